This is an optimization exercise on Yosys and OpenROAD, whose aim is small area, a short achievable clock period and few clock cycles per item, not a production implementation.
Where RTL was checked, it was by simulation tests only, not by an equivalence proof against the original.
The runs stand in the order in which they began. Some may have run side by side, so a run need not build on the results above it, and the first need not be the original design.
Some runs may be left out. An edit can pass the tests and still lose a function that they never use.
No functional check of the RTL was part of runs 1, 2, 6 and 8 to 10.
Power and IR drop assume default switching activity.

### design/flow/constraint.sdc
create_clock -name core_clock -period 10.0 [get_ports {clk}]
set_input_delay 2.0000 -clock core_clock [delete_from_list [all_inputs] [get_ports {clk}]]
set_output_delay 2.0000 -clock core_clock [all_outputs]
set_load 0.01 [all_outputs]
### design/flow/design.v
module multi_64_33_9_10_16_3(clk, reset, s_data_in_x, s_valid_x, s_ready_x, m_data_out_y, m_valid_y, m_ready_y);
	input 				clk, reset, s_valid_x, m_ready_y;
	input signed [15:0] 		s_data_in_x;
	output logic        		s_ready_x, m_valid_y;
	output logic signed [15:0] m_data_out_y;
	logic 				m_valid_y0, m_valid_y1, m_ready_y0, m_ready_y1;
	logic signed [15:0]		m_data_out_y0, m_data_out_y1;
	layer1_64_33_16_1 conv1(clk, reset, s_data_in_x, s_valid_x, s_ready_x, m_data_out_y0, m_valid_y0, m_ready_y0);
	layer2_32_9_16_1 conv2(clk, reset, m_data_out_y0, m_valid_y0, m_ready_y0, m_data_out_y1, m_valid_y1, m_ready_y1);
	layer3_24_9_16_1 conv3(clk, reset, m_data_out_y1, m_valid_y1, m_ready_y1, m_data_out_y, m_valid_y, m_ready_y);
endmodule
module layer1_64_33_16_1(clk, reset, s_data_in_x, s_valid_x, s_ready_x, m_data_out_y, m_valid_y, m_ready_y);
	input 				clk, reset, s_valid_x, m_ready_y;
	input signed [15:0] 		s_data_in_x;
	output logic        		s_ready_x, m_valid_y;
	output logic signed [15:0] m_data_out_y;
	logic [5:0]		addr_f;
	logic [5:0]		addr_x;
	logic [5:0]		acc_addr;
	logic 					wr_en_x, clear_acc, en_acc, valid_out, bias_addr_x;
	controlpath_64_33_16_1 mycontrolpath(	clk, reset, s_valid_x, s_ready_x, m_valid_y, m_ready_y,
					addr_x, wr_en_x,addr_f, clear_acc, en_acc, acc_addr,
					valid_out, bias_addr_x);
	datapath_64_33_16_1 mydatapath(	clk, reset, s_data_in_x, addr_x, wr_en_x, addr_f, clear_acc, en_acc,
				m_data_out_y, acc_addr, valid_out, bias_addr_x);
endmodule
module controlpath_64_33_16_1(	clk, reset, s_valid_x, s_ready_x,
			m_valid_y, m_ready_y, addr_x, wr_en_x,
			addr_f, clear_acc, en_acc, acc_addr, valid_out, bias_addr_x);
	input 			clk, reset, s_valid_x, m_ready_y, valid_out;
	output logic    	s_ready_x, m_valid_y, wr_en_x, clear_acc, en_acc, bias_addr_x;
		logic [1:0]		x_state, acc_state, acc_state_cntr;
	logic [5:0]	L_cntr;
	logic			pipeline_delay; 
	output logic [5:0]	addr_f;
	output logic [5:0] addr_x;
	output logic [5:0] acc_addr;
	always_ff @(posedge clk) begin
	    if(reset==1) begin
	    	s_ready_x<=1; m_valid_y<=0; addr_x<=0; bias_addr_x<=0;
	    	addr_f<=0; clear_acc<=1; en_acc<=0; x_state<=0;
		acc_state<=0; L_cntr <=0; acc_addr<=0; pipeline_delay<=0;
	    end
	    else begin
	    	if(x_state==0) begin 
		    if(s_valid_x==1) begin
			if(addr_x==63) begin  
		    	    x_state <= 1;
			    addr_x <= 0;
			    s_ready_x <= 0;
			end else begin
			    addr_x <= addr_x + 1;
			end
		    end
		end
		if(acc_state==0) begin 
		    acc_state_cntr <= 0;
		    en_acc <= 0;
		    if(x_state==1) begin
			acc_state <= 1;
			addr_x <= 0; addr_f <= 0;
			L_cntr <= 1;
			bias_addr_x <= 1;
		    end
		end else if(acc_state==1) begin 
		    if(acc_addr == 32) begin
			acc_state <= 2;
			acc_addr <= 0;
			en_acc <= 0;
			addr_x <= 0; addr_f <= 0;
			x_state <= 0;
			s_ready_x <= 1;
			bias_addr_x <= 0;
		    end else begin
			en_acc <= 1;
		    	if(pipeline_delay==1) begin 
			    addr_f <= 0;
			    addr_x <= 1*L_cntr;
			    L_cntr <= L_cntr + 1;
			    acc_addr <= L_cntr;
			    clear_acc <= 1;
			    pipeline_delay <= 0;
			end else if(addr_f!=32) begin
			    clear_acc <= 0;
			    addr_f <= addr_f + 1;
			    addr_x <= addr_x + 1;
			end else if(valid_out==1)
			    pipeline_delay <= 1;
		    end
		end else if(acc_state==2) begin 
		    if(m_ready_y==1) begin
			if(m_valid_y == 1) begin
			    if(acc_addr == 31) begin
			        acc_addr <= 0;
			        acc_state <= 0;
			        m_valid_y <= 0;
			    end else begin
				acc_addr <= acc_addr + 1;
			    	m_valid_y <= 0;
			    end
			end else
			    m_valid_y <= 1;
		    end
		end
	    end
	end
	always_comb begin
	    if(x_state==0)
		wr_en_x = s_valid_x;
	    else
		wr_en_x = 0;
	end
endmodule
module datapath_64_33_16_1(clk, reset, s_data_in_x, 
		addr_x, wr_en_x, addr_f, clear_acc, en_acc, 
		m_data_out_y, acc_addr, valid_out, bias_addr_x);
	input 				clk, reset, wr_en_x, clear_acc, en_acc, bias_addr_x;
	input signed [15:0] 		s_data_in_x;
	input [5:0]		addr_f;
	input [5:0]		addr_x;
	output logic signed [15:0] m_data_out_y;
	logic [15:0]			dout_x, dout_f;
	logic signed [15:0]	din_y, ReLU;
	input [5:0]		acc_addr;
	output logic 			valid_out;
	memory_64_33_16_1 #(64, 6) memX(clk, s_data_in_x, dout_x, addr_x, wr_en_x);
	layer1_64_33_16_1_f_rom my_rom(clk, addr_f, dout_f);
	memory_64_33_16_1 #(32, 6) memY(clk, ReLU, m_data_out_y, acc_addr, valid_out);
	mult_acc_64_33_16_1 my_mult_acc(clk, clear_acc, dout_x, dout_f, en_acc, din_y, valid_out);
	always_comb begin
	    if(din_y < 0)
		ReLU = 0;
	    else
		ReLU = din_y;
    end
endmodule
module layer1_64_33_16_1_f_rom(clk, addr, z);
   input clk;
   input [5:0] addr;
   output logic signed [15:0] z;
   always_ff @(posedge clk) begin
      case(addr)
        0: z <= -16'd65;
        1: z <= 16'd6;
        2: z <= -16'd72;
        3: z <= -16'd157;
        4: z <= -16'd196;
        5: z <= 16'd198;
        6: z <= -16'd111;
        7: z <= 16'd193;
        8: z <= -16'd256;
        9: z <= 16'd43;
        10: z <= 16'd187;
        11: z <= 16'd74;
        12: z <= -16'd71;
        13: z <= 16'd207;
        14: z <= 16'd203;
        15: z <= -16'd246;
        16: z <= -16'd208;
        17: z <= -16'd194;
        18: z <= 16'd111;
        19: z <= -16'd12;
        20: z <= 16'd17;
        21: z <= -16'd223;
        22: z <= 16'd135;
        23: z <= -16'd165;
        24: z <= 16'd216;
        25: z <= -16'd242;
        26: z <= -16'd238;
        27: z <= -16'd198;
        28: z <= 16'd181;
        29: z <= 16'd45;
        30: z <= 16'd136;
        31: z <= -16'd139;
        32: z <= -16'd205;
      endcase
   end
endmodule
module memory_64_33_16_1(clk, data_in, data_out, addr, wr_en);
    parameter                   		SIZE=64, LOGSIZE=6;
    input [15:0]			data_in;
    output logic [15:0]   	data_out;
    input [LOGSIZE-1:0]         		addr;
    input                       		clk, wr_en;
    logic [SIZE-1:0][15:0]	mem;
    always_ff @(posedge clk) begin
	    data_out <= mem[addr];
	    if (wr_en)
		mem[addr] <= data_in;
    end
endmodule
module mult_acc_64_33_16_1(clk, reset, a, b, valid_in, f, valid_out);
    input 				clk, reset, valid_in;
    input signed [15:0] 		a, b; 
    output logic signed [15:0] 	f;
    output logic 			valid_out;
    logic signed [37:0] 		sum, product;
    logic [32:0]			sum_count;
    logic				pipeline_delay;
    localparam signed [37:0] MAXVAL = 38'd32767; 
    localparam signed [37:0] MINVAL = -38'd32768; 
    always_ff @(posedge clk) begin
        if(reset == 1) begin
	    f <= 0;
	    valid_out <= 0;
	    sum_count <= 0;
	    product <= 0;
	    pipeline_delay <= 0;
	end
	else begin
	    if(valid_in == 1) begin
		if( sum < MINVAL )
		    f <= -16'd32768; 
		else if ( sum > MAXVAL )
		    f <= 16'd32767; 
		else
	    	    f <= sum;
		if( a*b < MINVAL )
		    product <= -16'd32768; 
		else if ( a*b > MAXVAL)
		    product <= 16'd32767; 
		else
	    	    product <= a*b;
		if(pipeline_delay == 1) begin
	    	    valid_out <= 1;
		    sum_count <= 0;
		    pipeline_delay <= 0;
		end else if(sum_count == 32)
		    pipeline_delay <= 1;
	    	else begin
		    valid_out <= 0;
		    sum_count <= sum_count + 1;
		end
	    end
	end
    end
    always_comb begin
	sum = product+f;
    end 
endmodule
module layer2_32_9_16_1(clk, reset, s_data_in_x, s_valid_x, s_ready_x, m_data_out_y, m_valid_y, m_ready_y);
	input 				clk, reset, s_valid_x, m_ready_y;
	input signed [15:0] 		s_data_in_x;
	output logic        		s_ready_x, m_valid_y;
	output logic signed [15:0] m_data_out_y;
	logic [3:0]		addr_f;
	logic [4:0]		addr_x;
	logic [5:0]		acc_addr;
	logic 					wr_en_x, clear_acc, en_acc, valid_out, bias_addr_x;
	controlpath_32_9_16_1 mycontrolpath(	clk, reset, s_valid_x, s_ready_x, m_valid_y, m_ready_y,
					addr_x, wr_en_x,addr_f, clear_acc, en_acc, acc_addr,
					valid_out, bias_addr_x);
	datapath_32_9_16_1 mydatapath(	clk, reset, s_data_in_x, addr_x, wr_en_x, addr_f, clear_acc, en_acc,
				m_data_out_y, acc_addr, valid_out, bias_addr_x);
endmodule
module controlpath_32_9_16_1(	clk, reset, s_valid_x, s_ready_x,
			m_valid_y, m_ready_y, addr_x, wr_en_x,
			addr_f, clear_acc, en_acc, acc_addr, valid_out, bias_addr_x);
	input 			clk, reset, s_valid_x, m_ready_y, valid_out;
	output logic    	s_ready_x, m_valid_y, wr_en_x, clear_acc, en_acc, bias_addr_x;
		logic [1:0]		x_state, acc_state, acc_state_cntr;
	logic [5:0]	L_cntr;
	logic			pipeline_delay; 
	output logic [3:0]	addr_f;
	output logic [4:0] addr_x;
	output logic [5:0] acc_addr;
	always_ff @(posedge clk) begin
	    if(reset==1) begin
	    	s_ready_x<=1; m_valid_y<=0; addr_x<=0; bias_addr_x<=0;
	    	addr_f<=0; clear_acc<=1; en_acc<=0; x_state<=0;
		acc_state<=0; L_cntr <=0; acc_addr<=0; pipeline_delay<=0;
	    end
	    else begin
	    	if(x_state==0) begin 
		    if(s_valid_x==1) begin
			if(addr_x==31) begin  
		    	    x_state <= 1;
			    addr_x <= 0;
			    s_ready_x <= 0;
			end else begin
			    addr_x <= addr_x + 1;
			end
		    end
		end
		if(acc_state==0) begin 
		    acc_state_cntr <= 0;
		    en_acc <= 0;
		    if(x_state==1) begin
			acc_state <= 1;
			addr_x <= 0; addr_f <= 0;
			L_cntr <= 1;
			bias_addr_x <= 1;
		    end
		end else if(acc_state==1) begin 
		    if(acc_addr == 24) begin
			acc_state <= 2;
			acc_addr <= 0;
			en_acc <= 0;
			addr_x <= 0; addr_f <= 0;
			x_state <= 0;
			s_ready_x <= 1;
			bias_addr_x <= 0;
		    end else begin
			en_acc <= 1;
		    	if(pipeline_delay==1) begin 
			    addr_f <= 0;
			    addr_x <= 1*L_cntr;
			    L_cntr <= L_cntr + 1;
			    acc_addr <= L_cntr;
			    clear_acc <= 1;
			    pipeline_delay <= 0;
			end else if(addr_f!=8) begin
			    clear_acc <= 0;
			    addr_f <= addr_f + 1;
			    addr_x <= addr_x + 1;
			end else if(valid_out==1)
			    pipeline_delay <= 1;
		    end
		end else if(acc_state==2) begin 
		    if(m_ready_y==1) begin
			if(m_valid_y == 1) begin
			    if(acc_addr == 23) begin
			        acc_addr <= 0;
			        acc_state <= 0;
			        m_valid_y <= 0;
			    end else begin
				acc_addr <= acc_addr + 1;
			    	m_valid_y <= 0;
			    end
			end else
			    m_valid_y <= 1;
		    end
		end
	    end
	end
	always_comb begin
	    if(x_state==0)
		wr_en_x = s_valid_x;
	    else
		wr_en_x = 0;
	end
endmodule
module datapath_32_9_16_1(clk, reset, s_data_in_x, 
		addr_x, wr_en_x, addr_f, clear_acc, en_acc, 
		m_data_out_y, acc_addr, valid_out, bias_addr_x);
	input 				clk, reset, wr_en_x, clear_acc, en_acc, bias_addr_x;
	input signed [15:0] 		s_data_in_x;
	input [3:0]		addr_f;
	input [4:0]		addr_x;
	output logic signed [15:0] m_data_out_y;
	logic [15:0]			dout_x, dout_f;
	logic signed [15:0]	din_y, ReLU;
	input [5:0]		acc_addr;
	output logic 			valid_out;
	memory_32_9_16_1 #(32, 5) memX(clk, s_data_in_x, dout_x, addr_x, wr_en_x);
	layer2_32_9_16_1_f_rom my_rom(clk, addr_f, dout_f);
	memory_32_9_16_1 #(24, 6) memY(clk, ReLU, m_data_out_y, acc_addr, valid_out);
	mult_acc_32_9_16_1 my_mult_acc(clk, clear_acc, dout_x, dout_f, en_acc, din_y, valid_out);
	always_comb begin
	    if(din_y < 0)
		ReLU = 0;
	    else
		ReLU = din_y;
    end
endmodule
module layer2_32_9_16_1_f_rom(clk, addr, z);
   input clk;
   input [3:0] addr;
   output logic signed [15:0] z;
   always_ff @(posedge clk) begin
      case(addr)
        0: z <= -16'd192;
        1: z <= -16'd40;
        2: z <= -16'd144;
        3: z <= -16'd250;
        4: z <= 16'd105;
        5: z <= -16'd207;
        6: z <= -16'd250;
        7: z <= -16'd107;
        8: z <= 16'd236;
      endcase
   end
endmodule
module memory_32_9_16_1(clk, data_in, data_out, addr, wr_en);
    parameter                   		SIZE=64, LOGSIZE=6;
    input [15:0]			data_in;
    output logic [15:0]   	data_out;
    input [LOGSIZE-1:0]         		addr;
    input                       		clk, wr_en;
    logic [SIZE-1:0][15:0]	mem;
    always_ff @(posedge clk) begin
	    data_out <= mem[addr];
	    if (wr_en)
		mem[addr] <= data_in;
    end
endmodule
module mult_acc_32_9_16_1(clk, reset, a, b, valid_in, f, valid_out);
    input 				clk, reset, valid_in;
    input signed [15:0] 		a, b; 
    output logic signed [15:0] 	f;
    output logic 			valid_out;
    logic signed [35:0] 		sum, product;
    logic [8:0]			sum_count;
    logic				pipeline_delay;
    localparam signed [35:0] MAXVAL = 36'd32767; 
    localparam signed [35:0] MINVAL = -36'd32768; 
    always_ff @(posedge clk) begin
        if(reset == 1) begin
	    f <= 0;
	    valid_out <= 0;
	    sum_count <= 0;
	    product <= 0;
	    pipeline_delay <= 0;
	end
	else begin
	    if(valid_in == 1) begin
		if( sum < MINVAL )
		    f <= -16'd32768; 
		else if ( sum > MAXVAL )
		    f <= 16'd32767; 
		else
	    	    f <= sum;
		if( a*b < MINVAL )
		    product <= -16'd32768; 
		else if ( a*b > MAXVAL)
		    product <= 16'd32767; 
		else
	    	    product <= a*b;
		if(pipeline_delay == 1) begin
	    	    valid_out <= 1;
		    sum_count <= 0;
		    pipeline_delay <= 0;
		end else if(sum_count == 8)
		    pipeline_delay <= 1;
	    	else begin
		    valid_out <= 0;
		    sum_count <= sum_count + 1;
		end
	    end
	end
    end
    always_comb begin
	sum = product+f;
    end 
endmodule
module layer3_24_9_16_1(clk, reset, s_data_in_x, s_valid_x, s_ready_x, m_data_out_y, m_valid_y, m_ready_y);
	input 				clk, reset, s_valid_x, m_ready_y;
	input signed [15:0] 		s_data_in_x;
	output logic        		s_ready_x, m_valid_y;
	output logic signed [15:0] m_data_out_y;
	logic [3:0]		addr_f;
	logic [4:0]		addr_x;
	logic [4:0]		acc_addr;
	logic 					wr_en_x, clear_acc, en_acc, valid_out, bias_addr_x;
	controlpath_24_10_16_1 mycontrolpath(	clk, reset, s_valid_x, s_ready_x, m_valid_y, m_ready_y,
					addr_x, wr_en_x,addr_f, clear_acc, en_acc, acc_addr,
					valid_out, bias_addr_x);
	datapath_24_10_16_1 mydatapath(	clk, reset, s_data_in_x, addr_x, wr_en_x, addr_f, clear_acc, en_acc,
				m_data_out_y, acc_addr, valid_out, bias_addr_x);
endmodule
module controlpath_24_10_16_1(	clk, reset, s_valid_x, s_ready_x,
			m_valid_y, m_ready_y, addr_x, wr_en_x,
			addr_f, clear_acc, en_acc, acc_addr, valid_out, bias_addr_x);
	input 			clk, reset, s_valid_x, m_ready_y, valid_out;
	output logic    	s_ready_x, m_valid_y, wr_en_x, clear_acc, en_acc, bias_addr_x;
		logic [1:0]		x_state, acc_state, acc_state_cntr;
	logic [4:0]	L_cntr;
	logic			pipeline_delay; 
	output logic [3:0]	addr_f;
	output logic [4:0] addr_x;
	output logic [4:0] acc_addr;
	always_ff @(posedge clk) begin
	    if(reset==1) begin
	    	s_ready_x<=1; m_valid_y<=0; addr_x<=0; bias_addr_x<=0;
	    	addr_f<=0; clear_acc<=1; en_acc<=0; x_state<=0;
		acc_state<=0; L_cntr <=0; acc_addr<=0; pipeline_delay<=0;
	    end
	    else begin
	    	if(x_state==0) begin 
		    if(s_valid_x==1) begin
			if(addr_x==23) begin  
		    	    x_state <= 1;
			    addr_x <= 0;
			    s_ready_x <= 0;
			end else begin
			    addr_x <= addr_x + 1;
			end
		    end
		end
		if(acc_state==0) begin 
		    acc_state_cntr <= 0;
		    en_acc <= 0;
		    if(x_state==1) begin
			acc_state <= 1;
			addr_x <= 0; addr_f <= 0;
			L_cntr <= 1;
			bias_addr_x <= 1;
		    end
		end else if(acc_state==1) begin 
		    if(acc_addr == 15) begin
			acc_state <= 2;
			acc_addr <= 0;
			en_acc <= 0;
			addr_x <= 0; addr_f <= 0;
			x_state <= 0;
			s_ready_x <= 1;
			bias_addr_x <= 0;
		    end else begin
			en_acc <= 1;
		    	if(pipeline_delay==1) begin 
			    addr_f <= 0;
			    addr_x <= 1*L_cntr;
			    L_cntr <= L_cntr + 1;
			    acc_addr <= L_cntr;
			    clear_acc <= 1;
			    pipeline_delay <= 0;
			end else if(addr_f!=9) begin
			    clear_acc <= 0;
			    addr_f <= addr_f + 1;
			    addr_x <= addr_x + 1;
			end else if(valid_out==1)
			    pipeline_delay <= 1;
		    end
		end else if(acc_state==2) begin 
		    if(m_ready_y==1) begin
			if(m_valid_y == 1) begin
			    if(acc_addr == 14) begin
			        acc_addr <= 0;
			        acc_state <= 0;
			        m_valid_y <= 0;
			    end else begin
				acc_addr <= acc_addr + 1;
			    	m_valid_y <= 0;
			    end
			end else
			    m_valid_y <= 1;
		    end
		end
	    end
	end
	always_comb begin
	    if(x_state==0)
		wr_en_x = s_valid_x;
	    else
		wr_en_x = 0;
	end
endmodule
module datapath_24_10_16_1(clk, reset, s_data_in_x, 
		addr_x, wr_en_x, addr_f, clear_acc, en_acc, 
		m_data_out_y, acc_addr, valid_out, bias_addr_x);
	input 				clk, reset, wr_en_x, clear_acc, en_acc, bias_addr_x;
	input signed [15:0] 		s_data_in_x;
	input [3:0]		addr_f;
	input [4:0]		addr_x;
	output logic signed [15:0] m_data_out_y;
	logic [15:0]			dout_x, dout_f;
	logic signed [15:0]	din_y, ReLU;
	input [4:0]		acc_addr;
	output logic 			valid_out;
	memory_24_10_16_1 #(24, 5) memX(clk, s_data_in_x, dout_x, addr_x, wr_en_x);
	layer3_24_9_16_1_f_rom my_rom(clk, addr_f, dout_f);
	memory_24_10_16_1 #(15, 5) memY(clk, ReLU, m_data_out_y, acc_addr, valid_out);
	mult_acc_24_10_16_1 my_mult_acc(clk, clear_acc, dout_x, dout_f, en_acc, din_y, valid_out);
	always_comb begin
	    if(din_y < 0)
		ReLU = 0;
	    else
		ReLU = din_y;
    end
endmodule
module layer3_24_9_16_1_f_rom(clk, addr, z);
   input clk;
   input [3:0] addr;
   output logic signed [15:0] z;
   always_ff @(posedge clk) begin
      case(addr)
        0: z <= 16'd80;
        1: z <= 16'd78;
        2: z <= 16'd187;
        3: z <= 16'd27;
        4: z <= 16'd88;
        5: z <= 16'd236;
        6: z <= 16'd90;
        7: z <= -16'd57;
        8: z <= -16'd32;
        9: z <= -16'd149;
      endcase
   end
endmodule
module memory_24_10_16_1(clk, data_in, data_out, addr, wr_en);
    parameter                   		SIZE=64, LOGSIZE=6;
    input [15:0]			data_in;
    output logic [15:0]   	data_out;
    input [LOGSIZE-1:0]         		addr;
    input                       		clk, wr_en;
    logic [SIZE-1:0][15:0]	mem;
    always_ff @(posedge clk) begin
	    data_out <= mem[addr];
	    if (wr_en)
		mem[addr] <= data_in;
    end
endmodule
module mult_acc_24_10_16_1(clk, reset, a, b, valid_in, f, valid_out);
    input 				clk, reset, valid_in;
    input signed [15:0] 		a, b; 
    output logic signed [15:0] 	f;
    output logic 			valid_out;
    logic signed [35:0] 		sum, product;
    logic [9:0]			sum_count;
    logic				pipeline_delay;
    localparam signed [35:0] MAXVAL = 36'd32767; 
    localparam signed [35:0] MINVAL = -36'd32768; 
    always_ff @(posedge clk) begin
        if(reset == 1) begin
	    f <= 0;
	    valid_out <= 0;
	    sum_count <= 0;
	    product <= 0;
	    pipeline_delay <= 0;
	end
	else begin
	    if(valid_in == 1) begin
		if( sum < MINVAL )
		    f <= -16'd32768; 
		else if ( sum > MAXVAL )
		    f <= 16'd32767; 
		else
	    	    f <= sum;
		if( a*b < MINVAL )
		    product <= -16'd32768; 
		else if ( a*b > MAXVAL)
		    product <= 16'd32767; 
		else
	    	    product <= a*b;
		if(pipeline_delay == 1) begin
	    	    valid_out <= 1;
		    sum_count <= 0;
		    pipeline_delay <= 0;
		end else if(sum_count == 9)
		    pipeline_delay <= 1;
	    	else begin
		    valid_out <= 0;
		    sum_count <= sum_count + 1;
		end
	    end
	end
    end
    always_comb begin
	sum = product+f;
    end 
endmodule
### design/flow/config.mk
export PLATFORM = sky130hd
export DESIGN_NAME = multi_64_33_9_10_16_3
export DESIGN_NICKNAME = multi_64_33_9_10_16_3
export VERILOG_FILES = /design/flow/design.v
export SDC_FILE = /design/flow/constraint.sdc
export NUM_CORES = 4
export LEC_CHECK = 0
export CAP_MARGIN = 20
export CORE_MARGIN = 2
export CORE_UTILIZATION = 40
export SLEW_MARGIN = 20
### design/flow/run.sh
#!/bin/bash
# synth_recipe.tcl (not shown) runs the flow's synth.tcl, then flattens the netlist and writes it again
# the make line also repeats each setting of config.mk as NAME=value (left out here)
make -C /OpenROAD-flow-scripts/flow DESIGN_CONFIG=/design/flow/config.mk WORK_HOME=/design/flow/orfs CLKGATE_MAP_FILE= SYNTH_SCRIPT=/design/flow/synth_recipe.tcl finish
==> results.ini, run 1 <==
[synth]
post_synth_inst_count=16110
synth-seq-cells=3472
yosys_most_used_dff=sky130_fd_sc_hd__edfxtp_1
netlist.area_leader.share=0.4576
ys_async_sr_fraction=0
number_of_synthesized_flops_with_an_enable_pin=3083
synth_top_cell_by_area=sky130_fd_sc_hd__edfxtp_1
ys_top_cells_by_area=sky130_fd_sc_hd__edfxtp_1 (46%), sky130_fd_sc_hd__mux4_2 (10%), sky130_fd_sc_hd__fa_1 (7.5%), sky130_fd_sc_hd__mux2_2 (5.4%), sky130_fd_sc_hd__dfxtp_1 (3.8%)
ys_seq_area_frac=0.4961
syn_area_per_cell_um2=12.56
synthDistinctLibCells=103
synth.yosys.warnings=18
syn_area_um2=202300

[floorplanning]
chipWidth_um=715.2
placement_rows=261
io_pins=38
start_util=0.4010
design.die.area_um2=511500
die_height_um=715.2
fp.coreArea_um2=504500

[route]
postRouteAntennaNets=0
drt_first_iter_violations=13850
routed.top_layer=met5
drt_drc_violations_left=0
dr_total_vias=131200
routedLengthMet1_mm=235.8
routed_wire_length_per_instance_um=23.77
met3WireLength_mm=35.24
drt-pass1-iter-count=6
routed-wl-met2_mm=251.3
route.detailed.vias_per_inst=5.790
route.final.wire_length_mm=538.8

[cells_and_area]
final-seq-area_um2=100400
design_area_um2=222100
final_common_cell=sky130_fd_sc_hd__edfxtp_1
nNetsFinal=16800
drive_gt1_frac=0.1823
syn_to_final_growth_pct=9.793
fillerInstances=46120
combined_area_of_the_multi_input_logic_cells_um2=93950
layout.cells.most_common_list=sky130_fd_sc_hd__edfxtp_1 (3083), sky130_fd_sc_hd__nand2_1 (1939), sky130_fd_sc_hd__o21ai_0 (1442)

[clock_tree]
clock_path_buffers=4
cts_hold_buffers=0
cts.repair.resized=0
clock_pin_slew_on_the_worst_setup_and_hold_paths_ps=60
tritoncts.num_buffers=389
ctsRootBufferMaster=sky130_fd_sc_hd__clkbuf_16
cts_htree_levels=5
cts.sink_count=3472
tritoncts=yes
clkLatencyLatePin_ps=1080
post_cts_setup_buffer_count=0

[global_routing]
vias_in_the_first_global_route=130200
grt_max_degree=188
grt_overflow=0
grtUsageTotal=0.2054
grt_pass1_wl_mm=821.5
antenna_violations_before_repair=17

[placed_design]
placed_cell_area_um2=209100
placement.io_buffers=37
dp_hpwl_mm=345.1
routability_congestion_estimate=0.8695

[critical_path]
cp-end-kind=flop
path_cells=nand2_1 -> inv_1 -> fa_1 -> fa_1 -> fa_1 -> fa_1 -> fa_1 -> inv_1 -> fa_1 -> inv_1 -> ha_1 -> a21o_1 -> a21o_1 -> a21oi_1 -> mux2_2 -> a311oi_1 -> o311ai_0 -> or4_1 -> nor2_1 -> nand4b_1 -> a221oi_1
path_class=flop to flop
worstSetupStartpoint=conv2.mydatapath.my_rom.z[14]
critPathLaunchType=flop
crit_slowest_cell=sky130_fd_sc_hd__edfxtp_1
r2r-start=conv2.mydatapath.my_rom.z[14]
cp_slowest_stage_delay_ps=840
worst-path-max-fanout=23
cpMostUsedCell=sky130_fd_sc_hd__fa_1
cp.required_ps=10840
arrival_time_worst_endpoint_ps=9250

[sta]
grt_setup_unrepaired=no
timing.setup.tns_ps=0
setup-violations-final=0
clock_tree_skew_after_final_layout_ps=140.4
max_slew.worst_pin.slew_ps=1180
final-max-slew-violation-count=0
slew-limit-headroom=0.2136
timing_hold_violations_final=0
finalCritPeriodShare=0.8402
fmaxAchievable_mhz=119.0
final.min_clock_period_ps=8402

[min_path]
min_path_type=flop to flop
min-delay-start=conv1.mydatapath.my_mult_acc.product[36]

[run]
timing.max_cap.violations=0

[run_status]
outcome=complete, no violations

[layout make-up]
type / instances / area share
sequential: 3472 / 0.4522
multi-input combinational: 10460 / 0.4229
clock buffer: 513 / 0.04788
tap: 6706 / 0.03777
inverter: 976 / 0.01658
timing repair buffer: 322 / 0.01229
clock inverter: 211 / 0.01027
antenna: 7 / 0.00007886
[Yosys cell counts (154+ instances only)]
master                        n
sky130_fd_sc_hd__inv_1      973
sky130_fd_sc_hd__edfxtp_1  3083
sky130_fd_sc_hd__fa_1       754
sky130_fd_sc_hd__mux2i_1    154
sky130_fd_sc_hd__a21oi_1    323
sky130_fd_sc_hd__ha_1       404
sky130_fd_sc_hd__nand2_1   1944
sky130_fd_sc_hd__mux2_2     979
sky130_fd_sc_hd__o21ai_0   1444
sky130_fd_sc_hd__mux4_2     906
sky130_fd_sc_hd__clkbuf_1  1044
sky130_fd_sc_hd__a22o_1     787
sky130_fd_sc_hd__nor2_1     573
sky130_fd_sc_hd__and2_1     420
sky130_fd_sc_hd__dfxtp_1    389
[flip-flops by register name, summed over array words and instances (netlist names), 33 cells and up]
| name | flops |
|---|---|
| conv1.mydatapath.memY.mem | 512 |
| conv1.mydatapath.memX.mem | 1024 |
| conv3.mydatapath.memX.mem | 384 |
| conv2.mydatapath.memY.mem | 384 |
| conv2.mydatapath.memX.mem | 512 |
| conv3.mydatapath.memY.mem | 240 |
| conv1.mydatapath.my_mult_acc.sum_count | 33 |
[layer usage]
layer	vias up	global-route usage
met1	67350	0.2913
met3	772	0.02718
met4	4	0.05948
li1	58800	-
met2	4304	0.3310
met5	-	0
[worst max-delay path: cells and delay by family, from the launching register on]
| family | cells | cell delay [ps] |
|---|---|---|
| DFF | 1 | 840 |
| adders and majority gates | 7 | 3370 |
| AOI/OAI and AO/OA | 6 | 1760 |
| muxes | 1 | 380 |
| and+or+nand+nor | 4 | 1490 |
| buffers and inverters | 3 | 380 |
[cells by family (layout without fill, tap and decap cells)]
logic type      after synthesis  count (layout)  synth area share
fa+ha+maj                  1158            1158           0.09959
buf+inv                    2173            2022           0.04067
other cells                   0               7                 0
mux                        2040            2040            0.1630
simple gates               3758            3758           0.08453
xor+xnor                    258             258           0.01117
flops                      3472            3472            0.4961
compound gates             3246            3246            0.1049
[stage by stage]
step / hold WS [ps] / std cells / util / worst slack, ps
final: 454.9 / 22670 / 0.4403 / 1598
after global routing: 469.6 / 22660 / 0.4402 / 991.8
after CTS: 460.0 / 22660 / 0.4400 / 1645
after detailed placement: 446.1 / 21930 / 0.4144 / 1694
after global placement: 438.3 / 21930 / 0.4142 / 1814
after floorplan: 429.8 / 16110 / - / -8532
[final timing paths]
| check | depth (start not counted) | end | slack, ps |
|---|---|---|---|
| worst max-delay path | 21 | conv2.mydatapath.my_mult_acc.product[5] | 1600 |
| worst min-delay path | 1 | conv1.mydatapath.my_mult_acc.product[36] | 450 |
| worst max register to register | 21 | conv2.mydatapath.my_mult_acc.product[5] | 1600 |
| worst min register to register | 1 | conv1.mydatapath.my_mult_acc.product[36] | 450 |
Power of run 1 is not shown: the default activity estimate is doubtful for this run.
==> run 2, diff against run 1 <==
==> design/flow/design.v (replaced) <==
module multi_64_33_9_10_16_3(clk, reset, s_data_in_x, s_valid_x, s_ready_x, m_data_out_y, m_valid_y, m_ready_y);
  input                       clk, reset, s_valid_x, m_ready_y;
  input signed [15:0]         s_data_in_x;
  output logic                s_ready_x, m_valid_y;
  output logic signed [15:0]  m_data_out_y;
  logic [5:0] cnt;               
  logic       acc_in;
  assign acc_in = s_valid_x & s_ready_x;
  logic signed [15:0] x_r;
  logic       v1;
  logic [5:0] i1;
  always_ff @(posedge clk) begin
    x_r <= s_data_in_x;
    i1  <= cnt;
    if (reset) begin
      cnt <= 6'd0;
      v1  <= 1'b0;
    end else begin
      v1  <= acc_in;
      if (acc_in) cnt <= cnt + 6'd1;
    end
  end
  logic signed [16:0] vs_l1;
  assign vs_l1 = x_r;
  logic signed [15:0] l1_p [0:32];
  logic signed [15:0] l1_m0;
  assign l1_m0 = (16'sd0 - x_r) - (x_r <<< 6);
  logic signed [15:0] l1_m1;
  assign l1_m1 = (16'sd0 - (x_r <<< 1)) + (x_r <<< 3);
  logic signed [15:0] l1_m2;
  assign l1_m2 = (16'sd0 - (x_r <<< 3)) - (x_r <<< 6);
  logic signed [15:0] l1_m3;
  assign l1_m3 = (16'sd0 - x_r) + (x_r <<< 2) - (x_r <<< 5) - (x_r <<< 7);
  logic signed [15:0] l1_m4;
  assign l1_m4 = (16'sd0 - (x_r <<< 2)) + (x_r <<< 6) - (x_r <<< 8);
  logic signed [15:0] l1_m5;
  assign l1_m5 = (16'sd0 - (x_r <<< 1)) + (x_r <<< 3) - (x_r <<< 6) + (x_r <<< 8);
  logic signed [15:0] l1_m6;
  assign l1_m6 = x_r + (x_r <<< 4) - (x_r <<< 7);
  logic signed [15:0] l1_m7;
  assign l1_m7 = x_r - (x_r <<< 6) + (x_r <<< 8);
  logic signed [15:0] l1_m8;
  assign l1_m8 = (16'sd0 - (x_r <<< 8));
  logic signed [15:0] l1_m9;
  assign l1_m9 = (16'sd0 - x_r) - (x_r <<< 2) - (x_r <<< 4) + (x_r <<< 6);
  logic signed [15:0] l1_m10;
  assign l1_m10 = (16'sd0 - x_r) - (x_r <<< 2) - (x_r <<< 6) + (x_r <<< 8);
  logic signed [15:0] l1_m11;
  assign l1_m11 = (x_r <<< 1) + (x_r <<< 3) + (x_r <<< 6);
  logic signed [15:0] l1_m12;
  assign l1_m12 = x_r - (x_r <<< 3) - (x_r <<< 6);
  logic signed [15:0] l1_m13;
  assign l1_m13 = (16'sd0 - x_r) + (x_r <<< 4) - (x_r <<< 6) + (x_r <<< 8);
  logic signed [15:0] l1_m14;
  assign l1_m14 = (16'sd0 - x_r) - (x_r <<< 2) + (x_r <<< 4) - (x_r <<< 6) + (x_r <<< 8);
  logic signed [15:0] l1_m15;
  assign l1_m15 = (x_r <<< 1) + (x_r <<< 3) - (x_r <<< 8);
  logic signed [15:0] l1_m16;
  assign l1_m16 = (16'sd0 - (x_r <<< 4)) + (x_r <<< 6) - (x_r <<< 8);
  logic signed [15:0] l1_m17;
  assign l1_m17 = (16'sd0 - (x_r <<< 1)) + (x_r <<< 6) - (x_r <<< 8);
  logic signed [15:0] l1_m18;
  assign l1_m18 = (16'sd0 - x_r) - (x_r <<< 4) + (x_r <<< 7);
  logic signed [15:0] l1_m19;
  assign l1_m19 = (x_r <<< 2) - (x_r <<< 4);
  logic signed [15:0] l1_m20;
  assign l1_m20 = x_r + (x_r <<< 4);
  logic signed [15:0] l1_m21;
  assign l1_m21 = x_r + (x_r <<< 5) - (x_r <<< 8);
  logic signed [15:0] l1_m22;
  assign l1_m22 = (16'sd0 - x_r) + (x_r <<< 3) + (x_r <<< 7);
  logic signed [15:0] l1_m23;
  assign l1_m23 = (16'sd0 - x_r) - (x_r <<< 2) - (x_r <<< 5) - (x_r <<< 7);
  logic signed [15:0] l1_m24;
  assign l1_m24 = (16'sd0 - (x_r <<< 3)) - (x_r <<< 5) + (x_r <<< 8);
  logic signed [15:0] l1_m25;
  assign l1_m25 = (16'sd0 - (x_r <<< 1)) + (x_r <<< 4) - (x_r <<< 8);
  logic signed [15:0] l1_m26;
  assign l1_m26 = (x_r <<< 1) + (x_r <<< 4) - (x_r <<< 8);
  logic signed [15:0] l1_m27;
  assign l1_m27 = (x_r <<< 1) - (x_r <<< 3) + (x_r <<< 6) - (x_r <<< 8);
  logic signed [15:0] l1_m28;
  assign l1_m28 = x_r + (x_r <<< 2) - (x_r <<< 4) - (x_r <<< 6) + (x_r <<< 8);
  logic signed [15:0] l1_m29;
  assign l1_m29 = x_r - (x_r <<< 2) - (x_r <<< 4) + (x_r <<< 6);
  logic signed [15:0] l1_m30;
  assign l1_m30 = (x_r <<< 3) + (x_r <<< 7);
  logic signed [15:0] l1_m31;
  assign l1_m31 = x_r + (x_r <<< 2) - (x_r <<< 4) - (x_r <<< 7);
  logic signed [15:0] l1_m32;
  assign l1_m32 = (16'sd0 - x_r) + (x_r <<< 2) - (x_r <<< 4) + (x_r <<< 6) - (x_r <<< 8);
  always_ff @(posedge clk) begin
    l1_p[0] <= (vs_l1 <= -17'sd505) ? 16'sd32767 : ((vs_l1 >= 17'sd505) ? -16'sd32768 : l1_m0);
    l1_p[1] <= (vs_l1 >= 17'sd5462) ? 16'sd32767 : ((vs_l1 <= -17'sd5462) ? -16'sd32768 : l1_m1);
    l1_p[2] <= (vs_l1 <= -17'sd456) ? 16'sd32767 : ((vs_l1 >= 17'sd456) ? -16'sd32768 : l1_m2);
    l1_p[3] <= (vs_l1 <= -17'sd209) ? 16'sd32767 : ((vs_l1 >= 17'sd209) ? -16'sd32768 : l1_m3);
    l1_p[4] <= (vs_l1 <= -17'sd168) ? 16'sd32767 : ((vs_l1 >= 17'sd168) ? -16'sd32768 : l1_m4);
    l1_p[5] <= (vs_l1 >= 17'sd166) ? 16'sd32767 : ((vs_l1 <= -17'sd166) ? -16'sd32768 : l1_m5);
    l1_p[6] <= (vs_l1 <= -17'sd296) ? 16'sd32767 : ((vs_l1 >= 17'sd296) ? -16'sd32768 : l1_m6);
    l1_p[7] <= (vs_l1 >= 17'sd170) ? 16'sd32767 : ((vs_l1 <= -17'sd170) ? -16'sd32768 : l1_m7);
    l1_p[8] <= (vs_l1 <= -17'sd128) ? 16'sd32767 : ((vs_l1 >= 17'sd128) ? -16'sd32768 : l1_m8);
    l1_p[9] <= (vs_l1 >= 17'sd763) ? 16'sd32767 : ((vs_l1 <= -17'sd763) ? -16'sd32768 : l1_m9);
    l1_p[10] <= (vs_l1 >= 17'sd176) ? 16'sd32767 : ((vs_l1 <= -17'sd176) ? -16'sd32768 : l1_m10);
    l1_p[11] <= (vs_l1 >= 17'sd443) ? 16'sd32767 : ((vs_l1 <= -17'sd443) ? -16'sd32768 : l1_m11);
    l1_p[12] <= (vs_l1 <= -17'sd462) ? 16'sd32767 : ((vs_l1 >= 17'sd462) ? -16'sd32768 : l1_m12);
    l1_p[13] <= (vs_l1 >= 17'sd159) ? 16'sd32767 : ((vs_l1 <= -17'sd159) ? -16'sd32768 : l1_m13);
    l1_p[14] <= (vs_l1 >= 17'sd162) ? 16'sd32767 : ((vs_l1 <= -17'sd162) ? -16'sd32768 : l1_m14);
    l1_p[15] <= (vs_l1 <= -17'sd134) ? 16'sd32767 : ((vs_l1 >= 17'sd134) ? -16'sd32768 : l1_m15);
    l1_p[16] <= (vs_l1 <= -17'sd158) ? 16'sd32767 : ((vs_l1 >= 17'sd158) ? -16'sd32768 : l1_m16);
    l1_p[17] <= (vs_l1 <= -17'sd169) ? 16'sd32767 : ((vs_l1 >= 17'sd169) ? -16'sd32768 : l1_m17);
    l1_p[18] <= (vs_l1 >= 17'sd296) ? 16'sd32767 : ((vs_l1 <= -17'sd296) ? -16'sd32768 : l1_m18);
    l1_p[19] <= (vs_l1 <= -17'sd2731) ? 16'sd32767 : ((vs_l1 >= 17'sd2731) ? -16'sd32768 : l1_m19);
    l1_p[20] <= (vs_l1 >= 17'sd1928) ? 16'sd32767 : ((vs_l1 <= -17'sd1928) ? -16'sd32768 : l1_m20);
    l1_p[21] <= (vs_l1 <= -17'sd147) ? 16'sd32767 : ((vs_l1 >= 17'sd147) ? -16'sd32768 : l1_m21);
    l1_p[22] <= (vs_l1 >= 17'sd243) ? 16'sd32767 : ((vs_l1 <= -17'sd243) ? -16'sd32768 : l1_m22);
    l1_p[23] <= (vs_l1 <= -17'sd199) ? 16'sd32767 : ((vs_l1 >= 17'sd199) ? -16'sd32768 : l1_m23);
    l1_p[24] <= (vs_l1 >= 17'sd152) ? 16'sd32767 : ((vs_l1 <= -17'sd152) ? -16'sd32768 : l1_m24);
    l1_p[25] <= (vs_l1 <= -17'sd136) ? 16'sd32767 : ((vs_l1 >= 17'sd136) ? -16'sd32768 : l1_m25);
    l1_p[26] <= (vs_l1 <= -17'sd138) ? 16'sd32767 : ((vs_l1 >= 17'sd138) ? -16'sd32768 : l1_m26);
    l1_p[27] <= (vs_l1 <= -17'sd166) ? 16'sd32767 : ((vs_l1 >= 17'sd166) ? -16'sd32768 : l1_m27);
    l1_p[28] <= (vs_l1 >= 17'sd182) ? 16'sd32767 : ((vs_l1 <= -17'sd182) ? -16'sd32768 : l1_m28);
    l1_p[29] <= (vs_l1 >= 17'sd729) ? 16'sd32767 : ((vs_l1 <= -17'sd729) ? -16'sd32768 : l1_m29);
    l1_p[30] <= (vs_l1 >= 17'sd241) ? 16'sd32767 : ((vs_l1 <= -17'sd241) ? -16'sd32768 : l1_m30);
    l1_p[31] <= (vs_l1 <= -17'sd236) ? 16'sd32767 : ((vs_l1 >= 17'sd236) ? -16'sd32768 : l1_m31);
    l1_p[32] <= (vs_l1 <= -17'sd160) ? 16'sd32767 : ((vs_l1 >= 17'sd160) ? -16'sd32768 : l1_m32);
  end
  logic v2;
  logic [5:0] i2;
  always_ff @(posedge clk) begin
    i2 <= i1;
    v2 <= reset ? 1'b0 : v1;
  end
  logic [32:1][15:0] l1_s;
  logic [32:0][16:0] l1_t;
  assign l1_t[0] = {l1_p[0][15], l1_p[0]};
  assign l1_t[1] = {l1_s[1][15], l1_s[1]} + {l1_p[1][15], l1_p[1]};
  assign l1_t[2] = {l1_s[2][15], l1_s[2]} + {l1_p[2][15], l1_p[2]};
  assign l1_t[3] = {l1_s[3][15], l1_s[3]} + {l1_p[3][15], l1_p[3]};
  assign l1_t[4] = {l1_s[4][15], l1_s[4]} + {l1_p[4][15], l1_p[4]};
  assign l1_t[5] = {l1_s[5][15], l1_s[5]} + {l1_p[5][15], l1_p[5]};
  assign l1_t[6] = {l1_s[6][15], l1_s[6]} + {l1_p[6][15], l1_p[6]};
  assign l1_t[7] = {l1_s[7][15], l1_s[7]} + {l1_p[7][15], l1_p[7]};
  assign l1_t[8] = {l1_s[8][15], l1_s[8]} + {l1_p[8][15], l1_p[8]};
  assign l1_t[9] = {l1_s[9][15], l1_s[9]} + {l1_p[9][15], l1_p[9]};
  assign l1_t[10] = {l1_s[10][15], l1_s[10]} + {l1_p[10][15], l1_p[10]};
  assign l1_t[11] = {l1_s[11][15], l1_s[11]} + {l1_p[11][15], l1_p[11]};
  assign l1_t[12] = {l1_s[12][15], l1_s[12]} + {l1_p[12][15], l1_p[12]};
  assign l1_t[13] = {l1_s[13][15], l1_s[13]} + {l1_p[13][15], l1_p[13]};
  assign l1_t[14] = {l1_s[14][15], l1_s[14]} + {l1_p[14][15], l1_p[14]};
  assign l1_t[15] = {l1_s[15][15], l1_s[15]} + {l1_p[15][15], l1_p[15]};
  assign l1_t[16] = {l1_s[16][15], l1_s[16]} + {l1_p[16][15], l1_p[16]};
  assign l1_t[17] = {l1_s[17][15], l1_s[17]} + {l1_p[17][15], l1_p[17]};
  assign l1_t[18] = {l1_s[18][15], l1_s[18]} + {l1_p[18][15], l1_p[18]};
  assign l1_t[19] = {l1_s[19][15], l1_s[19]} + {l1_p[19][15], l1_p[19]};
  assign l1_t[20] = {l1_s[20][15], l1_s[20]} + {l1_p[20][15], l1_p[20]};
  assign l1_t[21] = {l1_s[21][15], l1_s[21]} + {l1_p[21][15], l1_p[21]};
  assign l1_t[22] = {l1_s[22][15], l1_s[22]} + {l1_p[22][15], l1_p[22]};
  assign l1_t[23] = {l1_s[23][15], l1_s[23]} + {l1_p[23][15], l1_p[23]};
  assign l1_t[24] = {l1_s[24][15], l1_s[24]} + {l1_p[24][15], l1_p[24]};
  assign l1_t[25] = {l1_s[25][15], l1_s[25]} + {l1_p[25][15], l1_p[25]};
  assign l1_t[26] = {l1_s[26][15], l1_s[26]} + {l1_p[26][15], l1_p[26]};
  assign l1_t[27] = {l1_s[27][15], l1_s[27]} + {l1_p[27][15], l1_p[27]};
  assign l1_t[28] = {l1_s[28][15], l1_s[28]} + {l1_p[28][15], l1_p[28]};
  assign l1_t[29] = {l1_s[29][15], l1_s[29]} + {l1_p[29][15], l1_p[29]};
  assign l1_t[30] = {l1_s[30][15], l1_s[30]} + {l1_p[30][15], l1_p[30]};
  assign l1_t[31] = {l1_s[31][15], l1_s[31]} + {l1_p[31][15], l1_p[31]};
  assign l1_t[32] = {l1_s[32][15], l1_s[32]} + {l1_p[32][15], l1_p[32]};
  logic [14:0] l1_y;    
  logic [14:0] b_r;
  assign l1_y = l1_t[32][16] ? 15'd0 : (l1_t[32][15] ? 15'h7fff : l1_t[32][14:0]);
  always_ff @(posedge clk) begin
    if (v2) begin
      l1_s[1] <= (l1_t[0][16] != l1_t[0][15]) ? (l1_t[0][16] ? -16'sd32768 : 16'sd32767) : l1_t[0][15:0];
      l1_s[2] <= (l1_t[1][16] != l1_t[1][15]) ? (l1_t[1][16] ? -16'sd32768 : 16'sd32767) : l1_t[1][15:0];
      l1_s[3] <= (l1_t[2][16] != l1_t[2][15]) ? (l1_t[2][16] ? -16'sd32768 : 16'sd32767) : l1_t[2][15:0];
      l1_s[4] <= (l1_t[3][16] != l1_t[3][15]) ? (l1_t[3][16] ? -16'sd32768 : 16'sd32767) : l1_t[3][15:0];
      l1_s[5] <= (l1_t[4][16] != l1_t[4][15]) ? (l1_t[4][16] ? -16'sd32768 : 16'sd32767) : l1_t[4][15:0];
      l1_s[6] <= (l1_t[5][16] != l1_t[5][15]) ? (l1_t[5][16] ? -16'sd32768 : 16'sd32767) : l1_t[5][15:0];
      l1_s[7] <= (l1_t[6][16] != l1_t[6][15]) ? (l1_t[6][16] ? -16'sd32768 : 16'sd32767) : l1_t[6][15:0];
      l1_s[8] <= (l1_t[7][16] != l1_t[7][15]) ? (l1_t[7][16] ? -16'sd32768 : 16'sd32767) : l1_t[7][15:0];
      l1_s[9] <= (l1_t[8][16] != l1_t[8][15]) ? (l1_t[8][16] ? -16'sd32768 : 16'sd32767) : l1_t[8][15:0];
      l1_s[10] <= (l1_t[9][16] != l1_t[9][15]) ? (l1_t[9][16] ? -16'sd32768 : 16'sd32767) : l1_t[9][15:0];
      l1_s[11] <= (l1_t[10][16] != l1_t[10][15]) ? (l1_t[10][16] ? -16'sd32768 : 16'sd32767) : l1_t[10][15:0];
      l1_s[12] <= (l1_t[11][16] != l1_t[11][15]) ? (l1_t[11][16] ? -16'sd32768 : 16'sd32767) : l1_t[11][15:0];
      l1_s[13] <= (l1_t[12][16] != l1_t[12][15]) ? (l1_t[12][16] ? -16'sd32768 : 16'sd32767) : l1_t[12][15:0];
      l1_s[14] <= (l1_t[13][16] != l1_t[13][15]) ? (l1_t[13][16] ? -16'sd32768 : 16'sd32767) : l1_t[13][15:0];
      l1_s[15] <= (l1_t[14][16] != l1_t[14][15]) ? (l1_t[14][16] ? -16'sd32768 : 16'sd32767) : l1_t[14][15:0];
      l1_s[16] <= (l1_t[15][16] != l1_t[15][15]) ? (l1_t[15][16] ? -16'sd32768 : 16'sd32767) : l1_t[15][15:0];
      l1_s[17] <= (l1_t[16][16] != l1_t[16][15]) ? (l1_t[16][16] ? -16'sd32768 : 16'sd32767) : l1_t[16][15:0];
      l1_s[18] <= (l1_t[17][16] != l1_t[17][15]) ? (l1_t[17][16] ? -16'sd32768 : 16'sd32767) : l1_t[17][15:0];
      l1_s[19] <= (l1_t[18][16] != l1_t[18][15]) ? (l1_t[18][16] ? -16'sd32768 : 16'sd32767) : l1_t[18][15:0];
      l1_s[20] <= (l1_t[19][16] != l1_t[19][15]) ? (l1_t[19][16] ? -16'sd32768 : 16'sd32767) : l1_t[19][15:0];
      l1_s[21] <= (l1_t[20][16] != l1_t[20][15]) ? (l1_t[20][16] ? -16'sd32768 : 16'sd32767) : l1_t[20][15:0];
      l1_s[22] <= (l1_t[21][16] != l1_t[21][15]) ? (l1_t[21][16] ? -16'sd32768 : 16'sd32767) : l1_t[21][15:0];
      l1_s[23] <= (l1_t[22][16] != l1_t[22][15]) ? (l1_t[22][16] ? -16'sd32768 : 16'sd32767) : l1_t[22][15:0];
      l1_s[24] <= (l1_t[23][16] != l1_t[23][15]) ? (l1_t[23][16] ? -16'sd32768 : 16'sd32767) : l1_t[23][15:0];
      l1_s[25] <= (l1_t[24][16] != l1_t[24][15]) ? (l1_t[24][16] ? -16'sd32768 : 16'sd32767) : l1_t[24][15:0];
      l1_s[26] <= (l1_t[25][16] != l1_t[25][15]) ? (l1_t[25][16] ? -16'sd32768 : 16'sd32767) : l1_t[25][15:0];
      l1_s[27] <= (l1_t[26][16] != l1_t[26][15]) ? (l1_t[26][16] ? -16'sd32768 : 16'sd32767) : l1_t[26][15:0];
      l1_s[28] <= (l1_t[27][16] != l1_t[27][15]) ? (l1_t[27][16] ? -16'sd32768 : 16'sd32767) : l1_t[27][15:0];
      l1_s[29] <= (l1_t[28][16] != l1_t[28][15]) ? (l1_t[28][16] ? -16'sd32768 : 16'sd32767) : l1_t[28][15:0];
      l1_s[30] <= (l1_t[29][16] != l1_t[29][15]) ? (l1_t[29][16] ? -16'sd32768 : 16'sd32767) : l1_t[29][15:0];
      l1_s[31] <= (l1_t[30][16] != l1_t[30][15]) ? (l1_t[30][16] ? -16'sd32768 : 16'sd32767) : l1_t[30][15:0];
      l1_s[32] <= (l1_t[31][16] != l1_t[31][15]) ? (l1_t[31][16] ? -16'sd32768 : 16'sd32767) : l1_t[31][15:0];
    end
    b_r <= l1_y;
  end
  logic bv;
  logic [4:0] bi;
  always_ff @(posedge clk) begin
    bi <= i2[4:0];
    bv <= reset ? 1'b0 : (v2 & i2[5]);
  end
  logic signed [15:0] bx;
  assign bx = {1'b0, b_r};
  logic signed [16:0] vs_l2;
  assign vs_l2 = bx;
  logic signed [15:0] l2_p [0:8];
  logic signed [15:0] l2_m0;
  assign l2_m0 = (bx <<< 6) - (bx <<< 8);
  logic signed [15:0] l2_m1;
  assign l2_m1 = (16'sd0 - (bx <<< 3)) - (bx <<< 5);
  logic signed [15:0] l2_m2;
  assign l2_m2 = (16'sd0 - (bx <<< 4)) - (bx <<< 7);
  logic signed [15:0] l2_m3;
  assign l2_m3 = (16'sd0 - (bx <<< 1)) + (bx <<< 3) - (bx <<< 8);
  logic signed [15:0] l2_m4;
  assign l2_m4 = bx + (bx <<< 3) - (bx <<< 5) + (bx <<< 7);
  logic signed [15:0] l2_m5;
  assign l2_m5 = bx - (bx <<< 4) + (bx <<< 6) - (bx <<< 8);
  logic signed [15:0] l2_m6;
  assign l2_m6 = (16'sd0 - (bx <<< 1)) + (bx <<< 3) - (bx <<< 8);
  logic signed [15:0] l2_m7;
  assign l2_m7 = bx + (bx <<< 2) + (bx <<< 4) - (bx <<< 7);
  logic signed [15:0] l2_m8;
  assign l2_m8 = (16'sd0 - (bx <<< 2)) - (bx <<< 4) + (bx <<< 8);
  always_ff @(posedge clk) begin
    l2_p[0] <= (vs_l2 >= 17'sd171) ? -16'sd32768 : l2_m0;
    l2_p[1] <= (vs_l2 >= 17'sd820) ? -16'sd32768 : l2_m1;
    l2_p[2] <= (vs_l2 >= 17'sd228) ? -16'sd32768 : l2_m2;
    l2_p[3] <= (vs_l2 >= 17'sd132) ? -16'sd32768 : l2_m3;
    l2_p[4] <= (vs_l2 >= 17'sd313) ? 16'sd32767 : (l2_m4);
    l2_p[5] <= (vs_l2 >= 17'sd159) ? -16'sd32768 : l2_m5;
    l2_p[6] <= (vs_l2 >= 17'sd132) ? -16'sd32768 : l2_m6;
    l2_p[7] <= (vs_l2 >= 17'sd307) ? -16'sd32768 : l2_m7;
    l2_p[8] <= (vs_l2 >= 17'sd139) ? 16'sd32767 : (l2_m8);
  end
  logic v3;
  logic [4:0] bi3;
  always_ff @(posedge clk) begin
    bi3 <= bi;
    v3 <= reset ? 1'b0 : bv;
  end
  logic [8:1][15:0] l2_s;
  logic [8:0][16:0] l2_t;
  assign l2_t[0] = {l2_p[0][15], l2_p[0]};
  assign l2_t[1] = {l2_s[1][15], l2_s[1]} + {l2_p[1][15], l2_p[1]};
  assign l2_t[2] = {l2_s[2][15], l2_s[2]} + {l2_p[2][15], l2_p[2]};
  assign l2_t[3] = {l2_s[3][15], l2_s[3]} + {l2_p[3][15], l2_p[3]};
  assign l2_t[4] = {l2_s[4][15], l2_s[4]} + {l2_p[4][15], l2_p[4]};
  assign l2_t[5] = {l2_s[5][15], l2_s[5]} + {l2_p[5][15], l2_p[5]};
  assign l2_t[6] = {l2_s[6][15], l2_s[6]} + {l2_p[6][15], l2_p[6]};
  assign l2_t[7] = {l2_s[7][15], l2_s[7]} + {l2_p[7][15], l2_p[7]};
  assign l2_t[8] = {l2_s[8][15], l2_s[8]} + {l2_p[8][15], l2_p[8]};
  logic [14:0] l2_y;    
  logic [14:0] c_r;
  assign l2_y = l2_t[8][16] ? 15'd0 : (l2_t[8][15] ? 15'h7fff : l2_t[8][14:0]);
  always_ff @(posedge clk) begin
    if (v3) begin
      l2_s[1] <= (l2_t[0][16] != l2_t[0][15]) ? (l2_t[0][16] ? -16'sd32768 : 16'sd32767) : l2_t[0][15:0];
      l2_s[2] <= (l2_t[1][16] != l2_t[1][15]) ? (l2_t[1][16] ? -16'sd32768 : 16'sd32767) : l2_t[1][15:0];
      l2_s[3] <= (l2_t[2][16] != l2_t[2][15]) ? (l2_t[2][16] ? -16'sd32768 : 16'sd32767) : l2_t[2][15:0];
      l2_s[4] <= (l2_t[3][16] != l2_t[3][15]) ? (l2_t[3][16] ? -16'sd32768 : 16'sd32767) : l2_t[3][15:0];
      l2_s[5] <= (l2_t[4][16] != l2_t[4][15]) ? (l2_t[4][16] ? -16'sd32768 : 16'sd32767) : l2_t[4][15:0];
      l2_s[6] <= (l2_t[5][16] != l2_t[5][15]) ? (l2_t[5][16] ? -16'sd32768 : 16'sd32767) : l2_t[5][15:0];
      l2_s[7] <= (l2_t[6][16] != l2_t[6][15]) ? (l2_t[6][16] ? -16'sd32768 : 16'sd32767) : l2_t[6][15:0];
      l2_s[8] <= (l2_t[7][16] != l2_t[7][15]) ? (l2_t[7][16] ? -16'sd32768 : 16'sd32767) : l2_t[7][15:0];
    end
    c_r <= l2_y;
  end
  logic cv;
  logic [4:0] ci;
  always_ff @(posedge clk) begin
    ci <= bi3 - 5'd8;
    cv <= reset ? 1'b0 : (v3 & (bi3 >= 5'd8));
  end
  logic signed [15:0] cx;
  assign cx = {1'b0, c_r};
  logic signed [16:0] vs_l3;
  assign vs_l3 = cx;
  logic signed [15:0] l3_p [0:9];
  logic signed [15:0] l3_m0;
  assign l3_m0 = (cx <<< 4) + (cx <<< 6);
  logic signed [15:0] l3_m1;
  assign l3_m1 = (16'sd0 - (cx <<< 1)) + (cx <<< 4) + (cx <<< 6);
  logic signed [15:0] l3_m2;
  assign l3_m2 = (16'sd0 - cx) - (cx <<< 2) - (cx <<< 6) + (cx <<< 8);
  logic signed [15:0] l3_m3;
  assign l3_m3 = (16'sd0 - cx) - (cx <<< 2) + (cx <<< 5);
  logic signed [15:0] l3_m4;
  assign l3_m4 = (16'sd0 - (cx <<< 3)) - (cx <<< 5) + (cx <<< 7);
  logic signed [15:0] l3_m5;
  assign l3_m5 = (16'sd0 - (cx <<< 2)) - (cx <<< 4) + (cx <<< 8);
  logic signed [15:0] l3_m6;
  assign l3_m6 = (cx <<< 1) - (cx <<< 3) - (cx <<< 5) + (cx <<< 7);
  logic signed [15:0] l3_m7;
  assign l3_m7 = (16'sd0 - cx) + (cx <<< 3) - (cx <<< 6);
  logic signed [15:0] l3_m8;
  assign l3_m8 = (16'sd0 - (cx <<< 5));
  logic signed [15:0] l3_m9;
  assign l3_m9 = (16'sd0 - cx) - (cx <<< 2) - (cx <<< 4) - (cx <<< 7);
  always_ff @(posedge clk) begin
    l3_p[0] <= (vs_l3 >= 17'sd410) ? 16'sd32767 : (l3_m0);
    l3_p[1] <= (vs_l3 >= 17'sd421) ? 16'sd32767 : (l3_m1);
    l3_p[2] <= (vs_l3 >= 17'sd176) ? 16'sd32767 : (l3_m2);
    l3_p[3] <= (vs_l3 >= 17'sd1214) ? 16'sd32767 : (l3_m3);
    l3_p[4] <= (vs_l3 >= 17'sd373) ? 16'sd32767 : (l3_m4);
    l3_p[5] <= (vs_l3 >= 17'sd139) ? 16'sd32767 : (l3_m5);
    l3_p[6] <= (vs_l3 >= 17'sd365) ? 16'sd32767 : (l3_m6);
    l3_p[7] <= (vs_l3 >= 17'sd575) ? -16'sd32768 : l3_m7;
    l3_p[8] <= (vs_l3 >= 17'sd1024) ? -16'sd32768 : l3_m8;
    l3_p[9] <= (vs_l3 >= 17'sd220) ? -16'sd32768 : l3_m9;
  end
  logic v5;
  logic [4:0] ci5;
  always_ff @(posedge clk) begin
    ci5 <= ci;
    v5 <= reset ? 1'b0 : cv;
  end
  logic [9:1][15:0] l3_s;
  logic [9:0][16:0] l3_t;
  assign l3_t[0] = {l3_p[0][15], l3_p[0]};
  assign l3_t[1] = {l3_s[1][15], l3_s[1]} + {l3_p[1][15], l3_p[1]};
  assign l3_t[2] = {l3_s[2][15], l3_s[2]} + {l3_p[2][15], l3_p[2]};
  assign l3_t[3] = {l3_s[3][15], l3_s[3]} + {l3_p[3][15], l3_p[3]};
  assign l3_t[4] = {l3_s[4][15], l3_s[4]} + {l3_p[4][15], l3_p[4]};
  assign l3_t[5] = {l3_s[5][15], l3_s[5]} + {l3_p[5][15], l3_p[5]};
  assign l3_t[6] = {l3_s[6][15], l3_s[6]} + {l3_p[6][15], l3_p[6]};
  assign l3_t[7] = {l3_s[7][15], l3_s[7]} + {l3_p[7][15], l3_p[7]};
  assign l3_t[8] = {l3_s[8][15], l3_s[8]} + {l3_p[8][15], l3_p[8]};
  assign l3_t[9] = {l3_s[9][15], l3_s[9]} + {l3_p[9][15], l3_p[9]};
  logic [14:0] l3_y;    
  assign l3_y = l3_t[9][16] ? 15'd0 : (l3_t[9][15] ? 15'h7fff : l3_t[9][14:0]);
  always_ff @(posedge clk) begin
    if (v5) begin
      l3_s[1] <= (l3_t[0][16] != l3_t[0][15]) ? (l3_t[0][16] ? -16'sd32768 : 16'sd32767) : l3_t[0][15:0];
      l3_s[2] <= (l3_t[1][16] != l3_t[1][15]) ? (l3_t[1][16] ? -16'sd32768 : 16'sd32767) : l3_t[1][15:0];
      l3_s[3] <= (l3_t[2][16] != l3_t[2][15]) ? (l3_t[2][16] ? -16'sd32768 : 16'sd32767) : l3_t[2][15:0];
      l3_s[4] <= (l3_t[3][16] != l3_t[3][15]) ? (l3_t[3][16] ? -16'sd32768 : 16'sd32767) : l3_t[3][15:0];
      l3_s[5] <= (l3_t[4][16] != l3_t[4][15]) ? (l3_t[4][16] ? -16'sd32768 : 16'sd32767) : l3_t[4][15:0];
      l3_s[6] <= (l3_t[5][16] != l3_t[5][15]) ? (l3_t[5][16] ? -16'sd32768 : 16'sd32767) : l3_t[5][15:0];
      l3_s[7] <= (l3_t[6][16] != l3_t[6][15]) ? (l3_t[6][16] ? -16'sd32768 : 16'sd32767) : l3_t[6][15:0];
      l3_s[8] <= (l3_t[7][16] != l3_t[7][15]) ? (l3_t[7][16] ? -16'sd32768 : 16'sd32767) : l3_t[7][15:0];
      l3_s[9] <= (l3_t[8][16] != l3_t[8][15]) ? (l3_t[8][16] ? -16'sd32768 : 16'sd32767) : l3_t[8][15:0];
    end
  end
  logic       push;
  assign push = v5 & (ci5 >= 5'd9);
  logic [6:0][14:0] q;
  logic [2:0] wp, rp;
  logic [3:0] qn;
  logic [3:0] pend, pend_n;
  logic [14:0] out_r;
  logic        out_v, pop;
  logic [5:0]  cnt_n;
  assign pop = out_v & m_ready_y;
  assign m_valid_y = out_v;
  assign m_data_out_y = {1'b0, out_r};
  assign cnt_n = acc_in ? cnt + 6'd1 : cnt;
  assign pend_n = pend + 4'(acc_in & (cnt >= 6'd49)) - 4'(pop);
  always_ff @(posedge clk) begin
    if (reset) begin
      out_v <= 1'b0; qn <= '0; wp <= '0; rp <= '0; pend <= '0; s_ready_x <= 1'b1;
    end else begin
      pend <= pend_n;
      s_ready_x <= (cnt_n < 6'd49) | (pend_n < 4'd8);
      if (!out_v || pop) begin
        if (qn != 0) begin
          out_r <= q[rp]; out_v <= 1'b1;
          rp <= (rp == 3'd6) ? '0 : rp + 1'b1;
          if (push) begin
            q[wp] <= l3_y;
            wp <= (wp == 3'd6) ? '0 : wp + 1'b1;
          end else qn <= qn - 1'b1;
        end else if (push) begin
          out_r <= l3_y; out_v <= 1'b1;
        end else out_v <= 1'b0;
      end else if (push) begin
        q[wp] <= l3_y;
        wp <= (wp == 3'd6) ? '0 : wp + 1'b1;
        qn <= qn + 1'b1;
      end
    end
  end
endmodule
==> results.ini, run 2 <==
[clock_tree]
cts.sink_count=1769  ; -49%
post_cts_setup_buffer_count=0  ; unchanged
cts_hold_buffers=0  ; unchanged
clock_pin_slew_on_the_worst_setup_and_hold_paths_ps=60  ; about the same
tritoncts.num_buffers=206  ; -47%
ctsRootBufferMaster=sky130_fd_sc_hd__clkbuf_16
clkLatencyLatePin_ps=920  ; -160 ps
cts_htree_levels=4  ; -1
tritoncts=yes
clock_path_buffers=4  ; unchanged
cts.repair.resized=0  ; unchanged

[sta]
timing.setup.tns_ps=0  ; unchanged
timing_hold_violations_final=0  ; unchanged
fmaxAchievable_mhz=127.2  ; +6.9%
finalCritPeriodShare=0.7861  ; -0.05409
setup-violations-final=0  ; unchanged
final-max-slew-violation-count=0  ; unchanged
max_slew.worst_pin.slew_ps=1285  ; +105.9 ps
slew-limit-headroom=0.1413  ; -0.07237
final.min_clock_period_ps=7861  ; -540.9 ps
clock_tree_skew_after_final_layout_ps=87.24  ; -53.14 ps
grt_setup_unrepaired=no

[synth]
synth_adder_area_share=0.2150  ; +0.1154
cell_with_the_most_instances_after_synthesis=sky130_fd_sc_hd__ha_1
yosys_most_used_dff=sky130_fd_sc_hd__edfxtp_1
synthDistinctLibCells=114  ; +11%
synth.yosys.warnings=4  ; -14
synth_top_family_by_area=adder cells
post_synth_mux_area_share=0.005972  ; -0.1570
synth-compound-area-share=0.2023  ; +0.09740
post_synth_inst_count=13260  ; -18%
ys_seq_area_frac=0.3474  ; -0.1487
synth.cells.most_frequent=sky130_fd_sc_hd__ha_1 (1553), sky130_fd_sc_hd__o21ai_0 (1172), sky130_fd_sc_hd__a21oi_1 (1075)
syn_area_um2=127600  ; -37%
netlist.area_leader.share=0.2097  ; -0.2479
synth-seq-cells=1769  ; -49%
number_of_synthesized_flops_with_an_enable_pin=891  ; -71%
ys_top_cells_by_area=sky130_fd_sc_hd__edfxtp_1 (21%), sky130_fd_sc_hd__ha_1 (15%), sky130_fd_sc_hd__dfxtp_1 (14%), sky130_fd_sc_hd__fa_1 (6.1%), sky130_fd_sc_hd__o21ai_0 (4.6%)
ys_async_sr_fraction=0  ; unchanged
syn_area_per_cell_um2=9.620  ; -23%
synth_simple_gate_area_share=0.1105  ; +0.02600
synth_xor_area_frac=0.07963  ; +0.06846
synth_top_cell_by_area=sky130_fd_sc_hd__edfxtp_1

[placed_design]
placed_cell_area_um2=133600  ; -36%
placement.io_buffers=36  ; -2.7%
routability_congestion_estimate=0.9976  ; +15%
placed_cells_incl_taps=17360  ; -21%
dp_hpwl_mm=303.1  ; -12%

[cells_and_area]
drive_gt1_frac=0.05748  ; -0.1248
top_regs=l1_s: 512 flops, l1_p: 510 flops, l3_p: 149 flops
max_flop_register=l1_s
syn_to_final_growth_pct=10.25
nNetsFinal=15360  ; -8.6%
max_reg_flops=512  ; -50%
final_cells=17770  ; -22%
finalCoreUtilization=0.4427  ; +0.002407
layout.cells.most_common_list=sky130_fd_sc_hd__ha_1 (1553), sky130_fd_sc_hd__o21ai_0 (1170), sky130_fd_sc_hd__a21oi_1 (1071)
design_area_um2=140700  ; -37%
final_common_cell=sky130_fd_sc_hd__ha_1

[critical_path]
endpoint=l1_p[23][14]
timing.rr.end=l1_p[23][14]
worst-path-max-fanout=28  ; +22%
cp-end-kind=flop
critPathLaunchType=flop
arrival_time_worst_endpoint_ps=8590  ; -660 ps
r2r-start=x_r[3]
worstSetupStartpoint=x_r[3]
worst-r2r-cell-count=24  ; +14%
path_class=flop to flop
setup.reg_to_reg.worst_slack_ps=2140  ; +540 ps
cp.required_ps=10730  ; -110 ps

[route]
routed_wire_length_per_instance_um=22.37  ; -5.9%
drt_drc_violations_left=0  ; unchanged
route.final.wire_length_mm=397.4  ; -26%
drt_first_iter_violations=8515  ; -38%
route.detailed.vias_per_inst=5.601  ; -3.2%
dr_total_vias=99520  ; -24%
drt-pass1-iter-count=7  ; +1
postRouteAntennaNets=0  ; unchanged

[floorplanning]
design.die.area_um2=323500  ; -37%
die_height_um=568.8  ; -20%
start_util=0.4015  ; +0.0005323
io_pins=38  ; unchanged
chipWidth_um=568.8  ; -20%
placement_rows=207  ; -21%
fp.coreArea_um2=317800  ; -37%

[pwr]
power_per_cell_area_nw_per_um2=264.0
p_leak_nw=57.54
vdd_ir_drop_max_mv=0.4463

[global_routing]
antenna_violations_before_repair=22  ; +5
grtUsageTotal=0.2397  ; +0.03422
grt_pass1_wl_mm=594.9  ; -28%
vias_in_the_first_global_route=95760  ; -26%
grt_max_degree=158  ; -16%
grt_overflow=0  ; unchanged

[min_path]
min_path_type=flop to flop

[run]
timing.max_cap.violations=0  ; unchanged

[run_status]
outcome=complete, no violations

run 2: kinds of logic (layout without fill, tap and decap cells):
kind of cell / count (synthesis) / in the layout
muxes: 56 / 56
xor gates and xnor gates: 1157 / 1157
other: 1 / 18
DFF: 1769 / 1769
buffers and inverters: 1302 / 1607
and+or+nand+nor: 2933 / 2933
adders and majority gates: 1964 / 1964
AOI/OAI and AO/OA: 4082 / 4082
run 2: worst max-delay path, cell delays in order, from the launching register on:
cell and delay, ps:
sky130_fd_sc_hd__dfxtp_4 500, sky130_fd_sc_hd__inv_2 590, sky130_fd_sc_hd__buf_4 730, sky130_fd_sc_hd__ha_1 370, sky130_fd_sc_hd__nand3_1 140, sky130_fd_sc_hd__xnor2_1 620
sky130_fd_sc_hd__inv_1 450, sky130_fd_sc_hd__ha_1 540, sky130_fd_sc_hd__o21a_1 180, sky130_fd_sc_hd__o21ai_0 140, sky130_fd_sc_hd__nand2_1 110, sky130_fd_sc_hd__xnor2_1 590
sky130_fd_sc_hd__inv_1 200, sky130_fd_sc_hd__fa_1 520, sky130_fd_sc_hd__inv_1 40, sky130_fd_sc_hd__ha_1 340, sky130_fd_sc_hd__a21o_1 180, sky130_fd_sc_hd__a21o_1 190
sky130_fd_sc_hd__a211oi_1 410, sky130_fd_sc_hd__o21bai_1 160, sky130_fd_sc_hd__a21oi_1 250, sky130_fd_sc_hd__nor2b_1 80, sky130_fd_sc_hd__nor2_1 120, sky130_fd_sc_hd__xor2_1 160
sky130_fd_sc_hd__o21ai_0 80
run 2: report_power, final:
part | total [W] | internal (W) | switching (W)
clock network | 0.00779 | 0.00450 | 0.00329
logic | 0.0200 | 0.00785 | 0.0121
registers | 0.00939 | 0.00882 | 0.000574
run 2: worst min-delay path by stage:
stage / startpoint / endpoint / cells after the start
2_1_floorplan: bi[0] / bi3[0] / 0
5_1_grt: ci[1] / ci5[1] / 0
4_1_cts: ci[0] / ci5[0] / 0
6_report: i1[4] / i2[4] / 0
3_5_place_dp: bi[2] / bi3[2] / 0
3_3_place_gp: bi3[2] / ci[2] / 0
run 2: through the flow:
stage	setup slack (ps)	hold slack (ps)	total power (W)
floorplan	1076	309.6	0.02345
global placement	2633	310.5	0.02900
detailed placement	2439	312.1	0.02902
CTS	2417	326.1	0.03698
global route	1955	329.2	0.03962
finish	2139	323.8	0.03713
run 2: final cells by class:
cell class | instances | area (um2)
multi-input combinational | 10190 | 78520
fill | 30520 | 177100
timing repair buffer | 222 | 1798
antenna | 17 | 42.54
clock inverter | 122 | 1252
tap | 4180 | 5230
clock buffer | 259 | 5687
sequential | 1769 | 44370
inverter | 1004 | 3776
run 2: routing by layer:
| metal | up-vias | global-route usage | share of wire |
|---|---|---|---|
| met5 | - | 0 | 0.00024 |
| met4 | 14 | 0.1022 | 0.050 |
| met3 | 781 | 0.03550 | 0.066 |
| met2 | 3089 | 0.3818 | 0.44 |
| met1 | 47630 | 0.3232 | 0.44 |
| li1 | 48010 | - | - |
==> run 3, diff against run 2 <==
==> design/flow/design.v (replaced) <==
module multi_64_33_9_10_16_3(clk, reset, s_data_in_x, s_valid_x, s_ready_x, m_data_out_y, m_valid_y, m_ready_y);
  input                       clk, reset, s_valid_x, m_ready_y;
  input signed [15:0]         s_data_in_x;
  output logic                s_ready_x, m_valid_y;
  output logic signed [15:0]  m_data_out_y;
  logic [5:0] cnt;               
  logic       acc_in;
  assign acc_in = s_valid_x & s_ready_x;
  logic signed [15:0] x_r;
  logic       v1;
  logic [5:0] i1;
  always_ff @(posedge clk) begin
    x_r <= s_data_in_x;
    i1  <= cnt;
    if (reset) begin
      cnt <= 6'd0;
      v1  <= 1'b0;
    end else begin
      v1  <= acc_in;
      if (acc_in) cnt <= cnt + 6'd1;
    end
  end
  logic signed [15:0] l1_in1;    
  always_ff @(posedge clk) l1_in1 <= x_r;
  logic signed [15:0] l1_d3;
  assign l1_d3 = (x_r <<< 1) + x_r;
  logic signed [15:0] l1_d5;
  assign l1_d5 = (x_r <<< 2) + x_r;
  logic signed [15:0] l1_d9;
  assign l1_d9 = (x_r <<< 3) + x_r;
  logic signed [15:0] l1_d17;
  assign l1_d17 = (x_r <<< 4) + x_r;
  logic signed [15:0] l1_d65;
  assign l1_d65 = (x_r <<< 6) + x_r;
  logic signed [15:0] l1_m3, l1_f3;
  assign l1_m3 = l1_d3;
  logic signed [15:0] l1_m9, l1_f9;
  assign l1_m9 = l1_d9;
  logic signed [15:0] l1_m13, l1_f13;
  assign l1_m13 = x_r + (l1_d3 <<< 2);
  logic signed [15:0] l1_m17, l1_f17;
  assign l1_m17 = l1_d17;
  logic signed [15:0] l1_m27, l1_f27;
  assign l1_m27 = (x_r <<< 5) - l1_d5;
  logic signed [15:0] l1_m37, l1_f37;
  assign l1_m37 = (x_r <<< 5) + l1_d5;
  logic signed [15:0] l1_m43, l1_f43;
  assign l1_m43 = l1_d3 + (l1_d5 <<< 3);
  logic signed [15:0] l1_m45, l1_f45;
  assign l1_m45 = (l1_d3 <<< 4) - l1_d3;
  logic signed [15:0] l1_m49, l1_f49;
  assign l1_m49 = x_r + (l1_d3 <<< 4);
  logic signed [15:0] l1_m65, l1_f65;
  assign l1_m65 = l1_d65;
  logic signed [15:0] l1_m71, l1_f71;
  assign l1_m71 = (l1_d9 <<< 3) - x_r;
  logic signed [15:0] l1_m97, l1_f97;
  assign l1_m97 = x_r + (l1_d3 <<< 5);
  logic signed [15:0] l1_m99, l1_f99;
  assign l1_m99 = l1_d3 + (l1_d3 <<< 5);
  logic signed [15:0] l1_m111, l1_f111;
  assign l1_m111 = (x_r <<< 7) - l1_d17;
  logic signed [15:0] l1_m119, l1_f119;
  assign l1_m119 = (x_r <<< 7) - l1_d9;
  logic signed [15:0] l1_m121, l1_f121;
  assign l1_m121 = (l1_d65 <<< 1) - l1_d9;
  logic signed [15:0] l1_m123, l1_f123;
  assign l1_m123 = (x_r <<< 7) - l1_d5;
  logic signed [15:0] l1_m135, l1_f135;
  assign l1_m135 = (l1_d17 <<< 3) - x_r;
  logic signed [15:0] l1_m139, l1_f139;
  assign l1_m139 = l1_d3 + (l1_d17 <<< 3);
  logic signed [15:0] l1_m157, l1_f157;
  assign l1_m157 = (l1_d5 <<< 5) - l1_d3;
  logic signed [15:0] l1_m165, l1_f165;
  assign l1_m165 = l1_d5 + (l1_d5 <<< 5);
  logic signed [15:0] l1_m181, l1_f181;
  assign l1_m181 = x_r - (l1_d3 <<< 2) + (l1_d3 <<< 6);
  logic signed [15:0] l1_m187, l1_f187;
  assign l1_m187 = (l1_d3 <<< 6) - l1_d5;
  logic signed [15:0] l1_m193, l1_f193;
  assign l1_m193 = x_r + (l1_d3 <<< 6);
  logic signed [15:0] l1_m203, l1_f203;
  assign l1_m203 = (x_r <<< 3) + l1_d3 + (l1_d3 <<< 6);
  logic signed [15:0] l1_m205, l1_f205;
  assign l1_m205 = x_r + (l1_d3 <<< 2) + (l1_d3 <<< 6);
  logic signed [15:0] l1_m207, l1_f207;
  assign l1_m207 = (l1_d17 <<< 4) - l1_d65;
  logic signed [15:0] l1_m223, l1_f223;
  assign l1_m223 = (l1_d9 <<< 5) - l1_d65;
  logic [32:0] l1_sat;    
  logic l1_neg;             
  logic l1_va;
  always_ff @(posedge clk) begin
    l1_f3 <= l1_m3;
    l1_f9 <= l1_m9;
    l1_f13 <= l1_m13;
    l1_f17 <= l1_m17;
    l1_f27 <= l1_m27;
    l1_f37 <= l1_m37;
    l1_f43 <= l1_m43;
    l1_f45 <= l1_m45;
    l1_f49 <= l1_m49;
    l1_f65 <= l1_m65;
    l1_f71 <= l1_m71;
    l1_f97 <= l1_m97;
    l1_f99 <= l1_m99;
    l1_f111 <= l1_m111;
    l1_f119 <= l1_m119;
    l1_f121 <= l1_m121;
    l1_f123 <= l1_m123;
    l1_f135 <= l1_m135;
    l1_f139 <= l1_m139;
    l1_f157 <= l1_m157;
    l1_f165 <= l1_m165;
    l1_f181 <= l1_m181;
    l1_f187 <= l1_m187;
    l1_f193 <= l1_m193;
    l1_f203 <= l1_m203;
    l1_f205 <= l1_m205;
    l1_f207 <= l1_m207;
    l1_f223 <= l1_m223;
    l1_sat[0] <= (x_r <= -16'sd505) | (x_r >= 16'sd505);
    l1_sat[1] <= (x_r >= 16'sd5462) | (x_r <= -16'sd5462);
    l1_sat[2] <= (x_r <= -16'sd456) | (x_r >= 16'sd456);
    l1_sat[3] <= (x_r <= -16'sd209) | (x_r >= 16'sd209);
    l1_sat[4] <= (x_r <= -16'sd168) | (x_r >= 16'sd168);
    l1_sat[5] <= (x_r >= 16'sd166) | (x_r <= -16'sd166);
    l1_sat[6] <= (x_r <= -16'sd296) | (x_r >= 16'sd296);
    l1_sat[7] <= (x_r >= 16'sd170) | (x_r <= -16'sd170);
    l1_sat[8] <= (x_r <= -16'sd128) | (x_r >= 16'sd128);
    l1_sat[9] <= (x_r >= 16'sd763) | (x_r <= -16'sd763);
    l1_sat[10] <= (x_r >= 16'sd176) | (x_r <= -16'sd176);
    l1_sat[11] <= (x_r >= 16'sd443) | (x_r <= -16'sd443);
    l1_sat[12] <= (x_r <= -16'sd462) | (x_r >= 16'sd462);
    l1_sat[13] <= (x_r >= 16'sd159) | (x_r <= -16'sd159);
    l1_sat[14] <= (x_r >= 16'sd162) | (x_r <= -16'sd162);
    l1_sat[15] <= (x_r <= -16'sd134) | (x_r >= 16'sd134);
    l1_sat[16] <= (x_r <= -16'sd158) | (x_r >= 16'sd158);
    l1_sat[17] <= (x_r <= -16'sd169) | (x_r >= 16'sd169);
    l1_sat[18] <= (x_r >= 16'sd296) | (x_r <= -16'sd296);
    l1_sat[19] <= (x_r <= -16'sd2731) | (x_r >= 16'sd2731);
    l1_sat[20] <= (x_r >= 16'sd1928) | (x_r <= -16'sd1928);
    l1_sat[21] <= (x_r <= -16'sd147) | (x_r >= 16'sd147);
    l1_sat[22] <= (x_r >= 16'sd243) | (x_r <= -16'sd243);
    l1_sat[23] <= (x_r <= -16'sd199) | (x_r >= 16'sd199);
    l1_sat[24] <= (x_r >= 16'sd152) | (x_r <= -16'sd152);
    l1_sat[25] <= (x_r <= -16'sd136) | (x_r >= 16'sd136);
    l1_sat[26] <= (x_r <= -16'sd138) | (x_r >= 16'sd138);
    l1_sat[27] <= (x_r <= -16'sd166) | (x_r >= 16'sd166);
    l1_sat[28] <= (x_r >= 16'sd182) | (x_r <= -16'sd182);
    l1_sat[29] <= (x_r >= 16'sd729) | (x_r <= -16'sd729);
    l1_sat[30] <= (x_r >= 16'sd241) | (x_r <= -16'sd241);
    l1_sat[31] <= (x_r <= -16'sd236) | (x_r >= 16'sd236);
    l1_sat[32] <= (x_r <= -16'sd160) | (x_r >= 16'sd160);
    l1_neg <= x_r[15];
    l1_va <= reset ? 1'b0 : v1;
  end
  logic [32:1][15:0] l1_s;
  logic [32:0][16:0] l1_t;
  logic signed [16:0] l1_o0;
  assign l1_o0 = (l1_sat[0] ? (l1_neg ? -17'sd32767 : 17'sd32768) : 17'(signed'(l1_f65)));
  assign l1_t[0] = 17'sd0 - l1_o0;
  logic signed [16:0] l1_o1;
  assign l1_o1 = (l1_sat[1] ? (!l1_neg ? 17'sd32767 : -17'sd32768) : 17'(signed'((l1_f3 <<< 1))));
  assign l1_t[1] = 17'(signed'(l1_s[1])) + l1_o1;
  logic signed [16:0] l1_o2;
  assign l1_o2 = (l1_sat[2] ? (l1_neg ? -17'sd32767 : 17'sd32768) : 17'(signed'((l1_f9 <<< 3))));
  assign l1_t[2] = 17'(signed'(l1_s[2])) - l1_o2;
  logic signed [16:0] l1_o3;
  assign l1_o3 = (l1_sat[3] ? (l1_neg ? -17'sd32767 : 17'sd32768) : 17'(signed'(l1_f157)));
  assign l1_t[3] = 17'(signed'(l1_s[3])) - l1_o3;
  logic signed [16:0] l1_o4;
  assign l1_o4 = (l1_sat[4] ? (l1_neg ? -17'sd32767 : 17'sd32768) : 17'(signed'((l1_f49 <<< 2))));
  assign l1_t[4] = 17'(signed'(l1_s[4])) - l1_o4;
  logic signed [16:0] l1_o5;
  assign l1_o5 = (l1_sat[5] ? (!l1_neg ? 17'sd32767 : -17'sd32768) : 17'(signed'((l1_f99 <<< 1))));
  assign l1_t[5] = 17'(signed'(l1_s[5])) + l1_o5;
  logic signed [16:0] l1_o6;
  assign l1_o6 = (l1_sat[6] ? (l1_neg ? -17'sd32767 : 17'sd32768) : 17'(signed'(l1_f111)));
  assign l1_t[6] = 17'(signed'(l1_s[6])) - l1_o6;
  logic signed [16:0] l1_o7;
  assign l1_o7 = (l1_sat[7] ? (!l1_neg ? 17'sd32767 : -17'sd32768) : 17'(signed'(l1_f193)));
  assign l1_t[7] = 17'(signed'(l1_s[7])) + l1_o7;
  logic signed [16:0] l1_o8;
  assign l1_o8 = (l1_sat[8] ? (l1_neg ? -17'sd32767 : 17'sd32768) : 17'(signed'((l1_in1 <<< 8))));
  assign l1_t[8] = 17'(signed'(l1_s[8])) - l1_o8;
  logic signed [16:0] l1_o9;
  assign l1_o9 = (l1_sat[9] ? (!l1_neg ? 17'sd32767 : -17'sd32768) : 17'(signed'(l1_f43)));
  assign l1_t[9] = 17'(signed'(l1_s[9])) + l1_o9;
  logic signed [16:0] l1_o10;
  assign l1_o10 = (l1_sat[10] ? (!l1_neg ? 17'sd32767 : -17'sd32768) : 17'(signed'(l1_f187)));
  assign l1_t[10] = 17'(signed'(l1_s[10])) + l1_o10;
  logic signed [16:0] l1_o11;
  assign l1_o11 = (l1_sat[11] ? (!l1_neg ? 17'sd32767 : -17'sd32768) : 17'(signed'((l1_f37 <<< 1))));
  assign l1_t[11] = 17'(signed'(l1_s[11])) + l1_o11;
  logic signed [16:0] l1_o12;
  assign l1_o12 = (l1_sat[12] ? (l1_neg ? -17'sd32767 : 17'sd32768) : 17'(signed'(l1_f71)));
  assign l1_t[12] = 17'(signed'(l1_s[12])) - l1_o12;
  logic signed [16:0] l1_o13;
  assign l1_o13 = (l1_sat[13] ? (!l1_neg ? 17'sd32767 : -17'sd32768) : 17'(signed'(l1_f207)));
  assign l1_t[13] = 17'(signed'(l1_s[13])) + l1_o13;
  logic signed [16:0] l1_o14;
  assign l1_o14 = (l1_sat[14] ? (!l1_neg ? 17'sd32767 : -17'sd32768) : 17'(signed'(l1_f203)));
  assign l1_t[14] = 17'(signed'(l1_s[14])) + l1_o14;
  logic signed [16:0] l1_o15;
  assign l1_o15 = (l1_sat[15] ? (l1_neg ? -17'sd32767 : 17'sd32768) : 17'(signed'((l1_f123 <<< 1))));
  assign l1_t[15] = 17'(signed'(l1_s[15])) - l1_o15;
  logic signed [16:0] l1_o16;
  assign l1_o16 = (l1_sat[16] ? (l1_neg ? -17'sd32767 : 17'sd32768) : 17'(signed'((l1_f13 <<< 4))));
  assign l1_t[16] = 17'(signed'(l1_s[16])) - l1_o16;
  logic signed [16:0] l1_o17;
  assign l1_o17 = (l1_sat[17] ? (l1_neg ? -17'sd32767 : 17'sd32768) : 17'(signed'((l1_f97 <<< 1))));
  assign l1_t[17] = 17'(signed'(l1_s[17])) - l1_o17;
  logic signed [16:0] l1_o18;
  assign l1_o18 = (l1_sat[18] ? (!l1_neg ? 17'sd32767 : -17'sd32768) : 17'(signed'(l1_f111)));
  assign l1_t[18] = 17'(signed'(l1_s[18])) + l1_o18;
  logic signed [16:0] l1_o19;
  assign l1_o19 = (l1_sat[19] ? (l1_neg ? -17'sd32767 : 17'sd32768) : 17'(signed'((l1_f3 <<< 2))));
  assign l1_t[19] = 17'(signed'(l1_s[19])) - l1_o19;
  logic signed [16:0] l1_o20;
  assign l1_o20 = (l1_sat[20] ? (!l1_neg ? 17'sd32767 : -17'sd32768) : 17'(signed'(l1_f17)));
  assign l1_t[20] = 17'(signed'(l1_s[20])) + l1_o20;
  logic signed [16:0] l1_o21;
  assign l1_o21 = (l1_sat[21] ? (l1_neg ? -17'sd32767 : 17'sd32768) : 17'(signed'(l1_f223)));
  assign l1_t[21] = 17'(signed'(l1_s[21])) - l1_o21;
  logic signed [16:0] l1_o22;
  assign l1_o22 = (l1_sat[22] ? (!l1_neg ? 17'sd32767 : -17'sd32768) : 17'(signed'(l1_f135)));
  assign l1_t[22] = 17'(signed'(l1_s[22])) + l1_o22;
  logic signed [16:0] l1_o23;
  assign l1_o23 = (l1_sat[23] ? (l1_neg ? -17'sd32767 : 17'sd32768) : 17'(signed'(l1_f165)));
  assign l1_t[23] = 17'(signed'(l1_s[23])) - l1_o23;
  logic signed [16:0] l1_o24;
  assign l1_o24 = (l1_sat[24] ? (!l1_neg ? 17'sd32767 : -17'sd32768) : 17'(signed'((l1_f27 <<< 3))));
  assign l1_t[24] = 17'(signed'(l1_s[24])) + l1_o24;
  logic signed [16:0] l1_o25;
  assign l1_o25 = (l1_sat[25] ? (l1_neg ? -17'sd32767 : 17'sd32768) : 17'(signed'((l1_f121 <<< 1))));
  assign l1_t[25] = 17'(signed'(l1_s[25])) - l1_o25;
  logic signed [16:0] l1_o26;
  assign l1_o26 = (l1_sat[26] ? (l1_neg ? -17'sd32767 : 17'sd32768) : 17'(signed'((l1_f119 <<< 1))));
  assign l1_t[26] = 17'(signed'(l1_s[26])) - l1_o26;
  logic signed [16:0] l1_o27;
  assign l1_o27 = (l1_sat[27] ? (l1_neg ? -17'sd32767 : 17'sd32768) : 17'(signed'((l1_f99 <<< 1))));
  assign l1_t[27] = 17'(signed'(l1_s[27])) - l1_o27;
  logic signed [16:0] l1_o28;
  assign l1_o28 = (l1_sat[28] ? (!l1_neg ? 17'sd32767 : -17'sd32768) : 17'(signed'(l1_f181)));
  assign l1_t[28] = 17'(signed'(l1_s[28])) + l1_o28;
  logic signed [16:0] l1_o29;
  assign l1_o29 = (l1_sat[29] ? (!l1_neg ? 17'sd32767 : -17'sd32768) : 17'(signed'(l1_f45)));
  assign l1_t[29] = 17'(signed'(l1_s[29])) + l1_o29;
  logic signed [16:0] l1_o30;
  assign l1_o30 = (l1_sat[30] ? (!l1_neg ? 17'sd32767 : -17'sd32768) : 17'(signed'((l1_f17 <<< 3))));
  assign l1_t[30] = 17'(signed'(l1_s[30])) + l1_o30;
  logic signed [16:0] l1_o31;
  assign l1_o31 = (l1_sat[31] ? (l1_neg ? -17'sd32767 : 17'sd32768) : 17'(signed'(l1_f139)));
  assign l1_t[31] = 17'(signed'(l1_s[31])) - l1_o31;
  logic signed [16:0] l1_o32;
  assign l1_o32 = (l1_sat[32] ? (l1_neg ? -17'sd32767 : 17'sd32768) : 17'(signed'(l1_f205)));
  assign l1_t[32] = 17'(signed'(l1_s[32])) - l1_o32;
  always_ff @(posedge clk) begin
    if (l1_va) begin
      l1_s[1] <= (l1_t[0][16] != l1_t[0][15]) ? (l1_t[0][16] ? 16'h8000 : 16'h7fff) : l1_t[0][15:0];
      l1_s[2] <= (l1_t[1][16] != l1_t[1][15]) ? (l1_t[1][16] ? 16'h8000 : 16'h7fff) : l1_t[1][15:0];
      l1_s[3] <= (l1_t[2][16] != l1_t[2][15]) ? (l1_t[2][16] ? 16'h8000 : 16'h7fff) : l1_t[2][15:0];
      l1_s[4] <= (l1_t[3][16] != l1_t[3][15]) ? (l1_t[3][16] ? 16'h8000 : 16'h7fff) : l1_t[3][15:0];
      l1_s[5] <= (l1_t[4][16] != l1_t[4][15]) ? (l1_t[4][16] ? 16'h8000 : 16'h7fff) : l1_t[4][15:0];
      l1_s[6] <= (l1_t[5][16] != l1_t[5][15]) ? (l1_t[5][16] ? 16'h8000 : 16'h7fff) : l1_t[5][15:0];
      l1_s[7] <= (l1_t[6][16] != l1_t[6][15]) ? (l1_t[6][16] ? 16'h8000 : 16'h7fff) : l1_t[6][15:0];
      l1_s[8] <= (l1_t[7][16] != l1_t[7][15]) ? (l1_t[7][16] ? 16'h8000 : 16'h7fff) : l1_t[7][15:0];
      l1_s[9] <= (l1_t[8][16] != l1_t[8][15]) ? (l1_t[8][16] ? 16'h8000 : 16'h7fff) : l1_t[8][15:0];
      l1_s[10] <= (l1_t[9][16] != l1_t[9][15]) ? (l1_t[9][16] ? 16'h8000 : 16'h7fff) : l1_t[9][15:0];
      l1_s[11] <= (l1_t[10][16] != l1_t[10][15]) ? (l1_t[10][16] ? 16'h8000 : 16'h7fff) : l1_t[10][15:0];
      l1_s[12] <= (l1_t[11][16] != l1_t[11][15]) ? (l1_t[11][16] ? 16'h8000 : 16'h7fff) : l1_t[11][15:0];
      l1_s[13] <= (l1_t[12][16] != l1_t[12][15]) ? (l1_t[12][16] ? 16'h8000 : 16'h7fff) : l1_t[12][15:0];
      l1_s[14] <= (l1_t[13][16] != l1_t[13][15]) ? (l1_t[13][16] ? 16'h8000 : 16'h7fff) : l1_t[13][15:0];
      l1_s[15] <= (l1_t[14][16] != l1_t[14][15]) ? (l1_t[14][16] ? 16'h8000 : 16'h7fff) : l1_t[14][15:0];
      l1_s[16] <= (l1_t[15][16] != l1_t[15][15]) ? (l1_t[15][16] ? 16'h8000 : 16'h7fff) : l1_t[15][15:0];
      l1_s[17] <= (l1_t[16][16] != l1_t[16][15]) ? (l1_t[16][16] ? 16'h8000 : 16'h7fff) : l1_t[16][15:0];
      l1_s[18] <= (l1_t[17][16] != l1_t[17][15]) ? (l1_t[17][16] ? 16'h8000 : 16'h7fff) : l1_t[17][15:0];
      l1_s[19] <= (l1_t[18][16] != l1_t[18][15]) ? (l1_t[18][16] ? 16'h8000 : 16'h7fff) : l1_t[18][15:0];
      l1_s[20] <= (l1_t[19][16] != l1_t[19][15]) ? (l1_t[19][16] ? 16'h8000 : 16'h7fff) : l1_t[19][15:0];
      l1_s[21] <= (l1_t[20][16] != l1_t[20][15]) ? (l1_t[20][16] ? 16'h8000 : 16'h7fff) : l1_t[20][15:0];
      l1_s[22] <= (l1_t[21][16] != l1_t[21][15]) ? (l1_t[21][16] ? 16'h8000 : 16'h7fff) : l1_t[21][15:0];
      l1_s[23] <= (l1_t[22][16] != l1_t[22][15]) ? (l1_t[22][16] ? 16'h8000 : 16'h7fff) : l1_t[22][15:0];
      l1_s[24] <= (l1_t[23][16] != l1_t[23][15]) ? (l1_t[23][16] ? 16'h8000 : 16'h7fff) : l1_t[23][15:0];
      l1_s[25] <= (l1_t[24][16] != l1_t[24][15]) ? (l1_t[24][16] ? 16'h8000 : 16'h7fff) : l1_t[24][15:0];
      l1_s[26] <= (l1_t[25][16] != l1_t[25][15]) ? (l1_t[25][16] ? 16'h8000 : 16'h7fff) : l1_t[25][15:0];
      l1_s[27] <= (l1_t[26][16] != l1_t[26][15]) ? (l1_t[26][16] ? 16'h8000 : 16'h7fff) : l1_t[26][15:0];
      l1_s[28] <= (l1_t[27][16] != l1_t[27][15]) ? (l1_t[27][16] ? 16'h8000 : 16'h7fff) : l1_t[27][15:0];
      l1_s[29] <= (l1_t[28][16] != l1_t[28][15]) ? (l1_t[28][16] ? 16'h8000 : 16'h7fff) : l1_t[28][15:0];
      l1_s[30] <= (l1_t[29][16] != l1_t[29][15]) ? (l1_t[29][16] ? 16'h8000 : 16'h7fff) : l1_t[29][15:0];
      l1_s[31] <= (l1_t[30][16] != l1_t[30][15]) ? (l1_t[30][16] ? 16'h8000 : 16'h7fff) : l1_t[30][15:0];
      l1_s[32] <= (l1_t[31][16] != l1_t[31][15]) ? (l1_t[31][16] ? 16'h8000 : 16'h7fff) : l1_t[31][15:0];
    end
  end
  logic [14:0] l1_y;    
  assign l1_y = l1_t[32][16] ? 15'd0 : (l1_t[32][15] ? 15'h7fff : l1_t[32][14:0]);
  logic [5:0] i2;
  always_ff @(posedge clk) i2 <= i1;
  logic [14:0] b_r;
  logic bv;
  logic [4:0] bi;
  always_ff @(posedge clk) begin
    b_r <= l1_y;
    bi <= i2[4:0];
    bv <= reset ? 1'b0 : (l1_va & i2[5]);
  end
  logic signed [15:0] bx;
  assign bx = {1'b0, b_r};
  logic signed [15:0] l2_d3;
  assign l2_d3 = (bx <<< 1) + bx;
  logic signed [15:0] l2_d5;
  assign l2_d5 = (bx <<< 2) + bx;
  logic signed [15:0] l2_d9;
  assign l2_d9 = (bx <<< 3) + bx;
  logic signed [15:0] l2_d127;
  assign l2_d127 = (bx <<< 7) - bx;
  logic signed [15:0] l2_m3, l2_f3;
  assign l2_m3 = l2_d3;
  logic signed [15:0] l2_m5, l2_f5;
  assign l2_m5 = l2_d5;
  logic signed [15:0] l2_m9, l2_f9;
  assign l2_m9 = l2_d9;
  logic signed [15:0] l2_m59, l2_f59;
  assign l2_m59 = (bx <<< 6) - l2_d5;
  logic signed [15:0] l2_m105, l2_f105;
  assign l2_m105 = (l2_d3 <<< 5) + l2_d9;
  logic signed [15:0] l2_m107, l2_f107;
  assign l2_m107 = l2_d127 - (l2_d5 <<< 2);
  logic signed [15:0] l2_m125, l2_f125;
  assign l2_m125 = (bx <<< 7) - l2_d3;
  logic signed [15:0] l2_m207, l2_f207;
  assign l2_m207 = (l2_d5 <<< 4) + l2_d127;
  logic [8:0] l2_sat;    
  logic l2_va;
  always_ff @(posedge clk) begin
    l2_f3 <= l2_m3;
    l2_f5 <= l2_m5;
    l2_f9 <= l2_m9;
    l2_f59 <= l2_m59;
    l2_f105 <= l2_m105;
    l2_f107 <= l2_m107;
    l2_f125 <= l2_m125;
    l2_f207 <= l2_m207;
    l2_sat[0] <= (bx >= 16'sd171);
    l2_sat[1] <= (bx >= 16'sd820);
    l2_sat[2] <= (bx >= 16'sd228);
    l2_sat[3] <= (bx >= 16'sd132);
    l2_sat[4] <= (bx >= 16'sd313);
    l2_sat[5] <= (bx >= 16'sd159);
    l2_sat[6] <= (bx >= 16'sd132);
    l2_sat[7] <= (bx >= 16'sd307);
    l2_sat[8] <= (bx >= 16'sd139);
    l2_va <= reset ? 1'b0 : bv;
  end
  logic [8:1][15:0] l2_s;
  logic [8:0][16:0] l2_t;
  logic signed [16:0] l2_o0;
  assign l2_o0 = (l2_sat[0] ? (1'b0 ? -17'sd32767 : 17'sd32768) : 17'(signed'((l2_f3 <<< 6))));
  assign l2_t[0] = 17'sd0 - l2_o0;
  logic signed [16:0] l2_o1;
  assign l2_o1 = (l2_sat[1] ? (1'b0 ? -17'sd32767 : 17'sd32768) : 17'(signed'((l2_f5 <<< 3))));
  assign l2_t[1] = 17'(signed'(l2_s[1])) - l2_o1;
  logic signed [16:0] l2_o2;
  assign l2_o2 = (l2_sat[2] ? (1'b0 ? -17'sd32767 : 17'sd32768) : 17'(signed'((l2_f9 <<< 4))));
  assign l2_t[2] = 17'(signed'(l2_s[2])) - l2_o2;
  logic signed [16:0] l2_o3;
  assign l2_o3 = (l2_sat[3] ? (1'b0 ? -17'sd32767 : 17'sd32768) : 17'(signed'((l2_f125 <<< 1))));
  assign l2_t[3] = 17'(signed'(l2_s[3])) - l2_o3;
  logic signed [16:0] l2_o4;
  assign l2_o4 = (l2_sat[4] ? (1'b1 ? 17'sd32767 : -17'sd32768) : 17'(signed'(l2_f105)));
  assign l2_t[4] = 17'(signed'(l2_s[4])) + l2_o4;
  logic signed [16:0] l2_o5;
  assign l2_o5 = (l2_sat[5] ? (1'b0 ? -17'sd32767 : 17'sd32768) : 17'(signed'(l2_f207)));
  assign l2_t[5] = 17'(signed'(l2_s[5])) - l2_o5;
  logic signed [16:0] l2_o6;
  assign l2_o6 = (l2_sat[6] ? (1'b0 ? -17'sd32767 : 17'sd32768) : 17'(signed'((l2_f125 <<< 1))));
  assign l2_t[6] = 17'(signed'(l2_s[6])) - l2_o6;
  logic signed [16:0] l2_o7;
  assign l2_o7 = (l2_sat[7] ? (1'b0 ? -17'sd32767 : 17'sd32768) : 17'(signed'(l2_f107)));
  assign l2_t[7] = 17'(signed'(l2_s[7])) - l2_o7;
  logic signed [16:0] l2_o8;
  assign l2_o8 = (l2_sat[8] ? (1'b1 ? 17'sd32767 : -17'sd32768) : 17'(signed'((l2_f59 <<< 2))));
  assign l2_t[8] = 17'(signed'(l2_s[8])) + l2_o8;
  always_ff @(posedge clk) begin
    if (l2_va) begin
      l2_s[1] <= (l2_t[0][16] != l2_t[0][15]) ? (l2_t[0][16] ? 16'h8000 : 16'h7fff) : l2_t[0][15:0];
      l2_s[2] <= (l2_t[1][16] != l2_t[1][15]) ? (l2_t[1][16] ? 16'h8000 : 16'h7fff) : l2_t[1][15:0];
      l2_s[3] <= (l2_t[2][16] != l2_t[2][15]) ? (l2_t[2][16] ? 16'h8000 : 16'h7fff) : l2_t[2][15:0];
      l2_s[4] <= (l2_t[3][16] != l2_t[3][15]) ? (l2_t[3][16] ? 16'h8000 : 16'h7fff) : l2_t[3][15:0];
      l2_s[5] <= (l2_t[4][16] != l2_t[4][15]) ? (l2_t[4][16] ? 16'h8000 : 16'h7fff) : l2_t[4][15:0];
      l2_s[6] <= (l2_t[5][16] != l2_t[5][15]) ? (l2_t[5][16] ? 16'h8000 : 16'h7fff) : l2_t[5][15:0];
      l2_s[7] <= (l2_t[6][16] != l2_t[6][15]) ? (l2_t[6][16] ? 16'h8000 : 16'h7fff) : l2_t[6][15:0];
      l2_s[8] <= (l2_t[7][16] != l2_t[7][15]) ? (l2_t[7][16] ? 16'h8000 : 16'h7fff) : l2_t[7][15:0];
    end
  end
  logic [14:0] l2_y;    
  assign l2_y = l2_t[8][16] ? 15'd0 : (l2_t[8][15] ? 15'h7fff : l2_t[8][14:0]);
  logic [4:0] bi3;
  always_ff @(posedge clk) bi3 <= bi;
  logic [14:0] c_r;
  logic cv;
  logic [4:0] ci;
  always_ff @(posedge clk) begin
    c_r <= l2_y;
    ci <= bi3 - 5'd8;
    cv <= reset ? 1'b0 : (l2_va & (bi3 >= 5'd8));
  end
  logic signed [15:0] cx;
  assign cx = {1'b0, c_r};
  logic signed [15:0] l3_in1;
  always_ff @(posedge clk) l3_in1 <= cx;
  logic signed [15:0] l3_d5;
  assign l3_d5 = (cx <<< 2) + cx;
  logic signed [15:0] l3_m5, l3_f5;
  assign l3_m5 = l3_d5;
  logic signed [15:0] l3_m11, l3_f11;
  assign l3_m11 = cx + (l3_d5 <<< 1);
  logic signed [15:0] l3_m27, l3_f27;
  assign l3_m27 = (cx <<< 5) - l3_d5;
  logic signed [15:0] l3_m39, l3_f39;
  assign l3_m39 = (l3_d5 <<< 3) - cx;
  logic signed [15:0] l3_m45, l3_f45;
  assign l3_m45 = l3_d5 + (l3_d5 <<< 3);
  logic signed [15:0] l3_m57, l3_f57;
  assign l3_m57 = cx - (cx <<< 3) + (cx <<< 6);
  logic signed [15:0] l3_m59, l3_f59;
  assign l3_m59 = (cx <<< 6) - l3_d5;
  logic signed [15:0] l3_m149, l3_f149;
  assign l3_m149 = cx + (cx <<< 7) + (l3_d5 <<< 2);
  logic signed [15:0] l3_m187, l3_f187;
  assign l3_m187 = (cx <<< 6) + (cx <<< 7) - l3_d5;
  logic [9:0] l3_sat;    
  logic l3_va;
  always_ff @(posedge clk) begin
    l3_f5 <= l3_m5;
    l3_f11 <= l3_m11;
    l3_f27 <= l3_m27;
    l3_f39 <= l3_m39;
    l3_f45 <= l3_m45;
    l3_f57 <= l3_m57;
    l3_f59 <= l3_m59;
    l3_f149 <= l3_m149;
    l3_f187 <= l3_m187;
    l3_sat[0] <= (cx >= 16'sd410);
    l3_sat[1] <= (cx >= 16'sd421);
    l3_sat[2] <= (cx >= 16'sd176);
    l3_sat[3] <= (cx >= 16'sd1214);
    l3_sat[4] <= (cx >= 16'sd373);
    l3_sat[5] <= (cx >= 16'sd139);
    l3_sat[6] <= (cx >= 16'sd365);
    l3_sat[7] <= (cx >= 16'sd575);
    l3_sat[8] <= (cx >= 16'sd1024);
    l3_sat[9] <= (cx >= 16'sd220);
    l3_va <= reset ? 1'b0 : cv;
  end
  logic [9:1][15:0] l3_s;
  logic [9:0][16:0] l3_t;
  logic signed [16:0] l3_o0;
  assign l3_o0 = (l3_sat[0] ? (1'b1 ? 17'sd32767 : -17'sd32768) : 17'(signed'((l3_f5 <<< 4))));
  assign l3_t[0] = 17'sd0 + l3_o0;
  logic signed [16:0] l3_o1;
  assign l3_o1 = (l3_sat[1] ? (1'b1 ? 17'sd32767 : -17'sd32768) : 17'(signed'((l3_f39 <<< 1))));
  assign l3_t[1] = 17'(signed'(l3_s[1])) + l3_o1;
  logic signed [16:0] l3_o2;
  assign l3_o2 = (l3_sat[2] ? (1'b1 ? 17'sd32767 : -17'sd32768) : 17'(signed'(l3_f187)));
  assign l3_t[2] = 17'(signed'(l3_s[2])) + l3_o2;
  logic signed [16:0] l3_o3;
  assign l3_o3 = (l3_sat[3] ? (1'b1 ? 17'sd32767 : -17'sd32768) : 17'(signed'(l3_f27)));
  assign l3_t[3] = 17'(signed'(l3_s[3])) + l3_o3;
  logic signed [16:0] l3_o4;
  assign l3_o4 = (l3_sat[4] ? (1'b1 ? 17'sd32767 : -17'sd32768) : 17'(signed'((l3_f11 <<< 3))));
  assign l3_t[4] = 17'(signed'(l3_s[4])) + l3_o4;
  logic signed [16:0] l3_o5;
  assign l3_o5 = (l3_sat[5] ? (1'b1 ? 17'sd32767 : -17'sd32768) : 17'(signed'((l3_f59 <<< 2))));
  assign l3_t[5] = 17'(signed'(l3_s[5])) + l3_o5;
  logic signed [16:0] l3_o6;
  assign l3_o6 = (l3_sat[6] ? (1'b1 ? 17'sd32767 : -17'sd32768) : 17'(signed'((l3_f45 <<< 1))));
  assign l3_t[6] = 17'(signed'(l3_s[6])) + l3_o6;
  logic signed [16:0] l3_o7;
  assign l3_o7 = (l3_sat[7] ? (1'b0 ? -17'sd32767 : 17'sd32768) : 17'(signed'(l3_f57)));
  assign l3_t[7] = 17'(signed'(l3_s[7])) - l3_o7;
  logic signed [16:0] l3_o8;
  assign l3_o8 = (l3_sat[8] ? (1'b0 ? -17'sd32767 : 17'sd32768) : 17'(signed'((l3_in1 <<< 5))));
  assign l3_t[8] = 17'(signed'(l3_s[8])) - l3_o8;
  logic signed [16:0] l3_o9;
  assign l3_o9 = (l3_sat[9] ? (1'b0 ? -17'sd32767 : 17'sd32768) : 17'(signed'(l3_f149)));
  assign l3_t[9] = 17'(signed'(l3_s[9])) - l3_o9;
  always_ff @(posedge clk) begin
    if (l3_va) begin
      l3_s[1] <= (l3_t[0][16] != l3_t[0][15]) ? (l3_t[0][16] ? 16'h8000 : 16'h7fff) : l3_t[0][15:0];
      l3_s[2] <= (l3_t[1][16] != l3_t[1][15]) ? (l3_t[1][16] ? 16'h8000 : 16'h7fff) : l3_t[1][15:0];
      l3_s[3] <= (l3_t[2][16] != l3_t[2][15]) ? (l3_t[2][16] ? 16'h8000 : 16'h7fff) : l3_t[2][15:0];
      l3_s[4] <= (l3_t[3][16] != l3_t[3][15]) ? (l3_t[3][16] ? 16'h8000 : 16'h7fff) : l3_t[3][15:0];
      l3_s[5] <= (l3_t[4][16] != l3_t[4][15]) ? (l3_t[4][16] ? 16'h8000 : 16'h7fff) : l3_t[4][15:0];
      l3_s[6] <= (l3_t[5][16] != l3_t[5][15]) ? (l3_t[5][16] ? 16'h8000 : 16'h7fff) : l3_t[5][15:0];
      l3_s[7] <= (l3_t[6][16] != l3_t[6][15]) ? (l3_t[6][16] ? 16'h8000 : 16'h7fff) : l3_t[6][15:0];
      l3_s[8] <= (l3_t[7][16] != l3_t[7][15]) ? (l3_t[7][16] ? 16'h8000 : 16'h7fff) : l3_t[7][15:0];
      l3_s[9] <= (l3_t[8][16] != l3_t[8][15]) ? (l3_t[8][16] ? 16'h8000 : 16'h7fff) : l3_t[8][15:0];
    end
  end
  logic [14:0] l3_y;    
  assign l3_y = l3_t[9][16] ? 15'd0 : (l3_t[9][15] ? 15'h7fff : l3_t[9][14:0]);
  logic [4:0] ci5;
  always_ff @(posedge clk) ci5 <= ci;
  logic       push;
  assign push = l3_va & (ci5 >= 5'd9);
  logic [6:0][14:0] q;
  logic [2:0] wp, rp;
  logic [3:0] qn;
  logic [3:0] pend, pend_n;
  logic [14:0] out_r;
  logic        out_v, pop;
  logic [5:0]  cnt_n;
  assign pop = out_v & m_ready_y;
  assign m_valid_y = out_v;
  assign m_data_out_y = {1'b0, out_r};
  assign cnt_n = acc_in ? cnt + 6'd1 : cnt;
  assign pend_n = pend + 4'(acc_in & (cnt >= 6'd49)) - 4'(pop);
  logic        take;        
  logic        adv;         
  assign take = ~out_v | m_ready_y;
  assign adv  = take & ((qn != 0) | push);
  always_ff @(posedge clk) begin
    if (push) q[wp] <= l3_y;
    if (take) out_r <= (qn != 0) ? q[rp] : l3_y;
    if (reset) begin
      out_v <= 1'b0; qn <= '0; wp <= '0; rp <= '0; pend <= '0; s_ready_x <= 1'b1;
    end else begin
      pend <= pend_n;
      s_ready_x <= (cnt_n < 6'd49) | (pend_n < 4'd8);
      if (take) out_v <= (qn != 0) | push;
      if (push) wp <= (wp == 3'd6) ? '0 : wp + 1'b1;
      if (adv)  rp <= (rp == 3'd6) ? '0 : rp + 1'b1;
      qn <= qn + 4'(push) - 4'(adv);
    end
  end
endmodule
==> results.ini, run 3 <==
[cells_and_area]
max_reg_flops=512  ; unchanged
nNetsFinal=13620  ; -11%
combined_area_of_the_multi_input_logic_cells_um2=68650  ; -13%
final-seq-area_um2=40760  ; -8.1%
design_area_um2=124700  ; -11%
layout.cells.most_common_list=sky130_fd_sc_hd__ha_1 (1355), sky130_fd_sc_hd__a21oi_1 (1033), sky130_fd_sc_hd__o21ai_0 (1016)
drive_gt1_frac=0.05726  ; -0.0002271
syn_to_final_growth_pct=9.997
final_common_cell=sky130_fd_sc_hd__ha_1
fillerInstances=27430  ; -10%
max_flop_register=l1_s
top_regs=l1_s: 512 flops, l3_s: 141 flops, l2_s: 119 flops

[min_path]
hold-path-cell-count=0  ; unchanged
min_path_type=flop to flop

[critical_path]
arrival_time_worst_endpoint_ps=6720  ; -1870 ps
worst-path-max-fanout=21  ; -25%
critPathLaunchType=flop
cp.required_ps=10730  ; about the same
cp-end-kind=flop
worst-r2r-cell-count=18  ; -25%
path_class=flop to flop

[placed_design]
placed_cell_area_um2=118200  ; -11%
dp_hpwl_mm=269.3  ; -11%
routability_congestion_estimate=0.9796  ; -1.8%
placement.io_buffers=36  ; unchanged

[floorplanning]
die_height_um=536.3  ; -5.7%
placement_rows=195  ; -5.8%
design.die.area_um2=287600  ; -11%
start_util=0.4019  ; about the same
fp.coreArea_um2=282000  ; -11%
chipWidth_um=536.3  ; -5.7%
io_pins=38  ; unchanged

[global_routing]
vias_in_the_first_global_route=83610  ; -13%
grt_max_degree=154  ; -2.5%
grt_pass1_wl_mm=521.2  ; -12%
antenna_violations_before_repair=20  ; -9.1%
grt_overflow=0  ; unchanged
grtUsageTotal=0.2365  ; -0.003176

[route]
route.final.wire_length_mm=349.8  ; -12%
route.detailed.vias_per_inst=5.509  ; -1.7%
dr_total_vias=88360  ; -11%
drt-pass1-iter-count=6  ; -1
routed_wire_length_per_instance_um=21.81  ; -2.5%
drt_first_iter_violations=7015  ; -18%
postRouteAntennaNets=0  ; unchanged
drt_drc_violations_left=0  ; unchanged

[clock_tree]
clkLatencyLatePin_ps=880  ; -40 ps
cts_hold_buffers=0  ; unchanged
ctsRootBufferMaster=sky130_fd_sc_hd__clkbuf_16
tritoncts=yes
cts_htree_levels=4  ; unchanged
post_cts_setup_buffer_count=0  ; unchanged
clock_path_buffers=4  ; unchanged
tritoncts.num_buffers=188  ; -8.7%
clock_pin_slew_on_the_worst_setup_and_hold_paths_ps=60  ; about the same
cts.sink_count=1589  ; -10%
cts.repair.resized=0  ; unchanged

[synth]
ys_seq_area_frac=0.3594  ; +0.01200
synth.cells.most_frequent=sky130_fd_sc_hd__ha_1 (1355), sky130_fd_sc_hd__a21oi_1 (1036), sky130_fd_sc_hd__o21ai_0 (1016)
syn_area_per_cell_um2=9.388  ; -2.4%
netlist.area_leader.share=0.2363  ; +0.02664
cell_with_the_most_instances_after_synthesis=sky130_fd_sc_hd__ha_1
synth-seq-cells=1589  ; -10%
synth.yosys.warnings=1  ; -3
synthDistinctLibCells=96  ; -16%
number_of_synthesized_flops_with_an_enable_pin=892  ; +0.11%
synth_top_cell_by_area=sky130_fd_sc_hd__edfxtp_1
yosys_most_used_dff=sky130_fd_sc_hd__edfxtp_1
ys_top_cells_by_area=sky130_fd_sc_hd__edfxtp_1 (24%), sky130_fd_sc_hd__ha_1 (15%), sky130_fd_sc_hd__dfxtp_1 (12%), sky130_fd_sc_hd__xnor2_1 (6.0%), sky130_fd_sc_hd__a21oi_1 (4.6%)
syn_area_um2=113300  ; -11%
ys_async_sr_fraction=0  ; unchanged
post_synth_inst_count=12070  ; -9.0%

[pwr]
vdd_ir_drop_max_mv=0.4090  ; -8.3%
p_leak_nw=50.67  ; -12%
power_per_cell_area_nw_per_um2=285.5  ; +8.2%

[sta]
setup-violations-final=0  ; unchanged
timing_hold_violations_final=0  ; unchanged
fmaxAchievable_mhz=166.9  ; +31%
finalCritPeriodShare=0.5991  ; -0.1870
clock_tree_skew_after_final_layout_ps=54.16  ; -33.08 ps
timing.hold.ws_ps=325.2  ; +1.407 ps
slew-limit-headroom=0.1573  ; +0.01601
timing.setup.tns_ps=0  ; unchanged
final-max-slew-violation-count=0  ; unchanged
grt_setup_unrepaired=no
final.min_clock_period_ps=5991  ; -1870 ps
max_slew.worst_pin.slew_ps=1264  ; -21.36 ps

[run_status]
outcome=complete, no violations

[run]
timing.max_cap.violations=0  ; unchanged

==> run 3: cell types whose count changed after synthesis, sizes merged, moves of 98 or more <==
cell and change:
maj3 +98, fa -274, ha -198, nor3 -105, xor2 -135, nand2b +187, o21ai -136, dfxtp -181
xnor2 +136, inv -208
==> run 3: final timing paths <==
| path | end | slack, ps | from |
|---|---|---|---|
| worst max register to register | l1_f203[15] | 4010 | x_r[5] |
| worst min register to register | i2[4] | 330 | i1[4] |
| worst max-delay path | l1_f203[15] | 4010 | x_r[5] |
| worst min-delay path | i2[4] | 330 | i1[4] |
==> run 3: cell families (layout without fill, tap and decap cells) <==
kind of cell               Yosys count  in the layout  synth area share
other                                1             20        0.00003308
DFF                               1589           1589            0.3594
adders and majority gates         1590           1590            0.1805
xor gates and xnor gates          1159           1159           0.09006
buffers and inverters             1079           1283           0.03588
AOI/OAI and AO/OA                 3564           3564            0.1942
and+or+nand+nor                   3027           3027            0.1324
muxes                               65             65          0.007573
==> run 3: cell type report <==
type / count / area share
multi-input cells: 9406 / 0.5506
well taps: 3743 / 0.03756
inverters: 796 / 0.02399
diodes: 19 / 0.0003814
repair buffers: 145 / 0.009634
clock buffers: 262 / 0.04427
clock inverters: 80 / 0.006573
flip-flops and latches: 1589 / 0.3270
==> run 3: critical path, stage by stage (launching register included) <==
cell,delay (ps)
sky130_fd_sc_hd__dfxtp_2,770
sky130_fd_sc_hd__inv_1,410
sky130_fd_sc_hd__ha_1,430
sky130_fd_sc_hd__o21a_1,110
sky130_fd_sc_hd__o31a_1,130
sky130_fd_sc_hd__o31a_1,300
sky130_fd_sc_hd__o31a_1,290
sky130_fd_sc_hd__a21o_1,190
sky130_fd_sc_hd__a21oi_1,170
sky130_fd_sc_hd__xor2_1,640
sky130_fd_sc_hd__inv_1,500
sky130_fd_sc_hd__fa_1,560
sky130_fd_sc_hd__ha_1,360
sky130_fd_sc_hd__nand2_1,90
sky130_fd_sc_hd__a21oi_1,60
sky130_fd_sc_hd__a41o_1,220
sky130_fd_sc_hd__o41ai_1,340
sky130_fd_sc_hd__xnor2_1,140
sky130_fd_sc_hd__xnor2_1,150
==> run 3: per-stage QoR <==
step                        util  power [W]  std cells  setup slack [ps]
after global routing      0.4420    0.03792      16030              3980
after global placement    0.4192    0.02837      15680              4258
final                     0.4420    0.03560      16040              4009
after CTS                 0.4417    0.03563      16020              4219
after floorplan                -    0.02288      12070              1942
after detailed placement  0.4192    0.02834      15680              4216
==> run 3: report_power, final <==
part	total, W	internal, W	switching [W]	leakage, nW
Sequential	0.00979	0.00877	0.00102	14.0
Clock	0.00711	0.00418	0.00293	3.11
Combinational	0.0187	0.00768	0.0110	33.6
==> run 3: metal layers <==
layer  up-vias  part of all wire  global-route usage
met3       603             0.053             0.02699
met1     41700              0.44              0.3103
li1      43630                 -                   -
met2      2419              0.46              0.3863
met5         -           0.00011                   0
met4         6             0.055              0.1155
Testbench counts for the RTL of run 3, summed over its fixed seeds: cycles 5,176, frames 80.
==> run 4, diff against run 3 <==
--- a/design/flow/config.mk
+++ b/design/flow/config.mk
@@ -7,5 +7,6 @@
 export LEC_CHECK = 0
+export ABC_CLOCK_PERIOD_IN_PS = 3000
 export CAP_MARGIN = 20
 export CORE_MARGIN = 2
-export CORE_UTILIZATION = 40
+export CORE_UTILIZATION = 55
 export SLEW_MARGIN = 20
==> results.ini, run 4 <==
[run_status]
outcome=complete, no violations

[synth]
post_synth_inst_count=12070  ; unchanged
synthDistinctLibCells=96  ; unchanged
netlist.area_leader.share=0.2363  ; unchanged
synth-seq-cells=1589  ; unchanged
ys_seq_area_frac=0.3594  ; unchanged
syn_area_um2=113300  ; unchanged
yosys_most_used_dff=sky130_fd_sc_hd__edfxtp_1
synth.yosys.warnings=1  ; unchanged
syn_area_per_cell_um2=9.388  ; unchanged
cell_with_the_most_instances_after_synthesis=sky130_fd_sc_hd__ha_1
ys_top_cells_by_area=sky130_fd_sc_hd__edfxtp_1 (24%), sky130_fd_sc_hd__ha_1 (15%), sky130_fd_sc_hd__dfxtp_1 (12%), sky130_fd_sc_hd__xnor2_1 (6.0%), sky130_fd_sc_hd__a21oi_1 (4.6%)
synth.cells.most_frequent=sky130_fd_sc_hd__ha_1 (1355), sky130_fd_sc_hd__a21oi_1 (1036), sky130_fd_sc_hd__o21ai_0 (1016)
number_of_synthesized_flops_with_an_enable_pin=892  ; unchanged
synth_top_cell_by_area=sky130_fd_sc_hd__edfxtp_1
ys_async_sr_fraction=0  ; unchanged

[cells_and_area]
finalCoreUtilization=0.6023  ; +0.1602
layout.cells.most_common_list=sky130_fd_sc_hd__ha_1 (1355), sky130_fd_sc_hd__a21oi_1 (1033), sky130_fd_sc_hd__o21ai_0 (1016)
drive_gt1_frac=0.05647  ; -0.0007915
fillerInstances=17470  ; -36%
final_common_cell=sky130_fd_sc_hd__ha_1
top_regs=l1_s: 512 flops, l3_s: 141 flops, l2_s: 119 flops
max_flop_register=l1_s
nNetsFinal=13610  ; -0.066%
final_cells=14970  ; -6.6%
max_reg_flops=512  ; unchanged
syn_to_final_growth_pct=8.816

[placed_design]
placed_cells_incl_taps=14620  ; -6.7%
dp_hpwl_mm=278.7  ; +3.5%
placement.io_buffers=36  ; unchanged
routability_congestion_estimate=0.9953  ; +1.6%

[sta]
timing_hold_violations_final=0  ; unchanged
timing.setup.tns_ps=0  ; unchanged
finalCritPeriodShare=0.6013  ; +0.002266
fmaxAchievable_mhz=166.3  ; -0.38%
clock_tree_skew_after_final_layout_ps=68.56  ; +14.40 ps
setup-violations-final=0  ; unchanged
final.min_clock_period_ps=6013  ; +22.66 ps
final-max-slew-violation-count=0  ; unchanged
max_slew.worst_pin.slew_ps=1173  ; -91.10 ps
grt_setup_unrepaired=no
slew-limit-headroom=0.2180  ; +0.06073

[route]
dr_total_vias=90350  ; +2.2%
postRouteAntennaNets=0  ; unchanged
drt_drc_violations_left=0  ; unchanged
routed.top_layer=met5
drt_first_iter_violations=7894  ; +13%
route.detailed.vias_per_inst=6.034  ; +9.5%
routed_wire_length_per_instance_um=23.77  ; +9.0%
route.final.wire_length_mm=355.9  ; +1.7%
routed-wl-met2_mm=161.2  ; +1.2%
routedLengthMet1_mm=150.4  ; -1.4%
drt-pass1-iter-count=7  ; +1
met3WireLength_mm=20.32  ; +9.7%

[critical_path]
setup.reg_to_reg.worst_slack_ps=3990  ; -20 ps
timing.rr.end=l1_f203[15]
path_cells=buf_4 -> inv_1 -> ha_1 -> o21a_1 -> o31a_1 -> o31a_1 -> o31a_1 -> a21o_1 -> a21oi_1 -> xor2_1 -> inv_1 -> fa_1 -> ha_1 -> nand2_1 -> a21oi_1 -> a41o_1 -> o41ai_1 -> xnor2_1 -> xnor2_1
cp.required_ps=10740  ; about the same
worst-r2r-cell-count=19  ; +1
crit_slowest_cell=sky130_fd_sc_hd__xor2_1
path_class=flop to flop
cp_slowest_stage_delay_ps=670  ; -100 ps
cp-end-kind=flop
worst-path-max-fanout=24  ; +14%
cpMostUsedCell=sky130_fd_sc_hd__o31a_1
arrival_time_worst_endpoint_ps=6760  ; +40 ps
r2r-start=x_r[4]
critPathLaunchType=flop

[clock_tree]
ctsRootBufferMaster=sky130_fd_sc_hd__clkbuf_16
cts.repair.resized=0  ; unchanged
cts_hold_buffers=0  ; unchanged
tritoncts.num_buffers=179  ; -4.8%
tritoncts=yes
post_cts_setup_buffer_count=0  ; unchanged
cts.sink_count=1589  ; unchanged
clock_path_buffers=3  ; -1
cts_htree_levels=4  ; unchanged
clock_pin_slew_on_the_worst_setup_and_hold_paths_ps=70  ; about the same
clkLatencyLatePin_ps=890  ; about the same

[floorplanning]
placement_rows=166  ; -15%
io_pins=38  ; unchanged
fp.coreArea_um2=204800  ; -27%
chipWidth_um=458.0  ; -15%
start_util=0.5535  ; +0.1516
die_height_um=458.0  ; -15%
design.die.area_um2=209700  ; -27%

[global_routing]
grt_max_degree=163  ; +5.8%
grt_pass1_wl_mm=530.5  ; +1.8%
grtUsageTotal=0.3315  ; +0.09502
grt_overflow=0  ; unchanged
antenna_violations_before_repair=31  ; +55%
vias_in_the_first_global_route=87110  ; +4.2%

[run]
timing.max_cap.violations=0  ; unchanged

[pwr]
p_leak_nw=50.63  ; about the same
vdd_ir_drop_max_mv=0.3577  ; -13%
design_power_total_w=0.03562  ; about the same
power_per_cell_area_nw_per_um2=288.8  ; +1.1%

[min_path]
min-delay-start=bi[0]
hold-path-cell-count=0  ; unchanged
whs_endpoint=bi3[0]
min_path_type=flop to flop

run 4: logic make-up after synthesis:
| logic type | count (synthesis) | share of synthesized area |
|---|---|---|
| AOI/OAI and AO/OA | 3564 | 0.1942 |
| and+or+nand+nor | 3027 | 0.1324 |
| adders and majority gates | 1590 | 0.1805 |
| DFF | 1589 | 0.3594 |
| xor gates and xnor gates | 1159 | 0.09006 |
| buffers and inverters | 1079 | 0.03588 |
| muxes | 65 | 0.007573 |
| other | 1 | 0.00003308 |
run 4: through the flow:
| step | hold WS [ps] | cell area, um2 | setup slack (ps) |
|---|---|---|---|
| after floorplan | 309.6 | 113300 | 1942 |
| after global placement | 313.4 | 116900 | 4027 |
| after detailed placement | 312.1 | 116900 | 3993 |
| after CTS | 326.6 | 123300 | 3987 |
| after global routing | 336.2 | 123300 | 3672 |
| final | 324.8 | 123300 | 3987 |
run 4: area by class of cell:
type                       count  area, um2  share of cell area
multi-input combinational   9406      68620              0.5563
clock inverter               118       1506             0.01221
sequential                  1589      40760              0.3305
tap                         2688       3363             0.02727
timing repair buffer         145       1220            0.009891
inverter                     796       2990             0.02425
clock buffer                 219       4847             0.03930
antenna                       13      32.53           0.0002638
run 4: critical path: cells and delay by family (launching register included):
| family | cells | cell delay, ps |
|---|---|---|
| AO/OA/AOI/OAI | 9 | 1910 |
| adder cells (fa/ha/maj) | 3 | 1360 |
| buffers and inverters | 3 | 1260 |
| XOR/XNOR | 3 | 940 |
| flip-flops | 1 | 310 |
| AND/OR/NAND/NOR | 1 | 90 |
run 4: worst max-delay path by stage:
stage / from / end / slack (ps) / cells after the start
after floorplan: l3_va / qn[2] / 1940 / 10
after global placement: x_r[2] / l1_f203[15] / 4030 / 19
after detailed placement: x_r[2] / l1_f203[15] / 3990 / 19
after CTS: x_r[2] / l1_f203[15] / 3990 / 19
after global routing: c_r[3] / l3_f187[15] / 3670 / 18
final: x_r[4] / l1_f203[15] / 3990 / 19
run 4: layer usage:
layer,vias up,global-route usage
met5,-,0
met1,43060,0.4255
met4,12,0.1942
met3,762,0.04002
li1,43620,-
met2,2889,0.5389
run 4: power breakdown:
part           total (W)  switching [W]  internal [W]
clock            0.00707        0.00297       0.00411
sequential       0.00970       0.000929       0.00877
combinational     0.0188         0.0111       0.00771
==> run 5, diff against run 4 <==
==> design/flow/flow/run.sh (new file) <==
#!/bin/bash
set -euo pipefail
MARGIN=$(cat flow/margin.txt)
echo "running standard.sh with SETUP_SLACK_MARGIN=$MARGIN" > flow_run.log
bash standard.sh SETUP_SLACK_MARGIN=$MARGIN finish > standard_make.log 2>&1
echo "done" >> flow_run.log
==> design/flow/flow/margin.txt (new file) <==
6.7
==> design/flow/standard.sh (new file) <==
#!/bin/bash
# synth_recipe.tcl (not shown) runs the flow's synth.tcl, then flattens the netlist and writes it again
# the make line also repeats each setting of config.mk as NAME=value (left out here)
make -C /OpenROAD-flow-scripts/flow DESIGN_CONFIG=/design/flow/config.mk WORK_HOME=/design/flow/orfs CLKGATE_MAP_FILE= SYNTH_SCRIPT=/design/flow/synth_recipe.tcl "${@:-finish}"
--- a/design/flow/config.mk
+++ b/design/flow/config.mk
@@ -7,6 +7,5 @@
 export LEC_CHECK = 0
-export ABC_CLOCK_PERIOD_IN_PS = 3000
 export CAP_MARGIN = 20
 export CORE_MARGIN = 2
-export CORE_UTILIZATION = 55
+export CORE_UTILIZATION = 40
 export SLEW_MARGIN = 20
removed: design/flow/run.sh
==> results.ini, run 5 <==
[run_status]
outcome=finished with violations
failed_checks=max-capacitance violations, max-slew violations

[floorplanning]
die_height_um=536.3  ; +17%
placement_rows=195  ; +17%
io_pins=38  ; unchanged
design.die.area_um2=287600  ; +37%
chipWidth_um=536.3  ; +17%
fp.coreArea_um2=282000  ; +38%
start_util=0.4019  ; -0.1516

[global_routing]
vias_in_the_first_global_route=94690  ; +8.7%
grt_overflow=0  ; unchanged
grt_pass1_wl_mm=583.9  ; +10%
antenna_violations_before_repair=30  ; -3.2%
grtUsageTotal=0.2650  ; -0.06654
grt_max_degree=144  ; -12%

[critical_path]
path_class=flop to flop
critPathLaunchType=flop
cp-end-kind=flop
worst-path-max-fanout=23  ; -4.2%
worstSetupStartpoint=x_r[9]
arrival_time_worst_endpoint_ps=5320  ; -1440 ps
cp.required_ps=10770  ; +30 ps
r2r-start=x_r[9]

[sta]
clock_tree_skew_after_final_layout_ps=56.53  ; -12.03 ps
slew-limit-headroom=-0.2993  ; -0.5173
timing_hold_violations_final=0  ; unchanged
final.min_clock_period_ps=4543  ; -1471 ps
max_slew.worst_pin.slew_ps=1935  ; +762.0 ps
timing.setup.tns_ps=0  ; unchanged
final-max-slew-violation-count=2  ; +2
timing.hold.ws_ps=325.5  ; +0.7160 ps
fmaxAchievable_mhz=220.1  ; +32%
grt_setup_unrepaired=yes
setup-violations-final=0  ; unchanged
finalCritPeriodShare=0.4543  ; -0.1471

[synth]
synth-seq-cells=1589  ; unchanged
synth_simple_gate_area_share=0.1324  ; unchanged
yosys_most_used_dff=sky130_fd_sc_hd__edfxtp_1
post_synth_inst_count=12070  ; unchanged
synth_top_cell_by_area=sky130_fd_sc_hd__edfxtp_1
synth_top_family_by_area=compound AO/OA/AOI/OAI gates
synthDistinctLibCells=96  ; unchanged
number_of_synthesized_flops_with_an_enable_pin=892  ; unchanged
ys_top_cells_by_area=sky130_fd_sc_hd__edfxtp_1 (24%), sky130_fd_sc_hd__ha_1 (15%), sky130_fd_sc_hd__dfxtp_1 (12%), sky130_fd_sc_hd__xnor2_1 (6.0%), sky130_fd_sc_hd__a21oi_1 (4.6%)
syn_area_per_cell_um2=9.388  ; unchanged
synth.yosys.warnings=1  ; unchanged
cell_with_the_most_instances_after_synthesis=sky130_fd_sc_hd__ha_1
ys_seq_area_frac=0.3594  ; unchanged
syn_area_um2=113300  ; unchanged
synth-compound-area-share=0.1942  ; unchanged
synth.cells.most_frequent=sky130_fd_sc_hd__ha_1 (1355), sky130_fd_sc_hd__a21oi_1 (1036), sky130_fd_sc_hd__o21ai_0 (1016)
synth_adder_area_share=0.1805  ; unchanged
ys_async_sr_fraction=0  ; unchanged
netlist.area_leader.share=0.2363  ; unchanged
post_synth_mux_area_share=0.007573  ; unchanged
synth_xor_area_frac=0.09006  ; unchanged

[clock_tree]
clock_path_buffers=4  ; +1
clkLatencyLatePin_ps=890  ; about the same
ctsRootBufferMaster=sky130_fd_sc_hd__clkbuf_16
tritoncts.num_buffers=187  ; +4.5%
clock_pin_slew_on_the_worst_setup_and_hold_paths_ps=70  ; about the same
cts_htree_levels=4  ; unchanged
cts.sink_count=1589  ; unchanged
tritoncts=yes

[route]
dr_total_vias=100600  ; +11%
drt_first_iter_violations=8845  ; +12%
drt_drc_violations_left=0  ; unchanged
route.detailed.vias_per_inst=5.736  ; -4.9%
routed_wire_length_per_instance_um=23.45  ; -1.3%
drt-pass1-iter-count=6  ; -1
postRouteAntennaNets=0  ; unchanged
route.final.wire_length_mm=411.2  ; +16%

[placed_design]
dp_hpwl_mm=271.5  ; -2.6%
placement.io_buffers=36  ; unchanged
routability_congestion_estimate=0.9983  ; +0.30%
placed_cells_incl_taps=15680  ; +7.2%

[cells_and_area]
finalCoreUtilization=0.5480  ; -0.05430
max_reg_flops=512  ; unchanged
layout.cells.most_common_list=sky130_fd_sc_hd__ha_1 (1064), sky130_fd_sc_hd__buf_4 (1006), sky130_fd_sc_hd__edfxtp_1 (892)
final_common_cell=sky130_fd_sc_hd__ha_1
final_cells=17540  ; +17%
max_flop_register=l1_s
top_regs=l1_s: 512 flops, l3_s: 141 flops, l2_s: 119 flops
nNetsFinal=15120  ; +11%
syn_to_final_growth_pct=36.35
drive_gt1_frac=0.3297  ; +0.2733

[min_path]
min_path_type=flop to flop
min-delay-start=ci[3]

[pwr]
vdd_ir_drop_max_mv=0.6915  ; +93%
p_leak_nw=62.00  ; +22%
power_per_cell_area_nw_per_um2=301.9  ; +4.5%
design_power_total_w=0.04666  ; +31%

[run]
timing.max_cap.violations=1  ; +1

-- run 5: changes by cell type in the layout (fill, tap and decap cells not counted), moves of 106 or more --
cell	previous run	this run
sky130_fd_sc_hd__xnor2_2	7	134
sky130_fd_sc_hd__xnor2_1	769	580
sky130_fd_sc_hd__a21oi_2	3	372
sky130_fd_sc_hd__o21ai_2	0	277
sky130_fd_sc_hd__ha_4	0	233
sky130_fd_sc_hd__inv_1	793	655
sky130_fd_sc_hd__a21oi_1	1033	589
sky130_fd_sc_hd__o21ai_1	51	157
sky130_fd_sc_hd__buf_6	1	412
sky130_fd_sc_hd__o21ai_0	1016	589
sky130_fd_sc_hd__ha_1	1355	1064
sky130_fd_sc_hd__buf_4	105	1006
-- run 5: critical path: stages, from the launching register on --
cell                         delay, ps
sky130_fd_sc_hd__dfxtp_1           360
sky130_fd_sc_hd__buf_8             340
sky130_fd_sc_hd__clkinvlp_4        270
sky130_fd_sc_hd__ha_1              600
sky130_fd_sc_hd__nand4_1           240
sky130_fd_sc_hd__o21ai_0           210
sky130_fd_sc_hd__o21ai_1           150
sky130_fd_sc_hd__xnor2_2           290
sky130_fd_sc_hd__buf_4             230
sky130_fd_sc_hd__inv_1             210
sky130_fd_sc_hd__fa_1              580
sky130_fd_sc_hd__inv_1              50
sky130_fd_sc_hd__ha_1              350
sky130_fd_sc_hd__nor3_1            200
sky130_fd_sc_hd__nor2_1             70
sky130_fd_sc_hd__o41ai_2            60
sky130_fd_sc_hd__xnor2_1           130
sky130_fd_sc_hd__xnor2_1           130
-- run 5: timing repair --
item | in CTS | in global routing
gates resized for setup | 2503 | 1652
endpoints found under the setup margin | 1248 | 1131
cloned | 67 | 12
buffers inserted | 980 | 444
hold buffers | 0 | 0
pin swaps | 958 | 1078
-- run 5: cell type report --
class / instances / area (um2)
Antenna cell: 17 / 42.54
Timing Repair Buffer: 1591 / 15150
Sequential cell: 1589 / 40920
Tap cell: 3743 / 4683
Multi-Input combinational cell: 9461 / 84100
Clock inverter: 85 / 799.5
Fill cell: 24020 / 127500
Clock buffer: 253 / 5615
Inverter: 796 / 3243
-- run 5: through the flow --
stage | cell area (um2) | setup WS, ps
final | 154500 | 5458
after global routing | 154500 | 5328
after CTS | 143700 | 5599
after detailed placement | 118500 | 4387
after global placement | 118500 | 4347
after floorplan | 113700 | 5300
-- run 5: report_power, final --
group | internal (W) | switching [W] | total [W]
Combinational | 0.0141 | 0.0157 | 0.0298
Sequential | 0.00878 | 0.000902 | 0.00969
Clock | 0.00421 | 0.00295 | 0.00717
-- run 5: kinds of logic (layout without fill, tap and decap cells) --
group | Yosys count | in the layout
AO/OA/AOI/OAI | 3564 | 3571
AND/OR/NAND/NOR | 3027 | 3070
adder cells (fa/ha/maj) | 1590 | 1590
flip-flops | 1589 | 1589
XOR/XNOR | 1159 | 1163
buffers and inverters | 1079 | 2725
multiplexers | 65 | 66
other | 1 | 18
-- run 5: path summary, 6_finish.rpt --
check	endpoint	slack, ps	cells past startpoint
worst min-delay path	ci5[3]	330	0
worst max register to register	l1_f203[15]	5460	17
worst max-delay path	l1_f203[15]	5460	17
worst min register to register	ci5[3]	330	0
-- run 5: metal layers --
| layer | vias to the layer above | track usage | part of all wire |
|---|---|---|---|
| met5 | - | 0 | 0.00033 |
| met4 | 22 | 0.1644 | 0.078 |
| met3 | 1409 | 0.04574 | 0.073 |
| met2 | 4117 | 0.4214 | 0.45 |
| met1 | 48240 | 0.3343 | 0.40 |
| li1 | 46790 | - | - |
==> run 6, diff against run 5 <==
==> design/flow/design.v (replaced) <==
module multi_64_33_9_10_16_3(clk, reset, s_data_in_x, s_valid_x, s_ready_x, m_data_out_y, m_valid_y, m_ready_y);
  input                       clk, reset, s_valid_x, m_ready_y;
  input signed [15:0]         s_data_in_x;
  output logic                s_ready_x, m_valid_y;
  output logic signed [15:0]  m_data_out_y;
  logic [5:0] cnt;               
  logic       acc_in;
  assign acc_in = s_valid_x & s_ready_x;
  logic signed [15:0] x_r;
  logic       v0;
  logic [5:0] i0;
  always_ff @(posedge clk) begin
    x_r <= s_data_in_x;
    i0  <= cnt;
    if (reset) begin
      cnt <= 6'd0;
      v0  <= 1'b0;
    end else begin
      v0  <= acc_in;
      if (acc_in) cnt <= cnt + 6'd1;
    end
  end
  logic signed [15:0] l1_x;
  logic signed [15:0] l1_d3;
  logic signed [15:0] l1_d5;
  logic signed [15:0] l1_d9;
  logic signed [15:0] l1_d15;
  logic signed [15:0] l1_d17;
  logic signed [15:0] l1_d129;
  logic [32:0] l1_sat;    
  logic l1_neg;             
  logic l1_v1, l1_v2;
  always_ff @(posedge clk) begin
    l1_x <= x_r;
    l1_d3 <= (x_r <<< 1) + x_r;
    l1_d5 <= (x_r <<< 2) + x_r;
    l1_d9 <= (x_r <<< 3) + x_r;
    l1_d15 <= (x_r <<< 4) - x_r;
    l1_d17 <= (x_r <<< 4) + x_r;
    l1_d129 <= (x_r <<< 7) + x_r;
    l1_sat[0] <= (x_r <= -16'sd505) | (x_r >= 16'sd505);
    l1_sat[1] <= (x_r >= 16'sd5462) | (x_r <= -16'sd5462);
    l1_sat[2] <= (x_r <= -16'sd456) | (x_r >= 16'sd456);
    l1_sat[3] <= (x_r <= -16'sd209) | (x_r >= 16'sd209);
    l1_sat[4] <= (x_r <= -16'sd168) | (x_r >= 16'sd168);
    l1_sat[5] <= (x_r >= 16'sd166) | (x_r <= -16'sd166);
    l1_sat[6] <= (x_r <= -16'sd296) | (x_r >= 16'sd296);
    l1_sat[7] <= (x_r >= 16'sd170) | (x_r <= -16'sd170);
    l1_sat[8] <= (x_r <= -16'sd128) | (x_r >= 16'sd128);
    l1_sat[9] <= (x_r >= 16'sd763) | (x_r <= -16'sd763);
    l1_sat[10] <= (x_r >= 16'sd176) | (x_r <= -16'sd176);
    l1_sat[11] <= (x_r >= 16'sd443) | (x_r <= -16'sd443);
    l1_sat[12] <= (x_r <= -16'sd462) | (x_r >= 16'sd462);
    l1_sat[13] <= (x_r >= 16'sd159) | (x_r <= -16'sd159);
    l1_sat[14] <= (x_r >= 16'sd162) | (x_r <= -16'sd162);
    l1_sat[15] <= (x_r <= -16'sd134) | (x_r >= 16'sd134);
    l1_sat[16] <= (x_r <= -16'sd158) | (x_r >= 16'sd158);
    l1_sat[17] <= (x_r <= -16'sd169) | (x_r >= 16'sd169);
    l1_sat[18] <= (x_r >= 16'sd296) | (x_r <= -16'sd296);
    l1_sat[19] <= (x_r <= -16'sd2731) | (x_r >= 16'sd2731);
    l1_sat[20] <= (x_r >= 16'sd1928) | (x_r <= -16'sd1928);
    l1_sat[21] <= (x_r <= -16'sd147) | (x_r >= 16'sd147);
    l1_sat[22] <= (x_r >= 16'sd243) | (x_r <= -16'sd243);
    l1_sat[23] <= (x_r <= -16'sd199) | (x_r >= 16'sd199);
    l1_sat[24] <= (x_r >= 16'sd152) | (x_r <= -16'sd152);
    l1_sat[25] <= (x_r <= -16'sd136) | (x_r >= 16'sd136);
    l1_sat[26] <= (x_r <= -16'sd138) | (x_r >= 16'sd138);
    l1_sat[27] <= (x_r <= -16'sd166) | (x_r >= 16'sd166);
    l1_sat[28] <= (x_r >= 16'sd182) | (x_r <= -16'sd182);
    l1_sat[29] <= (x_r >= 16'sd729) | (x_r <= -16'sd729);
    l1_sat[30] <= (x_r >= 16'sd241) | (x_r <= -16'sd241);
    l1_sat[31] <= (x_r <= -16'sd236) | (x_r >= 16'sd236);
    l1_sat[32] <= (x_r <= -16'sd160) | (x_r >= 16'sd160);
    l1_neg <= x_r[15];
    l1_v1 <= reset ? 1'b0 : v0;
  end
  logic [15:0] l1_p0;
  logic [15:0] l1_p1;
  logic [15:0] l1_p2;
  logic [15:0] l1_p3;
  logic [15:0] l1_p4;
  logic [15:0] l1_p5;
  logic [15:0] l1_p6;
  logic [15:0] l1_p7;
  logic [15:0] l1_p8;
  logic [15:0] l1_p9;
  logic [15:0] l1_p10;
  logic [15:0] l1_p11;
  logic [15:0] l1_p12;
  logic [15:0] l1_p13;
  logic [15:0] l1_p14;
  logic [15:0] l1_p15;
  logic [15:0] l1_p16;
  logic [15:0] l1_p17;
  logic [15:0] l1_p18;
  logic [15:0] l1_p19;
  logic [15:0] l1_p20;
  logic [15:0] l1_p21;
  logic [15:0] l1_p22;
  logic [15:0] l1_p23;
  logic [15:0] l1_p24;
  logic [15:0] l1_p25;
  logic [15:0] l1_p26;
  logic [15:0] l1_p27;
  logic [15:0] l1_p28;
  logic [15:0] l1_p29;
  logic [15:0] l1_p30;
  logic [15:0] l1_p31;
  logic [15:0] l1_p32;
  always_ff @(posedge clk) begin
    l1_p0 <= l1_sat[0] ? (l1_neg ? 16'sh7fff : 16'sh8000) : 16'((l1_x <<< 6) - l1_d129);
    l1_p1 <= l1_sat[1] ? (!l1_neg ? 16'sh7fff : 16'sh8000) : 16'(((l1_d3) <<< 1));
    l1_p2 <= l1_sat[2] ? (l1_neg ? 16'sh7fff : 16'sh8000) : 16'(((16'sd0 - l1_d9) <<< 3));
    l1_p3 <= l1_sat[3] ? (l1_neg ? 16'sh7fff : 16'sh8000) : 16'(l1_d3 - (l1_d5 <<< 5));
    l1_p4 <= l1_sat[4] ? (l1_neg ? 16'sh7fff : 16'sh8000) : 16'(((16'sd0 - (l1_x <<< 6) + l1_d15) <<< 2));
    l1_p5 <= l1_sat[5] ? (!l1_neg ? 16'sh7fff : 16'sh8000) : 16'(((l1_d3 + (l1_d3 <<< 5)) <<< 1));
    l1_p6 <= l1_sat[6] ? (l1_neg ? 16'sh7fff : 16'sh8000) : 16'(16'sd0 - (l1_x <<< 7) + l1_d17);
    l1_p7 <= l1_sat[7] ? (!l1_neg ? 16'sh7fff : 16'sh8000) : 16'(l1_x + (l1_d3 <<< 6));
    l1_p8 <= l1_sat[8] ? (l1_neg ? 16'sh7fff : 16'sh8000) : 16'(((16'sd0 - l1_x) <<< 8));
    l1_p9 <= l1_sat[9] ? (!l1_neg ? 16'sh7fff : 16'sh8000) : 16'(l1_d3 + (l1_d5 <<< 3));
    l1_p10 <= l1_sat[10] ? (!l1_neg ? 16'sh7fff : 16'sh8000) : 16'((l1_d3 <<< 6) - l1_d5);
    l1_p11 <= l1_sat[11] ? (!l1_neg ? 16'sh7fff : 16'sh8000) : 16'((((l1_x <<< 5) + l1_d5) <<< 1));
    l1_p12 <= l1_sat[12] ? (l1_neg ? 16'sh7fff : 16'sh8000) : 16'(l1_x - (l1_d9 <<< 3));
    l1_p13 <= l1_sat[13] ? (!l1_neg ? 16'sh7fff : 16'sh8000) : 16'((l1_d3 <<< 6) + l1_d15);
    l1_p14 <= l1_sat[14] ? (!l1_neg ? 16'sh7fff : 16'sh8000) : 16'((l1_x <<< 3) + l1_d3 + (l1_d3 <<< 6));
    l1_p15 <= l1_sat[15] ? (l1_neg ? 16'sh7fff : 16'sh8000) : 16'(((16'sd0 - (l1_x <<< 7) + l1_d5) <<< 1));
    l1_p16 <= l1_sat[16] ? (l1_neg ? 16'sh7fff : 16'sh8000) : 16'(((16'sd0 - (l1_x <<< 4) + l1_d3) <<< 4));
    l1_p17 <= l1_sat[17] ? (l1_neg ? 16'sh7fff : 16'sh8000) : 16'((((l1_x <<< 5) - l1_d129) <<< 1));
    l1_p18 <= l1_sat[18] ? (!l1_neg ? 16'sh7fff : 16'sh8000) : 16'((l1_x <<< 7) - l1_d17);
    l1_p19 <= l1_sat[19] ? (l1_neg ? 16'sh7fff : 16'sh8000) : 16'(((16'sd0 - l1_d3) <<< 2));
    l1_p20 <= l1_sat[20] ? (!l1_neg ? 16'sh7fff : 16'sh8000) : 16'(l1_d17);
    l1_p21 <= l1_sat[21] ? (l1_neg ? 16'sh7fff : 16'sh8000) : 16'(16'sd0 - (l1_d15 <<< 4) + l1_d17);
    l1_p22 <= l1_sat[22] ? (!l1_neg ? 16'sh7fff : 16'sh8000) : 16'(16'sd0 - l1_x + (l1_d17 <<< 3));
    l1_p23 <= l1_sat[23] ? (l1_neg ? 16'sh7fff : 16'sh8000) : 16'(l1_x - (l1_d3 <<< 1) - (l1_d5 <<< 5));
    l1_p24 <= l1_sat[24] ? (!l1_neg ? 16'sh7fff : 16'sh8000) : 16'((((l1_x <<< 5) - l1_d5) <<< 3));
    l1_p25 <= l1_sat[25] ? (l1_neg ? 16'sh7fff : 16'sh8000) : 16'((((l1_x <<< 3) - l1_d129) <<< 1));
    l1_p26 <= l1_sat[26] ? (l1_neg ? 16'sh7fff : 16'sh8000) : 16'(((16'sd0 - (l1_x <<< 7) + l1_d9) <<< 1));
    l1_p27 <= l1_sat[27] ? (l1_neg ? 16'sh7fff : 16'sh8000) : 16'((((l1_d15 <<< 1) - l1_d129) <<< 1));
    l1_p28 <= l1_sat[28] ? (!l1_neg ? 16'sh7fff : 16'sh8000) : 16'(l1_x - (l1_d3 <<< 2) + (l1_d3 <<< 6));
    l1_p29 <= l1_sat[29] ? (!l1_neg ? 16'sh7fff : 16'sh8000) : 16'(16'sd0 - l1_d3 + (l1_d3 <<< 4));
    l1_p30 <= l1_sat[30] ? (!l1_neg ? 16'sh7fff : 16'sh8000) : 16'(((l1_d17) <<< 3));
    l1_p31 <= l1_sat[31] ? (l1_neg ? 16'sh7fff : 16'sh8000) : 16'(l1_d5 - (l1_d9 <<< 4));
    l1_p32 <= l1_sat[32] ? (l1_neg ? 16'sh7fff : 16'sh8000) : 16'((l1_x <<< 1) - (l1_d3 <<< 6) - l1_d15);
    l1_v2 <= reset ? 1'b0 : l1_v1;
  end
  logic [15:0] l1_r0;
  assign l1_r0 = 16'sd0 + l1_p0;
  logic [15:0] l1_s1;
  logic [15:0] l1_r1;
  assign l1_r1 = l1_s1 + l1_p1;
  logic [15:0] l1_s2;
  logic [15:0] l1_r2;
  assign l1_r2 = l1_s2 + l1_p2;
  logic [15:0] l1_s3;
  logic [15:0] l1_r3;
  assign l1_r3 = l1_s3 + l1_p3;
  logic [15:0] l1_s4;
  logic [15:0] l1_r4;
  assign l1_r4 = l1_s4 + l1_p4;
  logic [15:0] l1_s5;
  logic [15:0] l1_r5;
  assign l1_r5 = l1_s5 + l1_p5;
  logic [15:0] l1_s6;
  logic [15:0] l1_r6;
  assign l1_r6 = l1_s6 + l1_p6;
  logic [15:0] l1_s7;
  logic [15:0] l1_r7;
  assign l1_r7 = l1_s7 + l1_p7;
  logic [15:0] l1_s8;
  logic [15:0] l1_r8;
  assign l1_r8 = l1_s8 + l1_p8;
  logic [15:0] l1_s9;
  logic [15:0] l1_r9;
  assign l1_r9 = l1_s9 + l1_p9;
  logic [15:0] l1_s10;
  logic [15:0] l1_r10;
  assign l1_r10 = l1_s10 + l1_p10;
  logic [15:0] l1_s11;
  logic [15:0] l1_r11;
  assign l1_r11 = l1_s11 + l1_p11;
  logic [15:0] l1_s12;
  logic [15:0] l1_r12;
  assign l1_r12 = l1_s12 + l1_p12;
  logic [15:0] l1_s13;
  logic [15:0] l1_r13;
  assign l1_r13 = l1_s13 + l1_p13;
  logic [15:0] l1_s14;
  logic [15:0] l1_r14;
  assign l1_r14 = l1_s14 + l1_p14;
  logic [15:0] l1_s15;
  logic [15:0] l1_r15;
  assign l1_r15 = l1_s15 + l1_p15;
  logic [15:0] l1_s16;
  logic [15:0] l1_r16;
  assign l1_r16 = l1_s16 + l1_p16;
  logic [15:0] l1_s17;
  logic [15:0] l1_r17;
  assign l1_r17 = l1_s17 + l1_p17;
  logic [15:0] l1_s18;
  logic [15:0] l1_r18;
  assign l1_r18 = l1_s18 + l1_p18;
  logic [15:0] l1_s19;
  logic [15:0] l1_r19;
  assign l1_r19 = l1_s19 + l1_p19;
  logic [15:0] l1_s20;
  logic [15:0] l1_r20;
  assign l1_r20 = l1_s20 + l1_p20;
  logic [15:0] l1_s21;
  logic [15:0] l1_r21;
  assign l1_r21 = l1_s21 + l1_p21;
  logic [15:0] l1_s22;
  logic [15:0] l1_r22;
  assign l1_r22 = l1_s22 + l1_p22;
  logic [15:0] l1_s23;
  logic [15:0] l1_r23;
  assign l1_r23 = l1_s23 + l1_p23;
  logic [15:0] l1_s24;
  logic [15:0] l1_r24;
  assign l1_r24 = l1_s24 + l1_p24;
  logic [15:0] l1_s25;
  logic [15:0] l1_r25;
  assign l1_r25 = l1_s25 + l1_p25;
  logic [15:0] l1_s26;
  logic [15:0] l1_r26;
  assign l1_r26 = l1_s26 + l1_p26;
  logic [15:0] l1_s27;
  logic [15:0] l1_r27;
  assign l1_r27 = l1_s27 + l1_p27;
  logic [15:0] l1_s28;
  logic [15:0] l1_r28;
  assign l1_r28 = l1_s28 + l1_p28;
  logic [15:0] l1_s29;
  logic [15:0] l1_r29;
  assign l1_r29 = l1_s29 + l1_p29;
  logic [15:0] l1_s30;
  logic [15:0] l1_r30;
  assign l1_r30 = l1_s30 + l1_p30;
  logic [15:0] l1_s31;
  logic [15:0] l1_r31;
  assign l1_r31 = l1_s31 + l1_p31;
  logic [15:0] l1_s32;
  logic [15:0] l1_r32;
  assign l1_r32 = l1_s32 + l1_p32;
  logic [14:0] l1_y;    
  assign l1_y = (l1_s32[15] & l1_p32[15] & ~l1_r32[15]) ? 15'd0 : ((~l1_s32[15] & ~l1_p32[15] & l1_r32[15]) ? 15'h7fff : (l1_r32[15] ? 15'd0 : l1_r32[14:0]));
  always_ff @(posedge clk) begin
    if (l1_v2) begin
      l1_s1 <= l1_r0[15:0];
      l1_s2 <= (l1_s1[15] & l1_p1[15] & ~l1_r1[15]) ? 16'h8000 : ((~l1_s1[15] & ~l1_p1[15] & l1_r1[15]) ? 16'h7fff : l1_r1[15:0]);
      l1_s3 <= (l1_s2[15] & l1_p2[15] & ~l1_r2[15]) ? 16'h8000 : ((~l1_s2[15] & ~l1_p2[15] & l1_r2[15]) ? 16'h7fff : l1_r2[15:0]);
      l1_s4 <= (l1_s3[15] & l1_p3[15] & ~l1_r3[15]) ? 16'h8000 : ((~l1_s3[15] & ~l1_p3[15] & l1_r3[15]) ? 16'h7fff : l1_r3[15:0]);
      l1_s5 <= (l1_s4[15] & l1_p4[15] & ~l1_r4[15]) ? 16'h8000 : ((~l1_s4[15] & ~l1_p4[15] & l1_r4[15]) ? 16'h7fff : l1_r4[15:0]);
      l1_s6 <= (l1_s5[15] & l1_p5[15] & ~l1_r5[15]) ? 16'h8000 : ((~l1_s5[15] & ~l1_p5[15] & l1_r5[15]) ? 16'h7fff : l1_r5[15:0]);
      l1_s7 <= (l1_s6[15] & l1_p6[15] & ~l1_r6[15]) ? 16'h8000 : ((~l1_s6[15] & ~l1_p6[15] & l1_r6[15]) ? 16'h7fff : l1_r6[15:0]);
      l1_s8 <= (l1_s7[15] & l1_p7[15] & ~l1_r7[15]) ? 16'h8000 : ((~l1_s7[15] & ~l1_p7[15] & l1_r7[15]) ? 16'h7fff : l1_r7[15:0]);
      l1_s9 <= (l1_s8[15] & l1_p8[15] & ~l1_r8[15]) ? 16'h8000 : ((~l1_s8[15] & ~l1_p8[15] & l1_r8[15]) ? 16'h7fff : l1_r8[15:0]);
      l1_s10 <= (l1_s9[15] & l1_p9[15] & ~l1_r9[15]) ? 16'h8000 : ((~l1_s9[15] & ~l1_p9[15] & l1_r9[15]) ? 16'h7fff : l1_r9[15:0]);
      l1_s11 <= (l1_s10[15] & l1_p10[15] & ~l1_r10[15]) ? 16'h8000 : ((~l1_s10[15] & ~l1_p10[15] & l1_r10[15]) ? 16'h7fff : l1_r10[15:0]);
      l1_s12 <= (l1_s11[15] & l1_p11[15] & ~l1_r11[15]) ? 16'h8000 : ((~l1_s11[15] & ~l1_p11[15] & l1_r11[15]) ? 16'h7fff : l1_r11[15:0]);
      l1_s13 <= (l1_s12[15] & l1_p12[15] & ~l1_r12[15]) ? 16'h8000 : ((~l1_s12[15] & ~l1_p12[15] & l1_r12[15]) ? 16'h7fff : l1_r12[15:0]);
      l1_s14 <= (l1_s13[15] & l1_p13[15] & ~l1_r13[15]) ? 16'h8000 : ((~l1_s13[15] & ~l1_p13[15] & l1_r13[15]) ? 16'h7fff : l1_r13[15:0]);
      l1_s15 <= (l1_s14[15] & l1_p14[15] & ~l1_r14[15]) ? 16'h8000 : ((~l1_s14[15] & ~l1_p14[15] & l1_r14[15]) ? 16'h7fff : l1_r14[15:0]);
      l1_s16 <= (l1_s15[15] & l1_p15[15] & ~l1_r15[15]) ? 16'h8000 : ((~l1_s15[15] & ~l1_p15[15] & l1_r15[15]) ? 16'h7fff : l1_r15[15:0]);
      l1_s17 <= (l1_s16[15] & l1_p16[15] & ~l1_r16[15]) ? 16'h8000 : ((~l1_s16[15] & ~l1_p16[15] & l1_r16[15]) ? 16'h7fff : l1_r16[15:0]);
      l1_s18 <= (l1_s17[15] & l1_p17[15] & ~l1_r17[15]) ? 16'h8000 : ((~l1_s17[15] & ~l1_p17[15] & l1_r17[15]) ? 16'h7fff : l1_r17[15:0]);
      l1_s19 <= (l1_s18[15] & l1_p18[15] & ~l1_r18[15]) ? 16'h8000 : ((~l1_s18[15] & ~l1_p18[15] & l1_r18[15]) ? 16'h7fff : l1_r18[15:0]);
      l1_s20 <= (l1_s19[15] & l1_p19[15] & ~l1_r19[15]) ? 16'h8000 : ((~l1_s19[15] & ~l1_p19[15] & l1_r19[15]) ? 16'h7fff : l1_r19[15:0]);
      l1_s21 <= (l1_s20[15] & l1_p20[15] & ~l1_r20[15]) ? 16'h8000 : ((~l1_s20[15] & ~l1_p20[15] & l1_r20[15]) ? 16'h7fff : l1_r20[15:0]);
      l1_s22 <= (l1_s21[15] & l1_p21[15] & ~l1_r21[15]) ? 16'h8000 : ((~l1_s21[15] & ~l1_p21[15] & l1_r21[15]) ? 16'h7fff : l1_r21[15:0]);
      l1_s23 <= (l1_s22[15] & l1_p22[15] & ~l1_r22[15]) ? 16'h8000 : ((~l1_s22[15] & ~l1_p22[15] & l1_r22[15]) ? 16'h7fff : l1_r22[15:0]);
      l1_s24 <= (l1_s23[15] & l1_p23[15] & ~l1_r23[15]) ? 16'h8000 : ((~l1_s23[15] & ~l1_p23[15] & l1_r23[15]) ? 16'h7fff : l1_r23[15:0]);
      l1_s25 <= (l1_s24[15] & l1_p24[15] & ~l1_r24[15]) ? 16'h8000 : ((~l1_s24[15] & ~l1_p24[15] & l1_r24[15]) ? 16'h7fff : l1_r24[15:0]);
      l1_s26 <= (l1_s25[15] & l1_p25[15] & ~l1_r25[15]) ? 16'h8000 : ((~l1_s25[15] & ~l1_p25[15] & l1_r25[15]) ? 16'h7fff : l1_r25[15:0]);
      l1_s27 <= (l1_s26[15] & l1_p26[15] & ~l1_r26[15]) ? 16'h8000 : ((~l1_s26[15] & ~l1_p26[15] & l1_r26[15]) ? 16'h7fff : l1_r26[15:0]);
      l1_s28 <= (l1_s27[15] & l1_p27[15] & ~l1_r27[15]) ? 16'h8000 : ((~l1_s27[15] & ~l1_p27[15] & l1_r27[15]) ? 16'h7fff : l1_r27[15:0]);
      l1_s29 <= (l1_s28[15] & l1_p28[15] & ~l1_r28[15]) ? 16'h8000 : ((~l1_s28[15] & ~l1_p28[15] & l1_r28[15]) ? 16'h7fff : l1_r28[15:0]);
      l1_s30 <= (l1_s29[15] & l1_p29[15] & ~l1_r29[15]) ? 16'h8000 : ((~l1_s29[15] & ~l1_p29[15] & l1_r29[15]) ? 16'h7fff : l1_r29[15:0]);
      l1_s31 <= (l1_s30[15] & l1_p30[15] & ~l1_r30[15]) ? 16'h8000 : ((~l1_s30[15] & ~l1_p30[15] & l1_r30[15]) ? 16'h7fff : l1_r30[15:0]);
      l1_s32 <= (l1_s31[15] & l1_p31[15] & ~l1_r31[15]) ? 16'h8000 : ((~l1_s31[15] & ~l1_p31[15] & l1_r31[15]) ? 16'h7fff : l1_r31[15:0]);
    end
  end
  logic [5:0] i1a, i1b;
  always_ff @(posedge clk) begin i1a <= i0; i1b <= i1a; end
  logic [14:0] b_r;
  logic bv;
  logic [4:0] bi;
  always_ff @(posedge clk) begin
    b_r <= l1_y;
    bi <= i1b[4:0];
    bv <= reset ? 1'b0 : (l1_v2 & i1b[5]);
  end
  logic signed [15:0] bx;
  assign bx = {1'b0, b_r};
  logic signed [15:0] l2_x;
  logic signed [15:0] l2_d3;
  logic signed [15:0] l2_d5;
  logic signed [15:0] l2_d7;
  logic [8:0] l2_sat;    
  logic l2_v1, l2_v2;
  always_ff @(posedge clk) begin
    l2_x <= bx;
    l2_d3 <= (bx <<< 1) + bx;
    l2_d5 <= (bx <<< 2) + bx;
    l2_d7 <= (bx <<< 3) - bx;
    l2_sat[0] <= (bx >= 16'sd171);
    l2_sat[1] <= (bx >= 16'sd820);
    l2_sat[2] <= (bx >= 16'sd228);
    l2_sat[3] <= (bx >= 16'sd132);
    l2_sat[4] <= (bx >= 16'sd313);
    l2_sat[5] <= (bx >= 16'sd159);
    l2_sat[6] <= (bx >= 16'sd132);
    l2_sat[7] <= (bx >= 16'sd307);
    l2_sat[8] <= (bx >= 16'sd139);
    l2_v1 <= reset ? 1'b0 : bv;
  end
  logic [15:0] l2_p0;
  logic [15:0] l2_p1;
  logic [15:0] l2_p2;
  logic [15:0] l2_p3;
  logic [14:0] l2_p4;
  logic [15:0] l2_p5;
  logic [15:0] l2_p6;
  logic [15:0] l2_p7;
  logic [14:0] l2_p8;
  always_ff @(posedge clk) begin
    l2_p0 <= l2_sat[0] ? 16'sh8000 : 16'(((16'sd0 - l2_d3) <<< 6));
    l2_p1 <= l2_sat[1] ? 16'sh8000 : 16'(((16'sd0 - l2_d5) <<< 3));
    l2_p2 <= l2_sat[2] ? 16'sh8000 : 16'(((l2_x - (l2_d5 <<< 1)) <<< 4));
    l2_p3 <= l2_sat[3] ? 16'sh8000 : 16'(((16'sd0 - (l2_x <<< 7) + l2_d3) <<< 1));
    l2_p4 <= 15'(l2_sat[4] ? 16'sh7fff : 16'(16'sd0 - l2_d7 + (l2_d7 <<< 4)));
    l2_p5 <= l2_sat[5] ? 16'sh8000 : 16'(l2_x - (l2_x <<< 4) - (l2_d3 <<< 6));
    l2_p6 <= l2_sat[6] ? 16'sh8000 : 16'(((16'sd0 - (l2_x <<< 7) + l2_d3) <<< 1));
    l2_p7 <= l2_sat[7] ? 16'sh8000 : 16'(l2_d5 - (l2_d7 <<< 4));
    l2_p8 <= 15'(l2_sat[8] ? 16'sh7fff : 16'((((l2_x <<< 6) - l2_d5) <<< 2)));
    l2_v2 <= reset ? 1'b0 : l2_v1;
  end
  logic [15:0] l2_r0;
  assign l2_r0 = 16'sd0 + l2_p0;
  logic [15:0] l2_s1;
  logic [15:0] l2_r1;
  assign l2_r1 = l2_s1 + l2_p1;
  logic [15:0] l2_s2;
  logic [15:0] l2_r2;
  assign l2_r2 = l2_s2 + l2_p2;
  logic [15:0] l2_s3;
  logic [15:0] l2_r3;
  assign l2_r3 = l2_s3 + l2_p3;
  logic [15:0] l2_s4;
  logic [15:0] l2_r4;
  assign l2_r4 = l2_s4 + 16'(l2_p4);
  logic [15:0] l2_s5;
  logic [15:0] l2_r5;
  assign l2_r5 = l2_s5 + l2_p5;
  logic [15:0] l2_s6;
  logic [15:0] l2_r6;
  assign l2_r6 = l2_s6 + l2_p6;
  logic [15:0] l2_s7;
  logic [15:0] l2_r7;
  assign l2_r7 = l2_s7 + l2_p7;
  logic [15:0] l2_s8;
  logic [15:0] l2_r8;
  assign l2_r8 = l2_s8 + 16'(l2_p8);
  logic [14:0] l2_y;    
  assign l2_y = (~l2_s8[15] & l2_r8[15]) ? 15'h7fff : (l2_r8[15] ? 15'd0 : l2_r8[14:0]);
  always_ff @(posedge clk) begin
    if (l2_v2) begin
      l2_s1 <= l2_r0[15:0];
      l2_s2 <= (l2_s1[15] & ~l2_r1[15]) ? 16'h8000 : (l2_r1[15:0]);
      l2_s3 <= (l2_s2[15] & ~l2_r2[15]) ? 16'h8000 : (l2_r2[15:0]);
      l2_s4 <= (l2_s3[15] & ~l2_r3[15]) ? 16'h8000 : (l2_r3[15:0]);
      l2_s5 <= l2_r4[15:0];
      l2_s6 <= (l2_s5[15] & ~l2_r5[15]) ? 16'h8000 : (l2_r5[15:0]);
      l2_s7 <= (l2_s6[15] & ~l2_r6[15]) ? 16'h8000 : (l2_r6[15:0]);
      l2_s8 <= (l2_s7[15] & ~l2_r7[15]) ? 16'h8000 : (l2_r7[15:0]);
    end
  end
  logic [4:0] bi2a, bi2b;
  always_ff @(posedge clk) begin bi2a <= bi; bi2b <= bi2a; end
  logic [14:0] c_r;
  logic cv;
  logic [4:0] ci;
  always_ff @(posedge clk) begin
    c_r <= l2_y;
    ci <= bi2b - 5'd8;
    cv <= reset ? 1'b0 : (l2_v2 & (bi2b >= 5'd8));
  end
  logic signed [15:0] cx;
  assign cx = {1'b0, c_r};
  logic signed [15:0] l3_x;
  logic signed [15:0] l3_d5;
  logic [9:0] l3_sat;    
  logic l3_v1, l3_v2;
  always_ff @(posedge clk) begin
    l3_x <= cx;
    l3_d5 <= (cx <<< 2) + cx;
    l3_sat[0] <= (cx >= 16'sd410);
    l3_sat[1] <= (cx >= 16'sd421);
    l3_sat[2] <= (cx >= 16'sd176);
    l3_sat[3] <= (cx >= 16'sd1214);
    l3_sat[4] <= (cx >= 16'sd373);
    l3_sat[5] <= (cx >= 16'sd139);
    l3_sat[6] <= (cx >= 16'sd365);
    l3_sat[7] <= (cx >= 16'sd575);
    l3_sat[8] <= (cx >= 16'sd1024);
    l3_sat[9] <= (cx >= 16'sd220);
    l3_v1 <= reset ? 1'b0 : cv;
  end
  logic [14:0] l3_p0;
  logic [14:0] l3_p1;
  logic [14:0] l3_p2;
  logic [14:0] l3_p3;
  logic [14:0] l3_p4;
  logic [14:0] l3_p5;
  logic [14:0] l3_p6;
  logic [15:0] l3_p7;
  logic [15:0] l3_p8;
  logic [15:0] l3_p9;
  always_ff @(posedge clk) begin
    l3_p0 <= 15'(l3_sat[0] ? 16'sh7fff : 16'(((l3_d5) <<< 4)));
    l3_p1 <= 15'(l3_sat[1] ? 16'sh7fff : 16'(((16'sd0 - l3_x + (l3_d5 <<< 3)) <<< 1)));
    l3_p2 <= 15'(l3_sat[2] ? 16'sh7fff : 16'((l3_x <<< 6) + (l3_x <<< 7) - l3_d5));
    l3_p3 <= 15'(l3_sat[3] ? 16'sh7fff : 16'((l3_x <<< 5) - l3_d5));
    l3_p4 <= 15'(l3_sat[4] ? 16'sh7fff : 16'(((l3_x + (l3_d5 <<< 1)) <<< 3)));
    l3_p5 <= 15'(l3_sat[5] ? 16'sh7fff : 16'((((l3_x <<< 6) - l3_d5) <<< 2)));
    l3_p6 <= 15'(l3_sat[6] ? 16'sh7fff : 16'(((l3_d5 + (l3_d5 <<< 3)) <<< 1)));
    l3_p7 <= l3_sat[7] ? 16'sh8000 : 16'((l3_x <<< 3) - l3_x - (l3_x <<< 6));
    l3_p8 <= l3_sat[8] ? 16'sh8000 : 16'(((16'sd0 - l3_x) <<< 5));
    l3_p9 <= l3_sat[9] ? 16'sh8000 : 16'(l3_x + (l3_d5 <<< 1) - (l3_d5 <<< 5));
    l3_v2 <= reset ? 1'b0 : l3_v1;
  end
  logic [15:0] l3_r0;
  assign l3_r0 = 16'sd0 + 16'(l3_p0);
  logic [14:0] l3_s1;
  logic [15:0] l3_r1;
  assign l3_r1 = 16'(l3_s1) + 16'(l3_p1);
  logic [14:0] l3_s2;
  logic [15:0] l3_r2;
  assign l3_r2 = 16'(l3_s2) + 16'(l3_p2);
  logic [14:0] l3_s3;
  logic [15:0] l3_r3;
  assign l3_r3 = 16'(l3_s3) + 16'(l3_p3);
  logic [14:0] l3_s4;
  logic [15:0] l3_r4;
  assign l3_r4 = 16'(l3_s4) + 16'(l3_p4);
  logic [14:0] l3_s5;
  logic [15:0] l3_r5;
  assign l3_r5 = 16'(l3_s5) + 16'(l3_p5);
  logic [14:0] l3_s6;
  logic [15:0] l3_r6;
  assign l3_r6 = 16'(l3_s6) + 16'(l3_p6);
  logic [14:0] l3_s7;
  logic [15:0] l3_r7;
  assign l3_r7 = 16'(l3_s7) + l3_p7;
  logic [15:0] l3_s8;
  logic [15:0] l3_r8;
  assign l3_r8 = l3_s8 + l3_p8;
  logic [15:0] l3_s9;
  logic [15:0] l3_r9;
  assign l3_r9 = l3_s9 + l3_p9;
  logic [14:0] l3_y;    
  assign l3_y = (l3_s9[15] & ~l3_r9[15]) ? 15'd0 : (l3_r9[15] ? 15'd0 : l3_r9[14:0]);
  always_ff @(posedge clk) begin
    if (l3_v2) begin
      l3_s1 <= l3_r0[14:0];
      l3_s2 <= (~1'b0 & l3_r1[15]) ? 15'h7fff : l3_r1[14:0];
      l3_s3 <= (~1'b0 & l3_r2[15]) ? 15'h7fff : l3_r2[14:0];
      l3_s4 <= (~1'b0 & l3_r3[15]) ? 15'h7fff : l3_r3[14:0];
      l3_s5 <= (~1'b0 & l3_r4[15]) ? 15'h7fff : l3_r4[14:0];
      l3_s6 <= (~1'b0 & l3_r5[15]) ? 15'h7fff : l3_r5[14:0];
      l3_s7 <= (~1'b0 & l3_r6[15]) ? 15'h7fff : l3_r6[14:0];
      l3_s8 <= l3_r7[15:0];
      l3_s9 <= (l3_s8[15] & ~l3_r8[15]) ? 16'h8000 : (l3_r8[15:0]);
    end
  end
  logic [4:0] ci3a, ci3b;
  always_ff @(posedge clk) begin ci3a <= ci; ci3b <= ci3a; end
  logic       push;
  assign push = l3_v2 & (ci3b >= 5'd9);
  logic [9:0][14:0] q;
  logic [3:0] wp, rp;
  logic [3:0] qn;
  logic [3:0] pend, pend_n;
  logic [14:0] out_r;
  logic        out_v;
  logic [5:0]  cnt_n;
  assign m_valid_y = out_v;
  assign m_data_out_y = {1'b0, out_r};
  assign cnt_n = acc_in ? cnt + 6'd1 : cnt;
  assign pend_n = pend + 4'(acc_in & (cnt >= 6'd49)) - 4'(out_v & m_ready_y);
  logic        take;        
  logic        adv;         
  assign take = ~out_v | m_ready_y;
  assign adv  = take & ((qn != 0) | push);
  always_ff @(posedge clk) begin
    if (push) q[wp] <= l3_y;
    if (take) out_r <= (qn != 0) ? q[rp] : l3_y;
    if (reset) begin
      out_v <= 1'b0; qn <= '0; wp <= '0; rp <= '0; pend <= '0; s_ready_x <= 1'b1;
    end else begin
      pend <= pend_n;
      s_ready_x <= (cnt_n < 6'd49) | (pend_n < 4'd11);
      if (take) out_v <= (qn != 0) | push;
      if (push) wp <= (wp == 4'd9) ? '0 : wp + 1'b1;
      if (adv)  rp <= (rp == 4'd9) ? '0 : rp + 1'b1;
      qn <= qn + 4'(push) - 4'(adv);
    end
  end
endmodule
==> design/flow/run.sh (new file) <==
#!/bin/bash
# synth_recipe.tcl (not shown) runs the flow's synth.tcl, then flattens the netlist and writes it again
# the make line also repeats each setting of config.mk as NAME=value (left out here)
make -C /OpenROAD-flow-scripts/flow DESIGN_CONFIG=/design/flow/config.mk WORK_HOME=/design/flow/orfs CLKGATE_MAP_FILE= SYNTH_SCRIPT=/design/flow/synth_recipe.tcl finish
--- a/design/flow/config.mk
+++ b/design/flow/config.mk
@@ -10,2 +10,3 @@
 export CORE_UTILIZATION = 40
+export SETUP_SLACK_MARGIN = 5
 export SLEW_MARGIN = 20
removed: design/flow/flow/run.sh
removed: design/flow/flow/margin.txt
removed: design/flow/standard.sh
==> results.ini, run 6 <==
[synth]
synth-seq-cells=2041  ; +28%
ys_seq_area_frac=0.3965  ; +0.03709
netlist.area_leader.share=0.2200  ; -0.01637
syn_area_um2=126400  ; +12%
synthDistinctLibCells=104  ; +8.3%
synth_top_cell_by_area=sky130_fd_sc_hd__edfxtp_1
post_synth_inst_count=13090  ; +8.4%
syn_area_per_cell_um2=9.659  ; +2.9%
cell_with_the_most_instances_after_synthesis=sky130_fd_sc_hd__ha_1
ys_async_sr_fraction=0  ; unchanged
ys_top_cells_by_area=sky130_fd_sc_hd__edfxtp_1 (22%), sky130_fd_sc_hd__dfxtp_1 (18%), sky130_fd_sc_hd__ha_1 (14%), sky130_fd_sc_hd__o21ai_0 (4.3%), sky130_fd_sc_hd__xnor2_1 (4.2%)
synth.yosys.warnings=1  ; unchanged
yosys_most_used_dff=sky130_fd_sc_hd__dfxtp_1
synth.cells.most_frequent=sky130_fd_sc_hd__ha_1 (1433), sky130_fd_sc_hd__dfxtp_1 (1115), sky130_fd_sc_hd__o21ai_0 (1098)
number_of_synthesized_flops_with_an_enable_pin=926  ; +3.8%

[clock_tree]
cts_htree_levels=4  ; unchanged
ctsRootBufferMaster=sky130_fd_sc_hd__clkbuf_16
cts.repair.resized=0  ; -100%
clock_path_buffers=4  ; unchanged
tritoncts=yes
cts.sink_count=2041  ; +28%
clkLatencyLatePin_ps=940  ; +50 ps
cts_hold_buffers=0  ; unchanged
clock_pin_slew_on_the_worst_setup_and_hold_paths_ps=60  ; about the same
post_cts_setup_buffer_count=0  ; -100%
tritoncts.num_buffers=230  ; +23%

[min_path]
min_path_type=flop to flop

[sta]
slew-limit-headroom=0.2386  ; +0.5379
fmaxAchievable_mhz=216.1  ; -1.9%
timing_hold_violations_final=0  ; unchanged
finalCritPeriodShare=0.4628  ; +0.008573
clock_tree_skew_after_final_layout_ps=74.87  ; +18.33 ps
timing.setup.tns_ps=0  ; unchanged
max_slew.worst_pin.slew_ps=1134  ; -801.1 ps
grt_setup_unrepaired=no
final.min_clock_period_ps=4628  ; +85.73 ps
setup-violations-final=0  ; unchanged
final-max-slew-violation-count=0  ; -2
timing.hold.ws_ps=292.4  ; -33.04 ps

[floorplanning]
chipWidth_um=566.2  ; +5.6%
fp.coreArea_um2=314700  ; +12%
io_pins=38  ; unchanged
die_height_um=566.2  ; +5.6%
placement_rows=206  ; +5.6%
start_util=0.4017  ; about the same
design.die.area_um2=320600  ; +11%

[cells_and_area]
final-seq-area_um2=50150  ; +23%
drive_gt1_frac=0.05635  ; -0.2734
layout.cells.most_common_list=sky130_fd_sc_hd__ha_1 (1433), sky130_fd_sc_hd__dfxtp_1 (1107), sky130_fd_sc_hd__o21ai_0 (1098)
fillerInstances=30000  ; +25%
combined_area_of_the_multi_input_logic_cells_um2=71540  ; -15%
max_reg_flops=150  ; -71%
top_regs=q: 150 flops, l1_sat: 31 flops
max_flop_register=q
final_common_cell=sky130_fd_sc_hd__ha_1
nNetsFinal=14740  ; -2.5%
syn_to_final_growth_pct=10.46
design_area_um2=139600  ; -9.6%

[pwr]
vdd_ir_drop_max_mv=0.1660  ; -76%
power_frac_clock=0.277  ; +0.123
power_per_cell_area_nw_per_um2=234.3  ; -22%
part_of_the_power_in_combinational_logic=0.396  ; -0.243
p_leak_nw=57.71  ; -6.9%
seq_power_share=0.327  ; +0.119
net-switching-power_w=0.01233  ; -37%
power_switching_share=0.3768  ; -0.04176
internal_power_consumption_w=0.02039  ; -25%

[route]
dr_total_vias=97320  ; -3.2%
drt_first_iter_violations=8516  ; -3.7%
drt_drc_violations_left=0  ; unchanged
drt-pass1-iter-count=6  ; unchanged
postRouteAntennaNets=0  ; unchanged
route.detailed.vias_per_inst=5.558  ; -3.1%
routed_wire_length_per_instance_um=22.11  ; -5.7%
route.final.wire_length_mm=387.2  ; -5.8%

[run_status]
outcome=complete, no violations

[critical_path]
cp-end-kind=flop
critPathLaunchType=flop
worst-r2r-cell-count=14  ; -3
cp.required_ps=10770  ; about the same
endpoint=l3_p1[14]
worst-path-max-fanout=14  ; -39%
setup.reg_to_reg.worst_slack_ps=5370  ; -90 ps
timing.rr.end=l3_p1[14]
worstSetupStartpoint=l3_d5[0]
r2r-start=l3_d5[0]
path_class=flop to flop
arrival_time_worst_endpoint_ps=5400  ; +80 ps

[global_routing]
grt_max_degree=158  ; +9.7%
grtUsageTotal=0.2342  ; -0.03082
vias_in_the_first_global_route=92920  ; -1.9%
grt_pass1_wl_mm=577.7  ; -1.1%
antenna_violations_before_repair=27  ; -10%
grt_overflow=0  ; unchanged

[placed_design]
routability_congestion_estimate=0.9841  ; -1.4%
placement.io_buffers=36  ; unchanged
dp_hpwl_mm=293.7  ; +8.2%
placed_cell_area_um2=131500  ; +11%

[run]
timing.max_cap.violations=0  ; -1

-- run 6: critical path: stages (launching register included) --
cell                       delay, ps
sky130_fd_sc_hd__dfxtp_1         530
sky130_fd_sc_hd__inv_1           480
sky130_fd_sc_hd__ha_1            430
sky130_fd_sc_hd__inv_1           100
sky130_fd_sc_hd__nor4_1          750
sky130_fd_sc_hd__nor2_1          200
sky130_fd_sc_hd__fa_1            480
sky130_fd_sc_hd__a21o_1          180
sky130_fd_sc_hd__a21oi_1         240
sky130_fd_sc_hd__o21bai_1         90
sky130_fd_sc_hd__a21oi_1         220
sky130_fd_sc_hd__o21ai_0         180
sky130_fd_sc_hd__nand3_1         130
sky130_fd_sc_hd__a21oi_1          60
sky130_fd_sc_hd__or3b_2          430
-- run 6: how the worst min path moves through the flow --
stage	depth (start not counted)	startpoint	end	slack, ps
2_1_floorplan	0	bi[0]	bi2a[0]	310
3_3_place_gp	0	bi2b[2]	ci[2]	310
3_5_place_dp	0	bi[4]	bi2a[4]	310
4_1_cts	0	bi2a[3]	bi2b[3]	290
5_1_grt	0	bi2a[3]	bi2b[3]	310
6_report	0	bi2a[3]	bi2b[3]	290
-- run 6: layout make-up --
cell class,count,area share
clock buffer,292,0.04606
clock inverter,141,0.01208
sequential,2041,0.3591
tap,4160,0.03727
antenna,5,0.00008960
inverter,928,0.02494
multi-input combinational,9808,0.5123
timing repair buffer,135,0.008082
-- run 6: metal layers --
| metal | wire, um | GRT usage |
|---|---|---|
| met5 | 91 | 0 |
| met4 | 18340 | 0.09933 |
| met3 | 24870 | 0.03123 |
| met2 | 175800 | 0.3819 |
| met1 | 168100 | 0.3106 |
-- run 6: power groups by stage --
stage               sequential (W)  combinational [W]  clock (W)
global route                0.0108             0.0144    0.00952
global placement            0.0109             0.0128          0
finish                      0.0107             0.0130    0.00906
floorplan                   0.0104            0.00953          0
CTS                         0.0107             0.0129    0.00921
detailed placement          0.0109             0.0128          0
-- run 6: cell families after synthesis --
kind of cell | count (synthesis) | synth area share
muxes | 118 | 0.01236
and+or+nand+nor | 3378 | 0.1315
other | 1 | 0.00002966
AOI/OAI and AO/OA | 3761 | 0.1900
buffers and inverters | 1239 | 0.03782
adders and majority gates | 1574 | 0.1642
xor gates and xnor gates | 976 | 0.06762
DFF | 2041 | 0.3965
-- run 6: metrics by stage --
step / utilization / setup slack (ps) / total power, W / cells
4_1_cts: 0.4436 / 5424 / 0.03276 / 17510
2_1_floorplan: - / 5272 / 0.01989 / 13090
3_5_place_dp: 0.4178 / 5406 / 0.02363 / 17070
6_report: 0.4437 / 5372 / 0.03272 / 17510
3_3_place_gp: 0.4178 / 5380 / 0.02363 / 17070
5_1_grt: 0.4437 / 5058 / 0.03464 / 17510
==> run 7, diff against run 6 <==
==> design/flow/design.v: back to that of run 3 <==
==> results.ini, run 7 <==
[run_status]
outcome=complete, no violations

[clock_tree]
clock_pin_slew_on_the_worst_setup_and_hold_paths_ps=70  ; about the same
tritoncts=yes
ctsRootBufferMaster=sky130_fd_sc_hd__clkbuf_16
cts_htree_levels=4  ; unchanged
cts.sink_count=1589  ; -22%
clkLatencyLatePin_ps=860  ; -80 ps
clock_path_buffers=4  ; unchanged
tritoncts.num_buffers=188  ; -18%

[critical_path]
cp_slowest_stage_delay_ps=390  ; -360 ps
r2r-start=x_r[2]
critPathLaunchType=flop
arrival_time_worst_endpoint_ps=5600  ; +200 ps
crit_slowest_cell=sky130_fd_sc_hd__dfxtp_4
cp-end-kind=flop
worst-path-max-fanout=13  ; -1
worstSetupStartpoint=x_r[2]
path_cells=buf_12 -> clkinvlp_4 -> ha_1 -> a21o_1 -> a21oi_2 -> o21bai_1 -> a21oi_2 -> o21bai_1 -> a21oi_2 -> xnor2_4 -> buf_6 -> ha_1 -> a21o_1 -> a21oi_1 -> xnor2_1 -> ha_1 -> a21oi_1 -> o21ai_0 -> a21o_1 -> a21oi_1 -> xor2_1 -> xnor2_1
cp.required_ps=10760  ; about the same
path_class=flop to flop

[sta]
clock_tree_skew_after_final_layout_ps=48.79  ; -26.08 ps
timing.hold.ws_ps=325.3  ; +32.89 ps
slew-limit-headroom=0.1254  ; -0.1132
max_slew.worst_pin.slew_ps=1312  ; +178.0 ps
grt_setup_unrepaired=yes
fmaxAchievable_mhz=206.8  ; -4.3%
timing.final.ws_setup_ps=5164  ; -207.7 ps
final-max-slew-violation-count=0  ; unchanged
timing_hold_violations_final=0  ; unchanged
setup-violations-final=0  ; unchanged
final.min_clock_period_ps=4836  ; +207.7 ps
finalCritPeriodShare=0.4836  ; +0.02076
timing.setup.tns_ps=0  ; unchanged

[route]
route.final.wire_length_mm=348.2  ; -10%
drt_first_iter_violations=7118  ; -16%
postRouteAntennaNets=0  ; unchanged
drt_drc_violations_left=0  ; unchanged
route.detailed.vias_per_inst=5.506  ; -0.94%
drt-pass1-iter-count=6  ; unchanged
dr_total_vias=88540  ; -9.0%
routed_wire_length_per_instance_um=21.65  ; -2.1%

[pwr]
vdd_ir_drop_max_mv=0.4128  ; +150%
p_leak_nw=51.00  ; -12%
power_per_cell_area_nw_per_um2=285.7  ; +22%

[global_routing]
grt_max_degree=161  ; +1.9%
vias_in_the_first_global_route=83550  ; -10%
antenna_violations_before_repair=22  ; -19%
grt_overflow=0  ; unchanged
grtUsageTotal=0.2348  ; +0.0006763
grt_pass1_wl_mm=518.2  ; -10%

[placed_design]
routability_congestion_estimate=1.003  ; +1.9%
placement.io_buffers=36  ; unchanged
place_worst_setup_slack_ps=4365  ; -1041 ps
dp_hpwl_mm=267.3  ; -9.0%

[floorplanning]
placement_rows=195  ; -5.3%
fp.coreArea_um2=282000  ; -10%
design.die.area_um2=287600  ; -10%
chipWidth_um=536.3  ; -5.3%
start_util=0.4019  ; about the same
io_pins=38  ; unchanged
die_height_um=536.3  ; -5.3%

[cells_and_area]
nNetsFinal=13660  ; -7.3%
max_reg_flops=512  ; +240%
drive_gt1_frac=0.06492  ; +0.008574
layout.cells.most_common_list=sky130_fd_sc_hd__ha_1 (1351), sky130_fd_sc_hd__a21oi_1 (1025), sky130_fd_sc_hd__o21ai_0 (1015)
max_flop_register=l1_s
final_common_cell=sky130_fd_sc_hd__ha_1
top_regs=l1_s: 512 flops, l3_s: 141 flops, l2_s: 119 flops
syn_to_final_growth_pct=10.78

[run]
timing.max_cap.violations=0  ; unchanged

[synth]
syn_area_um2=113300  ; -10%
synth.cells.most_frequent=sky130_fd_sc_hd__ha_1 (1355), sky130_fd_sc_hd__a21oi_1 (1036), sky130_fd_sc_hd__o21ai_0 (1016)
ys_async_sr_fraction=0  ; unchanged
synth-seq-cells=1589  ; -22%
post_synth_inst_count=12070  ; -7.7%
yosys_most_used_dff=sky130_fd_sc_hd__edfxtp_1
synthDistinctLibCells=96  ; -7.7%
number_of_synthesized_flops_with_an_enable_pin=892  ; -3.7%
cell_with_the_most_instances_after_synthesis=sky130_fd_sc_hd__ha_1
synth_xor_area_frac=0.09006  ; +0.02244
synth_adder_area_share=0.1805  ; +0.01634
post_synth_mux_area_share=0.007573  ; -0.004789
syn_area_per_cell_um2=9.388  ; -2.8%
ys_seq_area_frac=0.3594  ; -0.03709
netlist.area_leader.share=0.2363  ; +0.01637
synth_top_family_by_area=compound AO/OA/AOI/OAI gates
synth_simple_gate_area_share=0.1324  ; +0.0008820
synth_top_cell_by_area=sky130_fd_sc_hd__edfxtp_1
synth-compound-area-share=0.1942  ; +0.004159
ys_top_cells_by_area=sky130_fd_sc_hd__edfxtp_1 (24%), sky130_fd_sc_hd__ha_1 (15%), sky130_fd_sc_hd__dfxtp_1 (12%), sky130_fd_sc_hd__xnor2_1 (6.0%), sky130_fd_sc_hd__a21oi_1 (4.6%)
synth.yosys.warnings=1  ; unchanged

[min_path]
min-delay-start=i1[5]
min_path_type=flop to flop

run 7: cell count changes after synthesis, moves of 79 or more:
cell,previous run,this run
sky130_fd_sc_hd__a22o_1,140,22
sky130_fd_sc_hd__xnor2_1,609,775
sky130_fd_sc_hd__o21ai_0,1098,1016
sky130_fd_sc_hd__o21a_1,277,198
sky130_fd_sc_hd__nor2_1,809,716
sky130_fd_sc_hd__dfxtp_1,1115,697
sky130_fd_sc_hd__nor3_1,392,199
sky130_fd_sc_hd__nand2b_1,207,383
sky130_fd_sc_hd__maj3_1,0,112
sky130_fd_sc_hd__a21oi_1,904,1036
sky130_fd_sc_hd__inv_1,926,794
run 7: cell type report:
cell class,count,area [um2]
Fill cell,27410,156500
Multi-Input combinational cell,9406,68910
Sequential cell,1589,40790
Clock buffer,247,5404
Tap cell,3743,4683
Inverter,796,3029
Timing Repair Buffer,191,1652
Clock inverter,93,1057
Antenna cell,17,42.54
run 7: through the flow:
| stage | util | total power [W] | instance area [um2] | std cells |
|---|---|---|---|---|
| 2_1_floorplan | - | 0.02287 | 113400 | 12070 |
| 3_3_place_gp | 0.4195 | 0.02839 | 118300 | 15680 |
| 3_5_place_dp | 0.4195 | 0.02835 | 118300 | 15680 |
| 6_report | 0.4452 | 0.03587 | 125600 | 16080 |
| 5_1_grt | 0.4451 | 0.03828 | 125500 | 16070 |
| 4_1_cts | 0.4429 | 0.03583 | 124900 | 16030 |
run 7: report_power, final:
group	total, W	switching, W	internal (W)	leakage [nW]
clock	0.00723	0.00294	0.00429	3.18
sequential	0.00968	0.000904	0.00877	14.0
combinational	0.0190	0.0112	0.00780	33.8
run 7: path summary, 6_finish.rpt:
kind	slack (ps)	depth (start not counted)	end
worst min register to register	330	0	i2[5]
worst max register to register	5160	22	l1_f205[15]
worst max-delay path	5160	22	l1_f205[15]
worst min-delay path	330	0	i2[5]
run 7: what timing repair did:
item | CTS | global route
setup endpoints to repair | 51 | 130
setup buffers | 8 | 33
hold endpoints to repair | 0 | 0
pin swaps | 2 | 4
hold buffers | 0 | 0
gates cloned | 0 | 1
gates resized for setup | 23 | 63
run 7: logic make-up (layout without fill, tap and decap cells):
family / Yosys count / in the layout
AOI/OAI and AO/OA: 3564 / 3564
and+or+nand+nor: 3027 / 3027
adders and majority gates: 1590 / 1590
DFF: 1589 / 1589
xor gates and xnor gates: 1159 / 1159
buffers and inverters: 1079 / 1327
muxes: 65 / 65
other: 1 / 18
run 7: per-layer routing:
layer / wire length, um / global-route usage / vias up
li1: - / - / 43730
met4: 16660 / 0.1010 / 14
met3: 19270 / 0.02831 / 602
met5: 92 / 0 / -
met2: 156700 / 0.3771 / 2363
met1: 155500 / 0.3176 / 41830
run 7: critical path, delay by kind of cell, from the launching register on:
kind	cells	cell delay (ps)
compound gates	12	2150
xor+xnor	4	690
fa+ha+maj	3	920
buf+inv	3	570
flops	1	390
Testbench counts for the RTL of run 7, summed over its fixed seeds: cycles 5,176, frames 80.
==> run 8, diff against run 7 <==
--- a/design/flow/design.v
+++ b/design/flow/design.v
@@ -355,45 +355,42 @@
   end
-  logic [8:1][15:0] l2_s;
-  logic [8:0][16:0] l2_t;
-  logic signed [16:0] l2_o0;
-  assign l2_o0 = (l2_sat[0] ? (1'b0 ? -17'sd32767 : 17'sd32768) : 17'(signed'((l2_f3 <<< 6))));
-  assign l2_t[0] = 17'sd0 - l2_o0;
-  logic signed [16:0] l2_o1;
-  assign l2_o1 = (l2_sat[1] ? (1'b0 ? -17'sd32767 : 17'sd32768) : 17'(signed'((l2_f5 <<< 3))));
-  assign l2_t[1] = 17'(signed'(l2_s[1])) - l2_o1;
-  logic signed [16:0] l2_o2;
-  assign l2_o2 = (l2_sat[2] ? (1'b0 ? -17'sd32767 : 17'sd32768) : 17'(signed'((l2_f9 <<< 4))));
-  assign l2_t[2] = 17'(signed'(l2_s[2])) - l2_o2;
-  logic signed [16:0] l2_o3;
-  assign l2_o3 = (l2_sat[3] ? (1'b0 ? -17'sd32767 : 17'sd32768) : 17'(signed'((l2_f125 <<< 1))));
-  assign l2_t[3] = 17'(signed'(l2_s[3])) - l2_o3;
-  logic signed [16:0] l2_o4;
-  assign l2_o4 = (l2_sat[4] ? (1'b1 ? 17'sd32767 : -17'sd32768) : 17'(signed'(l2_f105)));
-  assign l2_t[4] = 17'(signed'(l2_s[4])) + l2_o4;
-  logic signed [16:0] l2_o5;
-  assign l2_o5 = (l2_sat[5] ? (1'b0 ? -17'sd32767 : 17'sd32768) : 17'(signed'(l2_f207)));
-  assign l2_t[5] = 17'(signed'(l2_s[5])) - l2_o5;
-  logic signed [16:0] l2_o6;
-  assign l2_o6 = (l2_sat[6] ? (1'b0 ? -17'sd32767 : 17'sd32768) : 17'(signed'((l2_f125 <<< 1))));
-  assign l2_t[6] = 17'(signed'(l2_s[6])) - l2_o6;
-  logic signed [16:0] l2_o7;
-  assign l2_o7 = (l2_sat[7] ? (1'b0 ? -17'sd32767 : 17'sd32768) : 17'(signed'(l2_f107)));
-  assign l2_t[7] = 17'(signed'(l2_s[7])) - l2_o7;
-  logic signed [16:0] l2_o8;
-  assign l2_o8 = (l2_sat[8] ? (1'b1 ? 17'sd32767 : -17'sd32768) : 17'(signed'((l2_f59 <<< 2))));
-  assign l2_t[8] = 17'(signed'(l2_s[8])) + l2_o8;
+  logic [15:0] l2_r0;
+  assign l2_r0 = 16'd0 + (l2_sat[0] ? 16'h8000 : ~(16'((l2_f3 <<< 6)))) + {15'd0, !l2_sat[0]};
+  logic [15:0] l2_s1;
+  logic [15:0] l2_r1;
+  assign l2_r1 = l2_s1 + (l2_sat[1] ? 16'h8000 : ~(16'((l2_f5 <<< 3)))) + {15'd0, !l2_sat[1]};
+  logic [15:0] l2_s2;
+  logic [15:0] l2_r2;
+  assign l2_r2 = l2_s2 + (l2_sat[2] ? 16'h8000 : ~(16'((l2_f9 <<< 4)))) + {15'd0, !l2_sat[2]};
+  logic [15:0] l2_s3;
+  logic [15:0] l2_r3;
+  assign l2_r3 = l2_s3 + (l2_sat[3] ? 16'h8000 : ~(16'((l2_f125 <<< 1)))) + {15'd0, !l2_sat[3]};
+  logic [15:0] l2_s4;
+  logic [15:0] l2_r4;
+  assign l2_r4 = l2_s4 + (l2_sat[4] ? 16'h7fff : 16'(l2_f105)) + {15'd0, 1'b0};
+  logic [15:0] l2_s5;
+  logic [15:0] l2_r5;
+  assign l2_r5 = l2_s5 + (l2_sat[5] ? 16'h8000 : ~(16'(l2_f207))) + {15'd0, !l2_sat[5]};
+  logic [15:0] l2_s6;
+  logic [15:0] l2_r6;
+  assign l2_r6 = l2_s6 + (l2_sat[6] ? 16'h8000 : ~(16'((l2_f125 <<< 1)))) + {15'd0, !l2_sat[6]};
+  logic [15:0] l2_s7;
+  logic [15:0] l2_r7;
+  assign l2_r7 = l2_s7 + (l2_sat[7] ? 16'h8000 : ~(16'(l2_f107))) + {15'd0, !l2_sat[7]};
+  logic [15:0] l2_s8;
+  logic [15:0] l2_r8;
+  assign l2_r8 = l2_s8 + (l2_sat[8] ? 16'h7fff : 16'((l2_f59 <<< 2))) + {15'd0, 1'b0};
+  logic [14:0] l2_y;    
+  assign l2_y = (~l2_s8[15] & l2_r8[15]) ? 15'h7fff : (l2_r8[15] ? 15'd0 : l2_r8[14:0]);
   always_ff @(posedge clk) begin
     if (l2_va) begin
-      l2_s[1] <= (l2_t[0][16] != l2_t[0][15]) ? (l2_t[0][16] ? 16'h8000 : 16'h7fff) : l2_t[0][15:0];
-      l2_s[2] <= (l2_t[1][16] != l2_t[1][15]) ? (l2_t[1][16] ? 16'h8000 : 16'h7fff) : l2_t[1][15:0];
-      l2_s[3] <= (l2_t[2][16] != l2_t[2][15]) ? (l2_t[2][16] ? 16'h8000 : 16'h7fff) : l2_t[2][15:0];
-      l2_s[4] <= (l2_t[3][16] != l2_t[3][15]) ? (l2_t[3][16] ? 16'h8000 : 16'h7fff) : l2_t[3][15:0];
-      l2_s[5] <= (l2_t[4][16] != l2_t[4][15]) ? (l2_t[4][16] ? 16'h8000 : 16'h7fff) : l2_t[4][15:0];
-      l2_s[6] <= (l2_t[5][16] != l2_t[5][15]) ? (l2_t[5][16] ? 16'h8000 : 16'h7fff) : l2_t[5][15:0];
-      l2_s[7] <= (l2_t[6][16] != l2_t[6][15]) ? (l2_t[6][16] ? 16'h8000 : 16'h7fff) : l2_t[6][15:0];
-      l2_s[8] <= (l2_t[7][16] != l2_t[7][15]) ? (l2_t[7][16] ? 16'h8000 : 16'h7fff) : l2_t[7][15:0];
+      l2_s1 <= l2_r0[15:0];
+      l2_s2 <= (l2_s1[15] & ~l2_r1[15]) ? 16'h8000 : (l2_r1[15:0]);
+      l2_s3 <= (l2_s2[15] & ~l2_r2[15]) ? 16'h8000 : (l2_r2[15:0]);
+      l2_s4 <= (l2_s3[15] & ~l2_r3[15]) ? 16'h8000 : (l2_r3[15:0]);
+      l2_s5 <= l2_r4[15:0];
+      l2_s6 <= (l2_s5[15] & ~l2_r5[15]) ? 16'h8000 : (l2_r5[15:0]);
+      l2_s7 <= (l2_s6[15] & ~l2_r6[15]) ? 16'h8000 : (l2_r6[15:0]);
+      l2_s8 <= (l2_s7[15] & ~l2_r7[15]) ? 16'h8000 : (l2_r7[15:0]);
     end
   end
-  logic [14:0] l2_y;    
-  assign l2_y = l2_t[8][16] ? 15'd0 : (l2_t[8][15] ? 15'h7fff : l2_t[8][14:0]);
   logic [4:0] bi3;
@@ -456,49 +453,46 @@
   end
-  logic [9:1][15:0] l3_s;
-  logic [9:0][16:0] l3_t;
-  logic signed [16:0] l3_o0;
-  assign l3_o0 = (l3_sat[0] ? (1'b1 ? 17'sd32767 : -17'sd32768) : 17'(signed'((l3_f5 <<< 4))));
-  assign l3_t[0] = 17'sd0 + l3_o0;
-  logic signed [16:0] l3_o1;
-  assign l3_o1 = (l3_sat[1] ? (1'b1 ? 17'sd32767 : -17'sd32768) : 17'(signed'((l3_f39 <<< 1))));
-  assign l3_t[1] = 17'(signed'(l3_s[1])) + l3_o1;
-  logic signed [16:0] l3_o2;
-  assign l3_o2 = (l3_sat[2] ? (1'b1 ? 17'sd32767 : -17'sd32768) : 17'(signed'(l3_f187)));
-  assign l3_t[2] = 17'(signed'(l3_s[2])) + l3_o2;
-  logic signed [16:0] l3_o3;
-  assign l3_o3 = (l3_sat[3] ? (1'b1 ? 17'sd32767 : -17'sd32768) : 17'(signed'(l3_f27)));
-  assign l3_t[3] = 17'(signed'(l3_s[3])) + l3_o3;
-  logic signed [16:0] l3_o4;
-  assign l3_o4 = (l3_sat[4] ? (1'b1 ? 17'sd32767 : -17'sd32768) : 17'(signed'((l3_f11 <<< 3))));
-  assign l3_t[4] = 17'(signed'(l3_s[4])) + l3_o4;
-  logic signed [16:0] l3_o5;
-  assign l3_o5 = (l3_sat[5] ? (1'b1 ? 17'sd32767 : -17'sd32768) : 17'(signed'((l3_f59 <<< 2))));
-  assign l3_t[5] = 17'(signed'(l3_s[5])) + l3_o5;
-  logic signed [16:0] l3_o6;
-  assign l3_o6 = (l3_sat[6] ? (1'b1 ? 17'sd32767 : -17'sd32768) : 17'(signed'((l3_f45 <<< 1))));
-  assign l3_t[6] = 17'(signed'(l3_s[6])) + l3_o6;
-  logic signed [16:0] l3_o7;
-  assign l3_o7 = (l3_sat[7] ? (1'b0 ? -17'sd32767 : 17'sd32768) : 17'(signed'(l3_f57)));
-  assign l3_t[7] = 17'(signed'(l3_s[7])) - l3_o7;
-  logic signed [16:0] l3_o8;
-  assign l3_o8 = (l3_sat[8] ? (1'b0 ? -17'sd32767 : 17'sd32768) : 17'(signed'((l3_in1 <<< 5))));
-  assign l3_t[8] = 17'(signed'(l3_s[8])) - l3_o8;
-  logic signed [16:0] l3_o9;
-  assign l3_o9 = (l3_sat[9] ? (1'b0 ? -17'sd32767 : 17'sd32768) : 17'(signed'(l3_f149)));
-  assign l3_t[9] = 17'(signed'(l3_s[9])) - l3_o9;
+  logic [15:0] l3_r0;
+  assign l3_r0 = 16'd0 + (l3_sat[0] ? 16'h7fff : 16'((l3_f5 <<< 4))) + {15'd0, 1'b0};
+  logic [14:0] l3_s1;
+  logic [15:0] l3_r1;
+  assign l3_r1 = {1'b0, l3_s1} + (l3_sat[1] ? 16'h7fff : 16'((l3_f39 <<< 1))) + {15'd0, 1'b0};
+  logic [14:0] l3_s2;
+  logic [15:0] l3_r2;
+  assign l3_r2 = {1'b0, l3_s2} + (l3_sat[2] ? 16'h7fff : 16'(l3_f187)) + {15'd0, 1'b0};
+  logic [14:0] l3_s3;
+  logic [15:0] l3_r3;
+  assign l3_r3 = {1'b0, l3_s3} + (l3_sat[3] ? 16'h7fff : 16'(l3_f27)) + {15'd0, 1'b0};
+  logic [14:0] l3_s4;
+  logic [15:0] l3_r4;
+  assign l3_r4 = {1'b0, l3_s4} + (l3_sat[4] ? 16'h7fff : 16'((l3_f11 <<< 3))) + {15'd0, 1'b0};
+  logic [14:0] l3_s5;
+  logic [15:0] l3_r5;
+  assign l3_r5 = {1'b0, l3_s5} + (l3_sat[5] ? 16'h7fff : 16'((l3_f59 <<< 2))) + {15'd0, 1'b0};
+  logic [14:0] l3_s6;
+  logic [15:0] l3_r6;
+  assign l3_r6 = {1'b0, l3_s6} + (l3_sat[6] ? 16'h7fff : 16'((l3_f45 <<< 1))) + {15'd0, 1'b0};
+  logic [14:0] l3_s7;
+  logic [15:0] l3_r7;
+  assign l3_r7 = {1'b0, l3_s7} + (l3_sat[7] ? 16'h8000 : ~(16'(l3_f57))) + {15'd0, !l3_sat[7]};
+  logic [15:0] l3_s8;
+  logic [15:0] l3_r8;
+  assign l3_r8 = l3_s8 + (l3_sat[8] ? 16'h8000 : ~(16'((l3_in1 <<< 5)))) + {15'd0, !l3_sat[8]};
+  logic [15:0] l3_s9;
+  logic [15:0] l3_r9;
+  assign l3_r9 = l3_s9 + (l3_sat[9] ? 16'h8000 : ~(16'(l3_f149))) + {15'd0, !l3_sat[9]};
+  logic [14:0] l3_y;    
+  assign l3_y = (l3_s9[15] & ~l3_r9[15]) ? 15'd0 : (l3_r9[15] ? 15'd0 : l3_r9[14:0]);
   always_ff @(posedge clk) begin
     if (l3_va) begin
-      l3_s[1] <= (l3_t[0][16] != l3_t[0][15]) ? (l3_t[0][16] ? 16'h8000 : 16'h7fff) : l3_t[0][15:0];
-      l3_s[2] <= (l3_t[1][16] != l3_t[1][15]) ? (l3_t[1][16] ? 16'h8000 : 16'h7fff) : l3_t[1][15:0];
-      l3_s[3] <= (l3_t[2][16] != l3_t[2][15]) ? (l3_t[2][16] ? 16'h8000 : 16'h7fff) : l3_t[2][15:0];
-      l3_s[4] <= (l3_t[3][16] != l3_t[3][15]) ? (l3_t[3][16] ? 16'h8000 : 16'h7fff) : l3_t[3][15:0];
-      l3_s[5] <= (l3_t[4][16] != l3_t[4][15]) ? (l3_t[4][16] ? 16'h8000 : 16'h7fff) : l3_t[4][15:0];
-      l3_s[6] <= (l3_t[5][16] != l3_t[5][15]) ? (l3_t[5][16] ? 16'h8000 : 16'h7fff) : l3_t[5][15:0];
-      l3_s[7] <= (l3_t[6][16] != l3_t[6][15]) ? (l3_t[6][16] ? 16'h8000 : 16'h7fff) : l3_t[6][15:0];
-      l3_s[8] <= (l3_t[7][16] != l3_t[7][15]) ? (l3_t[7][16] ? 16'h8000 : 16'h7fff) : l3_t[7][15:0];
-      l3_s[9] <= (l3_t[8][16] != l3_t[8][15]) ? (l3_t[8][16] ? 16'h8000 : 16'h7fff) : l3_t[8][15:0];
+      l3_s1 <= l3_r0[14:0];
+      l3_s2 <= (~1'b0 & l3_r1[15]) ? 15'h7fff : l3_r1[14:0];
+      l3_s3 <= (~1'b0 & l3_r2[15]) ? 15'h7fff : l3_r2[14:0];
+      l3_s4 <= (~1'b0 & l3_r3[15]) ? 15'h7fff : l3_r3[14:0];
+      l3_s5 <= (~1'b0 & l3_r4[15]) ? 15'h7fff : l3_r4[14:0];
+      l3_s6 <= (~1'b0 & l3_r5[15]) ? 15'h7fff : l3_r5[14:0];
+      l3_s7 <= (~1'b0 & l3_r6[15]) ? 15'h7fff : l3_r6[14:0];
+      l3_s8 <= l3_r7[15:0];
+      l3_s9 <= (l3_s8[15] & ~l3_r8[15]) ? 16'h8000 : (l3_r8[15:0]);
     end
   end
-  logic [14:0] l3_y;    
-  assign l3_y = l3_t[9][16] ? 15'd0 : (l3_t[9][15] ? 15'h7fff : l3_t[9][14:0]);
   logic [4:0] ci5;
==> results.ini, run 8 <==
[route]
dr_total_vias=89860  ; +1.5%
postRouteAntennaNets=0  ; unchanged
drt-pass1-iter-count=7  ; +1
drt_drc_violations_left=0  ; unchanged
drt_first_iter_violations=7208  ; +1.3%
routed_wire_length_per_instance_um=22.88  ; +5.7%
route.final.wire_length_mm=364.4  ; +4.7%
route.detailed.vias_per_inst=5.642  ; +2.5%

[synth]
cell_with_the_most_instances_after_synthesis=sky130_fd_sc_hd__ha_1
ys_seq_area_frac=0.3616  ; +0.002143
syn_area_um2=112000  ; -1.2%
synth.yosys.warnings=1  ; unchanged
ys_top_cells_by_area=sky130_fd_sc_hd__edfxtp_1 (24%), sky130_fd_sc_hd__ha_1 (15%), sky130_fd_sc_hd__dfxtp_1 (12%), sky130_fd_sc_hd__xnor2_1 (5.9%), sky130_fd_sc_hd__a21oi_1 (4.2%)
synth-seq-cells=1580  ; -0.57%
synthDistinctLibCells=93  ; -3.1%
yosys_most_used_dff=sky130_fd_sc_hd__edfxtp_1
syn_area_per_cell_um2=9.398  ; +0.12%
netlist.area_leader.share=0.2373  ; +0.001001
post_synth_inst_count=11920  ; -1.3%
number_of_synthesized_flops_with_an_enable_pin=885  ; -0.78%
ys_async_sr_fraction=0  ; unchanged
synth.cells.most_frequent=sky130_fd_sc_hd__ha_1 (1347), sky130_fd_sc_hd__a21oi_1 (934), sky130_fd_sc_hd__edfxtp_1 (885)
synth_top_cell_by_area=sky130_fd_sc_hd__edfxtp_1

[floorplanning]
io_pins=38  ; unchanged
placement_rows=194  ; -0.51%
die_height_um=533.1  ; -0.60%
chipWidth_um=533.1  ; -0.60%
fp.coreArea_um2=278900  ; -1.1%
start_util=0.4015  ; about the same
design.die.area_um2=284200  ; -1.2%

[clock_tree]
tritoncts.num_buffers=193  ; +2.7%
clock_pin_slew_on_the_worst_setup_and_hold_paths_ps=70  ; about the same
cts.sink_count=1580  ; -0.57%
tritoncts=yes
ctsRootBufferMaster=sky130_fd_sc_hd__clkbuf_16
cts_hold_buffers=0  ; unchanged
cts_htree_levels=4  ; unchanged
clock_path_buffers=4  ; unchanged
clkLatencyLatePin_ps=900  ; +40 ps

[min_path]
min_path_type=flop to flop

[placed_design]
routability_congestion_estimate=0.9749  ; -2.8%
placement.io_buffers=36  ; unchanged
dp_hpwl_mm=281.6  ; +5.3%

[cells_and_area]
combined_area_of_the_multi_input_logic_cells_um2=68240  ; -0.96%
final-seq-area_um2=40530  ; -0.63%
layout.cells.most_common_list=sky130_fd_sc_hd__ha_1 (1338), sky130_fd_sc_hd__a21oi_1 (920), sky130_fd_sc_hd__edfxtp_1 (885)
max_reg_flops=512  ; unchanged
nNetsFinal=13520  ; -1.1%
final_common_cell=sky130_fd_sc_hd__ha_1
fillerInstances=26530  ; -3.2%
max_flop_register=l1_s
drive_gt1_frac=0.07054  ; +0.005619
syn_to_final_growth_pct=11.21
top_regs=l1_s: 512 flops, q: 105 flops, l1_sat: 31 flops

[critical_path]
arrival_time_worst_endpoint_ps=5640  ; +40 ps
path_class=flop to flop
worst-path-max-fanout=22  ; +9
cp-end-kind=flop
cp.required_ps=10760  ; about the same
critPathLaunchType=flop

[run]
timing.max_cap.violations=0  ; unchanged

[global_routing]
vias_in_the_first_global_route=87750  ; +5.0%
antenna_violations_before_repair=24  ; +9.1%
grt_max_degree=181  ; +12%
grt_overflow=0  ; unchanged
grt_pass1_wl_mm=540.2  ; +4.2%
grtUsageTotal=0.2471  ; +0.01228

[pwr]
design_power_total_w=0.03567  ; -0.56%
p_leak_nw=51.32  ; +0.65%
power_per_cell_area_nw_per_um2=286.4  ; +0.26%
vdd_ir_drop_max_mv=0.3240  ; -22%

[sta]
setup-violations-final=0  ; unchanged
timing.hold.ws_ps=315.5  ; -9.857 ps
final-max-slew-violation-count=0  ; unchanged
finalCritPeriodShare=0.4882  ; +0.004605
slew-limit-headroom=0.2152  ; +0.08979
fmaxAchievable_mhz=204.8  ; -0.94%
timing.setup.tns_ps=0  ; unchanged
max_slew.worst_pin.slew_ps=1169  ; -143.1 ps
final.min_clock_period_ps=4882  ; +46.05 ps
clock_tree_skew_after_final_layout_ps=82.69  ; +33.90 ps
timing_hold_violations_final=0  ; unchanged
grt_setup_unrepaired=no

[run_status]
outcome=complete, no violations

## run 8: changes by cell type after synthesis, moves of 52 or more
cell	change
sky130_fd_sc_hd__o21ai_0	-161
sky130_fd_sc_hd__nor2_1	+126
sky130_fd_sc_hd__nor3_1	+121
sky130_fd_sc_hd__a21oi_1	-102
sky130_fd_sc_hd__nand2b_1	-96
sky130_fd_sc_hd__nand2_1	+61
sky130_fd_sc_hd__inv_1	-54
sky130_fd_sc_hd__a21o_1	+52
## run 8: per-layer routing
layer  routed length [um]  share of wire  track usage  up-vias
met5                   78        0.00021            0        -
met3                20460          0.056      0.03671      750
li1                     -              -            -    43220
met4                19940          0.055       0.1202       12
met2               169200           0.46       0.4119     2736
met1               154700           0.42       0.3122    43140
## run 8: path summary, 6_finish.rpt
check | depth (start not counted) | slack (ps) | from | to
min | 0 | 320 | bi3[2] | ci[2]
max reg2reg | 18 | 5120 | x_r[0] | l1_f165[14]
min reg2reg | 0 | 320 | bi3[2] | ci[2]
max | 18 | 5120 | x_r[0] | l1_f165[14]
## run 8: area by class of cell
cell class | instances | area share
diodes | 12 | 0.0002411
clock buffers | 265 | 0.04529
clock inverters | 88 | 0.007505
inverters | 740 | 0.02267
multi-input cells | 9329 | 0.5480
flip-flops and latches | 1580 | 0.3255
well taps | 3724 | 0.03742
repair buffers | 189 | 0.01341
## run 8: cells by family (layout without fill, tap and decap cells)
kind of cell / count (synthesis) / after routing / share of synthesized area
AND/OR/NAND/NOR: 3246 / 3246 / 0.1402
AO/OA/AOI/OAI: 3343 / 3343 / 0.1893
XOR/XNOR: 1131 / 1131 / 0.08870
adder cells (fa/ha/maj): 1539 / 1539 / 0.1780
other: 1 / 14 / 0.00003349
buffers and inverters: 1007 / 1282 / 0.03418
flip-flops: 1580 / 1580 / 0.3616
multiplexers: 68 / 68 / 0.007967
## run 8: worst max-delay path, stage by stage, from the launching register on
cell and delay, ps:
sky130_fd_sc_hd__dfxtp_4 430, sky130_fd_sc_hd__buf_4 210, sky130_fd_sc_hd__buf_6 310, sky130_fd_sc_hd__ha_2 330, sky130_fd_sc_hd__fa_1 230, sky130_fd_sc_hd__a21o_1 130
sky130_fd_sc_hd__a21oi_1 90, sky130_fd_sc_hd__xnor2_1 670, sky130_fd_sc_hd__buf_4 360, sky130_fd_sc_hd__ha_1 320, sky130_fd_sc_hd__a21o_1 220, sky130_fd_sc_hd__a21oi_1 260
sky130_fd_sc_hd__o21bai_1 100, sky130_fd_sc_hd__a21oi_1 230, sky130_fd_sc_hd__o21bai_1 90, sky130_fd_sc_hd__a21oi_1 220, sky130_fd_sc_hd__o21bai_1 100, sky130_fd_sc_hd__a21oi_1 190
sky130_fd_sc_hd__xnor2_1 230
## run 8: timing repair
action / CTS / global route
setup endpoints to repair: 254 / 223
pin swaps: 1 / 11
resized for setup: 61 / 76
gates cloned: 0 / 1
buffers inserted: 14 / 24
## run 8: per-stage QoR
| step | cell area, um2 | util | worst slack, ps | instances |
|---|---|---|---|---|
| floorplan | 112000 | - | 5007 | 11920 |
| global placement | 116900 | 0.4193 | 4209 | 15520 |
| detailed placement | 117000 | 0.4194 | 4066 | 15520 |
| CTS | 123900 | 0.4444 | 4940 | 15890 |
| global route | 124500 | 0.4464 | 4889 | 15920 |
| finish | 124500 | 0.4465 | 5118 | 15930 |
## run 8: power by group
| group | switching [W] | internal (W) | total, W |
|---|---|---|---|
| clock | 0.00295 | 0.00435 | 0.00730 |
| sequential | 0.000958 | 0.00868 | 0.00964 |
| combinational | 0.0111 | 0.00768 | 0.0187 |
==> run 9, diff against run 8 <==
--- a/design/flow/config.mk
+++ b/design/flow/config.mk
@@ -9,3 +9,5 @@
 export CORE_MARGIN = 2
-export CORE_UTILIZATION = 40
+export CORE_UTILIZATION = 60
+export CTS_BUF_LIST = sky130_fd_sc_hd__clkbuf_8
+export CTS_CLUSTER_SIZE = 20
 export SETUP_SLACK_MARGIN = 5
==> results.ini, run 9 <==
[route]
dr_total_vias=91700  ; +2.0%
route.detailed.vias_per_inst=6.182  ; +9.6%
drt_drc_violations_left=0  ; unchanged
postRouteAntennaNets=0  ; unchanged
route.final.wire_length_mm=353.2  ; -3.1%
routed_wire_length_per_instance_um=23.81  ; +4.1%
drt_first_iter_violations=7832  ; +8.7%
drt-pass1-iter-count=8  ; +1

[synth]
synthDistinctLibCells=93  ; unchanged
ys_seq_area_frac=0.3616  ; unchanged
ys_top_cells_by_area=sky130_fd_sc_hd__edfxtp_1 (24%), sky130_fd_sc_hd__ha_1 (15%), sky130_fd_sc_hd__dfxtp_1 (12%), sky130_fd_sc_hd__xnor2_1 (5.9%), sky130_fd_sc_hd__a21oi_1 (4.2%)
cell_with_the_most_instances_after_synthesis=sky130_fd_sc_hd__ha_1
synth.cells.most_frequent=sky130_fd_sc_hd__ha_1 (1347), sky130_fd_sc_hd__a21oi_1 (934), sky130_fd_sc_hd__edfxtp_1 (885)
synth_xor_area_frac=0.08870  ; unchanged
ys_async_sr_fraction=0  ; unchanged
synth-seq-cells=1580  ; unchanged
post_synth_mux_area_share=0.007967  ; unchanged
synth_top_cell_by_area=sky130_fd_sc_hd__edfxtp_1
yosys_most_used_dff=sky130_fd_sc_hd__edfxtp_1
post_synth_inst_count=11920  ; unchanged
synth_top_family_by_area=compound AO/OA/AOI/OAI gates
netlist.area_leader.share=0.2373  ; unchanged
syn_area_um2=112000  ; unchanged
synth.yosys.warnings=1  ; unchanged
synth-compound-area-share=0.1893  ; unchanged
synth_simple_gate_area_share=0.1402  ; unchanged
synth_adder_area_share=0.1780  ; unchanged
number_of_synthesized_flops_with_an_enable_pin=885  ; unchanged
syn_area_per_cell_um2=9.398  ; unchanged

[cells_and_area]
combined_area_of_the_multi_input_logic_cells_um2=68080  ; -0.24%
fillerInstances=15170  ; -43%
final_cells=14830  ; -6.9%
layout.cells.most_common_list=sky130_fd_sc_hd__ha_1 (1342), sky130_fd_sc_hd__a21oi_1 (925), sky130_fd_sc_hd__edfxtp_1 (885)
final_common_cell=sky130_fd_sc_hd__ha_1
nNetsFinal=13600  ; +0.63%
top_regs=l1_s: 512 flops, q: 105 flops, l1_sat: 31 flops
max_reg_flops=512  ; unchanged
syn_to_final_growth_pct=9.084
max_flop_register=l1_s
drive_gt1_frac=0.07581  ; +0.005269
final-seq-area_um2=40520  ; about the same

[sta]
timing_hold_violations_final=0  ; unchanged
finalCritPeriodShare=0.4957  ; +0.007459
final.min_clock_period_ps=4957  ; +74.59 ps
grt_setup_unrepaired=yes
timing.setup.tns_ps=0  ; unchanged
fmaxAchievable_mhz=201.8  ; -1.5%
final-max-slew-violation-count=0  ; unchanged
clock_tree_skew_after_final_layout_ps=60.53  ; -22.16 ps
setup-violations-final=0  ; unchanged
timing.final.ws_setup_ps=5043  ; -74.59 ps
max_slew.worst_pin.slew_ps=1223  ; +54.39 ps
slew-limit-headroom=0.1787  ; -0.03652
timing.hold.ws_ps=318.5  ; +3.000 ps

[critical_path]
critPathLaunchType=flop
worst-path-max-fanout=17  ; -23%
worstSetupStartpoint=l3_sat[9]
r2r-start=l3_sat[9]
cp-end-kind=flop
path_class=flop to flop
arrival_time_worst_endpoint_ps=5640  ; about the same
cp.required_ps=10680  ; -80 ps

[clock_tree]
clock_path_buffers=4  ; unchanged
cts_hold_buffers=0  ; unchanged
clkLatencyLatePin_ps=1060  ; +160 ps
cts_htree_levels=5  ; +1
tritoncts=yes
tritoncts.num_buffers=294  ; +52%
ctsRootBufferMaster=sky130_fd_sc_hd__clkbuf_8
cts.sink_count=1580  ; unchanged
clock_pin_slew_on_the_worst_setup_and_hold_paths_ps=60  ; about the same

[global_routing]
vias_in_the_first_global_route=89240  ; +1.7%
grtUsageTotal=0.3612  ; +0.1141
grt_overflow=0  ; unchanged
antenna_violations_before_repair=16  ; -33%
grt_pass1_wl_mm=529.4  ; -2.0%
grt_max_degree=168  ; -7.2%

[placed_design]
dp_hpwl_mm=271.1  ; -3.7%
placed_cells_incl_taps=14270  ; -8.1%
place_worst_setup_slack_ps=4234  ; +168.4 ps
routability_congestion_estimate=1.018  ; +4.5%
placement.io_buffers=36  ; unchanged

[pwr]
power_switching_share=0.4266  ; +0.007301
p_leak_nw=51.29  ; about the same
internal_power_consumption_w=0.02001  ; -3.4%
power_per_cell_area_nw_per_um2=285.6  ; -0.28%
part_of_the_power_in_combinational_logic=0.538  ; +0.013
seq_power_share=0.275  ; +0.005
net-switching-power_w=0.01489  ; -0.48%
power_frac_clock=0.187  ; -0.018
vdd_ir_drop_max_mv=0.3856  ; +19%

[run_status]
outcome=complete, no violations

[floorplanning]
io_pins=38  ; unchanged
chipWidth_um=436.0  ; -18%
placement_rows=158  ; -19%
start_util=0.6039  ; +0.2024
die_height_um=436.0  ; -18%
design.die.area_um2=190100  ; -33%
fp.coreArea_um2=185400  ; -34%

[min_path]
min-delay-start=i1[5]
min_path_type=flop to flop

[run]
timing.max_cap.violations=0  ; unchanged

## run 9: cell families (layout without fill, tap and decap cells)
family,Yosys count,count (layout)
muxes,68,68
and+or+nand+nor,3246,3246
AOI/OAI and AO/OA,3343,3343
xor gates and xnor gates,1131,1131
DFF,1580,1580
buffers and inverters,1007,1424
other,1,23
adders and majority gates,1539,1539
## run 9: power by group through the flow
stage / clock network [W] / logic (W) / registers, W
after floorplan: 0 / 0.0133 / 0.00924
after global placement: 0 / 0.0178 / 0.00969
after detailed placement: 0 / 0.0181 / 0.00969
after CTS: 0.00660 / 0.0184 / 0.00958
after global routing: 0.00688 / 0.0205 / 0.00967
final: 0.00653 / 0.0188 / 0.00960
## run 9: final timing paths
path,endpoint,slack [ps],cells after the start
worst min register to register,i2[5],320,0
worst min-delay path,i2[5],320,0
worst max register to register,out_r[11],5040,11
worst max-delay path,out_r[11],5040,11
## run 9: routing by layer
metal / track usage / vias up / share of wire
li1: - / 43490 / -
met1: 0.4376 / 43640 / 0.40
met2: 0.5895 / 3499 / 0.46
met3: 0.05557 / 1072 / 0.066
met4: 0.2543 / 4 / 0.080
met5: 0 / - / 0.000082
## run 9: what timing repair did
| action | in CTS | in global routing |
|---|---|---|
| gates resized for setup | 40 | 52 |
| setup buffers | 13 | 16 |
| endpoints found under the setup margin | 170 | 165 |
| pin swaps | 0 | 1 |
| gates cloned | 0 | 2 |
## run 9: final cells by class
cell class,instances,share of cell area
diodes,21,0.0004302
clock buffers,354,0.03989
clock inverters,157,0.009382
inverters,740,0.02314
multi-input cells,9329,0.5573
flip-flops and latches,1580,0.3317
well taps,2480,0.02540
repair buffers,172,0.01268
repair inverters,1,0.00004097
## run 9: through the flow
step	area, um2	total power [W]	util
global route	122100	0.03700	0.6585
detailed placement	115300	0.02782	0.6220
finish	122200	0.03489	0.6587
global placement	115300	0.02744	0.6219
floorplan	112000	0.02251	-
CTS	121600	0.03455	0.6559
## run 9: critical path, cell delays in order (launching register included)
cell and delay (ps):
sky130_fd_sc_hd__dfxtp_1 710, sky130_fd_sc_hd__inv_1 200, sky130_fd_sc_hd__fa_1 440, sky130_fd_sc_hd__a21o_1 170, sky130_fd_sc_hd__a21o_1 190, sky130_fd_sc_hd__a21o_1 190, sky130_fd_sc_hd__o31a_1 270, sky130_fd_sc_hd__a311oi_2 480
sky130_fd_sc_hd__a31oi_1 160, sky130_fd_sc_hd__mux2_2 500, sky130_fd_sc_hd__nand2_1 300, sky130_fd_sc_hd__o21ai_0 980
==> run 10, diff against run 9 <==
==> design/flow/flow/run.sh (new file) <==
#!/bin/bash
set -euo pipefail
MARGIN=$(cat flow/margin.txt)
echo "running standard.sh with SETUP_SLACK_MARGIN=$MARGIN" > flow_run.log
bash standard.sh SETUP_SLACK_MARGIN=$MARGIN finish > standard_make.log 2>&1
echo "done" >> flow_run.log
==> design/flow/flow/margin.txt (new file) <==
5.6
==> design/flow/standard.sh (new file) <==
#!/bin/bash
# synth_recipe.tcl (not shown) runs the flow's synth.tcl, then flattens the netlist and writes it again
# the make line also repeats each setting of config.mk as NAME=value (left out here)
make -C /OpenROAD-flow-scripts/flow DESIGN_CONFIG=/design/flow/config.mk WORK_HOME=/design/flow/orfs CLKGATE_MAP_FILE= SYNTH_SCRIPT=/design/flow/synth_recipe.tcl "${@:-finish}"
--- a/design/flow/config.mk
+++ b/design/flow/config.mk
@@ -9,6 +9,3 @@
 export CORE_MARGIN = 2
-export CORE_UTILIZATION = 60
-export CTS_BUF_LIST = sky130_fd_sc_hd__clkbuf_8
-export CTS_CLUSTER_SIZE = 20
-export SETUP_SLACK_MARGIN = 5
+export CORE_UTILIZATION = 40
 export SLEW_MARGIN = 20
removed: design/flow/run.sh
==> results.ini, run 10 <==
[run_status]
outcome=complete, no violations

[sta]
max_slew.worst_pin.slew_ps=1118  ; -105.1 ps
final-max-slew-violation-count=0  ; unchanged
clock_tree_skew_after_final_layout_ps=48.72  ; -11.81 ps
fmaxAchievable_mhz=226.5  ; +12%
slew-limit-headroom=0.2546  ; +0.07594
final.min_clock_period_ps=4415  ; -541.9 ps
finalCritPeriodShare=0.4415  ; -0.05419
timing.setup.tns_ps=0  ; unchanged
timing.hold.ws_ps=325.6  ; +7.149 ps
timing_hold_violations_final=0  ; unchanged
grt_setup_unrepaired=yes
setup-violations-final=0  ; unchanged

[route]
postRouteAntennaNets=0  ; unchanged
routedLengthMet1_mm=161.3  ; +15%
routed_wire_length_per_instance_um=23.41  ; -1.7%
drt_first_iter_violations=7377  ; -5.8%
routed-wl-met2_mm=172.2  ; +6.4%
route.detailed.vias_per_inst=5.660  ; -8.4%
route.final.wire_length_mm=375.7  ; +6.4%
dr_total_vias=90840  ; -0.94%
met3WireLength_mm=20.48  ; -12%
drt_drc_violations_left=0  ; unchanged
drt-pass1-iter-count=8  ; unchanged
routed.top_layer=met5

[synth]
syn_area_per_cell_um2=9.398  ; unchanged
syn_area_um2=112000  ; unchanged
synth.cells.most_frequent=sky130_fd_sc_hd__ha_1 (1347), sky130_fd_sc_hd__a21oi_1 (934), sky130_fd_sc_hd__edfxtp_1 (885)
synthDistinctLibCells=93  ; unchanged
synth_top_family_by_area=compound AO/OA/AOI/OAI gates
synth-compound-area-share=0.1893  ; unchanged
synth.yosys.warnings=1  ; unchanged
yosys_most_used_dff=sky130_fd_sc_hd__edfxtp_1
synth_top_cell_by_area=sky130_fd_sc_hd__edfxtp_1
synth_adder_area_share=0.1780  ; unchanged
netlist.area_leader.share=0.2373  ; unchanged
ys_seq_area_frac=0.3616  ; unchanged
post_synth_inst_count=11920  ; unchanged
cell_with_the_most_instances_after_synthesis=sky130_fd_sc_hd__ha_1
synth_xor_area_frac=0.08870  ; unchanged
ys_async_sr_fraction=0  ; unchanged
ys_top_cells_by_area=sky130_fd_sc_hd__edfxtp_1 (24%), sky130_fd_sc_hd__ha_1 (15%), sky130_fd_sc_hd__dfxtp_1 (12%), sky130_fd_sc_hd__xnor2_1 (5.9%), sky130_fd_sc_hd__a21oi_1 (4.2%)
number_of_synthesized_flops_with_an_enable_pin=885  ; unchanged
synth-seq-cells=1580  ; unchanged
post_synth_mux_area_share=0.007967  ; unchanged
synth_simple_gate_area_share=0.1402  ; unchanged

[placed_design]
placement.io_buffers=36  ; unchanged
dp_hpwl_mm=288.1  ; +6.2%
placed_cells_incl_taps=15530  ; +8.8%
placed_cell_area_um2=117200  ; +1.6%
routability_congestion_estimate=0.9725  ; -4.5%

[critical_path]
path_class=flop to flop
worst-path-max-fanout=6  ; -11
arrival_time_worst_endpoint_ps=5200  ; -440 ps
cp.required_ps=10780  ; +100 ps
critPathLaunchType=flop
cp-end-kind=flop

[min_path]
min_path_type=flop to flop

[clock_tree]
ctsRootBufferMaster=sky130_fd_sc_hd__clkbuf_16
cts_htree_levels=4  ; -1
tritoncts.num_buffers=188  ; -36%
clkLatencyLatePin_ps=900  ; -160 ps
cts_hold_buffers=0  ; unchanged
tritoncts=yes
cts.sink_count=1580  ; unchanged
clock_path_buffers=4  ; unchanged
clock_pin_slew_on_the_worst_setup_and_hold_paths_ps=60  ; about the same

[cells_and_area]
design_area_um2=126900  ; +3.9%
layout.cells.most_common_list=sky130_fd_sc_hd__ha_1 (1310), sky130_fd_sc_hd__a21oi_1 (891), sky130_fd_sc_hd__edfxtp_1 (885)
drive_gt1_frac=0.09625  ; +0.02043
max_reg_flops=512  ; unchanged
syn_to_final_growth_pct=13.29
final_cells=16050  ; +8.2%
final_common_cell=sky130_fd_sc_hd__ha_1
nNetsFinal=13640  ; +0.26%
max_flop_register=l1_s
top_regs=l1_s: 512 flops, q: 105 flops, l1_sat: 31 flops

[run]
timing.max_cap.violations=0  ; unchanged

[global_routing]
grtUsageTotal=0.2532  ; -0.1080
grt_pass1_wl_mm=549.7  ; +3.8%
antenna_violations_before_repair=37  ; +21
grt_overflow=0  ; unchanged
vias_in_the_first_global_route=87890  ; -1.5%
grt_max_degree=151  ; -10%

[floorplanning]
io_pins=38  ; unchanged
start_util=0.4015  ; -0.2024
die_height_um=533.1  ; +22%
placement_rows=194  ; +23%
chipWidth_um=533.1  ; +22%
fp.coreArea_um2=278900  ; +50%
design.die.area_um2=284200  ; +49%

[pwr]
p_leak_nw=52.10  ; +1.6%
power_per_cell_area_nw_per_um2=286.2  ; +0.20%
vdd_ir_drop_max_mv=0.3493  ; -9.4%
design_power_total_w=0.03631  ; +4.1%

-- run 10: cell counts after synthesis --
No cell type changed its count.
-- run 10: metrics by stage --
step             util  worst slack (ps)
2_1_floorplan       -              5561
4_1_cts        0.4479              5381
3_3_place_gp   0.4201              4330
3_5_place_dp   0.4201              4278
5_1_grt        0.4548              5417
6_report       0.4549              5585
-- run 10: worst paths after layout --
kind / start / to / slack [ps] / cells past startpoint
worst max-delay path: x_r[2] / l1_f205[15] / 5590 / 22
worst min-delay path: bi[4] / bi3[4] / 330 / 0
worst max register to register: x_r[2] / l1_f205[15] / 5590 / 22
worst min register to register: bi[4] / bi3[4] / 330 / 0
-- run 10: area by class of cell --
class	count	area [um2]
fillers	26320	152000
multi-input cells	9332	69400
flip-flops and latches	1580	40560
clock buffers	259	5453
well taps	3724	4659
repair buffers	311	2902
inverters	740	2878
clock inverters	90	978.4
diodes	13	32.53
-- run 10: kinds of logic (layout without fill, tap and decap cells) --
logic type      after synthesis  in the layout
compound gates             3343           3344
xor+xnor                   1131           1131
fa+ha+maj                  1539           1539
buf+inv                    1007           1400
flops                      1580           1580
mux                          68             68
other cells                   1             15
simple gates               3246           3248
-- run 10: critical path, cell delays in order (launching register included) --
cell                         delay, ps
sky130_fd_sc_hd__dfxtp_4           430
sky130_fd_sc_hd__clkinvlp_4        180
sky130_fd_sc_hd__buf_6             160
sky130_fd_sc_hd__fa_2              620
sky130_fd_sc_hd__clkinvlp_4        190
sky130_fd_sc_hd__ha_4              270
sky130_fd_sc_hd__a21o_1            180
sky130_fd_sc_hd__a21oi_2           180
sky130_fd_sc_hd__o21bai_1          100
sky130_fd_sc_hd__a21oi_2           190
sky130_fd_sc_hd__nor2b_2            70
sky130_fd_sc_hd__o21a_1            170
sky130_fd_sc_hd__nor2_1            110
sky130_fd_sc_hd__xnor2_1           170
sky130_fd_sc_hd__ha_1              330
sky130_fd_sc_hd__nand2_1            90
sky130_fd_sc_hd__o21ai_1            80
sky130_fd_sc_hd__o21ai_1           130
sky130_fd_sc_hd__nand2b_1          100
sky130_fd_sc_hd__a21oi_2           200
sky130_fd_sc_hd__o21ai_2            90
sky130_fd_sc_hd__xnor2_2           140
sky130_fd_sc_hd__xnor2_1           150
-- run 10: power by group --
group	internal [W]	total [W]	switching, W
registers	0.00869	0.00967	0.000980
logic	0.00811	0.0195	0.0114
clock network	0.00417	0.00717	0.00299
-- run 10: timing repair --
item | CTS | global route
pin swaps | 8 | 65
setup buffers | 63 | 91
setup endpoints to repair | 436 | 501
hold endpoints to repair | 0 | 0
cloned | 1 | 6
gates resized for setup | 167 | 228
-- run 10: routing by layer --
layer,GRT usage,up-vias
met5,0,-
met4,0.1348,12
met3,0.03023,708
met2,0.4140,2731
met1,0.3269,43870
li1,-,43520
==> run 11, diff against run 10 <==
--- a/design/flow/design.v
+++ b/design/flow/design.v
@@ -10,6 +10,6 @@
   logic       v1;
-  logic [5:0] i1;
+  logic [2:0] i1;               
   always_ff @(posedge clk) begin
     x_r <= s_data_in_x;
-    i1  <= cnt;
+    i1  <= {cnt >= 6'd49, cnt >= 6'd40, cnt[5]};
     if (reset) begin
@@ -297,3 +297,3 @@
   assign l1_y = l1_t[32][16] ? 15'd0 : (l1_t[32][15] ? 15'h7fff : l1_t[32][14:0]);
-  logic [5:0] i2;
+  logic [2:0] i2;
   always_ff @(posedge clk) i2 <= i1;
@@ -301,7 +301,7 @@
   logic bv;
-  logic [4:0] bi;
+  logic [1:0] bi;
   always_ff @(posedge clk) begin
     b_r <= l1_y;
-    bi <= i2[4:0];
-    bv <= reset ? 1'b0 : (l1_va & i2[5]);
+    bi <= i2[2:1];
+    bv <= reset ? 1'b0 : (l1_va & i2[0]);
   end
@@ -395,3 +395,3 @@
   end
-  logic [4:0] bi3;
+  logic [1:0] bi3;
   always_ff @(posedge clk) bi3 <= bi;
@@ -399,7 +399,7 @@
   logic cv;
-  logic [4:0] ci;
+  logic ci;
   always_ff @(posedge clk) begin
     c_r <= l2_y;
-    ci <= bi3 - 5'd8;
-    cv <= reset ? 1'b0 : (l2_va & (bi3 >= 5'd8));
+    ci <= bi3[1];
+    cv <= reset ? 1'b0 : (l2_va & bi3[0]);
   end
@@ -497,6 +497,6 @@
   end
-  logic [4:0] ci5;
+  logic ci5;
   always_ff @(posedge clk) ci5 <= ci;
   logic       push;
-  assign push = l3_va & (ci5 >= 5'd9);
+  assign push = l3_va & ci5;
   logic [6:0][14:0] q;
--- a/design/flow/config.mk
+++ b/design/flow/config.mk
@@ -10,2 +10,3 @@
 export CORE_UTILIZATION = 40
+export CTS_CLUSTER_SIZE = 28
 export SLEW_MARGIN = 20
==> results.ini, run 11 <==
[run_status]
outcome=complete, no violations

[sta]
clock_tree_skew_after_final_layout_ps=49.30  ; +0.5806 ps
final.min_clock_period_ps=4473  ; +58.00 ps
setup-violations-final=0  ; unchanged
final-max-slew-violation-count=0  ; unchanged
max_slew.worst_pin.slew_ps=1201  ; +82.91 ps
grt_setup_unrepaired=yes
slew-limit-headroom=0.1993  ; -0.05528
timing.setup.tns_ps=0  ; unchanged
timing_hold_violations_final=0  ; unchanged
finalCritPeriodShare=0.4473  ; +0.005800
fmaxAchievable_mhz=223.6  ; -1.3%

[clock_tree]
clock_pin_slew_on_the_worst_setup_and_hold_paths_ps=70  ; about the same
tritoncts.num_buffers=189  ; +0.53%
clock_path_buffers=4  ; unchanged
tritoncts=yes
cts.sink_count=1562  ; -1.1%
cts_htree_levels=4  ; unchanged
cts_hold_buffers=0  ; unchanged
ctsRootBufferMaster=sky130_fd_sc_hd__clkbuf_16
clkLatencyLatePin_ps=880  ; -20 ps

[synth]
yosys_most_used_dff=sky130_fd_sc_hd__edfxtp_1
synth_top_cell_by_area=sky130_fd_sc_hd__edfxtp_1
ys_top_cells_by_area=sky130_fd_sc_hd__edfxtp_1 (24%), sky130_fd_sc_hd__ha_1 (15%), sky130_fd_sc_hd__dfxtp_1 (12%), sky130_fd_sc_hd__xnor2_1 (6.2%), sky130_fd_sc_hd__a21oi_1 (4.6%)
post_synth_inst_count=11840  ; -0.67%
synth.yosys.warnings=1  ; unchanged
cell_with_the_most_instances_after_synthesis=sky130_fd_sc_hd__ha_1
number_of_synthesized_flops_with_an_enable_pin=885  ; unchanged
synth-compound-area-share=0.1858  ; -0.003533
ys_seq_area_frac=0.3626  ; +0.001053
synth_xor_area_frac=0.09209  ; +0.003386
synthDistinctLibCells=89  ; -4.3%
syn_area_per_cell_um2=9.350  ; -0.51%
synth.cells.most_frequent=sky130_fd_sc_hd__ha_1 (1346), sky130_fd_sc_hd__a21oi_1 (1009), sky130_fd_sc_hd__o21ai_0 (957)
synth-seq-cells=1562  ; -1.1%
synth_top_family_by_area=compound AO/OA/AOI/OAI gates
synth_simple_gate_area_share=0.1357  ; -0.004503
netlist.area_leader.share=0.2401  ; +0.002828
ys_async_sr_fraction=0  ; unchanged
synth_adder_area_share=0.1805  ; +0.002461
syn_area_um2=110700  ; -1.2%
post_synth_mux_area_share=0.007553  ; -0.0004139

[global_routing]
antenna_violations_before_repair=21  ; -43%
vias_in_the_first_global_route=87190  ; -0.80%
grt_overflow=0  ; unchanged
grtUsageTotal=0.2520  ; -0.001246
grt_pass1_wl_mm=539.0  ; -1.9%
grt_max_degree=164  ; +8.6%

[route]
postRouteAntennaNets=0  ; unchanged
routed_wire_length_per_instance_um=22.90  ; -2.2%
drt_first_iter_violations=6928  ; -6.1%
route.detailed.vias_per_inst=5.619  ; -0.73%
route.final.wire_length_mm=365.1  ; -2.8%
drt-pass1-iter-count=7  ; -1
drt_drc_violations_left=0  ; unchanged
dr_total_vias=89600  ; -1.4%

[cells_and_area]
final_common_cell=sky130_fd_sc_hd__ha_1
nNetsFinal=13550  ; -0.62%
finalCoreUtilization=0.4552  ; about the same
layout.cells.most_common_list=sky130_fd_sc_hd__ha_1 (1318), sky130_fd_sc_hd__a21oi_1 (965), sky130_fd_sc_hd__o21ai_0 (936)
design_area_um2=125500  ; -1.1%
syn_to_final_growth_pct=13.42
final_cells=15950  ; -0.64%
top_regs=l1_s: 512 flops, q: 105 flops, l1_sat: 31 flops
max_reg_flops=512  ; unchanged
drive_gt1_frac=0.09420  ; -0.002045
max_flop_register=l1_s

[floorplanning]
placement_rows=193  ; -0.52%
start_util=0.4013  ; about the same
fp.coreArea_um2=275800  ; -1.1%
design.die.area_um2=280900  ; -1.2%
io_pins=38  ; unchanged
die_height_um=530.0  ; -0.59%
chipWidth_um=530.0  ; -0.59%

[run]
timing.max_cap.violations=0  ; unchanged

[critical_path]
cp.required_ps=10790  ; about the same
cpMostUsedCell=sky130_fd_sc_hd__a21oi_2
path_cells=ha_4 -> fa_2 -> a21oi_1 -> nor2_1 -> nor2_2 -> xnor2_4 -> buf_4 -> ha_1 -> a21oi_2 -> nand2_1 -> a21oi_1 -> xnor2_1 -> ha_1 -> inv_1 -> o21bai_1 -> a21oi_2 -> o21ai_1 -> a21o_1 -> a21oi_2 -> xor2_1 -> xnor2_1
cp_slowest_stage_delay_ps=460  ; -160 ps
crit_slowest_cell=sky130_fd_sc_hd__fa_2
arrival_time_worst_endpoint_ps=5260  ; +60 ps
critPathLaunchType=flop
worst-path-max-fanout=8  ; +2
cp-end-kind=flop
path_class=flop to flop

[placed_design]
placement.io_buffers=36  ; unchanged
placed_cell_area_um2=115800  ; -1.2%
routability_congestion_estimate=0.9579  ; -1.5%
dp_hpwl_mm=278.6  ; -3.3%
placed_cells_incl_taps=15410  ; -0.76%

[pwr]
p_leak_nw=51.53  ; -1.1%
power_per_cell_area_nw_per_um2=292.2  ; +2.1%
vdd_ir_drop_max_mv=0.3491  ; about the same
design_power_total_w=0.03668  ; +1.0%

[min_path]
min_path_type=flop to flop

## run 11: where the power goes
group	internal [W]	switching, W	leakage (nW)
clock	0.00432	0.00296	3.25
sequential	0.00863	0.000935	13.7
combinational	0.00816	0.0117	34.5
total	0.0211	0.0156	51.5
## run 11: path summary, 6_finish.rpt
path	from	end	slack [ps]	cells after the start
worst min register to register	ci	ci5	320	0
worst max register to register	x_r[0]	l1_f205[15]	5530	21
worst max-delay path	x_r[0]	l1_f205[15]	5530	21
worst min-delay path	ci	ci5	320	0
## run 11: kinds of logic (layout without fill, tap and decap cells)
group,Yosys count,count (layout)
buffers and inverters,1052,1442
xor gates and xnor gates,1162,1162
muxes,63,63
DFF,1562,1562
AOI/OAI and AO/OA,3336,3336
and+or+nand+nor,3117,3120
other,1,14
adders and majority gates,1542,1542
## run 11: final cells by class
class,instances,area [um2]
sequential,1562,40210
timing repair buffer,312,2897
clock buffer,265,5697
tap,3705,4636
clock inverter,87,915.9
antenna,12,30.03
inverter,778,3000
fill,26210,150300
multi-input combinational,9225,68130
## run 11: critical path: cells and delay by family, from the launching register on
kind / cells / cell delay [ps]
adder cells (fa/ha/maj): 4 / 1310
AO/OA/AOI/OAI: 8 / 1360
AND/OR/NAND/NOR: 3 / 340
XOR/XNOR: 4 / 650
flip-flops: 1 / 400
buffers and inverters: 2 / 330
## run 11: routing by layer
layer / vias to the layer above / routed length, um / track usage / part of all wire
li1: 43030 / - / - / -
met1: 43170 / 155000 / 0.3194 / 0.42
met2: 2688 / 170800 / 0.4212 / 0.47
met3: 697 / 19880 / 0.03433 / 0.054
met4: 14 / 19070 / 0.1200 / 0.052
met5: - / 322 / 0.006154 / 0.00088
## run 11: timing repair
item,in CTS,in global routing
gates resized for setup,175,195
pin swaps,24,58
setup endpoints to repair,513,403
buffers inserted,79,88
gates cloned,5,1
endpoints found under the hold margin,0,0
## run 11: metrics by stage
| step | worst slack [ps] | hold slack (ps) |
|---|---|---|
| 6_report | 5527 | 320.0 |
| 5_1_grt | 5305 | 332.2 |
| 4_1_cts | 5388 | 326.0 |
| 3_5_place_dp | 4090 | 314.4 |
| 3_3_place_gp | 3840 | 313.3 |
| 2_1_floorplan | 5423 | 309.6 |
Testbench counts for the RTL of run 11, summed over its fixed seeds: cycles 5,176, frames 80.
==> run 12, diff against run 11 <==
==> design/flow/flow/margin.txt (replaced) <==
6.0
--- a/design/flow/config.mk
+++ b/design/flow/config.mk
@@ -10,3 +10,2 @@
 export CORE_UTILIZATION = 40
-export CTS_CLUSTER_SIZE = 28
 export SLEW_MARGIN = 20
==> results.ini, run 12 <==
[synth]
netlist.area_leader.share=0.2401  ; unchanged
ys_async_sr_fraction=0  ; unchanged
yosys_most_used_dff=sky130_fd_sc_hd__edfxtp_1
post_synth_inst_count=11840  ; unchanged
ys_seq_area_frac=0.3626  ; unchanged
syn_area_um2=110700  ; unchanged
number_of_synthesized_flops_with_an_enable_pin=885  ; unchanged
synthDistinctLibCells=89  ; unchanged
synth.yosys.warnings=1  ; unchanged
syn_area_per_cell_um2=9.350  ; unchanged
synth_top_cell_by_area=sky130_fd_sc_hd__edfxtp_1
ys_top_cells_by_area=sky130_fd_sc_hd__edfxtp_1 (24%), sky130_fd_sc_hd__ha_1 (15%), sky130_fd_sc_hd__dfxtp_1 (12%), sky130_fd_sc_hd__xnor2_1 (6.2%), sky130_fd_sc_hd__a21oi_1 (4.6%)
synth.cells.most_frequent=sky130_fd_sc_hd__ha_1 (1346), sky130_fd_sc_hd__a21oi_1 (1009), sky130_fd_sc_hd__o21ai_0 (957)
cell_with_the_most_instances_after_synthesis=sky130_fd_sc_hd__ha_1
synth-seq-cells=1562  ; unchanged

[cells_and_area]
fillerInstances=25740  ; -1.8%
top_regs=l1_s: 512 flops, q: 105 flops, l1_sat: 31 flops
combined_area_of_the_multi_input_logic_cells_um2=70430  ; +3.4%
max_reg_flops=512  ; unchanged
final-seq-area_um2=40230  ; about the same
drive_gt1_frac=0.1346  ; +0.04041
syn_to_final_growth_pct=17.01
max_flop_register=l1_s
design_area_um2=129500  ; +3.2%
final_common_cell=sky130_fd_sc_hd__ha_1
nNetsFinal=13750  ; +1.4%
layout.cells.most_common_list=sky130_fd_sc_hd__ha_1 (1258), sky130_fd_sc_hd__a21oi_1 (909), sky130_fd_sc_hd__edfxtp_1 (885)

[run_status]
outcome=complete, no violations

[floorplanning]
start_util=0.4013  ; unchanged
placement_rows=193  ; unchanged
design.die.area_um2=280900  ; unchanged
chipWidth_um=530.0  ; unchanged
die_height_um=530.0  ; unchanged
io_pins=38  ; unchanged
fp.coreArea_um2=275800  ; unchanged

[critical_path]
setup.reg_to_reg.worst_slack_ps=5800  ; +280 ps
arrival_time_worst_endpoint_ps=4940  ; -320 ps
worst-r2r-cell-count=19  ; -9.5%
crit_buf_inv=5  ; +3
worst-path-max-fanout=4  ; -4
timing.rr.end=l1_f181[15]
cp_top_family=adder cells
critPathLaunchType=flop
cp_slowest_stage_delay_ps=440  ; -20 ps
path_class=flop to flop
worstSetupPathDepth=19  ; -9.5%
crit_slowest_cell=sky130_fd_sc_hd__dfxtp_4
path_cells=clkinvlp_4 -> buf_6 -> ha_4 -> a21oi_1 -> nor2_1 -> nor2_2 -> xnor2_2 -> buf_12 -> buf_4 -> clkinvlp_4 -> fa_2 -> ha_4 -> a21oi_4 -> nor2b_4 -> or2_4 -> o311a_4 -> o41ai_4 -> o21ai_1 -> xnor2_1
r2r-start=x_r[2]
cp-end-kind=flop
cp.required_ps=10740  ; -50 ps

[sta]
setup-violations-final=0  ; unchanged
timing.setup.tns_ps=0  ; unchanged
clock_tree_skew_after_final_layout_ps=51.59  ; +2.290 ps
grt_setup_unrepaired=yes
max_slew.worst_pin.slew_ps=1119  ; -82.43 ps
timing_hold_violations_final=0  ; unchanged
final-max-slew-violation-count=0  ; unchanged
final.min_clock_period_ps=4196  ; -277.0 ps
fmaxAchievable_mhz=238.3  ; +6.6%
slew-limit-headroom=0.2506  ; +0.05128
finalCritPeriodShare=0.4196  ; -0.02770

[clock_tree]
clock_path_buffers=4  ; unchanged
cts_htree_levels=4  ; unchanged
cts.sink_count=1562  ; unchanged
tritoncts.num_buffers=187  ; -1.1%
ctsRootBufferMaster=sky130_fd_sc_hd__clkbuf_16
tritoncts=yes
clkLatencyLatePin_ps=890  ; about the same
cts_hold_buffers=0  ; unchanged
clock_pin_slew_on_the_worst_setup_and_hold_paths_ps=60  ; about the same

[global_routing]
antenna_violations_before_repair=33  ; +57%
vias_in_the_first_global_route=88770  ; +1.8%
grt_pass1_wl_mm=543.7  ; +0.87%
grt_max_degree=140  ; -15%
grtUsageTotal=0.2530  ; +0.001049
grt_overflow=0  ; unchanged

[placed_design]
routability_congestion_estimate=0.9793  ; +2.2%
placed_cell_area_um2=115900  ; about the same
placement.io_buffers=36  ; unchanged
dp_hpwl_mm=275.5  ; -1.1%

[run]
timing.max_cap.violations=0  ; unchanged

[route]
drt_drc_violations_left=0  ; unchanged
drt_first_iter_violations=7687  ; +11%
route.detailed.vias_per_inst=5.661  ; +0.75%
postRouteAntennaNets=0  ; unchanged
drt-pass1-iter-count=9  ; +2
routed_wire_length_per_instance_um=22.93  ; +0.15%
dr_total_vias=91360  ; +2.0%
route.final.wire_length_mm=370.1  ; +1.4%

[min_path]
min_path_type=flop to flop
min-delay-start=ci
hold-path-cell-count=0  ; unchanged
whs_endpoint=ci5

[pwr]
power_switching_share=0.4181  ; -0.006155
internal_power_consumption_w=0.02174  ; +3.0%
power_per_cell_area_nw_per_um2=288.6  ; -1.2%
power_frac_clock=0.191  ; -0.008
p_leak_nw=52.91  ; +2.7%
design_power_total_w=0.03737  ; +1.9%
seq_power_share=0.256  ; -0.005
vdd_ir_drop_max_mv=0.3430  ; -1.7%
part_of_the_power_in_combinational_logic=0.553  ; +0.012
net-switching-power_w=0.01563  ; +0.42%

-- run 12: cell count changes in the layout (fill, tap and decap cells not counted), moves of 19 or more --
cell / change
sky130_fd_sc_hd__ha_1: -60
sky130_fd_sc_hd__buf_4: +148
sky130_fd_sc_hd__a21oi_2: +40
sky130_fd_sc_hd__ha_2: +21
sky130_fd_sc_hd__a21oi_1: -56
sky130_fd_sc_hd__o21ai_0: -66
sky130_fd_sc_hd__ha_4: +39
sky130_fd_sc_hd__xnor2_1: -19
sky130_fd_sc_hd__o21ai_1: +48
-- run 12: worst max-delay path by stage --
stage,startpoint,to,slack [ps]
after floorplan,x_r[1],l1_f205[15],5470
after global placement,l1_neg,l1_s[322],4550
after detailed placement,l1_neg,l1_s[233],4320
after CTS,x_r[2],l1_f181[15],5770
after global routing,x_r[0],l1_f205[15],5660
final,x_r[2],l1_f181[15],5800
-- run 12: kinds of logic after synthesis --
logic type	after synthesis	synth area share
compound gates	3336	0.1858
simple gates	3117	0.1357
flops	1562	0.3626
fa+ha+maj	1542	0.1805
xor+xnor	1162	0.09209
buf+inv	1052	0.03573
mux	63	0.007553
other cells	1	0.00003389
-- run 12: repair_timing --
| action | CTS | global route |
|---|---|---|
| setup endpoints to repair | 844 | 604 |
| setup buffers | 191 | 156 |
| gates cloned | 13 | 11 |
| resized for setup | 452 | 449 |
| pin swaps | 90 | 214 |
-- run 12: power groups by stage --
stage | combinational [W] | sequential (W) | clock, W
after global placement | 0.0180 | 0.00972 | 0
after CTS | 0.0195 | 0.00956 | 0.00726
after detailed placement | 0.0183 | 0.00972 | 0
after floorplan | 0.0134 | 0.00918 | 0
after global routing | 0.0226 | 0.00964 | 0.00750
final | 0.0207 | 0.00957 | 0.00712
-- run 12: routing by layer --
metal,vias up,track usage,part of all wire
met2,3111,0.4159,0.46
met3,832,0.03472,0.062
li1,43430,-,-
met1,43960,0.3235,0.42
met4,18,0.1298,0.060
met5,-,0,0.00031
-- run 12: metrics by stage --
stage,utilization,instances,hold slack [ps],setup slack (ps)
finish,0.4696,16140,328.1,5804
global route,0.4695,16130,324.6,5660
CTS,0.4572,15960,326.7,5772
detailed placement,0.4202,15410,315.7,4319
global placement,0.4200,15400,313.3,4549
floorplan,-,11840,309.6,5471
-- run 12: layout make-up --
class / instances / area share
multi-input cells: 9235 / 0.5439
flip-flops and latches: 1562 / 0.3107
clock buffers: 247 / 0.04086
repair buffers: 499 / 0.03664
well taps: 3705 / 0.03580
inverters: 778 / 0.02340
clock inverters: 100 / 0.008493
diodes: 12 / 0.0002319
-- run 12: worst reg2reg max path: stages, from the launching register on --
cell	delay (ps)
sky130_fd_sc_hd__dfxtp_4	440
sky130_fd_sc_hd__clkinvlp_4	200
sky130_fd_sc_hd__buf_6	160
sky130_fd_sc_hd__ha_4	320
sky130_fd_sc_hd__a21oi_1	90
sky130_fd_sc_hd__nor2_1	130
sky130_fd_sc_hd__nor2_2	70
sky130_fd_sc_hd__xnor2_2	220
sky130_fd_sc_hd__buf_12	150
sky130_fd_sc_hd__buf_4	160
sky130_fd_sc_hd__clkinvlp_4	180
sky130_fd_sc_hd__fa_2	400
sky130_fd_sc_hd__ha_4	270
sky130_fd_sc_hd__a21oi_4	160
sky130_fd_sc_hd__nor2b_4	50
sky130_fd_sc_hd__or2_4	230
sky130_fd_sc_hd__o311a_4	330
sky130_fd_sc_hd__o41ai_4	250
sky130_fd_sc_hd__o21ai_1	150
sky130_fd_sc_hd__xnor2_1	130
==> run 13, diff against run 12 <==
==> design/flow/flow/margin.txt (replaced) <==
6.3
==> results.ini, run 13 <==
[clock_tree]
tritoncts.num_buffers=189  ; +1.1%
clock_path_buffers=4  ; unchanged
cts_hold_buffers=0  ; unchanged
clkLatencyLatePin_ps=880  ; about the same
clock_pin_slew_on_the_worst_setup_and_hold_paths_ps=60  ; about the same
cts.sink_count=1562  ; unchanged
ctsRootBufferMaster=sky130_fd_sc_hd__clkbuf_16
cts_htree_levels=4  ; unchanged
tritoncts=yes

[global_routing]
grt_max_degree=161  ; +15%
grt_overflow=0  ; unchanged
vias_in_the_first_global_route=91240  ; +2.8%
antenna_violations_before_repair=36  ; +9.1%
grtUsageTotal=0.2624  ; +0.009333
grt_pass1_wl_mm=561.4  ; +3.3%

[cells_and_area]
final_cells=16500  ; +2.3%
top_regs=l1_s: 512 flops, q: 105 flops, l1_sat: 31 flops
nNetsFinal=14110  ; +2.6%
max_flop_register=l1_s
syn_to_final_growth_pct=23.78
layout.cells.most_common_list=sky130_fd_sc_hd__ha_1 (1181), sky130_fd_sc_hd__edfxtp_1 (885), sky130_fd_sc_hd__nand2_1 (809)
finalCoreUtilization=0.4967  ; +0.02715
drive_gt1_frac=0.2069  ; +0.07233
final_common_cell=sky130_fd_sc_hd__ha_1
max_reg_flops=512  ; unchanged

[placed_design]
dp_hpwl_mm=277.5  ; +0.75%
place_worst_setup_slack_ps=4279  ; -40.20 ps
routability_congestion_estimate=0.9596  ; -2.0%
placement.io_buffers=36  ; unchanged
placed_cells_incl_taps=15410  ; -0.0065%

[route]
route.final.wire_length_mm=386.9  ; +4.6%
drt_first_iter_violations=8075  ; +5.0%
drt-pass1-iter-count=6  ; -3
route.detailed.vias_per_inst=5.675  ; +0.25%
routed_wire_length_per_instance_um=23.45  ; +2.2%
postRouteAntennaNets=0  ; unchanged
dr_total_vias=93650  ; +2.5%
drt_drc_violations_left=0  ; unchanged

[sta]
slew-limit-headroom=0.2550  ; +0.004349
grt_setup_unrepaired=yes
timing.final.ws_setup_ps=5793  ; -11.52 ps
finalCritPeriodShare=0.4207  ; +0.001152
clock_tree_skew_after_final_layout_ps=36.80  ; -14.79 ps
setup-violations-final=0  ; unchanged
timing.hold.ws_ps=326.7  ; -1.431 ps
timing_hold_violations_final=0  ; unchanged
max_slew.worst_pin.slew_ps=1118  ; -1.018 ps
timing.setup.tns_ps=0  ; unchanged
final.min_clock_period_ps=4207  ; +11.52 ps
fmaxAchievable_mhz=237.7  ; -0.27%
final-max-slew-violation-count=0  ; unchanged

[synth]
number_of_synthesized_flops_with_an_enable_pin=885  ; unchanged
synth_top_cell_by_area=sky130_fd_sc_hd__edfxtp_1
netlist.area_leader.share=0.2401  ; unchanged
cell_with_the_most_instances_after_synthesis=sky130_fd_sc_hd__ha_1
syn_area_um2=110700  ; unchanged
ys_async_sr_fraction=0  ; unchanged
synth-seq-cells=1562  ; unchanged
yosys_most_used_dff=sky130_fd_sc_hd__edfxtp_1
syn_area_per_cell_um2=9.350  ; unchanged
post_synth_inst_count=11840  ; unchanged
ys_seq_area_frac=0.3626  ; unchanged
synth.yosys.warnings=1  ; unchanged
synth.cells.most_frequent=sky130_fd_sc_hd__ha_1 (1346), sky130_fd_sc_hd__a21oi_1 (1009), sky130_fd_sc_hd__o21ai_0 (957)
ys_top_cells_by_area=sky130_fd_sc_hd__edfxtp_1 (24%), sky130_fd_sc_hd__ha_1 (15%), sky130_fd_sc_hd__dfxtp_1 (12%), sky130_fd_sc_hd__xnor2_1 (6.2%), sky130_fd_sc_hd__a21oi_1 (4.6%)
synthDistinctLibCells=89  ; unchanged

[pwr]
net-switching-power_w=0.01665  ; +6.6%
part_of_the_power_in_combinational_logic=0.576  ; +0.023
power_per_cell_area_nw_per_um2=288.6  ; about the same
p_leak_nw=55.58  ; +5.0%
seq_power_share=0.242  ; -0.014
power_frac_clock=0.182  ; -0.009
vdd_ir_drop_max_mv=0.3843  ; +12%
power_switching_share=0.4212  ; +0.003106
internal_power_consumption_w=0.02288  ; +5.2%

[run_status]
outcome=complete, no violations

[min_path]
min_path_type=flop to flop
hold-path-cell-count=0  ; unchanged
whs_endpoint=i2[0]
min-delay-start=i1[0]

[run]
timing.max_cap.violations=0  ; unchanged

[floorplanning]
placement_rows=193  ; unchanged
io_pins=38  ; unchanged
fp.coreArea_um2=275800  ; unchanged
design.die.area_um2=280900  ; unchanged
start_util=0.4013  ; unchanged
die_height_um=530.0  ; unchanged
chipWidth_um=530.0  ; unchanged

[critical_path]
timing.rr.end=l1_f203[15]
worst-path-max-fanout=5  ; +1
cp.required_ps=10790  ; +50 ps
path_class=flop to flop
cp-end-kind=flop
worst-r2r-cell-count=18  ; -1
worstSetupStartpoint=x_r[1]
critPathLaunchType=flop
setup.reg_to_reg.worst_slack_ps=5790  ; about the same
arrival_time_worst_endpoint_ps=4990  ; +50 ps
r2r-start=x_r[1]

==> run 13: cell types whose count changed in the layout (fill, tap and decap cells not counted), sizes merged, moves of 7 or more <==
cell           change
clkdlybuf4s50     -18
buf              +342
clkinv            +10
nand2              +8
nor2               +8
dlygate4sd2       +16
clkbuf            -14
clkinvlp           +7
==> run 13: kinds of logic after synthesis <==
family / count (synthesis) / synth area share
AO/OA/AOI/OAI: 3336 / 0.1858
XOR/XNOR: 1162 / 0.09209
adder cells (fa/ha/maj): 1542 / 0.1805
buffers and inverters: 1052 / 0.03573
flip-flops: 1562 / 0.3626
multiplexers: 63 / 0.007553
other: 1 / 0.00003389
AND/OR/NAND/NOR: 3117 / 0.1357
==> run 13: power by group through the flow <==
stage	logic (W)	clock network (W)	registers, W
finish	0.0228	0.00720	0.00955
global route	0.0247	0.00760	0.00963
CTS	0.0207	0.00734	0.00954
detailed placement	0.0185	0	0.00971
global placement	0.0182	0	0.00970
floorplan	0.0134	0	0.00918
==> run 13: stage by stage <==
step | cell area (um2) | power (W)
3_3_place_gp | 116000 | 0.02791
6_report | 137000 | 0.03953
5_1_grt | 137000 | 0.04189
2_1_floorplan | 111300 | 0.02262
4_1_cts | 130400 | 0.03759
3_5_place_dp | 116000 | 0.02823
==> run 13: metal layers <==
| metal | part of all wire | vias to the layer above | wire length (um) | track usage |
|---|---|---|---|---|
| li1 | - | 44220 | - | - |
| met1 | 0.42 | 45380 | 160600 | 0.3306 |
| met2 | 0.46 | 3062 | 178800 | 0.4365 |
| met3 | 0.061 | 964 | 23460 | 0.03802 |
| met4 | 0.062 | 24 | 23870 | 0.1327 |
| met5 | 0.00047 | - | 182 | 0 |
==> run 13: worst max-delay path by stage <==
| stage | to | slack, ps | cells past startpoint |
|---|---|---|---|
| after global routing | l1_f205[15] | 5610 | 23 |
| after global placement | l1_f205[15] | 4280 | 21 |
| after floorplan | l1_f205[15] | 5470 | 22 |
| final | l1_f203[15] | 5790 | 18 |
| after CTS | l1_f203[15] | 5760 | 16 |
| after detailed placement | l1_f45[14] | 4280 | 18 |
==> run 13: area by class of cell <==
class | count | area, um2
diodes | 11 | 27.53
flip-flops and latches | 1562 | 40280
repair buffers | 836 | 7880
clock inverters | 118 | 1287
multi-input cells | 9259 | 74610
fillers | 25180 | 138800
clock buffers | 233 | 5155
well taps | 3705 | 4636
inverters | 778 | 3107
==> run 13: worst max-delay path: stages (launching register included) <==
cell and delay, ps:
sky130_fd_sc_hd__dfxtp_4 370, sky130_fd_sc_hd__buf_12 150, sky130_fd_sc_hd__ha_4 180, sky130_fd_sc_hd__fa_2 370
sky130_fd_sc_hd__a211o_1 280, sky130_fd_sc_hd__a21oi_2 180, sky130_fd_sc_hd__o21ai_2 100, sky130_fd_sc_hd__a21oi_2 210
sky130_fd_sc_hd__o21bai_1 110, sky130_fd_sc_hd__a21oi_2 180, sky130_fd_sc_hd__xnor2_2 130, sky130_fd_sc_hd__buf_6 160
sky130_fd_sc_hd__fa_2 460, sky130_fd_sc_hd__ha_4 270, sky130_fd_sc_hd__and3_4 170, sky130_fd_sc_hd__a211o_1 320
sky130_fd_sc_hd__a21o_1 200, sky130_fd_sc_hd__a21oi_2 160, sky130_fd_sc_hd__xnor2_1 130
==> run 13: timing repair <==
action	in CTS	in global routing
setup endpoints to repair	1012	865
setup buffers	393	288
gates cloned	25	27
gates resized for setup	984	945
pin swaps	309	533
==> run 14, diff against run 13 <==
--- a/design/flow/design.v
+++ b/design/flow/design.v
@@ -25,11 +25,13 @@
   logic signed [15:0] l1_d3;
-  assign l1_d3 = (x_r <<< 1) + x_r;
   logic signed [15:0] l1_d5;
-  assign l1_d5 = (x_r <<< 2) + x_r;
   logic signed [15:0] l1_d9;
-  assign l1_d9 = (x_r <<< 3) + x_r;
   logic signed [15:0] l1_d17;
-  assign l1_d17 = (x_r <<< 4) + x_r;
   logic signed [15:0] l1_d65;
-  assign l1_d65 = (x_r <<< 6) + x_r;
+  always_ff @(posedge clk) begin
+    l1_d3 <= (s_data_in_x <<< 1) + s_data_in_x;
+    l1_d5 <= (s_data_in_x <<< 2) + s_data_in_x;
+    l1_d9 <= (s_data_in_x <<< 3) + s_data_in_x;
+    l1_d17 <= (s_data_in_x <<< 4) + s_data_in_x;
+    l1_d65 <= (s_data_in_x <<< 6) + s_data_in_x;
+  end
   logic signed [15:0] l1_m3, l1_f3;
==> results.ini, run 14 <==
[sta]
final.min_clock_period_ps=3890  ; -317.4 ps
slew-limit-headroom=0.2618  ; +0.006804
fmaxAchievable_mhz=257.1  ; +8.2%
max_slew.worst_pin.slew_ps=1107  ; -10.21 ps
timing.setup.tns_ps=0  ; unchanged
final-max-slew-violation-count=0  ; unchanged
grt_setup_unrepaired=yes
timing.final.ws_setup_ps=6110  ; +317.4 ps
setup-violations-final=0  ; unchanged
clock_tree_skew_after_final_layout_ps=65.39  ; +28.59 ps
timing_hold_violations_final=0  ; unchanged
finalCritPeriodShare=0.3890  ; -0.03174

[floorplanning]
start_util=0.4032  ; +0.001883
fp.coreArea_um2=277000  ; +0.44%
placement_rows=193  ; unchanged
die_height_um=532.4  ; +0.45%
chipWidth_um=532.4  ; +0.45%
io_pins=38  ; unchanged
design.die.area_um2=283400  ; +0.90%

[min_path]
min_path_type=flop to flop

[clock_tree]
ctsRootBufferMaster=sky130_fd_sc_hd__clkbuf_16
clkLatencyLatePin_ps=880  ; about the same
clock_path_buffers=4  ; unchanged
cts_htree_levels=4  ; unchanged
tritoncts.num_buffers=195  ; +3.2%
cts.sink_count=1628  ; +4.2%
clock_pin_slew_on_the_worst_setup_and_hold_paths_ps=60  ; about the same
tritoncts=yes
cts_hold_buffers=0  ; unchanged

[synth]
syn_area_um2=111700  ; +0.91%
synth_adder_area_share=0.1729  ; -0.007609
ys_seq_area_frac=0.3712  ; +0.008565
yosys_most_used_dff=sky130_fd_sc_hd__edfxtp_1
number_of_synthesized_flops_with_an_enable_pin=885  ; unchanged
ys_async_sr_fraction=0  ; unchanged
synth_xor_area_frac=0.08912  ; -0.002970
cell_with_the_most_instances_after_synthesis=sky130_fd_sc_hd__ha_1
ys_top_cells_by_area=sky130_fd_sc_hd__edfxtp_1 (24%), sky130_fd_sc_hd__ha_1 (15%), sky130_fd_sc_hd__dfxtp_1 (13%), sky130_fd_sc_hd__xnor2_1 (5.8%), sky130_fd_sc_hd__a21oi_1 (4.4%)
synth_top_family_by_area=compound AO/OA/AOI/OAI gates
synth-seq-cells=1628  ; +4.2%
synth.cells.most_frequent=sky130_fd_sc_hd__ha_1 (1319), sky130_fd_sc_hd__a21oi_1 (980), sky130_fd_sc_hd__edfxtp_1 (885)
netlist.area_leader.share=0.2380  ; -0.002163
post_synth_mux_area_share=0.009468  ; +0.001915
synthDistinctLibCells=113  ; +27%
post_synth_inst_count=11780  ; -0.49%
synth-compound-area-share=0.1872  ; +0.001385
synth.yosys.warnings=1  ; unchanged
synth_simple_gate_area_share=0.1341  ; -0.001637
syn_area_per_cell_um2=9.482  ; +1.4%
synth_top_cell_by_area=sky130_fd_sc_hd__edfxtp_1

[critical_path]
crit_buf_inv=7  ; +5
cp-end-kind=flop
cp_slowest_stage_delay_ps=370  ; -90 ps
setup.reg_to_reg.worst_slack_ps=6110  ; +320 ps
critPathLaunchType=flop
worst-path-max-fanout=15  ; +10
path_cells=buf_12 -> buf_16 -> buf_12 -> buf_4 -> nand2b_2 -> buf_4 -> buf_4 -> nand2_1 -> ha_1 -> nor2b_1 -> a311o_1 -> o31a_1 -> a22o_1 -> or3_4 -> a21oi_4 -> buf_12 -> o21ai_1
cp.required_ps=10600  ; -190 ps
crit_slowest_cell=sky130_fd_sc_hd__dfxtp_4
arrival_time_worst_endpoint_ps=4490  ; -500 ps
cp_top_family=compound AO/OA/AOI/OAI gates
path_class=flop to flop

[placed_design]
dp_hpwl_mm=264.5  ; -4.7%
routability_congestion_estimate=0.9983  ; +4.0%
placement.io_buffers=36  ; unchanged
place_worst_setup_slack_ps=4503  ; +223.9 ps
placed_cell_area_um2=116700  ; +0.62%
placed_cells_incl_taps=15350  ; -0.34%

[pwr]
power_per_cell_area_nw_per_um2=282.1  ; -2.3%
p_leak_nw=53.60  ; -3.6%
design_power_total_w=0.03705  ; -6.3%
vdd_ir_drop_max_mv=0.5683  ; +48%

[cells_and_area]
max_reg_flops=512  ; unchanged
top_regs=l1_s: 512 flops, q: 105 flops, l1_sat: 31 flops
design_area_um2=131300  ; -4.1%
final_common_cell=sky130_fd_sc_hd__ha_1
final-seq-area_um2=41580  ; +3.2%
nNetsFinal=13740  ; -2.6%
combined_area_of_the_multi_input_logic_cells_um2=70570  ; -5.4%
fillerInstances=25540  ; +1.4%
drive_gt1_frac=0.1485  ; -0.05848
final_cells=16160  ; -2.1%
syn_to_final_growth_pct=17.61
max_flop_register=l1_s
layout.cells.most_common_list=sky130_fd_sc_hd__ha_1 (1253), sky130_fd_sc_hd__edfxtp_1 (885), sky130_fd_sc_hd__a21oi_1 (849)

[run]
timing.max_cap.violations=0  ; unchanged

[global_routing]
antenna_violations_before_repair=24  ; -33%
grt_pass1_wl_mm=530.9  ; -5.4%
vias_in_the_first_global_route=87700  ; -3.9%
grt_max_degree=157  ; -2.5%
grtUsageTotal=0.2414  ; -0.02100
grt_overflow=0  ; unchanged

[route]
route.final.wire_length_mm=361.9  ; -6.5%
routedLengthMet1_mm=154.9  ; -3.6%
drt_first_iter_violations=7291  ; -9.7%
postRouteAntennaNets=0  ; unchanged
drt_drc_violations_left=0  ; unchanged
routed_wire_length_per_instance_um=22.39  ; -4.5%
route.detailed.vias_per_inst=5.647  ; -0.50%
dr_total_vias=91250  ; -2.6%
met3WireLength_mm=22.59  ; -3.7%
routed-wl-met2_mm=163.4  ; -8.6%
routed.top_layer=met5
drt-pass1-iter-count=6  ; unchanged

[run_status]
outcome=complete, no violations

-- run 14: cell types whose count changed after synthesis, moves of 31 or more --
cell / change
sky130_fd_sc_hd__a22o_1: +50
sky130_fd_sc_hd__clkbuf_1: -53
sky130_fd_sc_hd__dfxtp_1: +66
sky130_fd_sc_hd__maj3_1: -31
sky130_fd_sc_hd__nand2_1: -101
sky130_fd_sc_hd__nor2_1: +88
sky130_fd_sc_hd__o21a_1: +56
sky130_fd_sc_hd__o21ai_0: -146
sky130_fd_sc_hd__xnor2_1: -53
-- run 14: power breakdown --
part / total (W) / switching [W] / internal (W)
Combinational: 0.0200 / 0.0113 / 0.00875
Sequential: 0.00979 / 0.000974 / 0.00882
Clock: 0.00724 / 0.00299 / 0.00425
Total: 0.0370 / 0.0152 / 0.0218
-- run 14: through the flow --
step,hold slack [ps],utilization
finish,316.1,0.4742
CTS,292.2,0.4581
detailed placement,312.1,0.4214
floorplan,309.6,-
global route,303.5,0.4741
global placement,314.7,0.4214
-- run 14: cells by family after synthesis --
group / count (synthesis)
DFF: 1628
xor gates and xnor gates: 1133
adders and majority gates: 1483
AOI/OAI and AO/OA: 3302
muxes: 85
buffers and inverters: 1054
and+or+nand+nor: 3091
other: 1
-- run 14: what timing repair did --
action	CTS	global route
hold endpoints to repair	0	0
setup buffers	193	209
gates resized for setup	499	614
pin swaps	134	326
gates cloned	18	22
endpoints found under the setup margin	919	800
-- run 14: worst paths after layout --
path              cells after the start    from  endpoint
hold / removal                        0   i2[1]     bi[0]
setup / recovery                     17  l1_neg  l1_s[93]
hold reg to reg                       0   i2[1]     bi[0]
setup reg to reg                     17  l1_neg  l1_s[93]
-- run 14: layout make-up --
type	instances	share of cell area
Clock inverter	97	0.006869
Timing Repair Buffer	539	0.03785
Antenna cell	8	0.0001524
Clock buffer	259	0.04232
Multi-Input combinational cell	9127	0.5373
Sequential cell	1628	0.3166
Inverter	797	0.02357
Tap cell	3705	0.03530
-- run 14: worst register-to-register path, delay by kind of cell, from the launching register on --
kind	cells	cell delay (ps)
AO/OA/AOI/OAI	5	1170
AND/OR/NAND/NOR	4	790
adder cells (fa/ha/maj)	1	280
buffers and inverters	7	1030
flip-flops	1	370
-- run 14: metal layers --
metal,up-vias,track usage
met5,-,0
met4,26,0.1200
li1,43420,-
met2,2921,0.3893
met3,856,0.03794
met1,44030,0.3133
Testbench counts for the RTL of run 14, summed over its fixed seeds: cycles 5,176, frames 80.
==> run 15, diff against run 14 <==
==> design/flow/flow/margin.txt (replaced) <==
6.6
==> results.ini, run 15 <==
[cells_and_area]
syn_to_final_growth_pct=25.65
nNetsFinal=14200  ; +3.3%
finalCoreUtilization=0.5066  ; +0.03244
max_reg_flops=512  ; unchanged
layout.cells.most_common_list=sky130_fd_sc_hd__ha_1 (1167), sky130_fd_sc_hd__edfxtp_1 (885), sky130_fd_sc_hd__nor2_1 (806)
fillerInstances=24740  ; -3.2%
top_regs=l1_s: 512 flops, q: 105 flops, l1_sat: 31 flops
max_flop_register=l1_s
drive_gt1_frac=0.2345  ; +0.08602
final_common_cell=sky130_fd_sc_hd__ha_1

[min_path]
min-delay-start=i1[2]
min_path_type=flop to flop

[critical_path]
path_class=flop to flop
crit_slowest_cell=sky130_fd_sc_hd__a221o_1
worstSetupStartpoint=l1_neg
cpMostUsedCell=sky130_fd_sc_hd__buf_4
r2r-start=l1_neg
cp-end-kind=flop
worst-path-max-fanout=8  ; -7
arrival_time_worst_endpoint_ps=4480  ; about the same
critPathLaunchType=flop
crit_buf_inv=5  ; -2
cp.required_ps=10640  ; +40 ps
cp_slowest_stage_delay_ps=380  ; about the same
path_cells=buf_12 -> buf_16 -> nand2b_4 -> buf_4 -> buf_4 -> o21ai_0 -> ha_1 -> o21a_1 -> o21a_1 -> o41ai_2 -> a21oi_2 -> o41a_1 -> a221o_1 -> buf_4 -> nor3_4 -> o21bai_4 -> a21o_1
cp_top_family=compound AO/OA/AOI/OAI gates

[global_routing]
grtUsageMet2=0.4201  ; +0.03079
vias_in_the_first_global_route=90460  ; +3.2%
grt_overflow=0  ; unchanged
grt_pass1_wl_mm=553.5  ; +4.3%
grt_max_degree=164  ; +4.5%
use_met1=0.3162  ; +0.002893
met3_usage=0.03389  ; -0.004056
grtUsageTotal=0.2541  ; +0.01279
antenna_violations_before_repair=19  ; -21%
gr-max-usage-layer=met2

[sta]
slew-limit-headroom=0.2726  ; +0.01084
max_slew.worst_pin.slew_ps=1082  ; -25.51 ps
clock_tree_skew_after_final_layout_ps=65.64  ; +0.2518 ps
timing.hold.ws_ps=324.5  ; +8.424 ps
grt_setup_unrepaired=yes
timing.setup.tns_ps=0  ; unchanged
finalCritPeriodShare=0.3849  ; -0.004078
setup-violations-final=0  ; unchanged
final.min_clock_period_ps=3849  ; -40.78 ps
timing_hold_violations_final=0  ; unchanged
final-max-slew-violation-count=0  ; unchanged
fmaxAchievable_mhz=259.8  ; +1.1%

[synth]
synth.cells.most_frequent=sky130_fd_sc_hd__ha_1 (1319), sky130_fd_sc_hd__a21oi_1 (980), sky130_fd_sc_hd__edfxtp_1 (885)
ys_seq_area_frac=0.3712  ; unchanged
cell_with_the_most_instances_after_synthesis=sky130_fd_sc_hd__ha_1
netlist.area_leader.share=0.2380  ; unchanged
synth.yosys.warnings=1  ; unchanged
yosys_most_used_dff=sky130_fd_sc_hd__edfxtp_1
syn_area_um2=111700  ; unchanged
synth_top_cell_by_area=sky130_fd_sc_hd__edfxtp_1
number_of_synthesized_flops_with_an_enable_pin=885  ; unchanged
synthDistinctLibCells=113  ; unchanged
synth-seq-cells=1628  ; unchanged
syn_area_per_cell_um2=9.482  ; unchanged
post_synth_inst_count=11780  ; unchanged
ys_async_sr_fraction=0  ; unchanged
ys_top_cells_by_area=sky130_fd_sc_hd__edfxtp_1 (24%), sky130_fd_sc_hd__ha_1 (15%), sky130_fd_sc_hd__dfxtp_1 (13%), sky130_fd_sc_hd__xnor2_1 (5.8%), sky130_fd_sc_hd__a21oi_1 (4.4%)

[run_status]
outcome=complete, no violations

[placed_design]
placement.io_buffers=36  ; unchanged
routability_congestion_estimate=0.9582  ; -4.0%
dp_hpwl_mm=274.6  ; +3.8%

[clock_tree]
cts_htree_levels=4  ; unchanged
tritoncts=yes
clock_path_buffers=4  ; unchanged
cts.sink_count=1628  ; unchanged
ctsRootBufferMaster=sky130_fd_sc_hd__clkbuf_16
clkLatencyLatePin_ps=890  ; about the same
cts_hold_buffers=0  ; unchanged
tritoncts.num_buffers=193  ; -1.0%
clock_pin_slew_on_the_worst_setup_and_hold_paths_ps=70  ; about the same

[floorplanning]
chipWidth_um=532.4  ; unchanged
start_util=0.4032  ; unchanged
design.die.area_um2=283400  ; unchanged
io_pins=38  ; unchanged
placement_rows=193  ; unchanged
die_height_um=532.4  ; unchanged
fp.coreArea_um2=277000  ; unchanged

[pwr]
vdd_ir_drop_max_mv=0.3992  ; -30%
power_per_cell_area_nw_per_um2=279.4  ; -0.96%
p_leak_nw=56.80  ; +6.0%
design_power_total_w=0.03920  ; +5.8%

[route]
route.final.wire_length_mm=386.2  ; +6.7%
drt-pass1-iter-count=6  ; unchanged
route.detailed.vias_per_inst=5.668  ; +0.37%
postRouteAntennaNets=0  ; unchanged
routed_wire_length_per_instance_um=23.25  ; +3.8%
drt_first_iter_violations=7262  ; -0.40%
dr_total_vias=94130  ; +3.2%
drt_drc_violations_left=0  ; unchanged

[run]
timing.max_cap.violations=0  ; unchanged

==> run 15: power breakdown <==
group / leakage, nW / total [W] / internal, W / switching, W
registers: 14.3 / 0.00976 / 0.00882 / 0.000940
clock network: 3.11 / 0.00719 / 0.00419 / 0.00300
logic: 39.4 / 0.0223 / 0.0100 / 0.0123
==> run 15: per-stage QoR <==
stage | cell area (um2) | cells | worst slack, ps
2_1_floorplan | 112500 | 11780 | 5795
3_3_place_gp | 117000 | 15360 | 4591
3_5_place_dp | 117000 | 15370 | 4706
4_1_cts | 131500 | 16180 | 6214
5_1_grt | 140300 | 16600 | 5938
6_report | 140300 | 16610 | 6151
==> run 15: path summary, 6_finish.rpt <==
check                            endpoint  slack, ps  cells past startpoint
worst max-delay path            l1_s[226]       6150                     17
worst min-delay path                i2[2]        320                      0
worst max register to register  l1_s[226]       6150                     17
worst min register to register      i2[2]        320                      0
==> run 15: what timing repair did <==
action / 4_1_cts / 5_1_grt
setup buffers: 434 / 391
cloned: 33 / 27
resized for setup: 1160 / 1246
endpoints found under the setup margin: 1040 / 936
pin swaps: 341 / 668
endpoints found under the hold margin: 0 / 0
==> run 15: layout make-up <==
type,count,area (um2),area share
diodes,7,17.52,0.0001248
clock buffers,252,5439,0.03876
clock inverters,99,991.0,0.007062
inverters,797,3123,0.02226
multi-input cells,9141,75270,0.5364
flip-flops and latches,1628,41630,0.2967
well taps,3705,4636,0.03304
repair buffers,979,9215,0.06567
==> run 15: cells by family (layout without fill, tap and decap cells) <==
kind of cell             Yosys count  after routing  share of synthesized area
XOR/XNOR                        1133           1137                    0.08912
multiplexers                      85             85                   0.009468
AO/OA/AOI/OAI                   3302           3313                     0.1872
AND/OR/NAND/NOR                 3091           3121                     0.1341
flip-flops                      1628           1628                     0.3712
buffers and inverters           1054           2127                    0.03608
adder cells (fa/ha/maj)         1483           1483                     0.1729
other                              1              9                 0.00003358
==> run 15: metal layers <==
layer	up-vias	share of wire
met4	6	0.069
met3	978	0.058
li1	44350	-
met1	45720	0.41
met2	3083	0.47
met5	-	0.00010
==> run 16, diff against run 15 <==
==> design/flow/flow/margin.txt (replaced) <==
6.0
==> results.ini, run 16 <==
[cells_and_area]
nNetsFinal=13450  ; -5.2%
layout.cells.most_common_list=sky130_fd_sc_hd__ha_1 (1302), sky130_fd_sc_hd__a21oi_1 (940), sky130_fd_sc_hd__edfxtp_1 (885)
finalCoreUtilization=0.4550  ; -0.05163
max_reg_flops=512  ; unchanged
max_flop_register=l1_s
design_area_um2=126000  ; -10%
top_regs=l1_s: 512 flops, q: 105 flops, l1_sat: 31 flops
final_common_cell=sky130_fd_sc_hd__ha_1
syn_to_final_growth_pct=12.85
drive_gt1_frac=0.09445  ; -0.1400

[sta]
final.min_clock_period_ps=3979  ; +129.6 ps
finalCritPeriodShare=0.3979  ; +0.01296
clock_tree_skew_after_final_layout_ps=83.76  ; +18.12 ps
max_slew.worst_pin.slew_ps=1143  ; +61.01 ps
setup-violations-final=0  ; unchanged
slew-limit-headroom=0.2300  ; -0.04256
timing_hold_violations_final=0  ; unchanged
final-max-slew-violation-count=0  ; unchanged
fmaxAchievable_mhz=251.3  ; -3.3%
grt_setup_unrepaired=yes
timing.setup.tns_ps=0  ; unchanged

[route]
dr_total_vias=89370  ; -5.1%
postRouteAntennaNets=0  ; unchanged
route.detailed.vias_per_inst=5.631  ; -0.66%
route.final.wire_length_mm=360.7  ; -6.6%
drt_drc_violations_left=0  ; unchanged
drt-pass1-iter-count=6  ; unchanged
drt_first_iter_violations=7023  ; -3.3%
routed_wire_length_per_instance_um=22.72  ; -2.3%

[clock_tree]
cts.sink_count=1628  ; unchanged
tritoncts.num_buffers=192  ; -0.52%
ctsRootBufferMaster=sky130_fd_sc_hd__clkbuf_16
clkLatencyLatePin_ps=880  ; about the same
cts_htree_levels=4  ; unchanged
cts_hold_buffers=0  ; unchanged
clock_pin_slew_on_the_worst_setup_and_hold_paths_ps=60  ; about the same
clock_path_buffers=4  ; unchanged
tritoncts=yes

[run]
timing.max_cap.violations=0  ; unchanged

[critical_path]
crit_slowest_cell=sky130_fd_sc_hd__fa_1
arrival_time_worst_endpoint_ps=4730  ; +250 ps
cp-end-kind=flop
setup.reg_to_reg.worst_slack_ps=6020  ; -130 ps
path_class=flop to flop
critPathLaunchType=flop
r2r-start=c_r[0]
cp.required_ps=10750  ; +110 ps
cp_slowest_stage_delay_ps=490  ; +110 ps
timing.rr.end=l3_f187[14]
path_cells=ha_2 -> fa_2 -> a21o_1 -> a21oi_2 -> o21bai_2 -> a21oi_2 -> xnor2_4 -> inv_4 -> fa_1 -> ha_4 -> nand2_1 -> a2111oi_2 -> o21ai_1 -> a21boi_1 -> o21ai_0 -> nand2b_1 -> a21oi_2 -> xnor2_1
worst-path-max-fanout=4  ; -4
cpMostUsedCell=sky130_fd_sc_hd__a21oi_2
worst-r2r-cell-count=18  ; +1

[placed_design]
routability_congestion_estimate=0.9580  ; about the same
placement.io_buffers=36  ; unchanged
placed_cell_area_um2=116500  ; -0.44%
dp_hpwl_mm=270.1  ; -1.7%

[floorplanning]
placement_rows=193  ; unchanged
io_pins=38  ; unchanged
chipWidth_um=532.4  ; unchanged
fp.coreArea_um2=277000  ; unchanged
start_util=0.4032  ; unchanged
design.die.area_um2=283400  ; unchanged
die_height_um=532.4  ; unchanged

[global_routing]
grt_max_degree=163  ; -0.61%
grt_pass1_wl_mm=530.4  ; -4.2%
vias_in_the_first_global_route=86680  ; -4.2%
antenna_violations_before_repair=25  ; +6
grtUsageTotal=0.2427  ; -0.01141
grt_overflow=0  ; unchanged

[synth]
syn_area_um2=111700  ; unchanged
yosys_most_used_dff=sky130_fd_sc_hd__edfxtp_1
ys_top_cells_by_area=sky130_fd_sc_hd__edfxtp_1 (24%), sky130_fd_sc_hd__ha_1 (15%), sky130_fd_sc_hd__dfxtp_1 (13%), sky130_fd_sc_hd__xnor2_1 (5.8%), sky130_fd_sc_hd__a21oi_1 (4.4%)
synth.yosys.warnings=1  ; unchanged
synth_top_cell_by_area=sky130_fd_sc_hd__edfxtp_1
number_of_synthesized_flops_with_an_enable_pin=885  ; unchanged
ys_async_sr_fraction=0  ; unchanged
ys_seq_area_frac=0.3712  ; unchanged
post_synth_inst_count=11780  ; unchanged
synthDistinctLibCells=113  ; unchanged
syn_area_per_cell_um2=9.482  ; unchanged
synth-seq-cells=1628  ; unchanged
cell_with_the_most_instances_after_synthesis=sky130_fd_sc_hd__ha_1
synth.cells.most_frequent=sky130_fd_sc_hd__ha_1 (1319), sky130_fd_sc_hd__a21oi_1 (980), sky130_fd_sc_hd__edfxtp_1 (885)
netlist.area_leader.share=0.2380  ; unchanged

[pwr]
p_leak_nw=51.60  ; -9.1%
power_per_cell_area_nw_per_um2=275.8  ; -1.3%
design_power_total_w=0.03476  ; -11%
vdd_ir_drop_max_mv=0.3486  ; -13%

[run_status]
outcome=complete, no violations

[min_path]
min-delay-start=i1[1]
hold-path-cell-count=0  ; unchanged
whs_endpoint=i2[1]
min_path_type=flop to flop

[run 16: cell counts after synthesis]
Identical to the previous run, type by type.
[run 16: cells by family (layout without fill, tap and decap cells)]
| logic type | after synthesis | in the layout | share of synthesized area |
|---|---|---|---|
| xor gates and xnor gates | 1133 | 1134 | 0.08912 |
| buffers and inverters | 1054 | 1422 | 0.03608 |
| AOI/OAI and AO/OA | 3302 | 3306 | 0.1872 |
| DFF | 1628 | 1628 | 0.3712 |
| adders and majority gates | 1483 | 1483 | 0.1729 |
| muxes | 85 | 85 | 0.009468 |
| other | 1 | 16 | 0.00003358 |
| and+or+nand+nor | 3091 | 3094 | 0.1341 |
[run 16: what timing repair did]
action	CTS	global route
pin swaps	13	55
buffers inserted	46	89
endpoints found under the setup margin	649	595
cloned	2	12
gates resized for setup	181	265
[run 16: how the worst max path moves through the flow]
stage	end	start	slack (ps)	cells after the start
after floorplan	l1_s[0]	l1_va	5800	0
after global placement	l1_d17[14]	s_data_in_x[1]	4690	12
after detailed placement	l1_s[466]	l1_neg	4690	14
after CTS	out_r[2]	l3_sat[9]	5940	11
after global routing	l3_f187[14]	c_r[0]	5860	18
final	l3_f187[14]	c_r[0]	6020	18
[run 16: routing by layer]
| metal | up-vias | GRT usage | wire [um] |
|---|---|---|---|
| met2 | 2754 | 0.3980 | 164600 |
| li1 | 42810 | - | - |
| met1 | 43080 | 0.3163 | 155400 |
| met5 | - | 0 | 41 |
| met4 | 6 | 0.1114 | 18730 |
| met3 | 726 | 0.03328 | 21900 |
[run 16: final cells by class]
cell class / instances / area [um2]
fillers: 26110 / 151000
multi-input cells: 9104 / 67640
flip-flops and latches: 1628 / 41540
clock buffers: 257 / 5664
well taps: 3705 / 4636
inverters: 797 / 3058
repair buffers: 276 / 2623
clock inverters: 92 / 822.0
diodes: 14 / 35.03
[run 16: critical path, delay by kind of cell, from the launching register on]
kind / cells / cell delay (ps)
adder cells (fa/ha/maj): 4 / 1380
XOR/XNOR: 2 / 310
buffers and inverters: 1 / 110
AND/OR/NAND/NOR: 2 / 160
flip-flops: 1 / 350
AO/OA/AOI/OAI: 9 / 1540
[run 16: where the power goes]
part / switching, W / internal, W
logic: 0.0103 / 0.00747
clock network: 0.00301 / 0.00423
registers: 0.000970 / 0.00881
total: 0.0142 / 0.0205
[run 16: per-stage QoR]
stage / cells / hold WS [ps] / setup slack, ps
floorplan: 11780 / 309.6 / 5795
detailed placement: 15360 / 312.1 / 4687
global placement: 15360 / 310.7 / 4693
finish: 15870 / 326.4 / 6021
global route: 15870 / 332.9 / 5860
CTS: 15760 / 327.1 / 5938
==> run 17, diff against run 16 <==
--- a/design/flow/config.mk
+++ b/design/flow/config.mk
@@ -9,3 +9,3 @@
 export CORE_MARGIN = 2
-export CORE_UTILIZATION = 40
+export CORE_UTILIZATION = 55
 export SLEW_MARGIN = 20
==> results.ini, run 17 <==
[route]
drt-pass1-iter-count=8  ; +2
routed_wire_length_per_instance_um=23.97  ; +5.5%
dr_total_vias=90290  ; +1.0%
route.detailed.vias_per_inst=6.086  ; +8.1%
drt_drc_violations_left=0  ; unchanged
route.final.wire_length_mm=355.6  ; -1.4%
drt_first_iter_violations=8007  ; +14%
postRouteAntennaNets=0  ; unchanged

[critical_path]
cp.required_ps=10580  ; -170 ps
cp_slowest_stage_delay_ps=660  ; +170 ps
path_cells=buf_4 -> clkinv_1 -> nor2_1 -> nand3_1 -> a211oi_2 -> o21ai_0 -> a21oi_1 -> o21ai_0
path_class=flop to flop
arrival_time_worst_endpoint_ps=4620  ; -110 ps
cpMostUsedCell=sky130_fd_sc_hd__o21ai_0
crit_slowest_cell=sky130_fd_sc_hd__a211oi_2
critPathLaunchType=flop
worst-path-max-fanout=14  ; +10
cp-end-kind=flop

[global_routing]
grt_pass1_wl_mm=521.7  ; -1.6%
antenna_violations_before_repair=32  ; +28%
grt_max_degree=153  ; -6.1%
vias_in_the_first_global_route=85850  ; -0.96%
grt_overflow=0  ; unchanged
grtUsageTotal=0.3333  ; +0.09053

[clock_tree]
tritoncts=yes
cts_htree_levels=4  ; unchanged
cts_hold_buffers=0  ; unchanged
clkLatencyLatePin_ps=850  ; -30 ps
tritoncts.num_buffers=182  ; -5.2%
ctsRootBufferMaster=sky130_fd_sc_hd__clkbuf_16
clock_pin_slew_on_the_worst_setup_and_hold_paths_ps=60  ; about the same
cts.sink_count=1628  ; unchanged
clock_path_buffers=3  ; -1

[cells_and_area]
final_cells=14830  ; -6.5%
top_regs=l1_s: 512 flops, q: 105 flops, l1_sat: 31 flops
final_common_cell=sky130_fd_sc_hd__ha_1
max_flop_register=l1_s
fillerInstances=17020  ; -35%
drive_gt1_frac=0.09232  ; -0.002139
syn_to_final_growth_pct=11.44
nNetsFinal=13450  ; -0.045%
layout.cells.most_common_list=sky130_fd_sc_hd__ha_1 (1301), sky130_fd_sc_hd__a21oi_1 (948), sky130_fd_sc_hd__edfxtp_1 (885)
finalCoreUtilization=0.6163  ; +0.1614
max_reg_flops=512  ; unchanged

[placed_design]
dp_hpwl_mm=268.5  ; -0.59%
routability_congestion_estimate=1.006  ; +5.0%
placement.io_buffers=36  ; unchanged
placed_cells_incl_taps=14340  ; -6.7%

[sta]
max_slew.worst_pin.slew_ps=1249  ; +106.5 ps
timing_hold_violations_final=0  ; unchanged
finalCritPeriodShare=0.4037  ; +0.005843
final.min_clock_period_ps=4037  ; +58.43 ps
grt_setup_unrepaired=yes
fmaxAchievable_mhz=247.7  ; -1.4%
setup-violations-final=0  ; unchanged
slew-limit-headroom=0.1583  ; -0.07174
timing.setup.tns_ps=0  ; unchanged
timing.hold.ws_ps=325.6  ; -0.8090 ps
final-max-slew-violation-count=0  ; unchanged
clock_tree_skew_after_final_layout_ps=28.95  ; -54.81 ps

[synth]
netlist.area_leader.share=0.2380  ; unchanged
syn_area_per_cell_um2=9.482  ; unchanged
synth-seq-cells=1628  ; unchanged
synth.yosys.warnings=1  ; unchanged
cell_with_the_most_instances_after_synthesis=sky130_fd_sc_hd__ha_1
ys_top_cells_by_area=sky130_fd_sc_hd__edfxtp_1 (24%), sky130_fd_sc_hd__ha_1 (15%), sky130_fd_sc_hd__dfxtp_1 (13%), sky130_fd_sc_hd__xnor2_1 (5.8%), sky130_fd_sc_hd__a21oi_1 (4.4%)
number_of_synthesized_flops_with_an_enable_pin=885  ; unchanged
post_synth_inst_count=11780  ; unchanged
ys_async_sr_fraction=0  ; unchanged
yosys_most_used_dff=sky130_fd_sc_hd__edfxtp_1
ys_seq_area_frac=0.3712  ; unchanged
syn_area_um2=111700  ; unchanged
synthDistinctLibCells=113  ; unchanged
synth.cells.most_frequent=sky130_fd_sc_hd__ha_1 (1319), sky130_fd_sc_hd__a21oi_1 (980), sky130_fd_sc_hd__edfxtp_1 (885)
synth_top_cell_by_area=sky130_fd_sc_hd__edfxtp_1

[floorplanning]
io_pins=38  ; unchanged
placement_rows=165  ; -15%
design.die.area_um2=206700  ; -27%
die_height_um=454.6  ; -15%
start_util=0.5531  ; +0.1499
chipWidth_um=454.6  ; -15%
fp.coreArea_um2=201900  ; -27%

[run]
timing.max_cap.violations=0  ; unchanged

[pwr]
power_per_cell_area_nw_per_um2=281.3  ; +2.0%
p_leak_nw=51.44  ; -0.31%
vdd_ir_drop_max_mv=0.3751  ; +7.6%
design_power_total_w=0.03500  ; +0.69%

[min_path]
min_path_type=flop to flop

[run_status]
outcome=complete, no violations

==> run 17: cell counts after synthesis <==
No cell type changed its count.
==> run 17: layout make-up <==
type,count,area (um2),area share
Inverter,797,3052,0.02452
Timing Repair Buffer,280,2579,0.02072
Clock inverter,111,1202,0.009663
Multi-Input combinational cell,9104,67600,0.5433
Tap cell,2672,3343,0.02687
Antenna cell,8,20.02,0.0001609
Sequential cell,1628,41520,0.3337
Clock buffer,234,5120,0.04114
==> run 17: cell families (layout without fill, tap and decap cells) <==
kind of cell / count (synthesis) / count (layout) / share of synthesized area
XOR/XNOR: 1133 / 1134 / 0.08912
AO/OA/AOI/OAI: 3302 / 3304 / 0.1872
other: 1 / 10 / 0.00003358
flip-flops: 1628 / 1628 / 0.3712
adder cells (fa/ha/maj): 1483 / 1483 / 0.1729
buffers and inverters: 1054 / 1422 / 0.03608
multiplexers: 85 / 85 / 0.009468
AND/OR/NAND/NOR: 3091 / 3096 / 0.1341
==> run 17: through the flow <==
step,setup WS [ps],area [um2]
2_1_floorplan,5795,111800
3_3_place_gp,4703,115300
3_5_place_dp,4729,115300
4_1_cts,5958,122600
5_1_grt,5832,124400
6_report,5963,124400
==> run 17: path summary, 6_finish.rpt <==
kind	startpoint	end	slack [ps]	cells past startpoint
max	x_r[9]	l1_sat[26]	5960	8
min	i1[1]	i2[1]	330	0
max reg2reg	x_r[9]	l1_sat[26]	5960	8
min reg2reg	i1[1]	i2[1]	330	0
==> run 17: where the power goes <==
| part | internal (W) | switching, W | total (W) |
|---|---|---|---|
| sequential | 0.00881 | 0.000981 | 0.00979 |
| clock | 0.00410 | 0.00299 | 0.00709 |
| combinational | 0.00753 | 0.0106 | 0.0181 |
| total | 0.0204 | 0.0146 | 0.0350 |
==> run 17: per-layer routing <==
metal	vias to the layer above	GRT usage	share of wire
li1	42810	-	-
met1	43160	0.4523	0.43
met2	3456	0.5114	0.44
met3	842	0.05906	0.082
met4	12	0.1655	0.055
met5	-	0	0.00021
==> run 17: critical path, delay by kind of cell, from the launching register on <==
family / cells / cell delay, ps
AOI/OAI and AO/OA: 4 / 1450
and+or+nand+nor: 2 / 1020
buffers and inverters: 2 / 960
DFF: 1 / 310
==> run 17: timing repair <==
action | CTS | global route
gates resized for setup | 159 | 252
endpoints found under the setup margin | 666 | 700
cloned | 2 | 10
setup buffers | 47 | 85
pin swaps | 14 | 59

[afterwards: timing with drivers on the ports]
In the flow no input, the clock included, has a driving cell. The finished layouts below were timed again as built, in two steps. Step 1: set_driving_cell puts a clkbuf_16 on clk and a buf_2 on each other input, an assumption about the parent block. Step 2, shift: input delay + t, output delay - t, t = (earliest + latest rising clock arrival at the registers) / 2. This alone moves slack from input paths to output paths. Three values: ideal ports, drivers, drivers and shift; two values: the first two.
run | t, ns | setup slack, ns | hold WS [ns] | latest minus earliest clock arrival (ns)
run 1 | 1.116 | 1.598 / 1.598 / 1.598 | 0.455 / 0.455 / 0.455 | 0.163 / 0.163
run 2 | 0.982 | 2.139 / 2.139 / 2.139 | 0.324 / 0.324 / 0.324 | 0.093 / 0.094
run 3 | 0.954 | 4.009 / 4.009 / 4.009 | 0.325 / 0.325 / 0.325 | 0.056 / 0.055
run 4 | 0.955 | 3.987 / 3.987 / 3.987 | 0.325 / 0.325 / 0.325 | 0.071 / 0.071
run 5 | 0.959 | 5.457 / 5.457 / 5.457 | 0.325 / 0.325 / 0.325 | 0.060 / 0.059
run 6 | 1.011 | 5.372 / 5.372 / 5.368 | 0.292 / 0.292 / 0.292 | 0.081 / 0.080
run 7 | 0.940 | 5.164 / 5.164 / 5.164 | 0.325 / 0.325 / 0.325 | 0.053 / 0.053
run 8 | 0.962 | 5.118 / 5.118 / 5.118 | 0.315 / 0.315 / 0.315 | 0.086 / 0.086
run 9 | 1.120 | 5.043 / 5.043 / 5.043 | 0.318 / 0.318 / 0.318 | 0.068 / 0.068
run 10 | 0.974 | 5.585 / 5.585 / 5.202 | 0.326 / 0.326 / 0.326 | 0.058 / 0.058
run 11 | 0.966 | 5.527 / 5.527 / 5.144 | 0.320 / 0.320 / 0.320 | 0.056 / 0.057
run 12 | 0.964 | 5.804 / 5.804 / 5.242 | 0.328 / 0.328 / 0.328 | 0.055 / 0.056
run 13 | 0.966 | 5.793 / 5.793 / 5.535 | 0.327 / 0.327 / 0.327 | 0.041 / 0.041
run 14 | 0.961 | 6.110 / 6.110 / 5.547 | 0.316 / 0.316 / 0.316 | 0.082 / 0.082
run 15 | 0.958 | 6.151 / 6.151 / 5.705 | 0.325 / 0.325 / 0.325 | 0.069 / 0.069
run 16 | 0.945 | 6.021 / 6.021 / 5.288 | 0.326 / 0.326 / 0.326 | 0.087 / 0.087
run 17 | 0.936 | 5.963 / 5.963 / 5.282 | 0.326 / 0.326 / 0.326 | 0.039 / 0.039
The setup slack of run 16, which loses most, moves by 0.000 ns with the drivers and by -0.733 ns with both steps.
